This design comes from an exercise in tuning for small area on the open sky130 flow, not from production work.
At most, simulation tests tie the RTL to the original design; equivalence was not proved.
Runs are listed by start time; runs that overlapped did not see each other's results, and the first one shown may already differ from the original design.
The series may have gaps, and a smaller design here may also do less where the tests do not look.
Only the layout flow was run in runs 2, 3, 6 and 7; the RTL was not checked for function there.

<file path="design.v">
module slide_puzzle(
	input clk,
	input resetn,
	input [3: 0] KEY,
	output [7: 0] x,
	output [6: 0] y,
	output [2: 0] colour,
	output [6: 0] HEX0,
	output [6: 0] HEX1,
	output [6: 0] HEX2,
	output [6: 0] HEX3,
	output [6: 0] HEX4,
	output [6: 0] HEX5
);
	wire [2:0] color;
	wire ifInGame, ifGameOver, ifWin;
	wire [5: 0] second;
	wire [3: 0] minute;
	wire [11: 0] count;
	assign colour = color;
	reg [2: 0] go;
	always @(posedge clk) 
	begin
		if (KEY[3] == 1'b0)
			go <= 3'b001;
		else if (KEY[2] == 1'b0)
			go <= 3'b010;
		else if (KEY[1] == 1'b0)
			go <= 3'b011;
		else if (KEY[0] == 1'b0)
			go <= 3'b100;
		else
			go <= 3'b000;
	end
	game g0(
		.clk(clk),
		.resetn(resetn),
		.go(go),
		.xOut(x),
		.yOut(y),
		.colourOut(color),
		.minuteOut(minute),
		.secondOut(second),
		.countOut(count),
		.ifInGame(ifInGame),
		.ifGameOver(ifGameOver),
		.ifWin(ifWin)
	);
	hex_decoder h0(
		.hex_digit(second % 10),
		.segments(HEX0),
		.ifInGame(ifInGame),
		.ifGameOver(ifGameOver),
		.ifWin(ifWin),
		.hexID(3'b000)
	);
	hex_decoder h1(
		.hex_digit(second / 10),
		.segments(HEX1),
		.ifInGame(ifInGame),
		.ifGameOver(ifGameOver),
		.ifWin(ifWin),
		.hexID(3'b001)
	);
	hex_decoder h2(
		.hex_digit(minute),
		.segments(HEX2),
		.ifInGame(ifInGame),
		.ifGameOver(ifGameOver),
		.ifWin(ifWin),
		.hexID(3'b010)
	);
	hex_decoder h3(
		.hex_digit(count % 10),
		.segments(HEX3),
		.ifInGame(ifInGame),
		.ifGameOver(ifGameOver),
		.ifWin(ifWin),
		.hexID(3'b011)
	);
	hex_decoder h4(
		.hex_digit((count / 10) % 10),
		.segments(HEX4),
		.ifInGame(ifInGame),
		.ifGameOver(ifGameOver),
		.ifWin(ifWin),
		.hexID(3'b100)
	);
	hex_decoder h5(
		.hex_digit(count / 100),
		.segments(HEX5),
		.ifInGame(ifInGame),
		.ifGameOver(ifGameOver),
		.ifWin(ifWin),
		.hexID(3'b101)
	);
endmodule
module game(
	input clk,
    input resetn,
	input [2: 0] go,  
	output [7: 0] xOut,
	output [6: 0] yOut,
	output [2: 0] colourOut,
	output [3: 0] minuteOut,
	output [5: 0] secondOut,
	output [11: 0] countOut,
	output ifInGame,
	output ifGameOver,
	output ifWin
);
	wire gameOver, drawGrid, drawEZ, drawHARD, drawNORMAL, drawNum, clear, inGame;
	assign ifInGame = inGame;
	assign ifGameOver = gameOver;
	wire [63: 0] blockState, initialGameBoard;
	wire [6: 0] initialState;
	wire [3: 0] minuteGiven;
	wire [5: 0] secondGiven;
	wire ifLose;
	wire gameBoardReset;
	assign gameBoardReset = ~((resetn == 1'b0) || (inGame == 1'b0));
	assign ifLose = (secondOut == 6'b000000) && (minuteOut == 4'b0000);
	movementCounter m0(
		.clk(clk),
		.resetn(gameBoardReset),
		.go(go),
		.enable(inGame),  
		.countOut(countOut)
	);
	countDown c0(
		.clk(clk),
		.resetn(gameBoardReset),
		.enable(inGame),  
		.minuteIn(minuteGiven),
		.secondIn(secondGiven),
		.minuteOut(minuteOut),
		.secondOut(secondOut)
	);
	gameStateFSM g0(
		.clk(clk),
		.resetn(resetn),
		.go(go),
		.win(ifWin),  
		.lose(ifLose),
		.drawGrid(drawGrid),
		.drawEZ(drawEZ),
		.drawNORMAL(drawNORMAL),
		.drawHARD(drawHARD),
		.inGame(inGame),
		.drawNum(drawNum),
		.gameOver(gameOver),
		.clear(clear)
	);
	gameStateDatapath d0(
		.clk(clk), 
		.resetn(resetn),
		.drawGrid(drawGrid), 
		.drawEZ(drawEZ), 
		.drawNORMAL(drawNORMAL), 
		.drawHARD(drawHARD), 
		.drawNum(drawNum), 
		.clear(clear),
		.numbers(blockState),  
		.colorOut(colourOut),
		.xOut(xOut),
		.yOut(yOut),
		.initialGameBoard(initialGameBoard),
		.initialState(initialState),
		.secondGiven(secondGiven),
		.minuteGiven(minuteGiven)
	);
	gameBoardPart2 g1(
		.clk(clk),
		.resetn(gameBoardReset),
		.initialGameBoard(initialGameBoard),
		.go(go),
		.initialState(initialState),
		.ifWin(ifWin),  
		.blockState(blockState)  
	);
endmodule
module hex_decoder(hex_digit, segments, ifInGame, ifGameOver, ifWin, hexID);
    input [3:0] hex_digit;
	input ifGameOver, ifInGame, ifWin;
	input [2:0] hexID;
    output reg [6:0] segments;
    always @(*)
		if (ifInGame == 1'b1)
		begin
			case (hex_digit)
				4'h0: segments = 7'b100_0000;
				4'h1: segments = 7'b111_1001;
				4'h2: segments = 7'b010_0100;
				4'h3: segments = 7'b011_0000;
				4'h4: segments = 7'b001_1001;
				4'h5: segments = 7'b001_0010;
				4'h6: segments = 7'b000_0010;
				4'h7: segments = 7'b111_1000;
				4'h8: segments = 7'b000_0000;
				4'h9: segments = 7'b001_1000;
				4'hA: segments = 7'b000_1000;
				4'hB: segments = 7'b000_0011;
				4'hC: segments = 7'b100_0110;
				4'hD: segments = 7'b010_0001;
				4'hE: segments = 7'b000_0110;
				4'hF: segments = 7'b000_1110;   
				default: segments = 7'h7f;
			endcase
		end
		else if (ifGameOver == 1'b1)
		begin
			if (ifWin == 1'b1) 
			begin
				case(hexID)
					3'b000: segments = 7'b010_0001;
					3'b001: segments = 7'b010_0011;
					3'b010: segments = 7'b010_0011; 
					3'b011: segments = 7'b001_1000;
					default: segments = 7'h7f;
				endcase
			end
			else
			begin
				case(hexID)
					3'b000: segments = 7'b000_0110;
					3'b001: segments = 7'b001_0010;
					3'b010: segments = 7'b100_0000; 
					3'b011: segments = 7'b100_0111;
					default: segments = 7'h7f;
				endcase
			end
		end
		else
			segments = 7'h7f;
endmodule
module clear(clk, enable, resetn, colorOut, xOut, yOut);
	input clk, enable, resetn;
	output [2: 0] colorOut;
	output [7: 0] xOut;
	output [6: 0] yOut;
	reg [7:0]x;
	reg [6:0]y;
	always @(posedge clk)
	begin
		if (resetn == 0)
			begin
				x <= 0;
				y <= 0;
			end
		else if (enable == 1'b1)
			begin
				if (y == 7'd116 && x != 8'd116)
					begin
						y <= 0;
						x <= x + 1;
					end
				else if (y == 7'd116 && x == 8'd116)
					begin
						x <= 0;
						y <= 0;
					end
				else
					y <= y + 1;
			end
	end
	assign xOut = x;
	assign yOut = y;
	assign colorOut = 3'b000;
endmodule
module countDown(clk, resetn, enable, minuteIn, secondIn, minuteOut, secondOut);
	input resetn, clk, enable;
	input [3: 0] minuteIn;
	input [5: 0] secondIn;
	output reg [3: 0] minuteOut;  
	output reg [5: 0] secondOut;  
	wire secondClk;  
	rateDivider r0(
		.load(26'd999),  
		.enable(enable),
		.clk(clk),
		.resetn(resetn),
		.out(secondClk)
	);
	always @(posedge clk)
	begin
		if (resetn == 1'b0)
			begin
				minuteOut <= minuteIn;
				secondOut <= secondIn;
			end
		else if (enable == 1'b1 && secondClk == 1'b1)
			begin
				if (secondOut > 0)
					secondOut <= secondOut - 1;
				else if (secondOut == 0 && minuteOut > 0)
					begin
						secondOut <= 6'd59;
						minuteOut <= minuteOut - 1;
					end
			end
	end
endmodule
module rateDivider(load, enable, clk, resetn, out);
	input enable, clk, resetn;
	input [25: 0] load;
	output out;
	reg [25: 0] cnt;
	always @(posedge clk)
	begin
		if (resetn == 1'b0)
			cnt <= load;
		else if (enable == 1'b1)
			begin
				if (cnt == 0)
					cnt <= load;
				else
					cnt <= cnt - 1;
			end
	end
	assign out = (cnt == 0)? 1: 0;
endmodule
module gameBoardDatapath(
	input clk,
    input resetn,
	input [4: 0] moveTo,
	input [4: 0] moveFrom,
	input [63: 0] initialGameBoard,
	output ifWin,
	output reg [63: 0] blockState  
);
	wire [15: 0] bitState; 
	assign bitState[1] = (blockState[3: 0] == 4'b0001);
	assign bitState[2] = (blockState[7: 4] == 4'b0010);
	assign bitState[3] = (blockState[11: 8] == 4'b0011);
	assign bitState[4] = (blockState[15: 12] == 4'b0100);
	assign bitState[5] = (blockState[19: 16] == 4'b0101);
	assign bitState[6] = (blockState[23: 20] == 4'b0110);
	assign bitState[7] = (blockState[27: 24] == 4'b0111);
	assign bitState[8] = (blockState[31: 28] == 4'b1000);
	assign bitState[9] = (blockState[35: 32] == 4'b1001);
	assign bitState[10] = (blockState[39: 36] == 4'b1010);
	assign bitState[11] = (blockState[43: 40] == 4'b1011);
	assign bitState[12] = (blockState[47: 44] == 4'b1100);
	assign bitState[13] = (blockState[51: 48] == 4'b1101);
	assign bitState[14] = (blockState[55: 52] == 4'b1110);
	assign bitState[15] = (blockState[59: 56] == 4'b1111);
	wire fromValid = (moveFrom >= 5'd1) && (moveFrom <= 5'd16);
	wire toValid = (moveTo >= 5'd1) && (moveTo <= 5'd16);
	always @(posedge clk)
	begin
		if (resetn == 1'b0)
			begin
				blockState <= initialGameBoard;
			end
		else
			begin
				if (fromValid && blockState[(moveFrom-1)*4 +: 4] != 4'b0000)
				begin
					if (toValid)
						blockState[(moveTo-1)*4 +: 4] <= blockState[(moveFrom-1)*4 +: 4];
					blockState[(moveFrom-1)*4 +: 4] <= 4'b0000;
				end
			end
	end
	assign ifWin = & (bitState[15: 1]);
endmodule
module gameBoardFSM(
    input clk,
    input resetn,
    input [2: 0] go,   
	input [5: 0] initialState,  
    output reg [4: 0] moveTo,
	output reg [4: 0] moveFrom
    );
    reg [5: 0] current_state, next_state, last_state, last_last_state; 
    localparam  S_1        	= 6'd1,
                S_2        	= 6'd2,
				S_3        	= 6'd3,
				S_4        	= 6'd4,
				S_5        	= 6'd5,
				S_6        	= 6'd6,
				S_7        	= 6'd7,
				S_8        	= 6'd8,
				S_9        	= 6'd9,
				S_10        = 6'd10,
				S_11        = 6'd11,
				S_12        = 6'd12,
				S_13        = 6'd13,
				S_14        = 6'd14,
				S_15        = 6'd15,
				S_16        = 6'd16,  
				S_1_WAIT   	= 6'd17,
                S_2_WAIT   	= 6'd18,
                S_3_WAIT   	= 6'd19,
                S_4_WAIT   	= 6'd20,
                S_5_WAIT   	= 6'd21,
				S_6_WAIT   	= 6'd22,
				S_7_WAIT   	= 6'd23,
				S_8_WAIT   	= 6'd24, 
				S_9_WAIT   	= 6'd25, 
				S_10_WAIT   = 6'd26, 
				S_11_WAIT   = 6'd27, 
				S_12_WAIT   = 6'd28, 
				S_13_WAIT   = 6'd29, 
				S_14_WAIT   = 6'd30, 
				S_15_WAIT   = 6'd31, 
				S_16_WAIT   = 6'd32,  
				UP			= 3'b001,
				DOWN		= 3'b010,
				LEFT		= 3'b011,
				RIGHT		= 3'b100;
    always@(posedge clk)
    begin: state_table 
            case (current_state)
                S_1:begin
						if (go == UP)
							next_state <= S_5_WAIT;
						else if (go == DOWN)
							next_state <= S_1_WAIT;
						else if (go == LEFT)
							next_state <= S_2_WAIT;
						else if (go == RIGHT)
							next_state <= S_1_WAIT;
					end
                S_1_WAIT: next_state <= (go != 3'b000) ? S_1_WAIT : S_1; 
                S_2:begin
						if (go == UP)
							next_state <= S_6_WAIT;
						else if (go == DOWN)
							next_state <= S_2_WAIT;
						else if (go == LEFT)
							next_state <= S_3_WAIT;
						else if (go == RIGHT)
							next_state <= S_1_WAIT;
					end
                S_2_WAIT: next_state <= (go != 3'b000) ? S_2_WAIT : S_2; 
                S_3:begin
						if (go == UP)
							next_state <= S_7_WAIT;
						else if (go == DOWN)
							next_state <= S_3_WAIT;
						else if (go == LEFT)
							next_state <= S_4_WAIT;
						else if (go == RIGHT)
							next_state <= S_2_WAIT;
					end
                S_3_WAIT: next_state <= (go != 3'b000) ? S_3_WAIT : S_3; 
                S_4:begin
						if (go == UP)
							next_state <= S_8_WAIT;
						else if (go == DOWN)
							next_state <= S_4_WAIT;
						else if (go == LEFT)
							next_state <= S_4_WAIT;
						else if (go == RIGHT)
							next_state <= S_3_WAIT;
					end
                S_4_WAIT: next_state <= (go != 3'b000) ? S_4_WAIT : S_4; 
				S_5:begin
						if (go == UP)
							next_state <= S_9_WAIT;
						else if (go == DOWN)
							next_state <= S_1_WAIT;
						else if (go == LEFT)
							next_state <= S_6_WAIT;
						else if (go == RIGHT)
							next_state <= S_5_WAIT;
					end
				S_5_WAIT: next_state <= (go != 3'b000) ? S_5_WAIT : S_5; 
				S_6:begin
						if (go == UP)
							next_state <= S_10_WAIT;
						else if (go == DOWN)
							next_state <= S_2_WAIT;
						else if (go == LEFT)
							next_state <= S_7_WAIT;
						else if (go == RIGHT)
							next_state <= S_5_WAIT;
					end
				S_6_WAIT: next_state <= (go != 3'b000) ? S_6_WAIT : S_6; 
				S_7:begin
						if (go == UP)
							next_state <= S_11_WAIT;
						else if (go == DOWN)
							next_state <= S_3_WAIT;
						else if (go == LEFT)
							next_state <= S_8_WAIT;
						else if (go == RIGHT)
							next_state <= S_6_WAIT;
					end
				S_7_WAIT: next_state <= (go != 3'b000) ? S_7_WAIT : S_7; 
				S_8:begin
						if (go == UP)
							next_state <= S_12_WAIT;
						else if (go == DOWN)
							next_state <= S_4_WAIT;
						else if (go == LEFT)
							next_state <= S_8_WAIT;
						else if (go == RIGHT)
							next_state <= S_7_WAIT;
					end
				S_8_WAIT: next_state <= (go != 3'b000) ? S_8_WAIT : S_8; 
				S_9:begin
						if (go == UP)
							next_state <= S_13_WAIT;
						else if (go == DOWN)
							next_state <= S_5_WAIT;
						else if (go == LEFT)
							next_state <= S_10_WAIT;
						else if (go == RIGHT)
							next_state <= S_9_WAIT;
					end
				S_9_WAIT: next_state <= (go != 3'b000) ? S_9_WAIT : S_9; 
				S_10:begin
						if (go == UP)
							next_state <= S_14_WAIT;
						else if (go == DOWN)
							next_state <= S_6_WAIT;
						else if (go == LEFT)
							next_state <= S_11_WAIT;
						else if (go == RIGHT)
							next_state <= S_9_WAIT;
					end
				S_10_WAIT: next_state <= (go != 3'b000) ? S_10_WAIT : S_10; 
				S_11:begin
						if (go == UP)
							next_state <= S_15_WAIT;
						else if (go == DOWN)
							next_state <= S_7_WAIT;
						else if (go == LEFT)
							next_state <= S_12_WAIT;
						else if (go == RIGHT)
							next_state <= S_10_WAIT;
					end
				S_11_WAIT: next_state <= (go != 3'b000) ? S_11_WAIT : S_11; 
				S_12:begin
						if (go == UP)
							next_state <= S_16_WAIT;
						else if (go == DOWN)
							next_state <= S_8_WAIT;
						else if (go == LEFT)
							next_state <= S_12_WAIT;
						else if (go == RIGHT)
							next_state <= S_11_WAIT;
					end
				S_12_WAIT: next_state <= (go != 3'b000) ? S_12_WAIT : S_12;
				S_13:begin
						if (go == UP)
							next_state <= S_13_WAIT;
						else if (go == DOWN)
							next_state <= S_9_WAIT;
						else if (go == LEFT)
							next_state <= S_14_WAIT;
						else if (go == RIGHT)
							next_state <= S_13_WAIT;
					end				
				S_13_WAIT: next_state <= (go != 3'b000) ? S_13_WAIT : S_13; 
				S_14:begin
						if (go == UP)
							next_state <= S_14_WAIT;
						else if (go == DOWN)
							next_state <= S_10_WAIT;
						else if (go == LEFT)
							next_state <= S_15_WAIT;
						else if (go == RIGHT)
							next_state <= S_13_WAIT;
					end
				S_14_WAIT: next_state <= (go != 3'b000) ? S_14_WAIT : S_14; 
				S_15:begin
						if (go == UP)
							next_state <= S_15_WAIT;
						else if (go == DOWN)
							next_state <= S_11_WAIT;
						else if (go == LEFT)
							next_state <= S_16_WAIT;
						else if (go == RIGHT)
							next_state <= S_14_WAIT;
					end
				S_15_WAIT: next_state <= (go != 3'b000) ? S_15_WAIT : S_15; 
				S_16:begin
						if (go == UP)
							next_state <= S_16_WAIT;
						else if (go == DOWN)
							next_state <= S_12_WAIT;
						else if (go == LEFT)
							next_state <= S_16_WAIT;
						else if (go == RIGHT)
							next_state <= S_15_WAIT;
					end
				S_16_WAIT: next_state <= (go != 3'b000) ? S_16_WAIT : S_16; 
				default: next_state <= initialState;
        endcase
    end  
    always @(posedge clk)
    begin: enable_signals
		moveFrom <= current_state[4: 0];		 
		moveTo <= last_last_state[4: 0]; 
    end  
    always @(posedge clk)
    begin: state_FFs
        if(!resetn)
			begin
				current_state <= initialState;
				last_state <= initialState;
				last_last_state <= initialState;
			end
        else
			begin
				if (current_state != next_state)
					begin
						last_state <= current_state;
						last_last_state <= last_state;
					end
				else
					last_state <= last_state;
				current_state <= next_state;
			end
    end  
endmodule
module gameBoardPart2(
	input clk,
    input resetn,
	input [63: 0] initialGameBoard,
	input [2: 0] go,   
	input [5: 0] initialState,  
	output ifWin,
	output [63: 0] blockState
);
	wire [4: 0] moveTo, moveFrom;
	gameBoardFSM f0(
		.clk(clk),
		.resetn(resetn),
		.go(go),
		.initialState(initialState),
		.moveTo(moveTo),
		.moveFrom(moveFrom)
	);
	gameBoardDatapath d0(
		.clk(clk),
		.resetn(resetn),
		.moveTo(moveTo),
		.moveFrom(moveFrom),
		.initialGameBoard(initialGameBoard),
		.ifWin(ifWin),
		.blockState(blockState)
	);
endmodule
module gameStateFSM(
    input clk,
    input resetn,
    input [2: 0] go,
	input win, lose,
	output reg drawGrid, drawEZ, drawNORMAL, drawHARD, inGame, drawNum, gameOver, clear
);
	reg [3: 0] current_state, next_state;
	reg [7:0] counter;
	reg [3:0] slc;  
	reg [2:0] stc;  
	reg [6:0] flag;
    localparam DRAW_GRID_WAIT = 4'd0,
					DRAW_GRID = 4'd1,
					SELECT = 4'd2,
					DRAW_EZ_WAIT = 4'd3,
					DRAW_EZ = 4'd4,
					DRAW_NORMAL_WAIT = 4'd5,
					DRAW_NORMAL = 4'd6,
					DRAW_HARD_WAIT = 4'd7,
					DRAW_HARD = 4'd8,
					GAME_START = 4'd9,
					IN_GAME = 4'd10,
					DRAW_NUM_WAIT = 4'd11,
					DRAW_NUM = 4'd12,
					GAME_OVER = 4'd13,
					CLEAR_WAIT = 4'd14,
					CLEAR = 4'd15;
	always @(posedge clk)
	begin
		if (resetn == 0 || flag != {drawGrid, drawEZ, drawNORMAL, drawHARD, inGame, drawNum, clear})
			begin
				counter <= 0;
				slc <= 0;
				stc <= 0;
				flag <= {drawGrid, drawEZ, drawNORMAL, drawHARD, inGame, drawNum, clear};
			end
		else
			begin
				if (counter == 8'd200 && slc != 4'd15)
					begin
						counter <= 0;
						slc <= slc + 1;
					end
				else if (counter == 8'd200 && slc == 4'd15)
					begin
						counter <= 0;
						slc <= 0;
						stc <= stc + 1;
					end
				else
					begin
						counter <= counter + 1;
					end
			end
	end
	always@(posedge clk)
   begin
		case (current_state)
			DRAW_GRID_WAIT: next_state <= DRAW_GRID;
			DRAW_GRID:
				begin
					if (stc == 3'd1 && inGame == 0)
						next_state <= SELECT;
					else if (stc == 3'd1 && inGame == 1)
						next_state <= DRAW_NUM_WAIT;
					else
						next_state <= DRAW_GRID;
				end
			SELECT:
				begin
					if (go == 3'b001)
						begin
							next_state <= DRAW_EZ_WAIT;
						end
					else if (go == 3'b010)
						begin
							next_state <= DRAW_NORMAL_WAIT;
						end
					else if (go == 3'b100)
						begin
							next_state <= DRAW_HARD_WAIT;
						end
					else
						next_state <= SELECT;						
				end
			DRAW_EZ_WAIT: next_state <= DRAW_EZ;
			DRAW_EZ:
				begin
					if (stc == 3'd1)
						next_state <= GAME_START;
					else
						next_state <= DRAW_EZ;
				end
			DRAW_NORMAL_WAIT: next_state <= DRAW_NORMAL;
			DRAW_NORMAL:
				begin
					if (stc == 3'd1)
						next_state <= GAME_START;
					else
						next_state <= DRAW_NORMAL;
				end
			DRAW_HARD_WAIT: next_state <= DRAW_HARD;
			DRAW_HARD:
				begin
					if (stc == 3'd1)
						next_state <= GAME_START;
					else
						next_state <= DRAW_HARD;
				end
			GAME_START:
				begin
					if (go == 3'b000)
						next_state <= IN_GAME;
					else
						next_state <= GAME_START;
				end
			IN_GAME: 
				begin
					if (win == 1 || lose == 1)
						next_state <= GAME_OVER;
					else if (go != 3'b000)
						next_state <= CLEAR_WAIT;
					else
						next_state <= IN_GAME;
				end
			DRAW_NUM_WAIT: next_state <= DRAW_NUM;
			DRAW_NUM:
				begin
					if (stc == 3'd1 && go == 3'b000)
						next_state <= IN_GAME;
					else
						next_state <= DRAW_NUM;
				end
			GAME_OVER:
				begin
					if (go != 3'b000)
						begin
							next_state <= CLEAR_WAIT;
						end
					else
						next_state <= GAME_OVER;
				end
			CLEAR_WAIT: next_state <= (go != 3'b000) ? CLEAR_WAIT : CLEAR; 
			CLEAR:
				begin
					if (stc == 3'd5)
						begin
							next_state <= DRAW_GRID_WAIT;
						end
					else
						next_state <= CLEAR;
				end
		endcase
	end
	always@(posedge clk)
		begin
			if(!resetn)
				current_state <= CLEAR;
			else
				current_state <= next_state;
		end
	always @(posedge clk)
		begin
			if (resetn == 0)
				begin
					drawGrid <= 1'b0;
					drawEZ <= 1'b0;
					drawNORMAL <= 1'b0;
					drawHARD <= 1'b0;
					inGame <= 1'b0;
					drawNum <= 1'b0;
					gameOver <= 1'b0;
					clear <= 1'b0;
				end
			else
				begin
					case (current_state)
						DRAW_GRID_WAIT:
							begin
								clear <= 1'b0;
								drawGrid <= 1'b1;
							end
						SELECT:
							begin
								drawGrid <= 1'b0;
							end
						DRAW_EZ_WAIT:
							begin
								drawEZ <= 1'b1;
							end
						DRAW_NORMAL_WAIT:
							begin
								drawNORMAL <= 1'b1;
							end
						DRAW_HARD_WAIT:
							begin
								drawHARD <= 1'b1;
							end
						GAME_START:
							begin
								drawEZ <= 1'b0;
								drawNORMAL <= 1'b0;
								drawHARD <= 1'b0;
							end
						IN_GAME:
							begin
								inGame <= 1'b1;
								drawNum <= 1'b0;
							end
						DRAW_NUM_WAIT:
							begin
								drawGrid <= 1'b0;
								drawNum <= 1'b1;
							end
						GAME_OVER:
							begin
								inGame <= 1'b0;
								gameOver <= 1'b1;
							end
						CLEAR:
							begin
								drawNum <= 1'b0;
								gameOver <= 1'b0;
								clear <= 1'b1;
							end
				endcase
			end
		end
endmodule
module gameStateDatapath(
	input clk, resetn,
	input drawGrid, drawEZ, drawNORMAL, drawHARD, drawNum, clear,
	input [63:0] numbers,
	output reg [2:0] colorOut,
	output reg [7:0] xOut,
	output reg [6:0] yOut,
	output reg [63: 0] initialGameBoard,
	output reg [5: 0] initialState,
	output reg [3: 0] minuteGiven,
	output reg [5: 0] secondGiven
	);
	wire [2:0] gridColor, ezColor, normalColor, hardColor, numColor, clearColor;
	wire [7: 0] gridXOut, ezXOut, normalXOut, hardXOut, numXOut, clearXOut;
	wire [6: 0] gridYOut, ezYOut, normalYOut, hardYOut, numYOut, clearYOut;
	gridDrawer g0(
		.clk(clk),
		.enable(drawGrid),
		.resetn(resetn),
		.colorOut(gridColor),
		.xOut(gridXOut),
		.yOut(gridYOut)
	);
	numberDrawer d0(
		.numbers(64'b0000_1011_1110_1101_1111_1100_1010_1001_1000_0111_0110_0101_0100_0011_0010_0001),
		.clk(clk),
		.enable(drawEZ),
		.resetn(resetn),
		.colorOut(ezColor),
		.xOut(ezXOut),
		.yOut(ezYOut)
	);
	numberDrawer d1(
		.numbers(64'b0000_1011_1110_1101_1111_0111_1010_1001_1100_0110_0101_0001_1000_0100_0011_0010),
		.clk(clk),
		.enable(drawNORMAL),
		.resetn(resetn),
		.colorOut(normalColor),
		.xOut(normalXOut),
		.yOut(normalYOut)
	);
	numberDrawer d2(
		.numbers(64'b0000_0101_1010_1110_1111_0010_0011_1101_0100_1100_1000_0110_1001_0111_1011_0001),
		.clk(clk),
		.enable(drawHARD),
		.resetn(resetn),
		.colorOut(hardColor),
		.xOut(hardXOut),
		.yOut(hardYOut)
	);
	numberDrawer d3(
		.numbers(numbers),
		.clk(clk),
		.enable(drawNum),
		.resetn(resetn),
		.colorOut(numColor),
		.xOut(numXOut),
		.yOut(numYOut)
	);
	clear c0(
		.clk(clk),
		.enable(clear),
		.resetn(resetn),
		.colorOut(clearColor),
		.xOut(clearXOut),
		.yOut(clearYOut)
	);
	always@(*)
	begin
		if (resetn == 0)
			begin
				xOut = 8'd0;
				yOut = 7'd0;
				colorOut = 3'd0;
			end
		else if (drawGrid == 1'b1)
			begin
				xOut = gridXOut;
				yOut = gridYOut;
				colorOut = gridColor;
			end
		else if (drawEZ == 1'b1)
			begin
				xOut = ezXOut;
				yOut = ezYOut;
				colorOut = ezColor;
			end
		else if (drawNORMAL == 1'b1)
			begin
				xOut = normalXOut;
				yOut = normalYOut;
				colorOut = normalColor;
			end
		else if (drawHARD == 1'b1)
			begin
				xOut = hardXOut;
				yOut = hardYOut;
				colorOut = hardColor;
			end
		else if (drawNum == 1'b1)
			begin
				xOut = numXOut;
				yOut = numYOut;
				colorOut = numColor;
			end
		else if (clear == 1'b1)
			begin
				xOut = clearXOut;
				yOut = clearYOut;
				colorOut = clearColor;
			end
		else
			begin
				xOut = 8'd0;
				yOut = 7'd0;
				colorOut = 3'b111;
			end
	end
	always@(posedge clk)
	begin
		if (resetn == 0)
			begin
				initialGameBoard <= 64'd0;
				initialState <= 6'd0;
				secondGiven <= 6'd0;
				minuteGiven <= 4'd0;
			end
		else if (drawGrid == 1'b1)
			begin
			end
		else if (drawEZ == 1'b1)
			begin
				initialGameBoard <= 64'b0000_1011_1110_1101_1111_1100_1010_1001_1000_0111_0110_0101_0100_0011_0010_0001;
				initialState <= 6'b010000;
				secondGiven <= 6'b111011;
				minuteGiven <= 4'b1001;
			end
		else if (drawNORMAL == 1'b1)
			begin
				initialGameBoard <= 64'b0000_1011_1110_1101_1111_0111_1010_1001_1100_0110_0101_0001_1000_0100_0011_0010;
				initialState <= 6'b010000;
				secondGiven <= 6'b111011;
				minuteGiven <= 4'b0101;
			end
		else if (drawHARD == 1'b1)
			begin
				initialGameBoard <= 64'b0000_0101_1010_1110_1111_0010_0011_1101_0100_1100_1000_0110_1001_0111_1011_0001;
				initialState <= 6'b010000;
				secondGiven <= 6'b111011;
				minuteGiven <= 4'b0010;
			end
	end
endmodule
module gridDrawer(clk, enable, resetn, colorOut, xOut, yOut);
	input clk, enable, resetn;
	output [2: 0] colorOut;
	output [7: 0] xOut;
	output [6: 0] yOut;
	wire [7: 0] horizontalXOut, verticalXOut;
	wire [6: 0] horizontalYOut, verticalYOut;
	wire [6: 0] pixelCount;
	reg slowerClk;
	horizontalGridDrawer d0(
		.clk(clk),
		.enable(enable),
		.resetn(resetn),
		.xOut(horizontalXOut),
		.yOut(horizontalYOut)
	);
	verticalGridDrawer d1(
		.clk(clk),
		.enable(enable),
		.resetn(resetn),
		.xOut(verticalXOut),
		.yOut(verticalYOut)
	);
	linePixelCounter c0(
		.clk(clk),
		.enable(enable),
		.resetn(resetn),
		.load(7'b1111111),  
		.out(pixelCount)
	);
	always @(posedge clk)
	begin
		if (resetn == 1'b0)
			slowerClk <= 1'b0;
		else if (pixelCount == 0)
			slowerClk <= ~slowerClk;
	end
	assign xOut = (slowerClk == 0)? horizontalXOut : verticalXOut;
	assign yOut = (slowerClk == 0)? horizontalYOut : verticalYOut;	
	assign colorOut = 3'b111;
endmodule
module horizontalGridDrawer(clk, enable, resetn, xOut, yOut);
	input clk, enable, resetn;
	output [7: 0] xOut;
	output [6: 0] yOut;
	wire [6: 0] x;
	reg [6: 0] y;
	always @(posedge clk)
	begin
		if (resetn == 0)
				y <= 0;
		else if (enable == 1'b1)
			begin
				if (y == 7'd116)
					y <= 0;
				else 
					y <= y + 5'd29;
			end
	end
	linePixelCounter c0(
		.clk(clk),
		.enable(enable),
		.resetn(resetn),
		.load(7'b1110100),  
		.out(x)
	);
	assign xOut = {1'b0, x};
	assign yOut = y;
endmodule
module verticalGridDrawer(clk, enable, resetn, xOut, yOut);
	input clk, enable, resetn;
	output [7: 0] xOut;
	output [6: 0] yOut;
	reg [7: 0] x;
	wire [6: 0] y;
	always @(posedge clk)
	begin
		if (resetn == 0)
			begin
				x <= 0;
			end	
		else if (enable == 1'b1)
			begin
				if (x == 7'd116)
					x <= 0;
				else 
					x <= x + 5'd29;
			end
	end
	linePixelCounter c0(
		.clk(clk),
		.enable(enable),
		.resetn(resetn),
		.load(7'b1110100),  
		.out(y)
	);
	assign xOut = x;
	assign yOut = y;
endmodule
module linePixelCounter(clk, enable, resetn, load, out);
	input clk, enable, resetn;
	input [6: 0] load;
	reg [6: 0] cnt;
	output [6: 0] out;
	always @(posedge clk)
	begin 
		if (resetn == 0 || cnt >= load) 
			cnt <= 0;
		else if (enable == 1'b1)
			cnt <= cnt + 1;
	end
	assign out = cnt;
endmodule
module horizontalLine(x, y, distance, clk, enable, resetn, xOut, yOut);
	input [4:0] x, y, distance;
	input clk, enable, resetn;
	output [4:0] xOut, yOut;
	reg ycounter;
	reg [4:0] xcounter;
	always @(posedge clk)
	begin
		if (resetn == 0)
			begin
				xcounter <= 0;
				ycounter <= 0;
			end	
		else if (enable == 1'b1)
			begin
				if (xcounter == distance)
					begin
						xcounter <= 0;
						ycounter <= ycounter + 1;
					end
				else 
					xcounter <= xcounter + 1;
			end
	end
	assign xOut = x + xcounter;
	assign yOut = y + ycounter;
endmodule 
module movementCounter(clk, resetn, go, enable, countOut);
	input clk, resetn, enable;
	input [2: 0] go;
	output reg [11: 0] countOut;
	reg pressed;  
	always @(posedge clk)
	begin
		pressed <= (go != 3'b000);
		if (go != 3'b000 && !pressed)
		begin
			if (resetn == 1'b0 || countOut == 12'b111111111111)
				countOut <= 0;
			else if (enable == 1)
				countOut <= countOut + 1;
		end
	end
endmodule
module number1(xIn, yIn, clk, enable, resetn, xOut, yOut);
	input [7: 0] xIn;
	input [6: 0] yIn;
	input clk, enable, resetn;
	output [7: 0] xOut;
	output [6: 0] yOut;
	wire [4:0]x, y;
	verticalLine v0(
		.x(5'd14),
		.y(5'd7),
		.distance(5'd15),
		.clk(clk),
		.enable(enable),
		.resetn(resetn),
		.xOut(x),
		.yOut(y)
	);
	assign xOut = xIn + x;
	assign yOut = yIn + y;
endmodule
module number10(xIn, yIn, clk, enable, resetn, xOut, yOut);
	input [7: 0] xIn;
	input [6: 0] yIn;
	input clk, enable, resetn;
	output [7: 0] xOut;
	output [6: 0] yOut;
	wire [4:0]x0, y0, x1, y1, x2, y2, x3, y3, x4, y4;
	reg [7:0]counter;
	reg [2:0]ld;
	reg [4:0]x,y;
	always @(posedge clk)
	begin
		if (resetn == 0)
			begin
				counter <= 0;
				ld <= 0;
			end				
		else if (enable == 1'b1)
			begin
				if (counter == 8'd140)
					begin
						counter <= 0;
						ld <= 3'd0;
					end
				else if (counter == 8'd20)
					begin
						ld <= 3'd1;
						counter <= counter + 1;
					end
				else if (counter == 8'd40)
					begin
						ld <= 3'd2;
						counter <= counter + 1;
					end
				else if (counter == 8'd80)
					begin
						ld <= 3'd3;
						counter <= counter + 1;
					end
				else if (counter == 8'd110)
					begin
						ld <= 3'd4;
						counter <= counter + 1;
					end
				else 
					counter <= counter + 1;
			end
	end
	horizontalLine h0(
		.x(5'd17),
		.y(5'd7),
		.distance(5'd7),
		.clk(clk),
		.enable(enable),
		.resetn(resetn),
		.xOut(x0),
		.yOut(y0)
	);
	horizontalLine h1(
		.x(5'd17),
		.y(5'd21),
		.distance(5'd7),
		.clk(clk),
		.enable(enable),
		.resetn(resetn),
		.xOut(x1),
		.yOut(y1)
	);
	verticalLine v0(
		.x(5'd8),
		.y(5'd7),
		.distance(5'd15),
		.clk(clk),
		.enable(enable),
		.resetn(resetn),
		.xOut(x2),
		.yOut(y2)
	);
	verticalLine v1(
		.x(5'd17),
		.y(5'd9),
		.distance(5'd11),
		.clk(clk),
		.enable(enable),
		.resetn(resetn),
		.xOut(x3),
		.yOut(y3)
	);
	verticalLine v2(
		.x(5'd23),
		.y(5'd9),
		.distance(5'd11),
		.clk(clk),
		.enable(enable),
		.resetn(resetn),
		.xOut(x4),
		.yOut(y4)
	);
	always @(*)
	begin
		case (ld)
			3'd0: begin
						x = x0;
						y = y0;
					end
			3'd1: begin
						x = x1;
						y = y1;
					end
			3'd2: begin
						x = x2;
						y = y2;
					end
			3'd3: begin
						x = x3;
						y = y3;
					end
			3'd4: begin
						x = x4;
						y = y4;
					end
			default: begin
					x = x0;
					y = y0;
				end
		endcase
	end
	assign xOut = xIn + x;
	assign yOut = yIn + y;
endmodule
module number11(xIn, yIn, clk, enable, resetn, xOut, yOut);
	input [7: 0] xIn;
	input [6: 0] yIn;
	input clk, enable, resetn;
	output [7: 0] xOut;
	output [6: 0] yOut;
	wire [4:0]x0, y0, x1, y1;
	reg [6:0]counter;
	reg [2:0]ld;
	reg [4:0]x,y;
	always @(posedge clk)
	begin
		if (resetn == 0)
			begin
				counter <= 0;
				ld <= 0;
			end				
		else if (enable == 1'b1)
			begin
				if (counter == 7'd80)
					begin
						counter <= 0;
						ld <= 3'd0;
					end
				else if (counter == 7'd40)
					begin
						ld <= 3'd1;
						counter <= counter + 1;
					end
				else 
					counter <= counter + 1;
			end
	end
	verticalLine v0(
		.x(5'd8),
		.y(5'd7),
		.distance(5'd15),
		.clk(clk),
		.enable(enable),
		.resetn(resetn),
		.xOut(x0),
		.yOut(y0)
	);
	verticalLine v1(
		.x(5'd20),
		.y(5'd7),
		.distance(5'd15),
		.clk(clk),
		.enable(enable),
		.resetn(resetn),
		.xOut(x1),
		.yOut(y1)
	);
	always @(*)
	begin
		case (ld)
			3'd0: begin
						x = x0;
						y = y0;
					end
			3'd1: begin
						x = x1;
						y = y1;
					end
			default: begin
					x = x0;
					y = y0;
				end
		endcase
	end
	assign xOut = xIn + x;
	assign yOut = yIn + y;
endmodule
module number12(xIn, yIn, clk, enable, resetn, xOut, yOut);
	input [7: 0] xIn;
	input [6: 0] yIn;
	input clk, enable, resetn;
	output [7: 0] xOut;
	output [6: 0] yOut;
	wire [4:0]x0, y0, x1, y1, x2, y2, x3, y3, x4, y4, x5, y5;
	reg [7:0]counter;
	reg [2:0]ld;
	reg [4:0]x,y;
	always @(posedge clk)
	begin
		if (resetn == 0)
			begin
				counter <= 0;
				ld <= 0;
			end				
		else if (enable == 1'b1)
			begin
				if (counter == 8'd140)
					begin
						counter <= 0;
						ld <= 3'd0;
					end
				else if (counter == 8'd20)
					begin
						ld <= 3'd1;
						counter <= counter + 1;
					end
				else if (counter == 8'd40)
					begin
						ld <= 3'd2;
						counter <= counter + 1;
					end
				else if (counter == 8'd60)
					begin
						ld <= 3'd3;
						counter <= counter + 1;
					end
				else if (counter == 8'd100)
					begin
						ld <= 3'd4;
						counter <= counter + 1;
					end
				else if (counter == 8'd120)
					begin
						ld <= 3'd5;
						counter <= counter + 1;
					end
				else 
					counter <= counter + 1;
			end
	end
	horizontalLine h0(
		.x(5'd17),
		.y(5'd7),
		.distance(5'd7),
		.clk(clk),
		.enable(enable),
		.resetn(resetn),
		.xOut(x0),
		.yOut(y0)
	);
	horizontalLine h1(
		.x(5'd17),
		.y(5'd14),
		.distance(5'd7),
		.clk(clk),
		.enable(enable),
		.resetn(resetn),
		.xOut(x1),
		.yOut(y1)
	);
	horizontalLine h2(
		.x(5'd17),
		.y(5'd21),
		.distance(5'd7),
		.clk(clk),
		.enable(enable),
		.resetn(resetn),
		.xOut(x2),
		.yOut(y2)
	);
	verticalLine v0(
		.x(5'd8),
		.y(5'd7),
		.distance(5'd15),
		.clk(clk),
		.enable(enable),
		.resetn(resetn),
		.xOut(x3),
		.yOut(y3)
	);
	verticalLine v1(
		.x(5'd23),
		.y(5'd9),
		.distance(5'd4),
		.clk(clk),
		.enable(enable),
		.resetn(resetn),
		.xOut(x4),
		.yOut(y4)
	);
	verticalLine v2(
		.x(5'd17),
		.y(5'd16),
		.distance(5'd4),
		.clk(clk),
		.enable(enable),
		.resetn(resetn),
		.xOut(x5),
		.yOut(y5)
	);
	always @(*)
	begin
		case (ld)
			3'd0: begin
						x = x0;
						y = y0;
					end
			3'd1: begin
						x = x1;
						y = y1;
					end
			3'd2: begin
						x = x2;
						y = y2;
					end
			3'd3: begin
						x = x3;
						y = y3;
					end
			3'd4: begin
						x = x4;
						y = y4;
					end
			3'd5: begin
						x = x5;
						y = y5;
					end
			default: begin
					x = x0;
					y = y0;
				end
		endcase
	end
	assign xOut = xIn + x;
	assign yOut = yIn + y;
endmodule
module number13(xIn, yIn, clk, enable, resetn, xOut, yOut);
	input [7: 0] xIn;
	input [6: 0] yIn;
	input clk, enable, resetn;
	output [7: 0] xOut;
	output [6: 0] yOut;
	wire [4:0]x0, y0, x1, y1, x2, y2, x3, y3, x4, y4;
	reg [7:0]counter;
	reg [2:0]ld;
	reg [4:0]x,y;
	always @(posedge clk)
	begin
		if (resetn == 0)
			begin
				counter <= 0;
				ld <= 0;
			end				
		else if (enable == 1'b1)
			begin
				if (counter == 8'd130)
					begin
						counter <= 0;
						ld <= 3'd0;
					end
				else if (counter == 8'd20)
					begin
						ld <= 3'd1;
						counter <= counter + 1;
					end
				else if (counter == 8'd40)
					begin
						ld <= 3'd2;
						counter <= counter + 1;
					end
				else if (counter == 8'd60)
					begin
						ld <= 3'd3;
						counter <= counter + 1;
					end
				else if (counter == 8'd100)
					begin
						ld <= 3'd4;
						counter <= counter + 1;
					end
				else 
					counter <= counter + 1;
			end
	end
	horizontalLine h0(
		.x(5'd17),
		.y(5'd7),
		.distance(5'd7),
		.clk(clk),
		.enable(enable),
		.resetn(resetn),
		.xOut(x0),
		.yOut(y0)
	);
	horizontalLine h1(
		.x(5'd17),
		.y(5'd14),
		.distance(5'd7),
		.clk(clk),
		.enable(enable),
		.resetn(resetn),
		.xOut(x1),
		.yOut(y1)
	);
	horizontalLine h2(
		.x(5'd17),
		.y(5'd21),
		.distance(5'd7),
		.clk(clk),
		.enable(enable),
		.resetn(resetn),
		.xOut(x2),
		.yOut(y2)
	);
	verticalLine v0(
		.x(5'd8),
		.y(5'd7),
		.distance(5'd15),
		.clk(clk),
		.enable(enable),
		.resetn(resetn),
		.xOut(x3),
		.yOut(y3)
	);
	verticalLine v1(
		.x(5'd23),
		.y(5'd9),
		.distance(5'd11),
		.clk(clk),
		.enable(enable),
		.resetn(resetn),
		.xOut(x4),
		.yOut(y4)
	);
	always @(*)
	begin
		case (ld)
			3'd0: begin
						x = x0;
						y = y0;
					end
			3'd1: begin
						x = x1;
						y = y1;
					end
			3'd2: begin
						x = x2;
						y = y2;
					end
			3'd3: begin
						x = x3;
						y = y3;
					end
			3'd4: begin
						x = x4;
						y = y4;
					end
			default: begin
					x = x0;
					y = y0;
				end
		endcase
	end
	assign xOut = xIn + x;
	assign yOut = yIn + y;
endmodule
module number14(xIn, yIn, clk, enable, resetn, xOut, yOut);
	input [7: 0] xIn;
	input [6: 0] yIn;
	input clk, enable, resetn;
	output [7: 0] xOut;
	output [6: 0] yOut;
	wire [4:0]x0, y0, x1, y1, x2, y2, x3, y3;
	reg [7:0]counter;
	reg [2:0]ld;
	reg [4:0]x,y;
	always @(posedge clk)
	begin
		if (resetn == 0)
			begin
				counter <= 0;
				ld <= 0;
			end				
		else if (enable == 1'b1)
			begin
				if (counter == 8'd120)
					begin
						counter <= 0;
						ld <= 3'd0;
					end
				else if (counter == 8'd20)
					begin
						ld <= 3'd1;
						counter <= counter + 1;
					end
				else if (counter == 8'd60)
					begin
						ld <= 3'd2;
						counter <= counter + 1;
					end
				else if (counter == 8'd80)
					begin
						ld <= 3'd3;
						counter <= counter + 1;
					end
				else 
					counter <= counter + 1;
			end
	end
	horizontalLine h0(
		.x(5'd17),
		.y(5'd14),
		.distance(5'd5),
		.clk(clk),
		.enable(enable),
		.resetn(resetn),
		.xOut(x0),
		.yOut(y0)
	);
	verticalLine v0(
		.x(5'd8),
		.y(5'd7),
		.distance(5'd15),
		.clk(clk),
		.enable(enable),
		.resetn(resetn),
		.xOut(x1),
		.yOut(y1)
	);
	verticalLine v1(
		.x(5'd17),
		.y(5'd7),
		.distance(5'd6),
		.clk(clk),
		.enable(enable),
		.resetn(resetn),
		.xOut(x2),
		.yOut(y2)
	);
	verticalLine v2(
		.x(5'd23),
		.y(5'd7),
		.distance(5'd15),
		.clk(clk),
		.enable(enable),
		.resetn(resetn),
		.xOut(x3),
		.yOut(y3)
	);
	always @(*)
	begin
		case (ld)
			3'd0: begin
						x = x0;
						y = y0;
					end
			3'd1: begin
						x = x1;
						y = y1;
					end
			3'd2: begin
						x = x2;
						y = y2;
					end
			3'd3: begin
						x = x3;
						y = y3;
					end
			default: begin
					x = x0;
					y = y0;
				end
		endcase
	end
	assign xOut = xIn + x;
	assign yOut = yIn + y;
endmodule
module number15(xIn, yIn, clk, enable, resetn, xOut, yOut);
	input [7: 0] xIn;
	input [6: 0] yIn;
	input clk, enable, resetn;
	output [7: 0] xOut;
	output [6: 0] yOut;
	wire [4:0]x0, y0, x1, y1, x2, y2, x3, y3, x4, y4, x5, y5;
	reg [7:0]counter;
	reg [2:0]ld;
	reg [4:0]x,y;
	always @(posedge clk)
	begin
		if (resetn == 0)
			begin
				counter <= 0;
				ld <= 0;
			end				
		else if (enable == 1'b1)
			begin
				if (counter == 8'd140)
					begin
						counter <= 0;
						ld <= 3'd0;
					end
				else if (counter == 8'd20)
					begin
						ld <= 3'd1;
						counter <= counter + 1;
					end
				else if (counter == 8'd40)
					begin
						ld <= 3'd2;
						counter <= counter + 1;
					end
				else if (counter == 8'd60)
					begin
						ld <= 3'd3;
						counter <= counter + 1;
					end
				else if (counter == 8'd100)
					begin
						ld <= 3'd4;
						counter <= counter + 1;
					end
				else if (counter == 8'd120)
					begin
						ld <= 3'd5;
						counter <= counter + 1;
					end
				else 
					counter <= counter + 1;
			end
	end
	horizontalLine h0(
		.x(5'd17),
		.y(5'd7),
		.distance(5'd7),
		.clk(clk),
		.enable(enable),
		.resetn(resetn),
		.xOut(x0),
		.yOut(y0)
	);
	horizontalLine h1(
		.x(5'd17),
		.y(5'd14),
		.distance(5'd7),
		.clk(clk),
		.enable(enable),
		.resetn(resetn),
		.xOut(x1),
		.yOut(y1)
	);
	horizontalLine h2(
		.x(5'd17),
		.y(5'd21),
		.distance(5'd7),
		.clk(clk),
		.enable(enable),
		.resetn(resetn),
		.xOut(x2),
		.yOut(y2)
	);
	verticalLine v0(
		.x(5'd8),
		.y(5'd7),
		.distance(5'd15),
		.clk(clk),
		.enable(enable),
		.resetn(resetn),
		.xOut(x3),
		.yOut(y3)
	);
	verticalLine v1(
		.x(5'd17),
		.y(5'd9),
		.distance(5'd4),
		.clk(clk),
		.enable(enable),
		.resetn(resetn),
		.xOut(x4),
		.yOut(y4)
	);
	verticalLine v2(
		.x(5'd23),
		.y(5'd16),
		.distance(5'd4),
		.clk(clk),
		.enable(enable),
		.resetn(resetn),
		.xOut(x5),
		.yOut(y5)
	);
	always @(*)
	begin
		case (ld)
			3'd0: begin
						x = x0;
						y = y0;
					end
			3'd1: begin
						x = x1;
						y = y1;
					end
			3'd2: begin
						x = x2;
						y = y2;
					end
			3'd3: begin
						x = x3;
						y = y3;
					end
			3'd4: begin
						x = x4;
						y = y4;
					end
			3'd5: begin
						x = x5;
						y = y5;
					end
			default: begin
					x = x0;
					y = y0;
				end
		endcase
	end
	assign xOut = xIn + x;
	assign yOut = yIn + y;
endmodule
module number2(xIn, yIn, clk, enable, resetn, xOut, yOut);
	input [7: 0] xIn;
	input [6: 0] yIn;
	input clk, enable, resetn;
	output [7: 0] xOut;
	output [6: 0] yOut;
	wire [4:0]x0, y0, x1, y1, x2, y2, x3, y3, x4, y4;
	reg [6:0]counter;
	reg [2:0]ld;
	reg [4:0]x,y;
	always @(posedge clk)
	begin
		if (resetn == 0)
			begin
				counter <= 0;
				ld <= 0;
			end				
		else if (enable == 1'b1)
			begin
				if (counter == 7'd100)
					begin
						counter <= 0;
						ld <= 3'd0;
					end
				else if (counter == 7'd20)
					begin
						ld <= 3'd1;
						counter <= counter + 1;
					end
				else if (counter == 7'd40)
					begin
						ld <= 3'd2;
						counter <= counter + 1;
					end
				else if (counter == 7'd60)
					begin
						ld <= 3'd3;
						counter <= counter + 1;
					end
				else if (counter == 7'd80)
					begin
						ld <= 3'd4;
						counter <= counter + 1;
					end
				else 
					counter <= counter + 1;
			end
	end
	horizontalLine h0(
		.x(5'd11),
		.y(5'd7),
		.distance(5'd7),
		.clk(clk),
		.enable(enable),
		.resetn(resetn),
		.xOut(x0),
		.yOut(y0)
	);
	horizontalLine h1(
		.x(5'd11),
		.y(5'd14),
		.distance(5'd7),
		.clk(clk),
		.enable(enable),
		.resetn(resetn),
		.xOut(x1),
		.yOut(y1)
	);
	horizontalLine h2(
		.x(5'd11),
		.y(5'd21),
		.distance(5'd7),
		.clk(clk),
		.enable(enable),
		.resetn(resetn),
		.xOut(x2),
		.yOut(y2)
	);
	verticalLine v0(
		.x(5'd17),
		.y(5'd9),
		.distance(5'd4),
		.clk(clk),
		.enable(enable),
		.resetn(resetn),
		.xOut(x3),
		.yOut(y3)
	);
	verticalLine v1(
		.x(5'd11),
		.y(5'd16),
		.distance(5'd4),
		.clk(clk),
		.enable(enable),
		.resetn(resetn),
		.xOut(x4),
		.yOut(y4)
	);
	always @(*)
	begin
		case (ld)
			3'd0: begin
						x = x0;
						y = y0;
					end
			3'd1: begin
						x = x1;
						y = y1;
					end
			3'd2: begin
						x = x2;
						y = y2;
					end
			3'd3: begin
						x = x3;
						y = y3;
					end
			3'd4: begin
						x = x4;
						y = y4;
					end
			default: begin
					x = x0;
					y = y0;
				end
		endcase
	end
	assign xOut = xIn + x;
	assign yOut = yIn + y;
endmodule
module number3(xIn, yIn, clk, enable, resetn, xOut, yOut);
	input [7: 0] xIn;
	input [6: 0] yIn;
	input clk, enable, resetn;
	output [7: 0] xOut;
	output [6: 0] yOut;
	wire [4:0]x0, y0, x1, y1, x2, y2, x3, y3;
	reg [6:0]counter;
	reg [2:0]ld;
	reg [4:0]x,y;
	always @(posedge clk)
	begin
		if (resetn == 0)
			begin
				counter <= 0;
				ld <= 0;
			end				
		else if (enable == 1'b1)
			begin
				if (counter == 7'd100)
					begin
						counter <= 0;
						ld <= 3'd0;
					end
				else if (counter == 7'd20)
					begin
						ld <= 3'd1;
						counter <= counter + 1;
					end
				else if (counter == 7'd40)
					begin
						ld <= 3'd2;
						counter <= counter + 1;
					end
				else if (counter == 7'd60)
					begin
						ld <= 3'd3;
						counter <= counter + 1;
					end
				else 
					counter <= counter + 1;
			end
	end
	horizontalLine h0(
		.x(5'd11),
		.y(5'd7),
		.distance(5'd5),
		.clk(clk),
		.enable(enable),
		.resetn(resetn),
		.xOut(x0),
		.yOut(y0)
	);
	horizontalLine h1(
		.x(5'd11),
		.y(5'd14),
		.distance(5'd5),
		.clk(clk),
		.enable(enable),
		.resetn(resetn),
		.xOut(x1),
		.yOut(y1)
	);
	horizontalLine h2(
		.x(5'd11),
		.y(5'd21),
		.distance(5'd5),
		.clk(clk),
		.enable(enable),
		.resetn(resetn),
		.xOut(x2),
		.yOut(y2)
	);
	verticalLine v0(
		.x(5'd17),
		.y(5'd7),
		.distance(5'd15),
		.clk(clk),
		.enable(enable),
		.resetn(resetn),
		.xOut(x3),
		.yOut(y3)
	);
	always @(*)
	begin
		case (ld)
			3'd0: begin
						x = x0;
						y = y0;
					end
			3'd1: begin
						x = x1;
						y = y1;
					end
			3'd2: begin
						x = x2;
						y = y2;
					end
			3'd3: begin
						x = x3;
						y = y3;
					end
			default: begin
					x = x0;
					y = y0;
				end
		endcase
	end
	assign xOut = xIn + x;
	assign yOut = yIn + y;
endmodule
module number4(xIn, yIn, clk, enable, resetn, xOut, yOut);
	input [7: 0] xIn;
	input [6: 0] yIn;
	input clk, enable, resetn;
	output [7: 0] xOut;
	output [6: 0] yOut;
	wire [4:0]x0, y0, x1, y1, x2, y2;
	reg [6:0]counter;
	reg [2:0]ld;
	reg [4:0]x,y;
	always @(posedge clk)
	begin
		if (resetn == 0)
			begin
				counter <= 0;
				ld <= 0;
			end				
		else if (enable == 1'b1)
			begin
				if (counter == 7'd80)
					begin
						counter <= 0;
						ld <= 3'd0;
					end
				else if (counter == 7'd20)
					begin
						ld <= 3'd1;
						counter <= counter + 1;
					end
				else if (counter == 7'd40)
					begin
						ld <= 3'd2;
						counter <= counter + 1;
					end
				else 
					counter <= counter + 1;
			end
	end
	horizontalLine h0(
		.x(5'd11),
		.y(5'd14),
		.distance(5'd5),
		.clk(clk),
		.enable(enable),
		.resetn(resetn),
		.xOut(x0),
		.yOut(y0)
	);
	verticalLine v0(
		.x(5'd11),
		.y(5'd7),
		.distance(5'd6),
		.clk(clk),
		.enable(enable),
		.resetn(resetn),
		.xOut(x1),
		.yOut(y1)
	);
	verticalLine v1(
		.x(5'd17),
		.y(5'd7),
		.distance(5'd15),
		.clk(clk),
		.enable(enable),
		.resetn(resetn),
		.xOut(x2),
		.yOut(y2)
	);
	always @(*)
	begin
		case (ld)
			3'd0: begin
						x = x0;
						y = y0;
					end
			3'd1: begin
						x = x1;
						y = y1;
					end
			3'd2: begin
						x = x2;
						y = y2;
					end
			default: begin
					x = x0;
					y = y0;
				end
		endcase
	end
	assign xOut = xIn + x;
	assign yOut = yIn + y;
endmodule
module number5(xIn, yIn, clk, enable, resetn, xOut, yOut);
	input [7: 0] xIn;
	input [6: 0] yIn;
	input clk, enable, resetn;
	output [7: 0] xOut;
	output [6: 0] yOut;
	wire [4:0]x0, y0, x1, y1, x2, y2, x3, y3, x4, y4;
	reg [6:0]counter;
	reg [2:0]ld;
	reg [4:0]x,y;
	always @(posedge clk)
	begin
		if (resetn == 0)
			begin
				counter <= 0;
				ld <= 0;
			end				
		else if (enable == 1'b1)
			begin
				if (counter == 7'd100)
					begin
						counter <= 0;
						ld <= 3'd0;
					end
				else if (counter == 7'd20)
					begin
						ld <= 3'd1;
						counter <= counter + 1;
					end
				else if (counter == 7'd40)
					begin
						ld <= 3'd2;
						counter <= counter + 1;
					end
				else if (counter == 7'd60)
					begin
						ld <= 3'd3;
						counter <= counter + 1;
					end
				else if (counter == 7'd80)
					begin
						ld <= 3'd4;
						counter <= counter + 1;
					end
				else 
					counter <= counter + 1;
			end
	end
	horizontalLine h0(
		.x(5'd11),
		.y(5'd7),
		.distance(5'd7),
		.clk(clk),
		.enable(enable),
		.resetn(resetn),
		.xOut(x0),
		.yOut(y0)
	);
	horizontalLine h1(
		.x(5'd11),
		.y(5'd14),
		.distance(5'd7),
		.clk(clk),
		.enable(enable),
		.resetn(resetn),
		.xOut(x1),
		.yOut(y1)
	);
	horizontalLine h2(
		.x(5'd11),
		.y(5'd21),
		.distance(5'd7),
		.clk(clk),
		.enable(enable),
		.resetn(resetn),
		.xOut(x2),
		.yOut(y2)
	);
	verticalLine v0(
		.x(5'd11),
		.y(5'd9),
		.distance(5'd4),
		.clk(clk),
		.enable(enable),
		.resetn(resetn),
		.xOut(x3),
		.yOut(y3)
	);
	verticalLine v1(
		.x(5'd17),
		.y(5'd16),
		.distance(5'd4),
		.clk(clk),
		.enable(enable),
		.resetn(resetn),
		.xOut(x4),
		.yOut(y4)
	);
	always @(*)
	begin
		case (ld)
			3'd0: begin
						x = x0;
						y = y0;
					end
			3'd1: begin
						x = x1;
						y = y1;
					end
			3'd2: begin
						x = x2;
						y = y2;
					end
			3'd3: begin
						x = x3;
						y = y3;
					end
			3'd4: begin
						x = x4;
						y = y4;
					end
			default: begin
					x = x0;
					y = y0;
				end
		endcase
	end
	assign xOut = xIn + x;
	assign yOut = yIn + y;
endmodule
module number6(xIn, yIn, clk, enable, resetn, xOut, yOut);
	input [7: 0] xIn;
	input [6: 0] yIn;
	input clk, enable, resetn;
	output [7: 0] xOut;
	output [6: 0] yOut;
	wire [4:0]x0, y0, x1, y1, x2, y2, x3, y3, x4, y4;
	reg [6:0]counter;
	reg [2:0]ld;
	reg [4:0]x,y;
	always @(posedge clk)
	begin
		if (resetn == 0)
			begin
				counter <= 0;
				ld <= 0;
			end				
		else if (enable == 1'b1)
			begin
				if (counter == 7'd110)
					begin
						counter <= 0;
						ld <= 3'd0;
					end
				else if (counter == 7'd20)
					begin
						ld <= 3'd1;
						counter <= counter + 1;
					end
				else if (counter == 7'd40)
					begin
						ld <= 3'd2;
						counter <= counter + 1;
					end
				else if (counter == 7'd60)
					begin
						ld <= 3'd3;
						counter <= counter + 1;
					end
				else if (counter == 7'd90)
					begin
						ld <= 3'd4;
						counter <= counter + 1;
					end
				else 
					counter <= counter + 1;
			end
	end
	horizontalLine h0(
		.x(5'd11),
		.y(5'd7),
		.distance(5'd7),
		.clk(clk),
		.enable(enable),
		.resetn(resetn),
		.xOut(x0),
		.yOut(y0)
	);
	horizontalLine h1(
		.x(5'd11),
		.y(5'd14),
		.distance(5'd7),
		.clk(clk),
		.enable(enable),
		.resetn(resetn),
		.xOut(x1),
		.yOut(y1)
	);
	horizontalLine h2(
		.x(5'd11),
		.y(5'd21),
		.distance(5'd7),
		.clk(clk),
		.enable(enable),
		.resetn(resetn),
		.xOut(x2),
		.yOut(y2)
	);
	verticalLine v0(
		.x(5'd11),
		.y(5'd9),
		.distance(5'd11),
		.clk(clk),
		.enable(enable),
		.resetn(resetn),
		.xOut(x3),
		.yOut(y3)
	);
	verticalLine v1(
		.x(5'd17),
		.y(5'd16),
		.distance(5'd4),
		.clk(clk),
		.enable(enable),
		.resetn(resetn),
		.xOut(x4),
		.yOut(y4)
	);
	always @(*)
	begin
		case (ld)
			3'd0: begin
						x = x0;
						y = y0;
					end
			3'd1: begin
						x = x1;
						y = y1;
					end
			3'd2: begin
						x = x2;
						y = y2;
					end
			3'd3: begin
						x = x3;
						y = y3;
					end
			3'd4: begin
						x = x4;
						y = y4;
					end
			default: begin
					x = x0;
					y = y0;
				end
		endcase
	end
	assign xOut = xIn + x;
	assign yOut = yIn + y;
endmodule
module number7(xIn, yIn, clk, enable, resetn, xOut, yOut);
	input [7: 0] xIn;
	input [6: 0] yIn;
	input clk, enable, resetn;
	output [7: 0] xOut;
	output [6: 0] yOut;
	wire [4:0]x0, y0, x1, y1;
	reg [6:0]counter;
	reg [2:0]ld;
	reg [4:0]x,y;
	always @(posedge clk)
	begin
		if (resetn == 0)
			begin
				counter <= 0;
				ld <= 0;
			end				
		else if (enable == 1'b1)
			begin
				if (counter == 7'd50)
					begin
						counter <= 0;
						ld <= 3'd0;
					end
				else if (counter == 7'd20)
					begin
						ld <= 3'd1;
						counter <= counter + 1;
					end
				else 
					counter <= counter + 1;
			end
	end
	horizontalLine h0(
		.x(5'd11),
		.y(5'd7),
		.distance(5'd7),
		.clk(clk),
		.enable(enable),
		.resetn(resetn),
		.xOut(x0),
		.yOut(y0)
	);
	verticalLine v0(
		.x(5'd17),
		.y(5'd9),
		.distance(5'd13),
		.clk(clk),
		.enable(enable),
		.resetn(resetn),
		.xOut(x1),
		.yOut(y1)
	);
	always @(*)
	begin
		case (ld)
			3'd0: begin
						x = x0;
						y = y0;
					end
			3'd1: begin
						x = x1;
						y = y1;
					end
			default: begin
					x = x0;
					y = y0;
				end
		endcase
	end
	assign xOut = xIn + x;
	assign yOut = yIn + y;
endmodule
module number8(xIn, yIn, clk, enable, resetn, xOut, yOut);
	input [7: 0] xIn;
	input [6: 0] yIn;
	input clk, enable, resetn;
	output [7: 0] xOut;
	output [6: 0] yOut;
	wire [4:0]x0, y0, x1, y1, x2, y2, x3, y3, x4, y4;
	reg [6:0]counter;
	reg [2:0]ld;
	reg [4:0]x,y;
	always @(posedge clk)
	begin
		if (resetn == 0)
			begin
				counter <= 0;
				ld <= 0;
			end				
		else if (enable == 1'b1)
			begin
				if (counter == 7'd120)
					begin
						counter <= 0;
						ld <= 3'd0;
					end
				else if (counter == 7'd20)
					begin
						ld <= 3'd1;
						counter <= counter + 1;
					end
				else if (counter == 7'd40)
					begin
						ld <= 3'd2;
						counter <= counter + 1;
					end
				else if (counter == 7'd60)
					begin
						ld <= 3'd3;
						counter <= counter + 1;
					end
				else if (counter == 7'd90)
					begin
						ld <= 3'd4;
						counter <= counter + 1;
					end
				else 
					counter <= counter + 1;
			end
	end
	horizontalLine h0(
		.x(5'd11),
		.y(5'd7),
		.distance(5'd7),
		.clk(clk),
		.enable(enable),
		.resetn(resetn),
		.xOut(x0),
		.yOut(y0)
	);
	horizontalLine h1(
		.x(5'd11),
		.y(5'd14),
		.distance(5'd7),
		.clk(clk),
		.enable(enable),
		.resetn(resetn),
		.xOut(x1),
		.yOut(y1)
	);
	horizontalLine h2(
		.x(5'd11),
		.y(5'd21),
		.distance(5'd7),
		.clk(clk),
		.enable(enable),
		.resetn(resetn),
		.xOut(x2),
		.yOut(y2)
	);
	verticalLine v0(
		.x(5'd11),
		.y(5'd9),
		.distance(5'd11),
		.clk(clk),
		.enable(enable),
		.resetn(resetn),
		.xOut(x3),
		.yOut(y3)
	);
	verticalLine v1(
		.x(5'd17),
		.y(5'd9),
		.distance(5'd11),
		.clk(clk),
		.enable(enable),
		.resetn(resetn),
		.xOut(x4),
		.yOut(y4)
	);
	always @(*)
	begin
		case (ld)
			3'd0: begin
						x = x0;
						y = y0;
					end
			3'd1: begin
						x = x1;
						y = y1;
					end
			3'd2: begin
						x = x2;
						y = y2;
					end
			3'd3: begin
						x = x3;
						y = y3;
					end
			3'd4: begin
						x = x4;
						y = y4;
					end
			default: begin
					x = x0;
					y = y0;
				end
		endcase
	end
	assign xOut = xIn + x;
	assign yOut = yIn + y;
endmodule
module number9(xIn, yIn, clk, enable, resetn, xOut, yOut);
	input [7: 0] xIn;
	input [6: 0] yIn;
	input clk, enable, resetn;
	output [7: 0] xOut;
	output [6: 0] yOut;
	wire [4:0]x0, y0, x1, y1, x2, y2, x3, y3, x4, y4;
	reg [6:0]counter;
	reg [2:0]ld;
	reg [4:0]x,y;
	always @(posedge clk)
	begin
		if (resetn == 0)
			begin
				counter <= 0;
				ld <= 0;
			end				
		else if (enable == 1'b1)
			begin
				if (counter == 7'd110)
					begin
						counter <= 0;
						ld <= 3'd0;
					end
				else if (counter == 7'd20)
					begin
						ld <= 3'd1;
						counter <= counter + 1;
					end
				else if (counter == 7'd40)
					begin
						ld <= 3'd2;
						counter <= counter + 1;
					end
				else if (counter == 7'd60)
					begin
						ld <= 3'd3;
						counter <= counter + 1;
					end
				else if (counter == 7'd80)
					begin
						ld <= 3'd4;
						counter <= counter + 1;
					end
				else 
					counter <= counter + 1;
			end
	end
	horizontalLine h0(
		.x(5'd11),
		.y(5'd7),
		.distance(5'd7),
		.clk(clk),
		.enable(enable),
		.resetn(resetn),
		.xOut(x0),
		.yOut(y0)
	);
	horizontalLine h1(
		.x(5'd11),
		.y(5'd14),
		.distance(5'd7),
		.clk(clk),
		.enable(enable),
		.resetn(resetn),
		.xOut(x1),
		.yOut(y1)
	);
	horizontalLine h2(
		.x(5'd11),
		.y(5'd21),
		.distance(5'd7),
		.clk(clk),
		.enable(enable),
		.resetn(resetn),
		.xOut(x2),
		.yOut(y2)
	);
	verticalLine v0(
		.x(5'd11),
		.y(5'd9),
		.distance(5'd4),
		.clk(clk),
		.enable(enable),
		.resetn(resetn),
		.xOut(x3),
		.yOut(y3)
	);
	verticalLine v1(
		.x(5'd17),
		.y(5'd9),
		.distance(5'd11),
		.clk(clk),
		.enable(enable),
		.resetn(resetn),
		.xOut(x4),
		.yOut(y4)
	);
	always @(*)
	begin
		case (ld)
			3'd0: begin
						x = x0;
						y = y0;
					end
			3'd1: begin
						x = x1;
						y = y1;
					end
			3'd2: begin
						x = x2;
						y = y2;
					end
			3'd3: begin
						x = x3;
						y = y3;
					end
			3'd4: begin
						x = x4;
						y = y4;
					end
			default: begin
					x = x0;
					y = y0;
				end
		endcase
	end
	assign xOut = xIn + x;
	assign yOut = yIn + y;
endmodule
module numberDrawer(numbers, clk, enable, resetn, colorOut, xOut, yOut);
	input [63:0] numbers;
	input clk, enable, resetn;
	output [2: 0] colorOut;
	output [7: 0] xOut;
	output [6: 0] yOut;
	reg [3:0]number;
	reg [7:0]counter;
	reg [3:0]block;
	reg [7:0]x;
	reg [6:0]y;
	wire [7:0]x1, x2, x3, x4, x5, x6, x7, x8, x9, x10, x11, x12, x13, x14, x15;
	wire [6:0]y1, y2, y3, y4, y5, y6, y7, y8, y9, y10, y11, y12, y13, y14, y15;
	reg [7:0]xout;
	reg [6:0]yout;
	always @(posedge clk)
	begin
		if (resetn == 0)
			begin
				counter <= 0;
				block <= 0;
				x <= 0;
				y <= 0;
				number <= 4'b0000;
			end				
		else if (enable == 1'b1)
			begin
				if (counter == 8'd199 && block == 4'd15)
					begin
						counter <= 0;
						block <= 4'd0;
						x <= 0;
						y <= 0;
						number <= numbers[3:0];
					end						
				else if (counter == 8'd199 && block == 4'd0)
					begin
						counter <= 0;
						block <= 4'd1;
						x <= 8'd29;
						y <= 0;
						number <= numbers[7:4];
					end
				else if (counter == 8'd199 && block == 4'd1)
					begin
						counter <= 0;
						block <= 4'd2;
						x <= 8'd58;
						y <= 0;
						number <= numbers[11:8];
					end
				else if (counter == 8'd199 && block == 4'd2)
					begin
						counter <= 0;
						block <= 4'd3;
						x <= 8'd87;
						y <= 0;
						number <= numbers[15:12];
					end
				else if (counter == 8'd199 && block == 4'd3)
					begin
						counter <= 0;
						block <= 4'd4;
						x <= 8'd0;
						y <= 7'd29;
						number <= numbers[19:16];
					end
				else if (counter == 8'd199 && block == 4'd4)
					begin
						counter <= 0;
						block <= 4'd5;
						x <= 8'd29;
						number <= numbers[23:20];
					end
				else if (counter == 8'd199 && block == 4'd5)
					begin
						counter <= 0;
						block <= 4'd6;
						x <= 8'd58;
						number <= numbers[27:24];
					end
				else if (counter == 8'd199 && block == 4'd6)
					begin
						counter <= 0;
						block <= 4'd7;
						x <= 8'd87;
						number <= numbers[31:28];
					end
				else if (counter == 8'd199 && block == 4'd7)
					begin
						counter <= 0;
						block <= 4'd8;
						x <= 0;
						y <= 7'd58;
						number <= numbers[35:32];
					end
				else if (counter == 8'd199 && block == 4'd8)
					begin
						counter <= 0;
						block <= 4'd9;
						x <= 8'd29;
						number <= numbers[39:36];
					end
				else if (counter == 8'd199 && block == 4'd9)
					begin
						counter <= 0;
						block <= 4'd10;
						x <= 8'd58;
						number <= numbers[43:40];
					end
				else if (counter == 8'd199 && block == 4'd10)
					begin
						counter <= 0;
						block <= 4'd11;
						x <= 8'd87;
						number <= numbers[47:44];
					end
				else if (counter == 8'd199 && block == 4'd11)
					begin
						counter <= 0;
						block <= 4'd12;
						x <= 0;
						y <= 7'd87;
						number <= numbers[51:48];
					end
				else if (counter == 8'd199 && block == 4'd12)
					begin
						counter <= 0;
						block <= 4'd13;
						x <= 8'd29;
						number <= numbers[55:52];
					end
				else if (counter == 8'd199 && block == 4'd13)
					begin
						counter <= 0;
						block <= 4'd14;
						x <= 8'd58;
						number <= numbers[59:56];
					end
				else if (counter == 8'd199 && block == 4'd14)
					begin
						counter <= 0;
						block <= 4'd15;
						x <= 8'd87;
						number <= numbers[63:60];
					end
				else
					counter <= counter + 1;
			end
	end
	number1 n1(
		.xIn(x),
		.yIn(y),
		.clk(clk),
		.enable(enable),
		.resetn(resetn),
		.xOut(x1),
		.yOut(y1)
	);
	number2 n2(
		.xIn(x),
		.yIn(y),
		.clk(clk),
		.enable(enable),
		.resetn(resetn),
		.xOut(x2),
		.yOut(y2)
	);
	number3 n3(
		.xIn(x),
		.yIn(y),
		.clk(clk),
		.enable(enable),
		.resetn(resetn),
		.xOut(x3),
		.yOut(y3)
	);
	number4 n4(
		.xIn(x),
		.yIn(y),
		.clk(clk),
		.enable(enable),
		.resetn(resetn),
		.xOut(x4),
		.yOut(y4)
	);
	number5 n5(
		.xIn(x),
		.yIn(y),
		.clk(clk),
		.enable(enable),
		.resetn(resetn),
		.xOut(x5),
		.yOut(y5)
	);
	number6 n6(
		.xIn(x),
		.yIn(y),
		.clk(clk),
		.enable(enable),
		.resetn(resetn),
		.xOut(x6),
		.yOut(y6)
	);
	number7 n7(
		.xIn(x),
		.yIn(y),
		.clk(clk),
		.enable(enable),
		.resetn(resetn),
		.xOut(x7),
		.yOut(y7)
	);
	number8 n8(
		.xIn(x),
		.yIn(y),
		.clk(clk),
		.enable(enable),
		.resetn(resetn),
		.xOut(x8),
		.yOut(y8)
	);
	number9 n9(
		.xIn(x),
		.yIn(y),
		.clk(clk),
		.enable(enable),
		.resetn(resetn),
		.xOut(x9),
		.yOut(y9)
	);
	number10 n10(
		.xIn(x),
		.yIn(y),
		.clk(clk),
		.enable(enable),
		.resetn(resetn),
		.xOut(x10),
		.yOut(y10)
	);
	number11 n11(
		.xIn(x),
		.yIn(y),
		.clk(clk),
		.enable(enable),
		.resetn(resetn),
		.xOut(x11),
		.yOut(y11)
	);
	number12 n12(
		.xIn(x),
		.yIn(y),
		.clk(clk),
		.enable(enable),
		.resetn(resetn),
		.xOut(x12),
		.yOut(y12)
	);
	number13 n13(
		.xIn(x),
		.yIn(y),
		.clk(clk),
		.enable(enable),
		.resetn(resetn),
		.xOut(x13),
		.yOut(y13)
	);
	number14 n14(
		.xIn(x),
		.yIn(y),
		.clk(clk),
		.enable(enable),
		.resetn(resetn),
		.xOut(x14),
		.yOut(y14)
	);
	number15 n15(
		.xIn(x),
		.yIn(y),
		.clk(clk),
		.enable(enable),
		.resetn(resetn),
		.xOut(x15),
		.yOut(y15)
	);
	always @(*)
	begin
		case (number)
			4'd1: begin
						xout = x1;
						yout = y1;
					end
			4'd2: begin
						xout = x2;
						yout = y2;
					end
			4'd3: begin
						xout = x3;
						yout = y3;
					end
			4'd4: begin
						xout = x4;
						yout = y4;
					end
			4'd5: begin
						xout = x5;
						yout = y5;
					end
			4'd6: begin
						xout = x6;
						yout = y6;
					end
			4'd7: begin
						xout = x7;
						yout = y7;
					end
			4'd8: begin
						xout = x8;
						yout = y8;
					end
			4'd9: begin
						xout = x9;
						yout = y9;
					end
			4'd10: begin
						xout = x10;
						yout = y10;
					end
			4'd11: begin
						xout = x11;
						yout = y11;
					end
			4'd12: begin
						xout = x12;
						yout = y12;
					end
			4'd13: begin
						xout = x13;
						yout = y13;
					end
			4'd14: begin
						xout = x14;
						yout = y14;
					end
			4'd15: begin
						xout = x15;
						yout = y15;
					end
			default: begin
						xout = 0;
						yout = 0;
					end
		endcase
	end
	assign xOut = xout;
	assign yOut = yout;
	assign colorOut = 3'b111;
endmodule
module verticalLine(x, y, distance, clk, enable, resetn, xOut, yOut);
	input [4:0] x, y, distance;
	input clk, enable, resetn;
	output [4:0] xOut, yOut;
	reg xcounter;
	reg [4:0] ycounter;
	always @(posedge clk)
	begin
		if (resetn == 0)
			begin
				xcounter <= 0;
				ycounter <= 0;
			end	
		else if (enable == 1'b1)
			begin
				if (ycounter == distance)
					begin
						ycounter <= 0;
						xcounter <= xcounter + 1;
					end
				else 
					ycounter <= ycounter + 1;
			end
	end
	assign xOut = x + xcounter;
	assign yOut = y + ycounter;
endmodule 
</file>
<file path="run.sh">
#!/bin/bash
# synth_recipe.tcl (not shown) runs the flow's synth.tcl, then flattens the netlist and writes it again
# the make line also repeats each setting of config.mk as NAME=value (left out here)
make -C /OpenROAD-flow-scripts/flow DESIGN_CONFIG=/design/flow/config.mk WORK_HOME=/design/flow/orfs CLKGATE_MAP_FILE= SYNTH_SCRIPT=/design/flow/synth_recipe.tcl finish
</file>
<file path="config.mk">
export PLATFORM = sky130hd
export DESIGN_NAME = slide_puzzle
export DESIGN_NICKNAME = slide_puzzle
export VERILOG_FILES = /design/flow/design.v
export SDC_FILE = /design/flow/constraint.sdc
export NUM_CORES = 8
export LEC_CHECK = 0
export CAP_MARGIN = 20
export CORE_MARGIN = 2
export CORE_UTILIZATION = 40
export SLEW_MARGIN = 20
</file>
<file path="constraint.sdc">
create_clock -name core_clock -period 20.0 [get_ports {clk}]
set_input_delay 4.0000 -clock core_clock [delete_from_list [all_inputs] [get_ports {clk}]]
set_output_delay 4.0000 -clock core_clock [all_outputs]
set_load 0.01 [all_outputs]
</file>
==> results of run 1 <==
cell families (layout without fill, tap and decap cells):
kind of cell,after synthesis,in the layout
fa+ha+maj,743,743
simple gates,7376,7376
flops,2420,2420
xor+xnor,2066,2066
other cells,0,3
compound gates,3559,3559
buf+inv,1629,1292
mux,568,568
through the flow:
step | std cells | setup WS, ns | instance area [µm²] | hold slack, ns
2_1_floorplan | 18361 | 8.89 | 145000 | 0.323
3_3_place_gp | 22304 | 5.79 | 149000 | 0.324
3_5_place_dp | 22304 | 5.97 | 149000 | 0.327
4_1_cts | 22816 | 4.94 | 159000 | 0.340
5_1_grt | 22819 | 4.23 | 159000 | 0.343
6_report | 22821 | 5.14 | 159000 | 0.340
cell type report:
cell class                      count  area, µm²
Clock inverter                     74        772
Tap cell                         4794       6000
Clock buffer                      438       8730
Antenna cell                        3       7.51
Inverter                          602       2270
Timing Repair Buffer              178       1650
Sequential cell                  2420      49600
Multi-Input combinational cell  14312      89700
Fill cell                       36023     203000
layout by cell type, fill, tap and decap left out, types with 64 or more instances in the layout:
cell type,Yosys,routed
xor2_1,1353,1352
buf_4,12,100
nand2b_1,190,190
mux2i_1,500,499
a22oi_1,201,201
o21ai_0,901,901
xnor2_1,713,713
inv_1,590,586
a21oi_1,1168,1168
nor3_1,358,358
clkdlybuf4s50_1,0,64
edfxtp_1,109,109
dfxtp_1,2311,2305
nor4_1,87,87
nor2b_1,163,163
clkbuf_1,858,67
nand4_1,773,773
a211oi_1,103,101
nand3_1,376,376
a31oi_1,135,135
o211ai_1,77,77
nand2_1,1770,1769
and3_1,98,98
or3_1,139,139
ha_1,724,724
clkbuf_16,0,300
clkbuf_8,0,70
nor2_1,3023,3020
o22ai_1,177,177
metal layers:
layer | track usage (%) | wire [µm] | vias to the layer above
met2 | 31.9 | 169000 | 2634
met4 | 6.05 | 11100 | 2
met1 | 28.2 | 184000 | 58838
met5 | 0 | 20 | -
li1 | - | - | 63097
met3 | 2.45 | 19200 | 579
worst paths after layout:
path / startpoint / cells after the start / endpoint
max: g0.m0.countOut[10]$_SDFFCE_PP0P_ / 29 / HEX4[3]
min: g0.g1.f0.last_last_state[0]$_SDFFCE_PN0P_ / 0 / g0.g1.f0.moveTo[0]$_DFF_P_
max reg2reg: g0.g1.f0.moveFrom[0]$_DFF_P_ / 19 / g0.g1.d0.blockState[51]$_DFFE_PP_
min reg2reg: g0.g1.f0.last_last_state[0]$_SDFFCE_PN0P_ / 0 / g0.g1.f0.moveTo[0]$_DFF_P_
==> impl_metrics.env, run 1 <==
export IMPL_ys_warn_count=38
export IMPL_track_usage_pct=20.1
export IMPL_postCtsHoldBufs=0
export IMPL_async_reset_ff_share_pct=0
export IMPL_synth_seq_area_share_pct=34.1
export IMPL_fmax_mhz=67.3
export IMPL_critPathMaxFanout=32
export IMPL_path_clk_slew_ns=0.06
export IMPL_wl_per_cell_um=16.8
export IMPL_routabilityCongestion=0.926
export IMPL_finalHoldViolCount=0
export IMPL_cp_data_arrival_time_ns=10.86
export IMPL_synth_edf_count=109
export IMPL_fin_nets=18545
export IMPL_rows=221
export IMPL_drt_total_wl_um=384000
export IMPL_cts_inserted_buffers=293
export IMPL_cp_start_kind="register"
export IMPL_grt_max_degree=164
export IMPL_largestRegisters="g0.g1.d0.blockState: 64 flops, g0.c0.r0.cnt: 26 flops, g0.m0.countOut: 12 flops"
export IMPL_crit_path_end_kind="output pin"
export IMPL_dr_pass1_iters=9
export IMPL_top_register="g0.g1.d0.blockState"
export IMPL_crit_path_max_incr_delay_ns=0.87
export IMPL_synth_top_cell_by_area="dfxtp_1"
export IMPL_rsz0062_at_grt="false"
export IMPL_avgViaCountPerCell=5.48
export IMPL_cts_setup_buffers=0
export IMPL_synth_most_common_cell="nor2_1"
export IMPL_antenna_left=0
export IMPL_syn_inst=18361
export IMPL_drcViolationCount=0
export IMPL_chipHeight_um=607
export IMPL_setup_worst_path_class="register to output pin"
export IMPL_grt_pass1_vias=114242
export IMPL_area_growth_pct=9.16
export IMPL_syn_nets=19099
export IMPL_synth_top_area_share_pct=31.8
export IMPL_skew_ns=0.0636
export IMPL_cts_resized=0
export IMPL_syn_avg_cell_area_um2=7.92
export IMPL_synth_mux_area_fraction_pct=4.14
export IMPL_synth_area_top_cells="dfxtp_1, xor2_1, nor2_1"
export IMPL_slew_violations=0
export IMPL_timing_setup_tns_ns=0
export IMPL_synth_simple_area_share_pct=23.4
export IMPL_cp_num_buf_inv=5
export IMPL_synth_top_family_by_area="simple AND/OR/NAND/NOR gates"
export IMPL_vias=125150
export IMPL_synth_xor_area_share_pct=12.4
export IMPL_drv_cap=0
export IMPL_syn_area_mm2=0.145
export IMPL_utilization_pct=43.8
export IMPL_synth_compound_area_share_pct=15.2
export IMPL_start_util_pct=40.2
export IMPL_clockBufferDepth=4
export IMPL_fin_crit_ns=14.86
export IMPL_dieArea_mm2=0.368
export IMPL_relSlewSlack_pct=27.8
export IMPL_port_buffers=65
export IMPL_status="timing/DRC/antenna clean"
export IMPL_required_ns=16.00
export IMPL_grt_ovfl_total=0
export IMPL_r2r_slack_ns=15.17
export IMPL_cts_tree="done"
export IMPL_die_x_um=607
export IMPL_slowest_stage="o221ai_1"
export IMPL_largest_reg_flops=64
export IMPL_htreeDepth=5
export IMPL_cts_sink_count=2420
export IMPL_fin_crit_sh_pct=74.3
export IMPL_synthTopCellsByCount="nor2_1, dfxtp_1, nand2_1, xor2_1, a21oi_1"
export IMPL_dr_first_iter_drc_count=9737
export IMPL_dpl_hpwl_um=270000
export IMPL_cts_root_buffer="clkbuf_16"
export IMPL_coreArea_mm2=0.362
export IMPL_setup_violations=0
export IMPL_path_delay_family="compound AO/OA/AOI/OAI gates"
export IMPL_synth_distinct_cells=110
export IMPL_synthFlopType="dfxtp_1"
export IMPL_yosys_register_bits=2420
export IMPL_io_pins=66
export IMPL_hold_class="register to register"
export IMPL_clock_latency_ns=0.93
export IMPL_grt_pass1_wl_um=619000
export IMPL_synthAdderAreaFrac_pct=6.42
export IMPL_tightest_slew_ns=1.08
export IMPL_grt_antenna_before_repair=4
export IMPL_drive_gt1_share_pct=4.27
Power of run 1 is not shown: the default activity estimate is doubtful for this run.
--- run 2: outline of the changes from run 1 ---
design.v: 3260 -> 2932 lines; modules unchanged: 5
  slide_puzzle: edited, 97 -> 55 lines
  game: edited, 84 -> 85 lines
  hex_decoder: edited, 54 -> 54 lines
  countDown: edited, 33 -> 41 lines
  gameStateDatapath: edited, 153 -> 114 lines
  gridDrawer: edited, 41 -> 33 lines
  movementCounter: edited, 17 -> 34 lines
  drawerCnt: new, 49 lines
  glyph: new, 1877 lines, shown in part
  removed: rateDivider, horizontalGridDrawer, verticalGridDrawer, linePixelCounter, horizontalLine, number1, number10, number11, number12, number13, number14, number15, number2, number3, number4, number5, number6, number7, number8, number9, numberDrawer, verticalLine
==> module slide_puzzle as of run 2 <==
module slide_puzzle(
	input clk,
	input resetn,
	input [3: 0] KEY,
	output [7: 0] x,
	output [6: 0] y,
	output [2: 0] colour,
	output [6: 0] HEX0,
	output [6: 0] HEX1,
	output [6: 0] HEX2,
	output [6: 0] HEX3,
	output [6: 0] HEX4,
	output [6: 0] HEX5
);
	wire ifInGame, ifGameOver, ifWin;
	wire [3: 0] minute, sec1, sec0, cnt1, cnt0;
	wire [5: 0] cnt2;
	reg [2: 0] go;
	always @(posedge clk)
	begin
		if (KEY[3] == 1'b0)
			go <= 3'b001;
		else if (KEY[2] == 1'b0)
			go <= 3'b010;
		else if (KEY[1] == 1'b0)
			go <= 3'b011;
		else if (KEY[0] == 1'b0)
			go <= 3'b100;
		else
			go <= 3'b000;
	end
	game g0(
		.clk(clk),
		.resetn(resetn),
		.go(go),
		.xOut(x),
		.yOut(y),
		.colourOut(colour),
		.minuteOut(minute),
		.sec1(sec1),
		.sec0(sec0),
		.cnt2(cnt2),
		.cnt1(cnt1),
		.cnt0(cnt0),
		.ifInGame(ifInGame),
		.ifGameOver(ifGameOver),
		.ifWin(ifWin)
	);
	hex_decoder h0(.hex_digit(sec0), .segments(HEX0), .ifInGame(ifInGame), .ifGameOver(ifGameOver), .ifWin(ifWin), .hexID(3'b000));
	hex_decoder h1(.hex_digit(sec1), .segments(HEX1), .ifInGame(ifInGame), .ifGameOver(ifGameOver), .ifWin(ifWin), .hexID(3'b001));
	hex_decoder h2(.hex_digit(minute), .segments(HEX2), .ifInGame(ifInGame), .ifGameOver(ifGameOver), .ifWin(ifWin), .hexID(3'b010));
	hex_decoder h3(.hex_digit(cnt0), .segments(HEX3), .ifInGame(ifInGame), .ifGameOver(ifGameOver), .ifWin(ifWin), .hexID(3'b011));
	hex_decoder h4(.hex_digit(cnt1), .segments(HEX4), .ifInGame(ifInGame), .ifGameOver(ifGameOver), .ifWin(ifWin), .hexID(3'b100));
	hex_decoder h5(.hex_digit(cnt2[3:0]), .segments(HEX5), .ifInGame(ifInGame), .ifGameOver(ifGameOver), .ifWin(ifWin), .hexID(3'b101));
endmodule
==> module game as of run 2 <==
module game(
	input clk,
	input resetn,
	input [2: 0] go,
	output [7: 0] xOut,
	output [6: 0] yOut,
	output [2: 0] colourOut,
	output [3: 0] minuteOut,
	output [3: 0] sec1,
	output [3: 0] sec0,
	output [5: 0] cnt2,
	output [3: 0] cnt1,
	output [3: 0] cnt0,
	output ifInGame,
	output ifGameOver,
	output ifWin
);
	wire gameOver, drawGrid, drawEZ, drawHARD, drawNORMAL, drawNum, clear, inGame;
	assign ifInGame = inGame;
	assign ifGameOver = gameOver;
	wire [63: 0] blockState;
	wire [1: 0] lvl;
	wire gameBoardReset = resetn & inGame;
	wire ifLose = (sec1 == 4'd0) && (sec0 == 4'd0) && (minuteOut == 4'd0);
	movementCounter m0(
		.clk(clk),
		.resetn(gameBoardReset),
		.go(go),
		.c2(cnt2),
		.c1(cnt1),
		.c0(cnt0)
	);
	countDown c0(
		.clk(clk),
		.resetn(gameBoardReset),
		.lvl(lvl),
		.minuteOut(minuteOut),
		.s1(sec1),
		.s0(sec0)
	);
	gameStateFSM g0(
		.clk(clk),
		.resetn(resetn),
		.go(go),
		.win(ifWin),
		.lose(ifLose),
		.drawGrid(drawGrid),
		.drawEZ(drawEZ),
		.drawNORMAL(drawNORMAL),
		.drawHARD(drawHARD),
		.inGame(inGame),
		.drawNum(drawNum),
		.gameOver(gameOver),
		.clear(clear)
	);
	gameStateDatapath d0(
		.clk(clk),
		.resetn(resetn),
		.drawGrid(drawGrid),
		.drawEZ(drawEZ),
		.drawNORMAL(drawNORMAL),
		.drawHARD(drawHARD),
		.drawNum(drawNum),
		.clear(clear),
		.numbers(blockState),
		.colorOut(colourOut),
		.xOut(xOut),
		.yOut(yOut),
		.lvl(lvl)
	);
	wire [63: 0] initialGameBoard =
		(lvl == 2'd1) ? 64'b0000_1011_1110_1101_1111_1100_1010_1001_1000_0111_0110_0101_0100_0011_0010_0001 :
		(lvl == 2'd2) ? 64'b0000_1011_1110_1101_1111_0111_1010_1001_1100_0110_0101_0001_1000_0100_0011_0010 :
		(lvl == 2'd3) ? 64'b0000_0101_1010_1110_1111_0010_0011_1101_0100_1100_1000_0110_1001_0111_1011_0001 :
		64'd0;
	gameBoardPart2 g1(
		.clk(clk),
		.resetn(gameBoardReset),
		.initialGameBoard(initialGameBoard),
		.go(go),
		.initialState({1'b0, (lvl != 2'd0), 4'b0000}),
		.ifWin(ifWin),
		.blockState(blockState)
	);
endmodule
==> module hex_decoder as of run 2 <==
module hex_decoder(hex_digit, segments, ifInGame, ifGameOver, ifWin, hexID);
	input [3:0] hex_digit;
	input ifGameOver, ifInGame, ifWin;
	input [2:0] hexID;
	output reg [6:0] segments;
	always @(*)
		if (ifInGame == 1'b1)
		begin
			case (hex_digit)
				4'h0: segments = 7'b100_0000;
				4'h1: segments = 7'b111_1001;
				4'h2: segments = 7'b010_0100;
				4'h3: segments = 7'b011_0000;
				4'h4: segments = 7'b001_1001;
				4'h5: segments = 7'b001_0010;
				4'h6: segments = 7'b000_0010;
				4'h7: segments = 7'b111_1000;
				4'h8: segments = 7'b000_0000;
				4'h9: segments = 7'b001_1000;
				4'hA: segments = 7'b000_1000;
				4'hB: segments = 7'b000_0011;
				4'hC: segments = 7'b100_0110;
				4'hD: segments = 7'b010_0001;
				4'hE: segments = 7'b000_0110;
				4'hF: segments = 7'b000_1110;
				default: segments = 7'h7f;
			endcase
		end
		else if (ifGameOver == 1'b1)
		begin
			if (ifWin == 1'b1)
			begin
				case(hexID)
					3'b000: segments = 7'b010_0001;
					3'b001: segments = 7'b010_0011;
					3'b010: segments = 7'b010_0011;
					3'b011: segments = 7'b001_1000;
					default: segments = 7'h7f;
				endcase
			end
			else
			begin
				case(hexID)
					3'b000: segments = 7'b000_0110;
					3'b001: segments = 7'b001_0010;
					3'b010: segments = 7'b100_0000;
					3'b011: segments = 7'b100_0111;
					default: segments = 7'h7f;
				endcase
			end
		end
		else
			segments = 7'h7f;
endmodule
==> module countDown as of run 2 <==
module countDown(clk, resetn, lvl, minuteOut, s1, s0);
	input clk, resetn;
	input [1: 0] lvl;
	output reg [3: 0] minuteOut;
	output reg [3: 0] s1;  
	output reg [3: 0] s0;  
	reg [9: 0] cnt;  
	always @(posedge clk)
	begin
		if (resetn == 1'b0)
			begin
				cnt <= 10'd999;
				minuteOut <= (lvl == 2'd1) ? 4'd9 : (lvl == 2'd2) ? 4'd5 : (lvl == 2'd3) ? 4'd2 : 4'd0;
				s1 <= (lvl != 2'd0) ? 4'd5 : 4'd0;
				s0 <= (lvl != 2'd0) ? 4'd9 : 4'd0;
			end
		else
			begin
				cnt <= (cnt == 10'd0) ? 10'd999 : cnt - 1'b1;
				if (cnt == 10'd0)
					begin
						if (s1 != 4'd0 || s0 != 4'd0)
							begin
								if (s0 == 4'd0)
									begin
										s0 <= 4'd9;
										s1 <= s1 - 1'b1;
									end
								else
									s0 <= s0 - 1'b1;
							end
						else if (minuteOut != 4'd0)
							begin
								s1 <= 4'd5;
								s0 <= 4'd9;
								minuteOut <= minuteOut - 1'b1;
							end
					end
			end
	end
endmodule
==> module gameStateDatapath as of run 2 <==
module gameStateDatapath(
	input clk, resetn,
	input drawGrid, drawEZ, drawNORMAL, drawHARD, drawNum, clear,
	input [63:0] numbers,
	output reg [2:0] colorOut,
	output reg [7:0] xOut,
	output reg [6:0] yOut,
	output reg [1:0] lvl  
	);
	wire [7: 0] gridXOut, clearXOut, numXOut;
	wire [6: 0] gridYOut, clearYOut, numYOut;
	wire [2: 0] gridColor, clearColor;
	gridDrawer g0(
		.clk(clk),
		.enable(drawGrid),
		.resetn(resetn),
		.colorOut(gridColor),
		.xOut(gridXOut),
		.yOut(gridYOut)
	);
	clear c0(
		.clk(clk),
		.enable(clear),
		.resetn(resetn),
		.colorOut(clearColor),
		.xOut(clearXOut),
		.yOut(clearYOut)
	);
	wire [64: 0] sEZ, sNORMAL, sHARD, sNum;
	drawerCnt d0(.clk(clk), .resetn(resetn), .enable(drawEZ), .state(sEZ));
	drawerCnt d1(.clk(clk), .resetn(resetn), .enable(drawNORMAL), .state(sNORMAL));
	drawerCnt d2(.clk(clk), .resetn(resetn), .enable(drawHARD), .state(sHARD));
	drawerCnt d3(.clk(clk), .resetn(resetn), .enable(drawNum), .state(sNum));
	reg fEZ, fNORMAL, fHARD;
	reg [3: 0] numNum;
	wire [3: 0] bNext = sNum[11:8] + 1'b1;
	always @(posedge clk)
	begin
		if (resetn == 1'b0)
			begin
				fEZ <= 1'b0;
				fNORMAL <= 1'b0;
				fHARD <= 1'b0;
				numNum <= 4'd0;
			end
		else
			begin
				if (drawEZ && sEZ[7:0] == 8'd199)
					fEZ <= 1'b1;
				if (drawNORMAL && sNORMAL[7:0] == 8'd199)
					fNORMAL <= 1'b1;
				if (drawHARD && sHARD[7:0] == 8'd199)
					fHARD <= 1'b1;
				if (drawNum && sNum[7:0] == 8'd199)
					numNum <= numbers[bNext*4 +: 4];
			end
	end
	localparam [63: 0] EZ = 64'b0000_1011_1110_1101_1111_1100_1010_1001_1000_0111_0110_0101_0100_0011_0010_0001;
	localparam [63: 0] NORMAL = 64'b0000_1011_1110_1101_1111_0111_1010_1001_1100_0110_0101_0001_1000_0100_0011_0010;
	localparam [63: 0] HARD = 64'b0000_0101_1010_1110_1111_0010_0011_1101_0100_1100_1000_0110_1001_0111_1011_0001;
	wire [64: 0] sSel = drawEZ ? sEZ : drawNORMAL ? sNORMAL : drawHARD ? sHARD : sNum;
	wire [3: 0] bSel = sSel[11:8];
	wire [3: 0] numSel = drawEZ ? (fEZ ? EZ[bSel*4 +: 4] : 4'd0) :
		drawNORMAL ? (fNORMAL ? NORMAL[bSel*4 +: 4] : 4'd0) :
		drawHARD ? (fHARD ? HARD[bSel*4 +: 4] : 4'd0) : numNum;
	glyph u0(.s(sSel), .number(numSel), .xOut(numXOut), .yOut(numYOut));
	always@(*)
	begin
		if (resetn == 0)
			begin
				xOut = 8'd0;
				yOut = 7'd0;
				colorOut = 3'd0;
			end
		else if (drawGrid == 1'b1)
			begin
				xOut = gridXOut;
				yOut = gridYOut;
				colorOut = gridColor;
			end
		else if (drawEZ | drawNORMAL | drawHARD | drawNum)
			begin
				xOut = numXOut;
				yOut = numYOut;
				colorOut = 3'b111;
			end
		else if (clear == 1'b1)
			begin
				xOut = clearXOut;
				yOut = clearYOut;
				colorOut = clearColor;
			end
		else
			begin
				xOut = 8'd0;
				yOut = 7'd0;
				colorOut = 3'b111;
			end
	end
	always@(posedge clk)
	begin
		if (resetn == 0)
			lvl <= 2'd0;
		else if (drawGrid == 1'b1)
			begin
			end
		else if (drawEZ == 1'b1)
			lvl <= 2'd1;
		else if (drawNORMAL == 1'b1)
			lvl <= 2'd2;
		else if (drawHARD == 1'b1)
			lvl <= 2'd3;
	end
endmodule
==> module gridDrawer as of run 2 <==
module gridDrawer(clk, enable, resetn, colorOut, xOut, yOut);
	input clk, enable, resetn;
	output [2: 0] colorOut;
	output [7: 0] xOut;
	output [6: 0] yOut;
	reg [2: 0] line;   
	reg [6: 0] pix;    
	reg [6: 0] slow;   
	reg slowerClk;
	always @(posedge clk)
	begin
		if (resetn == 1'b0)
			line <= 3'd0;
		else if (enable == 1'b1)
			line <= (line == 3'd4) ? 3'd0 : line + 1'b1;
		if (resetn == 1'b0 || pix >= 7'd116)
			pix <= 7'd0;
		else if (enable == 1'b1)
			pix <= pix + 1'b1;
		if (resetn == 1'b0 || slow >= 7'd127)
			slow <= 7'd0;
		else if (enable == 1'b1)
			slow <= slow + 1'b1;
		if (resetn == 1'b0)
			slowerClk <= 1'b0;
		else if (slow == 7'd0)
			slowerClk <= ~slowerClk;
	end
	wire [6: 0] pos = {line, 4'b0000} + {line, 3'b000} + {line, 2'b00} + line;  
	assign xOut = (slowerClk == 1'b0) ? {1'b0, pix} : {1'b0, pos};
	assign yOut = (slowerClk == 1'b0) ? pos : pix;
	assign colorOut = 3'b111;
endmodule
==> module movementCounter as of run 2 <==
module movementCounter(clk, resetn, go, c2, c1, c0);
	input clk, resetn;
	input [2: 0] go;
	output reg [5: 0] c2;
	output reg [3: 0] c1;
	output reg [3: 0] c0;
	reg pressed;  
	always @(posedge clk)
	begin
		pressed <= (go != 3'b000);
		if (go != 3'b000 && !pressed)
		begin
			if (resetn == 1'b0 || (c2 == 6'd40 && c1 == 4'd9 && c0 == 4'd5))
				begin
					c2 <= 6'd0;
					c1 <= 4'd0;
					c0 <= 4'd0;
				end
			else if (c0 == 4'd9)
				begin
					c0 <= 4'd0;
					if (c1 == 4'd9)
						begin
							c1 <= 4'd0;
							c2 <= c2 + 1'b1;
						end
					else
						c1 <= c1 + 1'b1;
				end
			else
				c0 <= c0 + 1'b1;
		end
	end
endmodule
==> module drawerCnt as of run 2 <==
module drawerCnt(clk, resetn, enable, state);
	input clk, resetn, enable;
	output [64: 0] state;
	reg [7: 0] c;
	reg [3: 0] b;
	reg [2: 0] k7;
	reg [5: 0] k51;
	reg [6: 0] k111;
	reg [7: 0] k141;
	reg [6: 0] k81;
	reg [6: 0] k101;
	reg [6: 0] k121;
	reg [7: 0] k131;
	always @(posedge clk)
	begin
		if (resetn == 1'b0)
			begin
				c <= 8'd0;
				b <= 4'd0;
				k7 <= 3'd0;
				k51 <= 6'd0;
				k111 <= 7'd0;
				k141 <= 8'd0;
				k81 <= 7'd0;
				k101 <= 7'd0;
				k121 <= 7'd0;
				k131 <= 8'd0;
			end
		else if (enable == 1'b1)
			begin
				if (c == 8'd199)
					begin
						c <= 8'd0;
						b <= b + 1'b1;
					end
				else
					c <= c + 1'b1;
				k7 <= (k7 == 3'd6) ? 3'd0 : k7 + 1'b1;
				k51 <= (k51 == 6'd50) ? 6'd0 : k51 + 1'b1;
				k111 <= (k111 == 7'd110) ? 7'd0 : k111 + 1'b1;
				k141 <= (k141 == 8'd140) ? 8'd0 : k141 + 1'b1;
				k81 <= (k81 == 7'd80) ? 7'd0 : k81 + 1'b1;
				k101 <= (k101 == 7'd100) ? 7'd0 : k101 + 1'b1;
				k121 <= (k121 == 7'd120) ? 7'd0 : k121 + 1'b1;
				k131 <= (k131 == 8'd130) ? 8'd0 : k131 + 1'b1;
			end
	end
	assign state = {k131, k121, k101, k81, k141, k111, k51, k7, b, c};
endmodule
==> module glyph as of run 2, first 84 of 1877 lines <==
module glyph(s, number, xOut, yOut);
	input [64: 0] s;
	input [3: 0] number;
	output [7: 0] xOut;
	output [6: 0] yOut;
	wire [7: 0] c = s[7:0];
	wire [3: 0] b = s[11:8];
	wire [2: 0] k7 = s[14:12];
	wire [5: 0] k51 = s[20:15];
	wire [6: 0] k111 = s[27:21];
	wire [7: 0] k141 = s[35:28];
	wire [6: 0] k81 = s[42:36];
	wire [6: 0] k101 = s[49:43];
	wire [6: 0] k121 = s[56:50];
	wire [7: 0] k131 = s[64:57];
	reg [1: 0] r3;
	always @(*)
	begin
		case (k51)
			6'd0: r3 = 2'd0;
			6'd1: r3 = 2'd1;
			6'd2: r3 = 2'd2;
			6'd3: r3 = 2'd0;
			6'd4: r3 = 2'd1;
			6'd5: r3 = 2'd2;
			6'd6: r3 = 2'd0;
			6'd7: r3 = 2'd1;
			6'd8: r3 = 2'd2;
			6'd9: r3 = 2'd0;
			6'd10: r3 = 2'd1;
			6'd11: r3 = 2'd2;
			6'd12: r3 = 2'd0;
			6'd13: r3 = 2'd1;
			6'd14: r3 = 2'd2;
			6'd15: r3 = 2'd0;
			6'd16: r3 = 2'd1;
			6'd17: r3 = 2'd2;
			6'd18: r3 = 2'd0;
			6'd19: r3 = 2'd1;
			6'd20: r3 = 2'd2;
			6'd21: r3 = 2'd0;
			6'd22: r3 = 2'd1;
			6'd23: r3 = 2'd2;
			6'd24: r3 = 2'd0;
			6'd25: r3 = 2'd1;
			6'd26: r3 = 2'd2;
			6'd27: r3 = 2'd0;
			6'd28: r3 = 2'd1;
			6'd29: r3 = 2'd2;
			6'd30: r3 = 2'd0;
			6'd31: r3 = 2'd1;
			6'd32: r3 = 2'd2;
			6'd33: r3 = 2'd0;
			6'd34: r3 = 2'd1;
			6'd35: r3 = 2'd2;
			6'd36: r3 = 2'd0;
			6'd37: r3 = 2'd1;
			6'd38: r3 = 2'd2;
			6'd39: r3 = 2'd0;
			6'd40: r3 = 2'd1;
			6'd41: r3 = 2'd2;
			6'd42: r3 = 2'd0;
			6'd43: r3 = 2'd1;
			6'd44: r3 = 2'd2;
			6'd45: r3 = 2'd0;
			6'd46: r3 = 2'd1;
			6'd47: r3 = 2'd2;
			6'd48: r3 = 2'd0;
			6'd49: r3 = 2'd1;
			6'd50: r3 = 2'd2;
			default: r3 = 2'd0;
		endcase
	end
	reg [2: 0] ld_51_20;
	always @(*)
	begin
		case (k51)
			6'd0: ld_51_20 = 3'd0;
			6'd1: ld_51_20 = 3'd0;
			6'd2: ld_51_20 = 3'd0;
			6'd3: ld_51_20 = 3'd0;
			6'd4: ld_51_20 = 3'd0;
			6'd5: ld_51_20 = 3'd0;
			6'd6: ld_51_20 = 3'd0;
--- a/config.mk
+++ b/config.mk
@@ -6,4 +6,5 @@
 export NUM_CORES = 8
 export LEC_CHECK = 0
+export ABC_AREA = 1
 export CAP_MARGIN = 20
 export CORE_MARGIN = 2
==> run 2 against run 1 <==
Against the previous run: hold slack gained 0.011 ns; area after synthesis shrank 76%; utilization rose by 0.86 points; register-to-register slack got worse by 1.2 ns; worst setup slack improved by 0.038 ns; maximum frequency rose by 0.26%; first-iteration DRC count is 68% lower; global-route usage rose by 2.7 points; largest cell class unchanged; highest routed layer is now met4.
==> impl_metrics.env, run 2 <==
export IMPL_top_register="g0.g1.d0.blockState"
export IMPL_wl_per_cell_um=16.4
export IMPL_cts_setup_buffers=0
export IMPL_fill_cells=9047
export IMPL_dieArea_mm2=0.0898
export IMPL_synth_top_area_share_pct=23.2
export IMPL_slew_violations=0
export IMPL_rsz0062_at_grt="false"
export IMPL_grt_busiest_layer="met2"
export IMPL_path_clk_slew_ns=0.06
export IMPL_ys_warn_count=12
export IMPL_routabilityCongestion=0.977
export IMPL_async_reset_ff_share_pct=0
export IMPL_yosys_register_bits=511
export IMPL_coreArea_mm2=0.0868
export IMPL_fmax_mhz=67.5
export IMPL_avgViaCountPerCell=5.38
export IMPL_grt_pass1_vias=31761
export IMPL_synth_distinct_cells=73
export IMPL_met3_usage_pct=2.51
export IMPL_rows=108
export IMPL_hold_class="register to register"
export IMPL_final_common_cell="nand2_1"
export IMPL_htreeDepth=2
export IMPL_timing_setup_tns_ns=0
export IMPL_drt_total_wl_um=105000
export IMPL_synth_seq_area_share_pct=32.3
export IMPL_mostFrequentLayoutCells="nand2_1, inv_1, nor2_1"
export IMPL_r2r_cells=21
export IMPL_synth_most_common_cell="nand2_1"
export IMPL_cts_resized=0
export IMPL_synthTopCellsByCount="nand2_1, inv_1, nor2_1, o21ai_0, dfxtp_1"
export IMPL_drv_cap=0
export IMPL_io_pins=66
export IMPL_grtUsageMet1_pct=31.7
export IMPL_syn_avg_cell_area_um2=6.73
export IMPL_syn_area_mm2=0.0350
export IMPL_cp_num_buf_inv=10
export IMPL_finalInstanceArea_mm2=0.0388
export IMPL_postCtsHoldBufs=0
export IMPL_track_usage_pct=22.8
export IMPL_required_ns=16.00
export IMPL_antenna_left=0
export IMPL_hold_depth=0
export IMPL_cp_data_arrival_time_ns=10.82
export IMPL_cp_depth=54
export IMPL_port_buffers=65
export IMPL_clock_latency_ns=0.67
export IMPL_critPathMaxFanout=56
export IMPL_placed_cell_area_mm2=0.0367
export IMPL_dr_first_iter_drc_count=3085
export IMPL_cts_root_buffer="clkbuf_16"
export IMPL_die_x_um=300
export IMPL_grt_antenna_before_repair=0
export IMPL_cts_inserted_buffers=60
export IMPL_synthFlopType="dfxtp_1"
export IMPL_skew_ns=0.0768
export IMPL_chipHeight_um=300
export IMPL_status="timing/DRC/antenna clean"
export IMPL_slowest_stage="nor2_2"
export IMPL_drcViolationCount=0
export IMPL_vias=34440
export IMPL_tightest_slew_ns=1.12
export IMPL_synth_area_top_cells="dfxtp_1, nand2_1, edfxtp_1"
export IMPL_grt_ovfl_total=0
export IMPL_fin_cells=6407
export IMPL_synth_edf_count=105
export IMPL_start_util_pct=40.3
export IMPL_grt_pass1_wl_um=168000
export IMPL_fin_crit_ns=14.82
export IMPL_cp_start_kind="register"
export IMPL_fin_nets=5423
export IMPL_largestRegisters="g0.g1.d0.blockState: 64 flops, g0.c0.cnt: 10 flops"
export IMPL_relSlewSlack_pct=24.6
export IMPL_area_growth_pct=10.8
export IMPL_fin_crit_sh_pct=74.1
export IMPL_cts_sink_count=511
export IMPL_path_delay_family="simple AND/OR/NAND/NOR gates"
export IMPL_dr_pass1_iters=6
export IMPL_syn_inst=5198
export IMPL_synth_top_cell_by_area="dfxtp_1"
export IMPL_drive_gt1_share_pct=4.87
export IMPL_use_met2_pct=37.2
export IMPL_path_common_cell="nand2_1"
export IMPL_cts_tree="done"
export IMPL_setup_violations=0
export IMPL_largest_reg_flops=64
export IMPL_setup_worst_path_class="register to output pin"
export IMPL_crit_path_max_incr_delay_ns=0.79
export IMPL_dp_cells=6296
export IMPL_grt_max_degree=66
export IMPL_syn_nets=5418
export IMPL_dpl_hpwl_um=77100
export IMPL_utilization_pct=44.7
export IMPL_clockBufferDepth=3
export IMPL_finalHoldViolCount=0
export IMPL_crit_path_end_kind="output pin"
export IMPL_diodes=0
==> run 2: changes by cell type after synthesis, sizes merged, moves of 694 or more <==
cell / previous run / this run
nor2: 3024 / 621
dfxtp: 2311 / 406
xor2: 1353 / 57
a21oi: 1168 / 397
clkbuf: 859 / 108
nand2: 1770 / 1055
nand4: 773 / 72
xnor2: 713 / 19
==> run 2: path summary, 6_finish.rpt <==
kind	slack [ns]	end	startpoint
worst max-delay path	5.18	x[6]	g0.g0.drawEZ$_SDFFE_PN0P_
worst min register to register	0.35	g0.g1.f0.moveTo[2]$_DFF_P_	g0.g1.f0.last_last_state[2]$_SDFFE_PN0N_
worst max register to register	14.00	g0.g1.d0.blockState[44]$_DFFE_PP_	g0.g1.f0.moveFrom[0]$_DFF_P_
worst min-delay path	0.35	g0.g1.f0.moveTo[2]$_DFF_P_	g0.g1.f0.last_last_state[2]$_SDFFE_PN0N_
==> run 2: final cells by class <==
cell class,instances,area [µm²],area share [%]
clock buffer,83,1710,4.42
sequential,511,11300,29.1
tap,1155,1450,3.73
clock inverter,28,383,0.988
multi-input combinational,3798,20300,52.3
timing repair buffer,97,888,2.29
inverter,735,2760,7.13
==> run 2: stage by stage <==
stage          setup WS [ns]  hold slack, ns
5_1_grt                 4.35           0.363
3_5_place_dp            6.01           0.334
4_1_cts                 5.26           0.352
6_report                5.18           0.351
3_3_place_gp            6.10           0.334
2_1_floorplan           9.15           0.323
==> run 2: cells by family after synthesis <==
logic type,after synthesis,synth area share (%)
adder cells (fa/ha/maj),214,7.89
buffers and inverters,889,9.80
XOR/XNOR,76,1.90
multiplexers,5,0.147
AO/OA/AOI/OAI,1136,18.3
AND/OR/NAND/NOR,2367,29.7
flip-flops,511,32.3
==> run 2: metal layers <==
layer  vias up  part of all wire, %  routed length (µm)
met5         -                    0                   0
met4         0                  2.6                2750
met3       182                  6.0                6270
met2      1049                   44               46700
met1     15802                   47               49600
li1      17407                    -                   -
Power of run 2 is not shown: the default activity estimate is doubtful for this run.
==> run 3, diff against run 2 <==
--- a/design.v
+++ b/design.v
@@ -47,9 +47,9 @@
 		.ifWin(ifWin)
 	);
-	hex_decoder h0(.hex_digit(sec0), .segments(HEX0), .ifInGame(ifInGame), .ifGameOver(ifGameOver), .ifWin(ifWin), .hexID(3'b000));
-	hex_decoder h1(.hex_digit(sec1), .segments(HEX1), .ifInGame(ifInGame), .ifGameOver(ifGameOver), .ifWin(ifWin), .hexID(3'b001));
-	hex_decoder h2(.hex_digit(minute), .segments(HEX2), .ifInGame(ifInGame), .ifGameOver(ifGameOver), .ifWin(ifWin), .hexID(3'b010));
-	hex_decoder h3(.hex_digit(cnt0), .segments(HEX3), .ifInGame(ifInGame), .ifGameOver(ifGameOver), .ifWin(ifWin), .hexID(3'b011));
-	hex_decoder h4(.hex_digit(cnt1), .segments(HEX4), .ifInGame(ifInGame), .ifGameOver(ifGameOver), .ifWin(ifWin), .hexID(3'b100));
+	bcd_decoder h0(.hex_digit(sec0), .segments(HEX0), .ifInGame(ifInGame), .ifGameOver(ifGameOver), .ifWin(ifWin), .hexID(3'b000));
+	sec_decoder h1(.hex_digit(sec1), .segments(HEX1), .ifInGame(ifInGame), .ifGameOver(ifGameOver), .ifWin(ifWin), .hexID(3'b001));
+	bcd_decoder h2(.hex_digit(minute), .segments(HEX2), .ifInGame(ifInGame), .ifGameOver(ifGameOver), .ifWin(ifWin), .hexID(3'b010));
+	bcd_decoder h3(.hex_digit(cnt0), .segments(HEX3), .ifInGame(ifInGame), .ifGameOver(ifGameOver), .ifWin(ifWin), .hexID(3'b011));
+	bcd_decoder h4(.hex_digit(cnt1), .segments(HEX4), .ifInGame(ifInGame), .ifGameOver(ifGameOver), .ifWin(ifWin), .hexID(3'b100));
 	hex_decoder h5(.hex_digit(cnt2[3:0]), .segments(HEX5), .ifInGame(ifInGame), .ifGameOver(ifGameOver), .ifWin(ifWin), .hexID(3'b101));
 endmodule
@@ -193,4 +193,90 @@
 			segments = 7'h7f;
 endmodule
+module bcd_decoder(hex_digit, segments, ifInGame, ifGameOver, ifWin, hexID);
+	input [3:0] hex_digit;
+	input ifGameOver, ifInGame, ifWin;
+	input [2:0] hexID;
+	output reg [6:0] segments;
+	wire A = hex_digit[3], B = hex_digit[2], C = hex_digit[1], D = hex_digit[0];
+	wire [6:0] on;  
+	assign on[0] = A | (~B & ~D) | (B & D) | C;
+	assign on[1] = ~B | (~C & ~D) | (C & D);
+	assign on[2] = B | ~C | D;
+	assign on[3] = (~B & C) | (~B & ~D) | (B & ~C & D) | (C & ~D);
+	assign on[4] = (~B & ~D) | (C & ~D);
+	assign on[5] = A | (B & ~C) | (B & ~D) | (~C & ~D);
+	assign on[6] = A | (~B & C) | (B & ~C) | (B & ~D);
+	always @(*)
+		if (ifInGame == 1'b1)
+			segments = ~on;
+		else if (ifGameOver == 1'b1)
+		begin
+			if (ifWin == 1'b1)
+			begin
+				case(hexID)
+					3'b000: segments = 7'b010_0001;
+					3'b001: segments = 7'b010_0011;
+					3'b010: segments = 7'b010_0011;
+					3'b011: segments = 7'b001_1000;
+					default: segments = 7'h7f;
+				endcase
+			end
+			else
+			begin
+				case(hexID)
+					3'b000: segments = 7'b000_0110;
+					3'b001: segments = 7'b001_0010;
+					3'b010: segments = 7'b100_0000;
+					3'b011: segments = 7'b100_0111;
+					default: segments = 7'h7f;
+				endcase
+			end
+		end
+		else
+			segments = 7'h7f;
+endmodule
+module sec_decoder(hex_digit, segments, ifInGame, ifGameOver, ifWin, hexID);
+	input [3:0] hex_digit;
+	input ifGameOver, ifInGame, ifWin;
+	input [2:0] hexID;
+	output reg [6:0] segments;
+	wire A = hex_digit[3], B = hex_digit[2], C = hex_digit[1], D = hex_digit[0];
+	wire [6:0] on;  
+	assign on[0] = (~B & ~D) | (B & D) | C;
+	assign on[1] = ~B | ~D;
+	assign on[2] = ~C | D;
+	assign on[3] = (~B & ~D) | (B & D) | C;
+	assign on[4] = (~B & ~D);
+	assign on[5] = B | (~C & ~D);
+	assign on[6] = B | C;
+	always @(*)
+		if (ifInGame == 1'b1)
+			segments = ~on;
+		else if (ifGameOver == 1'b1)
+		begin
+			if (ifWin == 1'b1)
+			begin
+				case(hexID)
+					3'b000: segments = 7'b010_0001;
+					3'b001: segments = 7'b010_0011;
+					3'b010: segments = 7'b010_0011;
+					3'b011: segments = 7'b001_1000;
+					default: segments = 7'h7f;
+				endcase
+			end
+			else
+			begin
+				case(hexID)
+					3'b000: segments = 7'b000_0110;
+					3'b001: segments = 7'b001_0010;
+					3'b010: segments = 7'b100_0000;
+					3'b011: segments = 7'b100_0111;
+					default: segments = 7'h7f;
+				endcase
+			end
+		end
+		else
+			segments = 7'h7f;
+endmodule
 module clear(clk, enable, resetn, colorOut, xOut, yOut);
 	input clk, enable, resetn;
@@ -270,5 +356,5 @@
 module gameBoardDatapath(
 	input clk,
-    input resetn,
+	input resetn,
 	input [4: 0] moveTo,
 	input [4: 0] moveFrom,
@@ -277,275 +363,80 @@
 	output reg [63: 0] blockState  
 );
-	wire [15: 0] bitState; 
-	assign bitState[1] = (blockState[3: 0] == 4'b0001);
-	assign bitState[2] = (blockState[7: 4] == 4'b0010);
-	assign bitState[3] = (blockState[11: 8] == 4'b0011);
-	assign bitState[4] = (blockState[15: 12] == 4'b0100);
-	assign bitState[5] = (blockState[19: 16] == 4'b0101);
-	assign bitState[6] = (blockState[23: 20] == 4'b0110);
-	assign bitState[7] = (blockState[27: 24] == 4'b0111);
-	assign bitState[8] = (blockState[31: 28] == 4'b1000);
-	assign bitState[9] = (blockState[35: 32] == 4'b1001);
-	assign bitState[10] = (blockState[39: 36] == 4'b1010);
-	assign bitState[11] = (blockState[43: 40] == 4'b1011);
-	assign bitState[12] = (blockState[47: 44] == 4'b1100);
-	assign bitState[13] = (blockState[51: 48] == 4'b1101);
-	assign bitState[14] = (blockState[55: 52] == 4'b1110);
-	assign bitState[15] = (blockState[59: 56] == 4'b1111);
-	wire fromValid = (moveFrom >= 5'd1) && (moveFrom <= 5'd16);
-	wire toValid = (moveTo >= 5'd1) && (moveTo <= 5'd16);
+	wire [15: 0] fromSel, toSel;
+	genvar i;
+	generate
+		for (i = 0; i < 16; i = i + 1)
+		begin : sel
+			assign fromSel[i] = (moveFrom == i + 1);
+			assign toSel[i] = (moveTo == i + 1);
+		end
+	endgenerate
+	reg [3: 0] tile;
+	integer j;
+	always @(*)
+	begin
+		tile = 4'd0;
+		for (j = 0; j < 16; j = j + 1)
+			tile = tile | (blockState[j*4 +: 4] & {4{fromSel[j]}});
+	end
+	wire move = (tile != 4'd0);
+	integer k;
 	always @(posedge clk)
 	begin
 		if (resetn == 1'b0)
-			begin
-				blockState <= initialGameBoard;
-			end
-		else
-			begin
-				if (fromValid && blockState[(moveFrom-1)*4 +: 4] != 4'b0000)
+			blockState <= initialGameBoard;
+		else if (move)
+			for (k = 0; k < 16; k = k + 1)
 				begin
-					if (toValid)
-						blockState[(moveTo-1)*4 +: 4] <= blockState[(moveFrom-1)*4 +: 4];
-					blockState[(moveFrom-1)*4 +: 4] <= 4'b0000;
+					if (fromSel[k])
+						blockState[k*4 +: 4] <= 4'd0;
+					else if (toSel[k])
+						blockState[k*4 +: 4] <= tile;
 				end
-			end
 	end
-	assign ifWin = & (bitState[15: 1]);
+	assign ifWin = (blockState[59:0] == 60'hfedcba987654321);
 endmodule
 module gameBoardFSM(
-    input clk,
-    input resetn,
-    input [2: 0] go,   
+	input clk,
+	input resetn,
+	input [2: 0] go,   
 	input [5: 0] initialState,  
-    output reg [4: 0] moveTo,
+	output reg [4: 0] moveTo,
 	output reg [4: 0] moveFrom
-    );
-    reg [5: 0] current_state, next_state, last_state, last_last_state; 
-    localparam  S_1        	= 6'd1,
-                S_2        	= 6'd2,
-				S_3        	= 6'd3,
-				S_4        	= 6'd4,
-				S_5        	= 6'd5,
-				S_6        	= 6'd6,
-				S_7        	= 6'd7,
-				S_8        	= 6'd8,
-				S_9        	= 6'd9,
-				S_10        = 6'd10,
-				S_11        = 6'd11,
-				S_12        = 6'd12,
-				S_13        = 6'd13,
-				S_14        = 6'd14,
-				S_15        = 6'd15,
-				S_16        = 6'd16,  
-				S_1_WAIT   	= 6'd17,
-                S_2_WAIT   	= 6'd18,
-                S_3_WAIT   	= 6'd19,
-                S_4_WAIT   	= 6'd20,
-                S_5_WAIT   	= 6'd21,
-				S_6_WAIT   	= 6'd22,
-				S_7_WAIT   	= 6'd23,
-				S_8_WAIT   	= 6'd24, 
-				S_9_WAIT   	= 6'd25, 
-				S_10_WAIT   = 6'd26, 
-				S_11_WAIT   = 6'd27, 
-				S_12_WAIT   = 6'd28, 
-				S_13_WAIT   = 6'd29, 
-				S_14_WAIT   = 6'd30, 
-				S_15_WAIT   = 6'd31, 
-				S_16_WAIT   = 6'd32,  
-				UP			= 3'b001,
-				DOWN		= 3'b010,
-				LEFT		= 3'b011,
-				RIGHT		= 3'b100;
-    always@(posedge clk)
-    begin: state_table 
-            case (current_state)
-                S_1:begin
-						if (go == UP)
-							next_state <= S_5_WAIT;
-						else if (go == DOWN)
-							next_state <= S_1_WAIT;
-						else if (go == LEFT)
-							next_state <= S_2_WAIT;
-						else if (go == RIGHT)
-							next_state <= S_1_WAIT;
-					end
-                S_1_WAIT: next_state <= (go != 3'b000) ? S_1_WAIT : S_1; 
-                S_2:begin
-						if (go == UP)
-							next_state <= S_6_WAIT;
-						else if (go == DOWN)
-							next_state <= S_2_WAIT;
-						else if (go == LEFT)
-							next_state <= S_3_WAIT;
-						else if (go == RIGHT)
-							next_state <= S_1_WAIT;
-					end
-                S_2_WAIT: next_state <= (go != 3'b000) ? S_2_WAIT : S_2; 
-                S_3:begin
-						if (go == UP)
-							next_state <= S_7_WAIT;
-						else if (go == DOWN)
-							next_state <= S_3_WAIT;
-						else if (go == LEFT)
-							next_state <= S_4_WAIT;
-						else if (go == RIGHT)
-							next_state <= S_2_WAIT;
-					end
-                S_3_WAIT: next_state <= (go != 3'b000) ? S_3_WAIT : S_3; 
-                S_4:begin
-						if (go == UP)
-							next_state <= S_8_WAIT;
-						else if (go == DOWN)
-							next_state <= S_4_WAIT;
-						else if (go == LEFT)
-							next_state <= S_4_WAIT;
-						else if (go == RIGHT)
-							next_state <= S_3_WAIT;
-					end
-                S_4_WAIT: next_state <= (go != 3'b000) ? S_4_WAIT : S_4; 
-				S_5:begin
-						if (go == UP)
-							next_state <= S_9_WAIT;
-						else if (go == DOWN)
-							next_state <= S_1_WAIT;
-						else if (go == LEFT)
-							next_state <= S_6_WAIT;
-						else if (go == RIGHT)
-							next_state <= S_5_WAIT;
-					end
-				S_5_WAIT: next_state <= (go != 3'b000) ? S_5_WAIT : S_5; 
-				S_6:begin
-						if (go == UP)
-							next_state <= S_10_WAIT;
-						else if (go == DOWN)
-							next_state <= S_2_WAIT;
-						else if (go == LEFT)
-							next_state <= S_7_WAIT;
-						else if (go == RIGHT)
-							next_state <= S_5_WAIT;
-					end
-				S_6_WAIT: next_state <= (go != 3'b000) ? S_6_WAIT : S_6; 
-				S_7:begin
-						if (go == UP)
-							next_state <= S_11_WAIT;
-						else if (go == DOWN)
-							next_state <= S_3_WAIT;
-						else if (go == LEFT)
-							next_state <= S_8_WAIT;
-						else if (go == RIGHT)
-							next_state <= S_6_WAIT;
-					end
-				S_7_WAIT: next_state <= (go != 3'b000) ? S_7_WAIT : S_7; 
-				S_8:begin
-						if (go == UP)
-							next_state <= S_12_WAIT;
-						else if (go == DOWN)
-							next_state <= S_4_WAIT;
-						else if (go == LEFT)
-							next_state <= S_8_WAIT;
-						else if (go == RIGHT)
-							next_state <= S_7_WAIT;
-					end
-				S_8_WAIT: next_state <= (go != 3'b000) ? S_8_WAIT : S_8; 
-				S_9:begin
-						if (go == UP)
-							next_state <= S_13_WAIT;
-						else if (go == DOWN)
-							next_state <= S_5_WAIT;
-						else if (go == LEFT)
-							next_state <= S_10_WAIT;
-						else if (go == RIGHT)
-							next_state <= S_9_WAIT;
-					end
-				S_9_WAIT: next_state <= (go != 3'b000) ? S_9_WAIT : S_9; 
-				S_10:begin
-						if (go == UP)
-							next_state <= S_14_WAIT;
-						else if (go == DOWN)
-							next_state <= S_6_WAIT;
-						else if (go == LEFT)
-							next_state <= S_11_WAIT;
-						else if (go == RIGHT)
-							next_state <= S_9_WAIT;
-					end
-				S_10_WAIT: next_state <= (go != 3'b000) ? S_10_WAIT : S_10; 
-				S_11:begin
-						if (go == UP)
-							next_state <= S_15_WAIT;
-						else if (go == DOWN)
-							next_state <= S_7_WAIT;
-						else if (go == LEFT)
-							next_state <= S_12_WAIT;
-						else if (go == RIGHT)
-							next_state <= S_10_WAIT;
-					end
-				S_11_WAIT: next_state <= (go != 3'b000) ? S_11_WAIT : S_11; 
-				S_12:begin
-						if (go == UP)
-							next_state <= S_16_WAIT;
-						else if (go == DOWN)
-							next_state <= S_8_WAIT;
-						else if (go == LEFT)
-							next_state <= S_12_WAIT;
-						else if (go == RIGHT)
-							next_state <= S_11_WAIT;
-					end
-				S_12_WAIT: next_state <= (go != 3'b000) ? S_12_WAIT : S_12;
-				S_13:begin
-						if (go == UP)
-							next_state <= S_13_WAIT;
-						else if (go == DOWN)
-							next_state <= S_9_WAIT;
-						else if (go == LEFT)
-							next_state <= S_14_WAIT;
-						else if (go == RIGHT)
-							next_state <= S_13_WAIT;
-					end				
-				S_13_WAIT: next_state <= (go != 3'b000) ? S_13_WAIT : S_13; 
-				S_14:begin
-						if (go == UP)
-							next_state <= S_14_WAIT;
-						else if (go == DOWN)
-							next_state <= S_10_WAIT;
-						else if (go == LEFT)
-							next_state <= S_15_WAIT;
-						else if (go == RIGHT)
-							next_state <= S_13_WAIT;
-					end
-				S_14_WAIT: next_state <= (go != 3'b000) ? S_14_WAIT : S_14; 
-				S_15:begin
-						if (go == UP)
-							next_state <= S_15_WAIT;
-						else if (go == DOWN)
-							next_state <= S_11_WAIT;
-						else if (go == LEFT)
-							next_state <= S_16_WAIT;
-						else if (go == RIGHT)
-							next_state <= S_14_WAIT;
-					end
-				S_15_WAIT: next_state <= (go != 3'b000) ? S_15_WAIT : S_15; 
-				S_16:begin
-						if (go == UP)
-							next_state <= S_16_WAIT;
-						else if (go == DOWN)
-							next_state <= S_12_WAIT;
-						else if (go == LEFT)
-							next_state <= S_16_WAIT;
-						else if (go == RIGHT)
-							next_state <= S_15_WAIT;
-					end
-				S_16_WAIT: next_state <= (go != 3'b000) ? S_16_WAIT : S_16; 
-				default: next_state <= initialState;
-        endcase
-    end  
-    always @(posedge clk)
-    begin: enable_signals
-		moveFrom <= current_state[4: 0];		 
-		moveTo <= last_last_state[4: 0]; 
-    end  
-    always @(posedge clk)
-    begin: state_FFs
-        if(!resetn)
+	);
+	reg [5: 0] current_state, next_state, last_state, last_last_state;
+	wire isPos = (current_state >= 6'd1) && (current_state <= 6'd16);
+	wire isWait = (current_state >= 6'd17) && (current_state <= 6'd32);
+	wire [3: 0] p = current_state[3:0] - 1'b1;  
+	reg [3: 0] q;
+	always @(*)
+	begin
+		case (go)
+			3'b001: q = (p[3:2] != 2'd3) ? p + 4'd4 : p;  
+			3'b010: q = (p[3:2] != 2'd0) ? p - 4'd4 : p;  
+			3'b011: q = (p[1:0] != 2'd3) ? p + 4'd1 : p;  
+			default: q = (p[1:0] != 2'd0) ? p - 4'd1 : p;  
+		endcase
+	end
+	always @(posedge clk)
+	begin
+		if (isPos)
+			begin
+				if (go >= 3'b001 && go <= 3'b100)
+					next_state <= 6'd17 + q;
+			end
+		else if (isWait)
+			next_state <= (go != 3'b000) ? current_state : current_state - 6'd16;
+		else
+			next_state <= initialState;
+	end
+	always @(posedge clk)
+	begin
+		moveFrom <= current_state[4: 0];
+		moveTo <= last_last_state[4: 0];
+	end
+	always @(posedge clk)
+	begin
+		if (!resetn)
 			begin
 				current_state <= initialState;
@@ -553,5 +444,5 @@
 				last_last_state <= initialState;
 			end
-        else
+		else
 			begin
 				if (current_state != next_state)
@@ -560,9 +451,7 @@
 						last_last_state <= last_state;
 					end
-				else
-					last_state <= last_state;
 				current_state <= next_state;
 			end
-    end  
+	end
 endmodule
 module gameBoardPart2(
@@ -605,5 +494,6 @@
 	reg [3:0] slc;  
 	reg [2:0] stc;  
-	reg [6:0] flag;
+	reg chg;  
+	reg nGrid, nEZ, nNORMAL, nHARD, nInGame, nNum, nOver, nClear;
     localparam DRAW_GRID_WAIT = 4'd0,
 					DRAW_GRID = 4'd1,
@@ -624,10 +514,9 @@
 	always @(posedge clk)
 	begin
-		if (resetn == 0 || flag != {drawGrid, drawEZ, drawNORMAL, drawHARD, inGame, drawNum, clear})
+		if (resetn == 0 || chg)
 			begin
 				counter <= 0;
 				slc <= 0;
 				stc <= 0;
-				flag <= {drawGrid, drawEZ, drawNORMAL, drawHARD, inGame, drawNum, clear};
 			end
 		else
@@ -756,16 +645,18 @@
 				current_state <= next_state;
 		end
-	always @(posedge clk)
+	always @(*)
 		begin
+			{nGrid, nEZ, nNORMAL, nHARD, nInGame, nNum, nOver, nClear} =
+				{drawGrid, drawEZ, drawNORMAL, drawHARD, inGame, drawNum, gameOver, clear};
 			if (resetn == 0)
 				begin
-					drawGrid <= 1'b0;
-					drawEZ <= 1'b0;
-					drawNORMAL <= 1'b0;
-					drawHARD <= 1'b0;
-					inGame <= 1'b0;
-					drawNum <= 1'b0;
-					gameOver <= 1'b0;
-					clear <= 1'b0;
+					nGrid = 1'b0;
+					nEZ = 1'b0;
+					nNORMAL = 1'b0;
+					nHARD = 1'b0;
+					nInGame = 1'b0;
+					nNum = 1'b0;
+					nOver = 1'b0;
+					nClear = 1'b0;
 				end
 			else
@@ -774,53 +665,60 @@
 						DRAW_GRID_WAIT:
 							begin
-								clear <= 1'b0;
-								drawGrid <= 1'b1;
+								nClear = 1'b0;
+								nGrid = 1'b1;
 							end
 						SELECT:
 							begin
-								drawGrid <= 1'b0;
+								nGrid = 1'b0;
 							end
 						DRAW_EZ_WAIT:
 							begin
-								drawEZ <= 1'b1;
+								nEZ = 1'b1;
 							end
 						DRAW_NORMAL_WAIT:
 							begin
-								drawNORMAL <= 1'b1;
+								nNORMAL = 1'b1;
 							end
 						DRAW_HARD_WAIT:
 							begin
-								drawHARD <= 1'b1;
+								nHARD = 1'b1;
 							end
 						GAME_START:
 							begin
-								drawEZ <= 1'b0;
-								drawNORMAL <= 1'b0;
-								drawHARD <= 1'b0;
+								nEZ = 1'b0;
+								nNORMAL = 1'b0;
+								nHARD = 1'b0;
 							end
 						IN_GAME:
 							begin
-								inGame <= 1'b1;
-								drawNum <= 1'b0;
+								nInGame = 1'b1;
+								nNum = 1'b0;
 							end
 						DRAW_NUM_WAIT:
 							begin
-								drawGrid <= 1'b0;
-								drawNum <= 1'b1;
+								nGrid = 1'b0;
+								nNum = 1'b1;
 							end
 						GAME_OVER:
 							begin
-								inGame <= 1'b0;
-								gameOver <= 1'b1;
+								nInGame = 1'b0;
+								nOver = 1'b1;
 							end
 						CLEAR:
 							begin
-								drawNum <= 1'b0;
-								gameOver <= 1'b0;
-								clear <= 1'b1;
+								nNum = 1'b0;
+								nOver = 1'b0;
+								nClear = 1'b1;
 							end
 				endcase
 			end
 		end
+	always @(posedge clk)
+		begin
+			{drawGrid, drawEZ, drawNORMAL, drawHARD, inGame, drawNum, gameOver, clear} <=
+				{nGrid, nEZ, nNORMAL, nHARD, nInGame, nNum, nOver, nClear};
+			chg <= {nGrid, nEZ, nNORMAL, nHARD, nInGame, nNum, nClear} !=
+				{drawGrid, drawEZ, drawNORMAL, drawHARD, inGame, drawNum, clear};
+		end
 endmodule
 module gameStateDatapath(
@@ -884,9 +782,12 @@
 	localparam [63: 0] NORMAL = 64'b0000_1011_1110_1101_1111_0111_1010_1001_1100_0110_0101_0001_1000_0100_0011_0010;
 	localparam [63: 0] HARD = 64'b0000_0101_1010_1110_1111_0010_0011_1101_0100_1100_1000_0110_1001_0111_1011_0001;
-	wire [64: 0] sSel = drawEZ ? sEZ : drawNORMAL ? sNORMAL : drawHARD ? sHARD : sNum;
+	wire pEZ = drawEZ;
+	wire pNORMAL = ~drawEZ & drawNORMAL;
+	wire pHARD = ~drawEZ & ~drawNORMAL & drawHARD;
+	wire pNum = ~drawEZ & ~drawNORMAL & ~drawHARD;
+	wire [64: 0] sSel = ({65{pEZ}} & sEZ) | ({65{pNORMAL}} & sNORMAL) | ({65{pHARD}} & sHARD) | ({65{pNum}} & sNum);
 	wire [3: 0] bSel = sSel[11:8];
-	wire [3: 0] numSel = drawEZ ? (fEZ ? EZ[bSel*4 +: 4] : 4'd0) :
-		drawNORMAL ? (fNORMAL ? NORMAL[bSel*4 +: 4] : 4'd0) :
-		drawHARD ? (fHARD ? HARD[bSel*4 +: 4] : 4'd0) : numNum;
+	wire [3: 0] numSel = ({4{pEZ & fEZ}} & EZ[bSel*4 +: 4]) | ({4{pNORMAL & fNORMAL}} & NORMAL[bSel*4 +: 4]) |
+		({4{pHARD & fHARD}} & HARD[bSel*4 +: 4]) | ({4{pNum}} & numNum);
 	glyph u0(.s(sSel), .number(numSel), .xOut(numXOut), .yOut(numYOut));
 	always@(*)
@@ -1018,37 +919,17 @@
 	reg [6: 0] k121;
 	reg [7: 0] k131;
+	wire endc = enable & (c == 8'd199);
 	always @(posedge clk)
 	begin
-		if (resetn == 1'b0)
-			begin
-				c <= 8'd0;
-				b <= 4'd0;
-				k7 <= 3'd0;
-				k51 <= 6'd0;
-				k111 <= 7'd0;
-				k141 <= 8'd0;
-				k81 <= 7'd0;
-				k101 <= 7'd0;
-				k121 <= 7'd0;
-				k131 <= 8'd0;
-			end
-		else if (enable == 1'b1)
-			begin
-				if (c == 8'd199)
-					begin
-						c <= 8'd0;
-						b <= b + 1'b1;
-					end
-				else
-					c <= c + 1'b1;
-				k7 <= (k7 == 3'd6) ? 3'd0 : k7 + 1'b1;
-				k51 <= (k51 == 6'd50) ? 6'd0 : k51 + 1'b1;
-				k111 <= (k111 == 7'd110) ? 7'd0 : k111 + 1'b1;
-				k141 <= (k141 == 8'd140) ? 8'd0 : k141 + 1'b1;
-				k81 <= (k81 == 7'd80) ? 7'd0 : k81 + 1'b1;
-				k101 <= (k101 == 7'd100) ? 7'd0 : k101 + 1'b1;
-				k121 <= (k121 == 7'd120) ? 7'd0 : k121 + 1'b1;
-				k131 <= (k131 == 8'd130) ? 8'd0 : k131 + 1'b1;
-			end
+		c <= (resetn == 1'b0 || endc) ? 8'd0 : c + enable;
+		b <= (resetn == 1'b0) ? 4'd0 : b + endc;
+		k7 <= (resetn == 1'b0 || (enable && k7 == 3'd6)) ? 3'd0 : k7 + enable;
+		k51 <= (resetn == 1'b0 || (enable && k51 == 6'd50)) ? 6'd0 : k51 + enable;
+		k111 <= (resetn == 1'b0 || (enable && k111 == 7'd110)) ? 7'd0 : k111 + enable;
+		k141 <= (resetn == 1'b0 || (enable && k141 == 8'd140)) ? 8'd0 : k141 + enable;
+		k81 <= (resetn == 1'b0 || (enable && k81 == 7'd80)) ? 7'd0 : k81 + enable;
+		k101 <= (resetn == 1'b0 || (enable && k101 == 7'd100)) ? 7'd0 : k101 + enable;
+		k121 <= (resetn == 1'b0 || (enable && k121 == 7'd120)) ? 7'd0 : k121 + enable;
+		k131 <= (resetn == 1'b0 || (enable && k131 == 8'd130)) ? 8'd0 : k131 + enable;
 	end
 	assign state = {k131, k121, k101, k81, k141, k111, k51, k7, b, c};
==> run 3 against run 2 <==
Against the previous run: via count fell by 16%; highest routed layer unchanged; maximum frequency rose by 3.4%; still clean on timing, DRC and antenna; sequential cell count fell by 34.
==> impl_metrics.env, run 3 <==
export IMPL_status="timing/DRC/antenna clean"
export IMPL_setup_violations=0
export IMPL_slew_violations=0
export IMPL_coreArea_mm2=0.0761
export IMPL_cp_start_kind="register"
export IMPL_cts_root_buffer="clkbuf_16"
export IMPL_syn_area_mm2=0.0308
export IMPL_path_clk_slew_ns=0.06
export IMPL_fin_cells=5520
export IMPL_postCtsHoldBufs=0
export IMPL_dr_first_iter_drc_count=2288
export IMPL_synth_top_cell_by_area="dfxtp_1"
export IMPL_cp_data_arrival_time_ns=10.34
export IMPL_setup_ws_ns=5.66
export IMPL_final_common_cell="nand2_1"
export IMPL_grt_ovfl_total=0
export IMPL_routabilityCongestion=0.971
export IMPL_diodes=0
export IMPL_timing_setup_tns_ns=0
export IMPL_synth_distinct_cells=68
export IMPL_wl_per_cell_um=15.6
export IMPL_synth_seq_area_share_pct=34.2
export IMPL_grt_pass1_wl_um=139000
export IMPL_io_pins=66
export IMPL_drt_total_wl_um=85900
export IMPL_drcViolationCount=0
export IMPL_htreeDepth=2
export IMPL_crit_path_end_kind="output pin"
export IMPL_syn_inst=4400
export IMPL_syn_avg_cell_area_um2=7.00
export IMPL_rsz0062_at_grt="false"
export IMPL_fmax_mhz=69.7
export IMPL_whs_endpoint="g0.g1.f0.moveTo[4]$_DFF_P_"
export IMPL_r2r_start="g0.g0.inGame$_DFF_P_"
export IMPL_mostFrequentLayoutCells="nand2_1, inv_1, nor2_1"
export IMPL_largestRegisters="g0.g1.d0.blockState: 64 flops, g0.c0.cnt: 10 flops"
export IMPL_relSlewSlack_pct=23.8
export IMPL_yosys_register_bits=477
export IMPL_synth_top_area_share_pct=24.6
export IMPL_slowest_stage="clkdlybuf4s50_1"
export IMPL_setup_worst_path_class="register to output pin"
export IMPL_vias=28935
export IMPL_hold_start="g0.g1.f0.last_last_state[4]$_DFFE_PP_"
export IMPL_dr_pass1_iters=6
export IMPL_async_reset_ff_share_pct=0
export IMPL_avgViaCountPerCell=5.24
export IMPL_port_buffers=65
export IMPL_cts_resized=0
export IMPL_dp_cells=5420
export IMPL_cts_tree="done"
export IMPL_drv_cap=0
export IMPL_hold_class="register to register"
export IMPL_path_common_cell="nand2_1"
export IMPL_fin_crit_ns=14.34
export IMPL_die_x_um=281
export IMPL_tightest_slew_ns=1.13
export IMPL_syn_nets=4614
export IMPL_required_ns=16.00
export IMPL_synth_area_top_cells="dfxtp_1, nand2_1, edfxtp_1"
export IMPL_clockBufferDepth=3
export IMPL_fin_nets=4660
export IMPL_synth_most_common_cell="nand2_1"
export IMPL_cts_inserted_buffers=54
export IMPL_dp_worst_setup_slack_ns=6.40
export IMPL_drive_gt1_share_pct=5.32
export IMPL_critPathMaxFanout=31
export IMPL_synthTopCellsByCount="nand2_1, inv_1, nor2_1, dfxtp_1, o21ai_0"
export IMPL_cts_setup_buffers=0
export IMPL_rows=101
export IMPL_chipHeight_um=281
export IMPL_area_growth_pct=11.4
export IMPL_grt_max_degree=47
export IMPL_grt_pass1_vias=26758
export IMPL_antenna_left=0
export IMPL_start_util_pct=40.5
export IMPL_cp_startpoint="g0.g0.drawNORMAL$_DFF_P_"
export IMPL_dpl_hpwl_um=62900
export IMPL_finalHoldViolCount=0
export IMPL_dieArea_mm2=0.0792
export IMPL_synthFlopType="dfxtp_1"
export IMPL_ys_warn_count=14
export IMPL_grt_antenna_before_repair=0
export IMPL_r2r_slack_ns=15.95
export IMPL_clock_latency_ns=0.63
export IMPL_track_usage_pct=21.4
export IMPL_r2r_cells=16
export IMPL_fin_crit_sh_pct=71.7
export IMPL_hold_depth=0
export IMPL_top_register="g0.g1.d0.blockState"
export IMPL_crit_path_max_incr_delay_ns=0.59
export IMPL_synth_edf_count=98
export IMPL_skew_ns=0.0426
export IMPL_cts_sink_count=477
export IMPL_largest_reg_flops=64
==> run 3: metal layers <==
layer  track usage [%]  share of wire [%]  wire (µm)
met5                 0                  0          0
met4              7.05                2.8       2420
met3              2.64                5.0       4300
met2              35.6                 45      39000
met1              28.7                 47      40200
==> run 3: cell families after synthesis <==
family          Yosys count  share of synthesized area, %
flops                   477                          34.2
mux                       1                        0.0366
buf+inv                 753                          9.56
fa+ha+maj               208                          8.72
compound gates          784                          14.8
simple gates           2095                          30.4
xor+xnor                 82                          2.33
==> run 3: critical path: cells and delay by family, from the launching register on <==
kind            cells  cell delay [ns]
xor+xnor            2             0.34
buf+inv             7             1.95
flops               1             0.38
fa+ha+maj           6             2.07
simple gates       33             4.22
compound gates      4             0.72
==> run 3: worst max path at each step <==
stage / end / cells after the start
after floorplan: y[5] / 54
after global placement: y[5] / 53
after detailed placement: y[5] / 53
after CTS: y[5] / 54
after global routing: y[5] / 53
final: y[5] / 52
==> run 3: final cells by class <==
cell class	instances	area, µm²
fillers	7879	41800
multi-input cells	3170	17400
flip-flops and latches	477	10500
inverters	648	2430
clock buffers	77	1540
well taps	1030	1290
repair buffers	95	871
clock inverters	23	244
==> run 3: per-stage QoR <==
stage / hold slack (ns) / instance area, µm² / utilization [%]
6_report: 0.338 / 34300 / 45.1
5_1_grt: 0.346 / 34300 / 45.1
4_1_cts: 0.339 / 34300 / 45.1
3_5_place_dp: 0.328 / 32500 / 42.7
3_3_place_gp: 0.332 / 32500 / 42.7
2_1_floorplan: 0.323 / 30800 / -
Power of run 3 is not shown: the default activity estimate is doubtful for this run.
==> run 4, diff against run 3 <==
--- a/design.v
+++ b/design.v
@@ -750,12 +750,13 @@
 		.yOut(clearYOut)
 	);
-	wire [64: 0] sEZ, sNORMAL, sHARD, sNum;
-	drawerCnt d0(.clk(clk), .resetn(resetn), .enable(drawEZ), .state(sEZ));
-	drawerCnt d1(.clk(clk), .resetn(resetn), .enable(drawNORMAL), .state(sNORMAL));
-	drawerCnt d2(.clk(clk), .resetn(resetn), .enable(drawHARD), .state(sHARD));
-	drawerCnt d3(.clk(clk), .resetn(resetn), .enable(drawNum), .state(sNum));
+	wire [66: 0] sEZ, sNORMAL, sHARD, sNum;
+	wire lEZ, lNORMAL, lHARD, lNum;  
+	drawerCnt d0(.clk(clk), .resetn(resetn), .enable(drawEZ), .last(lEZ), .state(sEZ));
+	drawerCnt d1(.clk(clk), .resetn(resetn), .enable(drawNORMAL), .last(lNORMAL), .state(sNORMAL));
+	drawerCnt d2(.clk(clk), .resetn(resetn), .enable(drawHARD), .last(lHARD), .state(sHARD));
+	drawerCnt d3(.clk(clk), .resetn(resetn), .enable(drawNum), .last(lNum), .state(sNum));
 	reg fEZ, fNORMAL, fHARD;
 	reg [3: 0] numNum;
-	wire [3: 0] bNext = sNum[11:8] + 1'b1;
+	wire [3: 0] bNext = sNum[13:10] + 1'b1;
 	always @(posedge clk)
 	begin
@@ -769,11 +770,11 @@
 		else
 			begin
-				if (drawEZ && sEZ[7:0] == 8'd199)
+				if (drawEZ && lEZ)
 					fEZ <= 1'b1;
-				if (drawNORMAL && sNORMAL[7:0] == 8'd199)
+				if (drawNORMAL && lNORMAL)
 					fNORMAL <= 1'b1;
-				if (drawHARD && sHARD[7:0] == 8'd199)
+				if (drawHARD && lHARD)
 					fHARD <= 1'b1;
-				if (drawNum && sNum[7:0] == 8'd199)
+				if (drawNum && lNum)
 					numNum <= numbers[bNext*4 +: 4];
 			end
@@ -786,6 +787,6 @@
 	wire pHARD = ~drawEZ & ~drawNORMAL & drawHARD;
 	wire pNum = ~drawEZ & ~drawNORMAL & ~drawHARD;
-	wire [64: 0] sSel = ({65{pEZ}} & sEZ) | ({65{pNORMAL}} & sNORMAL) | ({65{pHARD}} & sHARD) | ({65{pNum}} & sNum);
-	wire [3: 0] bSel = sSel[11:8];
+	wire [66: 0] sSel = ({67{pEZ}} & sEZ) | ({67{pNORMAL}} & sNORMAL) | ({67{pHARD}} & sHARD) | ({67{pNum}} & sNum);
+	wire [3: 0] bSel = sSel[13:10];
 	wire [3: 0] numSel = ({4{pEZ & fEZ}} & EZ[bSel*4 +: 4]) | ({4{pNORMAL & fNORMAL}} & NORMAL[bSel*4 +: 4]) |
 		({4{pHARD & fHARD}} & HARD[bSel*4 +: 4]) | ({4{pNum}} & numNum);
@@ -906,8 +907,10 @@
 	end
 endmodule
-module drawerCnt(clk, resetn, enable, state);
+module drawerCnt(clk, resetn, enable, last, state);
 	input clk, resetn, enable;
-	output [64: 0] state;
-	reg [7: 0] c;
+	output last;  
+	output [66: 0] state;
+	reg [4: 0] t32;
+	reg [4: 0] t25;
 	reg [3: 0] b;
 	reg [2: 0] k7;
@@ -919,8 +922,10 @@
 	reg [6: 0] k121;
 	reg [7: 0] k131;
-	wire endc = enable & (c == 8'd199);
+	assign last = (t32[2:0] == 3'd7) && (t25 == 5'd24);
+	wire endc = enable & last;
 	always @(posedge clk)
 	begin
-		c <= (resetn == 1'b0 || endc) ? 8'd0 : c + enable;
+		t32 <= (resetn == 1'b0) ? 5'd0 : t32 + enable;
+		t25 <= (resetn == 1'b0 || (enable && t25 == 5'd24)) ? 5'd0 : t25 + enable;
 		b <= (resetn == 1'b0) ? 4'd0 : b + endc;
 		k7 <= (resetn == 1'b0 || (enable && k7 == 3'd6)) ? 3'd0 : k7 + enable;
@@ -933,21 +938,22 @@
 		k131 <= (resetn == 1'b0 || (enable && k131 == 8'd130)) ? 8'd0 : k131 + enable;
 	end
-	assign state = {k131, k121, k101, k81, k141, k111, k51, k7, b, c};
+	assign state = {k131, k121, k101, k81, k141, k111, k51, k7, b, t25, t32};
 endmodule
 module glyph(s, number, xOut, yOut);
-	input [64: 0] s;
+	input [66: 0] s;
 	input [3: 0] number;
 	output [7: 0] xOut;
 	output [6: 0] yOut;
-	wire [7: 0] c = s[7:0];
-	wire [3: 0] b = s[11:8];
-	wire [2: 0] k7 = s[14:12];
-	wire [5: 0] k51 = s[20:15];
-	wire [6: 0] k111 = s[27:21];
-	wire [7: 0] k141 = s[35:28];
-	wire [6: 0] k81 = s[42:36];
-	wire [6: 0] k101 = s[49:43];
-	wire [6: 0] k121 = s[56:50];
-	wire [7: 0] k131 = s[64:57];
+	wire [4: 0] t32 = s[4:0];
+	wire [4: 0] t25 = s[9:5];
+	wire [3: 0] b = s[13:10];
+	wire [2: 0] k7 = s[16:14];
+	wire [5: 0] k51 = s[22:17];
+	wire [6: 0] k111 = s[29:23];
+	wire [7: 0] k141 = s[37:30];
+	wire [6: 0] k81 = s[44:38];
+	wire [6: 0] k101 = s[51:45];
+	wire [6: 0] k121 = s[58:52];
+	wire [7: 0] k131 = s[66:59];
 	reg [1: 0] r3;
 	always @(*)
@@ -2477,215 +2483,41 @@
 		endcase
 	end
-	reg [3: 0] ph4;
+	reg [2: 0] t5;
 	always @(*)
 	begin
-		case (c)
-			8'd0: ph4 = 4'd0;
-			8'd1: ph4 = 4'd1;
-			8'd2: ph4 = 4'd2;
-			8'd3: ph4 = 4'd3;
-			8'd4: ph4 = 4'd4;
-			8'd5: ph4 = 4'd8;
-			8'd6: ph4 = 4'd9;
-			8'd7: ph4 = 4'd10;
-			8'd8: ph4 = 4'd11;
-			8'd9: ph4 = 4'd12;
-			8'd10: ph4 = 4'd0;
-			8'd11: ph4 = 4'd1;
-			8'd12: ph4 = 4'd2;
-			8'd13: ph4 = 4'd3;
-			8'd14: ph4 = 4'd4;
-			8'd15: ph4 = 4'd8;
-			8'd16: ph4 = 4'd9;
-			8'd17: ph4 = 4'd10;
-			8'd18: ph4 = 4'd11;
-			8'd19: ph4 = 4'd12;
-			8'd20: ph4 = 4'd0;
-			8'd21: ph4 = 4'd1;
-			8'd22: ph4 = 4'd2;
-			8'd23: ph4 = 4'd3;
-			8'd24: ph4 = 4'd4;
-			8'd25: ph4 = 4'd8;
-			8'd26: ph4 = 4'd9;
-			8'd27: ph4 = 4'd10;
-			8'd28: ph4 = 4'd11;
-			8'd29: ph4 = 4'd12;
-			8'd30: ph4 = 4'd0;
-			8'd31: ph4 = 4'd1;
-			8'd32: ph4 = 4'd2;
-			8'd33: ph4 = 4'd3;
-			8'd34: ph4 = 4'd4;
-			8'd35: ph4 = 4'd8;
-			8'd36: ph4 = 4'd9;
-			8'd37: ph4 = 4'd10;
-			8'd38: ph4 = 4'd11;
-			8'd39: ph4 = 4'd12;
-			8'd40: ph4 = 4'd0;
-			8'd41: ph4 = 4'd1;
-			8'd42: ph4 = 4'd2;
-			8'd43: ph4 = 4'd3;
-			8'd44: ph4 = 4'd4;
-			8'd45: ph4 = 4'd8;
-			8'd46: ph4 = 4'd9;
-			8'd47: ph4 = 4'd10;
-			8'd48: ph4 = 4'd11;
-			8'd49: ph4 = 4'd12;
-			8'd50: ph4 = 4'd0;
-			8'd51: ph4 = 4'd1;
-			8'd52: ph4 = 4'd2;
-			8'd53: ph4 = 4'd3;
-			8'd54: ph4 = 4'd4;
-			8'd55: ph4 = 4'd8;
-			8'd56: ph4 = 4'd9;
-			8'd57: ph4 = 4'd10;
-			8'd58: ph4 = 4'd11;
-			8'd59: ph4 = 4'd12;
-			8'd60: ph4 = 4'd0;
-			8'd61: ph4 = 4'd1;
-			8'd62: ph4 = 4'd2;
-			8'd63: ph4 = 4'd3;
-			8'd64: ph4 = 4'd4;
-			8'd65: ph4 = 4'd8;
-			8'd66: ph4 = 4'd9;
-			8'd67: ph4 = 4'd10;
-			8'd68: ph4 = 4'd11;
-			8'd69: ph4 = 4'd12;
-			8'd70: ph4 = 4'd0;
-			8'd71: ph4 = 4'd1;
-			8'd72: ph4 = 4'd2;
-			8'd73: ph4 = 4'd3;
-			8'd74: ph4 = 4'd4;
-			8'd75: ph4 = 4'd8;
-			8'd76: ph4 = 4'd9;
-			8'd77: ph4 = 4'd10;
-			8'd78: ph4 = 4'd11;
-			8'd79: ph4 = 4'd12;
-			8'd80: ph4 = 4'd0;
-			8'd81: ph4 = 4'd1;
-			8'd82: ph4 = 4'd2;
-			8'd83: ph4 = 4'd3;
-			8'd84: ph4 = 4'd4;
-			8'd85: ph4 = 4'd8;
-			8'd86: ph4 = 4'd9;
-			8'd87: ph4 = 4'd10;
-			8'd88: ph4 = 4'd11;
-			8'd89: ph4 = 4'd12;
-			8'd90: ph4 = 4'd0;
-			8'd91: ph4 = 4'd1;
-			8'd92: ph4 = 4'd2;
-			8'd93: ph4 = 4'd3;
-			8'd94: ph4 = 4'd4;
-			8'd95: ph4 = 4'd8;
-			8'd96: ph4 = 4'd9;
-			8'd97: ph4 = 4'd10;
-			8'd98: ph4 = 4'd11;
-			8'd99: ph4 = 4'd12;
-			8'd100: ph4 = 4'd0;
-			8'd101: ph4 = 4'd1;
-			8'd102: ph4 = 4'd2;
-			8'd103: ph4 = 4'd3;
-			8'd104: ph4 = 4'd4;
-			8'd105: ph4 = 4'd8;
-			8'd106: ph4 = 4'd9;
-			8'd107: ph4 = 4'd10;
-			8'd108: ph4 = 4'd11;
-			8'd109: ph4 = 4'd12;
-			8'd110: ph4 = 4'd0;
-			8'd111: ph4 = 4'd1;
-			8'd112: ph4 = 4'd2;
-			8'd113: ph4 = 4'd3;
-			8'd114: ph4 = 4'd4;
-			8'd115: ph4 = 4'd8;
-			8'd116: ph4 = 4'd9;
-			8'd117: ph4 = 4'd10;
-			8'd118: ph4 = 4'd11;
-			8'd119: ph4 = 4'd12;
-			8'd120: ph4 = 4'd0;
-			8'd121: ph4 = 4'd1;
-			8'd122: ph4 = 4'd2;
-			8'd123: ph4 = 4'd3;
-			8'd124: ph4 = 4'd4;
-			8'd125: ph4 = 4'd8;
-			8'd126: ph4 = 4'd9;
-			8'd127: ph4 = 4'd10;
-			8'd128: ph4 = 4'd11;
-			8'd129: ph4 = 4'd12;
-			8'd130: ph4 = 4'd0;
-			8'd131: ph4 = 4'd1;
-			8'd132: ph4 = 4'd2;
-			8'd133: ph4 = 4'd3;
-			8'd134: ph4 = 4'd4;
-			8'd135: ph4 = 4'd8;
-			8'd136: ph4 = 4'd9;
-			8'd137: ph4 = 4'd10;
-			8'd138: ph4 = 4'd11;
-			8'd139: ph4 = 4'd12;
-			8'd140: ph4 = 4'd0;
-			8'd141: ph4 = 4'd1;
-			8'd142: ph4 = 4'd2;
-			8'd143: ph4 = 4'd3;
-			8'd144: ph4 = 4'd4;
-			8'd145: ph4 = 4'd8;
-			8'd146: ph4 = 4'd9;
-			8'd147: ph4 = 4'd10;
-			8'd148: ph4 = 4'd11;
-			8'd149: ph4 = 4'd12;
-			8'd150: ph4 = 4'd0;
-			8'd151: ph4 = 4'd1;
-			8'd152: ph4 = 4'd2;
-			8'd153: ph4 = 4'd3;
-			8'd154: ph4 = 4'd4;
-			8'd155: ph4 = 4'd8;
-			8'd156: ph4 = 4'd9;
-			8'd157: ph4 = 4'd10;
-			8'd158: ph4 = 4'd11;
-			8'd159: ph4 = 4'd12;
-			8'd160: ph4 = 4'd0;
-			8'd161: ph4 = 4'd1;
-			8'd162: ph4 = 4'd2;
-			8'd163: ph4 = 4'd3;
-			8'd164: ph4 = 4'd4;
-			8'd165: ph4 = 4'd8;
-			8'd166: ph4 = 4'd9;
-			8'd167: ph4 = 4'd10;
-			8'd168: ph4 = 4'd11;
-			8'd169: ph4 = 4'd12;
-			8'd170: ph4 = 4'd0;
-			8'd171: ph4 = 4'd1;
-			8'd172: ph4 = 4'd2;
-			8'd173: ph4 = 4'd3;
-			8'd174: ph4 = 4'd4;
-			8'd175: ph4 = 4'd8;
-			8'd176: ph4 = 4'd9;
-			8'd177: ph4 = 4'd10;
-			8'd178: ph4 = 4'd11;
-			8'd179: ph4 = 4'd12;
-			8'd180: ph4 = 4'd0;
-			8'd181: ph4 = 4'd1;
-			8'd182: ph4 = 4'd2;
-			8'd183: ph4 = 4'd3;
-			8'd184: ph4 = 4'd4;
-			8'd185: ph4 = 4'd8;
-			8'd186: ph4 = 4'd9;
-			8'd187: ph4 = 4'd10;
-			8'd188: ph4 = 4'd11;
-			8'd189: ph4 = 4'd12;
-			8'd190: ph4 = 4'd0;
-			8'd191: ph4 = 4'd1;
-			8'd192: ph4 = 4'd2;
-			8'd193: ph4 = 4'd3;
-			8'd194: ph4 = 4'd4;
-			8'd195: ph4 = 4'd8;
-			8'd196: ph4 = 4'd9;
-			8'd197: ph4 = 4'd10;
-			8'd198: ph4 = 4'd11;
-			8'd199: ph4 = 4'd12;
-			default: ph4 = 4'd0;
+		case (t25)
+			5'd0: t5 = 3'd0;
+			5'd1: t5 = 3'd1;
+			5'd2: t5 = 3'd2;
+			5'd3: t5 = 3'd3;
+			5'd4: t5 = 3'd4;
+			5'd5: t5 = 3'd0;
+			5'd6: t5 = 3'd1;
+			5'd7: t5 = 3'd2;
+			5'd8: t5 = 3'd3;
+			5'd9: t5 = 3'd4;
+			5'd10: t5 = 3'd0;
+			5'd11: t5 = 3'd1;
+			5'd12: t5 = 3'd2;
+			5'd13: t5 = 3'd3;
+			5'd14: t5 = 3'd4;
+			5'd15: t5 = 3'd0;
+			5'd16: t5 = 3'd1;
+			5'd17: t5 = 3'd2;
+			5'd18: t5 = 3'd3;
+			5'd19: t5 = 3'd4;
+			5'd20: t5 = 3'd0;
+			5'd21: t5 = 3'd1;
+			5'd22: t5 = 3'd2;
+			5'd23: t5 = 3'd3;
+			5'd24: t5 = 3'd4;
+			default: t5 = 3'd0;
 		endcase
 	end
+	wire [3: 0] ph4 = {t5[0] ^ t32[0], t5};
 	reg [3: 0] ph5;
 	always @(*)
 	begin
-		case ({r3, c[1:0]})
+		case ({r3, t32[1:0]})
 			4'd0: ph5 = 4'd0;
 			4'd1: ph5 = 4'd11;
@@ -2706,5 +2538,5 @@
 	always @(*)
 	begin
-		case ({r3, c[2:0]})
+		case ({r3, t32[2:0]})
 			5'd0: ph11 = 5'd0;
 			5'd1: ph11 = 5'd9;
@@ -2737,5 +2569,5 @@
 	always @(*)
 	begin
-		case ({k7, c[0]})
+		case ({k7, t32[0]})
 			4'd0: ph6 = 4'd0;
 			4'd1: ph6 = 4'd8;
@@ -2758,5 +2590,5 @@
 	always @(*)
 	begin
-		case ({k7, c[1:0]})
+		case ({k7, t32[1:0]})
 			5'd0: ph13 = 5'd0;
 			5'd1: ph13 = 5'd23;
@@ -2790,5 +2622,4 @@
 		endcase
 	end
-	wire [4: 0] t32 = c[4:0] + {b[1:0], 3'b000};
 	reg [3: 0] m;
 	reg t;
@@ -2799,5 +2630,5 @@
 			3'd1: begin m = {1'b0, ph5[2:0]}; t = ph5[3]; end
 			3'd2: begin m = {1'b0, ph6[2:0]}; t = ph6[3]; end
-			3'd3: begin m = {1'b0, c[2:0]}; t = t32[3]; end
+			3'd3: begin m = {1'b0, t32[2:0]}; t = t32[3]; end
 			3'd4: begin m = ph11[3:0]; t = ph11[4]; end
 			3'd5: begin m = ph13[3:0]; t = ph13[4]; end
==> flow/run.sh (new file) <==
#!/bin/bash
# Layout flow: the standard ORFS flow, except that synthesis maps the logic
# with an area-oriented ABC script (abc_area.abc) instead of ORFS's. Every step
# before ABC (and so every register, its name and its cell) is the standard
# synthesis's; the layout steps are standard.sh's.
set -euo pipefail
WORK=$(pwd)
FLOWDIR=$WORK/flow

# 1. synthesis: synth_recipe.tcl with the ABC script replaced
sed -e "s#@ABC_SCRIPT@#$FLOWDIR/abc_area.abc#" -e "s#@DONE@#$WORK/own_abc.done#" $FLOWDIR/synth_area.tcl > $WORK/synth_area.tcl
cat $WORK/synth_recipe.tcl >> $WORK/synth_area.tcl
# the same make command standard.sh runs, with our synthesis script
CMD=$(grep '^make ' $WORK/standard.sh | sed -e "s#SYNTH_SCRIPT=[^ ]*#SYNTH_SCRIPT=$WORK/synth_area.tcl#" -e 's#"${@:-finish}"#synth#')
eval "$CMD" > $WORK/synth.log 2>&1
test -f $WORK/own_abc.done

# 2. layout: standard.sh from floorplan to finish (synthesis is up to date)
bash $WORK/standard.sh > $WORK/layout.log 2>&1
==> flow/abc_area.abc (new file) <==
strash
&get -n
&deepsyn -T 60
&put
dch -f
amap
==> flow/synth_area.tcl (new file) <==
# Replaces the script of every abc call by @ABC_SCRIPT@; all other arguments
# (liberty, don't-use cells, constraints) are ORFS's.
proc abc {args} {
  set i [lsearch -exact $args -script]
  if {$i >= 0} { set args [lreplace $args $i [expr {$i + 1}] -script @ABC_SCRIPT@] }
  yosys abc {*}$args
  close [open @DONE@ w]
}
==> standard.sh (new file) <==
#!/bin/bash
# synth_recipe.tcl (not shown) runs the flow's synth.tcl, then flattens the netlist and writes it again
# the make line also repeats each setting of config.mk as NAME=value (left out here)
make -C /OpenROAD-flow-scripts/flow DESIGN_CONFIG=/design/flow/config.mk WORK_HOME=/design/flow/orfs CLKGATE_MAP_FILE= SYNTH_SCRIPT=/design/flow/synth_recipe.tcl "${@:-finish}"
removed: run.sh
==> run 4 against run 3 <==
Against the previous run: die area decreased by 12%; clock skew decreased by 0.013 ns; sequential cell count increased by 8; non-clock buffer count increased by 11; utilization increased by 1.2 points; area after synthesis decreased by 12%; critical endpoint is now x[5]; largest cell class unchanged.
==> impl_metrics.env, run 4 <==
export IMPL_grt_max_degree=52
export IMPL_grt_pass1_vias=23696
export IMPL_top_register="g0.g1.d0.blockState"
export IMPL_skew_ns=0.0297
export IMPL_syn_inst=3307
export IMPL_setup_ws_ns=2.96
export IMPL_hold_class="register to register"
export IMPL_io_pins=66
export IMPL_drt_total_wl_um=80600
export IMPL_syn_avg_cell_area_um2=8.17
export IMPL_start_util_pct=40.3
export IMPL_setup_worst_path_class="register to output pin"
export IMPL_dp_cells=4284
export IMPL_fin_crit_sh_pct=85.2
export IMPL_port_buffers=65
export IMPL_dr_first_iter_drc_count=2115
export IMPL_path_clk_slew_ns=0.06
export IMPL_clock_latency_ns=0.64
export IMPL_htreeDepth=2
export IMPL_relSlewSlack_pct=26.2
export IMPL_clockBufferDepth=3
export IMPL_final_common_cell="nor2_1"
export IMPL_synth_top_cell_by_area="dfxtp_1"
export IMPL_critPathMaxFanout=33
export IMPL_cts_tree="done"
export IMPL_finalHoldViolCount=0
export IMPL_syn_nets=3527
export IMPL_largest_reg_flops=64
export IMPL_synth_edf_count=98
export IMPL_wl_per_cell_um=18.4
export IMPL_dieArea_mm2=0.0697
export IMPL_cts_sink_count=485
export IMPL_synth_area_top_cells="dfxtp_1, edfxtp_1, ha_1"
export IMPL_met3_usage_pct=3.02
export IMPL_dpl_hpwl_um=59000
export IMPL_grt_ovfl_total=0
export IMPL_die_x_um=264
export IMPL_slowest_stage="a221oi_1"
export IMPL_largestRegisters="g0.g1.d0.blockState: 64 flops, g0.c0.cnt: 10 flops"
export IMPL_cp_data_arrival_time_ns=13.04
export IMPL_grt_antenna_before_repair=2
export IMPL_fmax_mhz=58.7
export IMPL_path_common_cell="clkinv_1"
export IMPL_routabilityCongestion=0.976
export IMPL_coreArea_mm2=0.0670
export IMPL_synthTopCellsByCount="nor2_1, clkinv_1, dfxtp_1, nand2_1, o21ai_0"
export IMPL_status="timing/DRC/antenna clean"
export IMPL_synth_top_area_share_pct=28.7
export IMPL_slew_violations=0
export IMPL_postCtsHoldBufs=0
export IMPL_synthFlopType="dfxtp_1"
export IMPL_synth_most_common_cell="nor2_1"
export IMPL_synth_seq_area_share_pct=39.6
export IMPL_grtUsageMet1_pct=30.2
export IMPL_utilization_pct=46.3
export IMPL_dr_pass1_iters=7
export IMPL_synth_distinct_cells=55
export IMPL_vias=25041
export IMPL_cp_start_kind="register"
export IMPL_drv_cap=0
export IMPL_syn_area_mm2=0.0270
export IMPL_fin_cells=4385
export IMPL_yosys_register_bits=485
export IMPL_cts_setup_buffers=0
export IMPL_async_reset_ff_share_pct=0
export IMPL_fin_nets=3687
export IMPL_required_ns=16.00
export IMPL_setup_violations=0
export IMPL_grt_busiest_layer="met2"
export IMPL_ys_warn_count=14
export IMPL_antenna_left=0
export IMPL_crit_path_max_incr_delay_ns=0.70
export IMPL_cts_resized=0
export IMPL_use_met2_pct=38.2
export IMPL_drive_gt1_share_pct=3.99
export IMPL_dp_worst_setup_slack_ns=3.79
export IMPL_drcViolationCount=0
export IMPL_diodes=0
export IMPL_rsz0062_at_grt="false"
export IMPL_cts_root_buffer="clkbuf_16"
export IMPL_crit_path_end_kind="output pin"
export IMPL_track_usage_pct=22.9
export IMPL_avgViaCountPerCell=5.71
export IMPL_mostFrequentLayoutCells="nor2_1, clkinv_1, dfxtp_1"
export IMPL_grt_pass1_wl_um=130000
export IMPL_fin_crit_ns=17.04
export IMPL_tightest_slew_ns=1.11
export IMPL_chipHeight_um=264
export IMPL_timing_setup_tns_ns=0
export IMPL_rows=95
export IMPL_area_growth_pct=14.9
export IMPL_cts_inserted_buffers=54
run 4: final cells by class:
| type | instances | area (µm²) |
|---|---|---|
| sequential | 485 | 10700 |
| tap | 873 | 1090 |
| clock inverter | 25 | 352 |
| inverter | 395 | 1480 |
| multi-input combinational | 2425 | 14900 |
| clock buffer | 76 | 1560 |
| timing repair buffer | 106 | 950 |
| fill | 6607 | 36000 |
run 4: path summary, 6_finish.rpt:
kind                                    startpoint                          to  slack, ns  cells after the start
min reg2reg  g0.g1.f0.last_last_state[4]$_DFFE_PP_  g0.g1.f0.moveTo[4]$_DFF_P_       0.34                      0
max                           g0.g0.drawEZ$_DFF_P_                        x[5]       2.96                     48
max reg2reg                   g0.g0.inGame$_DFF_P_                    register      15.09                     17
min          g0.g1.f0.last_last_state[4]$_DFFE_PP_  g0.g1.f0.moveTo[4]$_DFF_P_       0.34                      0
run 4: metrics by stage:
stage	instance area (µm²)	hold slack, ns
global route	31100	0.363
finish	31100	0.340
CTS	31000	0.343
global placement	29100	0.326
detailed placement	29100	0.329
floorplan	27000	0.323
run 4: cell families (layout without fill, tap and decap cells):
logic type               after synthesis  in the layout  share of synthesized area [%]
buffers and inverters                397            602                           5.54
adder cells (fa/ha/maj)              214            214                           10.2
flip-flops                           485            485                           39.6
AND/OR/NAND/NOR                     1265           1265                           21.0
AO/OA/AOI/OAI                        946            946                           23.7
run 4: worst max-delay path, delay by kind of cell, from the launching register on:
family	cells	cell delay, ns
simple gates	9	2.44
compound gates	22	4.85
flops	1	0.31
buf+inv	13	3.25
fa+ha+maj	4	1.48
run 4: per-layer routing:
metal / part of all wire, % / vias up
li1: - / 12508
met1: 45 / 11483
met2: 46 / 845
met3: 5.9 / 205
met4: 4.0 / 0
met5: 0 / -
Power of run 4 is not shown: the default activity estimate is doubtful for this run.
==> run 5, diff against run 4 <==
==> run.sh (new file) <==
#!/bin/bash
# synth_recipe.tcl (not shown) runs the flow's synth.tcl, then flattens the netlist and writes it again
# the make line also repeats each setting of config.mk as NAME=value (left out here)
make -C /OpenROAD-flow-scripts/flow DESIGN_CONFIG=/design/flow/config.mk WORK_HOME=/design/flow/orfs CLKGATE_MAP_FILE= SYNTH_SCRIPT=/design/flow/synth_recipe.tcl finish
removed: flow/run.sh
removed: flow/abc_area.abc
removed: flow/synth_area.tcl
removed: standard.sh
==> run 5 against run 4 <==
Against the previous run: still clean on timing, DRC and antenna; worst setup slack improved by 2.9 ns; clock skew increased by 0.013 ns; maximum frequency increased by 21%; critical path depth increased by 2; die area increased by 13%; final area increased by 9.9%; first-iteration DRC count increased by 3.2%; via count increased by 13%; utilization decreased by 1.2 points.
==> impl_metrics.env, run 5 <==
export IMPL_status="timing/DRC/antenna clean"
export IMPL_drive_gt1_share_pct=5.72
export IMPL_port_buffers=65
export IMPL_setup_violations=0
export IMPL_coreArea_mm2=0.0757
export IMPL_cts_sink_count=485
export IMPL_cts_inserted_buffers=56
export IMPL_hold_depth=0
export IMPL_cts_tree="done"
export IMPL_path_clk_slew_ns=0.06
export IMPL_fill_cells=7711
export IMPL_routabilityCongestion=0.923
export IMPL_cts_root_buffer="clkbuf_16"
export IMPL_dr_first_iter_drc_count=2182
export IMPL_drv_cap=0
export IMPL_dpl_hpwl_um=61800
export IMPL_seqCellArea_mm2=0.0107
export IMPL_synth_distinct_cells=65
export IMPL_synth_top_cell_by_area="dfxtp_1"
export IMPL_rsz0062_at_grt="false"
export IMPL_grt_pass1_wl_um=136000
export IMPL_grt_max_degree=47
export IMPL_final_common_cell="nand2_1"
export IMPL_die_x_um=280
export IMPL_tightest_slew_ns=1.15
export IMPL_postCtsHoldBufs=0
export IMPL_setup_worst_path_class="register to output pin"
export IMPL_rows=101
export IMPL_clockBufferDepth=3
export IMPL_area_growth_pct=11.8
export IMPL_syn_inst=4292
export IMPL_crit_path_end_kind="output pin"
export IMPL_drt_total_wl_um=84900
export IMPL_hold_class="register to register"
export IMPL_syn_avg_cell_area_um2=7.11
export IMPL_crit_path_max_incr_delay_ns=0.59
export IMPL_wl_per_cell_um=15.8
export IMPL_fin_crit_sh_pct=70.6
export IMPL_cts_resized=0
export IMPL_grt_ovfl_total=0
export IMPL_multiInputGateArea_mm2=0.0170
export IMPL_fmax_mhz=70.8
export IMPL_start_util_pct=40.3
export IMPL_skew_ns=0.0431
export IMPL_dieArea_mm2=0.0785
export IMPL_required_ns=16.00
export IMPL_timing_setup_tns_ns=0
export IMPL_slew_violations=0
export IMPL_synth_area_top_cells="dfxtp_1, edfxtp_1, nand2_1"
export IMPL_synthTopCellsByCount="nand2_1, nor2_1, inv_1, dfxtp_1"
export IMPL_avgViaCountPerCell=5.26
export IMPL_grt_pass1_vias=26051
export IMPL_ys_warn_count=14
export IMPL_dr_pass1_iters=6
export IMPL_top_register="g0.g1.d0.blockState"
export IMPL_htreeDepth=2
export IMPL_fin_crit_ns=14.13
export IMPL_synth_edf_count=98
export IMPL_synthFlopType="dfxtp_1"
export IMPL_vias=28234
export IMPL_grt_antenna_before_repair=0
export IMPL_yosys_register_bits=485
export IMPL_chipHeight_um=280
export IMPL_fin_nets=4564
export IMPL_path_common_cell="nand2_1"
export IMPL_fin_cells=5370
export IMPL_critPathMaxFanout=39
export IMPL_syn_nets=4512
export IMPL_synth_top_area_share_pct=25.4
export IMPL_slowest_stage="clkdlybuf4s50_1"
export IMPL_finalHoldViolCount=0
export IMPL_relSlewSlack_pct=23.5
export IMPL_r2r_cells=17
export IMPL_cp_start_kind="register"
export IMPL_synth_seq_area_share_pct=35.0
export IMPL_cts_setup_buffers=0
export IMPL_async_reset_ff_share_pct=0
export IMPL_antenna_left=0
export IMPL_drcViolationCount=0
export IMPL_io_pins=66
export IMPL_clock_latency_ns=0.63
export IMPL_dp_cells=5264
export IMPL_synth_most_common_cell="nand2_1"
export IMPL_track_usage_pct=21.2
export IMPL_mostFrequentLayoutCells="nand2_1, nor2_1, inv_1"
export IMPL_cp_data_arrival_time_ns=10.13
export IMPL_largestRegisters="g0.g1.d0.blockState: 64 flops, g0.c0.cnt: 10 flops"
export IMPL_largest_reg_flops=64
export IMPL_syn_area_mm2=0.0305
## run 5: per-stage QoR
step                cell area (µm²)  util [%]  hold slack [ns]  worst slack, ns
global route                  34100      45.1            0.335             5.04
detailed placement            32200      42.5            0.329             6.66
CTS                           34100      45.0            0.324             5.95
finish                        34100      45.1            0.330             5.87
global placement              32100      42.4            0.327             6.72
floorplan                     30500         -            0.323             9.07
## run 5: final timing paths
check | from | endpoint | slack, ns
setup reg to reg | g0.g0.inGame$_DFF_P_ | register | 15.36
hold / removal | g0.g1.f0.last_last_state[0]$_SDFFE_PN0N_ | g0.g1.f0.moveTo[0]$_DFF_P_ | 0.33
setup / recovery | g0.g0.drawEZ$_DFF_P_ | y[5] | 5.87
hold reg to reg | g0.g1.f0.last_last_state[0]$_SDFFE_PN0N_ | g0.g1.f0.moveTo[0]$_DFF_P_ | 0.33
## run 5: per-layer routing
| layer | part of all wire (%) | up-vias | GRT usage (%) |
|---|---|---|---|
| met4 | 2.7 | 0 | 6.32 |
| li1 | - | 14314 | - |
| met5 | 0 | - | 0 |
| met1 | 47 | 12978 | 29.2 |
| met3 | 5.9 | 152 | 2.76 |
| met2 | 45 | 790 | 34.5 |
## run 5: area by class of cell
type / instances / area share (%)
antenna: 1 / 0.00733
clock buffer: 84 / 4.98
sequential: 485 / 31.3
multi-input combinational: 3057 / 49.7
inverter: 655 / 7.21
timing repair buffer: 89 / 2.43
tap: 978 / 3.59
clock inverter: 21 / 0.715
## run 5: critical path: cells and delay by family, from the launching register on
family	cells	cell delay, ns
buffers and inverters	6	1.57
adder cells (fa/ha/maj)	6	2.00
AND/OR/NAND/NOR	32	4.30
XOR/XNOR	2	0.26
flip-flops	1	0.55
AO/OA/AOI/OAI	4	0.72
## run 5: kinds of logic after synthesis
| kind of cell | after synthesis | share of synthesized area [%] |
|---|---|---|
| XOR/XNOR | 102 | 2.93 |
| adder cells (fa/ha/maj) | 214 | 9.04 |
| AO/OA/AOI/OAI | 732 | 14.1 |
| flip-flops | 485 | 35.0 |
| buffers and inverters | 750 | 9.66 |
| AND/OR/NAND/NOR | 2009 | 29.3 |
Power of run 5 is not shown: the default activity estimate is doubtful for this run.
==> run 6, diff against run 5 <==
--- a/design.v
+++ b/design.v
@@ -317,27 +317,30 @@
 	input [1: 0] lvl;
 	output reg [3: 0] minuteOut;
-	output reg [3: 0] s1;  
+	output [3: 0] s1;  
 	output reg [3: 0] s0;  
-	reg [9: 0] cnt;  
+	reg [9: 0] cnt;
+	reg [2: 0] s1r;
+	assign s1 = {1'b0, s1r};
+	wire tick = (cnt == 10'd690);
 	always @(posedge clk)
 	begin
 		if (resetn == 1'b0)
 			begin
-				cnt <= 10'd999;
+				cnt <= 10'd0;
 				minuteOut <= (lvl == 2'd1) ? 4'd9 : (lvl == 2'd2) ? 4'd5 : (lvl == 2'd3) ? 4'd2 : 4'd0;
-				s1 <= (lvl != 2'd0) ? 4'd5 : 4'd0;
+				s1r <= (lvl != 2'd0) ? 3'd5 : 3'd0;
 				s0 <= (lvl != 2'd0) ? 4'd9 : 4'd0;
 			end
 		else
 			begin
-				cnt <= (cnt == 10'd0) ? 10'd999 : cnt - 1'b1;
-				if (cnt == 10'd0)
+				cnt <= tick ? 10'd0 : {cnt[8:0], ~(cnt[9] ^ cnt[6])};
+				if (tick)
 					begin
-						if (s1 != 4'd0 || s0 != 4'd0)
+						if (s1r != 3'd0 || s0 != 4'd0)
 							begin
 								if (s0 == 4'd0)
 									begin
 										s0 <= 4'd9;
-										s1 <= s1 - 1'b1;
+										s1r <= s1r - 1'b1;
 									end
 								else
@@ -346,5 +349,5 @@
 						else if (minuteOut != 4'd0)
 							begin
-								s1 <= 4'd5;
+								s1r <= 3'd5;
 								s0 <= 4'd9;
 								minuteOut <= minuteOut - 1'b1;
==> flow/run.sh (new file) <==
#!/bin/bash
# Layout flow: the standard ORFS flow, except that synthesis maps the logic
# with an area-oriented ABC script (abc_area.abc) instead of ORFS's. Every step
# before ABC (and so every register, its name and its cell) is the standard
# synthesis's; the layout steps are standard.sh's.
set -euo pipefail
WORK=$(pwd)
FLOWDIR=$WORK/flow

# 1. synthesis: synth_recipe.tcl with the ABC script replaced
sed -e "s#@ABC_SCRIPT@#$FLOWDIR/abc_area.abc#" -e "s#@DONE@#$WORK/own_abc.done#" $FLOWDIR/synth_area.tcl > $WORK/synth_area.tcl
cat $WORK/synth_recipe.tcl >> $WORK/synth_area.tcl
# the same make command standard.sh runs, with our synthesis script
CMD=$(grep '^make ' $WORK/standard.sh | sed -e "s#SYNTH_SCRIPT=[^ ]*#SYNTH_SCRIPT=$WORK/synth_area.tcl#" -e 's#"${@:-finish}"#ADDER_MAP_FILE= synth#')
eval "$CMD" > $WORK/synth.log 2>&1
test -f $WORK/own_abc.done

# 2. layout: standard.sh from floorplan to finish (synthesis is up to date)
bash $WORK/standard.sh > $WORK/layout.log 2>&1
==> flow/abc_area.abc (new file) <==
strash
&get -n
&deepsyn -T 60
&put
dch -f
amap
==> flow/synth_area.tcl (new file) <==
# Replaces the script of every abc call by @ABC_SCRIPT@; all other arguments
# (liberty, don't-use cells, constraints) are ORFS's.
proc abc {args} {
  set i [lsearch -exact $args -script]
  if {$i >= 0} { set args [lreplace $args $i [expr {$i + 1}] -script @ABC_SCRIPT@] }
  yosys abc {*}$args
  close [open @DONE@ w]
}
==> standard.sh (new file) <==
#!/bin/bash
# synth_recipe.tcl (not shown) runs the flow's synth.tcl, then flattens the netlist and writes it again
# the make line also repeats each setting of config.mk as NAME=value (left out here)
make -C /OpenROAD-flow-scripts/flow DESIGN_CONFIG=/design/flow/config.mk WORK_HOME=/design/flow/orfs CLKGATE_MAP_FILE= SYNTH_SCRIPT=/design/flow/synth_recipe.tcl "${@:-finish}"
--- a/config.mk
+++ b/config.mk
@@ -10,3 +10,4 @@
 export CORE_MARGIN = 2
 export CORE_UTILIZATION = 40
+export CTS_BUF_LIST = sky130_fd_sc_hd__clkbuf_4
 export SLEW_MARGIN = 20
removed: run.sh
==> run 6 against run 5 <==
Against the previous run: hold slack better by 0.020 ns; final area is 19% lower; non-clock buffer count stayed put; wire length is 8.5% lower; highest routed layer unchanged; global-route usage is 3.3 points higher; critical path depth is 2 lower; sequential share of layout area is 7.2 points higher; register-to-register slack worse by 0.37 ns; worst setup slack worse by 2.7 ns; die area is 21% lower.
==> impl_metrics.env, run 6 <==
export IMPL_status="timing/DRC/antenna clean"
export IMPL_path_common_cell="nor2_1"
export IMPL_dr_first_iter_drc_count=2152
export IMPL_syn_area_mm2=0.0240
export IMPL_dp_worst_setup_slack_ns=4.44
export IMPL_clock_latency_ns=0.99
export IMPL_holdWs_ns=0.350
export IMPL_hold_class="register to register"
export IMPL_fmax_mhz=59.4
export IMPL_synth_edf_count=97
export IMPL_ys_warn_count=14
export IMPL_grt_pass1_wl_um=122000
export IMPL_dpl_hpwl_um=56700
export IMPL_avgViaCountPerCell=5.78
export IMPL_grt_pass1_vias=22827
export IMPL_drive_gt1_share_pct=7.38
export IMPL_syn_nets=3109
export IMPL_syn_avg_cell_area_um2=7.73
export IMPL_wl_per_cell_um=18.5
export IMPL_routabilityCongestion=0.932
export IMPL_synth_most_common_cell="nor2_1"
export IMPL_tightest_slew_ns=1.15
export IMPL_cp_start_kind="register"
export IMPL_die_x_um=249
export IMPL_synthFlopType="dfxtp_1"
export IMPL_chipHeight_um=249
export IMPL_synthTopCellsByCount="nor2_1, clkinv_1, dfxtp_1, nand2_1, o21ai_0"
export IMPL_synth_top_area_share_pct=32.3
export IMPL_dieArea_mm2=0.0619
export IMPL_setup_worst_path_class="register to output pin"
export IMPL_largest_reg_flops=64
export IMPL_synth_seq_area_share_pct=44.5
export IMPL_grt_antenna_before_repair=3
export IMPL_crit_path_max_incr_delay_ns=0.61
export IMPL_area_growth_pct=15.4
export IMPL_htreeDepth=4
export IMPL_async_reset_ff_share_pct=0
export IMPL_slowest_stage="clkdlybuf4s50_1"
export IMPL_drcViolationCount=0
export IMPL_cp_startpoint="g0.g0.drawEZ$_DFF_P_"
export IMPL_fin_nets=3333
export IMPL_setup_ws_ns=3.15
export IMPL_setup_violations=0
export IMPL_cp_endpoint="y[4]"
export IMPL_cts_resized=0
export IMPL_r2r_slack_ns=14.99
export IMPL_skew_ns=0.0566
export IMPL_cp_data_arrival_time_ns=12.85
export IMPL_io_pins=66
export IMPL_clockBufferDepth=3
export IMPL_critPathMaxFanout=39
export IMPL_r2r_start="g0.g0.inGame$_DFF_P_"
export IMPL_port_buffers=65
export IMPL_fin_crit_sh_pct=84.2
export IMPL_drv_cap=0
export IMPL_dr_pass1_iters=8
export IMPL_synth_distinct_cells=54
export IMPL_slew_violations=0
export IMPL_grt_ovfl_total=0
export IMPL_timing_setup_tns_ns=0
export IMPL_final_common_cell="nor2_1"
export IMPL_crit_path_end_kind="output pin"
export IMPL_syn_inst=3103
export IMPL_track_usage_pct=24.5
export IMPL_cts_setup_buffers=0
export IMPL_rows=89
export IMPL_start_util_pct=40.5
export IMPL_largestRegisters="g0.g1.d0.blockState: 64 flops, g0.c0.cnt: 10 flops"
export IMPL_cts_root_buffer="clkbuf_4"
export IMPL_r2r_cells=17
export IMPL_finalHoldViolCount=0
export IMPL_top_register="g0.g1.d0.blockState"
export IMPL_synth_area_top_cells="dfxtp_1, edfxtp_1, nor2_1"
export IMPL_synth_top_cell_by_area="dfxtp_1"
export IMPL_coreArea_mm2=0.0591
export IMPL_rsz0062_at_grt="false"
export IMPL_relSlewSlack_pct=23.5
export IMPL_fin_crit_ns=16.85
export IMPL_cts_tree="done"
export IMPL_grt_max_degree=60
export IMPL_required_ns=16.00
export IMPL_vias=24243
export IMPL_mostFrequentLayoutCells="nor2_1, clkinv_1, dfxtp_1"
export IMPL_cts_sink_count=484
export IMPL_antenna_left=0
export IMPL_path_clk_slew_ns=0.07
export IMPL_yosys_register_bits=484
export IMPL_drt_total_wl_um=77700
export IMPL_postCtsHoldBufs=0
export IMPL_cts_inserted_buffers=135
-- run 6: cell count changes after synthesis, moves of 67 or more --
cell	change
a211oi_1	+127
nand2_1	-475
inv_1	-629
clkinv_1	+400
a21oi_1	-133
xor2_1	-67
nand3_1	-187
ha_1	-203
-- run 6: per-layer routing --
metal | share of wire [%] | global-route usage (%) | up-vias | wire [µm]
met5 | 0 | 0 | - | 0
met1 | 45 | 33.3 | 11288 | 35100
met4 | 2.6 | 8.95 | 0 | 2040
li1 | - | - | 11848 | -
met3 | 9.2 | 6.95 | 159 | 7160
met2 | 43 | 37.1 | 948 | 33400
-- run 6: worst min path at each step --
| stage | start | cells after the start | endpoint | slack, ns |
|---|---|---|---|---|
| 6_report | g0.g1.f0.last_last_state[4]$_DFFE_PP_ | 0 | g0.g1.f0.moveTo[4]$_DFF_P_ | 0.35 |
| 5_1_grt | g0.g1.f0.last_last_state[2]$_SDFFE_PN0N_ | 0 | g0.g1.f0.moveTo[2]$_DFF_P_ | 0.37 |
| 4_1_cts | g0.g1.f0.last_last_state[4]$_DFFE_PP_ | 0 | g0.g1.f0.moveTo[4]$_DFF_P_ | 0.35 |
| 3_5_place_dp | g0.g1.f0.last_last_state[4]$_DFFE_PP_ | 0 | g0.g1.f0.moveTo[4]$_DFF_P_ | 0.33 |
| 3_3_place_gp | g0.g1.f0.last_last_state[4]$_DFFE_PP_ | 0 | g0.g1.f0.moveTo[4]$_DFF_P_ | 0.33 |
| 2_1_floorplan | g0.g1.f0.last_last_state[4]$_DFFE_PP_ | 0 | g0.g1.f0.moveTo[4]$_DFF_P_ | 0.32 |
-- run 6: critical path: cells and delay by family (launching register included) --
family          cells  cell delay [ns]
flops               1             0.49
simple gates       18             4.29
buf+inv            11             3.38
compound gates     19             3.71
-- run 6: per-stage QoR --
| stage | utilization, % | area [µm²] | instances |
|---|---|---|---|
| after global routing | 46.8 | 27600 | 4191 |
| after CTS | 46.6 | 27600 | 4189 |
| after floorplan | - | 24000 | 3103 |
| after global placement | 43.6 | 25800 | 3963 |
| after detailed placement | 43.6 | 25800 | 3963 |
| final | 46.8 | 27700 | 4195 |
-- run 6: area by class of cell --
type                       instances  area [µm²]
clock buffer                     198        1490
sequential                       484       10700
fill                            5744       31500
clock inverter                    28         310
tap                              773         967
antenna                            6        15.0
timing repair buffer              89         826
inverter                         412        1550
multi-input combinational       2205       11800
-- run 6: cell families after synthesis --
group	count (synthesis)	synth area share (%)
simple gates	1295	23.4
compound gates	910	25.7
flops	484	44.5
buf+inv	414	6.51
Power of run 6 is not shown: the default activity estimate is doubtful for this run.
==> run 7, diff against run 6 <==
--- a/config.mk
+++ b/config.mk
@@ -10,4 +10,4 @@
 export CORE_MARGIN = 2
 export CORE_UTILIZATION = 40
-export CTS_BUF_LIST = sky130_fd_sc_hd__clkbuf_4
+export CTS_BUF_LIST = sky130_fd_sc_hd__clkbuf_2 sky130_fd_sc_hd__clkbuf_4 sky130_fd_sc_hd__clkbuf_8
 export SLEW_MARGIN = 20
==> run 7 against run 6 <==
Against the previous run: still clean on timing, DRC and antenna; synthesized cell count unchanged; area after synthesis did not move; clock-buffer cell count fell by 65; via count down 1.5%.
==> impl_metrics.env, run 7 <==
export IMPL_crit_path_end_kind="output pin"
export IMPL_relSlewSlack_pct=24.8
export IMPL_largestRegisters="g0.g1.d0.blockState: 64 flops, g0.c0.cnt: 10 flops"
export IMPL_postCtsHoldBufs=0
export IMPL_grt_antenna_before_repair=1
export IMPL_synth_top_cell_by_area="dfxtp_1"
export IMPL_drt_total_wl_um=77100
export IMPL_status="timing/DRC/antenna clean"
export IMPL_clockBufferDepth=3
export IMPL_synth_distinct_cells=54
export IMPL_dp_cells=3963
export IMPL_synth_seq_area_share_pct=44.5
export IMPL_setup_violations=0
export IMPL_coreArea_mm2=0.0591
export IMPL_tightest_slew_ns=1.11
export IMPL_holdWs_ns=0.341
export IMPL_antenna_left=0
export IMPL_drcViolationCount=0
export IMPL_syn_inst=3103
export IMPL_cts_sink_count=484
export IMPL_port_buffers=65
export IMPL_track_usage_pct=24.3
export IMPL_cp_data_arrival_time_ns=12.51
export IMPL_syn_area_mm2=0.0240
export IMPL_htreeDepth=3
export IMPL_cts_root_buffer="clkbuf_8"
export IMPL_top_register="g0.g1.d0.blockState"
export IMPL_largest_reg_flops=64
export IMPL_final_common_cell="nor2_1"
export IMPL_yosys_register_bits=484
export IMPL_finalInstanceArea_mm2=0.0277
export IMPL_cts_inserted_buffers=85
export IMPL_slew_violations=0
export IMPL_cts_tree="done"
export IMPL_dr_first_iter_drc_count=2171
export IMPL_chipHeight_um=249
export IMPL_placed_cell_area_mm2=0.0258
export IMPL_syn_avg_cell_area_um2=7.73
export IMPL_timing_setup_tns_ns=0
export IMPL_grt_pass1_vias=22384
export IMPL_grt_max_degree=60
export IMPL_path_delay_family="simple AND/OR/NAND/NOR gates"
export IMPL_grt_pass1_wl_um=122000
export IMPL_dieArea_mm2=0.0619
export IMPL_die_x_um=249
export IMPL_path_clk_slew_ns=0.06
export IMPL_fin_crit_ns=16.51
export IMPL_setup_worst_path_class="register to output pin"
export IMPL_cp_start_kind="register"
export IMPL_vias=23874
export IMPL_fin_cells=4118
export IMPL_synthTopCellsByCount="nor2_1, clkinv_1, dfxtp_1, nand2_1, o21ai_0"
export IMPL_avgViaCountPerCell=5.80
export IMPL_start_util_pct=40.5
export IMPL_async_reset_ff_share_pct=0
export IMPL_mostFrequentLayoutCells="nor2_1, clkinv_1, dfxtp_1"
export IMPL_clock_latency_ns=0.69
export IMPL_synth_area_top_cells="dfxtp_1, edfxtp_1, nor2_1"
export IMPL_grt_ovfl_total=0
export IMPL_synth_edf_count=97
export IMPL_fin_nets=3283
export IMPL_area_growth_pct=15.6
export IMPL_cts_setup_buffers=0
export IMPL_rsz0062_at_grt="false"
export IMPL_skew_ns=0.0524
export IMPL_hold_class="register to register"
export IMPL_fin_crit_sh_pct=82.6
export IMPL_dpl_hpwl_um=56700
export IMPL_rows=89
export IMPL_fmax_mhz=60.6
export IMPL_syn_nets=3109
export IMPL_cp_num_buf_inv=10
export IMPL_critPathMaxFanout=39
export IMPL_routabilityCongestion=0.932
export IMPL_dr_pass1_iters=7
export IMPL_ys_warn_count=14
export IMPL_cts_resized=0
export IMPL_wl_per_cell_um=18.7
export IMPL_io_pins=66
export IMPL_drv_cap=0
export IMPL_synth_most_common_cell="nor2_1"
export IMPL_synthFlopType="dfxtp_1"
export IMPL_slowest_stage="a211oi_1"
export IMPL_path_common_cell="nor2_1"
export IMPL_required_ns=16.00
export IMPL_finalHoldViolCount=0
export IMPL_drive_gt1_share_pct=5.68
export IMPL_synth_top_area_share_pct=32.3
export IMPL_crit_path_max_incr_delay_ns=0.66
run 7: cells by family (layout without fill, tap and decap cells):
group	count (synthesis)	count (layout)	share of synthesized area, %
and+or+nand+nor	1295	1295	23.4
buffers and inverters	414	655	6.51
AOI/OAI and AO/OA	910	910	25.7
DFF	484	484	44.5
other	0	1	0
run 7: worst register-to-register path: cells and delay by family, from the launching register on:
kind                   cells  cell delay, ns
buffers and inverters      5            1.44
AO/OA/AOI/OAI              6            1.37
AND/OR/NAND/NOR            6            1.75
flip-flops                 1            0.33
run 7: worst paths after layout:
path / start / end / slack (ns) / cells past startpoint
hold / removal: g0.g1.f0.last_last_state[4]$_DFFE_PP_ / g0.g1.f0.moveTo[4]$_DFF_P_ / 0.34 / 0
hold reg to reg: g0.g1.f0.last_last_state[4]$_DFFE_PP_ / g0.g1.f0.moveTo[4]$_DFF_P_ / 0.34 / 0
setup reg to reg: g0.g0.inGame$_DFF_P_ / register / 15.00 / 17
setup / recovery: g0.g0.drawEZ$_DFF_P_ / y[4] / 3.49 / 49
run 7: cell type report:
class	count	area (µm²)
diodes	1	2.50
clock buffers	133	1610
clock inverters	21	260
fillers	5679	31400
inverters	412	1550
multi-input cells	2205	11800
flip-flops and latches	484	10700
well taps	773	967
repair buffers	89	826
run 7: metrics by stage:
step	setup WS, ns	utilization, %
after floorplan	4.40	-
after global placement	4.46	43.6
after detailed placement	4.44	43.6
after CTS	3.69	46.8
after global routing	2.21	46.9
final	3.49	46.9
run 7: layer usage:
metal | up-vias | track usage, % | part of all wire (%)
li1 | 11663 | - | -
met1 | 11121 | 34.1 | 46
met2 | 940 | 37.2 | 43
met3 | 150 | 4.69 | 8.8
met4 | 0 | 8.35 | 2.8
met5 | - | 0 | 0
Power of run 7 is not shown: the default activity estimate is doubtful for this run.
==> run 8, diff against run 7 <==
--- a/design.v
+++ b/design.v
@@ -144,27 +144,16 @@
 	input [2:0] hexID;
 	output reg [6:0] segments;
+	wire A = hex_digit[3], B = hex_digit[2], C = hex_digit[1], D = hex_digit[0];
+	wire [6:0] on;  
+	assign on[0] = (~A & B & D) | (~A & C) | (A & ~B & ~C) | (A & ~D) | (~B & ~D) | (B & C);
+	assign on[1] = (~A & ~B) | (~A & ~C & ~D) | (~A & C & D) | (A & ~C & D) | (~B & ~D);
+	assign on[2] = (~A & B) | (~A & ~C) | (~A & D) | (A & ~B) | (~C & D);
+	assign on[3] = (~A & ~B & ~D) | (A & ~C & ~D) | (~B & C & D) | (B & ~C & D) | (B & C & ~D);
+	assign on[4] = (A & B) | (A & C) | (~B & ~D) | (C & ~D);
+	assign on[5] = (~A & B & ~C) | (A & ~B) | (A & C) | (B & ~D) | (~C & ~D);
+	assign on[6] = (~A & B & ~C) | (A & ~B) | (A & D) | (~B & C) | (C & ~D);
 	always @(*)
 		if (ifInGame == 1'b1)
-		begin
-			case (hex_digit)
-				4'h0: segments = 7'b100_0000;
-				4'h1: segments = 7'b111_1001;
-				4'h2: segments = 7'b010_0100;
-				4'h3: segments = 7'b011_0000;
-				4'h4: segments = 7'b001_1001;
-				4'h5: segments = 7'b001_0010;
-				4'h6: segments = 7'b000_0010;
-				4'h7: segments = 7'b111_1000;
-				4'h8: segments = 7'b000_0000;
-				4'h9: segments = 7'b001_1000;
-				4'hA: segments = 7'b000_1000;
-				4'hB: segments = 7'b000_0011;
-				4'hC: segments = 7'b100_0110;
-				4'hD: segments = 7'b010_0001;
-				4'hE: segments = 7'b000_0110;
-				4'hF: segments = 7'b000_1110;
-				default: segments = 7'h7f;
-			endcase
-		end
+			segments = ~on;
 		else if (ifGameOver == 1'b1)
 		begin
@@ -323,4 +312,8 @@
 	assign s1 = {1'b0, s1r};
 	wire tick = (cnt == 10'd690);
+	wire secLeft = (s1r != 3'd0) || (s0 != 4'd0);
+	wire dec0 = tick & secLeft;                           
+	wire dec1 = dec0 & (s0 == 4'd0);                      
+	wire decM = tick & ~secLeft & (minuteOut != 4'd0);    
 	always @(posedge clk)
 	begin
@@ -335,23 +328,7 @@
 			begin
 				cnt <= tick ? 10'd0 : {cnt[8:0], ~(cnt[9] ^ cnt[6])};
-				if (tick)
-					begin
-						if (s1r != 3'd0 || s0 != 4'd0)
-							begin
-								if (s0 == 4'd0)
-									begin
-										s0 <= 4'd9;
-										s1r <= s1r - 1'b1;
-									end
-								else
-									s0 <= s0 - 1'b1;
-							end
-						else if (minuteOut != 4'd0)
-							begin
-								s1r <= 3'd5;
-								s0 <= 4'd9;
-								minuteOut <= minuteOut - 1'b1;
-							end
-					end
+				s0 <= ({4{decM | dec1}} & 4'd9) | ({4{dec0 & ~dec1}} & (s0 - 1'b1)) | ({4{~decM & ~dec0}} & s0);
+				s1r <= decM ? 3'd5 : s1r - dec1;
+				minuteOut <= minuteOut - decM;
 			end
 	end
@@ -384,18 +361,12 @@
 	end
 	wire move = (tile != 4'd0);
+	reg [63: 0] nextState;
 	integer k;
+	always @(*)
+		for (k = 0; k < 16; k = k + 1)
+			nextState[k*4 +: 4] = ({4{~(move & (fromSel[k] | toSel[k]))}} & blockState[k*4 +: 4]) |
+				({4{move & ~fromSel[k] & toSel[k]}} & tile);
 	always @(posedge clk)
-	begin
-		if (resetn == 1'b0)
-			blockState <= initialGameBoard;
-		else if (move)
-			for (k = 0; k < 16; k = k + 1)
-				begin
-					if (fromSel[k])
-						blockState[k*4 +: 4] <= 4'd0;
-					else if (toSel[k])
-						blockState[k*4 +: 4] <= tile;
-				end
-	end
+		blockState <= resetn ? nextState : initialGameBoard;
 	assign ifWin = (blockState[59:0] == 60'hfedcba987654321);
 endmodule
@@ -422,16 +393,9 @@
 		endcase
 	end
+	wire turn = isPos && (go >= 3'b001) && (go <= 3'b100);
+	wire [5: 0] waitNext = (go != 3'b000) ? current_state : current_state - 6'd16;
 	always @(posedge clk)
-	begin
-		if (isPos)
-			begin
-				if (go >= 3'b001 && go <= 3'b100)
-					next_state <= 6'd17 + q;
-			end
-		else if (isWait)
-			next_state <= (go != 3'b000) ? current_state : current_state - 6'd16;
-		else
-			next_state <= initialState;
-	end
+		next_state <= ({6{turn}} & (6'd17 + q)) | ({6{isPos & ~turn}} & next_state) |
+			({6{isWait}} & waitNext) | ({6{~isPos & ~isWait}} & initialState);
 	always @(posedge clk)
 	begin
@@ -439,4 +403,5 @@
 		moveTo <= last_last_state[4: 0];
 	end
+	wire moved = (current_state != next_state);
 	always @(posedge clk)
 	begin
@@ -449,9 +414,6 @@
 		else
 			begin
-				if (current_state != next_state)
-					begin
-						last_state <= current_state;
-						last_last_state <= last_state;
-					end
+				last_state <= ({6{moved}} & current_state) | ({6{~moved}} & last_state);
+				last_last_state <= ({6{moved}} & last_state) | ({6{~moved}} & last_last_state);
 				current_state <= next_state;
 			end
@@ -883,29 +845,16 @@
 	output reg [3: 0] c0;
 	reg pressed;  
+	wire press = (go != 3'b000) && !pressed;
+	wire zero = (resetn == 1'b0) || (c2 == 6'd40 && c1 == 4'd9 && c0 == 4'd5);
+	wire up0 = press & ~zero;
+	wire up1 = up0 & (c0 == 4'd9);
+	wire up2 = up1 & (c1 == 4'd9);
+	wire clr = press & zero;
 	always @(posedge clk)
 	begin
 		pressed <= (go != 3'b000);
-		if (go != 3'b000 && !pressed)
-		begin
-			if (resetn == 1'b0 || (c2 == 6'd40 && c1 == 4'd9 && c0 == 4'd5))
-				begin
-					c2 <= 6'd0;
-					c1 <= 4'd0;
-					c0 <= 4'd0;
-				end
-			else if (c0 == 4'd9)
-				begin
-					c0 <= 4'd0;
-					if (c1 == 4'd9)
-						begin
-							c1 <= 4'd0;
-							c2 <= c2 + 1'b1;
-						end
-					else
-						c1 <= c1 + 1'b1;
-				end
-			else
-				c0 <= c0 + 1'b1;
-		end
+		c0 <= {4{~clr}} & (up0 ? ((c0 == 4'd9) ? 4'd0 : c0 + 1'b1) : c0);
+		c1 <= {4{~clr}} & (up1 ? ((c1 == 4'd9) ? 4'd0 : c1 + 1'b1) : c1);
+		c2 <= {6{~clr}} & (c2 + up2);
 	end
 endmodule
==> flow/run.sh (replaced) <==
#!/bin/bash
# Layout flow: the standard flow, with one step added after synthesis and
# one setting changed.
# - After the standard synthesis (standard.sh synth, unchanged), the
#   combinational logic of its netlist is re-mapped by ABC with an
#   area-oriented script (abc_area.abc); every register instance keeps its
#   name and cell. resynth.py proves the result equivalent to the standard
#   netlist (Yosys, registers paired by name) before it replaces it.
# - The port buffers are buf_1 cells.
# The layout steps are standard.sh's. Each tool's output is in its own log.
set -euo pipefail
WORK=$(pwd)
RES=$WORK/orfs/results/$FLOW_PLATFORM/slide_puzzle/base
LIB=$FLOW_HOME/platforms/$FLOW_PLATFORM/lib/sky130_fd_sc_hd__tt_025C_1v80.lib

# 1. the standard synthesis
bash $WORK/standard.sh synth > $WORK/synth.log 2>&1
cp $RES/1_2_yosys.v $WORK/standard_netlist.v

# 2. re-map the logic; the new netlist replaces the standard one (make then
#    rebuilds 1_synth.odb from it)
python3 $WORK/flow/resynth.py $WORK/standard_netlist.v $WORK/resynth.v $LIB $WORK/flow/abc_area.abc $WORK > $WORK/resynth_py.log 2>&1
cp $WORK/resynth.v $RES/1_2_yosys.v
touch $RES/1_2_yosys.v

# 3. layout
export BUFFER_PORTS_ARGS="-buffer_cell sky130_fd_sc_hd__buf_1"
bash $WORK/standard.sh > $WORK/layout.log 2>&1
==> flow/resynth.py (new file) <==
#!/usr/bin/env python3
"""Re-maps the combinational logic of bench's standard synthesis netlist with
ABC (abc_area.abc), keeping every register instance (name, cell, pins) as the
standard synthesis made it, then proves the new netlist equivalent to the
standard one with Yosys (registers paired by instance name). Writes the new
netlist only when the proof succeeds.

usage: resynth.py STANDARD_NETLIST OUT_NETLIST LIBERTY ABC_SCRIPT WORKDIR"""
import re, subprocess, sys, os

std, out, lib, abc, work = sys.argv[1:6]
src = open(std).read()
cells = sorted(set(re.findall(r"\b(sky130_fd_sc_hd__\w+)\s+\S+\s*\(", src)))
seq = [c for c in cells if re.match(r"sky130_fd_sc_hd__(sed|ed|sd|d)f\w*$|sky130_fd_sc_hd__dl[xr]\w*$|\w*dlclkp\w*$", c)]
assert seq, "no registers found"

new = os.path.join(work, "resynth_all.v")
ys = os.path.join(work, "resynth.ys")
open(ys, "w").write(f"""
read_liberty -ignore_miss_func {lib}
read_verilog {std}
hierarchy -top slide_puzzle
setattr -mod -set keep_hierarchy 1 {' '.join(seq)}
flatten
select -module slide_puzzle
opt_clean
abc -script {abc} -liberty {lib} -dont_use *probe* -dont_use *lpflow*
opt_clean -purge
hilomap -singleton -hicell sky130_fd_sc_hd__conb_1 HI -locell sky130_fd_sc_hd__conb_1 LO
insbuf -buf sky130_fd_sc_hd__buf_1 A X
opt_clean -purge
select -clear
blackbox {' '.join(seq)}
stat -liberty {lib}
write_verilog -noattr -nohex -nodec {new}
""")
subprocess.run(["yosys", "-s", ys], check=True, stdout=open(os.path.join(work, "resynth.log"), "w"), stderr=subprocess.STDOUT)

# the same register instances, each in the same cell
reg = re.compile(r"\b(sky130_fd_sc_hd__\w+)\s+(\S+)\s*\(")
def regs(text):
    return sorted((n, c) for c, n in reg.findall(text) if c in seq)
got = open(new).read()
assert regs(got) == regs(src), "registers differ from the standard synthesis"
assert "assign" not in got, "netlist has assign statements"

eq = os.path.join(work, "equiv.ys")
open(eq, "w").write(f"""
read_liberty -ignore_miss_func {lib}
read_verilog {std}
rename slide_puzzle gold
read_verilog {new}
rename slide_puzzle gate
flatten gold gate
opt_clean
equiv_make gold gate eq
hierarchy -top eq
equiv_simple
equiv_status -assert
""")
subprocess.run(["yosys", "-s", eq], check=True, stdout=open(os.path.join(work, "equiv.log"), "w"), stderr=subprocess.STDOUT)
os.replace(new, out)
print("resynthesized netlist written to", out)
--- a/config.mk
+++ b/config.mk
@@ -10,4 +10,6 @@
 export CORE_MARGIN = 2
 export CORE_UTILIZATION = 40
-export CTS_BUF_LIST = sky130_fd_sc_hd__clkbuf_2 sky130_fd_sc_hd__clkbuf_4 sky130_fd_sc_hd__clkbuf_8
+export CTS_BUF_LIST = sky130_fd_sc_hd__clkbuf_8
+export CTS_CLUSTER_DIAMETER = 110
+export CTS_CLUSTER_SIZE = 14
 export SLEW_MARGIN = 20
removed: flow/synth_area.tcl
==> run 8 against run 7 <==
Against the previous run: wire length up 1.4%; worst setup slack worse by 1.8 ns; final area down 7.8%; synthesized cell count up 3.2%; critical path depth down 2; utilization down 2.7 points; clock-buffer cell count down 93; first-iteration DRC count down 11%; cell count down 0.15%; sequential cell count down 7; critical path type unchanged.
==> impl_metrics.env, run 8 <==
export IMPL_status="timing/DRC/antenna clean"
export IMPL_clockBufferDepth=3
export IMPL_slew_violations=0
export IMPL_grtUsageMet1_pct=33.4
export IMPL_rsz0062_at_grt="false"
export IMPL_dpl_hpwl_um=58100
export IMPL_cp_start_kind="register"
export IMPL_largest_reg_flops=64
export IMPL_grt_ovfl_total=0
export IMPL_dr_first_iter_drc_count=1926
export IMPL_cts_inserted_buffers=40
export IMPL_clock_latency_ns=0.66
export IMPL_grt_busiest_layer="met2"
export IMPL_syn_nets=3209
export IMPL_wl_per_cell_um=19.0
export IMPL_dr_pass1_iters=7
export IMPL_port_buffers=65
export IMPL_postCtsHoldBufs=0
export IMPL_met3_usage_pct=4.78
export IMPL_slowest_stage="o21ai_0"
export IMPL_htreeDepth=2
export IMPL_fin_crit_ns=18.31
export IMPL_crit_path_end_kind="output pin"
export IMPL_fmax_mhz=54.6
export IMPL_rows=88
export IMPL_drive_gt1_share_pct=2.75
export IMPL_final_common_cell="nor2_1"
export IMPL_tightest_slew_ns=1.03
export IMPL_track_usage_pct=25.4
export IMPL_drv_cap=0
export IMPL_r2r_slack_ns=15.69
export IMPL_cts_tree="done"
export IMPL_fin_crit_sh_pct=91.5
export IMPL_required_ns=16.00
export IMPL_cts_sink_count=477
export IMPL_routabilityCongestion=0.980
export IMPL_vias=23843
export IMPL_cp_data_arrival_time_ns=14.31
export IMPL_area_growth_pct=9.06
export IMPL_skew_ns=0.0297
export IMPL_dieArea_mm2=0.0606
export IMPL_setup_violations=0
export IMPL_relSlewSlack_pct=29.6
export IMPL_drcViolationCount=0
export IMPL_setup_worst_path_class="register to output pin"
export IMPL_hold_class="register to register"
export IMPL_avgViaCountPerCell=5.80
export IMPL_grt_max_degree=45
export IMPL_use_met2_pct=40.7
export IMPL_syn_avg_cell_area_um2=7.32
export IMPL_antenna_left=0
export IMPL_top_register="g0.g1.d0.blockState"
export IMPL_ys_warn_count=14
export IMPL_drt_total_wl_um=78200
export IMPL_fin_nets=3348
export IMPL_critPathMaxFanout=41
export IMPL_path_common_cell="clkinv_1"
export IMPL_syn_inst=3203
export IMPL_cts_resized=0
export IMPL_io_pins=66
export IMPL_cts_root_buffer="clkbuf_8"
export IMPL_timing_setup_tns_ns=0
export IMPL_largestRegisters="g0.g1.d0.blockState: 64 flops, g0.c0.cnt: 10 flops"
export IMPL_grt_pass1_vias=21925
export IMPL_mostFrequentLayoutCells="nor2_1, dfxtp_1, clkinv_1"
export IMPL_die_x_um=246
export IMPL_finalHoldViolCount=0
export IMPL_start_util_pct=40.6
export IMPL_syn_area_mm2=0.0234
export IMPL_grt_pass1_wl_um=122000
export IMPL_grt_antenna_before_repair=2
export IMPL_chipHeight_um=246
export IMPL_cts_setup_buffers=0
export IMPL_crit_path_max_incr_delay_ns=0.83
export IMPL_coreArea_mm2=0.0578
export IMPL_path_clk_slew_ns=0.10
run 8: stage by stage:
| step | hold WS, ns | setup WS, ns | utilization (%) | cells | cell area [µm²] |
|---|---|---|---|---|---|
| 5_1_grt | 0.359 | 0.583 | 44.2 | 4112 | 25600 |
| 6_report | 0.353 | 1.69 | 44.2 | 4112 | 25600 |
| 3_3_place_gp | 0.328 | 2.90 | 43.1 | 4065 | 24900 |
| 2_1_floorplan | 0.323 | 4.20 | - | 3203 | 23400 |
| 3_5_place_dp | 0.328 | 2.88 | 43.1 | 4065 | 24900 |
| 4_1_cts | 0.348 | 2.07 | 44.2 | 4111 | 25500 |
run 8: worst max-delay path: cells and delay by family (launching register included):
family                 cells  cell delay, ns
DFF                        1            0.32
AOI/OAI and AO/OA         17            6.05
buffers and inverters     12            3.80
and+or+nand+nor           18            3.44
run 8: layout make-up:
| class | instances | area (µm²) |
|---|---|---|
| timing repair buffer | 99 | 500 |
| inverter | 469 | 1760 |
| fill | 5973 | 32200 |
| clock inverter | 6 | 47.5 |
| antenna | 1 | 2.50 |
| tap | 765 | 957 |
| clock buffer | 40 | 551 |
| multi-input combinational | 2255 | 12200 |
| sequential | 477 | 9570 |
run 8: path summary, 6_finish.rpt:
kind,start,endpoint,cells after the start
worst max register to register,g0.g1.f0.moveFrom[0]$_DFF_P_,g0.g1.d0.blockState[4]$_DFF_P_,13
worst max-delay path,g0.g0.drawNORMAL$_DFF_P_,y[5],47
worst min register to register,register,g0.g1.f0.moveTo[3]$_DFF_P_,0
worst min-delay path,register,g0.g1.f0.moveTo[3]$_DFF_P_,0
run 8: layer usage:
metal / vias up / share of wire [%]
li1: 11856 / -
met1: 10927 / 45
met2: 876 / 44
met3: 184 / 7.1
met4: 0 / 4.0
met5: - / 0
Power of run 8 is not shown: the default activity estimate is doubtful for this run.
==> run 9, diff against run 8 <==
--- a/design.v
+++ b/design.v
@@ -273,30 +273,14 @@
 	output [7: 0] xOut;
 	output [6: 0] yOut;
-	reg [7:0]x;
-	reg [6:0]y;
+	reg [6:0] x;  
+	reg [6:0] y;
+	wire endY = enable & (y == 7'd116);
+	wire endX = endY & (x == 7'd116);
 	always @(posedge clk)
 	begin
-		if (resetn == 0)
-			begin
-				x <= 0;
-				y <= 0;
-			end
-		else if (enable == 1'b1)
-			begin
-				if (y == 7'd116 && x != 8'd116)
-					begin
-						y <= 0;
-						x <= x + 1;
-					end
-				else if (y == 7'd116 && x == 8'd116)
-					begin
-						x <= 0;
-						y <= 0;
-					end
-				else
-					y <= y + 1;
-			end
+		y <= (resetn == 1'b0 || endY) ? 7'd0 : y + enable;
+		x <= (resetn == 1'b0 || endX) ? 7'd0 : x + endY;
 	end
-	assign xOut = x;
+	assign xOut = {1'b0, x};
 	assign yOut = y;
 	assign colorOut = 3'b000;
==> flow/abc_area.abc (replaced) <==
strash
&get -n
&deepsyn -T 300
&put
dch -f
amap
strash
dch -f
amap
==> run 9 against run 8 <==
Against the previous run: final area decreased by 1.1%; global-route usage shrank 1.5 points; utilization down 0.30 points; maximum frequency increased by 10%; critical path depth up 3; still clean on timing, DRC and antenna; register-to-register slack better by 0.50 ns; die area decreased by 0.98%; wire length fell by 6.8%; via count fell by 2.2%; sequential share of layout area up 0.32 points.
==> impl_metrics.env, run 9 <==
export IMPL_rsz0062_at_grt="false"
export IMPL_clock_latency_ns=0.66
export IMPL_cts_root_buffer="clkbuf_8"
export IMPL_fin_crit_ns=16.62
export IMPL_cp_data_arrival_time_ns=12.62
export IMPL_grt_max_degree=55
export IMPL_largest_reg_flops=64
export IMPL_port_buffers=64
export IMPL_cp_start_kind="register"
export IMPL_cts_tree="done"
export IMPL_syn_avg_cell_area_um2=7.24
export IMPL_dp_cells=4062
export IMPL_cts_inserted_buffers=40
export IMPL_fmax_mhz=60.2
export IMPL_rows=88
export IMPL_skew_ns=0.0314
export IMPL_routabilityCongestion=1.03
export IMPL_coreArea_mm2=0.0576
export IMPL_met3_usage_pct=3.36
export IMPL_area_growth_pct=8.99
export IMPL_ys_warn_count=14
export IMPL_final_common_cell="nor2_1"
export IMPL_finalInstanceArea_mm2=0.0253
export IMPL_grt_busiest_layer="met2"
export IMPL_placed_cell_area_mm2=0.0247
export IMPL_dr_first_iter_drc_count=2336
export IMPL_grt_pass1_wl_um=116000
export IMPL_slowest_stage="clkinv_1"
export IMPL_fin_nets=3345
export IMPL_grt_antenna_before_repair=1
export IMPL_setup_violations=0
export IMPL_die_x_um=245
export IMPL_timing_setup_tns_ns=0
export IMPL_start_util_pct=40.3
export IMPL_postCtsHoldBufs=0
export IMPL_path_clk_slew_ns=0.09
export IMPL_htreeDepth=2
export IMPL_avgViaCountPerCell=5.67
export IMPL_crit_path_max_incr_delay_ns=0.77
export IMPL_largestRegisters="g0.g1.d0.blockState: 64 flops, g0.c0.cnt: 10 flops"
export IMPL_path_common_cell="nor2_1"
export IMPL_finalHoldViolCount=0
export IMPL_use_met2_pct=36.3
export IMPL_required_ns=16.00
export IMPL_clockBufferDepth=3
export IMPL_syn_nets=3213
export IMPL_tightest_slew_ns=0.967
export IMPL_fin_cells=4111
export IMPL_cts_sink_count=476
export IMPL_relSlewSlack_pct=34.7
export IMPL_grt_pass1_vias=21041
export IMPL_drive_gt1_share_pct=2.63
export IMPL_setup_worst_path_class="register to output pin"
export IMPL_mostFrequentLayoutCells="nor2_1, dfxtp_1, clkinv_1"
export IMPL_cts_resized=0
export IMPL_grt_ovfl_total=0
export IMPL_slew_violations=0
export IMPL_crit_path_end_kind="output pin"
export IMPL_syn_area_mm2=0.0232
export IMPL_track_usage_pct=23.8
export IMPL_dieArea_mm2=0.0600
export IMPL_chipHeight_um=245
export IMPL_status="timing/DRC/antenna clean"
export IMPL_antenna_left=0
export IMPL_drcViolationCount=0
export IMPL_cts_setup_buffers=0
export IMPL_syn_inst=3207
export IMPL_dpl_hpwl_um=53100
export IMPL_io_pins=66
export IMPL_drv_cap=0
export IMPL_vias=23321
export IMPL_wl_per_cell_um=17.7
export IMPL_critPathMaxFanout=30
export IMPL_grtUsageMet1_pct=34.8
export IMPL_top_register="g0.g1.d0.blockState"
export IMPL_hold_class="register to register"
export IMPL_fin_crit_sh_pct=83.1
export IMPL_drt_total_wl_um=72900
export IMPL_dr_pass1_iters=8
[run 9: metrics by stage]
step	util, %	setup WS [ns]	hold slack [ns]
floorplan	-	4.25	0.323
global placement	42.8	4.67	0.329
detailed placement	42.8	4.51	0.328
CTS	43.9	3.73	0.350
global route	43.9	2.15	0.366
finish	43.9	3.38	0.347
[run 9: critical path, delay by kind of cell (launching register included)]
family / cells / cell delay (ns)
AOI/OAI and AO/OA: 17 / 4.42
and+or+nand+nor: 23 / 4.33
buffers and inverters: 10 / 2.58
DFF: 1 / 0.60
[run 9: final timing paths]
check / start / to / slack, ns / depth (start not counted)
max: g0.g0.drawHARD$_DFF_P_ / x[4] / 3.38 / 50
min reg2reg: register / g0.g1.f0.moveTo[4]$_DFF_P_ / 0.35 / 0
max reg2reg: g0.g1.f0.moveFrom[1]$_DFF_P_ / g0.g1.d0.blockState[9]$_DFF_P_ / 16.19 / 15
min: register / g0.g1.f0.moveTo[4]$_DFF_P_ / 0.35 / 0
[run 9: cell type report]
cell class / count / area (µm²)
antenna: 1 / 2.50
clock buffer: 42 / 578
clock inverter: 6 / 36.3
fill: 5945 / 32300
inverter: 419 / 1570
multi-input combinational: 2309 / 12100
sequential: 476 / 9550
tap: 765 / 957
timing repair buffer: 93 / 459
[run 9: layer usage]
| metal | vias to the layer above | part of all wire [%] |
|---|---|---|
| met2 | 787 | 42 |
| met4 | 0 | 2.6 |
| met1 | 10582 | 48 |
| met5 | - | 0 |
| li1 | 11833 | - |
| met3 | 119 | 6.7 |
Power of run 9 is not shown: the default activity estimate is doubtful for this run.
==> run 10, diff against run 9 <==
==> design.v (replaced) <==
module slide_puzzle(
	input clk,
	input resetn,
	input [3: 0] KEY,
	output [7: 0] x,
	output [6: 0] y,
	output [2: 0] colour,
	output [6: 0] HEX0,
	output [6: 0] HEX1,
	output [6: 0] HEX2,
	output [6: 0] HEX3,
	output [6: 0] HEX4,
	output [6: 0] HEX5
);
	wire ifInGame, ifGameOver, ifWin;
	wire [3: 0] minute, sec1, sec0, cnt1, cnt0;
	wire [5: 0] cnt2;
	reg [2: 0] go;
	always @(posedge clk)
	begin
		if (KEY[3] == 1'b0)
			go <= 3'b001;
		else if (KEY[2] == 1'b0)
			go <= 3'b010;
		else if (KEY[1] == 1'b0)
			go <= 3'b011;
		else if (KEY[0] == 1'b0)
			go <= 3'b100;
		else
			go <= 3'b000;
	end
	game g0(
		.clk(clk),
		.resetn(resetn),
		.go(go),
		.xOut(x),
		.yOut(y),
		.colourOut(colour),
		.minuteOut(minute),
		.sec1(sec1),
		.sec0(sec0),
		.cnt2(cnt2),
		.cnt1(cnt1),
		.cnt0(cnt0),
		.ifInGame(ifInGame),
		.ifGameOver(ifGameOver),
		.ifWin(ifWin)
	);
	bcd_decoder h0(.hex_digit(sec0), .segments(HEX0), .ifInGame(ifInGame), .ifGameOver(ifGameOver), .ifWin(ifWin), .hexID(3'b000));
	sec_decoder h1(.hex_digit(sec1), .segments(HEX1), .ifInGame(ifInGame), .ifGameOver(ifGameOver), .ifWin(ifWin), .hexID(3'b001));
	bcd_decoder h2(.hex_digit(minute), .segments(HEX2), .ifInGame(ifInGame), .ifGameOver(ifGameOver), .ifWin(ifWin), .hexID(3'b010));
	bcd_decoder h3(.hex_digit(cnt0), .segments(HEX3), .ifInGame(ifInGame), .ifGameOver(ifGameOver), .ifWin(ifWin), .hexID(3'b011));
	bcd_decoder h4(.hex_digit(cnt1), .segments(HEX4), .ifInGame(ifInGame), .ifGameOver(ifGameOver), .ifWin(ifWin), .hexID(3'b100));
	hex_decoder h5(.hex_digit(cnt2[3:0]), .segments(HEX5), .ifInGame(ifInGame), .ifGameOver(ifGameOver), .ifWin(ifWin), .hexID(3'b101));
endmodule
module game(
	input clk,
	input resetn,
	input [2: 0] go,
	output [7: 0] xOut,
	output [6: 0] yOut,
	output [2: 0] colourOut,
	output [3: 0] minuteOut,
	output [3: 0] sec1,
	output [3: 0] sec0,
	output [5: 0] cnt2,
	output [3: 0] cnt1,
	output [3: 0] cnt0,
	output ifInGame,
	output ifGameOver,
	output ifWin
);
	wire gameOver, drawGrid, drawEZ, drawHARD, drawNORMAL, drawNum, clear, inGame;
	assign ifInGame = inGame;
	assign ifGameOver = gameOver;
	wire [63: 0] blockState;
	wire [1: 0] lvl;
	wire gameBoardReset = resetn & inGame;
	wire ifLose = (sec1 == 4'd0) && (sec0 == 4'd0) && (minuteOut == 4'd0);
	movementCounter m0(
		.clk(clk),
		.resetn(gameBoardReset),
		.go(go),
		.c2(cnt2),
		.c1(cnt1),
		.c0(cnt0)
	);
	countDown c0(
		.clk(clk),
		.resetn(gameBoardReset),
		.lvl(lvl),
		.minuteOut(minuteOut),
		.s1(sec1),
		.s0(sec0)
	);
	gameStateFSM g0(
		.clk(clk),
		.resetn(resetn),
		.go(go),
		.win(ifWin),
		.lose(ifLose),
		.drawGrid(drawGrid),
		.drawEZ(drawEZ),
		.drawNORMAL(drawNORMAL),
		.drawHARD(drawHARD),
		.inGame(inGame),
		.drawNum(drawNum),
		.gameOver(gameOver),
		.clear(clear)
	);
	gameStateDatapath d0(
		.clk(clk),
		.resetn(resetn),
		.drawGrid(drawGrid),
		.drawEZ(drawEZ),
		.drawNORMAL(drawNORMAL),
		.drawHARD(drawHARD),
		.drawNum(drawNum),
		.clear(clear),
		.numbers(blockState),
		.colorOut(colourOut),
		.xOut(xOut),
		.yOut(yOut),
		.lvl(lvl)
	);
	wire [63: 0] initialGameBoard =
		(lvl == 2'd1) ? 64'b0000_1011_1110_1101_1111_1100_1010_1001_1000_0111_0110_0101_0100_0011_0010_0001 :
		(lvl == 2'd2) ? 64'b0000_1011_1110_1101_1111_0111_1010_1001_1100_0110_0101_0001_1000_0100_0011_0010 :
		(lvl == 2'd3) ? 64'b0000_0101_1010_1110_1111_0010_0011_1101_0100_1100_1000_0110_1001_0111_1011_0001 :
		64'd0;
	gameBoardPart2 g1(
		.clk(clk),
		.resetn(gameBoardReset),
		.initialGameBoard(initialGameBoard),
		.go(go),
		.initialState({1'b0, (lvl != 2'd0), 4'b0000}),
		.ifWin(ifWin),
		.blockState(blockState)
	);
endmodule
module hex_decoder(hex_digit, segments, ifInGame, ifGameOver, ifWin, hexID);
	input [3:0] hex_digit;
	input ifGameOver, ifInGame, ifWin;
	input [2:0] hexID;
	output reg [6:0] segments;
	wire A = hex_digit[3], B = hex_digit[2], C = hex_digit[1], D = hex_digit[0];
	wire [6:0] on;  
	assign on[0] = (~A & B & D) | (~A & C) | (A & ~B & ~C) | (A & ~D) | (~B & ~D) | (B & C);
	assign on[1] = (~A & ~B) | (~A & ~C & ~D) | (~A & C & D) | (A & ~C & D) | (~B & ~D);
	assign on[2] = (~A & B) | (~A & ~C) | (~A & D) | (A & ~B) | (~C & D);
	assign on[3] = (~A & ~B & ~D) | (A & ~C & ~D) | (~B & C & D) | (B & ~C & D) | (B & C & ~D);
	assign on[4] = (A & B) | (A & C) | (~B & ~D) | (C & ~D);
	assign on[5] = (~A & B & ~C) | (A & ~B) | (A & C) | (B & ~D) | (~C & ~D);
	assign on[6] = (~A & B & ~C) | (A & ~B) | (A & D) | (~B & C) | (C & ~D);
	always @(*)
		if (ifInGame == 1'b1)
			segments = ~on;
		else if (ifGameOver == 1'b1)
		begin
			if (ifWin == 1'b1)
			begin
				case(hexID)
					3'b000: segments = 7'b010_0001;
					3'b001: segments = 7'b010_0011;
					3'b010: segments = 7'b010_0011;
					3'b011: segments = 7'b001_1000;
					default: segments = 7'h7f;
				endcase
			end
			else
			begin
				case(hexID)
					3'b000: segments = 7'b000_0110;
					3'b001: segments = 7'b001_0010;
					3'b010: segments = 7'b100_0000;
					3'b011: segments = 7'b100_0111;
					default: segments = 7'h7f;
				endcase
			end
		end
		else
			segments = 7'h7f;
endmodule
module bcd_decoder(hex_digit, segments, ifInGame, ifGameOver, ifWin, hexID);
	input [3:0] hex_digit;
	input ifGameOver, ifInGame, ifWin;
	input [2:0] hexID;
	output reg [6:0] segments;
	wire A = hex_digit[3], B = hex_digit[2], C = hex_digit[1], D = hex_digit[0];
	wire [6:0] on;  
	assign on[0] = A | (~B & ~D) | (B & D) | C;
	assign on[1] = ~B | (~C & ~D) | (C & D);
	assign on[2] = B | ~C | D;
	assign on[3] = (~B & C) | (~B & ~D) | (B & ~C & D) | (C & ~D);
	assign on[4] = (~B & ~D) | (C & ~D);
	assign on[5] = A | (B & ~C) | (B & ~D) | (~C & ~D);
	assign on[6] = A | (~B & C) | (B & ~C) | (B & ~D);
	always @(*)
		if (ifInGame == 1'b1)
			segments = ~on;
		else if (ifGameOver == 1'b1)
		begin
			if (ifWin == 1'b1)
			begin
				case(hexID)
					3'b000: segments = 7'b010_0001;
					3'b001: segments = 7'b010_0011;
					3'b010: segments = 7'b010_0011;
					3'b011: segments = 7'b001_1000;
					default: segments = 7'h7f;
				endcase
			end
			else
			begin
				case(hexID)
					3'b000: segments = 7'b000_0110;
					3'b001: segments = 7'b001_0010;
					3'b010: segments = 7'b100_0000;
					3'b011: segments = 7'b100_0111;
					default: segments = 7'h7f;
				endcase
			end
		end
		else
			segments = 7'h7f;
endmodule
module sec_decoder(hex_digit, segments, ifInGame, ifGameOver, ifWin, hexID);
	input [3:0] hex_digit;
	input ifGameOver, ifInGame, ifWin;
	input [2:0] hexID;
	output reg [6:0] segments;
	wire A = hex_digit[3], B = hex_digit[2], C = hex_digit[1], D = hex_digit[0];
	wire [6:0] on;  
	assign on[0] = (~B & ~D) | (B & D) | C;
	assign on[1] = ~B | ~D;
	assign on[2] = ~C | D;
	assign on[3] = (~B & ~D) | (B & D) | C;
	assign on[4] = (~B & ~D);
	assign on[5] = B | (~C & ~D);
	assign on[6] = B | C;
	always @(*)
		if (ifInGame == 1'b1)
			segments = ~on;
		else if (ifGameOver == 1'b1)
		begin
			if (ifWin == 1'b1)
			begin
				case(hexID)
					3'b000: segments = 7'b010_0001;
					3'b001: segments = 7'b010_0011;
					3'b010: segments = 7'b010_0011;
					3'b011: segments = 7'b001_1000;
					default: segments = 7'h7f;
				endcase
			end
			else
			begin
				case(hexID)
					3'b000: segments = 7'b000_0110;
					3'b001: segments = 7'b001_0010;
					3'b010: segments = 7'b100_0000;
					3'b011: segments = 7'b100_0111;
					default: segments = 7'h7f;
				endcase
			end
		end
		else
			segments = 7'h7f;
endmodule
module clear(clk, enable, resetn, colorOut, xOut, yOut);
	input clk, enable, resetn;
	output [2: 0] colorOut;
	output [7: 0] xOut;
	output [6: 0] yOut;
	reg [6:0] x;  
	reg [6:0] y;
	wire endY = enable & (y == 7'd116);
	wire endX = endY & (x == 7'd116);
	always @(posedge clk)
	begin
		y <= (resetn == 1'b0 || endY) ? 7'd0 : y + enable;
		x <= (resetn == 1'b0 || endX) ? 7'd0 : x + endY;
	end
	assign xOut = {1'b0, x};
	assign yOut = y;
	assign colorOut = 3'b000;
endmodule
module countDown(clk, resetn, lvl, minuteOut, s1, s0);
	input clk, resetn;
	input [1: 0] lvl;
	output reg [3: 0] minuteOut;
	output [3: 0] s1;  
	output reg [3: 0] s0;  
	reg [9: 0] cnt;
	reg [2: 0] s1r;
	assign s1 = {1'b0, s1r};
	wire tick = (cnt == 10'd690);
	wire secLeft = (s1r != 3'd0) || (s0 != 4'd0);
	wire dec0 = tick & secLeft;                           
	wire dec1 = dec0 & (s0 == 4'd0);                      
	wire decM = tick & ~secLeft & (minuteOut != 4'd0);    
	always @(posedge clk)
	begin
		if (resetn == 1'b0)
			begin
				cnt <= 10'd0;
				minuteOut <= (lvl == 2'd1) ? 4'd9 : (lvl == 2'd2) ? 4'd5 : (lvl == 2'd3) ? 4'd2 : 4'd0;
				s1r <= (lvl != 2'd0) ? 3'd5 : 3'd0;
				s0 <= (lvl != 2'd0) ? 4'd9 : 4'd0;
			end
		else
			begin
				cnt <= tick ? 10'd0 : {cnt[8:0], ~(cnt[9] ^ cnt[6])};
				s0 <= ({4{decM | dec1}} & 4'd9) | ({4{dec0 & ~dec1}} & (s0 - 1'b1)) | ({4{~decM & ~dec0}} & s0);
				s1r <= decM ? 3'd5 : s1r - dec1;
				minuteOut <= minuteOut - decM;
			end
	end
endmodule
module gameBoardDatapath(
	input clk,
	input resetn,
	input [4: 0] moveTo,
	input [4: 0] moveFrom,
	input [63: 0] initialGameBoard,
	output ifWin,
	output reg [63: 0] blockState  
);
	wire [15: 0] fromSel, toSel;
	genvar i;
	generate
		for (i = 0; i < 16; i = i + 1)
		begin : sel
			assign fromSel[i] = (moveFrom == i + 1);
			assign toSel[i] = (moveTo == i + 1);
		end
	endgenerate
	reg [3: 0] tile;
	integer j;
	always @(*)
	begin
		tile = 4'd0;
		for (j = 0; j < 16; j = j + 1)
			tile = tile | (blockState[j*4 +: 4] & {4{fromSel[j]}});
	end
	wire move = (tile != 4'd0);
	reg [63: 0] nextState;
	integer k;
	always @(*)
		for (k = 0; k < 16; k = k + 1)
			nextState[k*4 +: 4] = ({4{~(move & (fromSel[k] | toSel[k]))}} & blockState[k*4 +: 4]) |
				({4{move & ~fromSel[k] & toSel[k]}} & tile);
	always @(posedge clk)
		blockState <= resetn ? nextState : initialGameBoard;
	assign ifWin = (blockState[59:0] == 60'hfedcba987654321);
endmodule
module gameBoardFSM(
	input clk,
	input resetn,
	input [2: 0] go,   
	input [5: 0] initialState,  
	output reg [4: 0] moveTo,
	output reg [4: 0] moveFrom
	);
	reg [5: 0] current_state, next_state, last_state, last_last_state;
	wire isPos = (current_state >= 6'd1) && (current_state <= 6'd16);
	wire isWait = (current_state >= 6'd17) && (current_state <= 6'd32);
	wire [3: 0] p = current_state[3:0] - 1'b1;  
	reg [3: 0] q;
	always @(*)
	begin
		case (go)
			3'b001: q = (p[3:2] != 2'd3) ? p + 4'd4 : p;  
			3'b010: q = (p[3:2] != 2'd0) ? p - 4'd4 : p;  
			3'b011: q = (p[1:0] != 2'd3) ? p + 4'd1 : p;  
			default: q = (p[1:0] != 2'd0) ? p - 4'd1 : p;  
		endcase
	end
	wire turn = isPos && (go >= 3'b001) && (go <= 3'b100);
	wire [5: 0] waitNext = (go != 3'b000) ? current_state : current_state - 6'd16;
	always @(posedge clk)
		next_state <= ({6{turn}} & (6'd17 + q)) | ({6{isPos & ~turn}} & next_state) |
			({6{isWait}} & waitNext) | ({6{~isPos & ~isWait}} & initialState);
	always @(posedge clk)
	begin
		moveFrom <= current_state[4: 0];
		moveTo <= last_last_state[4: 0];
	end
	wire moved = (current_state != next_state);
	always @(posedge clk)
	begin
		if (!resetn)
			begin
				current_state <= initialState;
				last_state <= initialState;
				last_last_state <= initialState;
			end
		else
			begin
				last_state <= ({6{moved}} & current_state) | ({6{~moved}} & last_state);
				last_last_state <= ({6{moved}} & last_state) | ({6{~moved}} & last_last_state);
				current_state <= next_state;
			end
	end
endmodule
module gameBoardPart2(
	input clk,
    input resetn,
	input [63: 0] initialGameBoard,
	input [2: 0] go,   
	input [5: 0] initialState,  
	output ifWin,
	output [63: 0] blockState
);
	wire [4: 0] moveTo, moveFrom;
	gameBoardFSM f0(
		.clk(clk),
		.resetn(resetn),
		.go(go),
		.initialState(initialState),
		.moveTo(moveTo),
		.moveFrom(moveFrom)
	);
	gameBoardDatapath d0(
		.clk(clk),
		.resetn(resetn),
		.moveTo(moveTo),
		.moveFrom(moveFrom),
		.initialGameBoard(initialGameBoard),
		.ifWin(ifWin),
		.blockState(blockState)
	);
endmodule
module gameStateFSM(
    input clk,
    input resetn,
    input [2: 0] go,
	input win, lose,
	output reg drawGrid, drawEZ, drawNORMAL, drawHARD, inGame, drawNum, gameOver, clear
);
	reg [3: 0] current_state, next_state;
	reg [7:0] counter;
	reg [3:0] slc;  
	reg [2:0] stc;  
	reg chg;  
	reg nGrid, nEZ, nNORMAL, nHARD, nInGame, nNum, nOver, nClear;
    localparam DRAW_GRID_WAIT = 4'd0,
					DRAW_GRID = 4'd1,
					SELECT = 4'd2,
					DRAW_EZ_WAIT = 4'd3,
					DRAW_EZ = 4'd4,
					DRAW_NORMAL_WAIT = 4'd5,
					DRAW_NORMAL = 4'd6,
					DRAW_HARD_WAIT = 4'd7,
					DRAW_HARD = 4'd8,
					GAME_START = 4'd9,
					IN_GAME = 4'd10,
					DRAW_NUM_WAIT = 4'd11,
					DRAW_NUM = 4'd12,
					GAME_OVER = 4'd13,
					CLEAR_WAIT = 4'd14,
					CLEAR = 4'd15;
	always @(posedge clk)
	begin
		if (resetn == 0 || chg)
			begin
				counter <= 0;
				slc <= 0;
				stc <= 0;
			end
		else
			begin
				if (counter == 8'd200 && slc != 4'd15)
					begin
						counter <= 0;
						slc <= slc + 1;
					end
				else if (counter == 8'd200 && slc == 4'd15)
					begin
						counter <= 0;
						slc <= 0;
						stc <= stc + 1;
					end
				else
					begin
						counter <= counter + 1;
					end
			end
	end
	always@(posedge clk)
   begin
		case (current_state)
			DRAW_GRID_WAIT: next_state <= DRAW_GRID;
			DRAW_GRID:
				begin
					if (stc == 3'd1 && inGame == 0)
						next_state <= SELECT;
					else if (stc == 3'd1 && inGame == 1)
						next_state <= DRAW_NUM_WAIT;
					else
						next_state <= DRAW_GRID;
				end
			SELECT:
				begin
					if (go == 3'b001)
						begin
							next_state <= DRAW_EZ_WAIT;
						end
					else if (go == 3'b010)
						begin
							next_state <= DRAW_NORMAL_WAIT;
						end
					else if (go == 3'b100)
						begin
							next_state <= DRAW_HARD_WAIT;
						end
					else
						next_state <= SELECT;						
				end
			DRAW_EZ_WAIT: next_state <= DRAW_EZ;
			DRAW_EZ:
				begin
					if (stc == 3'd1)
						next_state <= GAME_START;
					else
						next_state <= DRAW_EZ;
				end
			DRAW_NORMAL_WAIT: next_state <= DRAW_NORMAL;
			DRAW_NORMAL:
				begin
					if (stc == 3'd1)
						next_state <= GAME_START;
					else
						next_state <= DRAW_NORMAL;
				end
			DRAW_HARD_WAIT: next_state <= DRAW_HARD;
			DRAW_HARD:
				begin
					if (stc == 3'd1)
						next_state <= GAME_START;
					else
						next_state <= DRAW_HARD;
				end
			GAME_START:
				begin
					if (go == 3'b000)
						next_state <= IN_GAME;
					else
						next_state <= GAME_START;
				end
			IN_GAME: 
				begin
					if (win == 1 || lose == 1)
						next_state <= GAME_OVER;
					else if (go != 3'b000)
						next_state <= CLEAR_WAIT;
					else
						next_state <= IN_GAME;
				end
			DRAW_NUM_WAIT: next_state <= DRAW_NUM;
			DRAW_NUM:
				begin
					if (stc == 3'd1 && go == 3'b000)
						next_state <= IN_GAME;
					else
						next_state <= DRAW_NUM;
				end
			GAME_OVER:
				begin
					if (go != 3'b000)
						begin
							next_state <= CLEAR_WAIT;
						end
					else
						next_state <= GAME_OVER;
				end
			CLEAR_WAIT: next_state <= (go != 3'b000) ? CLEAR_WAIT : CLEAR; 
			CLEAR:
				begin
					if (stc == 3'd5)
						begin
							next_state <= DRAW_GRID_WAIT;
						end
					else
						next_state <= CLEAR;
				end
		endcase
	end
	always@(posedge clk)
		begin
			if(!resetn)
				current_state <= CLEAR;
			else
				current_state <= next_state;
		end
	always @(*)
		begin
			{nGrid, nEZ, nNORMAL, nHARD, nInGame, nNum, nOver, nClear} =
				{drawGrid, drawEZ, drawNORMAL, drawHARD, inGame, drawNum, gameOver, clear};
			if (resetn == 0)
				begin
					nGrid = 1'b0;
					nEZ = 1'b0;
					nNORMAL = 1'b0;
					nHARD = 1'b0;
					nInGame = 1'b0;
					nNum = 1'b0;
					nOver = 1'b0;
					nClear = 1'b0;
				end
			else
				begin
					case (current_state)
						DRAW_GRID_WAIT:
							begin
								nClear = 1'b0;
								nGrid = 1'b1;
							end
						SELECT:
							begin
								nGrid = 1'b0;
							end
						DRAW_EZ_WAIT:
							begin
								nEZ = 1'b1;
							end
						DRAW_NORMAL_WAIT:
							begin
								nNORMAL = 1'b1;
							end
						DRAW_HARD_WAIT:
							begin
								nHARD = 1'b1;
							end
						GAME_START:
							begin
								nEZ = 1'b0;
								nNORMAL = 1'b0;
								nHARD = 1'b0;
							end
						IN_GAME:
							begin
								nInGame = 1'b1;
								nNum = 1'b0;
							end
						DRAW_NUM_WAIT:
							begin
								nGrid = 1'b0;
								nNum = 1'b1;
							end
						GAME_OVER:
							begin
								nInGame = 1'b0;
								nOver = 1'b1;
							end
						CLEAR:
							begin
								nNum = 1'b0;
								nOver = 1'b0;
								nClear = 1'b1;
							end
				endcase
			end
		end
	always @(posedge clk)
		begin
			{drawGrid, drawEZ, drawNORMAL, drawHARD, inGame, drawNum, gameOver, clear} <=
				{nGrid, nEZ, nNORMAL, nHARD, nInGame, nNum, nOver, nClear};
			chg <= {nGrid, nEZ, nNORMAL, nHARD, nInGame, nNum, nClear} !=
				{drawGrid, drawEZ, drawNORMAL, drawHARD, inGame, drawNum, clear};
		end
endmodule
module gameStateDatapath(
	input clk, resetn,
	input drawGrid, drawEZ, drawNORMAL, drawHARD, drawNum, clear,
	input [63:0] numbers,
	output reg [2:0] colorOut,
	output reg [7:0] xOut,
	output reg [6:0] yOut,
	output reg [1:0] lvl  
	);
	wire [7: 0] gridXOut, clearXOut, numXOut;
	wire [6: 0] gridYOut, clearYOut, numYOut;
	wire [2: 0] gridColor, clearColor;
	gridDrawer g0(
		.clk(clk),
		.enable(drawGrid),
		.resetn(resetn),
		.colorOut(gridColor),
		.xOut(gridXOut),
		.yOut(gridYOut)
	);
	clear c0(
		.clk(clk),
		.enable(clear),
		.resetn(resetn),
		.colorOut(clearColor),
		.xOut(clearXOut),
		.yOut(clearYOut)
	);
	wire [60: 0] sEZ, sNORMAL, sHARD, sNum;
	wire lEZ, lNORMAL, lHARD, lNum;  
	drawerCnt d0(.clk(clk), .resetn(resetn), .enable(drawEZ), .last(lEZ), .state(sEZ));
	drawerCnt d1(.clk(clk), .resetn(resetn), .enable(drawNORMAL), .last(lNORMAL), .state(sNORMAL));
	drawerCnt d2(.clk(clk), .resetn(resetn), .enable(drawHARD), .last(lHARD), .state(sHARD));
	drawerCnt d3(.clk(clk), .resetn(resetn), .enable(drawNum), .last(lNum), .state(sNum));
	reg fEZ, fNORMAL, fHARD;
	reg [3: 0] numNum;
	wire [3: 0] bNext = sNum[11:8] + 1'b1;
	always @(posedge clk)
	begin
		if (resetn == 1'b0)
			begin
				fEZ <= 1'b0;
				fNORMAL <= 1'b0;
				fHARD <= 1'b0;
				numNum <= 4'd0;
			end
		else
			begin
				if (drawEZ && lEZ)
					fEZ <= 1'b1;
				if (drawNORMAL && lNORMAL)
					fNORMAL <= 1'b1;
				if (drawHARD && lHARD)
					fHARD <= 1'b1;
				if (drawNum && lNum)
					numNum <= numbers[bNext*4 +: 4];
			end
	end
	localparam [63: 0] EZ = 64'b0000_1011_1110_1101_1111_1100_1010_1001_1000_0111_0110_0101_0100_0011_0010_0001;
	localparam [63: 0] NORMAL = 64'b0000_1011_1110_1101_1111_0111_1010_1001_1100_0110_0101_0001_1000_0100_0011_0010;
	localparam [63: 0] HARD = 64'b0000_0101_1010_1110_1111_0010_0011_1101_0100_1100_1000_0110_1001_0111_1011_0001;
	wire pEZ = drawEZ;
	wire pNORMAL = ~drawEZ & drawNORMAL;
	wire pHARD = ~drawEZ & ~drawNORMAL & drawHARD;
	wire pNum = ~drawEZ & ~drawNORMAL & ~drawHARD;
	wire [60: 0] sSel = ({61{pEZ}} & sEZ) | ({61{pNORMAL}} & sNORMAL) | ({61{pHARD}} & sHARD) | ({61{pNum}} & sNum);
	wire [3: 0] bSel = sSel[11:8];
	wire [3: 0] numSel = ({4{pEZ & fEZ}} & EZ[bSel*4 +: 4]) | ({4{pNORMAL & fNORMAL}} & NORMAL[bSel*4 +: 4]) |
		({4{pHARD & fHARD}} & HARD[bSel*4 +: 4]) | ({4{pNum}} & numNum);
	glyph u0(.s(sSel), .number(numSel), .xOut(numXOut), .yOut(numYOut));
	always@(*)
	begin
		if (resetn == 0)
			begin
				xOut = 8'd0;
				yOut = 7'd0;
				colorOut = 3'd0;
			end
		else if (drawGrid == 1'b1)
			begin
				xOut = gridXOut;
				yOut = gridYOut;
				colorOut = gridColor;
			end
		else if (drawEZ | drawNORMAL | drawHARD | drawNum)
			begin
				xOut = numXOut;
				yOut = numYOut;
				colorOut = 3'b111;
			end
		else if (clear == 1'b1)
			begin
				xOut = clearXOut;
				yOut = clearYOut;
				colorOut = clearColor;
			end
		else
			begin
				xOut = 8'd0;
				yOut = 7'd0;
				colorOut = 3'b111;
			end
	end
	always@(posedge clk)
	begin
		if (resetn == 0)
			lvl <= 2'd0;
		else if (drawGrid == 1'b1)
			begin
			end
		else if (drawEZ == 1'b1)
			lvl <= 2'd1;
		else if (drawNORMAL == 1'b1)
			lvl <= 2'd2;
		else if (drawHARD == 1'b1)
			lvl <= 2'd3;
	end
endmodule
module gridDrawer(clk, enable, resetn, colorOut, xOut, yOut);
	input clk, enable, resetn;
	output [2: 0] colorOut;
	output [7: 0] xOut;
	output [6: 0] yOut;
	reg [2: 0] line;   
	reg [6: 0] pix;    
	reg [6: 0] slow;   
	reg slowerClk;
	always @(posedge clk)
	begin
		if (resetn == 1'b0)
			line <= 3'd0;
		else if (enable == 1'b1)
			line <= (line == 3'd4) ? 3'd0 : line + 1'b1;
		if (resetn == 1'b0 || pix >= 7'd116)
			pix <= 7'd0;
		else if (enable == 1'b1)
			pix <= pix + 1'b1;
		if (resetn == 1'b0 || slow >= 7'd127)
			slow <= 7'd0;
		else if (enable == 1'b1)
			slow <= slow + 1'b1;
		if (resetn == 1'b0)
			slowerClk <= 1'b0;
		else if (slow == 7'd0)
			slowerClk <= ~slowerClk;
	end
	wire [6: 0] pos = {line, 4'b0000} + {line, 3'b000} + {line, 2'b00} + line;  
	assign xOut = (slowerClk == 1'b0) ? {1'b0, pix} : {1'b0, pos};
	assign yOut = (slowerClk == 1'b0) ? pos : pix;
	assign colorOut = 3'b111;
endmodule
module movementCounter(clk, resetn, go, c2, c1, c0);
	input clk, resetn;
	input [2: 0] go;
	output reg [5: 0] c2;
	output reg [3: 0] c1;
	output reg [3: 0] c0;
	reg pressed;  
	wire press = (go != 3'b000) && !pressed;
	wire zero = (resetn == 1'b0) || (c2 == 6'd40 && c1 == 4'd9 && c0 == 4'd5);
	wire up0 = press & ~zero;
	wire up1 = up0 & (c0 == 4'd9);
	wire up2 = up1 & (c1 == 4'd9);
	wire clr = press & zero;
	always @(posedge clk)
	begin
		pressed <= (go != 3'b000);
		c0 <= {4{~clr}} & (up0 ? ((c0 == 4'd9) ? 4'd0 : c0 + 1'b1) : c0);
		c1 <= {4{~clr}} & (up1 ? ((c1 == 4'd9) ? 4'd0 : c1 + 1'b1) : c1);
		c2 <= {6{~clr}} & (c2 + up2);
	end
endmodule
module drawerCnt(clk, resetn, enable, last, state);
	input clk, resetn, enable;
	output last;  
	output [60: 0] state;
	reg [2: 0] t8;
	reg [4: 0] t25;
	reg [3: 0] b;
	reg [2: 0] k7;
	reg [1: 0] r3;
	reg [4: 0] q17;
	reg [4: 0] q27;
	reg [5: 0] q37;
	reg [5: 0] q47;
	reg [6: 0] k101;
	reg [6: 0] k121;
	reg [7: 0] k131;
	assign last = (t8 == 3'd7) && (t25 == 5'd24);
	wire endc = enable & last;
	wire e3 = enable & (r3 == 2'd2);  
	always @(posedge clk)
	begin
		t8 <= (resetn == 1'b0) ? 3'd0 : t8 + enable;
		b <= (resetn == 1'b0) ? 4'd0 : b + endc;
		t25 <= (resetn == 1'b0 || (enable && t25 == 5'd24)) ? 5'd0 : t25 + enable;
		k7 <= (resetn == 1'b0 || (enable && k7 == 3'd6)) ? 3'd0 : k7 + enable;
		r3 <= (resetn == 1'b0 || (enable && r3 == 2'd2)) ? 2'd0 : r3 + enable;
		k101 <= (resetn == 1'b0 || (enable && k101 == 7'd100)) ? 7'd0 : k101 + enable;
		k121 <= (resetn == 1'b0 || (enable && k121 == 7'd120)) ? 7'd0 : k121 + enable;
		k131 <= (resetn == 1'b0 || (enable && k131 == 8'd130)) ? 8'd0 : k131 + enable;
		q17 <= (resetn == 1'b0 || (e3 && q17 == 5'd16)) ? 5'd0 : q17 + e3;
		q27 <= (resetn == 1'b0 || (e3 && q27 == 5'd26)) ? 5'd0 : q27 + e3;
		q37 <= (resetn == 1'b0 || (e3 && q37 == 6'd36)) ? 6'd0 : q37 + e3;
		q47 <= (resetn == 1'b0 || (e3 && q47 == 6'd46)) ? 6'd0 : q47 + e3;
	end
	assign state = {k131, k121, k101, q47, q37, q27, q17, r3, k7, b, t25, t8};
endmodule
module glyph(s, number, xOut, yOut);
	input [60: 0] s;
	input [3: 0] number;
	output [7: 0] xOut;
	output [6: 0] yOut;
	wire [2: 0] t8 = s[2:0];
	wire [4: 0] t25 = s[7:3];
	wire [3: 0] b = s[11:8];
	wire [2: 0] k7 = s[14:12];
	wire [1: 0] r3 = s[16:15];
	wire [4: 0] q17 = s[21:17];
	wire [4: 0] q27 = s[26:22];
	wire [5: 0] q37 = s[32:27];
	wire [5: 0] q47 = s[38:33];
	wire [6: 0] k101 = s[45:39];
	wire [6: 0] k121 = s[52:46];
	wire [7: 0] k131 = s[60:53];
	wire [5: 0] x51 = {q17, 1'b0} + q17 + r3;
	wire [6: 0] x81 = {q27, 1'b0} + q27 + r3;
	wire [6: 0] x111 = {q37, 1'b0} + q37 + r3;
	wire [7: 0] x141 = {q47, 1'b0} + q47 + r3;
	reg [2: 0] ld;
	always @(*)
	begin
		case (number)
			4'd2: ld = (k101 > 7'd20) + (k101 > 7'd40) + (k101 > 7'd60) + (k101 > 7'd80);
			4'd3: ld = (k101 > 7'd20) + (k101 > 7'd40) + (k101 > 7'd60);
			4'd4: ld = (x81 > 7'd20) + (x81 > 7'd40);
			4'd5: ld = (k101 > 7'd20) + (k101 > 7'd40) + (k101 > 7'd60) + (k101 > 7'd80);
			4'd6: ld = (x111 > 7'd20) + (x111 > 7'd40) + (x111 > 7'd60) + (x111 > 7'd90);
			4'd7: ld = (x51 > 6'd20);
			4'd8: ld = (k121 > 7'd20) + (k121 > 7'd40) + (k121 > 7'd60) + (k121 > 7'd90);
			4'd9: ld = (x111 > 7'd20) + (x111 > 7'd40) + (x111 > 7'd60) + (x111 > 7'd80);
			4'd10: ld = (x141 > 8'd20) + (x141 > 8'd40) + (x141 > 8'd80) + (x141 > 8'd110);
			4'd11: ld = (x81 > 7'd40);
			4'd12: ld = (x141 > 8'd20) + (x141 > 8'd40) + (x141 > 8'd60) + (x141 > 8'd100) + (x141 > 8'd120);
			4'd13: ld = (k131 > 8'd20) + (k131 > 8'd40) + (k131 > 8'd60) + (k131 > 8'd100);
			4'd14: ld = (k121 > 7'd20) + (k121 > 7'd60) + (k121 > 7'd80);
			4'd15: ld = (x141 > 8'd20) + (x141 > 8'd40) + (x141 > 8'd60) + (x141 > 8'd100) + (x141 > 8'd120);
			default: ld = 3'd0;
		endcase
	end
	reg h;
	reg [4: 0] x0, y0;
	reg [2: 0] d;
	always @(*)
	begin
		case ({number, ld})
			{4'd1, 3'd0}: begin h = 1'b0; x0 = 5'd14; y0 = 5'd7; d = 3'd6; end
			{4'd2, 3'd0}: begin h = 1'b1; x0 = 5'd11; y0 = 5'd7; d = 3'd3; end
			{4'd2, 3'd1}: begin h = 1'b1; x0 = 5'd11; y0 = 5'd14; d = 3'd3; end
			{4'd2, 3'd2}: begin h = 1'b1; x0 = 5'd11; y0 = 5'd21; d = 3'd3; end
			{4'd2, 3'd3}: begin h = 1'b0; x0 = 5'd17; y0 = 5'd9; d = 3'd0; end
			{4'd2, 3'd4}: begin h = 1'b0; x0 = 5'd11; y0 = 5'd16; d = 3'd0; end
			{4'd3, 3'd0}: begin h = 1'b1; x0 = 5'd11; y0 = 5'd7; d = 3'd1; end
			{4'd3, 3'd1}: begin h = 1'b1; x0 = 5'd11; y0 = 5'd14; d = 3'd1; end
			{4'd3, 3'd2}: begin h = 1'b1; x0 = 5'd11; y0 = 5'd21; d = 3'd1; end
			{4'd3, 3'd3}: begin h = 1'b0; x0 = 5'd17; y0 = 5'd7; d = 3'd6; end
			{4'd4, 3'd0}: begin h = 1'b1; x0 = 5'd11; y0 = 5'd14; d = 3'd1; end
			{4'd4, 3'd1}: begin h = 1'b0; x0 = 5'd11; y0 = 5'd7; d = 3'd2; end
			{4'd4, 3'd2}: begin h = 1'b0; x0 = 5'd17; y0 = 5'd7; d = 3'd6; end
			{4'd5, 3'd0}: begin h = 1'b1; x0 = 5'd11; y0 = 5'd7; d = 3'd3; end
			{4'd5, 3'd1}: begin h = 1'b1; x0 = 5'd11; y0 = 5'd14; d = 3'd3; end
			{4'd5, 3'd2}: begin h = 1'b1; x0 = 5'd11; y0 = 5'd21; d = 3'd3; end
			{4'd5, 3'd3}: begin h = 1'b0; x0 = 5'd11; y0 = 5'd9; d = 3'd0; end
			{4'd5, 3'd4}: begin h = 1'b0; x0 = 5'd17; y0 = 5'd16; d = 3'd0; end
			{4'd6, 3'd0}: begin h = 1'b1; x0 = 5'd11; y0 = 5'd7; d = 3'd3; end
			{4'd6, 3'd1}: begin h = 1'b1; x0 = 5'd11; y0 = 5'd14; d = 3'd3; end
			{4'd6, 3'd2}: begin h = 1'b1; x0 = 5'd11; y0 = 5'd21; d = 3'd3; end
			{4'd6, 3'd3}: begin h = 1'b0; x0 = 5'd11; y0 = 5'd9; d = 3'd4; end
			{4'd6, 3'd4}: begin h = 1'b0; x0 = 5'd17; y0 = 5'd16; d = 3'd0; end
			{4'd7, 3'd0}: begin h = 1'b1; x0 = 5'd11; y0 = 5'd7; d = 3'd3; end
			{4'd7, 3'd1}: begin h = 1'b0; x0 = 5'd17; y0 = 5'd9; d = 3'd5; end
			{4'd8, 3'd0}: begin h = 1'b1; x0 = 5'd11; y0 = 5'd7; d = 3'd3; end
			{4'd8, 3'd1}: begin h = 1'b1; x0 = 5'd11; y0 = 5'd14; d = 3'd3; end
			{4'd8, 3'd2}: begin h = 1'b1; x0 = 5'd11; y0 = 5'd21; d = 3'd3; end
			{4'd8, 3'd3}: begin h = 1'b0; x0 = 5'd11; y0 = 5'd9; d = 3'd4; end
			{4'd8, 3'd4}: begin h = 1'b0; x0 = 5'd17; y0 = 5'd9; d = 3'd4; end
			{4'd9, 3'd0}: begin h = 1'b1; x0 = 5'd11; y0 = 5'd7; d = 3'd3; end
			{4'd9, 3'd1}: begin h = 1'b1; x0 = 5'd11; y0 = 5'd14; d = 3'd3; end
			{4'd9, 3'd2}: begin h = 1'b1; x0 = 5'd11; y0 = 5'd21; d = 3'd3; end
			{4'd9, 3'd3}: begin h = 1'b0; x0 = 5'd11; y0 = 5'd9; d = 3'd0; end
			{4'd9, 3'd4}: begin h = 1'b0; x0 = 5'd17; y0 = 5'd9; d = 3'd4; end
			{4'd10, 3'd0}: begin h = 1'b1; x0 = 5'd17; y0 = 5'd7; d = 3'd3; end
			{4'd10, 3'd1}: begin h = 1'b1; x0 = 5'd17; y0 = 5'd21; d = 3'd3; end
			{4'd10, 3'd2}: begin h = 1'b0; x0 = 5'd8; y0 = 5'd7; d = 3'd6; end
			{4'd10, 3'd3}: begin h = 1'b0; x0 = 5'd17; y0 = 5'd9; d = 3'd4; end
			{4'd10, 3'd4}: begin h = 1'b0; x0 = 5'd23; y0 = 5'd9; d = 3'd4; end
			{4'd11, 3'd0}: begin h = 1'b0; x0 = 5'd8; y0 = 5'd7; d = 3'd6; end
			{4'd11, 3'd1}: begin h = 1'b0; x0 = 5'd20; y0 = 5'd7; d = 3'd6; end
			{4'd12, 3'd0}: begin h = 1'b1; x0 = 5'd17; y0 = 5'd7; d = 3'd3; end
			{4'd12, 3'd1}: begin h = 1'b1; x0 = 5'd17; y0 = 5'd14; d = 3'd3; end
			{4'd12, 3'd2}: begin h = 1'b1; x0 = 5'd17; y0 = 5'd21; d = 3'd3; end
			{4'd12, 3'd3}: begin h = 1'b0; x0 = 5'd8; y0 = 5'd7; d = 3'd6; end
			{4'd12, 3'd4}: begin h = 1'b0; x0 = 5'd23; y0 = 5'd9; d = 3'd0; end
			{4'd12, 3'd5}: begin h = 1'b0; x0 = 5'd17; y0 = 5'd16; d = 3'd0; end
			{4'd13, 3'd0}: begin h = 1'b1; x0 = 5'd17; y0 = 5'd7; d = 3'd3; end
			{4'd13, 3'd1}: begin h = 1'b1; x0 = 5'd17; y0 = 5'd14; d = 3'd3; end
			{4'd13, 3'd2}: begin h = 1'b1; x0 = 5'd17; y0 = 5'd21; d = 3'd3; end
			{4'd13, 3'd3}: begin h = 1'b0; x0 = 5'd8; y0 = 5'd7; d = 3'd6; end
			{4'd13, 3'd4}: begin h = 1'b0; x0 = 5'd23; y0 = 5'd9; d = 3'd4; end
			{4'd14, 3'd0}: begin h = 1'b1; x0 = 5'd17; y0 = 5'd14; d = 3'd1; end
			{4'd14, 3'd1}: begin h = 1'b0; x0 = 5'd8; y0 = 5'd7; d = 3'd6; end
			{4'd14, 3'd2}: begin h = 1'b0; x0 = 5'd17; y0 = 5'd7; d = 3'd2; end
			{4'd14, 3'd3}: begin h = 1'b0; x0 = 5'd23; y0 = 5'd7; d = 3'd6; end
			{4'd15, 3'd0}: begin h = 1'b1; x0 = 5'd17; y0 = 5'd7; d = 3'd3; end
			{4'd15, 3'd1}: begin h = 1'b1; x0 = 5'd17; y0 = 5'd14; d = 3'd3; end
			{4'd15, 3'd2}: begin h = 1'b1; x0 = 5'd17; y0 = 5'd21; d = 3'd3; end
			{4'd15, 3'd3}: begin h = 1'b0; x0 = 5'd8; y0 = 5'd7; d = 3'd6; end
			{4'd15, 3'd4}: begin h = 1'b0; x0 = 5'd17; y0 = 5'd9; d = 3'd0; end
			{4'd15, 3'd5}: begin h = 1'b0; x0 = 5'd23; y0 = 5'd16; d = 3'd0; end
			default: begin h = 1'b0; x0 = 5'd0; y0 = 5'd0; d = 3'd0; end
		endcase
	end
	reg [1: 0] c43;
	always @(*)
	begin
		case ({t25, t8})
			8'd0: c43 = 2'd0;
			8'd1: c43 = 2'd3;
			8'd2: c43 = 2'd2;
			8'd3: c43 = 2'd1;
			8'd4: c43 = 2'd0;
			8'd5: c43 = 2'd3;
			8'd6: c43 = 2'd2;
			8'd7: c43 = 2'd1;
			8'd8: c43 = 2'd2;
			8'd9: c43 = 2'd0;
			8'd10: c43 = 2'd3;
			8'd11: c43 = 2'd2;
			8'd12: c43 = 2'd1;
			8'd13: c43 = 2'd0;
			8'd14: c43 = 2'd3;
			8'd15: c43 = 2'd2;
			8'd16: c43 = 2'd3;
			8'd17: c43 = 2'd2;
			8'd18: c43 = 2'd0;
			8'd19: c43 = 2'd3;
			8'd20: c43 = 2'd2;
			8'd21: c43 = 2'd1;
			8'd22: c43 = 2'd0;
			8'd23: c43 = 2'd3;
			8'd24: c43 = 2'd0;
			8'd25: c43 = 2'd3;
			8'd26: c43 = 2'd2;
			8'd27: c43 = 2'd0;
			8'd28: c43 = 2'd3;
			8'd29: c43 = 2'd2;
			8'd30: c43 = 2'd1;
			8'd31: c43 = 2'd0;
			8'd32: c43 = 2'd1;
			8'd33: c43 = 2'd0;
			8'd34: c43 = 2'd3;
			8'd35: c43 = 2'd2;
			8'd36: c43 = 2'd0;
			8'd37: c43 = 2'd3;
			8'd38: c43 = 2'd2;
			8'd39: c43 = 2'd1;
			8'd40: c43 = 2'd2;
			8'd41: c43 = 2'd1;
			8'd42: c43 = 2'd0;
			8'd43: c43 = 2'd3;
			8'd44: c43 = 2'd2;
			8'd45: c43 = 2'd0;
			8'd46: c43 = 2'd3;
			8'd47: c43 = 2'd2;
			8'd48: c43 = 2'd3;
			8'd49: c43 = 2'd2;
			8'd50: c43 = 2'd1;
			8'd51: c43 = 2'd0;
			8'd52: c43 = 2'd3;
			8'd53: c43 = 2'd2;
			8'd54: c43 = 2'd0;
			8'd55: c43 = 2'd3;
			8'd56: c43 = 2'd0;
			8'd57: c43 = 2'd3;
			8'd58: c43 = 2'd2;
			8'd59: c43 = 2'd1;
			8'd60: c43 = 2'd0;
			8'd61: c43 = 2'd3;
			8'd62: c43 = 2'd2;
			8'd63: c43 = 2'd0;
			8'd64: c43 = 2'd1;
			8'd65: c43 = 2'd0;
			8'd66: c43 = 2'd3;
			8'd67: c43 = 2'd2;
			8'd68: c43 = 2'd1;
			8'd69: c43 = 2'd0;
			8'd70: c43 = 2'd3;
			8'd71: c43 = 2'd2;
			8'd72: c43 = 2'd3;
			8'd73: c43 = 2'd1;
			8'd74: c43 = 2'd0;
			8'd75: c43 = 2'd3;
			8'd76: c43 = 2'd2;
			8'd77: c43 = 2'd1;
			8'd78: c43 = 2'd0;
			8'd79: c43 = 2'd3;
			8'd80: c43 = 2'd0;
			8'd81: c43 = 2'd3;
			8'd82: c43 = 2'd1;
			8'd83: c43 = 2'd0;
			8'd84: c43 = 2'd3;
			8'd85: c43 = 2'd2;
			8'd86: c43 = 2'd1;
			8'd87: c43 = 2'd0;
			8'd88: c43 = 2'd1;
			8'd89: c43 = 2'd0;
			8'd90: c43 = 2'd3;
			8'd91: c43 = 2'd1;
			8'd92: c43 = 2'd0;
			8'd93: c43 = 2'd3;
			8'd94: c43 = 2'd2;
			8'd95: c43 = 2'd1;
			8'd96: c43 = 2'd2;
			8'd97: c43 = 2'd1;
			8'd98: c43 = 2'd0;
			8'd99: c43 = 2'd3;
			8'd100: c43 = 2'd1;
			8'd101: c43 = 2'd0;
			8'd102: c43 = 2'd3;
			8'd103: c43 = 2'd2;
			8'd104: c43 = 2'd3;
			8'd105: c43 = 2'd2;
			8'd106: c43 = 2'd1;
			8'd107: c43 = 2'd0;
			8'd108: c43 = 2'd3;
			8'd109: c43 = 2'd1;
			8'd110: c43 = 2'd0;
			8'd111: c43 = 2'd3;
			8'd112: c43 = 2'd0;
			8'd113: c43 = 2'd3;
			8'd114: c43 = 2'd2;
			8'd115: c43 = 2'd1;
			8'd116: c43 = 2'd0;
			8'd117: c43 = 2'd3;
			8'd118: c43 = 2'd1;
			8'd119: c43 = 2'd0;
			8'd120: c43 = 2'd1;
			8'd121: c43 = 2'd0;
			8'd122: c43 = 2'd3;
			8'd123: c43 = 2'd2;
			8'd124: c43 = 2'd1;
			8'd125: c43 = 2'd0;
			8'd126: c43 = 2'd3;
			8'd127: c43 = 2'd1;
			8'd128: c43 = 2'd2;
			8'd129: c43 = 2'd1;
			8'd130: c43 = 2'd0;
			8'd131: c43 = 2'd3;
			8'd132: c43 = 2'd2;
			8'd133: c43 = 2'd1;
			8'd134: c43 = 2'd0;
			8'd135: c43 = 2'd3;
			8'd136: c43 = 2'd0;
			8'd137: c43 = 2'd2;
			8'd138: c43 = 2'd1;
			8'd139: c43 = 2'd0;
			8'd140: c43 = 2'd3;
			8'd141: c43 = 2'd2;
			8'd142: c43 = 2'd1;
			8'd143: c43 = 2'd0;
			8'd144: c43 = 2'd1;
			8'd145: c43 = 2'd0;
			8'd146: c43 = 2'd2;
			8'd147: c43 = 2'd1;
			8'd148: c43 = 2'd0;
			8'd149: c43 = 2'd3;
			8'd150: c43 = 2'd2;
			8'd151: c43 = 2'd1;
			8'd152: c43 = 2'd2;
			8'd153: c43 = 2'd1;
			8'd154: c43 = 2'd0;
			8'd155: c43 = 2'd2;
			8'd156: c43 = 2'd1;
			8'd157: c43 = 2'd0;
			8'd158: c43 = 2'd3;
			8'd159: c43 = 2'd2;
			8'd160: c43 = 2'd3;
			8'd161: c43 = 2'd2;
			8'd162: c43 = 2'd1;
			8'd163: c43 = 2'd0;
			8'd164: c43 = 2'd2;
			8'd165: c43 = 2'd1;
			8'd166: c43 = 2'd0;
			8'd167: c43 = 2'd3;
			8'd168: c43 = 2'd0;
			8'd169: c43 = 2'd3;
			8'd170: c43 = 2'd2;
			8'd171: c43 = 2'd1;
			8'd172: c43 = 2'd0;
			8'd173: c43 = 2'd2;
			8'd174: c43 = 2'd1;
			8'd175: c43 = 2'd0;
			8'd176: c43 = 2'd1;
			8'd177: c43 = 2'd0;
			8'd178: c43 = 2'd3;
			8'd179: c43 = 2'd2;
			8'd180: c43 = 2'd1;
			8'd181: c43 = 2'd0;
			8'd182: c43 = 2'd2;
			8'd183: c43 = 2'd1;
			8'd184: c43 = 2'd2;
			8'd185: c43 = 2'd1;
			8'd186: c43 = 2'd0;
			8'd187: c43 = 2'd3;
			8'd188: c43 = 2'd2;
			8'd189: c43 = 2'd1;
			8'd190: c43 = 2'd0;
			8'd191: c43 = 2'd2;
			8'd192: c43 = 2'd3;
			8'd193: c43 = 2'd2;
			8'd194: c43 = 2'd1;
			8'd195: c43 = 2'd0;
			8'd196: c43 = 2'd3;
			8'd197: c43 = 2'd2;
			8'd198: c43 = 2'd1;
			8'd199: c43 = 2'd0;
			default: c43 = 2'd0;
		endcase
	end
	wire [4: 0] t32 = {c43 + b[1:0], t8};
	reg [2: 0] t5;
	always @(*)
	begin
		case (t25)
			5'd0: t5 = 3'd0;
			5'd1: t5 = 3'd1;
			5'd2: t5 = 3'd2;
			5'd3: t5 = 3'd3;
			5'd4: t5 = 3'd4;
			5'd5: t5 = 3'd0;
			5'd6: t5 = 3'd1;
			5'd7: t5 = 3'd2;
			5'd8: t5 = 3'd3;
			5'd9: t5 = 3'd4;
			5'd10: t5 = 3'd0;
			5'd11: t5 = 3'd1;
			5'd12: t5 = 3'd2;
			5'd13: t5 = 3'd3;
			5'd14: t5 = 3'd4;
			5'd15: t5 = 3'd0;
			5'd16: t5 = 3'd1;
			5'd17: t5 = 3'd2;
			5'd18: t5 = 3'd3;
			5'd19: t5 = 3'd4;
			5'd20: t5 = 3'd0;
			5'd21: t5 = 3'd1;
			5'd22: t5 = 3'd2;
			5'd23: t5 = 3'd3;
			5'd24: t5 = 3'd4;
			default: t5 = 3'd0;
		endcase
	end
	wire [3: 0] ph4 = {t5[0] ^ t32[0], t5};
	reg [3: 0] ph5;
	always @(*)
	begin
		case ({r3, t32[1:0]})
			4'd0: ph5 = 4'd0;
			4'd1: ph5 = 4'd11;
			4'd2: ph5 = 4'd8;
			4'd3: ph5 = 4'd3;
			4'd4: ph5 = 4'd4;
			4'd5: ph5 = 4'd1;
			4'd6: ph5 = 4'd12;
			4'd7: ph5 = 4'd9;
			4'd8: ph5 = 4'd10;
			4'd9: ph5 = 4'd5;
			4'd10: ph5 = 4'd2;
			4'd11: ph5 = 4'd13;
			default: ph5 = 4'd0;
		endcase
	end
	reg [4: 0] ph11;
	always @(*)
	begin
		case ({r3, t32[2:0]})
			5'd0: ph11 = 5'd0;
			5'd1: ph11 = 5'd9;
			5'd2: ph11 = 5'd22;
			5'd3: ph11 = 5'd3;
			5'd4: ph11 = 5'd16;
			5'd5: ph11 = 5'd25;
			5'd6: ph11 = 5'd6;
			5'd7: ph11 = 5'd19;
			5'd8: ph11 = 5'd20;
			5'd9: ph11 = 5'd1;
			5'd10: ph11 = 5'd10;
			5'd11: ph11 = 5'd23;
			5'd12: ph11 = 5'd4;
			5'd13: ph11 = 5'd17;
			5'd14: ph11 = 5'd26;
			5'd15: ph11 = 5'd7;
			5'd16: ph11 = 5'd8;
			5'd17: ph11 = 5'd21;
			5'd18: ph11 = 5'd2;
			5'd19: ph11 = 5'd11;
			5'd20: ph11 = 5'd24;
			5'd21: ph11 = 5'd5;
			5'd22: ph11 = 5'd18;
			5'd23: ph11 = 5'd27;
			default: ph11 = 5'd0;
		endcase
	end
	reg [3: 0] ph6;
	always @(*)
	begin
		case ({k7, t32[0]})
			4'd0: ph6 = 4'd0;
			4'd1: ph6 = 4'd8;
			4'd2: ph6 = 4'd9;
			4'd3: ph6 = 4'd1;
			4'd4: ph6 = 4'd2;
			4'd5: ph6 = 4'd10;
			4'd6: ph6 = 4'd11;
			4'd7: ph6 = 4'd3;
			4'd8: ph6 = 4'd4;
			4'd9: ph6 = 4'd12;
			4'd10: ph6 = 4'd13;
			4'd11: ph6 = 4'd5;
			4'd12: ph6 = 4'd6;
			4'd13: ph6 = 4'd14;
			default: ph6 = 4'd0;
		endcase
	end
	reg [4: 0] ph13;
	always @(*)
	begin
		case ({k7, t32[1:0]})
			5'd0: ph13 = 5'd0;
			5'd1: ph13 = 5'd23;
			5'd2: ph13 = 5'd16;
			5'd3: ph13 = 5'd7;
			5'd4: ph13 = 5'd8;
			5'd5: ph13 = 5'd1;
			5'd6: ph13 = 5'd24;
			5'd7: ph13 = 5'd17;
			5'd8: ph13 = 5'd18;
			5'd9: ph13 = 5'd9;
			5'd10: ph13 = 5'd2;
			5'd11: ph13 = 5'd25;
			5'd12: ph13 = 5'd26;
			5'd13: ph13 = 5'd19;
			5'd14: ph13 = 5'd10;
			5'd15: ph13 = 5'd3;
			5'd16: ph13 = 5'd4;
			5'd17: ph13 = 5'd27;
			5'd18: ph13 = 5'd20;
			5'd19: ph13 = 5'd11;
			5'd20: ph13 = 5'd12;
			5'd21: ph13 = 5'd5;
			5'd22: ph13 = 5'd28;
			5'd23: ph13 = 5'd21;
			5'd24: ph13 = 5'd22;
			5'd25: ph13 = 5'd13;
			5'd26: ph13 = 5'd6;
			5'd27: ph13 = 5'd29;
			default: ph13 = 5'd0;
		endcase
	end
	reg [3: 0] m;
	reg t;
	always @(*)
	begin
		case (d)
			3'd0: begin m = {1'b0, ph4[2:0]}; t = ph4[3]; end
			3'd1: begin m = {1'b0, ph5[2:0]}; t = ph5[3]; end
			3'd2: begin m = {1'b0, ph6[2:0]}; t = ph6[3]; end
			3'd3: begin m = {1'b0, t32[2:0]}; t = t32[3]; end
			3'd4: begin m = ph11[3:0]; t = ph11[4]; end
			3'd5: begin m = ph13[3:0]; t = ph13[4]; end
			default: begin m = t32[3:0]; t = t32[4]; end
		endcase
	end
	wire [4: 0] lx = x0 + (h ? {1'b0, m} : {4'd0, t});
	wire [4: 0] ly = y0 + (h ? {4'd0, t} : {1'b0, m});
	wire [6: 0] bx = {b[1:0], 4'b0000} + {b[1:0], 3'b000} + {b[1:0], 2'b00} + b[1:0];  
	wire [6: 0] by = {b[3:2], 4'b0000} + {b[3:2], 3'b000} + {b[3:2], 2'b00} + b[3:2];  
	assign xOut = (number == 4'd0) ? 8'd0 : {1'b0, bx} + lx;
	assign yOut = (number == 4'd0) ? 7'd0 : by + ly;
endmodule
==> run 10 against run 9 <==
Against the previous run: area after synthesis fell by 3.9%; worst setup slack better by 0.74 ns; die area shrank 3.9%; final area is 4.0% lower; synthesized cell count down 4.2%.
==> impl_metrics.env, run 10 <==
export IMPL_status="timing/DRC/antenna clean"
export IMPL_dr_pass1_iters=6
export IMPL_fin_nets=3212
export IMPL_largest_reg_flops=64
export IMPL_drive_gt1_share_pct=2.52
export IMPL_start_util_pct=40.5
export IMPL_track_usage_pct=26.9
export IMPL_drt_total_wl_um=77800
export IMPL_setup_violations=0
export IMPL_timing_setup_tns_ns=0
export IMPL_die_x_um=240
export IMPL_syn_inst=3072
export IMPL_routabilityCongestion=1.00
export IMPL_mostFrequentLayoutCells="nor2_1, dfxtp_1, clkinv_1"
export IMPL_coreArea_mm2=0.0551
export IMPL_dieArea_mm2=0.0576
export IMPL_cts_resized=0
export IMPL_cp_data_arrival_time_ns=11.88
export IMPL_chipHeight_um=240
export IMPL_io_pins=66
export IMPL_relSlewSlack_pct=24.7
export IMPL_drv_cap=0
export IMPL_final_common_cell="nor2_1"
export IMPL_top_register="g0.g1.d0.blockState"
export IMPL_setup_worst_path_class="register to output pin"
export IMPL_fmax_mhz=63.0
export IMPL_syn_avg_cell_area_um2=7.26
export IMPL_path_common_cell="nor2_1"
export IMPL_grt_ovfl_total=0
export IMPL_dr_first_iter_drc_count=1797
export IMPL_port_buffers=64
export IMPL_slew_violations=0
export IMPL_hold_class="register to register"
export IMPL_clockBufferDepth=3
export IMPL_antenna_left=0
export IMPL_finalHoldViolCount=0
export IMPL_topRoutingLayerUsed="met5"
export IMPL_dp_worst_setup_slack_ns=4.93
export IMPL_fin_crit_ns=15.88
export IMPL_area_growth_pct=8.97
export IMPL_grt_pass1_wl_um=122000
export IMPL_wirelength_met1_um=33100
export IMPL_grt_antenna_before_repair=4
export IMPL_fin_crit_sh_pct=79.4
export IMPL_postCtsHoldBufs=0
export IMPL_wl_per_cell_um=19.7
export IMPL_ys_warn_count=14
export IMPL_avgViaCountPerCell=5.90
export IMPL_met3WireLength_um=5160
export IMPL_critPathMaxFanout=17
export IMPL_htreeDepth=2
export IMPL_slowest_stage="dfxtp_1"
export IMPL_path_clk_slew_ns=0.10
export IMPL_drcViolationCount=0
export IMPL_dpl_hpwl_um=58200
export IMPL_tightest_slew_ns=1.13
export IMPL_grt_pass1_vias=21846
export IMPL_cts_inserted_buffers=38
export IMPL_crit_path_max_incr_delay_ns=0.63
export IMPL_required_ns=16.00
export IMPL_cp_start_kind="register"
export IMPL_cts_root_buffer="clkbuf_8"
export IMPL_skew_ns=0.0474
export IMPL_grt_max_degree=59
export IMPL_largestRegisters="g0.g1.d0.blockState: 64 flops, g0.c0.cnt: 10 flops"
export IMPL_cts_sink_count=452
export IMPL_syn_nets=3078
export IMPL_crit_path_end_kind="output pin"
export IMPL_rsz0062_at_grt="false"
export IMPL_vias=23346
export IMPL_syn_area_mm2=0.0223
export IMPL_dr_wl_met2_um=35300
export IMPL_setup_ws_ns=4.12
export IMPL_clock_latency_ns=0.67
export IMPL_cts_tree="done"
export IMPL_cts_setup_buffers=0
export IMPL_rows=86
## run 10: final timing paths
| kind | start | endpoint | slack, ns | depth (start not counted) |
|---|---|---|---|---|
| max | g0.g0.drawNORMAL$_DFF_P_ | y[4] | 4.12 | 54 |
| min | register | g0.g1.f0.moveTo[4]$_DFF_P_ | 0.35 | 0 |
| max reg2reg | g0.g1.f0.moveFrom[2]$_DFF_P_ | g0.g1.d0.blockState[12]$_DFF_P_ | 15.81 | 14 |
| min reg2reg | register | g0.g1.f0.moveTo[4]$_DFF_P_ | 0.35 | 0 |
## run 10: per-layer routing
metal  up-vias  global-route usage (%)
met4         4                    13.2
met5         -                       0
met1     10879                    34.2
met2       898                    44.4
li1      11354                       -
met3       211                    4.14
## run 10: critical path, delay by kind of cell, from the launching register on
kind	cells	cell delay [ns]
AOI/OAI and AO/OA	16	3.09
buffers and inverters	13	3.08
DFF	1	0.63
and+or+nand+nor	25	4.36
## run 10: area by class of cell
class,count,area [µm²]
clock inverter,4,27.5
inverter,431,1620
multi-input combinational,2186,11600
antenna,2,5.00
sequential,452,9070
tap,748,936
clock buffer,38,523
fill,5688,30800
timing repair buffer,97,489
## run 10: through the flow
| step | cell area [µm²] | util, % | hold slack [ns] | instances |
|---|---|---|---|---|
| finish | 24300 | 44.1 | 0.348 | 3958 |
| global route | 24300 | 44.1 | 0.360 | 3957 |
| global placement | 23700 | 43.1 | 0.324 | 3914 |
| detailed placement | 23700 | 43.1 | 0.337 | 3914 |
| floorplan | 22300 | - | 0.323 | 3072 |
| CTS | 24300 | 44.1 | 0.357 | 3956 |
Power of run 10 is not shown: the default activity estimate is doubtful for this run.
==> run 11, diff against run 10 <==
==> run.sh (new file) <==
#!/bin/bash
# synth_recipe.tcl (not shown) runs the flow's synth.tcl, then flattens the netlist and writes it again
# the make line also repeats each setting of config.mk as NAME=value (left out here)
make -C /OpenROAD-flow-scripts/flow DESIGN_CONFIG=/design/flow/config.mk WORK_HOME=/design/flow/orfs CLKGATE_MAP_FILE= SYNTH_SCRIPT=/design/flow/synth_recipe.tcl finish
removed: flow/run.sh
removed: flow/abc_area.abc
removed: flow/resynth.py
removed: standard.sh
==> run 11 against run 10 <==
Against the previous run: still clean on timing, DRC and antenna; synthesized cell count is 41% higher; clock-buffer cell count is 1 higher; final area is 33% higher; largest cell class unchanged; highest routed layer unchanged.
==> impl_metrics.env, run 11 <==
export IMPL_top_register="g0.g1.d0.blockState"
export IMPL_dr_pass1_iters=5
export IMPL_wl_per_cell_um=15.9
export IMPL_synthFlopType="dfxtp_1"
export IMPL_r2r_start="g0.g1.f0.moveFrom[0]$_DFF_P_"
export IMPL_area_growth_pct=7.74
export IMPL_synth_most_common_cell="nand2_1"
export IMPL_syn_avg_cell_area_um2=6.92
export IMPL_grt_pass1_wl_um=139000
export IMPL_yosys_register_bits=452
export IMPL_start_util_pct=40.4
export IMPL_mostFrequentLayoutCells="nand2_1, inv_1, nor2_1"
export IMPL_coreArea_mm2=0.0744
export IMPL_topRoutingLayerUsed="met5"
export IMPL_grt_pass1_vias=26454
export IMPL_r2r_slack_ns=15.44
export IMPL_drcViolationCount=0
export IMPL_ys_warn_count=14
export IMPL_required_ns=16.00
export IMPL_whs_endpoint="g0.g1.f0.moveTo[3]$_DFF_P_"
export IMPL_chipHeight_um=278
export IMPL_relSlewSlack_pct=22.8
export IMPL_grt_antenna_before_repair=1
export IMPL_syn_area_mm2=0.0300
export IMPL_postCtsHoldBufs=0
export IMPL_vias=28420
export IMPL_slowest_stage="clkdlybuf4s50_1"
export IMPL_rows=100
export IMPL_fin_nets=4658
export IMPL_syn_nets=4620
export IMPL_synth_top_cell_by_area="dfxtp_1"
export IMPL_drv_cap=0
export IMPL_hold_depth=0
export IMPL_synth_seq_area_share_pct=30.2
export IMPL_wirelength_met1_um=39600
export IMPL_tightest_slew_ns=1.15
export IMPL_synth_edf_count=2
export IMPL_synth_distinct_cells=71
export IMPL_slew_violations=0
export IMPL_syn_inst=4339
export IMPL_path_clk_slew_ns=0.09
export IMPL_cp_start_kind="register"
export IMPL_grt_max_degree=55
export IMPL_status="timing/DRC/antenna clean"
export IMPL_drt_total_wl_um=85000
export IMPL_clockBufferDepth=3
export IMPL_setup_violations=0
export IMPL_track_usage_pct=21.7
export IMPL_antenna_left=0
export IMPL_htreeDepth=2
export IMPL_crit_path_max_incr_delay_ns=0.57
export IMPL_fin_crit_ns=16.64
export IMPL_synthTopCellsByCount="nand2_1, inv_1, nor2_1, dfxtp_1, nand3_1"
export IMPL_skew_ns=0.0654
export IMPL_r2r_cells=18
export IMPL_cts_tree="done"
export IMPL_port_buffers=64
export IMPL_crit_path_end_kind="output pin"
export IMPL_dr_wl_met2_um=38100
export IMPL_critPathMaxFanout=29
export IMPL_dpl_hpwl_um=63900
export IMPL_drive_gt1_share_pct=4.43
export IMPL_cts_resized=0
export IMPL_setup_worst_path_class="register to output pin"
export IMPL_async_reset_ff_share_pct=0
export IMPL_avgViaCountPerCell=5.31
export IMPL_clock_latency_ns=0.67
export IMPL_die_x_um=278
export IMPL_cts_sink_count=452
export IMPL_rsz0062_at_grt="false"
export IMPL_synth_top_area_share_pct=30.0
export IMPL_largestRegisters="g0.g1.d0.blockState: 64 flops, g0.c0.cnt: 10 flops"
export IMPL_cts_setup_buffers=0
export IMPL_dieArea_mm2=0.0773
export IMPL_timing_setup_tns_ns=0
export IMPL_final_common_cell="nand2_1"
export IMPL_hold_class="register to register"
export IMPL_cp_data_arrival_time_ns=12.64
export IMPL_routabilityCongestion=0.987
export IMPL_grt_ovfl_total=0
export IMPL_fmax_mhz=60.1
export IMPL_largest_reg_flops=64
export IMPL_io_pins=66
export IMPL_reg2reg_to="g0.g1.d0.blockState[0]$_DFF_P_"
export IMPL_cts_inserted_buffers=39
export IMPL_dr_first_iter_drc_count=2471
export IMPL_finalHoldViolCount=0
export IMPL_fin_crit_sh_pct=83.2
export IMPL_met3WireLength_um=4890
export IMPL_synth_area_top_cells="dfxtp_1, ha_1, nand2_1"
export IMPL_cts_root_buffer="clkbuf_8"
export IMPL_path_common_cell="nand2_1"
==> run 11: critical path: cells and delay by family (launching register included) <==
| kind | cells | cell delay, ns |
|---|---|---|
| flip-flops | 1 | 0.35 |
| AO/OA/AOI/OAI | 7 | 1.34 |
| adder cells (fa/ha/maj) | 12 | 4.07 |
| AND/OR/NAND/NOR | 27 | 3.07 |
| buffers and inverters | 13 | 2.70 |
| XOR/XNOR | 3 | 0.38 |
==> run 11: logic make-up after synthesis <==
| family | count (synthesis) | share of synthesized area (%) |
|---|---|---|
| xor+xnor | 128 | 3.73 |
| fa+ha+maj | 275 | 12.1 |
| flops | 452 | 30.2 |
| simple gates | 1887 | 27.8 |
| buf+inv | 812 | 10.4 |
| other cells | 1 | 0.0125 |
| compound gates | 784 | 15.7 |
==> run 11: worst max path at each step <==
stage	startpoint	slack, ns	end
2_1_floorplan	g0.g0.drawNORMAL$_DFF_P_	5.76	x[6]
3_3_place_gp	g0.g0.drawHARD$_DFF_P_	4.41	x[6]
3_5_place_dp	g0.g0.drawHARD$_DFF_P_	4.19	y[5]
6_report	g0.g0.drawHARD$_DFF_P_	3.36	y[5]
5_1_grt	g0.g0.drawHARD$_DFF_P_	2.26	x[6]
4_1_cts	g0.g0.drawHARD$_DFF_P_	3.42	y[5]
==> run 11: stage by stage <==
| step | setup WS, ns | util [%] | cells | area (µm²) | hold slack, ns |
|---|---|---|---|---|---|
| final | 3.36 | 43.5 | 5354 | 32400 | 0.360 |
| after global routing | 2.26 | 43.5 | 5353 | 32400 | 0.359 |
| after CTS | 3.42 | 43.4 | 5351 | 32300 | 0.360 |
| after detailed placement | 4.19 | 42.6 | 5303 | 31700 | 0.339 |
| after global placement | 4.41 | 42.6 | 5303 | 31700 | 0.331 |
| after floorplan | 5.76 | - | 4339 | 30000 | 0.323 |
==> run 11: cell type report <==
class	instances	area, µm²
clock buffers	39	537
fillers	7720	42100
repair buffers	104	933
inverters	705	2650
flip-flops and latches	452	9070
well taps	969	1210
diodes	1	2.50
clock inverters	9	68.8
multi-input cells	3075	17900
==> run 11: metal layers <==
layer	GRT usage, %	up-vias
met2	35.7	827
met5	0	-
met1	29.7	13026
met3	2.56	154
met4	6.65	2
li1	-	14411
Power of run 11 is not shown: the default activity estimate is doubtful for this run.
==> run 12, diff against run 11 <==
==> flow/run.sh (new file) <==
#!/bin/bash
# Layout flow: the standard flow, with one step added after synthesis and
# one setting changed.
# - After the standard synthesis (standard.sh synth, unchanged), the
#   combinational logic of its netlist is re-mapped by ABC with an
#   area-oriented script (abc_area.abc); every register instance keeps its
#   name and cell. resynth.py proves the result equivalent to the standard
#   netlist (Yosys, registers paired by name) before it replaces it.
# - The port buffers are buf_1 cells.
# The layout steps are standard.sh's. Each tool's output is in its own log.
set -euo pipefail
WORK=$(pwd)
RES=$WORK/orfs/results/$FLOW_PLATFORM/slide_puzzle/base
LIB=$FLOW_HOME/platforms/$FLOW_PLATFORM/lib/sky130_fd_sc_hd__tt_025C_1v80.lib

# 1. the standard synthesis
bash $WORK/standard.sh synth > $WORK/synth.log 2>&1
cp $RES/1_2_yosys.v $WORK/standard_netlist.v

# 2. re-map the logic; the new netlist replaces the standard one (make then
#    rebuilds 1_synth.odb from it)
python3 $WORK/flow/resynth.py $WORK/standard_netlist.v $WORK/resynth.v $LIB $WORK/flow/abc_area.abc $WORK > $WORK/resynth_py.log 2>&1
cp $WORK/resynth.v $RES/1_2_yosys.v
touch $RES/1_2_yosys.v

# 3. layout
export BUFFER_PORTS_ARGS="-buffer_cell sky130_fd_sc_hd__buf_1"
bash $WORK/standard.sh > $WORK/layout.log 2>&1
==> flow/abc_area.abc (new file) <==
strash
&get -n
&deepsyn -T 60
&put
dch -f
amap
==> flow/resynth.py (new file) <==
#!/usr/bin/env python3
"""Re-maps the combinational logic of bench's standard synthesis netlist with
ABC (abc_area.abc), keeping every register instance (name, cell, pins) as the
standard synthesis made it, then proves the new netlist equivalent to the
standard one with Yosys (registers paired by instance name). Writes the new
netlist only when the proof succeeds.

usage: resynth.py STANDARD_NETLIST OUT_NETLIST LIBERTY ABC_SCRIPT WORKDIR"""
import re, subprocess, sys, os

std, out, lib, abc, work = sys.argv[1:6]
src = open(std).read()
cells = sorted(set(re.findall(r"\b(sky130_fd_sc_hd__\w+)\s+\S+\s*\(", src)))
seq = [c for c in cells if re.match(r"sky130_fd_sc_hd__(sed|ed|sd|d)f\w*$|sky130_fd_sc_hd__dl[xr]\w*$|\w*dlclkp\w*$", c)]
assert seq, "no registers found"

new = os.path.join(work, "resynth_all.v")
ys = os.path.join(work, "resynth.ys")
open(ys, "w").write(f"""
read_liberty -ignore_miss_func {lib}
read_verilog {std}
hierarchy -top slide_puzzle
setattr -mod -set keep_hierarchy 1 {' '.join(seq)}
flatten
select -module slide_puzzle
opt_clean
abc -script {abc} -liberty {lib} -dont_use *probe* -dont_use *lpflow*
opt_clean -purge
hilomap -singleton -hicell sky130_fd_sc_hd__conb_1 HI -locell sky130_fd_sc_hd__conb_1 LO
insbuf -buf sky130_fd_sc_hd__buf_1 A X
opt_clean -purge
select -clear
blackbox {' '.join(seq)}
stat -liberty {lib}
write_verilog -noattr -nohex -nodec {new}
""")
subprocess.run(["yosys", "-s", ys], check=True, stdout=open(os.path.join(work, "resynth.log"), "w"), stderr=subprocess.STDOUT)

# the same register instances, each in the same cell
reg = re.compile(r"\b(sky130_fd_sc_hd__\w+)\s+(\S+)\s*\(")
def regs(text):
    return sorted((n, c) for c, n in reg.findall(text) if c in seq)
got = open(new).read()
assert regs(got) == regs(src), "registers differ from the standard synthesis"
assert "assign" not in got, "netlist has assign statements"

eq = os.path.join(work, "equiv.ys")
open(eq, "w").write(f"""
read_liberty -ignore_miss_func {lib}
read_verilog {std}
rename slide_puzzle gold
read_verilog {new}
rename slide_puzzle gate
flatten gold gate
opt_clean
equiv_make gold gate eq
hierarchy -top eq
equiv_simple
equiv_status -assert
""")
subprocess.run(["yosys", "-s", eq], check=True, stdout=open(os.path.join(work, "equiv.log"), "w"), stderr=subprocess.STDOUT)
os.replace(new, out)
print("resynthesized netlist written to", out)
==> standard.sh (new file) <==
#!/bin/bash
# synth_recipe.tcl (not shown) runs the flow's synth.tcl, then flattens the netlist and writes it again
# the make line also repeats each setting of config.mk as NAME=value (left out here)
make -C /OpenROAD-flow-scripts/flow DESIGN_CONFIG=/design/flow/config.mk WORK_HOME=/design/flow/orfs CLKGATE_MAP_FILE= SYNTH_SCRIPT=/design/flow/synth_recipe.tcl "${@:-finish}"
--- a/config.mk
+++ b/config.mk
@@ -13,3 +13,4 @@
 export CTS_CLUSTER_DIAMETER = 110
 export CTS_CLUSTER_SIZE = 14
+export GPL_TIMING_DRIVEN = 0
 export SLEW_MARGIN = 20
removed: run.sh
==> run 12 against run 11 <==
Against the previous run: sequential cell count stayed put; worst setup slack worse by 1.2 ns; critical endpoint is now x[4]; global-route usage is 3.7 points higher; final area is 24% lower; highest routed layer is now met4.
==> impl_metrics.env, run 12 <==
export IMPL_fin_crit_sh_pct=89.4
export IMPL_cts_tree="done"
export IMPL_dr_first_iter_drc_count=2384
export IMPL_slew_violations=0
export IMPL_grt_max_degree=66
export IMPL_dieArea_mm2=0.0580
export IMPL_htreeDepth=2
export IMPL_io_pins=66
export IMPL_fmax_mhz=55.9
export IMPL_seqCellArea_mm2=0.00907
export IMPL_critPathMaxFanout=19
export IMPL_relSlewSlack_pct=21.6
export IMPL_path_delay_family="compound AO/OA/AOI/OAI gates"
export IMPL_r2r_slack_ns=14.80
export IMPL_syn_inst=3102
export IMPL_status="timing/DRC/antenna clean"
export IMPL_rsz0062_at_grt="false"
export IMPL_mostFrequentLayoutCells="nor2_1, clkinv_1, dfxtp_1"
export IMPL_setup_worst_path_class="register to output pin"
export IMPL_syn_nets=3108
export IMPL_antenna_left=0
export IMPL_setup_violations=0
export IMPL_cts_resized=0
export IMPL_reg2reg_to="g0.g1.d0.blockState[54]$_DFF_P_"
export IMPL_dpl_hpwl_um=55300
export IMPL_cts_setup_buffers=0
export IMPL_timing_setup_tns_ns=0
export IMPL_track_usage_pct=25.4
export IMPL_start_util_pct=40.6
export IMPL_drive_gt1_share_pct=2.26
export IMPL_syn_avg_cell_area_um2=7.23
export IMPL_dr_pass1_iters=8
export IMPL_cp_num_buf_inv=7
export IMPL_ys_warn_count=14
export IMPL_grt_pass1_vias=21948
export IMPL_multiInputGateArea_mm2=0.0117
export IMPL_clockBufferDepth=3
export IMPL_cp_endpoint="x[4]"
export IMPL_cp_data_arrival_time_ns=13.87
export IMPL_cp_startpoint="g0.g0.drawNORMAL$_DFF_P_"
export IMPL_fin_nets=3226
export IMPL_clock_latency_ns=0.64
export IMPL_rows=86
export IMPL_skew_ns=0.0369
export IMPL_drcViolationCount=0
export IMPL_finalHoldViolCount=0
export IMPL_largest_reg_flops=64
export IMPL_top_register="g0.g1.d0.blockState"
export IMPL_area_growth_pct=9.32
export IMPL_cp_start_kind="register"
export IMPL_fill_cells=5574
export IMPL_r2r_cells=8
export IMPL_cts_sink_count=452
export IMPL_path_common_cell="o21ai_0"
export IMPL_syn_area_mm2=0.0224
export IMPL_chipHeight_um=241
export IMPL_routabilityCongestion=0.939
export IMPL_wl_per_cell_um=18.8
export IMPL_die_x_um=241
export IMPL_tightest_slew_ns=1.18
export IMPL_vias=23515
export IMPL_required_ns=16.00
export IMPL_cts_root_buffer="clkbuf_8"
export IMPL_cp_depth=42
export IMPL_avgViaCountPerCell=5.92
export IMPL_cts_inserted_buffers=38
export IMPL_r2r_start="g0.g0.inGame$_DFF_P_"
export IMPL_slowest_stage="clkinv_1"
export IMPL_coreArea_mm2=0.0552
export IMPL_hold_class="register to register"
export IMPL_fin_crit_ns=17.87
export IMPL_final_common_cell="nor2_1"
export IMPL_drv_cap=0
export IMPL_port_buffers=64
export IMPL_grt_antenna_before_repair=1
export IMPL_grt_pass1_wl_um=118000
export IMPL_grt_ovfl_total=0
export IMPL_postCtsHoldBufs=0
export IMPL_drt_total_wl_um=74700
export IMPL_crit_path_max_incr_delay_ns=1.01
export IMPL_crit_path_end_kind="output pin"
export IMPL_path_clk_slew_ns=0.10
export IMPL_largestRegisters="g0.g1.d0.blockState: 64 flops, g0.c0.cnt: 10 flops"
==> run 12: cell type report <==
class | count | area share [%]
inverter | 455 | 6.99
antenna | 1 | 0.0102
buffer | 3 | 0.0459
multi-input combinational | 2192 | 47.8
clock buffer | 41 | 2.30
clock inverter | 3 | 0.0766
timing repair buffer | 78 | 1.93
sequential | 452 | 37.0
tap | 748 | 3.82
==> run 12: routing by layer <==
| layer | global-route usage [%] | wire (µm) | vias to the layer above |
|---|---|---|---|
| met5 | 0 | 0 | - |
| met2 | 39.6 | 32600 | 917 |
| li1 | - | - | 11409 |
| met1 | 35.6 | 34200 | 11028 |
| met3 | 4.25 | 5660 | 161 |
| met4 | 8.16 | 2250 | 0 |
==> run 12: worst min path at each step <==
stage              from                         end  slack (ns)  depth (start not counted)
6_report       register  g0.g1.f0.moveTo[4]$_DFF_P_        0.32                          0
5_1_grt        register  g0.g1.f0.moveTo[4]$_DFF_P_        0.34                          0
4_1_cts        register  g0.g1.f0.moveTo[4]$_DFF_P_        0.31                          0
3_5_place_dp   register  g0.g1.f0.moveTo[4]$_DFF_P_        0.33                          0
3_3_place_gp   register  g0.g1.f0.moveTo[4]$_DFF_P_        0.32                          0
2_1_floorplan  register  g0.g1.f0.moveTo[4]$_DFF_P_        0.32                          0
==> run 12: metrics by stage <==
step	utilization [%]	setup slack (ns)	hold slack (ns)	instance area (µm²)	std cells
finish	44.4	2.13	0.318	24500	3973
global route	44.4	1.23	0.340	24500	3973
CTS	44.4	2.40	0.314	24500	3972
global placement	42.7	-2.26	0.325	23600	3914
detailed placement	43.3	3.10	0.329	23900	3928
floorplan	-	5.04	0.323	22400	3102
Power of run 12 is not shown: the default activity estimate is doubtful for this run.
==> run 13, diff against run 12 <==
--- a/config.mk
+++ b/config.mk
@@ -13,4 +13,3 @@
 export CTS_CLUSTER_DIAMETER = 110
 export CTS_CLUSTER_SIZE = 14
-export GPL_TIMING_DRIVEN = 0
 export SLEW_MARGIN = 20
==> run 13 against run 12 <==
Against the previous run: sequential share of layout area up 0.052 points; critical path depth is 2 higher; via count increased by 0.91%; final area shrank 0.17%; critical endpoint is now x[5]; register-to-register slack better by 0.65 ns; sequential cell count did not move; clock-buffer cell count decreased by 2; area after synthesis about the same; still clean on timing, DRC and antenna; cell count unchanged; wire length is 4.5% higher.
==> impl_metrics.env, run 13 <==
export IMPL_port_buffers=64
export IMPL_fin_crit_sh_pct=79.5
export IMPL_setup_worst_path_class="register to output pin"
export IMPL_grt_pass1_wl_um=121000
export IMPL_holdWs_ns=0.338
export IMPL_seqCellArea_mm2=0.00907
export IMPL_fill_cells=5674
export IMPL_avgViaCountPerCell=5.97
export IMPL_topRoutingLayerUsed="met4"
export IMPL_chipHeight_um=241
export IMPL_vias=23730
export IMPL_dieArea_mm2=0.0580
export IMPL_multiInputGateArea_mm2=0.0118
export IMPL_rsz0062_at_grt="false"
export IMPL_fin_nets=3226
export IMPL_postCtsHoldBufs=0
export IMPL_drcViolationCount=0
export IMPL_cts_root_buffer="clkbuf_8"
export IMPL_track_usage_pct=26.5
export IMPL_finalHoldViolCount=0
export IMPL_required_ns=16.00
export IMPL_path_clk_slew_ns=0.10
export IMPL_antenna_left=0
export IMPL_grt_max_degree=47
export IMPL_path_common_cell="nor2_1"
export IMPL_dr_pass1_iters=8
export IMPL_syn_avg_cell_area_um2=7.26
export IMPL_met3WireLength_um=5440
export IMPL_skew_ns=0.0333
export IMPL_crit_path_end_kind="output pin"
export IMPL_rows=86
export IMPL_grt_pass1_vias=21987
export IMPL_largest_reg_flops=64
export IMPL_fin_cells=3973
export IMPL_final_common_cell="nor2_1"
export IMPL_cts_tree="done"
export IMPL_cts_sink_count=452
export IMPL_tightest_slew_ns=1.08
export IMPL_mostFrequentLayoutCells="nor2_1, dfxtp_1, clkinv_1"
export IMPL_critPathMaxFanout=16
export IMPL_largestRegisters="g0.g1.d0.blockState: 64 flops, g0.c0.cnt: 10 flops"
export IMPL_dp_cells=3927
export IMPL_clock_latency_ns=0.65
export IMPL_cts_resized=0
export IMPL_syn_area_mm2=0.0224
export IMPL_grt_antenna_before_repair=1
export IMPL_relSlewSlack_pct=27.3
export IMPL_grt_ovfl_total=0
export IMPL_area_growth_pct=9.08
export IMPL_crit_path_max_incr_delay_ns=0.71
export IMPL_dr_wl_met2_um=34100
export IMPL_io_pins=66
export IMPL_timing_setup_tns_ns=0
export IMPL_clockBufferDepth=3
export IMPL_die_x_um=241
export IMPL_fmax_mhz=62.9
export IMPL_hold_class="register to register"
export IMPL_routabilityCongestion=0.953
export IMPL_slowest_stage="nor2_2"
export IMPL_dr_first_iter_drc_count=2579
export IMPL_cp_start_kind="register"
export IMPL_htreeDepth=2
export IMPL_coreArea_mm2=0.0553
export IMPL_wl_per_cell_um=19.6
export IMPL_wirelength_met1_um=36200
export IMPL_syn_inst=3089
export IMPL_ys_warn_count=14
export IMPL_start_util_pct=40.6
export IMPL_top_register="g0.g1.d0.blockState"
export IMPL_dpl_hpwl_um=59100
export IMPL_slew_violations=0
export IMPL_setup_violations=0
export IMPL_syn_nets=3095
export IMPL_cts_setup_buffers=0
export IMPL_cts_inserted_buffers=38
export IMPL_drv_cap=0
export IMPL_status="timing/DRC/antenna clean"
export IMPL_cp_data_arrival_time_ns=11.90
export IMPL_drive_gt1_share_pct=2.70
export IMPL_drt_total_wl_um=78000
export IMPL_fin_crit_ns=15.90
==> run 13: layout make-up <==
class | count | area share, %
antenna | 1 | 0.0102
clock buffer | 39 | 2.19
clock inverter | 5 | 0.148
inverter | 439 | 6.74
multi-input combinational | 2195 | 48.1
sequential | 452 | 37.1
tap | 748 | 3.83
timing repair buffer | 94 | 1.90
==> run 13: per-layer routing <==
layer	vias to the layer above	track usage [%]
met4	0	8.40
met5	-	0
li1	11451	-
met3	152	3.50
met2	990	41.5
met1	11137	37.7
==> run 13: path summary, 6_finish.rpt <==
| check | from | to | slack [ns] | depth (start not counted) |
|---|---|---|---|---|
| max | g0.g0.drawHARD$_DFF_P_ | x[5] | 4.10 | 44 |
| min | register | g0.g1.f0.moveTo[4]$_DFF_P_ | 0.34 | 0 |
| max reg2reg | g0.g0.drawNORMAL$_DFF_P_ | g0.d0.d1.q47[0]$_SDFF_PP0_ | 15.45 | 11 |
| min reg2reg | register | g0.g1.f0.moveTo[4]$_DFF_P_ | 0.34 | 0 |
==> run 13: stage by stage <==
step	instance area (µm²)	util, %	setup WS (ns)
floorplan	22400	-	5.01
finish	24500	44.2	4.10
detailed placement	23800	43.1	5.06
global placement	23800	43.1	5.16
global route	24500	44.2	3.08
CTS	24400	44.1	4.32
==> run 13: worst max-delay path, delay by kind of cell, from the launching register on <==
family,cells,cell delay (ns)
AOI/OAI and AO/OA,16,4.31
buffers and inverters,7,1.82
DFF,1,0.70
and+or+nand+nor,21,4.39
Power of run 13 is not shown: the default activity estimate is doubtful for this run.
==> run 14, diff against run 13 <==
==> flow/abc_area.abc (replaced) <==
strash
&get -n
&deepsyn -T 1200
&put
dch -f
amap
strash
dch -f
amap
==> run 14 against run 13 <==
Against the previous run: still clean; sequential cell count is the same; utilization shrank 0.077 points; wire length is 1.0% lower.
==> impl_metrics.env, run 14 <==
export IMPL_grt_antenna_before_repair=2
export IMPL_slew_violations=0
export IMPL_drt_total_wl_um=77200
export IMPL_cp_num_buf_inv=11
export IMPL_path_common_cell="nor2_1"
export IMPL_path_delay_family="simple AND/OR/NAND/NOR gates"
export IMPL_critPathMaxFanout=38
export IMPL_fmax_mhz=57.7
export IMPL_coreArea_mm2=0.0550
export IMPL_io_pins=66
export IMPL_mostFrequentLayoutCells="nor2_1, dfxtp_1, clkinv_1"
export IMPL_drive_gt1_share_pct=2.68
export IMPL_wl_per_cell_um=19.5
export IMPL_tightest_slew_ns=1.24
export IMPL_cp_startpoint="g0.g0.drawHARD$_DFF_P_"
export IMPL_cts_setup_buffers=0
export IMPL_cp_data_arrival_time_ns=13.32
export IMPL_htreeDepth=2
export IMPL_dpl_hpwl_um=57400
export IMPL_die_x_um=240
export IMPL_start_util_pct=40.4
export IMPL_setup_worst_path_class="register to output pin"
export IMPL_final_common_cell="nor2_1"
export IMPL_syn_nets=3074
export IMPL_cts_inserted_buffers=38
export IMPL_cp_start_kind="register"
export IMPL_fill_cells=5637
export IMPL_status="timing/DRC/antenna clean"
export IMPL_crit_path_end_kind="output pin"
export IMPL_setup_violations=0
export IMPL_grt_pass1_wl_um=120000
export IMPL_clockBufferDepth=3
export IMPL_crit_path_max_incr_delay_ns=0.91
export IMPL_rsz0062_at_grt="false"
export IMPL_finalHoldViolCount=0
export IMPL_cts_sink_count=452
export IMPL_syn_area_mm2=0.0222
export IMPL_cts_tree="done"
export IMPL_rows=86
export IMPL_antenna_left=0
export IMPL_timing_setup_tns_ns=0
export IMPL_largest_reg_flops=64
export IMPL_routabilityCongestion=0.994
export IMPL_ys_warn_count=14
export IMPL_fin_nets=3206
export IMPL_vias=23234
export IMPL_drcViolationCount=0
export IMPL_grt_ovfl_total=0
export IMPL_required_ns=16.00
export IMPL_avgViaCountPerCell=5.87
export IMPL_seqCellArea_mm2=0.00907
export IMPL_track_usage_pct=26.5
export IMPL_postCtsHoldBufs=0
export IMPL_cts_root_buffer="clkbuf_8"
export IMPL_syn_inst=3068
export IMPL_multiInputGateArea_mm2=0.0116
export IMPL_slowest_stage="clkinv_1"
export IMPL_fin_crit_ns=17.32
export IMPL_clock_latency_ns=0.64
export IMPL_largestRegisters="g0.g1.d0.blockState: 64 flops, g0.c0.cnt: 10 flops"
export IMPL_syn_avg_cell_area_um2=7.24
export IMPL_top_register="g0.g1.d0.blockState"
export IMPL_hold_class="register to register"
export IMPL_dr_first_iter_drc_count=1998
export IMPL_grt_pass1_vias=21468
export IMPL_dr_pass1_iters=8
export IMPL_r2r_start="g0.g0.inGame$_DFF_P_"
export IMPL_path_clk_slew_ns=0.10
export IMPL_area_growth_pct=9.35
export IMPL_grt_max_degree=56
export IMPL_skew_ns=0.0362
export IMPL_fin_crit_sh_pct=86.6
export IMPL_dieArea_mm2=0.0574
export IMPL_cts_resized=0
export IMPL_relSlewSlack_pct=17.0
export IMPL_port_buffers=64
export IMPL_drv_cap=0
export IMPL_chipHeight_um=240
==> run 14: final timing paths <==
kind,slack [ns],end,cells past startpoint
worst max register to register,14.73,g0.g1.d0.blockState[54]$_DFF_P_,9
worst max-delay path,2.68,x[4],48
worst min register to register,0.36,g0.g1.f0.moveTo[4]$_DFF_P_,0
worst min-delay path,0.36,g0.g1.f0.moveTo[4]$_DFF_P_,0
==> run 14: stage by stage <==
step	setup slack [ns]	hold WS, ns	utilization, %	cells	cell area [µm²]
after floorplan	4.57	0.323	-	3068	22200
after global placement	4.00	0.327	43.0	3908	23600
after detailed placement	3.71	0.339	43.0	3908	23600
after CTS	2.95	0.361	44.1	3953	24200
after global routing	1.73	0.369	44.2	3954	24300
final	2.68	0.355	44.2	3955	24300
==> run 14: final cells by class <==
type	count	share of cell area, %
multi-input cells	2200	47.9
repair buffers	95	1.95
clock buffers	41	2.32
inverters	413	6.38
flip-flops and latches	452	37.4
well taps	748	3.85
clock inverters	4	0.191
diodes	2	0.0206
==> run 14: metal layers <==
layer  part of all wire [%]  vias up  wire [µm]  GRT usage (%)
li1                       -    11267          -              -
met1                     46    10993      35500           36.7
met2                     45      833      34400           42.5
met3                    6.6      139       5120           3.96
met4                    2.8        2       2150           7.90
met5                  0.017        -         13              0
Power of run 14 is not shown: the default activity estimate is doubtful for this run.

==> what the ideal ports hide <==
The results above use ideal ports. As a check the final layouts listed here were re-extracted and re-timed, cells and wires unchanged. Step 1 assumes that a clkbuf_16 drives the clock port and a buf_2 every other input. Step 2 moves the port delays by t, midway between the first and last clock arrival at a register: inputs arrive t later, outputs are due t later. That takes back most of the time a late clock gives input paths. a / b / c = no drivers / after step 1 / after step 2; a / b = the first two.
| run | t, ns | slack for setup (ns) | worst hold slack (ns) | clock arrival spread, ns | slew at the worst register clock pin (ns) |
|---|---|---|---|---|---|
| run 1 | 1.000 | 5.139 / 5.030 / 6.029 | 0.340 / 0.340 / 0.340 | 0.081 / 0.081 | 0.06 / 0.06 |
| run 2 | 0.697 | 5.177 / 5.111 / 5.808 | 0.351 / 0.351 / 0.351 | 0.076 / 0.076 | 0.06 / 0.06 |
| run 3 | 0.680 | 5.660 / 5.594 / 6.274 | 0.338 / 0.338 / 0.338 | 0.051 / 0.051 | 0.07 / 0.07 |
| run 4 | 0.687 | 2.961 / 2.897 / 3.584 | 0.340 / 0.340 / 0.340 | 0.034 / 0.034 | 0.07 / 0.07 |
| run 5 | 0.673 | 5.873 / 5.811 / 6.485 | 0.330 / 0.330 / 0.330 | 0.044 / 0.045 | 0.07 / 0.07 |
| run 6 | 1.015 | 3.152 / 3.093 / 4.108 | 0.350 / 0.350 / 0.350 | 0.066 / 0.066 | 0.07 / 0.07 |
| run 7 | 0.728 | 3.488 / 3.425 / 4.152 | 0.341 / 0.341 / 0.341 | 0.058 / 0.057 | 0.07 / 0.07 |
| run 8 | 0.714 | 1.691 / 1.624 / 2.339 | 0.353 / 0.353 / 0.353 | 0.030 / 0.031 | 0.11 / 0.11 |
| run 9 | 0.702 | 3.377 / 3.320 / 4.022 | 0.347 / 0.347 / 0.347 | 0.042 / 0.042 | 0.10 / 0.10 |
| run 10 | 0.702 | 4.119 / 4.061 / 4.763 | 0.348 / 0.348 / 0.348 | 0.050 / 0.050 | 0.10 / 0.10 |
| run 11 | 0.691 | 3.362 / 3.307 / 3.998 | 0.360 / 0.360 / 0.360 | 0.071 / 0.072 | 0.11 / 0.11 |
| run 12 | 0.675 | 2.127 / 2.072 / 2.747 | 0.318 / 0.318 / 0.318 | 0.045 / 0.046 | 0.10 / 0.10 |
| run 13 | 0.684 | 4.097 / 4.044 / 4.728 | 0.338 / 0.338 / 0.338 | 0.034 / 0.034 | 0.10 / 0.10 |
| run 14 | 0.682 | 2.680 / 2.623 / 3.305 | 0.355 / 0.355 / 0.355 | 0.039 / 0.039 | 0.11 / 0.11 |
After both steps every run listed still meets setup and hold.
